From an optimization exercise on the open Yosys and OpenROAD flow, aimed at small area; shortcuts taken in it are not production practice. The RTL was checked by simulation tests, not by an equivalence proof against the original design. The runs stand in the order in which they began. Some may have run side by side, so a run need not build on the results above it, and the first need not be the original design. Not every run is shown, and edits may drop behaviour that the tests do not exercise. Power figures rest on the tool's default switching activity, not on a simulated workload.

[flow/config.mk]
export PLATFORM = sky130hd
export DESIGN_NAME = LFSR_Transmitter
export DESIGN_NICKNAME = LFSR_Transmitter
export VERILOG_FILES = /design/flow/design.v
export SDC_FILE = /design/flow/constraint.sdc
export NUM_CORES = 4
export LEC_CHECK = 0
export CAP_MARGIN = 20
export CORE_MARGIN = 2
export CORE_UTILIZATION = 40
export SLEW_MARGIN = 20
[flow/constraint.sdc]
create_clock -name core_clock -period 6.0 [get_ports {i_clk}]
set_input_delay 1.2000 -clock core_clock [delete_from_list [all_inputs] [get_ports {i_clk}]]
set_output_delay 1.2000 -clock core_clock [all_outputs]
set_load 0.01 [all_outputs]
[flow/design.v]
module LFSR_Transmitter #(
    parameter WIDTH = 32  
)(
    input wire i_clk,                       
    input wire i_rst_n,                     
    input wire [1:0] i_state,               
    input wire i_enable_scrambeling_pattern,  
    input wire [1:0] i_functional_tx_lanes,  
    input wire i_enable_reversal,           
    input wire [WIDTH-1:0] i_lane_0, input wire [WIDTH-1:0] i_lane_1,
    input wire [WIDTH-1:0] i_lane_2, input wire [WIDTH-1:0] i_lane_3,
    input wire [WIDTH-1:0] i_lane_4, input wire [WIDTH-1:0] i_lane_5,
    input wire [WIDTH-1:0] i_lane_6, input wire [WIDTH-1:0] i_lane_7,
    input wire [WIDTH-1:0] i_lane_8, input wire [WIDTH-1:0] i_lane_9,
    input wire [WIDTH-1:0] i_lane_10, input wire [WIDTH-1:0] i_lane_11,
    input wire [WIDTH-1:0] i_lane_12, input wire [WIDTH-1:0] i_lane_13,
    input wire [WIDTH-1:0] i_lane_14, input wire [WIDTH-1:0] i_lane_15,
    output reg [WIDTH-1:0] o_lane_0, output reg [WIDTH-1:0] o_lane_1,
    output reg [WIDTH-1:0] o_lane_2, output reg [WIDTH-1:0] o_lane_3,
    output reg [WIDTH-1:0] o_lane_4, output reg [WIDTH-1:0] o_lane_5,
    output reg [WIDTH-1:0] o_lane_6, output reg [WIDTH-1:0] o_lane_7,
    output reg [WIDTH-1:0] o_lane_8, output reg [WIDTH-1:0] o_lane_9,
    output reg [WIDTH-1:0] o_lane_10, output reg [WIDTH-1:0] o_lane_11,
    output reg [WIDTH-1:0] o_lane_12, output reg [WIDTH-1:0] o_lane_13,
    output reg [WIDTH-1:0] o_lane_14, output reg [WIDTH-1:0] o_lane_15,
    output reg o_Lfsr_tx_done,
    output reg o_enable_frame           
);
    localparam IDLE           = 2'b00;
    localparam Clear_lfsr     = 2'b01;
    localparam PATTERN_LFSR   = 2'b10;
    localparam PER_LANE_IDE   = 2'b11;
    localparam DEGRADE_LANES_0_TO_7   = 2'b01;
    localparam DEGRADE_LANES_8_TO_15  = 2'b10;
    localparam DEGRADE_LANES_0_TO_15  = 2'b11;
    reg [6:0] counter_lfsr;         
    reg [5:0] counter_per_lane;     
    localparam LANE_ID_0  = 16'b1010_00000000_1010;
    localparam LANE_ID_1  = 16'b1010_00000001_1010;
    localparam LANE_ID_2  = 16'b1010_00000010_1010;
    localparam LANE_ID_3  = 16'b1010_00000011_1010;
    localparam LANE_ID_4  = 16'b1010_00000100_1010;
    localparam LANE_ID_5  = 16'b1010_00000101_1010;
    localparam LANE_ID_6  = 16'b1010_00000110_1010;
    localparam LANE_ID_7  = 16'b1010_00000111_1010;
    localparam LANE_ID_8  = 16'b1010_00001000_1010;
    localparam LANE_ID_9  = 16'b1010_00001001_1010;
    localparam LANE_ID_10 = 16'b1010_00001010_1010;
    localparam LANE_ID_11 = 16'b1010_00001011_1010;
    localparam LANE_ID_12 = 16'b1010_00001100_1010;
    localparam LANE_ID_13 = 16'b1010_00001101_1010;
    localparam LANE_ID_14 = 16'b1010_00001110_1010;
    localparam LANE_ID_15 = 16'b1010_00001111_1010;
    reg [1:0] current_state;
    reg [1:0] i_state_reg;
    wire i_state_changed = (i_state_reg != i_state);
    always @ (posedge i_clk or negedge i_rst_n) begin
        if (~i_rst_n) begin
            current_state <= IDLE;
            i_state_reg   <= 2'b00;
        end else begin
            i_state_reg <= i_state;
            case (current_state)
                IDLE: begin
                    if (i_state_changed && (i_state == 2'b01)) begin  
                        current_state <= Clear_lfsr;
                    end else if (i_state_changed && i_state == 2'b10) begin
                        current_state <= PATTERN_LFSR;
                    end else if (i_state_changed && i_state == 2'b11) begin
                        current_state <= PER_LANE_IDE;
                    end else begin
                        current_state <= IDLE;
                    end
                end
                Clear_lfsr: begin
                    current_state <= IDLE;
                end
                PATTERN_LFSR: begin
                    if (&counter_lfsr) begin  
                        current_state <= IDLE;
                    end else begin
                        current_state <= PATTERN_LFSR;
                    end
                end
                PER_LANE_IDE: begin
                    if (&counter_per_lane) begin  
                        current_state <= IDLE;
                    end else begin
                        current_state <= PER_LANE_IDE;
                    end
                end
                default: begin
                    current_state <= IDLE;
                end
            endcase
        end
    end
    reg [22:0] tx_lfsr_lane_0, tx_lfsr_lane_1, tx_lfsr_lane_2, tx_lfsr_lane_3;
    reg [22:0] tx_lfsr_lane_4, tx_lfsr_lane_5, tx_lfsr_lane_6, tx_lfsr_lane_7;
    reg [8:0] o_lane_0_23, o_lane_1_23, o_lane_2_23, o_lane_3_23;
    reg [8:0] o_lane_4_23, o_lane_5_23, o_lane_6_23, o_lane_7_23;
    reg lane_reversal_enabled;
    function [31:0] next_lfsr_state;
        input [22:0] current_state;
        reg [31:0] next_state;
        begin
            next_state[0]  = current_state[1] ^ current_state[2] ^ current_state[3] ^ current_state[4] ^ current_state[7] ^ current_state[8] ^ current_state[10] ^ current_state[14] ^ current_state[15] ^ current_state[17] ^ current_state[18] ^ current_state[19] ^ current_state[20] ^ current_state[22];
            next_state[1]  = current_state[0] ^ current_state[3] ^ current_state[4] ^ current_state[9] ^ current_state[11] ^ current_state[15] ^ current_state[18] ^ current_state[19] ^ current_state[20];
            next_state[2]  = current_state[1] ^ current_state[4] ^ current_state[5] ^ current_state[10] ^ current_state[12] ^ current_state[16] ^ current_state[19] ^ current_state[20] ^ current_state[21];
            next_state[3]  = current_state[2] ^ current_state[5] ^ current_state[6] ^ current_state[11] ^ current_state[13] ^ current_state[17] ^ current_state[20] ^ current_state[21] ^ current_state[22];
            next_state[4]  = current_state[0] ^ current_state[2] ^ current_state[3] ^ current_state[5] ^ current_state[6] ^ current_state[7] ^ current_state[8] ^ current_state[12] ^ current_state[14] ^ current_state[16] ^ current_state[18] ^ current_state[22];
            next_state[5]  = current_state[0] ^ current_state[1] ^ current_state[2] ^ current_state[3] ^ current_state[4] ^ current_state[5] ^ current_state[6] ^ current_state[7] ^ current_state[9] ^ current_state[13] ^ current_state[15] ^ current_state[16] ^ current_state[17] ^ current_state[19] ^ current_state[21];
            next_state[6]  = current_state[1] ^  current_state[2] ^ current_state[3] ^ current_state[4] ^ current_state[5] ^ current_state[6] ^ current_state[7] ^ current_state[8] ^ current_state[10] ^ current_state[14] ^ current_state[16] ^ current_state[17] ^ current_state[18] ^ current_state[20] ^ current_state[22];            next_state[7]  = current_state[0] ^ current_state[3] ^ current_state[4] ^ current_state[6] ^ current_state[7] ^ current_state[9] ^ current_state[11] ^ current_state[15] ^ current_state[16] ^ current_state[17] ^ current_state[18] ^ current_state[19];            
            next_state[7]  = current_state[0] ^ current_state[3] ^current_state[4]  ^current_state[6]  ^current_state[7]  ^current_state[9]  ^current_state[11]  ^current_state[15]  ^current_state[16]  ^current_state[17]  ^current_state[18]  ^current_state[19]  ;
            next_state[8]  = current_state[1] ^ current_state[4] ^ current_state[5] ^ current_state[7] ^ current_state[8] ^ current_state[10] ^ current_state[12] ^ current_state[16] ^ current_state[17] ^ current_state[18] ^ current_state[19] ^ current_state[20];
            next_state[9]  = current_state[2] ^ current_state[5] ^ current_state[6] ^ current_state[8] ^ current_state[9] ^ current_state[11] ^ current_state[13] ^ current_state[17] ^ current_state[18] ^ current_state[19] ^ current_state[20] ^ current_state[21];
            next_state[10] = current_state[3] ^ current_state[6] ^ current_state[7] ^ current_state[9] ^ current_state[10] ^ current_state[12] ^ current_state[14] ^ current_state[18] ^ current_state[19] ^ current_state[20] ^ current_state[21] ^ current_state[22];
            next_state[11] = current_state[0] ^ current_state[2] ^ current_state[4] ^ current_state[5] ^ current_state[7] ^ current_state[10] ^ current_state[11] ^ current_state[13] ^ current_state[15] ^ current_state[16] ^ current_state[19] ^ current_state[20] ^ current_state[22];
            next_state[12] = current_state[0] ^ current_state[1] ^ current_state[2] ^ current_state[3] ^ current_state[6] ^ current_state[11] ^ current_state[12] ^ current_state[14] ^ current_state[17] ^ current_state[20];
            next_state[13] = current_state[1] ^ current_state[2] ^ current_state[3] ^ current_state[4] ^ current_state[7] ^ current_state[12] ^ current_state[13] ^ current_state[15] ^ current_state[18] ^ current_state[21];
            next_state[14] = current_state[2] ^ current_state[3] ^ current_state[4] ^ current_state[5] ^ current_state[8] ^ current_state[13] ^ current_state[14] ^ current_state[16] ^ current_state[19] ^ current_state[22];
            next_state[15] = current_state[0] ^ current_state[2] ^ current_state[3] ^ current_state[4] ^ current_state[6] ^ current_state[8] ^ current_state[9] ^ current_state[14] ^ current_state[15] ^ current_state[16] ^ current_state[17] ^ current_state[20] ^ current_state[21];
            next_state[16] = current_state[1] ^ current_state[3] ^ current_state[4] ^ current_state[5] ^ current_state[7] ^ current_state[9] ^ current_state[10] ^ current_state[15] ^ current_state[16] ^ current_state[17] ^ current_state[18] ^ current_state[21] ^ current_state[22];
            next_state[17] = current_state[0] ^ current_state[4] ^ current_state[6] ^ current_state[10] ^ current_state[11] ^ current_state[17] ^ current_state[18] ^ current_state[19] ^ current_state[21] ^ current_state[22];
            next_state[18] = current_state[0] ^ current_state[1] ^ current_state[2] ^ current_state[7] ^ current_state[8] ^ current_state[11] ^ current_state[12] ^ current_state[16] ^ current_state[18] ^ current_state[19] ^ current_state[20] ^ current_state[21] ^ current_state[22];
            next_state[19] = current_state[0] ^ current_state[1] ^ current_state[3] ^ current_state[5] ^ current_state[9] ^ current_state[12] ^ current_state[13] ^ current_state[16] ^ current_state[17] ^ current_state[19] ^ current_state[20] ^ current_state[22];
            next_state[20] = current_state[0] ^ current_state[1] ^ current_state[4] ^ current_state[5] ^ current_state[6] ^ current_state[8] ^ current_state[10] ^ current_state[13] ^ current_state[14] ^ current_state[16] ^ current_state[17] ^ current_state[18] ^ current_state[20];
            next_state[21] = current_state[1] ^ current_state[2] ^ current_state[5] ^ current_state[6] ^ current_state[7] ^ current_state[9] ^ current_state[11] ^ current_state[14] ^ current_state[15] ^ current_state[17] ^ current_state[18] ^ current_state[19] ^ current_state[21];
            next_state[22] = current_state[2] ^ current_state[3] ^ current_state[6] ^ current_state[7] ^ current_state[8] ^ current_state[10] ^ current_state[12] ^ current_state[15] ^ current_state[16] ^ current_state[18] ^ current_state[19] ^ current_state[20] ^ current_state[22];
            next_state[23] = next_state[0] ^ next_state[2] ^ next_state[3] ^ next_state[4] ^ next_state[5] ^ next_state[7] ^ next_state[9] ^ next_state[11] ^ next_state[13] ^ next_state[17] ^ next_state[19] ^ next_state[20];
            next_state[24] = next_state[1] ^ next_state[3] ^ next_state[4] ^ next_state[5] ^ next_state[6] ^ next_state[8] ^ next_state[10] ^ next_state[12] ^ next_state[14] ^ next_state[18] ^ next_state[20] ^ next_state[21];
            next_state[25] = next_state[2] ^ next_state[4] ^ next_state[5] ^ next_state[6] ^ next_state[7] ^ next_state[9] ^ next_state[11] ^ next_state[13] ^ next_state[15] ^ next_state[19] ^ next_state[21] ^ next_state[22];
            next_state[26] = next_state[0] ^ next_state[2] ^ next_state[3] ^ next_state[6] ^ next_state[7] ^ next_state[10] ^ next_state[12] ^ next_state[14] ^ next_state[20] ^ next_state[21] ^ next_state[22];
            next_state[27] = next_state[0] ^ next_state[1] ^ next_state[2] ^ next_state[3] ^ next_state[4] ^ next_state[5] ^ next_state[7] ^ next_state[11] ^ next_state[13] ^ next_state[15] ^ next_state[16] ^ next_state[22];
            next_state[28] = next_state[0] ^ next_state[1] ^ next_state[3] ^ next_state[4] ^ next_state[6] ^ next_state[12] ^ next_state[14] ^ next_state[17] ^ next_state[21];
            next_state[29] = next_state[1] ^ next_state[2] ^ next_state[4] ^ next_state[5] ^ next_state[7] ^ next_state[13] ^ next_state[15] ^ next_state[18] ^ next_state[22];
            next_state[30] = next_state[0] ^ next_state[3] ^ next_state[6] ^ next_state[14] ^ next_state[19] ^ next_state[21];
            next_state[31] = next_state[1] ^ next_state[4] ^ next_state[7] ^ next_state[15] ^ next_state[20] ^ next_state[22];
            next_lfsr_state = next_state;
        end
    endfunction
    wire [22:0] seed_0;
    wire [22:0] seed_1;
    wire [22:0] seed_2;
    wire [22:0] seed_3;
    wire [22:0] seed_4;
    wire [22:0] seed_5;
    wire [22:0] seed_6;
    wire [22:0] seed_7;
    assign seed_0 = 23'h1DBFBC;
    assign seed_1 = 23'h0607BB;
    assign seed_2 = 23'h1EC760;
    assign seed_3 = 23'h18C0DB;
    assign seed_4 = 23'h010F12;
    assign seed_5 = 23'h19CFC9;
    assign seed_6 = 23'h0277CE;
    assign seed_7 = 23'h1BB807;
    reg x_1, x_4 ,x_7 ,x_15 ,x_20 ,x_22;
    always @(posedge i_clk or negedge i_rst_n) begin
        if (!i_rst_n) begin
            counter_lfsr <= 0;
            counter_per_lane <= 0;
            o_Lfsr_tx_done <= 0;
            o_enable_frame <= 0;
            lane_reversal_enabled <= 0;
            o_lane_0 <= 0; o_lane_1 <= 0; o_lane_2 <= 0; o_lane_3 <= 0;
            o_lane_4 <= 0; o_lane_5 <= 0; o_lane_6 <= 0; o_lane_7 <= 0;
            o_lane_8 <= 0; o_lane_9 <= 0; o_lane_10 <= 0; o_lane_11 <= 0;
            o_lane_12 <= 0; o_lane_13 <= 0; o_lane_14 <= 0; o_lane_15 <= 0;
            o_lane_0_23 <= 0; o_lane_1_23 <= 0; o_lane_2_23 <= 0; o_lane_3_23 <= 0;
            o_lane_4_23 <= 0; o_lane_5_23 <= 0; o_lane_6_23 <= 0; o_lane_7_23 <= 0;
            tx_lfsr_lane_0 <= 23'h1DBFBC; tx_lfsr_lane_1 <= 23'h0607BB;
            tx_lfsr_lane_2 <= 23'h1EC760; tx_lfsr_lane_3 <= 23'h18C0DB;
            tx_lfsr_lane_4 <= 23'h010F12; tx_lfsr_lane_5 <= 23'h19CFC9;
            tx_lfsr_lane_6 <= 23'h0277CE; tx_lfsr_lane_7 <= 23'h1BB807;
                    o_lane_0_23[8] <= seed_0[22] ^ seed_0[20] ^ seed_0[15] ^ 
                                      seed_0[7]  ^ seed_0[4]  ^ seed_0[1];
                    o_lane_0_23[7] <= seed_0[21] ^ seed_0[19] ^ seed_0[14] ^ 
                                      seed_0[6]  ^ seed_0[3]  ^ seed_0[0];
                    o_lane_0_23[6] <= seed_0[20] ^ seed_0[18] ^ seed_0[13] ^ 
                                      seed_0[5]  ^ seed_0[2]  ^ seed_0[22] ^ seed_0[20] ^
                                      seed_0[15] ^ seed_0[7]  ^  seed_0[4] ^ 
                                      seed_0[1];
                    o_lane_0_23[5] <= seed_0[19] ^ seed_0[17] ^ seed_0[12] ^ seed_0[4]  ^ 
                                      seed_0[1]  ^ seed_0[21] ^ seed_0[19] ^ seed_0[14] ^
                                      seed_0[6]  ^  seed_0[3] ^ seed_0[0];
                    o_lane_0_23[4] <= seed_0[18] ^ seed_0[16] ^ seed_0[11] ^ 
                                      seed_0[3]  ^ seed_0[0]  ^ seed_0[20] ^ seed_0[18] ^
                                      seed_0[13] ^ seed_0[5]  ^ seed_0[2]  ^ seed_0[22] ^
                                      seed_0[20] ^ seed_0[15] ^ seed_0[7]  ^
                                      seed_0[4]  ^ seed_0[1];
                    o_lane_0_23[3] <= seed_0[17] ^ seed_0[15] ^ seed_0[10] ^ seed_0[0]  ^
                                      seed_0[2]  ^ seed_0[22] ^ seed_0[20] ^ seed_0[15] ^ 
                                      seed_0[7]  ^ seed_0[4]  ^ seed_0[1]  ^ seed_0[19] ^
                                      seed_0[17] ^ seed_0[12] ^ seed_0[4]  ^ seed_0[1]  ^ 
                                      seed_0[21] ^ seed_0[19] ^ seed_0[14] ^ seed_0[6]  ^
                                      seed_0[3]  ;
                    o_lane_0_23[2] <= seed_0[16] ^ seed_0[14] ^ seed_0[9]  ^ seed_0[1]  ^
                                      seed_0[21] ^ seed_0[19] ^ seed_0[14] ^ seed_0[6]  ^
                                      seed_0[3]  ^ seed_0[0]  ^ seed_0[18] ^ seed_0[16] ^ 
                                      seed_0[11] ^ seed_0[3]  ^ seed_0[0]  ^ seed_0[20] ^
                                      seed_0[18] ^ seed_0[13] ^ seed_0[5]  ^ seed_0[2]  ^
                                      seed_0[22] ^ seed_0[20] ^ seed_0[15] ^ seed_0[7]  ^
                                      seed_0[4]  ^ seed_0[1] ;
                    o_lane_0_23[1] <= seed_0[15] ^ seed_0[13] ^ seed_0[8]  ^  seed_0[0] ^
                                      seed_0[0]  ^ seed_0[20] ^ seed_0[18] ^ seed_0[13] ^
                                      seed_0[5]  ^ seed_0[2]  ^ seed_0[22] ^ seed_0[20] ^ 
                                      seed_0[15] ^ seed_0[7]  ^ seed_0[4]  ^ seed_0[1]  ^
                                      seed_0[17] ^ seed_0[15] ^ seed_0[10] ^ seed_0[2]  ^  
                                      seed_0[22] ^ seed_0[20] ^ seed_0[15] ^ seed_0[7]  ^ 
                                      seed_0[4]  ^ seed_0[1]  ^ seed_0[19] ^ seed_0[17] ^ 
                                      seed_0[12] ^ seed_0[4]  ^ seed_0[1]  ^ seed_0[21] ^
                                      seed_0[19] ^ seed_0[14] ^ seed_0[6]  ^ seed_0[3]  ;
                    o_lane_0_23[0] <= seed_0[14] ^ seed_0[12] ^ seed_0[7]  ^ seed_0[22] ^
                                      seed_0[20] ^ seed_0[15] ^ seed_0[7]  ^ seed_0[4]  ^ 
                                      seed_0[1]  ^ seed_0[19] ^ seed_0[17] ^ seed_0[12] ^
                                      seed_0[4]  ^ seed_0[1]  ^ seed_0[21] ^ seed_0[19] ^
                                      seed_0[14] ^ seed_0[6]  ^ seed_0[3]  ^ seed_0[0]  ^
                                      seed_0[16] ^ seed_0[14] ^ seed_0[9]  ^ seed_0[1]  ^
                                      seed_0[21] ^ seed_0[19] ^ seed_0[14] ^ seed_0[6]  ^ 
                                      seed_0[3]  ^ seed_0[0]  ^ seed_0[18] ^ seed_0[16] ^
                                      seed_0[11] ^ seed_0[3]  ^ seed_0[0]  ^ seed_0[20] ^
                                      seed_0[18] ^ seed_0[13] ^ seed_0[5]  ^ seed_0[2]  ^
                                      seed_0[22] ^ seed_0[20] ^ seed_0[15] ^ seed_0[7]  ^
                                      seed_0[4]  ^ seed_0[1]  ; 
                    o_lane_1_23[8] <= seed_1[22] ^ seed_1[20] ^ seed_1[15] ^ 
                                      seed_1[7]  ^ seed_1[4]  ^ seed_1[1];
                    o_lane_1_23[7] <= seed_1[21] ^ seed_1[19] ^ seed_1[14] ^ 
                                      seed_1[6]  ^ seed_1[3]  ^ seed_1[0];
                    o_lane_1_23[6] <= seed_1[20] ^ seed_1[18] ^ seed_1[13] ^ 
                                      seed_1[5]  ^ seed_1[2]  ^ seed_1[22] ^ seed_1[20] ^
                                      seed_1[15] ^ seed_1[7]  ^  seed_1[4] ^ 
                                      seed_1[1];
                    o_lane_1_23[5] <= seed_1[19] ^ seed_1[17] ^ seed_1[12] ^ seed_1[4]  ^ 
                                      seed_1[1]  ^ seed_1[21] ^ seed_1[19] ^ seed_1[14] ^
                                      seed_1[6]  ^  seed_1[3] ^ seed_1[0];
                    o_lane_1_23[4] <= seed_1[18] ^ seed_1[16] ^ seed_1[11] ^ 
                                      seed_1[3]  ^ seed_1[0]  ^ seed_1[20] ^ seed_1[18] ^
                                      seed_1[13] ^ seed_1[5]  ^ seed_1[2]  ^ seed_1[22] ^
                                      seed_1[20] ^ seed_1[15] ^ seed_1[7]  ^
                                      seed_1[4]  ^ seed_1[1];
                    o_lane_1_23[3] <= seed_1[17] ^ seed_1[15] ^ seed_1[10] ^ seed_1[0]  ^
                                      seed_1[2]  ^ seed_1[22] ^ seed_1[20] ^ seed_1[15] ^ 
                                      seed_1[7]  ^ seed_1[4]  ^ seed_1[1]  ^ seed_1[19] ^
                                      seed_1[17] ^ seed_1[12] ^ seed_1[4]  ^ seed_1[1]  ^ 
                                      seed_1[21] ^ seed_1[19] ^ seed_1[14] ^ seed_1[6]  ^
                                      seed_1[3]  ;
                    o_lane_1_23[2] <= seed_1[16] ^ seed_1[14] ^ seed_1[9]  ^ seed_1[1]  ^
                                      seed_1[21] ^ seed_1[19] ^ seed_1[14] ^ seed_1[6]  ^
                                      seed_1[3]  ^ seed_1[0]  ^ seed_1[18] ^ seed_1[16] ^ 
                                      seed_1[11] ^ seed_1[3]  ^ seed_1[0]  ^ seed_1[20] ^
                                      seed_1[18] ^ seed_1[13] ^ seed_1[5]  ^ seed_1[2]  ^
                                      seed_1[22] ^ seed_1[20] ^ seed_1[15] ^ seed_1[7]  ^
                                      seed_1[4]  ^ seed_1[1] ;
                    o_lane_1_23[1] <= seed_1[15] ^ seed_1[13] ^ seed_1[8]  ^  seed_1[0] ^
                                      seed_1[0]  ^ seed_1[20] ^ seed_1[18] ^ seed_1[13] ^
                                      seed_1[5]  ^ seed_1[2]  ^ seed_1[22] ^ seed_1[20] ^ 
                                      seed_1[15] ^ seed_1[7]  ^ seed_1[4]  ^ seed_1[1]  ^
                                      seed_1[17] ^ seed_1[15] ^ seed_1[10] ^ seed_1[2]  ^  
                                      seed_1[22] ^ seed_1[20] ^ seed_1[15] ^ seed_1[7]  ^ 
                                      seed_1[4]  ^ seed_1[1]  ^ seed_1[19] ^ seed_1[17] ^ 
                                      seed_1[12] ^ seed_1[4]  ^ seed_1[1]  ^ seed_1[21] ^
                                      seed_1[19] ^ seed_1[14] ^ seed_1[6]  ^ seed_1[3]  ;
                    o_lane_1_23[0] <= seed_1[14] ^ seed_1[12] ^ seed_1[7]  ^ seed_1[22] ^
                                      seed_1[20] ^ seed_1[15] ^ seed_1[7]  ^ seed_1[4]  ^ 
                                      seed_1[1]  ^ seed_1[19] ^ seed_1[17] ^ seed_1[12] ^
                                      seed_1[4]  ^ seed_1[1]  ^ seed_1[21] ^ seed_1[19] ^
                                      seed_1[14] ^ seed_1[6]  ^ seed_1[3]  ^ seed_1[0]  ^
                                      seed_1[16] ^ seed_1[14] ^ seed_1[9]  ^ seed_1[1]  ^
                                      seed_1[21] ^ seed_1[19] ^ seed_1[14] ^ seed_1[6]  ^ 
                                      seed_1[3]  ^ seed_1[0]  ^ seed_1[18] ^ seed_1[16] ^
                                      seed_1[11] ^ seed_1[3]  ^ seed_1[0]  ^ seed_1[20] ^
                                      seed_1[18] ^ seed_1[13] ^ seed_1[5]  ^ seed_1[2]  ^
                                      seed_1[22] ^ seed_1[20] ^ seed_1[15] ^ seed_1[7]  ^
                                      seed_1[4]  ^ seed_1[1]  ;  
                    o_lane_2_23[8] <= seed_2[22] ^ seed_2[20] ^ seed_2[15] ^ 
                                      seed_2[7]  ^ seed_2[4]  ^ seed_2[1];
                    o_lane_2_23[7] <= seed_2[21] ^ seed_2[19] ^ seed_2[14] ^ 
                                      seed_2[6]  ^ seed_2[3]  ^ seed_2[0];
                    o_lane_2_23[6] <= seed_2[20] ^ seed_2[18] ^ seed_2[13] ^ 
                                      seed_2[5]  ^ seed_2[2]  ^ seed_2[22] ^ seed_2[20] ^
                                      seed_2[15] ^ seed_2[7]  ^  seed_2[4] ^ 
                                      seed_2[1];
                    o_lane_2_23[5] <= seed_2[19] ^ seed_2[17] ^ seed_2[12] ^ seed_2[4]  ^ 
                                      seed_2[1]  ^ seed_2[21] ^ seed_2[19] ^ seed_2[14] ^
                                      seed_2[6]  ^  seed_2[3] ^ seed_2[0];
                    o_lane_2_23[4] <= seed_2[18] ^ seed_2[16] ^ seed_2[11] ^ 
                                      seed_2[3]  ^ seed_2[0]  ^ seed_2[20] ^ seed_2[18] ^
                                      seed_2[13] ^ seed_2[5]  ^ seed_2[2]  ^ seed_2[22] ^
                                      seed_2[20] ^ seed_2[15] ^ seed_2[7]  ^
                                      seed_2[4]  ^ seed_2[1];
                    o_lane_2_23[3] <= seed_2[17] ^ seed_2[15] ^ seed_2[10] ^ seed_2[0]  ^
                                      seed_2[2]  ^ seed_2[22] ^ seed_2[20] ^ seed_2[15] ^ 
                                      seed_2[7]  ^ seed_2[4]  ^ seed_2[1]  ^ seed_2[19] ^
                                      seed_2[17] ^ seed_2[12] ^ seed_2[4]  ^ seed_2[1]  ^ 
                                      seed_2[21] ^ seed_2[19] ^ seed_2[14] ^ seed_2[6]  ^
                                      seed_2[3]  ;
                    o_lane_2_23[2] <= seed_2[16] ^ seed_2[14] ^ seed_2[9]  ^ seed_2[1]  ^
                                      seed_2[21] ^ seed_2[19] ^ seed_2[14] ^ seed_2[6]  ^
                                      seed_2[3]  ^ seed_2[0]  ^ seed_2[18] ^ seed_2[16] ^ 
                                      seed_2[11] ^ seed_2[3]  ^ seed_2[0]  ^ seed_2[20] ^
                                      seed_2[18] ^ seed_2[13] ^ seed_2[5]  ^ seed_2[2]  ^
                                      seed_2[22] ^ seed_2[20] ^ seed_2[15] ^ seed_2[7]  ^
                                      seed_2[4]  ^ seed_2[1] ;
                    o_lane_2_23[1] <= seed_2[15] ^ seed_2[13] ^ seed_2[8]  ^  seed_2[0] ^
                                      seed_2[0]  ^ seed_2[20] ^ seed_2[18] ^ seed_2[13] ^
                                      seed_2[5]  ^ seed_2[2]  ^ seed_2[22] ^ seed_2[20] ^ 
                                      seed_2[15] ^ seed_2[7]  ^ seed_2[4]  ^ seed_2[1]  ^
                                      seed_2[17] ^ seed_2[15] ^ seed_2[10] ^ seed_2[2]  ^  
                                      seed_2[22] ^ seed_2[20] ^ seed_2[15] ^ seed_2[7]  ^ 
                                      seed_2[4]  ^ seed_2[1]  ^ seed_2[19] ^ seed_2[17] ^ 
                                      seed_2[12] ^ seed_2[4]  ^ seed_2[1]  ^ seed_2[21] ^
                                      seed_2[19] ^ seed_2[14] ^ seed_2[6]  ^ seed_2[3]  ;
                    o_lane_2_23[0] <= seed_2[14] ^ seed_2[12] ^ seed_2[7]  ^ seed_2[22] ^
                                      seed_2[20] ^ seed_2[15] ^ seed_2[7]  ^ seed_2[4]  ^ 
                                      seed_2[1]  ^ seed_2[19] ^ seed_2[17] ^ seed_2[12] ^
                                      seed_2[4]  ^ seed_2[1]  ^ seed_2[21] ^ seed_2[19] ^
                                      seed_2[14] ^ seed_2[6]  ^ seed_2[3]  ^ seed_2[0]  ^
                                      seed_2[16] ^ seed_2[14] ^ seed_2[9]  ^ seed_2[1]  ^
                                      seed_2[21] ^ seed_2[19] ^ seed_2[14] ^ seed_2[6]  ^ 
                                      seed_2[3]  ^ seed_2[0]  ^ seed_2[18] ^ seed_2[16] ^
                                      seed_2[11] ^ seed_2[3]  ^ seed_2[0]  ^ seed_2[20] ^
                                      seed_2[18] ^ seed_2[13] ^ seed_2[5]  ^ seed_2[2]  ^
                                      seed_2[22] ^ seed_2[20] ^ seed_2[15] ^ seed_2[7]  ^
                                      seed_2[4]  ^ seed_2[1]  ; 
                  o_lane_3_23[8] <= seed_3[22] ^ seed_3[20] ^ seed_3[15] ^ 
                                    seed_3[7]  ^ seed_3[4]  ^ seed_3[1];
                  o_lane_3_23[7] <= seed_3[21] ^ seed_3[19] ^ seed_3[14] ^ 
                                    seed_3[6]  ^ seed_3[3]  ^ seed_3[0];
                  o_lane_3_23[6] <= seed_3[20] ^ seed_3[18] ^ seed_3[13] ^ 
                                    seed_3[5]  ^ seed_3[2]  ^ seed_3[22] ^ seed_3[20] ^
                                    seed_3[15] ^ seed_3[7]  ^  seed_3[4] ^ 
                                    seed_3[1];
                  o_lane_3_23[5] <= seed_3[19] ^ seed_3[17] ^ seed_3[12] ^ seed_3[4]  ^ 
                                    seed_3[1]  ^ seed_3[21] ^ seed_3[19] ^ seed_3[14] ^
                                    seed_3[6]  ^  seed_3[3] ^ seed_3[0];
                  o_lane_3_23[4] <= seed_3[18] ^ seed_3[16] ^ seed_3[11] ^ 
                                    seed_3[3]  ^ seed_3[0]  ^ seed_3[20] ^ seed_3[18] ^
                                    seed_3[13] ^ seed_3[5]  ^ seed_3[2]  ^ seed_3[22] ^
                                    seed_3[20] ^ seed_3[15] ^ seed_3[7]  ^
                                    seed_3[4]  ^ seed_3[1];
                  o_lane_3_23[3] <= seed_3[17] ^ seed_3[15] ^ seed_3[10] ^ seed_3[0]  ^
                                    seed_3[2]  ^ seed_3[22] ^ seed_3[20] ^ seed_3[15] ^ 
                                    seed_3[7]  ^ seed_3[4]  ^ seed_3[1]  ^ seed_3[19] ^
                                    seed_3[17] ^ seed_3[12] ^ seed_3[4]  ^ seed_3[1]  ^ 
                                    seed_3[21] ^ seed_3[19] ^ seed_3[14] ^ seed_3[6]  ^
                                    seed_3[3]  ;
                  o_lane_3_23[2] <= seed_3[16] ^ seed_3[14] ^ seed_3[9]  ^ seed_3[1]  ^
                                    seed_3[21] ^ seed_3[19] ^ seed_3[14] ^ seed_3[6]  ^
                                    seed_3[3]  ^ seed_3[0]  ^ seed_3[18] ^ seed_3[16] ^ 
                                    seed_3[11] ^ seed_3[3]  ^ seed_3[0]  ^ seed_3[20] ^
                                    seed_3[18] ^ seed_3[13] ^ seed_3[5]  ^ seed_3[2]  ^
                                    seed_3[22] ^ seed_3[20] ^ seed_3[15] ^ seed_3[7]  ^
                                    seed_3[4]  ^ seed_3[1] ;
                  o_lane_3_23[1] <= seed_3[15] ^ seed_3[13] ^ seed_3[8]  ^  seed_3[0] ^
                                    seed_3[0]  ^ seed_3[20] ^ seed_3[18] ^ seed_3[13] ^
                                    seed_3[5]  ^ seed_3[2]  ^ seed_3[22] ^ seed_3[20] ^ 
                                    seed_3[15] ^ seed_3[7]  ^ seed_3[4]  ^ seed_3[1]  ^
                                    seed_3[17] ^ seed_3[15] ^ seed_3[10] ^ seed_3[2]  ^  
                                    seed_3[22] ^ seed_3[20] ^ seed_3[15] ^ seed_3[7]  ^ 
                                    seed_3[4]  ^ seed_3[1]  ^ seed_3[19] ^ seed_3[17] ^ 
                                    seed_3[12] ^ seed_3[4]  ^ seed_3[1]  ^ seed_3[21] ^
                                    seed_3[19] ^ seed_3[14] ^ seed_3[6]  ^ seed_3[3]  ;
                  o_lane_3_23[0] <= seed_3[14] ^ seed_3[12] ^ seed_3[7]  ^ seed_3[22] ^
                                    seed_3[20] ^ seed_3[15] ^ seed_3[7]  ^ seed_3[4]  ^ 
                                    seed_3[1]  ^ seed_3[19] ^ seed_3[17] ^ seed_3[12] ^
                                    seed_3[4]  ^ seed_3[1]  ^ seed_3[21] ^ seed_3[19] ^
                                    seed_3[14] ^ seed_3[6]  ^ seed_3[3]  ^ seed_3[0]  ^
                                    seed_3[16] ^ seed_3[14] ^ seed_3[9]  ^ seed_3[1]  ^
                                    seed_3[21] ^ seed_3[19] ^ seed_3[14] ^ seed_3[6]  ^ 
                                    seed_3[3]  ^ seed_3[0]  ^ seed_3[18] ^ seed_3[16] ^
                                    seed_3[11] ^ seed_3[3]  ^ seed_3[0]  ^ seed_3[20] ^
                                    seed_3[18] ^ seed_3[13] ^ seed_3[5]  ^ seed_3[2]  ^
                                    seed_3[22] ^ seed_3[20] ^ seed_3[15] ^ seed_3[7]  ^
                                    seed_3[4]  ^ seed_3[1]  ;
                  o_lane_4_23[8] <= seed_4[22] ^ seed_4[20] ^ seed_4[15] ^ 
                                    seed_4[7]  ^ seed_4[4]  ^ seed_4[1];
                  o_lane_4_23[7] <= seed_4[21] ^ seed_4[19] ^ seed_4[14] ^ 
                                    seed_4[6]  ^ seed_4[3]  ^ seed_4[0];
                  o_lane_4_23[6] <= seed_4[20] ^ seed_4[18] ^ seed_4[13] ^ 
                                    seed_4[5]  ^ seed_4[2]  ^ seed_4[22] ^ seed_4[20] ^
                                    seed_4[15] ^ seed_4[7]  ^  seed_4[4] ^ 
                                    seed_4[1];
                  o_lane_4_23[5] <= seed_4[19] ^ seed_4[17] ^ seed_4[12] ^ seed_4[4]  ^ 
                                    seed_4[1]  ^ seed_4[21] ^ seed_4[19] ^ seed_4[14] ^
                                    seed_4[6]  ^  seed_4[3] ^ seed_4[0];
                  o_lane_4_23[4] <= seed_4[18] ^ seed_4[16] ^ seed_4[11] ^ 
                                    seed_4[3]  ^ seed_4[0]  ^ seed_4[20] ^ seed_4[18] ^
                                    seed_4[13] ^ seed_4[5]  ^ seed_4[2]  ^ seed_4[22] ^
                                    seed_4[20] ^ seed_4[15] ^ seed_4[7]  ^
                                    seed_4[4]  ^ seed_4[1];
                  o_lane_4_23[3] <= seed_4[17] ^ seed_4[15] ^ seed_4[10] ^ seed_4[0]  ^
                                    seed_4[2]  ^ seed_4[22] ^ seed_4[20] ^ seed_4[15] ^ 
                                    seed_4[7]  ^ seed_4[4]  ^ seed_4[1]  ^ seed_4[19] ^
                                    seed_4[17] ^ seed_4[12] ^ seed_4[4]  ^ seed_4[1]  ^ 
                                    seed_4[21] ^ seed_4[19] ^ seed_4[14] ^ seed_4[6]  ^
                                    seed_4[3];
                  o_lane_4_23[2] <= seed_4[16] ^ seed_4[14] ^ seed_4[9]  ^ seed_4[1]  ^
                                    seed_4[21] ^ seed_4[19] ^ seed_4[14] ^ seed_4[6]  ^
                                    seed_4[3]  ^ seed_4[0]  ^ seed_4[18] ^ seed_4[16] ^ 
                                    seed_4[11] ^ seed_4[3]  ^ seed_4[0]  ^ seed_4[20] ^
                                    seed_4[18] ^ seed_4[13] ^ seed_4[5]  ^ seed_4[2]  ^
                                    seed_4[22] ^ seed_4[20] ^ seed_4[15] ^ seed_4[7]  ^
                                    seed_4[4]  ^ seed_4[1];
                  o_lane_4_23[1] <= seed_4[15] ^ seed_4[13] ^ seed_4[8]  ^  seed_4[0] ^
                                    seed_4[0]  ^ seed_4[20] ^ seed_4[18] ^ seed_4[13] ^
                                    seed_4[5]  ^ seed_4[2]  ^ seed_4[22] ^ seed_4[20] ^ 
                                    seed_4[15] ^ seed_4[7]  ^ seed_4[4]  ^ seed_4[1]  ^
                                    seed_4[17] ^ seed_4[15] ^ seed_4[10] ^ seed_4[2]  ^  
                                    seed_4[22] ^ seed_4[20] ^ seed_4[15] ^ seed_4[7]  ^ 
                                    seed_4[4]  ^ seed_4[1]  ^ seed_4[19] ^ seed_4[17] ^ 
                                    seed_4[12] ^ seed_4[4]  ^ seed_4[1]  ^ seed_4[21] ^
                                    seed_4[19] ^ seed_4[14] ^ seed_4[6]  ^ seed_4[3];
                  o_lane_4_23[0] <= seed_4[14] ^ seed_4[12] ^ seed_4[7]  ^ seed_4[22] ^
                                    seed_4[20] ^ seed_4[15] ^ seed_4[7]  ^ seed_4[4]  ^ 
                                    seed_4[1]  ^ seed_4[19] ^ seed_4[17] ^ seed_4[12] ^
                                    seed_4[4]  ^ seed_4[1]  ^ seed_4[21] ^ seed_4[19] ^
                                    seed_4[14] ^ seed_4[6]  ^ seed_4[3]  ^ seed_4[0]  ^
                                    seed_4[16] ^ seed_4[14] ^ seed_4[9]  ^ seed_4[1]  ^
                                    seed_4[21] ^ seed_4[19] ^ seed_4[14] ^ seed_4[6]  ^ 
                                    seed_4[3]  ^ seed_4[0]  ^ seed_4[18] ^ seed_4[16] ^
                                    seed_4[11] ^ seed_4[3]  ^ seed_4[0]  ^ seed_4[20] ^
                                    seed_4[18] ^ seed_4[13] ^ seed_4[5]  ^ seed_4[2]  ^
                                    seed_4[22] ^ seed_4[20] ^ seed_4[15] ^ seed_4[7]  ^
                                    seed_4[4]  ^ seed_4[1]; 
                    o_lane_5_23[8] <= seed_5[22] ^ seed_5[20] ^ seed_5[15] ^ 
                                      seed_5[7]  ^ seed_5[4]  ^ seed_5[1];
                    o_lane_5_23[7] <= seed_5[21] ^ seed_5[19] ^ seed_5[14] ^ 
                                      seed_5[6]  ^ seed_5[3]  ^ seed_5[0];
                    o_lane_5_23[6] <= seed_5[20] ^ seed_5[18] ^ seed_5[13] ^ 
                                      seed_5[5]  ^ seed_5[2]  ^ seed_5[22] ^ seed_5[20] ^
                                      seed_5[15] ^ seed_5[7]  ^  seed_5[4] ^ 
                                      seed_5[1];
                    o_lane_5_23[5] <= seed_5[19] ^ seed_5[17] ^ seed_5[12] ^ seed_5[4]  ^ 
                                      seed_5[1]  ^ seed_5[21] ^ seed_5[19] ^ seed_5[14] ^
                                      seed_5[6]  ^  seed_5[3] ^ seed_5[0];
                    o_lane_5_23[4] <= seed_5[18] ^ seed_5[16] ^ seed_5[11] ^ 
                                      seed_5[3]  ^ seed_5[0]  ^ seed_5[20] ^ seed_5[18] ^
                                      seed_5[13] ^ seed_5[5]  ^ seed_5[2]  ^ seed_5[22] ^
                                      seed_5[20] ^ seed_5[15] ^ seed_5[7]  ^
                                      seed_5[4]  ^ seed_5[1];
                    o_lane_5_23[3] <= seed_5[17] ^ seed_5[15] ^ seed_5[10] ^ seed_5[0]  ^
                                      seed_5[2]  ^ seed_5[22] ^ seed_5[20] ^ seed_5[15] ^ 
                                      seed_5[7]  ^ seed_5[4]  ^ seed_5[1]  ^ seed_5[19] ^
                                      seed_5[17] ^ seed_5[12] ^ seed_5[4]  ^ seed_5[1]  ^ 
                                      seed_5[21] ^ seed_5[19] ^ seed_5[14] ^ seed_5[6]  ^
                                      seed_5[3]  ;
                    o_lane_5_23[2] <= seed_5[16] ^ seed_5[14] ^ seed_5[9]  ^ seed_5[1]  ^
                                      seed_5[21] ^ seed_5[19] ^ seed_5[14] ^ seed_5[6]  ^
                                      seed_5[3]  ^ seed_5[0]  ^ seed_5[18] ^ seed_5[16] ^ 
                                      seed_5[11] ^ seed_5[3]  ^ seed_5[0]  ^ seed_5[20] ^
                                      seed_5[18] ^ seed_5[13] ^ seed_5[5]  ^ seed_5[2]  ^
                                      seed_5[22] ^ seed_5[20] ^ seed_5[15] ^ seed_5[7]  ^
                                      seed_5[4]  ^ seed_5[1] ;
                    o_lane_5_23[1] <= seed_5[15] ^ seed_5[13] ^ seed_5[8]  ^  seed_5[0] ^
                                      seed_5[0]  ^ seed_5[20] ^ seed_5[18] ^ seed_5[13] ^
                                      seed_5[5]  ^ seed_5[2]  ^ seed_5[22] ^ seed_5[20] ^ 
                                      seed_5[15] ^ seed_5[7]  ^ seed_5[4]  ^ seed_5[1]  ^
                                      seed_5[17] ^ seed_5[15] ^ seed_5[10] ^ seed_5[2]  ^  
                                      seed_5[22] ^ seed_5[20] ^ seed_5[15] ^ seed_5[7]  ^ 
                                      seed_5[4]  ^ seed_5[1]  ^ seed_5[19] ^ seed_5[17] ^ 
                                      seed_5[12] ^ seed_5[4]  ^ seed_5[1]  ^ seed_5[21] ^
                                      seed_5[19] ^ seed_5[14] ^ seed_5[6]  ^ seed_5[3]  ;
                    o_lane_5_23[0] <= seed_5[14] ^ seed_5[12] ^ seed_5[7]  ^ seed_5[22] ^
                                      seed_5[20] ^ seed_5[15] ^ seed_5[7]  ^ seed_5[4]  ^ 
                                      seed_5[1]  ^ seed_5[19] ^ seed_5[17] ^ seed_5[12] ^
                                      seed_5[4]  ^ seed_5[1]  ^ seed_5[21] ^ seed_5[19] ^
                                      seed_5[14] ^ seed_5[6]  ^ seed_5[3]  ^ seed_5[0]  ^
                                      seed_5[16] ^ seed_5[14] ^ seed_5[9]  ^ seed_5[1]  ^
                                      seed_5[21] ^ seed_5[19] ^ seed_5[14] ^ seed_5[6]  ^ 
                                      seed_5[3]  ^ seed_5[0]  ^ seed_5[18] ^ seed_5[16] ^
                                      seed_5[11] ^ seed_5[3]  ^ seed_5[0]  ^ seed_5[20] ^
                                      seed_5[18] ^ seed_5[13] ^ seed_5[5]  ^ seed_5[2]  ^
                                      seed_5[22] ^ seed_5[20] ^ seed_5[15] ^ seed_5[7]  ^
                                      seed_5[4]  ^ seed_5[1]  ; 
                  o_lane_6_23[8] <= seed_6[22] ^ seed_6[20] ^ seed_6[15] ^ 
                                    seed_6[7]  ^ seed_6[4]  ^ seed_6[1];
                  o_lane_6_23[7] <= seed_6[21] ^ seed_6[19] ^ seed_6[14] ^ 
                                    seed_6[6]  ^ seed_6[3]  ^ seed_6[0];
                  o_lane_6_23[6] <= seed_6[20] ^ seed_6[18] ^ seed_6[13] ^ 
                                    seed_6[5]  ^ seed_6[2]  ^ seed_6[22] ^ seed_6[20] ^
                                    seed_6[15] ^ seed_6[7]  ^  seed_6[4] ^ 
                                    seed_6[1];
                  o_lane_6_23[5] <= seed_6[19] ^ seed_6[17] ^ seed_6[12] ^ seed_6[4]  ^ 
                                    seed_6[1]  ^ seed_6[21] ^ seed_6[19] ^ seed_6[14] ^
                                    seed_6[6]  ^  seed_6[3] ^ seed_6[0];
                  o_lane_6_23[4] <= seed_6[18] ^ seed_6[16] ^ seed_6[11] ^ 
                                    seed_6[3]  ^ seed_6[0]  ^ seed_6[20] ^ seed_6[18] ^
                                    seed_6[13] ^ seed_6[5]  ^ seed_6[2]  ^ seed_6[22] ^
                                    seed_6[20] ^ seed_6[15] ^ seed_6[7]  ^
                                    seed_6[4]  ^ seed_6[1];
                  o_lane_6_23[3] <= seed_6[17] ^ seed_6[15] ^ seed_6[10] ^ seed_6[0]  ^
                                    seed_6[2]  ^ seed_6[22] ^ seed_6[20] ^ seed_6[15] ^ 
                                    seed_6[7]  ^ seed_6[4]  ^ seed_6[1]  ^ seed_6[19] ^
                                    seed_6[17] ^ seed_6[12] ^ seed_6[4]  ^ seed_6[1]  ^ 
                                    seed_6[21] ^ seed_6[19] ^ seed_6[14] ^ seed_6[6]  ^
                                    seed_6[3] ;
                  o_lane_6_23[2] <= seed_6[16] ^ seed_6[14] ^ seed_6[9]  ^ seed_6[1]  ^
                                    seed_6[21] ^ seed_6[19] ^ seed_6[14] ^ seed_6[6]  ^
                                    seed_6[3]  ^ seed_6[0]  ^ seed_6[18] ^ seed_6[16] ^ 
                                    seed_6[11] ^ seed_6[3]  ^ seed_6[0]  ^ seed_6[20] ^
                                    seed_6[18] ^ seed_6[13] ^ seed_6[5]  ^ seed_6[2]  ^
                                    seed_6[22] ^ seed_6[20] ^ seed_6[15] ^ seed_6[7]  ^
                                    seed_6[4]  ^ seed_6[1];
                  o_lane_6_23[1] <= seed_6[15] ^ seed_6[13] ^ seed_6[8]  ^  seed_6[0] ^
                                    seed_6[0]  ^ seed_6[20] ^ seed_6[18] ^ seed_6[13] ^
                                    seed_6[5]  ^ seed_6[2]  ^ seed_6[22] ^ seed_6[20] ^ 
                                    seed_6[15] ^ seed_6[7]  ^ seed_6[4]  ^ seed_6[1]  ^
                                    seed_6[17] ^ seed_6[15] ^ seed_6[10] ^ seed_6[2]  ^  
                                    seed_6[22] ^ seed_6[20] ^ seed_6[15] ^ seed_6[7]  ^ 
                                    seed_6[4]  ^ seed_6[1]  ^ seed_6[19] ^ seed_6[17] ^ 
                                    seed_6[12] ^ seed_6[4]  ^ seed_6[1]  ^ seed_6[21] ^
                                    seed_6[19] ^ seed_6[14] ^ seed_6[6]  ^ seed_6[3];
                  o_lane_6_23[0] <= seed_6[14] ^ seed_6[12] ^ seed_6[7]  ^ seed_6[22] ^
                                    seed_6[20] ^ seed_6[15] ^ seed_6[7]  ^ seed_6[4]  ^ 
                                    seed_6[1]  ^ seed_6[19] ^ seed_6[17] ^ seed_6[12] ^
                                    seed_6[4]  ^ seed_6[1]  ^ seed_6[21] ^ seed_6[19] ^
                                    seed_6[14] ^ seed_6[6]  ^ seed_6[3]  ^ seed_6[0]  ^
                                    seed_6[16] ^ seed_6[14] ^ seed_6[9]  ^ seed_6[1]  ^
                                    seed_6[21] ^ seed_6[19] ^ seed_6[14] ^ seed_6[6]  ^ 
                                    seed_6[3]  ^ seed_6[0]  ^ seed_6[18] ^ seed_6[16] ^
                                    seed_6[11] ^ seed_6[3]  ^ seed_6[0]  ^ seed_6[20] ^
                                    seed_6[18] ^ seed_6[13] ^ seed_6[5]  ^ seed_6[2]  ^
                                    seed_6[22] ^ seed_6[20] ^ seed_6[15] ^ seed_6[7]  ^
                                    seed_6[4]  ^ seed_6[1]; 
                    o_lane_7_23[8] <= seed_7[22] ^ seed_7[20] ^ seed_7[15] ^ 
                                      seed_7[7]  ^ seed_7[4]  ^ seed_7[1];
                    o_lane_7_23[7] <= seed_7[21] ^ seed_7[19] ^ seed_7[14] ^ 
                                      seed_7[6]  ^ seed_7[3]  ^ seed_7[0];
                    o_lane_7_23[6] <= seed_7[20] ^ seed_7[18] ^ seed_7[13] ^ 
                                      seed_7[5]  ^ seed_7[2]  ^ seed_7[22] ^ seed_7[20] ^
                                      seed_7[15] ^ seed_7[7]  ^  seed_7[4] ^ 
                                      seed_7[1];
                    o_lane_7_23[5] <= seed_7[19] ^ seed_7[17] ^ seed_7[12] ^ seed_7[4]  ^ 
                                      seed_7[1]  ^ seed_7[21] ^ seed_7[19] ^ seed_7[14] ^
                                      seed_7[6]  ^  seed_7[3] ^ seed_7[0];
                    o_lane_7_23[4] <= seed_7[18] ^ seed_7[16] ^ seed_7[11] ^ 
                                      seed_7[3]  ^ seed_7[0]  ^ seed_7[20] ^ seed_7[18] ^
                                      seed_7[13] ^ seed_7[5]  ^ seed_7[2]  ^ seed_7[22] ^
                                      seed_7[20] ^ seed_7[15] ^ seed_7[7]  ^
                                      seed_7[4]  ^ seed_7[1];
                    o_lane_7_23[3] <= seed_7[17] ^ seed_7[15] ^ seed_7[10] ^ seed_7[0]  ^
                                      seed_7[2]  ^ seed_7[22] ^ seed_7[20] ^ seed_7[15] ^ 
                                      seed_7[7]  ^ seed_7[4]  ^ seed_7[1]  ^ seed_7[19] ^
                                      seed_7[17] ^ seed_7[12] ^ seed_7[4]  ^ seed_7[1]  ^ 
                                      seed_7[21] ^ seed_7[19] ^ seed_7[14] ^ seed_7[6]  ^
                                      seed_7[3];
                    o_lane_7_23[2] <= seed_7[16] ^ seed_7[14] ^ seed_7[9]  ^ seed_7[1]  ^
                                      seed_7[21] ^ seed_7[19] ^ seed_7[14] ^ seed_7[6]  ^
                                      seed_7[3]  ^ seed_7[0]  ^ seed_7[18] ^ seed_7[16] ^ 
                                      seed_7[11] ^ seed_7[3]  ^ seed_7[0]  ^ seed_7[20] ^
                                      seed_7[18] ^ seed_7[13] ^ seed_7[5]  ^ seed_7[2]  ^
                                      seed_7[22] ^ seed_7[20] ^ seed_7[15] ^ seed_7[7]  ^
                                      seed_7[4]  ^ seed_7[1];
                    o_lane_7_23[1] <= seed_7[15] ^ seed_7[13] ^ seed_7[8]  ^  seed_7[0] ^
                                      seed_7[0]  ^ seed_7[20] ^ seed_7[18] ^ seed_7[13] ^
                                      seed_7[5]  ^ seed_7[2]  ^ seed_7[22] ^ seed_7[20] ^ 
                                      seed_7[15] ^ seed_7[7]  ^ seed_7[4]  ^ seed_7[1]  ^
                                      seed_7[17] ^ seed_7[15] ^ seed_7[10] ^ seed_7[2]  ^  
                                      seed_7[22] ^ seed_7[20] ^ seed_7[15] ^ seed_7[7]  ^ 
                                      seed_7[4]  ^ seed_7[1]  ^ seed_7[19] ^ seed_7[17] ^ 
                                      seed_7[12] ^ seed_7[4]  ^ seed_7[1]  ^ seed_7[21] ^
                                      seed_7[19] ^ seed_7[14] ^ seed_7[6]  ^ seed_7[3];
                    o_lane_7_23[0] <= seed_7[14] ^ seed_7[12] ^ seed_7[7]  ^ seed_7[22] ^
                                      seed_7[20] ^ seed_7[15] ^ seed_7[7]  ^ seed_7[4]  ^ 
                                      seed_7[1]  ^ seed_7[19] ^ seed_7[17] ^ seed_7[12] ^
                                      seed_7[4]  ^ seed_7[1]  ^ seed_7[21] ^ seed_7[19] ^
                                      seed_7[14] ^ seed_7[6]  ^ seed_7[3]  ^ seed_7[0]  ^
                                      seed_7[16] ^ seed_7[14] ^ seed_7[9]  ^ seed_7[1]  ^
                                      seed_7[21] ^ seed_7[19] ^ seed_7[14] ^ seed_7[6]  ^ 
                                      seed_7[3]  ^ seed_7[0]  ^ seed_7[18] ^ seed_7[16] ^
                                      seed_7[11] ^ seed_7[3]  ^ seed_7[0]  ^ seed_7[20] ^
                                      seed_7[18] ^ seed_7[13] ^ seed_7[5]  ^ seed_7[2]  ^
                                      seed_7[22] ^ seed_7[20] ^ seed_7[15] ^ seed_7[7]  ^
                                      seed_7[4]  ^ seed_7[1]; 
        end
        else begin
            o_lane_0 <= 0; o_lane_1 <= 0; o_lane_2 <= 0; o_lane_3 <= 0;
            o_lane_4 <= 0; o_lane_5 <= 0; o_lane_6 <= 0; o_lane_7 <= 0;
            o_lane_8 <= 0; o_lane_9 <= 0; o_lane_10 <= 0; o_lane_11 <= 0;
            o_lane_12 <= 0; o_lane_13 <= 0; o_lane_14 <= 0; o_lane_15 <= 0;
            case (current_state)
                IDLE: begin
                    counter_lfsr <= 0;
                    counter_per_lane <= 0;
                    o_enable_frame <= 0;
                    if (i_enable_reversal) begin
                        lane_reversal_enabled <= 1;
                        o_Lfsr_tx_done <= 1;
                    end else begin
                        o_Lfsr_tx_done <= 0;
                    end
                end
                Clear_lfsr: begin
                    tx_lfsr_lane_0 <= 23'h1DBFBC; tx_lfsr_lane_1 <= 23'h0607BB;
                    tx_lfsr_lane_2 <= 23'h1EC760; tx_lfsr_lane_3 <= 23'h18C0DB;
                    tx_lfsr_lane_4 <= 23'h010F12; tx_lfsr_lane_5 <= 23'h19CFC9;
                    tx_lfsr_lane_6 <= 23'h0277CE; tx_lfsr_lane_7 <= 23'h1BB807;
                            o_lane_0_23[8] <= seed_0[22] ^ seed_0[20] ^ seed_0[15] ^ 
                                              seed_0[7]  ^ seed_0[4]  ^ seed_0[1];
                            o_lane_0_23[7] <= seed_0[21] ^ seed_0[19] ^ seed_0[14] ^ 
                                              seed_0[6]  ^ seed_0[3]  ^ seed_0[0];
                            o_lane_0_23[6] <= seed_0[20] ^ seed_0[18] ^ seed_0[13] ^ 
                                              seed_0[5]  ^ seed_0[2]  ^ seed_0[22] ^ seed_0[20] ^
                                              seed_0[15] ^ seed_0[7]  ^  seed_0[4] ^ 
                                              seed_0[1];
                            o_lane_0_23[5] <= seed_0[19] ^ seed_0[17] ^ seed_0[12] ^ seed_0[4]  ^ 
                                              seed_0[1]  ^ seed_0[21] ^ seed_0[19] ^ seed_0[14] ^
                                              seed_0[6]  ^  seed_0[3] ^ seed_0[0];
                            o_lane_0_23[4] <= seed_0[18] ^ seed_0[16] ^ seed_0[11] ^ 
                                              seed_0[3]  ^ seed_0[0]  ^ seed_0[20] ^ seed_0[18] ^
                                              seed_0[13] ^ seed_0[5]  ^ seed_0[2]  ^ seed_0[22] ^
                                              seed_0[20] ^ seed_0[15] ^ seed_0[7]  ^
                                              seed_0[4]  ^ seed_0[1];
                            o_lane_0_23[3] <= seed_0[17] ^ seed_0[15] ^ seed_0[10] ^ seed_0[0]  ^
                                              seed_0[2]  ^ seed_0[22] ^ seed_0[20] ^ seed_0[15] ^ 
                                              seed_0[7]  ^ seed_0[4]  ^ seed_0[1]  ^ seed_0[19] ^
                                              seed_0[17] ^ seed_0[12] ^ seed_0[4]  ^ seed_0[1]  ^ 
                                              seed_0[21] ^ seed_0[19] ^ seed_0[14] ^ seed_0[6]  ^
                                              seed_0[3]  ;
                            o_lane_0_23[2] <= seed_0[16] ^ seed_0[14] ^ seed_0[9]  ^ seed_0[1]  ^
                                              seed_0[21] ^ seed_0[19] ^ seed_0[14] ^ seed_0[6]  ^
                                              seed_0[3]  ^ seed_0[0]  ^ seed_0[18] ^ seed_0[16] ^ 
                                              seed_0[11] ^ seed_0[3]  ^ seed_0[0]  ^ seed_0[20] ^
                                              seed_0[18] ^ seed_0[13] ^ seed_0[5]  ^ seed_0[2]  ^
                                              seed_0[22] ^ seed_0[20] ^ seed_0[15] ^ seed_0[7]  ^
                                              seed_0[4]  ^ seed_0[1] ;
                            o_lane_0_23[1] <= seed_0[15] ^ seed_0[13] ^ seed_0[8]  ^  seed_0[0] ^
                                              seed_0[0]  ^ seed_0[20] ^ seed_0[18] ^ seed_0[13] ^
                                              seed_0[5]  ^ seed_0[2]  ^ seed_0[22] ^ seed_0[20] ^ 
                                              seed_0[15] ^ seed_0[7]  ^ seed_0[4]  ^ seed_0[1]  ^
                                              seed_0[17] ^ seed_0[15] ^ seed_0[10] ^ seed_0[2]  ^  
                                              seed_0[22] ^ seed_0[20] ^ seed_0[15] ^ seed_0[7]  ^ 
                                              seed_0[4]  ^ seed_0[1]  ^ seed_0[19] ^ seed_0[17] ^ 
                                              seed_0[12] ^ seed_0[4]  ^ seed_0[1]  ^ seed_0[21] ^
                                              seed_0[19] ^ seed_0[14] ^ seed_0[6]  ^ seed_0[3]  ;
                            o_lane_0_23[0] <= seed_0[14] ^ seed_0[12] ^ seed_0[7]  ^ seed_0[22] ^
                                              seed_0[20] ^ seed_0[15] ^ seed_0[7]  ^ seed_0[4]  ^ 
                                              seed_0[1]  ^ seed_0[19] ^ seed_0[17] ^ seed_0[12] ^
                                              seed_0[4]  ^ seed_0[1]  ^ seed_0[21] ^ seed_0[19] ^
                                              seed_0[14] ^ seed_0[6]  ^ seed_0[3]  ^ seed_0[0]  ^
                                              seed_0[16] ^ seed_0[14] ^ seed_0[9]  ^ seed_0[1]  ^
                                              seed_0[21] ^ seed_0[19] ^ seed_0[14] ^ seed_0[6]  ^ 
                                              seed_0[3]  ^ seed_0[0]  ^ seed_0[18] ^ seed_0[16] ^
                                              seed_0[11] ^ seed_0[3]  ^ seed_0[0]  ^ seed_0[20] ^
                                              seed_0[18] ^ seed_0[13] ^ seed_0[5]  ^ seed_0[2]  ^
                                              seed_0[22] ^ seed_0[20] ^ seed_0[15] ^ seed_0[7]  ^
                                              seed_0[4]  ^ seed_0[1]  ; 
                            o_lane_1_23[8] <= seed_1[22] ^ seed_1[20] ^ seed_1[15] ^ 
                                              seed_1[7]  ^ seed_1[4]  ^ seed_1[1];
                            o_lane_1_23[7] <= seed_1[21] ^ seed_1[19] ^ seed_1[14] ^ 
                                              seed_1[6]  ^ seed_1[3]  ^ seed_1[0];
                            o_lane_1_23[6] <= seed_1[20] ^ seed_1[18] ^ seed_1[13] ^ 
                                              seed_1[5]  ^ seed_1[2]  ^ seed_1[22] ^ seed_1[20] ^
                                              seed_1[15] ^ seed_1[7]  ^  seed_1[4] ^ 
                                              seed_1[1];
                            o_lane_1_23[5] <= seed_1[19] ^ seed_1[17] ^ seed_1[12] ^ seed_1[4]  ^ 
                                              seed_1[1]  ^ seed_1[21] ^ seed_1[19] ^ seed_1[14] ^
                                              seed_1[6]  ^  seed_1[3] ^ seed_1[0];
                            o_lane_1_23[4] <= seed_1[18] ^ seed_1[16] ^ seed_1[11] ^ 
                                              seed_1[3]  ^ seed_1[0]  ^ seed_1[20] ^ seed_1[18] ^
                                              seed_1[13] ^ seed_1[5]  ^ seed_1[2]  ^ seed_1[22] ^
                                              seed_1[20] ^ seed_1[15] ^ seed_1[7]  ^
                                              seed_1[4]  ^ seed_1[1];
                            o_lane_1_23[3] <= seed_1[17] ^ seed_1[15] ^ seed_1[10] ^ seed_1[0]  ^
                                              seed_1[2]  ^ seed_1[22] ^ seed_1[20] ^ seed_1[15] ^ 
                                              seed_1[7]  ^ seed_1[4]  ^ seed_1[1]  ^ seed_1[19] ^
                                              seed_1[17] ^ seed_1[12] ^ seed_1[4]  ^ seed_1[1]  ^ 
                                              seed_1[21] ^ seed_1[19] ^ seed_1[14] ^ seed_1[6]  ^
                                              seed_1[3]  ;
                            o_lane_1_23[2] <= seed_1[16] ^ seed_1[14] ^ seed_1[9]  ^ seed_1[1]  ^
                                              seed_1[21] ^ seed_1[19] ^ seed_1[14] ^ seed_1[6]  ^
                                              seed_1[3]  ^ seed_1[0]  ^ seed_1[18] ^ seed_1[16] ^ 
                                              seed_1[11] ^ seed_1[3]  ^ seed_1[0]  ^ seed_1[20] ^
                                              seed_1[18] ^ seed_1[13] ^ seed_1[5]  ^ seed_1[2]  ^
                                              seed_1[22] ^ seed_1[20] ^ seed_1[15] ^ seed_1[7]  ^
                                              seed_1[4]  ^ seed_1[1] ;
                            o_lane_1_23[1] <= seed_1[15] ^ seed_1[13] ^ seed_1[8]  ^  seed_1[0] ^
                                              seed_1[0]  ^ seed_1[20] ^ seed_1[18] ^ seed_1[13] ^
                                              seed_1[5]  ^ seed_1[2]  ^ seed_1[22] ^ seed_1[20] ^ 
                                              seed_1[15] ^ seed_1[7]  ^ seed_1[4]  ^ seed_1[1]  ^
                                              seed_1[17] ^ seed_1[15] ^ seed_1[10] ^ seed_1[2]  ^  
                                              seed_1[22] ^ seed_1[20] ^ seed_1[15] ^ seed_1[7]  ^ 
                                              seed_1[4]  ^ seed_1[1]  ^ seed_1[19] ^ seed_1[17] ^ 
                                              seed_1[12] ^ seed_1[4]  ^ seed_1[1]  ^ seed_1[21] ^
                                              seed_1[19] ^ seed_1[14] ^ seed_1[6]  ^ seed_1[3]  ;
                            o_lane_1_23[0] <= seed_1[14] ^ seed_1[12] ^ seed_1[7]  ^ seed_1[22] ^
                                              seed_1[20] ^ seed_1[15] ^ seed_1[7]  ^ seed_1[4]  ^ 
                                              seed_1[1]  ^ seed_1[19] ^ seed_1[17] ^ seed_1[12] ^
                                              seed_1[4]  ^ seed_1[1]  ^ seed_1[21] ^ seed_1[19] ^
                                              seed_1[14] ^ seed_1[6]  ^ seed_1[3]  ^ seed_1[0]  ^
                                              seed_1[16] ^ seed_1[14] ^ seed_1[9]  ^ seed_1[1]  ^
                                              seed_1[21] ^ seed_1[19] ^ seed_1[14] ^ seed_1[6]  ^ 
                                              seed_1[3]  ^ seed_1[0]  ^ seed_1[18] ^ seed_1[16] ^
                                              seed_1[11] ^ seed_1[3]  ^ seed_1[0]  ^ seed_1[20] ^
                                              seed_1[18] ^ seed_1[13] ^ seed_1[5]  ^ seed_1[2]  ^
                                              seed_1[22] ^ seed_1[20] ^ seed_1[15] ^ seed_1[7]  ^
                                              seed_1[4]  ^ seed_1[1]  ;  
                            o_lane_2_23[8] <= seed_2[22] ^ seed_2[20] ^ seed_2[15] ^ 
                                              seed_2[7]  ^ seed_2[4]  ^ seed_2[1];
                            o_lane_2_23[7] <= seed_2[21] ^ seed_2[19] ^ seed_2[14] ^ 
                                              seed_2[6]  ^ seed_2[3]  ^ seed_2[0];
                            o_lane_2_23[6] <= seed_2[20] ^ seed_2[18] ^ seed_2[13] ^ 
                                              seed_2[5]  ^ seed_2[2]  ^ seed_2[22] ^ seed_2[20] ^
                                              seed_2[15] ^ seed_2[7]  ^  seed_2[4] ^ 
                                              seed_2[1];
                            o_lane_2_23[5] <= seed_2[19] ^ seed_2[17] ^ seed_2[12] ^ seed_2[4]  ^ 
                                              seed_2[1]  ^ seed_2[21] ^ seed_2[19] ^ seed_2[14] ^
                                              seed_2[6]  ^  seed_2[3] ^ seed_2[0];
                            o_lane_2_23[4] <= seed_2[18] ^ seed_2[16] ^ seed_2[11] ^ 
                                              seed_2[3]  ^ seed_2[0]  ^ seed_2[20] ^ seed_2[18] ^
                                              seed_2[13] ^ seed_2[5]  ^ seed_2[2]  ^ seed_2[22] ^
                                              seed_2[20] ^ seed_2[15] ^ seed_2[7]  ^
                                              seed_2[4]  ^ seed_2[1];
                            o_lane_2_23[3] <= seed_2[17] ^ seed_2[15] ^ seed_2[10] ^ seed_2[0]  ^
                                              seed_2[2]  ^ seed_2[22] ^ seed_2[20] ^ seed_2[15] ^ 
                                              seed_2[7]  ^ seed_2[4]  ^ seed_2[1]  ^ seed_2[19] ^
                                              seed_2[17] ^ seed_2[12] ^ seed_2[4]  ^ seed_2[1]  ^ 
                                              seed_2[21] ^ seed_2[19] ^ seed_2[14] ^ seed_2[6]  ^
                                              seed_2[3]  ;
                            o_lane_2_23[2] <= seed_2[16] ^ seed_2[14] ^ seed_2[9]  ^ seed_2[1]  ^
                                              seed_2[21] ^ seed_2[19] ^ seed_2[14] ^ seed_2[6]  ^
                                              seed_2[3]  ^ seed_2[0]  ^ seed_2[18] ^ seed_2[16] ^ 
                                              seed_2[11] ^ seed_2[3]  ^ seed_2[0]  ^ seed_2[20] ^
                                              seed_2[18] ^ seed_2[13] ^ seed_2[5]  ^ seed_2[2]  ^
                                              seed_2[22] ^ seed_2[20] ^ seed_2[15] ^ seed_2[7]  ^
                                              seed_2[4]  ^ seed_2[1] ;
                            o_lane_2_23[1] <= seed_2[15] ^ seed_2[13] ^ seed_2[8]  ^  seed_2[0] ^
                                              seed_2[0]  ^ seed_2[20] ^ seed_2[18] ^ seed_2[13] ^
                                              seed_2[5]  ^ seed_2[2]  ^ seed_2[22] ^ seed_2[20] ^ 
                                              seed_2[15] ^ seed_2[7]  ^ seed_2[4]  ^ seed_2[1]  ^
                                              seed_2[17] ^ seed_2[15] ^ seed_2[10] ^ seed_2[2]  ^  
                                              seed_2[22] ^ seed_2[20] ^ seed_2[15] ^ seed_2[7]  ^ 
                                              seed_2[4]  ^ seed_2[1]  ^ seed_2[19] ^ seed_2[17] ^ 
                                              seed_2[12] ^ seed_2[4]  ^ seed_2[1]  ^ seed_2[21] ^
                                              seed_2[19] ^ seed_2[14] ^ seed_2[6]  ^ seed_2[3]  ;
                            o_lane_2_23[0] <= seed_2[14] ^ seed_2[12] ^ seed_2[7]  ^ seed_2[22] ^
                                              seed_2[20] ^ seed_2[15] ^ seed_2[7]  ^ seed_2[4]  ^ 
                                              seed_2[1]  ^ seed_2[19] ^ seed_2[17] ^ seed_2[12] ^
                                              seed_2[4]  ^ seed_2[1]  ^ seed_2[21] ^ seed_2[19] ^
                                              seed_2[14] ^ seed_2[6]  ^ seed_2[3]  ^ seed_2[0]  ^
                                              seed_2[16] ^ seed_2[14] ^ seed_2[9]  ^ seed_2[1]  ^
                                              seed_2[21] ^ seed_2[19] ^ seed_2[14] ^ seed_2[6]  ^ 
                                              seed_2[3]  ^ seed_2[0]  ^ seed_2[18] ^ seed_2[16] ^
                                              seed_2[11] ^ seed_2[3]  ^ seed_2[0]  ^ seed_2[20] ^
                                              seed_2[18] ^ seed_2[13] ^ seed_2[5]  ^ seed_2[2]  ^
                                              seed_2[22] ^ seed_2[20] ^ seed_2[15] ^ seed_2[7]  ^
                                              seed_2[4]  ^ seed_2[1]  ; 
                          o_lane_3_23[8] <= seed_3[22] ^ seed_3[20] ^ seed_3[15] ^ 
                                            seed_3[7]  ^ seed_3[4]  ^ seed_3[1];
                          o_lane_3_23[7] <= seed_3[21] ^ seed_3[19] ^ seed_3[14] ^ 
                                            seed_3[6]  ^ seed_3[3]  ^ seed_3[0];
                          o_lane_3_23[6] <= seed_3[20] ^ seed_3[18] ^ seed_3[13] ^ 
                                            seed_3[5]  ^ seed_3[2]  ^ seed_3[22] ^ seed_3[20] ^
                                            seed_3[15] ^ seed_3[7]  ^  seed_3[4] ^ 
                                            seed_3[1];
                          o_lane_3_23[5] <= seed_3[19] ^ seed_3[17] ^ seed_3[12] ^ seed_3[4]  ^ 
                                            seed_3[1]  ^ seed_3[21] ^ seed_3[19] ^ seed_3[14] ^
                                            seed_3[6]  ^  seed_3[3] ^ seed_3[0];
                          o_lane_3_23[4] <= seed_3[18] ^ seed_3[16] ^ seed_3[11] ^ 
                                            seed_3[3]  ^ seed_3[0]  ^ seed_3[20] ^ seed_3[18] ^
                                            seed_3[13] ^ seed_3[5]  ^ seed_3[2]  ^ seed_3[22] ^
                                            seed_3[20] ^ seed_3[15] ^ seed_3[7]  ^
                                            seed_3[4]  ^ seed_3[1];
                          o_lane_3_23[3] <= seed_3[17] ^ seed_3[15] ^ seed_3[10] ^ seed_3[0]  ^
                                            seed_3[2]  ^ seed_3[22] ^ seed_3[20] ^ seed_3[15] ^ 
                                            seed_3[7]  ^ seed_3[4]  ^ seed_3[1]  ^ seed_3[19] ^
                                            seed_3[17] ^ seed_3[12] ^ seed_3[4]  ^ seed_3[1]  ^ 
                                            seed_3[21] ^ seed_3[19] ^ seed_3[14] ^ seed_3[6]  ^
                                            seed_3[3]  ;
                          o_lane_3_23[2] <= seed_3[16] ^ seed_3[14] ^ seed_3[9]  ^ seed_3[1]  ^
                                            seed_3[21] ^ seed_3[19] ^ seed_3[14] ^ seed_3[6]  ^
                                            seed_3[3]  ^ seed_3[0]  ^ seed_3[18] ^ seed_3[16] ^ 
                                            seed_3[11] ^ seed_3[3]  ^ seed_3[0]  ^ seed_3[20] ^
                                            seed_3[18] ^ seed_3[13] ^ seed_3[5]  ^ seed_3[2]  ^
                                            seed_3[22] ^ seed_3[20] ^ seed_3[15] ^ seed_3[7]  ^
                                            seed_3[4]  ^ seed_3[1] ;
                          o_lane_3_23[1] <= seed_3[15] ^ seed_3[13] ^ seed_3[8]  ^  seed_3[0] ^
                                            seed_3[0]  ^ seed_3[20] ^ seed_3[18] ^ seed_3[13] ^
                                            seed_3[5]  ^ seed_3[2]  ^ seed_3[22] ^ seed_3[20] ^ 
                                            seed_3[15] ^ seed_3[7]  ^ seed_3[4]  ^ seed_3[1]  ^
                                            seed_3[17] ^ seed_3[15] ^ seed_3[10] ^ seed_3[2]  ^  
                                            seed_3[22] ^ seed_3[20] ^ seed_3[15] ^ seed_3[7]  ^ 
                                            seed_3[4]  ^ seed_3[1]  ^ seed_3[19] ^ seed_3[17] ^ 
                                            seed_3[12] ^ seed_3[4]  ^ seed_3[1]  ^ seed_3[21] ^
                                            seed_3[19] ^ seed_3[14] ^ seed_3[6]  ^ seed_3[3]  ;
                          o_lane_3_23[0] <= seed_3[14] ^ seed_3[12] ^ seed_3[7]  ^ seed_3[22] ^
                                            seed_3[20] ^ seed_3[15] ^ seed_3[7]  ^ seed_3[4]  ^ 
                                            seed_3[1]  ^ seed_3[19] ^ seed_3[17] ^ seed_3[12] ^
                                            seed_3[4]  ^ seed_3[1]  ^ seed_3[21] ^ seed_3[19] ^
                                            seed_3[14] ^ seed_3[6]  ^ seed_3[3]  ^ seed_3[0]  ^
                                            seed_3[16] ^ seed_3[14] ^ seed_3[9]  ^ seed_3[1]  ^
                                            seed_3[21] ^ seed_3[19] ^ seed_3[14] ^ seed_3[6]  ^ 
                                            seed_3[3]  ^ seed_3[0]  ^ seed_3[18] ^ seed_3[16] ^
                                            seed_3[11] ^ seed_3[3]  ^ seed_3[0]  ^ seed_3[20] ^
                                            seed_3[18] ^ seed_3[13] ^ seed_3[5]  ^ seed_3[2]  ^
                                            seed_3[22] ^ seed_3[20] ^ seed_3[15] ^ seed_3[7]  ^
                                            seed_3[4]  ^ seed_3[1]  ;
                          o_lane_4_23[8] <= seed_4[22] ^ seed_4[20] ^ seed_4[15] ^ 
                                            seed_4[7]  ^ seed_4[4]  ^ seed_4[1];
                          o_lane_4_23[7] <= seed_4[21] ^ seed_4[19] ^ seed_4[14] ^ 
                                            seed_4[6]  ^ seed_4[3]  ^ seed_4[0];
                          o_lane_4_23[6] <= seed_4[20] ^ seed_4[18] ^ seed_4[13] ^ 
                                            seed_4[5]  ^ seed_4[2]  ^ seed_4[22] ^ seed_4[20] ^
                                            seed_4[15] ^ seed_4[7]  ^  seed_4[4] ^ 
                                            seed_4[1];
                          o_lane_4_23[5] <= seed_4[19] ^ seed_4[17] ^ seed_4[12] ^ seed_4[4]  ^ 
                                            seed_4[1]  ^ seed_4[21] ^ seed_4[19] ^ seed_4[14] ^
                                            seed_4[6]  ^  seed_4[3] ^ seed_4[0];
                          o_lane_4_23[4] <= seed_4[18] ^ seed_4[16] ^ seed_4[11] ^ 
                                            seed_4[3]  ^ seed_4[0]  ^ seed_4[20] ^ seed_4[18] ^
                                            seed_4[13] ^ seed_4[5]  ^ seed_4[2]  ^ seed_4[22] ^
                                            seed_4[20] ^ seed_4[15] ^ seed_4[7]  ^
                                            seed_4[4]  ^ seed_4[1];
                          o_lane_4_23[3] <= seed_4[17] ^ seed_4[15] ^ seed_4[10] ^ seed_4[0]  ^
                                            seed_4[2]  ^ seed_4[22] ^ seed_4[20] ^ seed_4[15] ^ 
                                            seed_4[7]  ^ seed_4[4]  ^ seed_4[1]  ^ seed_4[19] ^
                                            seed_4[17] ^ seed_4[12] ^ seed_4[4]  ^ seed_4[1]  ^ 
                                            seed_4[21] ^ seed_4[19] ^ seed_4[14] ^ seed_4[6]  ^
                                            seed_4[3];
                          o_lane_4_23[2] <= seed_4[16] ^ seed_4[14] ^ seed_4[9]  ^ seed_4[1]  ^
                                            seed_4[21] ^ seed_4[19] ^ seed_4[14] ^ seed_4[6]  ^
                                            seed_4[3]  ^ seed_4[0]  ^ seed_4[18] ^ seed_4[16] ^ 
                                            seed_4[11] ^ seed_4[3]  ^ seed_4[0]  ^ seed_4[20] ^
                                            seed_4[18] ^ seed_4[13] ^ seed_4[5]  ^ seed_4[2]  ^
                                            seed_4[22] ^ seed_4[20] ^ seed_4[15] ^ seed_4[7]  ^
                                            seed_4[4]  ^ seed_4[1];
                          o_lane_4_23[1] <= seed_4[15] ^ seed_4[13] ^ seed_4[8]  ^  seed_4[0] ^
                                            seed_4[0]  ^ seed_4[20] ^ seed_4[18] ^ seed_4[13] ^
                                            seed_4[5]  ^ seed_4[2]  ^ seed_4[22] ^ seed_4[20] ^ 
                                            seed_4[15] ^ seed_4[7]  ^ seed_4[4]  ^ seed_4[1]  ^
                                            seed_4[17] ^ seed_4[15] ^ seed_4[10] ^ seed_4[2]  ^  
                                            seed_4[22] ^ seed_4[20] ^ seed_4[15] ^ seed_4[7]  ^ 
                                            seed_4[4]  ^ seed_4[1]  ^ seed_4[19] ^ seed_4[17] ^ 
                                            seed_4[12] ^ seed_4[4]  ^ seed_4[1]  ^ seed_4[21] ^
                                            seed_4[19] ^ seed_4[14] ^ seed_4[6]  ^ seed_4[3];
                          o_lane_4_23[0] <= seed_4[14] ^ seed_4[12] ^ seed_4[7]  ^ seed_4[22] ^
                                            seed_4[20] ^ seed_4[15] ^ seed_4[7]  ^ seed_4[4]  ^ 
                                            seed_4[1]  ^ seed_4[19] ^ seed_4[17] ^ seed_4[12] ^
                                            seed_4[4]  ^ seed_4[1]  ^ seed_4[21] ^ seed_4[19] ^
                                            seed_4[14] ^ seed_4[6]  ^ seed_4[3]  ^ seed_4[0]  ^
                                            seed_4[16] ^ seed_4[14] ^ seed_4[9]  ^ seed_4[1]  ^
                                            seed_4[21] ^ seed_4[19] ^ seed_4[14] ^ seed_4[6]  ^ 
                                            seed_4[3]  ^ seed_4[0]  ^ seed_4[18] ^ seed_4[16] ^
                                            seed_4[11] ^ seed_4[3]  ^ seed_4[0]  ^ seed_4[20] ^
                                            seed_4[18] ^ seed_4[13] ^ seed_4[5]  ^ seed_4[2]  ^
                                            seed_4[22] ^ seed_4[20] ^ seed_4[15] ^ seed_4[7]  ^
                                            seed_4[4]  ^ seed_4[1]; 
                            o_lane_5_23[8] <= seed_5[22] ^ seed_5[20] ^ seed_5[15] ^ 
                                              seed_5[7]  ^ seed_5[4]  ^ seed_5[1];
                            o_lane_5_23[7] <= seed_5[21] ^ seed_5[19] ^ seed_5[14] ^ 
                                              seed_5[6]  ^ seed_5[3]  ^ seed_5[0];
                            o_lane_5_23[6] <= seed_5[20] ^ seed_5[18] ^ seed_5[13] ^ 
                                              seed_5[5]  ^ seed_5[2]  ^ seed_5[22] ^ seed_5[20] ^
                                              seed_5[15] ^ seed_5[7]  ^  seed_5[4] ^ 
                                              seed_5[1];
                            o_lane_5_23[5] <= seed_5[19] ^ seed_5[17] ^ seed_5[12] ^ seed_5[4]  ^ 
                                              seed_5[1]  ^ seed_5[21] ^ seed_5[19] ^ seed_5[14] ^
                                              seed_5[6]  ^  seed_5[3] ^ seed_5[0];
                            o_lane_5_23[4] <= seed_5[18] ^ seed_5[16] ^ seed_5[11] ^ 
                                              seed_5[3]  ^ seed_5[0]  ^ seed_5[20] ^ seed_5[18] ^
                                              seed_5[13] ^ seed_5[5]  ^ seed_5[2]  ^ seed_5[22] ^
                                              seed_5[20] ^ seed_5[15] ^ seed_5[7]  ^
                                              seed_5[4]  ^ seed_5[1];
                            o_lane_5_23[3] <= seed_5[17] ^ seed_5[15] ^ seed_5[10] ^ seed_5[0]  ^
                                              seed_5[2]  ^ seed_5[22] ^ seed_5[20] ^ seed_5[15] ^ 
                                              seed_5[7]  ^ seed_5[4]  ^ seed_5[1]  ^ seed_5[19] ^
                                              seed_5[17] ^ seed_5[12] ^ seed_5[4]  ^ seed_5[1]  ^ 
                                              seed_5[21] ^ seed_5[19] ^ seed_5[14] ^ seed_5[6]  ^
                                              seed_5[3]  ;
                            o_lane_5_23[2] <= seed_5[16] ^ seed_5[14] ^ seed_5[9]  ^ seed_5[1]  ^
                                              seed_5[21] ^ seed_5[19] ^ seed_5[14] ^ seed_5[6]  ^
                                              seed_5[3]  ^ seed_5[0]  ^ seed_5[18] ^ seed_5[16] ^ 
                                              seed_5[11] ^ seed_5[3]  ^ seed_5[0]  ^ seed_5[20] ^
                                              seed_5[18] ^ seed_5[13] ^ seed_5[5]  ^ seed_5[2]  ^
                                              seed_5[22] ^ seed_5[20] ^ seed_5[15] ^ seed_5[7]  ^
                                              seed_5[4]  ^ seed_5[1] ;
                            o_lane_5_23[1] <= seed_5[15] ^ seed_5[13] ^ seed_5[8]  ^  seed_5[0] ^
                                              seed_5[0]  ^ seed_5[20] ^ seed_5[18] ^ seed_5[13] ^
                                              seed_5[5]  ^ seed_5[2]  ^ seed_5[22] ^ seed_5[20] ^ 
                                              seed_5[15] ^ seed_5[7]  ^ seed_5[4]  ^ seed_5[1]  ^
                                              seed_5[17] ^ seed_5[15] ^ seed_5[10] ^ seed_5[2]  ^  
                                              seed_5[22] ^ seed_5[20] ^ seed_5[15] ^ seed_5[7]  ^ 
                                              seed_5[4]  ^ seed_5[1]  ^ seed_5[19] ^ seed_5[17] ^ 
                                              seed_5[12] ^ seed_5[4]  ^ seed_5[1]  ^ seed_5[21] ^
                                              seed_5[19] ^ seed_5[14] ^ seed_5[6]  ^ seed_5[3]  ;
                            o_lane_5_23[0] <= seed_5[14] ^ seed_5[12] ^ seed_5[7]  ^ seed_5[22] ^
                                              seed_5[20] ^ seed_5[15] ^ seed_5[7]  ^ seed_5[4]  ^ 
                                              seed_5[1]  ^ seed_5[19] ^ seed_5[17] ^ seed_5[12] ^
                                              seed_5[4]  ^ seed_5[1]  ^ seed_5[21] ^ seed_5[19] ^
                                              seed_5[14] ^ seed_5[6]  ^ seed_5[3]  ^ seed_5[0]  ^
                                              seed_5[16] ^ seed_5[14] ^ seed_5[9]  ^ seed_5[1]  ^
                                              seed_5[21] ^ seed_5[19] ^ seed_5[14] ^ seed_5[6]  ^ 
                                              seed_5[3]  ^ seed_5[0]  ^ seed_5[18] ^ seed_5[16] ^
                                              seed_5[11] ^ seed_5[3]  ^ seed_5[0]  ^ seed_5[20] ^
                                              seed_5[18] ^ seed_5[13] ^ seed_5[5]  ^ seed_5[2]  ^
                                              seed_5[22] ^ seed_5[20] ^ seed_5[15] ^ seed_5[7]  ^
                                              seed_5[4]  ^ seed_5[1]  ; 
                          o_lane_6_23[8] <= seed_6[22] ^ seed_6[20] ^ seed_6[15] ^ 
                                            seed_6[7]  ^ seed_6[4]  ^ seed_6[1];
                          o_lane_6_23[7] <= seed_6[21] ^ seed_6[19] ^ seed_6[14] ^ 
                                            seed_6[6]  ^ seed_6[3]  ^ seed_6[0];
                          o_lane_6_23[6] <= seed_6[20] ^ seed_6[18] ^ seed_6[13] ^ 
                                            seed_6[5]  ^ seed_6[2]  ^ seed_6[22] ^ seed_6[20] ^
                                            seed_6[15] ^ seed_6[7]  ^  seed_6[4] ^ 
                                            seed_6[1];
                          o_lane_6_23[5] <= seed_6[19] ^ seed_6[17] ^ seed_6[12] ^ seed_6[4]  ^ 
                                            seed_6[1]  ^ seed_6[21] ^ seed_6[19] ^ seed_6[14] ^
                                            seed_6[6]  ^  seed_6[3] ^ seed_6[0];
                          o_lane_6_23[4] <= seed_6[18] ^ seed_6[16] ^ seed_6[11] ^ 
                                            seed_6[3]  ^ seed_6[0]  ^ seed_6[20] ^ seed_6[18] ^
                                            seed_6[13] ^ seed_6[5]  ^ seed_6[2]  ^ seed_6[22] ^
                                            seed_6[20] ^ seed_6[15] ^ seed_6[7]  ^
                                            seed_6[4]  ^ seed_6[1];
                          o_lane_6_23[3] <= seed_6[17] ^ seed_6[15] ^ seed_6[10] ^ seed_6[0]  ^
                                            seed_6[2]  ^ seed_6[22] ^ seed_6[20] ^ seed_6[15] ^ 
                                            seed_6[7]  ^ seed_6[4]  ^ seed_6[1]  ^ seed_6[19] ^
                                            seed_6[17] ^ seed_6[12] ^ seed_6[4]  ^ seed_6[1]  ^ 
                                            seed_6[21] ^ seed_6[19] ^ seed_6[14] ^ seed_6[6]  ^
                                            seed_6[3] ;
                          o_lane_6_23[2] <= seed_6[16] ^ seed_6[14] ^ seed_6[9]  ^ seed_6[1]  ^
                                            seed_6[21] ^ seed_6[19] ^ seed_6[14] ^ seed_6[6]  ^
                                            seed_6[3]  ^ seed_6[0]  ^ seed_6[18] ^ seed_6[16] ^ 
                                            seed_6[11] ^ seed_6[3]  ^ seed_6[0]  ^ seed_6[20] ^
                                            seed_6[18] ^ seed_6[13] ^ seed_6[5]  ^ seed_6[2]  ^
                                            seed_6[22] ^ seed_6[20] ^ seed_6[15] ^ seed_6[7]  ^
                                            seed_6[4]  ^ seed_6[1];
                          o_lane_6_23[1] <= seed_6[15] ^ seed_6[13] ^ seed_6[8]  ^  seed_6[0] ^
                                            seed_6[0]  ^ seed_6[20] ^ seed_6[18] ^ seed_6[13] ^
                                            seed_6[5]  ^ seed_6[2]  ^ seed_6[22] ^ seed_6[20] ^ 
                                            seed_6[15] ^ seed_6[7]  ^ seed_6[4]  ^ seed_6[1]  ^
                                            seed_6[17] ^ seed_6[15] ^ seed_6[10] ^ seed_6[2]  ^  
                                            seed_6[22] ^ seed_6[20] ^ seed_6[15] ^ seed_6[7]  ^ 
                                            seed_6[4]  ^ seed_6[1]  ^ seed_6[19] ^ seed_6[17] ^ 
                                            seed_6[12] ^ seed_6[4]  ^ seed_6[1]  ^ seed_6[21] ^
                                            seed_6[19] ^ seed_6[14] ^ seed_6[6]  ^ seed_6[3];
                          o_lane_6_23[0] <= seed_6[14] ^ seed_6[12] ^ seed_6[7]  ^ seed_6[22] ^
                                            seed_6[20] ^ seed_6[15] ^ seed_6[7]  ^ seed_6[4]  ^ 
                                            seed_6[1]  ^ seed_6[19] ^ seed_6[17] ^ seed_6[12] ^
                                            seed_6[4]  ^ seed_6[1]  ^ seed_6[21] ^ seed_6[19] ^
                                            seed_6[14] ^ seed_6[6]  ^ seed_6[3]  ^ seed_6[0]  ^
                                            seed_6[16] ^ seed_6[14] ^ seed_6[9]  ^ seed_6[1]  ^
                                            seed_6[21] ^ seed_6[19] ^ seed_6[14] ^ seed_6[6]  ^ 
                                            seed_6[3]  ^ seed_6[0]  ^ seed_6[18] ^ seed_6[16] ^
                                            seed_6[11] ^ seed_6[3]  ^ seed_6[0]  ^ seed_6[20] ^
                                            seed_6[18] ^ seed_6[13] ^ seed_6[5]  ^ seed_6[2]  ^
                                            seed_6[22] ^ seed_6[20] ^ seed_6[15] ^ seed_6[7]  ^
                                            seed_6[4]  ^ seed_6[1]; 
                            o_lane_7_23[8] <= seed_7[22] ^ seed_7[20] ^ seed_7[15] ^ 
                                              seed_7[7]  ^ seed_7[4]  ^ seed_7[1];
                            o_lane_7_23[7] <= seed_7[21] ^ seed_7[19] ^ seed_7[14] ^ 
                                              seed_7[6]  ^ seed_7[3]  ^ seed_7[0];
                            o_lane_7_23[6] <= seed_7[20] ^ seed_7[18] ^ seed_7[13] ^ 
                                              seed_7[5]  ^ seed_7[2]  ^ seed_7[22] ^ seed_7[20] ^
                                              seed_7[15] ^ seed_7[7]  ^  seed_7[4] ^ 
                                              seed_7[1];
                            o_lane_7_23[5] <= seed_7[19] ^ seed_7[17] ^ seed_7[12] ^ seed_7[4]  ^ 
                                              seed_7[1]  ^ seed_7[21] ^ seed_7[19] ^ seed_7[14] ^
                                              seed_7[6]  ^  seed_7[3] ^ seed_7[0];
                            o_lane_7_23[4] <= seed_7[18] ^ seed_7[16] ^ seed_7[11] ^ 
                                              seed_7[3]  ^ seed_7[0]  ^ seed_7[20] ^ seed_7[18] ^
                                              seed_7[13] ^ seed_7[5]  ^ seed_7[2]  ^ seed_7[22] ^
                                              seed_7[20] ^ seed_7[15] ^ seed_7[7]  ^
                                              seed_7[4]  ^ seed_7[1];
                            o_lane_7_23[3] <= seed_7[17] ^ seed_7[15] ^ seed_7[10] ^ seed_7[0]  ^
                                              seed_7[2]  ^ seed_7[22] ^ seed_7[20] ^ seed_7[15] ^ 
                                              seed_7[7]  ^ seed_7[4]  ^ seed_7[1]  ^ seed_7[19] ^
                                              seed_7[17] ^ seed_7[12] ^ seed_7[4]  ^ seed_7[1]  ^ 
                                              seed_7[21] ^ seed_7[19] ^ seed_7[14] ^ seed_7[6]  ^
                                              seed_7[3];
                            o_lane_7_23[2] <= seed_7[16] ^ seed_7[14] ^ seed_7[9]  ^ seed_7[1]  ^
                                              seed_7[21] ^ seed_7[19] ^ seed_7[14] ^ seed_7[6]  ^
                                              seed_7[3]  ^ seed_7[0]  ^ seed_7[18] ^ seed_7[16] ^ 
                                              seed_7[11] ^ seed_7[3]  ^ seed_7[0]  ^ seed_7[20] ^
                                              seed_7[18] ^ seed_7[13] ^ seed_7[5]  ^ seed_7[2]  ^
                                              seed_7[22] ^ seed_7[20] ^ seed_7[15] ^ seed_7[7]  ^
                                              seed_7[4]  ^ seed_7[1];
                            o_lane_7_23[1] <= seed_7[15] ^ seed_7[13] ^ seed_7[8]  ^  seed_7[0] ^
                                              seed_7[0]  ^ seed_7[20] ^ seed_7[18] ^ seed_7[13] ^
                                              seed_7[5]  ^ seed_7[2]  ^ seed_7[22] ^ seed_7[20] ^ 
                                              seed_7[15] ^ seed_7[7]  ^ seed_7[4]  ^ seed_7[1]  ^
                                              seed_7[17] ^ seed_7[15] ^ seed_7[10] ^ seed_7[2]  ^  
                                              seed_7[22] ^ seed_7[20] ^ seed_7[15] ^ seed_7[7]  ^ 
                                              seed_7[4]  ^ seed_7[1]  ^ seed_7[19] ^ seed_7[17] ^ 
                                              seed_7[12] ^ seed_7[4]  ^ seed_7[1]  ^ seed_7[21] ^
                                              seed_7[19] ^ seed_7[14] ^ seed_7[6]  ^ seed_7[3];
                            o_lane_7_23[0] <= seed_7[14] ^ seed_7[12] ^ seed_7[7]  ^ seed_7[22] ^
                                              seed_7[20] ^ seed_7[15] ^ seed_7[7]  ^ seed_7[4]  ^ 
                                              seed_7[1]  ^ seed_7[19] ^ seed_7[17] ^ seed_7[12] ^
                                              seed_7[4]  ^ seed_7[1]  ^ seed_7[21] ^ seed_7[19] ^
                                              seed_7[14] ^ seed_7[6]  ^ seed_7[3]  ^ seed_7[0]  ^
                                              seed_7[16] ^ seed_7[14] ^ seed_7[9]  ^ seed_7[1]  ^
                                              seed_7[21] ^ seed_7[19] ^ seed_7[14] ^ seed_7[6]  ^ 
                                              seed_7[3]  ^ seed_7[0]  ^ seed_7[18] ^ seed_7[16] ^
                                              seed_7[11] ^ seed_7[3]  ^ seed_7[0]  ^ seed_7[20] ^
                                              seed_7[18] ^ seed_7[13] ^ seed_7[5]  ^ seed_7[2]  ^
                                              seed_7[22] ^ seed_7[20] ^ seed_7[15] ^ seed_7[7]  ^
                                              seed_7[4]  ^ seed_7[1]; 
                end
                PATTERN_LFSR: begin
                    {o_lane_0_23, tx_lfsr_lane_0} <= next_lfsr_state(tx_lfsr_lane_0);
                    {o_lane_1_23, tx_lfsr_lane_1} <= next_lfsr_state(tx_lfsr_lane_1);
                    {o_lane_2_23, tx_lfsr_lane_2} <= next_lfsr_state(tx_lfsr_lane_2);
                    {o_lane_3_23, tx_lfsr_lane_3} <= next_lfsr_state(tx_lfsr_lane_3);
                    {o_lane_4_23, tx_lfsr_lane_4} <= next_lfsr_state(tx_lfsr_lane_4);
                    {o_lane_5_23, tx_lfsr_lane_5} <= next_lfsr_state(tx_lfsr_lane_5);
                    {o_lane_6_23, tx_lfsr_lane_6} <= next_lfsr_state(tx_lfsr_lane_6);
                    {o_lane_7_23, tx_lfsr_lane_7} <= next_lfsr_state(tx_lfsr_lane_7);
                    if (i_enable_scrambeling_pattern) begin
                        o_enable_frame <= 1;
                        case (i_functional_tx_lanes)
                            DEGRADE_LANES_0_TO_7: begin
                                if (lane_reversal_enabled) begin
                                    o_lane_0 <= {tx_lfsr_lane_7, o_lane_7_23} ^ i_lane_15;
                                    o_lane_1 <= {tx_lfsr_lane_6, o_lane_6_23} ^ i_lane_14;
                                    o_lane_2 <= {tx_lfsr_lane_5, o_lane_5_23} ^ i_lane_13;
                                    o_lane_3 <= {tx_lfsr_lane_4, o_lane_4_23} ^ i_lane_12;
                                    o_lane_4 <= {tx_lfsr_lane_3, o_lane_3_23} ^ i_lane_11;
                                    o_lane_5 <= {tx_lfsr_lane_2, o_lane_2_23} ^ i_lane_10;
                                    o_lane_6 <= {tx_lfsr_lane_1, o_lane_1_23} ^ i_lane_9;
                                    o_lane_7 <= {tx_lfsr_lane_0, o_lane_0_23} ^ i_lane_8;
                                end else begin
                                    o_lane_0 <= {tx_lfsr_lane_0, o_lane_0_23} ^ i_lane_0;
                                    o_lane_1 <= {tx_lfsr_lane_1, o_lane_1_23} ^ i_lane_1;
                                    o_lane_2 <= {tx_lfsr_lane_2, o_lane_2_23} ^ i_lane_2;
                                    o_lane_3 <= {tx_lfsr_lane_3, o_lane_3_23} ^ i_lane_3;
                                    o_lane_4 <= {tx_lfsr_lane_4, o_lane_4_23} ^ i_lane_4;
                                    o_lane_5 <= {tx_lfsr_lane_5, o_lane_5_23} ^ i_lane_5;
                                    o_lane_6 <= {tx_lfsr_lane_6, o_lane_6_23} ^ i_lane_6;
                                    o_lane_7 <= {tx_lfsr_lane_7, o_lane_7_23} ^ i_lane_7;
                                end
                            end
                            DEGRADE_LANES_8_TO_15: begin
                                if (lane_reversal_enabled) begin
                                    o_lane_8  <= {tx_lfsr_lane_7, o_lane_7_23} ^ i_lane_7;
                                    o_lane_9  <= {tx_lfsr_lane_6, o_lane_6_23} ^ i_lane_6;
                                    o_lane_10 <= {tx_lfsr_lane_5, o_lane_5_23} ^ i_lane_5;
                                    o_lane_11 <= {tx_lfsr_lane_4, o_lane_4_23} ^ i_lane_4;
                                    o_lane_12 <= {tx_lfsr_lane_3, o_lane_3_23} ^ i_lane_3;
                                    o_lane_13 <= {tx_lfsr_lane_2, o_lane_2_23} ^ i_lane_2;
                                    o_lane_14 <= {tx_lfsr_lane_1, o_lane_1_23} ^ i_lane_1;
                                    o_lane_15 <= {tx_lfsr_lane_0, o_lane_0_23} ^ i_lane_0;
                                end else begin
                                    o_lane_8  <= {tx_lfsr_lane_0, o_lane_0_23} ^ i_lane_8;
                                    o_lane_9  <= {tx_lfsr_lane_1, o_lane_1_23} ^ i_lane_9;
                                    o_lane_10 <= {tx_lfsr_lane_2, o_lane_2_23} ^ i_lane_10;
                                    o_lane_11 <= {tx_lfsr_lane_3, o_lane_3_23} ^ i_lane_11;
                                    o_lane_12 <= {tx_lfsr_lane_4, o_lane_4_23} ^ i_lane_12;
                                    o_lane_13 <= {tx_lfsr_lane_5, o_lane_5_23} ^ i_lane_13;
                                    o_lane_14 <= {tx_lfsr_lane_6, o_lane_6_23} ^ i_lane_14;
                                    o_lane_15 <= {tx_lfsr_lane_7, o_lane_7_23} ^ i_lane_15;
                                end
                            end
                            DEGRADE_LANES_0_TO_15: begin
                                if (lane_reversal_enabled) begin
                                    o_lane_0  <= {tx_lfsr_lane_7, o_lane_7_23} ^ i_lane_15;
                                    o_lane_1  <= {tx_lfsr_lane_6, o_lane_6_23} ^ i_lane_14;
                                    o_lane_2  <= {tx_lfsr_lane_5, o_lane_5_23} ^ i_lane_13;
                                    o_lane_3  <= {tx_lfsr_lane_4, o_lane_4_23} ^ i_lane_12;
                                    o_lane_4  <= {tx_lfsr_lane_3, o_lane_3_23} ^ i_lane_11;
                                    o_lane_5  <= {tx_lfsr_lane_2, o_lane_2_23} ^ i_lane_10;
                                    o_lane_6  <= {tx_lfsr_lane_1, o_lane_1_23} ^ i_lane_9;
                                    o_lane_7  <= {tx_lfsr_lane_0, o_lane_0_23} ^ i_lane_8;
                                    o_lane_8  <= {tx_lfsr_lane_7, o_lane_7_23} ^ i_lane_7;
                                    o_lane_9  <= {tx_lfsr_lane_6, o_lane_6_23} ^ i_lane_6;
                                    o_lane_10 <= {tx_lfsr_lane_5, o_lane_5_23} ^ i_lane_5;
                                    o_lane_11 <= {tx_lfsr_lane_4, o_lane_4_23} ^ i_lane_4;
                                    o_lane_12 <= {tx_lfsr_lane_3, o_lane_3_23} ^ i_lane_3;
                                    o_lane_13 <= {tx_lfsr_lane_2, o_lane_2_23} ^ i_lane_2;
                                    o_lane_14 <= {tx_lfsr_lane_1, o_lane_1_23} ^ i_lane_1;
                                    o_lane_15 <= {tx_lfsr_lane_0, o_lane_0_23} ^ i_lane_0;
                                end else begin
                                    o_lane_0  <= {tx_lfsr_lane_0, o_lane_0_23} ^ i_lane_0;
                                    o_lane_1  <= {tx_lfsr_lane_1, o_lane_1_23} ^ i_lane_1;
                                    o_lane_2  <= {tx_lfsr_lane_2, o_lane_2_23} ^ i_lane_2;
                                    o_lane_3  <= {tx_lfsr_lane_3, o_lane_3_23} ^ i_lane_3;
                                    o_lane_4  <= {tx_lfsr_lane_4, o_lane_4_23} ^ i_lane_4;
                                    o_lane_5  <= {tx_lfsr_lane_5, o_lane_5_23} ^ i_lane_5;
                                    o_lane_6  <= {tx_lfsr_lane_6, o_lane_6_23} ^ i_lane_6;
                                    o_lane_7  <= {tx_lfsr_lane_7, o_lane_7_23} ^ i_lane_7;
                                    o_lane_8  <= {tx_lfsr_lane_0, o_lane_0_23} ^ i_lane_8;
                                    o_lane_9  <= {tx_lfsr_lane_1, o_lane_1_23} ^ i_lane_9;
                                    o_lane_10 <= {tx_lfsr_lane_2, o_lane_2_23} ^ i_lane_10;
                                    o_lane_11 <= {tx_lfsr_lane_3, o_lane_3_23} ^ i_lane_11;
                                    o_lane_12 <= {tx_lfsr_lane_4, o_lane_4_23} ^ i_lane_12;
                                    o_lane_13 <= {tx_lfsr_lane_5, o_lane_5_23} ^ i_lane_13;
                                    o_lane_14 <= {tx_lfsr_lane_6, o_lane_6_23} ^ i_lane_14;
                                    o_lane_15 <= {tx_lfsr_lane_7, o_lane_7_23} ^ i_lane_15;
                                end
                            end
                        endcase
                    end
                    else begin
                        case (i_functional_tx_lanes)
                            DEGRADE_LANES_0_TO_7: begin
                                if (counter_lfsr == 127) begin
                                    counter_lfsr <= 0;
                                    o_Lfsr_tx_done <= 1;
                                    o_enable_frame <= 0;
                                end else begin
                                    if (lane_reversal_enabled) begin
                                        o_lane_0 <= {tx_lfsr_lane_7, o_lane_7_23};
                                        o_lane_1 <= {tx_lfsr_lane_6, o_lane_6_23};
                                        o_lane_2 <= {tx_lfsr_lane_5, o_lane_5_23};
                                        o_lane_3 <= {tx_lfsr_lane_4, o_lane_4_23};
                                        o_lane_4 <= {tx_lfsr_lane_3, o_lane_3_23};
                                        o_lane_5 <= {tx_lfsr_lane_2, o_lane_2_23};
                                        o_lane_6 <= {tx_lfsr_lane_1, o_lane_1_23};
                                        o_lane_7 <= {tx_lfsr_lane_0, o_lane_0_23};
                                    end else begin
                                        o_lane_0 <= {tx_lfsr_lane_0, o_lane_0_23};
                                        o_lane_1 <= {tx_lfsr_lane_1, o_lane_1_23};
                                        o_lane_2 <= {tx_lfsr_lane_2, o_lane_2_23};
                                        o_lane_3 <= {tx_lfsr_lane_3, o_lane_3_23};
                                        o_lane_4 <= {tx_lfsr_lane_4, o_lane_4_23};
                                        o_lane_5 <= {tx_lfsr_lane_5, o_lane_5_23};
                                        o_lane_6 <= {tx_lfsr_lane_6, o_lane_6_23};
                                        o_lane_7 <= {tx_lfsr_lane_7, o_lane_7_23};
                                    end
                                    counter_lfsr <= counter_lfsr + 1;
                                    o_Lfsr_tx_done <= 0;
                                    o_enable_frame <= 1;
                                end
                            end
                            DEGRADE_LANES_8_TO_15: begin
                                if (counter_lfsr == 127) begin
                                    counter_lfsr <= 0;
                                    o_Lfsr_tx_done <= 1;
                                    o_enable_frame <= 0;
                                end else begin
                                    if (lane_reversal_enabled) begin
                                        o_lane_8  <= {tx_lfsr_lane_7, o_lane_7_23};
                                        o_lane_9  <= {tx_lfsr_lane_6, o_lane_6_23};
                                        o_lane_10 <= {tx_lfsr_lane_5, o_lane_5_23};
                                        o_lane_11 <= {tx_lfsr_lane_4, o_lane_4_23};
                                        o_lane_12 <= {tx_lfsr_lane_3, o_lane_3_23};
                                        o_lane_13 <= {tx_lfsr_lane_2, o_lane_2_23};
                                        o_lane_14 <= {tx_lfsr_lane_1, o_lane_1_23};
                                        o_lane_15 <= {tx_lfsr_lane_0, o_lane_0_23};
                                    end else begin
                                        o_lane_8  <= {tx_lfsr_lane_0, o_lane_0_23};
                                        o_lane_9  <= {tx_lfsr_lane_1, o_lane_1_23};
                                        o_lane_10 <= {tx_lfsr_lane_2, o_lane_2_23};
                                        o_lane_11 <= {tx_lfsr_lane_3, o_lane_3_23};
                                        o_lane_12 <= {tx_lfsr_lane_4, o_lane_4_23};
                                        o_lane_13 <= {tx_lfsr_lane_5, o_lane_5_23};
                                        o_lane_14 <= {tx_lfsr_lane_6, o_lane_6_23};
                                        o_lane_15 <= {tx_lfsr_lane_7, o_lane_7_23};
                                    end
                                    counter_lfsr <= counter_lfsr + 1;
                                    o_Lfsr_tx_done <= 0;
                                    o_enable_frame <= 1;
                                end
                            end
                            DEGRADE_LANES_0_TO_15: begin
                                if (counter_lfsr == 127) begin
                                    counter_lfsr <= 0;
                                    o_Lfsr_tx_done <= 1;
                                    o_enable_frame <= 0;
                                end else begin
                                    if (lane_reversal_enabled) begin
                                        o_lane_0  <= {tx_lfsr_lane_7, o_lane_7_23};
                                        o_lane_1  <= {tx_lfsr_lane_6, o_lane_6_23};
                                        o_lane_2  <= {tx_lfsr_lane_5, o_lane_5_23};
                                        o_lane_3  <= {tx_lfsr_lane_4, o_lane_4_23};
                                        o_lane_4  <= {tx_lfsr_lane_3, o_lane_3_23};
                                        o_lane_5  <= {tx_lfsr_lane_2, o_lane_2_23};
                                        o_lane_6  <= {tx_lfsr_lane_1, o_lane_1_23};
                                        o_lane_7  <= {tx_lfsr_lane_0, o_lane_0_23};
                                        o_lane_8  <= {tx_lfsr_lane_7, o_lane_7_23};
                                        o_lane_9  <= {tx_lfsr_lane_6, o_lane_6_23};
                                        o_lane_10 <= {tx_lfsr_lane_5, o_lane_5_23};
                                        o_lane_11 <= {tx_lfsr_lane_4, o_lane_4_23};
                                        o_lane_12 <= {tx_lfsr_lane_3, o_lane_3_23};
                                        o_lane_13 <= {tx_lfsr_lane_2, o_lane_2_23};
                                        o_lane_14 <= {tx_lfsr_lane_1, o_lane_1_23};
                                        o_lane_15 <= {tx_lfsr_lane_0, o_lane_0_23};
                                    end else begin
                                        o_lane_0  <= {tx_lfsr_lane_0, o_lane_0_23};
                                        o_lane_1  <= {tx_lfsr_lane_1, o_lane_1_23};
                                        o_lane_2  <= {tx_lfsr_lane_2, o_lane_2_23};
                                        o_lane_3  <= {tx_lfsr_lane_3, o_lane_3_23};
                                        o_lane_4  <= {tx_lfsr_lane_4, o_lane_4_23};
                                        o_lane_5  <= {tx_lfsr_lane_5, o_lane_5_23};
                                        o_lane_6  <= {tx_lfsr_lane_6, o_lane_6_23};
                                        o_lane_7  <= {tx_lfsr_lane_7, o_lane_7_23};
                                        o_lane_8  <= {tx_lfsr_lane_0, o_lane_0_23};
                                        o_lane_9  <= {tx_lfsr_lane_1, o_lane_1_23};
                                        o_lane_10 <= {tx_lfsr_lane_2, o_lane_2_23};
                                        o_lane_11 <= {tx_lfsr_lane_3, o_lane_3_23};
                                        o_lane_12 <= {tx_lfsr_lane_4, o_lane_4_23};
                                        o_lane_13 <= {tx_lfsr_lane_5, o_lane_5_23};
                                        o_lane_14 <= {tx_lfsr_lane_6, o_lane_6_23};
                                        o_lane_15 <= {tx_lfsr_lane_7, o_lane_7_23};
                                    end
                                    counter_lfsr <= counter_lfsr + 1;
                                    o_Lfsr_tx_done <= 0;
                                    o_enable_frame <= 1;
                                end
                            end
                        endcase
                    end
                end
                PER_LANE_IDE: begin
                    case (i_functional_tx_lanes)
                        DEGRADE_LANES_0_TO_7: begin
                            if (counter_per_lane == 63) begin
                                counter_per_lane <= 0;
                                o_Lfsr_tx_done <= 1;
                                o_enable_frame <= 0;
                            end else begin
                                if (lane_reversal_enabled) begin
                                    o_lane_0 <= {LANE_ID_15, LANE_ID_15};
                                    o_lane_1 <= {LANE_ID_14, LANE_ID_14};
                                    o_lane_2 <= {LANE_ID_13, LANE_ID_13};
                                    o_lane_3 <= {LANE_ID_12, LANE_ID_12};
                                    o_lane_4 <= {LANE_ID_11, LANE_ID_11};
                                    o_lane_5 <= {LANE_ID_10, LANE_ID_10};
                                    o_lane_6 <= {LANE_ID_9, LANE_ID_9};
                                    o_lane_7 <= {LANE_ID_8, LANE_ID_8};
                                end else begin
                                    o_lane_0 <= {LANE_ID_0, LANE_ID_0};
                                    o_lane_1 <= {LANE_ID_1, LANE_ID_1};
                                    o_lane_2 <= {LANE_ID_2, LANE_ID_2};
                                    o_lane_3 <= {LANE_ID_3, LANE_ID_3};
                                    o_lane_4 <= {LANE_ID_4, LANE_ID_4};
                                    o_lane_5 <= {LANE_ID_5, LANE_ID_5};
                                    o_lane_6 <= {LANE_ID_6, LANE_ID_6};
                                    o_lane_7 <= {LANE_ID_7, LANE_ID_7};
                                end
                                counter_per_lane <= counter_per_lane + 1;
                                o_Lfsr_tx_done <= 0;
                                o_enable_frame <= 1;
                            end
                        end
                        DEGRADE_LANES_8_TO_15: begin
                            if (counter_per_lane == 63) begin
                                counter_per_lane <= 0;
                                o_Lfsr_tx_done <= 1;
                                o_enable_frame <= 0;
                            end else begin
                                if (lane_reversal_enabled) begin
                                    o_lane_8  <= {LANE_ID_7, LANE_ID_7};
                                    o_lane_9  <= {LANE_ID_6, LANE_ID_6};
                                    o_lane_10 <= {LANE_ID_5, LANE_ID_5};
                                    o_lane_11 <= {LANE_ID_4, LANE_ID_4};
                                    o_lane_12 <= {LANE_ID_3, LANE_ID_3};
                                    o_lane_13 <= {LANE_ID_2, LANE_ID_2};
                                    o_lane_14 <= {LANE_ID_1, LANE_ID_1};
                                    o_lane_15 <= {LANE_ID_0, LANE_ID_0};
                                end else begin
                                    o_lane_8  <= {LANE_ID_8, LANE_ID_8};
                                    o_lane_9  <= {LANE_ID_9, LANE_ID_9};
                                    o_lane_10 <= {LANE_ID_10, LANE_ID_10};
                                    o_lane_11 <= {LANE_ID_11, LANE_ID_11};
                                    o_lane_12 <= {LANE_ID_12, LANE_ID_12};
                                    o_lane_13 <= {LANE_ID_13, LANE_ID_13};
                                    o_lane_14 <= {LANE_ID_14, LANE_ID_14};
                                    o_lane_15 <= {LANE_ID_15, LANE_ID_15};
                                end
                                counter_per_lane <= counter_per_lane + 1;
                                o_Lfsr_tx_done <= 0;
                                o_enable_frame <= 1;
                            end
                        end
                        DEGRADE_LANES_0_TO_15: begin
                            if (counter_per_lane == 63) begin
                                counter_per_lane <= 0;
                                o_Lfsr_tx_done <= 1;
                                o_enable_frame <= 0;
                            end else begin
                                if (lane_reversal_enabled) begin
                                    o_lane_0  <= {LANE_ID_15, LANE_ID_15};
                                    o_lane_1  <= {LANE_ID_14, LANE_ID_14};
                                    o_lane_2  <= {LANE_ID_13, LANE_ID_13};
                                    o_lane_3  <= {LANE_ID_12, LANE_ID_12};
                                    o_lane_4  <= {LANE_ID_11, LANE_ID_11};
                                    o_lane_5  <= {LANE_ID_10, LANE_ID_10};
                                    o_lane_6  <= {LANE_ID_9, LANE_ID_9};
                                    o_lane_7  <= {LANE_ID_8, LANE_ID_8};
                                    o_lane_8  <= {LANE_ID_7, LANE_ID_7};
                                    o_lane_9  <= {LANE_ID_6, LANE_ID_6};
                                    o_lane_10 <= {LANE_ID_5, LANE_ID_5};
                                    o_lane_11 <= {LANE_ID_4, LANE_ID_4};
                                    o_lane_12 <= {LANE_ID_3, LANE_ID_3};
                                    o_lane_13 <= {LANE_ID_2, LANE_ID_2};
                                    o_lane_14 <= {LANE_ID_1, LANE_ID_1};
                                    o_lane_15 <= {LANE_ID_0, LANE_ID_0};
                                end else begin
                                    o_lane_0  <= {LANE_ID_0, LANE_ID_0};
                                    o_lane_1  <= {LANE_ID_1, LANE_ID_1};
                                    o_lane_2  <= {LANE_ID_2, LANE_ID_2};
                                    o_lane_3  <= {LANE_ID_3, LANE_ID_3};
                                    o_lane_4  <= {LANE_ID_4, LANE_ID_4};
                                    o_lane_5  <= {LANE_ID_5, LANE_ID_5};
                                    o_lane_6  <= {LANE_ID_6, LANE_ID_6};
                                    o_lane_7  <= {LANE_ID_7, LANE_ID_7};
                                    o_lane_8  <= {LANE_ID_8, LANE_ID_8};
                                    o_lane_9  <= {LANE_ID_9, LANE_ID_9};
                                    o_lane_10 <= {LANE_ID_10, LANE_ID_10};
                                    o_lane_11 <= {LANE_ID_11, LANE_ID_11};
                                    o_lane_12 <= {LANE_ID_12, LANE_ID_12};
                                    o_lane_13 <= {LANE_ID_13, LANE_ID_13};
                                    o_lane_14 <= {LANE_ID_14, LANE_ID_14};
                                    o_lane_15 <= {LANE_ID_15, LANE_ID_15};
                                end
                                counter_per_lane <= counter_per_lane + 1;
                                o_Lfsr_tx_done <= 0;
                                o_enable_frame <= 1;
                            end
                        end
                    endcase
                end
            endcase
        end
    end
endmodule
[flow/run.sh]
#!/bin/bash
# synth_recipe.tcl (not shown) runs the flow's synth.tcl, then flattens the netlist and writes it again
# the make line also repeats each setting of config.mk as NAME=value (left out here)
make -C /OpenROAD-flow-scripts/flow DESIGN_CONFIG=/design/flow/config.mk WORK_HOME=/design/flow/orfs CLKGATE_MAP_FILE= SYNTH_SCRIPT=/design/flow/synth_recipe.tcl finish
==> run notes, run 1 <==
area of the multi-input gates 0.03737 mm^2; Post-synth EDFFs 0; Port Buf Inserts 1033; Core Rows 141; adder-cell share of the synthesized area 0.1256%; Clock Latency Late Sink 740 ps; CTS tree yes; R2R setup slack 2360 ps; RePlAce Congestion 0.9834; post-route clock period utilization 60.59%; Post-CTS Hold Buffers 0; Synth async-reset ratio 100.0%; # IOs 1034; CTS sink cnt 788; Post-Syn Area 0.05976 mm^2; DR iter-0 viols 4649; kind of critical path flip-flop to flip-flop; Total Wirelength 263500 um; Final Cell Area 0.07424 mm^2; CTS max path bufs 3; DIE AREA 0.1525 mm^2; Clock Skews 31.45 ps; Post-DP HPWL 193400 um; CP endpoint kind flip-flop; worst-path fanout max 9; grt ovf 0; relative slew slack 21.04%; die height 390.5 um; filler cell count 13480; H-tree levels 3; xor/xnor share of the synthesized area 33.62%; cts repair resizes 0; drt first pass iters 8; Via density 5.691; storage element area 0.01988 mm^2; number of global-route vias before repair 48000; mux share of post-synthesis cell area 4.212%; Worst Tran Pin Value 1184 ps; Worst-path clk slew 60 ps; global-route wire length before repair 368600 um; Avg WL per Cell 30.34 um; RSZ-0062 raised after global routing no; PnR worst setup slack 2365 ps; placed cell area 0.07075 mm^2; GRT Util Overall 33.61%; Tmin final 3635 ps; root buffer cell clkbuf_16; CORE AREA 0.1480 mm^2; initial antenna violation count 62; post-CTS setup buffers 0; Post-Syn Instances 6014; # nets final 7145; CP required 6550 ps; final setup violation count 0; Remaining DRCs 0; CTS buffer count 100; Synth Area in Compound Gates 15.71%; Initial Util 40.38%; largest family of logic cells by synthesized area XOR/XNOR gates; crit path launch type flip-flop; Post-Synth Simple-Gate Area 8.693%; synthesized flop and latch total 788; Yosys Warn Count 1; Max Cap Violations 0; Final ANT Viol Nets 0; Max Fclk 275.1 MHz; worst hold path type flip-flop to flip-flop; Area growth, synth to finish 24.22%; pre-CTS setup slack 2382 ps; post-route setup TNS 0 ps; Vias 49420; largest net degree at the start of global routing 197; chip width 390.5 um; Hold Vio Cnt, Final 0; synth unique cells 54; fraction of layout cells with a size suffix above 1 9.484%; Slew Viols, Final 0; ys flop type dfrtp_1; worst path arrival time 4180 ps; Seq/Total Area, Yosys 33.26%; syn nets 6540; average cell area after synthesis 9.937 um^2; status no timing/DRC/antenna violations
-- cell usage in the layout, fill, tap and decap left out, types with 6 or more instances in the layout --
master	count
dfrtp_1	661
diode_2	48
mux2_2	108
nor2_1	219
o31ai_1	125
a211o_1	126
xnor3_1	293
nand3_1	9
buf_12	15
xor2_1	453
clkinv_2	15
nand2_1	707
a22o_1	41
o21ai_0	446
clkdlybuf4s50_1	1029
mux2i_1	130
xnor3_2	6
and3_1	126
o211a_1	116
xor2_2	8
a21oi_1	454
clkbuf_8	27
buf_4	40
o2bb2ai_1	57
dfstp_2	126
clkbuf_1	33
xor3_1	55
xnor2_2	30
or2_2	121
nand2_4	7
xnor2_1	833
o22a_1	57
o22ai_1	23
clkbuf_16	101
inv_1	35
-- stage by stage --
step / hold slack, ps / util (%) / instances
after floorplan: 445.2 / - / 6014
after global placement: 478.2 / 47.80 / 8447
after detailed placement: 472.8 / 47.80 / 8447
after CTS: 487.0 / 50.07 / 8636
after global routing: 513.6 / 50.15 / 8682
final: 491.3 / 50.16 / 8684
-- cell families after synthesis --
| group | Yosys count |
|---|---|
| fa+ha+maj | 6 |
| mux | 238 |
| simple gates | 1207 |
| buf+inv | 621 |
| xor+xnor | 1684 |
| compound gates | 1470 |
| flops | 788 |
-- critical path, stage by stage (launching register included) --
cell     delay, ps
dfrtp_1        770
xnor3_1        590
xnor3_1        500
xnor3_1        500
xnor3_1        470
xnor2_1        330
xnor2_1        200
o22ai_1        100
-- final timing paths --
check                                     from             endpoint  cells after the start
max                         tx_lfsr_lane_6[19]       o_lane_6_23[6]                      7
min                        counter_per_lane[5]  counter_per_lane[5]                      1
max reg2reg                 tx_lfsr_lane_6[19]       o_lane_6_23[6]                      7
min reg2reg                counter_per_lane[5]  counter_per_lane[5]                      1
max in group asynchronous              i_rst_n         o_lane_7[16]                      2
min in group asynchronous              i_rst_n        o_lane_12[31]                      1
-- cells in the mapped netlist, types with 8 or more instances --
cell type  count  share of area, %
mux2_2       108               2.0
a21oi_1      454               3.8
inv_1         35              0.22
o22ai_1       23              0.24
xor2_2         8              0.22
a22o_1        41              0.60
o31ai_1      125               1.6
nand3_1       11             0.092
clkbuf_1     366               2.3
xnor2_1      833                12
o21ai_0      447               3.7
xor2_1       453               6.6
or2_2        121               1.3
nor2_1       221               1.4
nand2_1      714               4.5
o22a_1        57              0.84
mux2i_1      130               2.2
o2bb2ai_1     57              0.84
buf_2        147               1.2
xor3_1        55               2.2
xnor3_1      293                11
dfrtp_1      662                28
a211o_1      126               1.8
o211a_1      116               1.9
and3_1       126               1.3
buf_1         45              0.28
xnor2_2       30              0.82
dfstp_2      126               5.5
buf_4         22              0.28
-- layout make-up --
type                       count  share of cell area [%]
clock inverter                28                  0.4635
multi-input combinational   4605                   50.33
antenna                       48                  0.1618
clock buffer                 161                   4.072
tap                         1930                   3.253
sequential                   788                   26.78
inverter                      38                  0.2157
timing repair buffer        1086                   14.72
-- layer usage --
layer,global-route usage [%],up-vias,routed length [um]
met3,5.693,587,17940
met5,0,-,157
met1,41.69,24750,101600
met4,18.97,22,16610
met2,55.43,2341,127200
li1,-,21720,-
Power of run 1 is left out: the tool's default activity adds up to more than one toggle a clock period on the data nets, which glitch-free logic cannot reach.
==> inputs of run 2 (changes only) <==
==> flow/design.v (replaced) <==
module lfsr_step (
    input  wire [31:0] w,
    output wire [31:0] nw
);
    wire [31:0] a;
    genvar j;
    generate
        for (j = 0; j < 32; j = j + 1) begin : g_a
            assign a[j] = w[31-j];
        end
    endgenerate
    wire t32 = a[5] ^ a[6];
    wire t33 = a[10] ^ a[30];
    wire t34 = a[21] ^ a[27];
    wire t35 = a[10] ^ a[17];
    wire t36 = a[9] ^ a[16];
    wire t37 = a[0] ^ a[1];
    wire t38 = a[2] ^ a[11];
    wire t39 = a[6] ^ a[31];
    wire t40 = t32 ^ t33;
    wire t41 = a[23] ^ a[29];
    wire t42 = a[22] ^ a[28];
    wire t43 = a[2] ^ a[12];
    wire t44 = a[3] ^ a[7];
    wire t45 = a[14] ^ a[18];
    wire t46 = a[3] ^ a[13];
    wire t47 = a[19] ^ a[26];
    wire t48 = a[0] ^ a[5];
    wire t49 = a[7] ^ t39;
    wire t50 = a[8] ^ t44;
    wire t51 = a[1] ^ a[26];
    wire t52 = a[25] ^ t35;
    wire t53 = a[24] ^ t32;
    wire t54 = a[8] ^ a[13];
    wire t55 = a[27] ^ t37;
    wire t56 = a[11] ^ a[14];
    wire t57 = a[23] ^ t49;
    wire t58 = a[25] ^ t48;
    wire t59 = t42 ^ t46;
    wire t60 = a[4] ^ t35;
    wire t61 = a[4] ^ a[14];
    wire t62 = t38 ^ t41;
    wire t63 = t34 ^ t50;
    wire t64 = a[15] ^ a[22];
    wire t65 = a[20] ^ t38;
    wire t66 = a[15] ^ t33;
    wire t67 = a[21] ^ t41;
    wire t68 = a[21] ^ t40;
    wire t69 = a[30] ^ t36;
    wire t70 = t69 ^ a[27];
    wire t71 = t70 ^ a[24];
    wire t72 = t71 ^ a[11];
    wire t73 = t52 ^ a[31];
    wire t74 = t73 ^ a[28];
    wire t75 = t74 ^ a[12];
    wire t76 = t40 ^ a[22];
    wire t77 = t76 ^ a[19];
    wire t78 = t77 ^ a[9];
    wire t79 = t78 ^ a[1];
    wire t80 = t65 ^ t57;
    wire t81 = t80 ^ a[10];
    wire t82 = t69 ^ t63;
    wire t83 = t82 ^ a[12];
    wire t84 = t60 ^ t54;
    wire t85 = t84 ^ t42;
    wire t86 = t85 ^ a[31];
    wire t87 = t86 ^ a[9];
    wire t88 = t68 ^ t54;
    wire t89 = t88 ^ t45;
    wire t90 = t89 ^ a[23];
    wire t91 = t90 ^ a[16];
    wire t92 = t45 ^ t34;
    wire t93 = t92 ^ a[31];
    wire t94 = t93 ^ a[24];
    wire t95 = t94 ^ a[20];
    wire t96 = t95 ^ a[0];
    wire t97 = t64 ^ t63;
    wire t98 = t97 ^ t56;
    wire t99 = t52 ^ t37;
    wire t100 = t99 ^ a[19];
    wire t101 = t65 ^ t51;
    wire t102 = t101 ^ a[18];
    wire t103 = t43 ^ t34;
    wire t104 = t103 ^ a[19];
    wire t105 = t104 ^ a[3];
    wire t106 = t59 ^ a[20];
    wire t107 = t106 ^ a[4];
    wire t108 = t67 ^ t61;
    wire t109 = t108 ^ a[5];
    wire t110 = t64 ^ t53;
    wire t111 = t110 ^ a[30];
    wire t112 = t57 ^ a[25];
    wire t113 = t112 ^ a[16];
    wire t114 = t40 ^ t37;
    wire t115 = t114 ^ a[20];
    wire t116 = t115 ^ a[15];
    wire t117 = t58 ^ t34;
    wire t118 = t117 ^ a[29];
    wire t119 = t118 ^ a[4];
    wire t120 = t51 ^ t42;
    wire t121 = t120 ^ t32;
    wire t122 = t121 ^ a[30];
    wire t123 = t67 ^ t48;
    wire t124 = t123 ^ t46;
    wire t125 = t53 ^ t51;
    wire t126 = t125 ^ t43;
    wire t127 = t126 ^ a[17];
    wire t128 = t58 ^ a[31];
    wire t129 = t128 ^ a[21];
    wire t130 = t129 ^ a[18];
    wire t131 = t61 ^ t50;
    wire t132 = t131 ^ t47;
    wire t133 = t132 ^ a[28];
    wire t134 = t56 ^ t39;
    wire t135 = t134 ^ t33;
    wire t136 = t135 ^ a[19];
    wire t137 = t136 ^ a[12];
    wire t138 = t68 ^ t36;
    wire t139 = t138 ^ a[28];
    wire t140 = t49 ^ t35;
    wire t141 = t140 ^ a[29];
    wire t142 = t141 ^ a[22];
    wire t143 = t142 ^ a[11];
    wire t144 = t43 ^ t36;
    wire t145 = t144 ^ a[29];
    wire t146 = t145 ^ a[15];
    wire t147 = t146 ^ a[13];
    wire t148 = t147 ^ a[6];
    wire t149 = t148 ^ a[0];
    wire t150 = t59 ^ t52;
    wire t151 = t150 ^ t36;
    wire t152 = t151 ^ a[1];
    wire t153 = t62 ^ t60;
    wire t154 = t153 ^ t45;
    wire t155 = t154 ^ a[26];
    wire t156 = t66 ^ t47;
    wire t157 = t156 ^ t34;
    wire t158 = t157 ^ a[12];
    wire t159 = t158 ^ a[11];
    wire t160 = t62 ^ t55;
    wire t161 = t160 ^ t47;
    wire t162 = t161 ^ a[13];
    wire t163 = t66 ^ t55;
    wire t164 = t163 ^ a[14];
    assign nw[31] = t72;
    assign nw[30] = t75;
    assign nw[29] = t79;
    assign nw[28] = t81;
    assign nw[27] = t83;
    assign nw[26] = t87;
    assign nw[25] = t91;
    assign nw[24] = t96;
    assign nw[23] = t98;
    assign nw[22] = t100;
    assign nw[21] = t102;
    assign nw[20] = t105;
    assign nw[19] = t107;
    assign nw[18] = t109;
    assign nw[17] = t111;
    assign nw[16] = t113;
    assign nw[15] = t116;
    assign nw[14] = t119;
    assign nw[13] = t122;
    assign nw[12] = t124;
    assign nw[11] = t127;
    assign nw[10] = t130;
    assign nw[9] = t133;
    assign nw[8] = t137;
    assign nw[7] = t139;
    assign nw[6] = t143;
    assign nw[5] = t149;
    assign nw[4] = t152;
    assign nw[3] = t155;
    assign nw[2] = t159;
    assign nw[1] = t162;
    assign nw[0] = t164;
endmodule
module LFSR_Transmitter #(
    parameter WIDTH = 32
)(
    input  wire i_clk,
    input  wire i_rst_n,
    input  wire [1:0] i_state,
    input  wire i_enable_scrambeling_pattern,
    input  wire [1:0] i_functional_tx_lanes,
    input  wire i_enable_reversal,
    input  wire [WIDTH-1:0] i_lane_0,
    input  wire [WIDTH-1:0] i_lane_1,
    input  wire [WIDTH-1:0] i_lane_2,
    input  wire [WIDTH-1:0] i_lane_3,
    input  wire [WIDTH-1:0] i_lane_4,
    input  wire [WIDTH-1:0] i_lane_5,
    input  wire [WIDTH-1:0] i_lane_6,
    input  wire [WIDTH-1:0] i_lane_7,
    input  wire [WIDTH-1:0] i_lane_8,
    input  wire [WIDTH-1:0] i_lane_9,
    input  wire [WIDTH-1:0] i_lane_10,
    input  wire [WIDTH-1:0] i_lane_11,
    input  wire [WIDTH-1:0] i_lane_12,
    input  wire [WIDTH-1:0] i_lane_13,
    input  wire [WIDTH-1:0] i_lane_14,
    input  wire [WIDTH-1:0] i_lane_15,
    output wire [WIDTH-1:0] o_lane_0,
    output wire [WIDTH-1:0] o_lane_1,
    output wire [WIDTH-1:0] o_lane_2,
    output wire [WIDTH-1:0] o_lane_3,
    output wire [WIDTH-1:0] o_lane_4,
    output wire [WIDTH-1:0] o_lane_5,
    output wire [WIDTH-1:0] o_lane_6,
    output wire [WIDTH-1:0] o_lane_7,
    output wire [WIDTH-1:0] o_lane_8,
    output wire [WIDTH-1:0] o_lane_9,
    output wire [WIDTH-1:0] o_lane_10,
    output wire [WIDTH-1:0] o_lane_11,
    output wire [WIDTH-1:0] o_lane_12,
    output wire [WIDTH-1:0] o_lane_13,
    output wire [WIDTH-1:0] o_lane_14,
    output wire [WIDTH-1:0] o_lane_15,
    output reg o_Lfsr_tx_done,
    output reg o_enable_frame
);
    localparam IDLE         = 2'b00;
    localparam CLEAR_LFSR   = 2'b01;
    localparam PATTERN_LFSR = 2'b10;
    localparam PER_LANE_IDE = 2'b11;
    localparam [255:0] SEED_WORDS = {32'h37700F17, 32'h04EF9C9E, 32'h339F9389, 32'h021E240D, 32'h3181B784, 32'h3D8EC0E7, 32'h0C0F7763, 32'h3B7F7874};
    reg [1:0] current_state;
    reg [1:0] i_state_reg;
    reg [6:0] counter;
    reg lane_reversal_enabled;
    reg [255:0] lfsr;       
    reg [511:0] olr;        
    wire st_idle = (current_state == IDLE);
    wire st_clr  = (current_state == CLEAR_LFSR);
    wire st_pat  = (current_state == PATTERN_LFSR);
    wire st_pl   = (current_state == PER_LANE_IDE);
    wire c127    = &counter;
    wire c63     = &counter[5:0];
    wire any_lane = |i_functional_tx_lanes;
    wire scr     = i_enable_scrambeling_pattern;
    wire rev     = lane_reversal_enabled;
    always @(posedge i_clk or negedge i_rst_n) begin
        if (!i_rst_n) begin
            current_state <= IDLE;
            i_state_reg   <= 2'b00;
        end else begin
            i_state_reg <= i_state;
            case (current_state)
                IDLE:         if (i_state_reg != i_state) current_state <= i_state;
                CLEAR_LFSR:   current_state <= IDLE;
                PATTERN_LFSR: if (c127) current_state <= IDLE;
                default:      if (c63)  current_state <= IDLE;
            endcase
        end
    end
    always @(posedge i_clk or negedge i_rst_n) begin
        if (!i_rst_n) begin
            counter <= 7'd0;
            o_Lfsr_tx_done <= 1'b0;
            o_enable_frame <= 1'b0;
            lane_reversal_enabled <= 1'b0;
        end else begin
            if (st_idle) begin
                counter <= 7'd0;
                o_enable_frame <= 1'b0;
                o_Lfsr_tx_done <= i_enable_reversal;
                if (i_enable_reversal) lane_reversal_enabled <= 1'b1;
            end else if (st_pat) begin
                if (scr) o_enable_frame <= 1'b1;
                else if (any_lane) begin
                    counter <= counter + 7'd1;
                    o_Lfsr_tx_done <= c127;
                    o_enable_frame <= ~c127;
                end
            end else if (st_pl) begin
                if (any_lane) begin
                    counter <= {1'b0, counter[5:0] + 6'd1};
                    o_Lfsr_tx_done <= c63;
                    o_enable_frame <= ~c63;
                end
            end
        end
    end
    wire [255:0] lfsr_next;
    genvar k, b, n;
    generate
        for (k = 0; k < 8; k = k + 1) begin : g_lfsr
            lfsr_step u_step (.w(lfsr[32*k +: 32]), .nw(lfsr_next[32*k +: 32]));
        end
    endgenerate
    always @(posedge i_clk or negedge i_rst_n) begin
        if (!i_rst_n)    lfsr <= SEED_WORDS;
        else if (st_clr) lfsr <= SEED_WORDS;
        else if (st_pat) lfsr <= lfsr_next;
    end
    wire [511:0] il;
    assign il[31:0] = i_lane_0;
    assign il[63:32] = i_lane_1;
    assign il[95:64] = i_lane_2;
    assign il[127:96] = i_lane_3;
    assign il[159:128] = i_lane_4;
    assign il[191:160] = i_lane_5;
    assign il[223:192] = i_lane_6;
    assign il[255:224] = i_lane_7;
    assign il[287:256] = i_lane_8;
    assign il[319:288] = i_lane_9;
    assign il[351:320] = i_lane_10;
    assign il[383:352] = i_lane_11;
    assign il[415:384] = i_lane_12;
    assign il[447:416] = i_lane_13;
    assign il[479:448] = i_lane_14;
    assign il[511:480] = i_lane_15;
    wire wp = st_pat & (scr | ~c127);    
    wire wi = st_pat & scr;              
    wire wd = st_pl & ~c63;              
    wire [1:0] wpg = {2{wp}} & i_functional_tx_lanes;
    wire [1:0] wdg = {2{wd}} & i_functional_tx_lanes;
    wire [1:0] sel_r  = wpg & {2{rev}};
    wire [1:0] sel_n  = wpg & {2{~rev}};
    wire [1:0] id_r   = wdg & {2{rev}};
    wire [1:0] id_n   = wdg & {2{~rev}};
    wire [511:0] olr_next;
    generate
        for (n = 0; n < 8; n = n + 1) begin : g_pair
            localparam integer M = 15 - n;
            localparam [3:0] NN = n;
            wire [31:0] x = lfsr[32*n +: 32]     ^ ({32{wi}} & il[32*n +: 32]);
            wire [31:0] y = lfsr[32*(7-n) +: 32] ^ ({32{wi}} & il[32*M +: 32]);
            for (b = 0; b < 32; b = b + 1) begin : g_bit
                localparam integer IB = b % 16;
                wire idn, idm;
                if (IB == 15 || IB == 13 || IB == 3 || IB == 1) begin : g_one
                    assign idn = wdg[0];
                    assign idm = wdg[1];
                end else if (IB == 7) begin : g_b3
                    assign idn = id_r[0];         
                    assign idm = id_n[1];         
                end else if (IB >= 4 && IB <= 6) begin : g_bj
                    if (NN[IB-4]) begin : g_1
                        assign idn = id_n[0];
                        assign idm = id_r[1];
                    end else begin : g_0
                        assign idn = id_r[0];
                        assign idm = id_n[1];
                    end
                end else begin : g_zero
                    assign idn = 1'b0;
                    assign idm = 1'b0;
                end
                assign olr_next[32*n + b] = (sel_n[0] & x[b]) | (sel_r[0] & y[b]) | idn;
                assign olr_next[32*M + b] = (sel_n[1] & y[b]) | (sel_r[1] & x[b]) | idm;
            end
        end
    endgenerate
    always @(posedge i_clk or negedge i_rst_n) begin
        if (!i_rst_n) olr <= 512'd0;
        else          olr <= olr_next;
    end
    assign o_lane_0 = olr[31:0];
    assign o_lane_1 = olr[63:32];
    assign o_lane_2 = olr[95:64];
    assign o_lane_3 = olr[127:96];
    assign o_lane_4 = olr[159:128];
    assign o_lane_5 = olr[191:160];
    assign o_lane_6 = olr[223:192];
    assign o_lane_7 = olr[255:224];
    assign o_lane_8 = olr[287:256];
    assign o_lane_9 = olr[319:288];
    assign o_lane_10 = olr[351:320];
    assign o_lane_11 = olr[383:352];
    assign o_lane_12 = olr[415:384];
    assign o_lane_13 = olr[447:416];
    assign o_lane_14 = olr[479:448];
    assign o_lane_15 = olr[511:480];
endmodule
==> run 2 against run 1 <==
Non-clock buffer count up 23; register-to-register slack better by 240 ps; hold slack worse by 1.6 ps; synthesized area down 22%.
==> run notes, run 2 <==
CTS sink cnt 782; Seq/Total Area, Yosys 42.28%; Port Buf Inserts 1033; cts repair resizes 0; Post-Syn Instances 4465; Cell Int Power 24650 uW; adder-cell share of the synthesized area 0.1341%; syn nets 4990; largest net degree at the start of global routing 178; post-route clock period utilization 63.33%; fraction of power consumed by sequential logic 26.8%; worst setup path startpoint i_enable_scrambeling_pattern; most frequent cell after synthesis xnor2_1; combinational share of power 59.4%; Clock Power Share 13.8%; initial antenna violation count 20; top cells by area, synth dfrtp_1, xnor2_1, xor2_1; post-CTS setup buffers 0; Clock Latency Late Sink 690 ps; GRT Util Overall 32.84%; largest area contributor in the netlist dfrtp_1; Post-DP HPWL 147600 um; DR iter-0 viols 3084; filler cell count 10480; worst r2r dst olr[5]; met2 WL 98590 um; largest family of logic cells by synthesized area XOR/XNOR gates; leading cell type in the layout, fill and taps excluded clkdlybuf4s50_1; average cell area after synthesis 10.45 um^2; Initial Util 40.26%; Worst-path clk slew 60 ps; Worst Tran Pin Value 1139 ps; Peak supply drop 0.0003914 V; Slew Viols, Final 0; ys flop type dfrtp_1; post-route setup TNS 0 ps; crit path launch type primary input; Remaining DRCs 0; grt ovf 0; worst hold path type primary input to asynchronous set/reset pin; relative slew slack 23.92%; kind of critical path primary input to flip-flop; top sig layer met5; Area growth, synth to finish 30.08%; CTS tree yes; drt first pass iters 8; Top reg by flops olr; synth cell count leaders xnor2_1, dfrtp_1, nand2_1; max reg flops 512; Total Wirelength 200600 um; mux share of post-synthesis cell area 0.6356%; PwrDens 717.3 mW/mm^2; CTS max path bufs 3; Vias 37470; CP required 6490 ps; Hold Vio Cnt, Final 0; worst-path fanout max 62; # IOs 1034; most frequent cells in the layout clkdlybuf4s50_1, xnor2_1, dfrtp_1; Final ANT Viol Nets 0; share of the synthesized area in the top cell type 35.19%; fraction of layout cells with a size suffix above 1 8.233%; Post-Synth Simple-Gate Area 7.603%; H-tree levels 3; final setup violation count 0; xor/xnor share of the synthesized area 32.03%; Yosys Warn Count 1; Max Cap Violations 0; root buffer cell clkbuf_16; RePlAce Congestion 0.9264; Post-Syn Area 0.04665 mm^2; Synth Area in Compound Gates 12.09%; R2R setup slack 2600 ps; RSZ-0062 raised after global routing no; WHS 489.7 ps; CP endpoint kind flip-flop; Core Rows 125; met3 wire length 15290 um; synthesized flop and latch total 782; Worst Setup EP olr[5]; # nets final 5668; Tmin final 3800 ps; Synth async-reset ratio 100.0%; number of global-route vias before repair 38120; Post-synth EDFFs 0; CORE AREA 0.1159 mm^2; sw frac 43.36%; RR Startpoint counter[6]; Leakage 0.02504 uW; met1 wire length 74360 um; Via density 5.549; Top Registers olr x512, lfsr x256, counter x7; chip width 345.5 um; Avg WL per Cell 29.70 um; Max Fclk 263.2 MHz; status no timing/DRC/antenna violations; Clock Skews 19.58 ps; global-route wire length before repair 284000 um; DIE AREA 0.1194 mm^2; Post-CTS Hold Buffers 0; CTS buffer count 93; reg2reg path depth 5; worst path arrival time 4290 ps; die height 345.5 um; synth unique cells 55; Switch Pwr 18880 uW
[run 2: cells by family (layout without fill, tap and decap cells)]
group | after synthesis | in the layout
other | 0 | 6
adder cells (fa/ha/maj) | 5 | 5
flip-flops | 782 | 782
AND/OR/NAND/NOR | 868 | 868
AO/OA/AOI/OAI | 782 | 782
buffers and inverters | 541 | 1299
multiplexers | 29 | 29
XOR/XNOR | 1458 | 1458
[run 2: power by group through the flow]
stage	clock network, uW	registers [uW]	logic, uW
final	6000	11700	25900
after global routing	6330	11700	27900
after CTS	6090	11700	25900
after detailed placement	0	11700	25700
after global placement	0	11800	25500
after floorplan	0	8120	21900
[run 2: per-stage QoR]
step,power [uW],instance area [um^2],setup WS (ps),instances,utilization (%)
4_1_cts,43640,60670,2368,6747,52.35
6_report,43530,60690,2200,6753,52.36
2_1_floorplan,30010,46650,3553,4465,-
3_5_place_dp,37450,57440,1614,6572,49.56
5_1_grt,45950,60680,2181,6749,52.36
3_3_place_gp,37250,57440,1727,6572,49.56
[run 2: final cells by class]
type / instances / area [um^2] / share of cell area [%]
Multi-Input combinational cell: 3142 / 24600 / 40.53
Sequential cell: 782 / 19730 / 32.51
Timing Repair Buffer: 1109 / 11150 / 18.37
Clock buffer: 132 / 2715 / 4.474
Tap cell: 1524 / 1907 / 3.142
Clock inverter: 43 / 516.7 / 0.8515
Inverter: 15 / 58.81 / 0.09690
Antenna cell: 6 / 15.01 / 0.02474
[run 2: worst max-delay path: stages]
cell      delay [ps]
buf_4            300
nor2b_1          730
nand3_1          510
nand2b_4         820
buf_12           320
o221ai_1         220
[run 2: worst min-delay path by stage]
stage / end / slack, ps / cells after the start
after global placement: o_Lfsr_tx_done / 490 / 1
after CTS: olr[430] / 490 / 1
after global routing: olr[78] / 520 / 1
after floorplan: counter[0] / 480 / 1
final: olr[430] / 490 / 1
after detailed placement: o_Lfsr_tx_done / 490 / 1
[run 2: layer usage]
layer | vias up | global-route usage [%]
met2 | 1872 | 55.83
met5 | - | 0
met1 | 18830 | 38.79
li1 | 16360 | -
met4 | 28 | 17.98
met3 | 381 | 6.901
==> inputs of run 3 (changes only) <==
==> flow/design.v (replaced) <==
module xr (
    input  wire a,
    input  wire b,
    output wire y
);
    assign y = a ^ b;
endmodule
module opair (
    input  wire pn,
    input  wire pm,
    input  wire in_n,
    input  wire in_m,
    input  wire wi,
    input  wire sn0,
    input  wire sr0,
    input  wire sn1,
    input  wire sr1,
    output wire on,
    output wire om
);
    wire x = pn ^ (wi & in_n);
    wire y = pm ^ (wi & in_m);
    assign on = (sn0 & x) | (sr0 & y);
    assign om = (sn1 & y) | (sr1 & x);
endmodule
module opair_id (
    input  wire pn,
    input  wire pm,
    input  wire in_n,
    input  wire in_m,
    input  wire wi,
    input  wire sn0,
    input  wire sr0,
    input  wire sn1,
    input  wire sr1,
    input  wire idn,
    input  wire idm,
    output wire on,
    output wire om
);
    wire x = pn ^ (wi & in_n);
    wire y = pm ^ (wi & in_m);
    assign on = (sn0 & x) | (sr0 & y) | idn;
    assign om = (sn1 & y) | (sr1 & x) | idm;
endmodule
module lfsr_word (
    input  wire [22:0] s,       
    output wire [31:0] w,       
    output wire [22:0] ns       
);
    wire [54:0] a;
    genvar j;
    generate
        for (j = 0; j < 23; j = j + 1) begin : g_a
            assign a[j] = s[22-j];
        end
        for (j = 0; j < 32; j = j + 1) begin : g_w
            assign w[31-j] = a[j];
        end
        for (j = 0; j < 23; j = j + 1) begin : g_ns
            assign ns[j] = a[54-j];
        end
    endgenerate
    wire t23;
    xr u_x23 (.a(a[15]), .b(a[20]), .y(t23));
    wire t24;
    xr u_x24 (.a(a[18]), .b(a[21]), .y(t24));
    wire t25;
    xr u_x25 (.a(a[19]), .b(a[22]), .y(t25));
    wire t26;
    xr u_x26 (.a(a[1]), .b(a[16]), .y(t26));
    wire t27;
    xr u_x27 (.a(a[9]), .b(a[17]), .y(t27));
    wire t28;
    xr u_x28 (.a(a[2]), .b(a[3]), .y(t28));
    wire t29;
    xr u_x29 (.a(a[0]), .b(t23), .y(t29));
    wire t30;
    xr u_x30 (.a(a[4]), .b(a[14]), .y(t30));
    wire t31;
    xr u_x31 (.a(a[7]), .b(t29), .y(t31));
    wire t32;
    xr u_x32 (.a(a[5]), .b(a[13]), .y(t32));
    wire t33;
    xr u_x33 (.a(t24), .b(t31), .y(t33));
    wire t34;
    xr u_x34 (.a(a[8]), .b(t26), .y(t34));
    wire t35;
    xr u_x35 (.a(a[11]), .b(a[18]), .y(t35));
    wire t36;
    xr u_x36 (.a(a[6]), .b(a[12]), .y(t36));
    wire t37;
    xr u_x37 (.a(t25), .b(t34), .y(t37));
    wire t38;
    xr u_x38 (.a(a[3]), .b(t37), .y(t38));
    wire t39;
    xr u_x39 (.a(a[10]), .b(t28), .y(t39));
    wire t40;
    xr u_x40 (.a(t24), .b(t39), .y(t40));
    wire t41;
    xr u_x41 (.a(t30), .b(t40), .y(t41));
    wire t42;
    xr u_x42 (.a(a[5]), .b(t38), .y(t42));
    wire t43;
    xr u_x43 (.a(a[17]), .b(t36), .y(t43));
    wire t44;
    xr u_x44 (.a(a[1]), .b(t43), .y(t44));
    wire t45;
    xr u_x45 (.a(t40), .b(t44), .y(t45));
    wire t46;
    xr u_x46 (.a(a[6]), .b(t38), .y(t46));
    wire t47;
    xr u_x47 (.a(a[4]), .b(t33), .y(t47));
    wire t48;
    xr u_x48 (.a(t27), .b(t47), .y(t48));
    wire t49;
    xr u_x49 (.a(a[10]), .b(t44), .y(t49));
    wire t50;
    xr u_x50 (.a(t27), .b(t32), .y(t50));
    wire t51;
    xr u_x51 (.a(t25), .b(t50), .y(t51));
    wire t52;
    xr u_x52 (.a(a[22]), .b(t29), .y(t52));
    wire t53;
    xr u_x53 (.a(t35), .b(t51), .y(t53));
    wire t54;
    xr u_x54 (.a(t28), .b(t53), .y(t54));
    wire t55;
    xr u_x55 (.a(t23), .b(t54), .y(t55));
    wire t56;
    xr u_x56 (.a(a[0]), .b(t48), .y(t56));
    wire t57;
    xr u_x57 (.a(a[15]), .b(a[18]), .y(t57));
    wire t58;
    xr u_x58 (.a(a[19]), .b(t36), .y(t58));
    wire t59;
    xr u_x59 (.a(a[8]), .b(t42), .y(t59));
    wire t60;
    xr u_x60 (.a(t41), .b(t46), .y(t60));
    wire t61;
    xr u_x61 (.a(a[4]), .b(a[6]), .y(t61));
    wire t62;
    xr u_x62 (.a(t59), .b(t61), .y(t62));
    wire t63;
    xr u_x63 (.a(a[1]), .b(t35), .y(t63));
    wire t64;
    xr u_x64 (.a(t40), .b(t42), .y(t64));
    wire t65;
    xr u_x65 (.a(a[2]), .b(t64), .y(t65));
    wire t66;
    xr u_x66 (.a(t30), .b(t49), .y(t66));
    wire t67;
    xr u_x67 (.a(t64), .b(t66), .y(t67));
    wire t68;
    xr u_x68 (.a(t52), .b(t67), .y(t68));
    wire t69;
    xr u_x69 (.a(a[13]), .b(t62), .y(t69));
    wire t70;
    xr u_x70 (.a(t56), .b(t69), .y(t70));
    wire t71;
    xr u_x71 (.a(t26), .b(t57), .y(t71));
    wire t72;
    xr u_x72 (.a(a[12]), .b(t29), .y(t72));
    wire t73;
    xr u_x73 (.a(t31), .b(t59), .y(t73));
    wire t74;
    xr u_x74 (.a(t53), .b(t73), .y(t74));
    wire t75;
    xr u_x75 (.a(a[10]), .b(t60), .y(t75));
    wire t76;
    xr u_x76 (.a(t32), .b(t54), .y(t76));
    wire t77;
    xr u_x77 (.a(a[0]), .b(t58), .y(t77));
    wire t78;
    xr u_x78 (.a(t38), .b(t39), .y(t78));
    wire t79;
    xr u_x79 (.a(t72), .b(t78), .y(t79));
    wire t80;
    xr u_x80 (.a(t49), .b(t77), .y(t80));
    wire t81;
    xr u_x81 (.a(t48), .b(t80), .y(t81));
    wire t82;
    xr u_x82 (.a(t37), .b(t72), .y(t82));
    wire t83;
    xr u_x83 (.a(t66), .b(t82), .y(t83));
    wire t84;
    xr u_x84 (.a(a[9]), .b(a[19]), .y(t84));
    wire t85;
    xr u_x85 (.a(t67), .b(t84), .y(t85));
    wire t86;
    xr u_x86 (.a(a[2]), .b(a[20]), .y(t86));
    wire t87;
    xr u_x87 (.a(t33), .b(t86), .y(t87));
    wire t88;
    xr u_x88 (.a(t63), .b(t64), .y(t88));
    wire t89;
    xr u_x89 (.a(a[20]), .b(t88), .y(t89));
    wire t90;
    xr u_x90 (.a(a[22]), .b(t43), .y(t90));
    wire t91;
    xr u_x91 (.a(t60), .b(t90), .y(t91));
    wire t92;
    xr u_x92 (.a(t58), .b(t73), .y(t92));
    wire t93;
    xr u_x93 (.a(t75), .b(t92), .y(t93));
    wire t94;
    xr u_x94 (.a(t59), .b(t76), .y(t94));
    wire t95;
    xr u_x95 (.a(t92), .b(t94), .y(t95));
    wire t96;
    xr u_x96 (.a(t57), .b(t94), .y(t96));
    wire t97;
    xr u_x97 (.a(t29), .b(t96), .y(t97));
    wire t98;
    xr u_x98 (.a(t35), .b(t62), .y(t98));
    wire t99;
    xr u_x99 (.a(t77), .b(t98), .y(t99));
    wire t100;
    xr u_x100 (.a(t55), .b(t78), .y(t100));
    wire t101;
    xr u_x101 (.a(t56), .b(t100), .y(t101));
    wire t102;
    xr u_x102 (.a(t64), .b(t101), .y(t102));
    wire t103;
    xr u_x103 (.a(t52), .b(t63), .y(t103));
    wire t104;
    xr u_x104 (.a(a[15]), .b(t43), .y(t104));
    wire t105;
    xr u_x105 (.a(t53), .b(t56), .y(t105));
    wire t106;
    xr u_x106 (.a(a[11]), .b(t48), .y(t106));
    wire t107;
    xr u_x107 (.a(a[5]), .b(t104), .y(t107));
    wire t108;
    xr u_x108 (.a(t41), .b(t107), .y(t108));
    wire t109;
    xr u_x109 (.a(t104), .b(t105), .y(t109));
    wire t110;
    xr u_x110 (.a(t103), .b(t109), .y(t110));
    wire t111;
    xr u_x111 (.a(t38), .b(t60), .y(t111));
    wire t112;
    xr u_x112 (.a(t103), .b(t111), .y(t112));
    wire t113;
    xr u_x113 (.a(t65), .b(t96), .y(t113));
    wire t114;
    xr u_x114 (.a(t61), .b(t106), .y(t114));
    wire t115;
    xr u_x115 (.a(t25), .b(t114), .y(t115));
    wire t116;
    xr u_x116 (.a(a[17]), .b(t38), .y(t116));
    wire t117;
    xr u_x117 (.a(t105), .b(t116), .y(t117));
    wire t118;
    xr u_x118 (.a(a[4]), .b(t113), .y(t118));
    wire t119;
    xr u_x119 (.a(t112), .b(t118), .y(t119));
    wire t120;
    xr u_x120 (.a(a[1]), .b(t119), .y(t120));
    wire t121;
    xr u_x121 (.a(t40), .b(t114), .y(t121));
    wire t122;
    xr u_x122 (.a(t105), .b(t121), .y(t122));
    wire t123;
    xr u_x123 (.a(a[4]), .b(t122), .y(t123));
    wire t124;
    xr u_x124 (.a(a[14]), .b(t69), .y(t124));
    wire t125;
    xr u_x125 (.a(t115), .b(t124), .y(t125));
    wire t126;
    xr u_x126 (.a(t87), .b(t125), .y(t126));
    wire t127;
    xr u_x127 (.a(t50), .b(t56), .y(t127));
    wire t128;
    xr u_x128 (.a(t57), .b(t127), .y(t128));
    wire t129;
    xr u_x129 (.a(t75), .b(t128), .y(t129));
    wire t130;
    xr u_x130 (.a(a[7]), .b(t63), .y(t130));
    wire t131;
    xr u_x131 (.a(a[15]), .b(t130), .y(t131));
    wire t132;
    xr u_x132 (.a(t69), .b(t131), .y(t132));
    wire t133;
    xr u_x133 (.a(t50), .b(t99), .y(t133));
    wire t134;
    xr u_x134 (.a(a[21]), .b(t133), .y(t134));
    wire t135;
    xr u_x135 (.a(t113), .b(t134), .y(t135));
    wire t136;
    xr u_x136 (.a(a[16]), .b(t58), .y(t136));
    wire t137;
    xr u_x137 (.a(t33), .b(t41), .y(t137));
    wire t138;
    xr u_x138 (.a(t136), .b(t137), .y(t138));
    assign a[23] = t87;
    assign a[24] = t38;
    assign a[25] = t48;
    assign a[26] = t65;
    assign a[27] = t115;
    assign a[28] = t79;
    assign a[29] = t74;
    assign a[30] = t91;
    assign a[31] = t55;
    assign a[32] = t138;
    assign a[33] = t117;
    assign a[34] = t85;
    assign a[35] = t123;
    assign a[36] = t112;
    assign a[37] = t99;
    assign a[38] = t110;
    assign a[39] = t129;
    assign a[40] = t120;
    assign a[41] = t81;
    assign a[42] = t89;
    assign a[43] = t95;
    assign a[44] = t135;
    assign a[45] = t126;
    assign a[46] = t108;
    assign a[47] = t132;
    assign a[48] = t68;
    assign a[49] = t70;
    assign a[50] = t83;
    assign a[51] = t97;
    assign a[52] = t45;
    assign a[53] = t102;
    assign a[54] = t93;
endmodule
module LFSR_Transmitter #(
    parameter WIDTH = 32
)(
    input  wire i_clk,
    input  wire i_rst_n,
    input  wire [1:0] i_state,
    input  wire i_enable_scrambeling_pattern,
    input  wire [1:0] i_functional_tx_lanes,
    input  wire i_enable_reversal,
    input  wire [WIDTH-1:0] i_lane_0,
    input  wire [WIDTH-1:0] i_lane_1,
    input  wire [WIDTH-1:0] i_lane_2,
    input  wire [WIDTH-1:0] i_lane_3,
    input  wire [WIDTH-1:0] i_lane_4,
    input  wire [WIDTH-1:0] i_lane_5,
    input  wire [WIDTH-1:0] i_lane_6,
    input  wire [WIDTH-1:0] i_lane_7,
    input  wire [WIDTH-1:0] i_lane_8,
    input  wire [WIDTH-1:0] i_lane_9,
    input  wire [WIDTH-1:0] i_lane_10,
    input  wire [WIDTH-1:0] i_lane_11,
    input  wire [WIDTH-1:0] i_lane_12,
    input  wire [WIDTH-1:0] i_lane_13,
    input  wire [WIDTH-1:0] i_lane_14,
    input  wire [WIDTH-1:0] i_lane_15,
    output wire [WIDTH-1:0] o_lane_0,
    output wire [WIDTH-1:0] o_lane_1,
    output wire [WIDTH-1:0] o_lane_2,
    output wire [WIDTH-1:0] o_lane_3,
    output wire [WIDTH-1:0] o_lane_4,
    output wire [WIDTH-1:0] o_lane_5,
    output wire [WIDTH-1:0] o_lane_6,
    output wire [WIDTH-1:0] o_lane_7,
    output wire [WIDTH-1:0] o_lane_8,
    output wire [WIDTH-1:0] o_lane_9,
    output wire [WIDTH-1:0] o_lane_10,
    output wire [WIDTH-1:0] o_lane_11,
    output wire [WIDTH-1:0] o_lane_12,
    output wire [WIDTH-1:0] o_lane_13,
    output wire [WIDTH-1:0] o_lane_14,
    output wire [WIDTH-1:0] o_lane_15,
    output reg o_Lfsr_tx_done,
    output reg o_enable_frame
);
    localparam IDLE         = 2'b00;
    localparam CLEAR_LFSR   = 2'b01;
    localparam PATTERN_LFSR = 2'b10;
    localparam PER_LANE_IDE = 2'b11;
    localparam [183:0] SEEDS = {23'h1BB807, 23'h0277CE, 23'h19CFC9, 23'h010F12, 23'h18C0DB, 23'h1EC760, 23'h0607BB, 23'h1DBFBC};
    reg [1:0] current_state;
    reg [1:0] i_state_reg;
    reg [6:0] counter;
    reg lane_reversal_enabled;
    reg [183:0] lfsr_x;
    wire [183:0] lfsr = lfsr_x ^ SEEDS;
    reg [511:0] olr;        
    wire st_idle = (current_state == IDLE);
    wire st_clr  = (current_state == CLEAR_LFSR);
    wire st_pat  = (current_state == PATTERN_LFSR);
    wire st_pl   = (current_state == PER_LANE_IDE);
    wire c127    = &counter;
    wire c63     = &counter[5:0];
    wire any_lane = |i_functional_tx_lanes;
    wire scr     = i_enable_scrambeling_pattern;
    wire rev     = lane_reversal_enabled;
    always @(posedge i_clk or negedge i_rst_n) begin
        if (!i_rst_n) begin
            current_state <= IDLE;
            i_state_reg   <= 2'b00;
        end else begin
            i_state_reg <= i_state;
            case (current_state)
                IDLE:         if (i_state_reg != i_state) current_state <= i_state;
                CLEAR_LFSR:   current_state <= IDLE;
                PATTERN_LFSR: if (c127) current_state <= IDLE;
                default:      if (c63)  current_state <= IDLE;
            endcase
        end
    end
    always @(posedge i_clk or negedge i_rst_n) begin
        if (!i_rst_n) begin
            counter <= 7'd0;
            o_Lfsr_tx_done <= 1'b0;
            o_enable_frame <= 1'b0;
            lane_reversal_enabled <= 1'b0;
        end else begin
            if (st_idle) begin
                counter <= 7'd0;
                o_enable_frame <= 1'b0;
                o_Lfsr_tx_done <= i_enable_reversal;
                if (i_enable_reversal) lane_reversal_enabled <= 1'b1;
            end else if (st_pat) begin
                if (scr) o_enable_frame <= 1'b1;
                else if (any_lane) begin
                    counter <= counter + 7'd1;
                    o_Lfsr_tx_done <= c127;
                    o_enable_frame <= ~c127;
                end
            end else if (st_pl) begin
                if (any_lane) begin
                    counter <= {1'b0, counter[5:0] + 6'd1};
                    o_Lfsr_tx_done <= c63;
                    o_enable_frame <= ~c63;
                end
            end
        end
    end
    wire [183:0] lfsr_next;
    wire [255:0] pw;        
    genvar k, b, n;
    generate
        for (k = 0; k < 8; k = k + 1) begin : g_lfsr
            lfsr_word u_word (.s(lfsr[23*k +: 23]), .w(pw[32*k +: 32]), .ns(lfsr_next[23*k +: 23]));
        end
    endgenerate
    always @(posedge i_clk or negedge i_rst_n) begin
        if (!i_rst_n)    lfsr_x <= 184'd0;
        else if (st_clr) lfsr_x <= 184'd0;
        else if (st_pat) lfsr_x <= lfsr_next ^ SEEDS;
    end
    wire [511:0] il;
    assign il[31:0] = i_lane_0;
    assign il[63:32] = i_lane_1;
    assign il[95:64] = i_lane_2;
    assign il[127:96] = i_lane_3;
    assign il[159:128] = i_lane_4;
    assign il[191:160] = i_lane_5;
    assign il[223:192] = i_lane_6;
    assign il[255:224] = i_lane_7;
    assign il[287:256] = i_lane_8;
    assign il[319:288] = i_lane_9;
    assign il[351:320] = i_lane_10;
    assign il[383:352] = i_lane_11;
    assign il[415:384] = i_lane_12;
    assign il[447:416] = i_lane_13;
    assign il[479:448] = i_lane_14;
    assign il[511:480] = i_lane_15;
    wire wp = st_pat & (scr | ~c127);    
    wire wi = st_pat & scr;              
    wire wd = st_pl & ~c63;              
    wire [1:0] wpg = {2{wp}} & i_functional_tx_lanes;
    wire [1:0] wdg = {2{wd}} & i_functional_tx_lanes;
    wire [1:0] sel_r  = wpg & {2{rev}};
    wire [1:0] sel_n  = wpg & {2{~rev}};
    wire [1:0] id_r   = wdg & {2{rev}};
    wire [1:0] id_n   = wdg & {2{~rev}};
    wire [511:0] olr_next;
    generate
        for (n = 0; n < 8; n = n + 1) begin : g_pair
            localparam integer M = 15 - n;
            localparam [3:0] NN = n;
            for (b = 0; b < 32; b = b + 1) begin : g_bit
                localparam integer IB = b % 16;
                wire idn, idm;
                if (IB == 15 || IB == 13 || IB == 3 || IB == 1) begin : g_one
                    assign idn = wdg[0];
                    assign idm = wdg[1];
                end else if (IB == 7) begin : g_b3
                    assign idn = id_r[0];         
                    assign idm = id_n[1];         
                end else if (IB >= 4 && IB <= 6) begin : g_bj
                    if (NN[IB-4]) begin : g_1
                        assign idn = id_n[0];
                        assign idm = id_r[1];
                    end else begin : g_0
                        assign idn = id_r[0];
                        assign idm = id_n[1];
                    end
                end else begin : g_zero
                    assign idn = 1'b0;
                    assign idm = 1'b0;
                end
                if (IB == 15 || IB == 13 || IB == 3 || IB == 1 || (IB >= 4 && IB <= 7)) begin : g_id
                    opair_id u_o (.pn(pw[32*n + b]), .pm(pw[32*(7-n) + b]),
                                  .in_n(il[32*n + b]), .in_m(il[32*M + b]), .wi(wi),
                                  .sn0(sel_n[0]), .sr0(sel_r[0]), .sn1(sel_n[1]), .sr1(sel_r[1]),
                                  .idn(idn), .idm(idm),
                                  .on(olr_next[32*n + b]), .om(olr_next[32*M + b]));
                end else begin : g_noid
                    opair u_o (.pn(pw[32*n + b]), .pm(pw[32*(7-n) + b]),
                               .in_n(il[32*n + b]), .in_m(il[32*M + b]), .wi(wi),
                               .sn0(sel_n[0]), .sr0(sel_r[0]), .sn1(sel_n[1]), .sr1(sel_r[1]),
                               .on(olr_next[32*n + b]), .om(olr_next[32*M + b]));
                end
            end
        end
    endgenerate
    always @(posedge i_clk or negedge i_rst_n) begin
        if (!i_rst_n) olr <= 512'd0;
        else          olr <= olr_next;
    end
    assign o_lane_0 = olr[31:0];
    assign o_lane_1 = olr[63:32];
    assign o_lane_2 = olr[95:64];
    assign o_lane_3 = olr[127:96];
    assign o_lane_4 = olr[159:128];
    assign o_lane_5 = olr[191:160];
    assign o_lane_6 = olr[223:192];
    assign o_lane_7 = olr[255:224];
    assign o_lane_8 = olr[287:256];
    assign o_lane_9 = olr[319:288];
    assign o_lane_10 = olr[351:320];
    assign o_lane_11 = olr[383:352];
    assign o_lane_12 = olr[415:384];
    assign o_lane_13 = olr[447:416];
    assign o_lane_14 = olr[479:448];
    assign o_lane_15 = olr[511:480];
endmodule
==> flow/flow/run.sh (new file) <==
#!/bin/bash
# Layout flow: the standard ORFS flow (standard.sh, unchanged synthesis, floorplan, power
# grid, placement, CTS and routing), except that the port buffers that global placement adds to
# every input and output are sky130_fd_sc_hd__buf_1 instead of the default clkdlybuf4s50_1.
# make's output goes to make_finish.log here; ORFS keeps each step's log under orfs/logs/.
set -euo pipefail
bash standard.sh "BUFFER_PORTS_ARGS=-buffer_cell sky130_fd_sc_hd__buf_1" finish > make_finish.log 2>&1
==> flow/standard.sh (new file) <==
#!/bin/bash
# synth_recipe.tcl (not shown) runs the flow's synth.tcl, then flattens the netlist and writes it again
# the make line also repeats each setting of config.mk as NAME=value (left out here)
make -C /OpenROAD-flow-scripts/flow DESIGN_CONFIG=/design/flow/config.mk WORK_HOME=/design/flow/orfs CLKGATE_MAP_FILE= SYNTH_SCRIPT=/design/flow/synth_recipe.tcl "${@:-finish}"
--- a/flow/config.mk
+++ b/flow/config.mk
@@ -8,4 +8,9 @@
 export CAP_MARGIN = 20
 export CORE_MARGIN = 2
 export CORE_UTILIZATION = 40
+export CTS_BUF_LIST = sky130_fd_sc_hd__clkbuf_16
+export CTS_CLUSTER_DIAMETER = 100
+export CTS_CLUSTER_SIZE = 20
 export SLEW_MARGIN = 20
+export SYNTH_HIERARCHICAL = 1
+export SYNTH_MINIMUM_KEEP_SIZE = 0
removed: flow/run.sh
==> run 3 against run 2 <==
Still clean; die area is 5.3% lower; first-iteration DRC count is 23% lower; clock-buffer cell count is 87 lower; flip-flop and latch count is 72 lower; worst setup slack worse by 770 ps; routed wire length is 21% lower; sequential share of layout area is 4.1 points higher; critical path type is now flip-flop to flip-flop; highest routed layer unchanged.
==> run notes, run 3 <==
leading cell type in the layout, fill and taps excluded buf_1; post-CTS setup buffers 0; DIE AREA 0.1131 mm^2; Post-Synth Simple-Gate Area 8.089%; Vias 34330; adder-cell share of the synthesized area 0.1700%; Slew Viols, Final 0; top cells by area, synth dfrtp_1, xor2_1, xnor2_1; worst-path fanout max 7; Worst Tran Pin Value 1215 ps; grt ovf 0; DR iter-0 viols 2364; ys flop type dfrtp_1; chip width 336.3 um; Area growth, synth to finish 9.817%; CTS sink cnt 710; synth unique cells 38; die height 336.3 um; largest family of logic cells by synthesized area XOR/XNOR gates; global-route wire length before repair 229700 um; CP required 6490 ps; Avg WL per Cell 24.26 um; syn nets 4926; CP peak stage delay 650 ps; Final Cell Area 0.04850 mm^2; RePlAce Congestion 0.9423; mux share of post-synthesis cell area 0.05100%; Final ANT Viol Nets 0; Worst-path clk slew 90 ps; Port Buf Inserts 1033; relative slew slack 18.97%; post-route clock period utilization 76.14%; Synth Area in Compound Gates 13.29%; cts repair resizes 0; CP endpoint kind flip-flop; Via density 5.249; # IOs 1034; largest net degree at the start of global routing 185; average cell area after synthesis 10.04 um^2; Post-Syn Area 0.04416 mm^2; GRT Util Overall 27.15%; largest area contributor in the netlist dfrtp_1; Hold Vio Cnt, Final 0; xor/xnor share of the synthesized area 28.48%; Post-DP HPWL 118800 um; filler cell count 10880; Post-synth EDFFs 0; Max Fclk 218.9 MHz; Core Rows 121; # nets final 5561; Remaining DRCs 0; CTS buffer count 45; share of the synthesized area in the top cell type 40.23%; Tmin final 4568 ps; max reg flops 512; H-tree levels 2; placed cell area 0.04711 mm^2; synth cell count leaders xor2_1, dfrtp_1, nand2_1; pre-CTS setup slack 1491 ps; RSZ-0062 raised after global routing no; worst path arrival time 5060 ps; root buffer cell clkbuf_16; Max Cap Violations 0; post-route setup TNS 0 ps; Post-CTS Hold Buffers 0; crit path launch type flip-flop; Synth async-reset ratio 100.0%; Final Util 44.43%; CTS tree yes; synthesized flop and latch total 710; worst hold path type flip-flop to flip-flop; drt first pass iters 6; Top reg by flops olr; Yosys Warn Count 7; number of global-route vias before repair 34830; Initial Util 40.46%; CP max stage cell xor2_1; most frequent cells in the layout buf_1, xor2_1, dfrtp_1; Clock Skews 23.09 ps; Top Registers olr x512, lfsr_x x184, counter x7; Total Wirelength 158600 um; status no timing/DRC/antenna violations; fraction of layout cells with a size suffix above 1 2.832%; CP cell instances inv_1 -> xor2_1 -> xor2_1 -> xor2_1 -> xor2_1 -> xor2_1 -> xor2_1 -> xor2_1 -> xor2_1 -> xor2_1 -> xor2_1 -> xor2_1 -> nor2_1 -> nand2_1 -> o21ai_0; Post-Syn Instances 4400; kind of critical path flip-flop to flip-flop; CTS max path bufs 3; initial antenna violation count 16; CORE AREA 0.1092 mm^2; final setup violation count 0; crit-path most repeated cell xor2_1; most frequent cell after synthesis xor2_1; Clock Latency Late Sink 650 ps; PnR worst setup slack 1432 ps; Seq/Total Area, Yosys 40.23%
-- run 3: per-layer routing --
metal	global-route usage (%)	up-vias	wire, um
met4	12.29	4	7066
met1	33.70	17180	64370
met3	4.642	311	9680
met5	0	-	22
met2	46.07	1327	77480
li1	-	15500	-
-- run 3: Yosys stat by module (local to each module, per instance) --
module / area [um^2] / flip-flops and latches / times used
opair_id: 45.04 / 0 / 128
opair: 42.54 / 0 / 128
xr: 8.758 / 0 / 920
lfsr_word: 412.9 / 0 / 8
LFSR_Transmitter: 21590 / 710 / 1
-- run 3: worst max-delay path: cells and delay by family (launching register included) --
| kind | cells | cell delay, ps |
|---|---|---|
| xor+xnor | 11 | 3610 |
| flops | 1 | 370 |
| simple gates | 2 | 120 |
| buf+inv | 1 | 250 |
| compound gates | 1 | 90 |
-- run 3: layout make-up --
class	count	area [um^2]	share of cell area, %
multi-input combinational	2994	22210	45.80
sequential	710	17770	36.64
timing repair buffer	1092	4562	9.407
tap	1476	1847	3.808
clock buffer	45	1126	2.322
inverter	192	725.7	1.496
clock inverter	16	224.0	0.4618
antenna	14	35.03	0.07224
-- run 3: final timing paths --
path                       slack [ps]  cells after the start      startpoint              to
max                              1430                     15       lfsr_x[7]       lfsr_x[9]
min                               530                      1  o_enable_frame  o_enable_frame
max reg2reg                      1430                     15       lfsr_x[7]       lfsr_x[9]
min reg2reg                       530                      1  o_enable_frame  o_enable_frame
max in group asynchronous        3940                      2         i_rst_n        olr[407]
min in group asynchronous         660                      1         i_rst_n        olr[344]
-- run 3: cell families after synthesis --
group                    count (synthesis)
multiplexers                             2
AND/OR/NAND/NOR                        834
adder cells (fa/ha/maj)                  6
AO/OA/AOI/OAI                          716
buffers and inverters                  696
XOR/XNOR                              1436
flip-flops                             710
-- run 3: per-stage QoR --
stage | hold slack, ps | instances
after floorplan | 492.1 | 4400
after global placement | 493.2 | 6464
after detailed placement | 503.1 | 6464
after CTS | 522.3 | 6525
after global routing | 536.9 | 6535
final | 525.7 | 6539
Power of run 3 is not shown: default switching activity piles up to over one toggle a cycle in this logic, so the estimate is an artifact.
## Run 4: large edit since run 3, in outline
flow/design.v: 536 -> 2406 lines; modules unchanged: 1
  xnr: new, 7 lines
  upd: new, 9 lines
  opair: edited, 18 -> 21 lines
  opair_id: edited, 20 -> 23 lines
  lfsr_word_0: new, 264 lines, not shown
  lfsr_word_1: new, 264 lines, not shown
  lfsr_word_2: new, 264 lines, not shown
  lfsr_word_3: new, 264 lines
  lfsr_word_4: new, 264 lines
  lfsr_word_5: new, 264 lines, shown in part
  lfsr_word_6: new, 264 lines, not shown
  lfsr_word_7: new, 264 lines
  LFSR_Transmitter: edited, 208 -> 227 lines
  removed: lfsr_word
==> module xnr as of run 4 <==
module xnr (
    input  wire a,
    input  wire b,
    output wire y
);
    assign y = ~(a ^ b);
endmodule
==> module upd as of run 4 <==
module upd (
    input  wire ld,
    input  wire n,
    input  wire hold,
    input  wire q,
    output wire d
);
    assign d = (ld & n) | (hold & q);
endmodule
==> module opair as of run 4 <==
module opair #(
    parameter INV_N = 0,
    parameter INV_M = 0
)(
    input  wire pn,
    input  wire pm,
    input  wire in_n,
    input  wire in_m,
    input  wire wi,
    input  wire sn0,
    input  wire sr0,
    input  wire sn1,
    input  wire sr1,
    output wire on,
    output wire om
);
    wire x = (pn ^ INV_N[0]) ^ (wi & in_n);
    wire y = (pm ^ INV_M[0]) ^ (wi & in_m);
    assign on = (sn0 & x) | (sr0 & y);
    assign om = (sn1 & y) | (sr1 & x);
endmodule
==> module opair_id as of run 4 <==
module opair_id #(
    parameter INV_N = 0,
    parameter INV_M = 0
)(
    input  wire pn,
    input  wire pm,
    input  wire in_n,
    input  wire in_m,
    input  wire wi,
    input  wire sn0,
    input  wire sr0,
    input  wire sn1,
    input  wire sr1,
    input  wire idn,
    input  wire idm,
    output wire on,
    output wire om
);
    wire x = (pn ^ INV_N[0]) ^ (wi & in_n);
    wire y = (pm ^ INV_M[0]) ^ (wi & in_m);
    assign on = (sn0 & x) | (sr0 & y) | idn;
    assign om = (sn1 & y) | (sr1 & x) | idm;
endmodule
==> module lfsr_word_3 as of run 4 <==
module lfsr_word_3 (
    input  wire [22:0] r,
    output wire [8:0]  ext,
    output wire [22:0] ns_x
);
    wire t23;
    xr u_x23 (.a(r[7]), .b(r[2]), .y(t23));
    wire t24;
    xr u_x24 (.a(r[4]), .b(r[1]), .y(t24));
    wire t25;
    xr u_x25 (.a(r[3]), .b(r[0]), .y(t25));
    wire t26;
    xr u_x26 (.a(r[21]), .b(r[6]), .y(t26));
    wire t27;
    xr u_x27 (.a(r[13]), .b(r[5]), .y(t27));
    wire t28;
    xr u_x28 (.a(r[20]), .b(r[19]), .y(t28));
    wire t29;
    xr u_x29 (.a(r[22]), .b(t23), .y(t29));
    wire t30;
    xr u_x30 (.a(r[18]), .b(r[8]), .y(t30));
    wire t31;
    xr u_x31 (.a(r[15]), .b(t29), .y(t31));
    wire t32;
    xr u_x32 (.a(r[17]), .b(r[16]), .y(t32));
    wire t33;
    xr u_x33 (.a(t24), .b(t31), .y(t33));
    wire t34;
    xr u_x34 (.a(r[14]), .b(t26), .y(t34));
    wire t35;
    xr u_x35 (.a(r[11]), .b(r[4]), .y(t35));
    wire t36;
    xr u_x36 (.a(r[12]), .b(t24), .y(t36));
    wire t37;
    xr u_x37 (.a(t25), .b(t34), .y(t37));
    wire t38;
    xnr u_x38 (.a(r[19]), .b(t37), .y(t38));
    wire t39;
    xr u_x39 (.a(r[10]), .b(t28), .y(t39));
    wire t40;
    xr u_x40 (.a(t30), .b(t39), .y(t40));
    wire t41;
    xr u_x41 (.a(r[9]), .b(t27), .y(t41));
    wire t42;
    xr u_x42 (.a(r[0]), .b(t40), .y(t42));
    wire t43;
    xr u_x43 (.a(t32), .b(t38), .y(t43));
    wire t44;
    xr u_x44 (.a(r[17]), .b(t26), .y(t44));
    wire t45;
    xr u_x45 (.a(r[16]), .b(t36), .y(t45));
    wire t46;
    xr u_x46 (.a(r[21]), .b(t45), .y(t46));
    wire t47;
    xr u_x47 (.a(r[18]), .b(t33), .y(t47));
    wire t48;
    xr u_x48 (.a(t27), .b(t47), .y(t48));
    wire t49;
    xr u_x49 (.a(r[22]), .b(t44), .y(t49));
    wire t50;
    xr u_x50 (.a(t33), .b(t42), .y(t50));
    wire t51;
    xr u_x51 (.a(r[15]), .b(r[9]), .y(t51));
    wire t52;
    xr u_x52 (.a(t37), .b(t50), .y(t52));
    wire t53;
    xnr u_x53 (.a(t44), .b(t52), .y(t53));
    wire t54;
    xr u_x54 (.a(t35), .b(t42), .y(t54));
    wire t55;
    xr u_x55 (.a(r[8]), .b(t54), .y(t55));
    wire t56;
    xr u_x56 (.a(r[20]), .b(t49), .y(t56));
    wire t57;
    xr u_x57 (.a(t55), .b(t56), .y(t57));
    wire t58;
    xr u_x58 (.a(r[14]), .b(t41), .y(t58));
    wire t59;
    xr u_x59 (.a(r[2]), .b(t28), .y(t59));
    wire t60;
    xr u_x60 (.a(t38), .b(t58), .y(t60));
    wire t61;
    xr u_x61 (.a(t43), .b(t59), .y(t61));
    wire t62;
    xr u_x62 (.a(t35), .b(t60), .y(t62));
    wire t63;
    xr u_x63 (.a(t29), .b(t46), .y(t63));
    wire t64;
    xr u_x64 (.a(r[11]), .b(t27), .y(t64));
    wire t65;
    xr u_x65 (.a(r[12]), .b(t48), .y(t65));
    wire t66;
    xr u_x66 (.a(t56), .b(t62), .y(t66));
    wire t67;
    xnr u_x67 (.a(t29), .b(t66), .y(t67));
    wire t68;
    xr u_x68 (.a(r[5]), .b(t38), .y(t68));
    wire t69;
    xr u_x69 (.a(t36), .b(t68), .y(t69));
    wire t70;
    xnr u_x70 (.a(t42), .b(t69), .y(t70));
    wire t71;
    xr u_x71 (.a(t24), .b(t63), .y(t71));
    wire t72;
    xr u_x72 (.a(r[8]), .b(t51), .y(t72));
    wire t73;
    xr u_x73 (.a(r[10]), .b(t54), .y(t73));
    wire t74;
    xnr u_x74 (.a(t63), .b(t73), .y(t74));
    wire t75;
    xr u_x75 (.a(t61), .b(t72), .y(t75));
    wire t76;
    xnr u_x76 (.a(r[4]), .b(t75), .y(t76));
    wire t77;
    xr u_x77 (.a(t70), .b(t71), .y(t77));
    wire t78;
    xr u_x78 (.a(r[17]), .b(t77), .y(t78));
    wire t79;
    xr u_x79 (.a(t25), .b(t78), .y(t79));
    wire t80;
    xr u_x80 (.a(t66), .b(t68), .y(t80));
    wire t81;
    xr u_x81 (.a(t32), .b(t37), .y(t81));
    wire t82;
    xr u_x82 (.a(t45), .b(t81), .y(t82));
    wire t83;
    xr u_x83 (.a(t59), .b(t64), .y(t83));
    wire t84;
    xr u_x84 (.a(r[11]), .b(t45), .y(t84));
    wire t85;
    xnr u_x85 (.a(t66), .b(t84), .y(t85));
    wire t86;
    xr u_x86 (.a(t46), .b(t52), .y(t86));
    wire t87;
    xr u_x87 (.a(r[14]), .b(t86), .y(t87));
    wire t88;
    xr u_x88 (.a(t31), .b(t62), .y(t88));
    wire t89;
    xr u_x89 (.a(t25), .b(t88), .y(t89));
    wire t90;
    xr u_x90 (.a(t35), .b(t61), .y(t90));
    wire t91;
    xnr u_x91 (.a(t46), .b(t90), .y(t91));
    wire t92;
    xr u_x92 (.a(r[5]), .b(t39), .y(t92));
    wire t93;
    xr u_x93 (.a(t46), .b(t92), .y(t93));
    wire t94;
    xr u_x94 (.a(t72), .b(t73), .y(t94));
    wire t95;
    xnr u_x95 (.a(r[3]), .b(t94), .y(t95));
    wire t96;
    xr u_x96 (.a(r[2]), .b(t56), .y(t96));
    wire t97;
    xnr u_x97 (.a(t64), .b(t96), .y(t97));
    wire t98;
    xr u_x98 (.a(t33), .b(t61), .y(t98));
    wire t99;
    xr u_x99 (.a(t81), .b(t98), .y(t99));
    wire t100;
    xr u_x100 (.a(r[22]), .b(t98), .y(t100));
    wire t101;
    xr u_x101 (.a(t55), .b(t65), .y(t101));
    wire t102;
    xr u_x102 (.a(t45), .b(t101), .y(t102));
    wire t103;
    xr u_x103 (.a(t42), .b(t77), .y(t103));
    wire t104;
    xr u_x104 (.a(t93), .b(t103), .y(t104));
    wire t105;
    xr u_x105 (.a(t97), .b(t100), .y(t105));
    wire t106;
    xr u_x106 (.a(r[14]), .b(t105), .y(t106));
    wire t107;
    xr u_x107 (.a(t32), .b(t75), .y(t107));
    wire t108;
    xr u_x108 (.a(t79), .b(t107), .y(t108));
    wire t109;
    xr u_x109 (.a(r[13]), .b(t79), .y(t109));
    wire t110;
    xnr u_x110 (.a(t29), .b(t109), .y(t110));
    wire t111;
    xr u_x111 (.a(t59), .b(t100), .y(t111));
    wire t112;
    xnr u_x112 (.a(t58), .b(t111), .y(t112));
    wire t113;
    xr u_x113 (.a(t48), .b(t80), .y(t113));
    wire t114;
    xr u_x114 (.a(t28), .b(t113), .y(t114));
    wire t115;
    xr u_x115 (.a(r[9]), .b(t83), .y(t115));
    wire t116;
    xr u_x116 (.a(t30), .b(t115), .y(t116));
    wire t117;
    xnr u_x117 (.a(t44), .b(t116), .y(t117));
    wire t118;
    xr u_x118 (.a(r[0]), .b(t52), .y(t118));
    wire t119;
    xr u_x119 (.a(r[15]), .b(t118), .y(t119));
    wire t120;
    xr u_x120 (.a(t93), .b(t119), .y(t120));
    wire t121;
    xr u_x121 (.a(r[18]), .b(t81), .y(t121));
    wire t122;
    xr u_x122 (.a(t73), .b(t97), .y(t122));
    wire t123;
    xr u_x123 (.a(t121), .b(t122), .y(t123));
    wire t124;
    xr u_x124 (.a(r[2]), .b(t36), .y(t124));
    wire t125;
    xr u_x125 (.a(t52), .b(t72), .y(t125));
    wire t126;
    xr u_x126 (.a(t124), .b(t125), .y(t126));
    wire t127;
    xr u_x127 (.a(r[0]), .b(t43), .y(t127));
    wire t128;
    xr u_x128 (.a(t56), .b(t124), .y(t128));
    wire t129;
    xr u_x129 (.a(r[7]), .b(t70), .y(t129));
    wire t130;
    xr u_x130 (.a(t127), .b(t129), .y(t130));
    wire t131;
    xr u_x131 (.a(t63), .b(t95), .y(t131));
    wire t132;
    xnr u_x132 (.a(t128), .b(t131), .y(t132));
    wire t133;
    xr u_x133 (.a(t63), .b(t80), .y(t133));
    wire t134;
    xr u_x134 (.a(t94), .b(t133), .y(t134));
    wire t135;
    xr u_x135 (.a(t43), .b(t134), .y(t135));
    assign ext[8] = t99;
    assign ext[7] = t38;
    assign ext[6] = t48;
    assign ext[5] = t82;
    assign ext[4] = t106;
    assign ext[3] = t104;
    assign ext[2] = t89;
    assign ext[1] = t70;
    assign ext[0] = t67;
    assign ns_x[22] = t87;
    assign ns_x[21] = t114;
    assign ns_x[20] = t110;
    assign ns_x[19] = t85;
    assign ns_x[18] = t74;
    assign ns_x[17] = t57;
    assign ns_x[16] = t108;
    assign ns_x[15] = t76;
    assign ns_x[14] = t123;
    assign ns_x[13] = t135;
    assign ns_x[12] = t91;
    assign ns_x[11] = t102;
    assign ns_x[10] = t126;
    assign ns_x[9] = t117;
    assign ns_x[8] = t130;
    assign ns_x[7] = t132;
    assign ns_x[6] = t78;
    assign ns_x[5] = t112;
    assign ns_x[4] = t120;
    assign ns_x[3] = t97;
    assign ns_x[2] = t93;
    assign ns_x[1] = t95;
    assign ns_x[0] = t53;
endmodule
==> module lfsr_word_4 as of run 4 <==
module lfsr_word_4 (
    input  wire [22:0] r,
    output wire [8:0]  ext,
    output wire [22:0] ns_x
);
    wire t23;
    xr u_x23 (.a(r[7]), .b(r[2]), .y(t23));
    wire t24;
    xr u_x24 (.a(r[4]), .b(r[1]), .y(t24));
    wire t25;
    xr u_x25 (.a(r[3]), .b(r[0]), .y(t25));
    wire t26;
    xr u_x26 (.a(r[21]), .b(r[6]), .y(t26));
    wire t27;
    xr u_x27 (.a(r[13]), .b(r[5]), .y(t27));
    wire t28;
    xr u_x28 (.a(r[20]), .b(r[19]), .y(t28));
    wire t29;
    xr u_x29 (.a(r[22]), .b(t23), .y(t29));
    wire t30;
    xr u_x30 (.a(r[18]), .b(r[8]), .y(t30));
    wire t31;
    xr u_x31 (.a(r[15]), .b(t29), .y(t31));
    wire t32;
    xr u_x32 (.a(r[17]), .b(r[16]), .y(t32));
    wire t33;
    xr u_x33 (.a(t24), .b(t31), .y(t33));
    wire t34;
    xr u_x34 (.a(r[14]), .b(t26), .y(t34));
    wire t35;
    xr u_x35 (.a(r[11]), .b(r[4]), .y(t35));
    wire t36;
    xr u_x36 (.a(r[12]), .b(t24), .y(t36));
    wire t37;
    xr u_x37 (.a(t25), .b(t34), .y(t37));
    wire t38;
    xr u_x38 (.a(r[19]), .b(t37), .y(t38));
    wire t39;
    xr u_x39 (.a(r[10]), .b(t28), .y(t39));
    wire t40;
    xr u_x40 (.a(t30), .b(t39), .y(t40));
    wire t41;
    xr u_x41 (.a(r[9]), .b(t27), .y(t41));
    wire t42;
    xr u_x42 (.a(r[0]), .b(t40), .y(t42));
    wire t43;
    xr u_x43 (.a(t32), .b(t38), .y(t43));
    wire t44;
    xr u_x44 (.a(r[17]), .b(t26), .y(t44));
    wire t45;
    xr u_x45 (.a(r[16]), .b(t36), .y(t45));
    wire t46;
    xr u_x46 (.a(r[21]), .b(t45), .y(t46));
    wire t47;
    xr u_x47 (.a(r[18]), .b(t33), .y(t47));
    wire t48;
    xr u_x48 (.a(t27), .b(t47), .y(t48));
    wire t49;
    xr u_x49 (.a(r[22]), .b(t44), .y(t49));
    wire t50;
    xr u_x50 (.a(t33), .b(t42), .y(t50));
    wire t51;
    xr u_x51 (.a(r[15]), .b(r[9]), .y(t51));
    wire t52;
    xr u_x52 (.a(t37), .b(t50), .y(t52));
    wire t53;
    xr u_x53 (.a(t44), .b(t52), .y(t53));
    wire t54;
    xr u_x54 (.a(t35), .b(t42), .y(t54));
    wire t55;
    xr u_x55 (.a(r[8]), .b(t54), .y(t55));
    wire t56;
    xr u_x56 (.a(r[20]), .b(t49), .y(t56));
    wire t57;
    xnr u_x57 (.a(t55), .b(t56), .y(t57));
    wire t58;
    xr u_x58 (.a(r[14]), .b(t41), .y(t58));
    wire t59;
    xr u_x59 (.a(r[2]), .b(t28), .y(t59));
    wire t60;
    xr u_x60 (.a(t38), .b(t58), .y(t60));
    wire t61;
    xr u_x61 (.a(t43), .b(t59), .y(t61));
    wire t62;
    xr u_x62 (.a(t35), .b(t60), .y(t62));
    wire t63;
    xr u_x63 (.a(t29), .b(t46), .y(t63));
    wire t64;
    xr u_x64 (.a(r[11]), .b(t27), .y(t64));
    wire t65;
    xr u_x65 (.a(r[12]), .b(t48), .y(t65));
    wire t66;
    xr u_x66 (.a(t56), .b(t62), .y(t66));
    wire t67;
    xnr u_x67 (.a(t29), .b(t66), .y(t67));
    wire t68;
    xr u_x68 (.a(r[5]), .b(t38), .y(t68));
    wire t69;
    xr u_x69 (.a(t36), .b(t68), .y(t69));
    wire t70;
    xr u_x70 (.a(t42), .b(t69), .y(t70));
    wire t71;
    xr u_x71 (.a(t24), .b(t63), .y(t71));
    wire t72;
    xr u_x72 (.a(r[8]), .b(t51), .y(t72));
    wire t73;
    xr u_x73 (.a(r[10]), .b(t54), .y(t73));
    wire t74;
    xr u_x74 (.a(t63), .b(t73), .y(t74));
    wire t75;
    xr u_x75 (.a(t61), .b(t72), .y(t75));
    wire t76;
    xr u_x76 (.a(r[4]), .b(t75), .y(t76));
    wire t77;
    xr u_x77 (.a(t70), .b(t71), .y(t77));
    wire t78;
    xnr u_x78 (.a(r[17]), .b(t77), .y(t78));
    wire t79;
    xr u_x79 (.a(t25), .b(t78), .y(t79));
    wire t80;
    xr u_x80 (.a(t66), .b(t68), .y(t80));
    wire t81;
    xr u_x81 (.a(t32), .b(t37), .y(t81));
    wire t82;
    xr u_x82 (.a(t45), .b(t81), .y(t82));
    wire t83;
    xr u_x83 (.a(t59), .b(t64), .y(t83));
    wire t84;
    xr u_x84 (.a(r[11]), .b(t45), .y(t84));
    wire t85;
    xnr u_x85 (.a(t66), .b(t84), .y(t85));
    wire t86;
    xr u_x86 (.a(t46), .b(t52), .y(t86));
    wire t87;
    xnr u_x87 (.a(r[14]), .b(t86), .y(t87));
    wire t88;
    xr u_x88 (.a(t31), .b(t62), .y(t88));
    wire t89;
    xnr u_x89 (.a(t25), .b(t88), .y(t89));
    wire t90;
    xr u_x90 (.a(t35), .b(t61), .y(t90));
    wire t91;
    xr u_x91 (.a(t46), .b(t90), .y(t91));
    wire t92;
    xr u_x92 (.a(r[5]), .b(t39), .y(t92));
    wire t93;
    xr u_x93 (.a(t46), .b(t92), .y(t93));
    wire t94;
    xr u_x94 (.a(t72), .b(t73), .y(t94));
    wire t95;
    xr u_x95 (.a(r[3]), .b(t94), .y(t95));
    wire t96;
    xr u_x96 (.a(r[2]), .b(t56), .y(t96));
    wire t97;
    xnr u_x97 (.a(t64), .b(t96), .y(t97));
    wire t98;
    xr u_x98 (.a(t33), .b(t61), .y(t98));
    wire t99;
    xr u_x99 (.a(t81), .b(t98), .y(t99));
    wire t100;
    xr u_x100 (.a(r[22]), .b(t98), .y(t100));
    wire t101;
    xr u_x101 (.a(t55), .b(t65), .y(t101));
    wire t102;
    xnr u_x102 (.a(t45), .b(t101), .y(t102));
    wire t103;
    xr u_x103 (.a(t42), .b(t77), .y(t103));
    wire t104;
    xnr u_x104 (.a(t93), .b(t103), .y(t104));
    wire t105;
    xr u_x105 (.a(t97), .b(t100), .y(t105));
    wire t106;
    xnr u_x106 (.a(r[14]), .b(t105), .y(t106));
    wire t107;
    xr u_x107 (.a(t32), .b(t75), .y(t107));
    wire t108;
    xnr u_x108 (.a(t79), .b(t107), .y(t108));
    wire t109;
    xr u_x109 (.a(r[13]), .b(t79), .y(t109));
    wire t110;
    xr u_x110 (.a(t29), .b(t109), .y(t110));
    wire t111;
    xr u_x111 (.a(t59), .b(t100), .y(t111));
    wire t112;
    xr u_x112 (.a(t58), .b(t111), .y(t112));
    wire t113;
    xr u_x113 (.a(t48), .b(t80), .y(t113));
    wire t114;
    xnr u_x114 (.a(t28), .b(t113), .y(t114));
    wire t115;
    xr u_x115 (.a(r[9]), .b(t83), .y(t115));
    wire t116;
    xr u_x116 (.a(t30), .b(t115), .y(t116));
    wire t117;
    xr u_x117 (.a(t44), .b(t116), .y(t117));
    wire t118;
    xr u_x118 (.a(r[0]), .b(t52), .y(t118));
    wire t119;
    xr u_x119 (.a(r[15]), .b(t118), .y(t119));
    wire t120;
    xnr u_x120 (.a(t93), .b(t119), .y(t120));
    wire t121;
    xr u_x121 (.a(r[18]), .b(t81), .y(t121));
    wire t122;
    xr u_x122 (.a(t73), .b(t97), .y(t122));
    wire t123;
    xr u_x123 (.a(t121), .b(t122), .y(t123));
    wire t124;
    xr u_x124 (.a(r[2]), .b(t36), .y(t124));
    wire t125;
    xr u_x125 (.a(t52), .b(t72), .y(t125));
    wire t126;
    xnr u_x126 (.a(t124), .b(t125), .y(t126));
    wire t127;
    xr u_x127 (.a(r[0]), .b(t43), .y(t127));
    wire t128;
    xr u_x128 (.a(t56), .b(t124), .y(t128));
    wire t129;
    xr u_x129 (.a(r[7]), .b(t70), .y(t129));
    wire t130;
    xr u_x130 (.a(t127), .b(t129), .y(t130));
    wire t131;
    xr u_x131 (.a(t63), .b(t95), .y(t131));
    wire t132;
    xr u_x132 (.a(t128), .b(t131), .y(t132));
    wire t133;
    xr u_x133 (.a(t63), .b(t80), .y(t133));
    wire t134;
    xr u_x134 (.a(t94), .b(t133), .y(t134));
    wire t135;
    xr u_x135 (.a(t43), .b(t134), .y(t135));
    assign ext[8] = t99;
    assign ext[7] = t38;
    assign ext[6] = t48;
    assign ext[5] = t82;
    assign ext[4] = t106;
    assign ext[3] = t104;
    assign ext[2] = t89;
    assign ext[1] = t70;
    assign ext[0] = t67;
    assign ns_x[22] = t87;
    assign ns_x[21] = t114;
    assign ns_x[20] = t110;
    assign ns_x[19] = t85;
    assign ns_x[18] = t74;
    assign ns_x[17] = t57;
    assign ns_x[16] = t108;
    assign ns_x[15] = t76;
    assign ns_x[14] = t123;
    assign ns_x[13] = t135;
    assign ns_x[12] = t91;
    assign ns_x[11] = t102;
    assign ns_x[10] = t126;
    assign ns_x[9] = t117;
    assign ns_x[8] = t130;
    assign ns_x[7] = t132;
    assign ns_x[6] = t78;
    assign ns_x[5] = t112;
    assign ns_x[4] = t120;
    assign ns_x[3] = t97;
    assign ns_x[2] = t93;
    assign ns_x[1] = t95;
    assign ns_x[0] = t53;
endmodule
==> module lfsr_word_5 as of run 4, first 64 of 264 lines <==
module lfsr_word_5 (
    input  wire [22:0] r,
    output wire [8:0]  ext,
    output wire [22:0] ns_x
);
    wire t23;
    xr u_x23 (.a(r[7]), .b(r[2]), .y(t23));
    wire t24;
    xr u_x24 (.a(r[4]), .b(r[1]), .y(t24));
    wire t25;
    xr u_x25 (.a(r[3]), .b(r[0]), .y(t25));
    wire t26;
    xr u_x26 (.a(r[21]), .b(r[6]), .y(t26));
    wire t27;
    xr u_x27 (.a(r[13]), .b(r[5]), .y(t27));
    wire t28;
    xr u_x28 (.a(r[20]), .b(r[19]), .y(t28));
    wire t29;
    xr u_x29 (.a(r[22]), .b(t23), .y(t29));
    wire t30;
    xr u_x30 (.a(r[18]), .b(r[8]), .y(t30));
    wire t31;
    xr u_x31 (.a(r[15]), .b(t29), .y(t31));
    wire t32;
    xr u_x32 (.a(r[17]), .b(r[16]), .y(t32));
    wire t33;
    xr u_x33 (.a(t24), .b(t31), .y(t33));
    wire t34;
    xr u_x34 (.a(r[14]), .b(t26), .y(t34));
    wire t35;
    xr u_x35 (.a(r[11]), .b(r[4]), .y(t35));
    wire t36;
    xr u_x36 (.a(r[12]), .b(t24), .y(t36));
    wire t37;
    xr u_x37 (.a(t25), .b(t34), .y(t37));
    wire t38;
    xnr u_x38 (.a(r[19]), .b(t37), .y(t38));
    wire t39;
    xr u_x39 (.a(r[10]), .b(t28), .y(t39));
    wire t40;
    xr u_x40 (.a(t30), .b(t39), .y(t40));
    wire t41;
    xr u_x41 (.a(r[9]), .b(t27), .y(t41));
    wire t42;
    xr u_x42 (.a(r[0]), .b(t40), .y(t42));
    wire t43;
    xr u_x43 (.a(t32), .b(t38), .y(t43));
    wire t44;
    xr u_x44 (.a(r[17]), .b(t26), .y(t44));
    wire t45;
    xr u_x45 (.a(r[16]), .b(t36), .y(t45));
    wire t46;
    xr u_x46 (.a(r[21]), .b(t45), .y(t46));
    wire t47;
    xr u_x47 (.a(r[18]), .b(t33), .y(t47));
    wire t48;
    xr u_x48 (.a(t27), .b(t47), .y(t48));
    wire t49;
    xr u_x49 (.a(r[22]), .b(t44), .y(t49));
    wire t50;
    xr u_x50 (.a(t33), .b(t42), .y(t50));
    wire t51;
    xr u_x51 (.a(r[15]), .b(r[9]), .y(t51));
    wire t52;
==> module lfsr_word_7 as of run 4 <==
module lfsr_word_7 (
    input  wire [22:0] r,
    output wire [8:0]  ext,
    output wire [22:0] ns_x
);
    wire t23;
    xr u_x23 (.a(r[7]), .b(r[2]), .y(t23));
    wire t24;
    xr u_x24 (.a(r[4]), .b(r[1]), .y(t24));
    wire t25;
    xr u_x25 (.a(r[3]), .b(r[0]), .y(t25));
    wire t26;
    xr u_x26 (.a(r[21]), .b(r[6]), .y(t26));
    wire t27;
    xr u_x27 (.a(r[13]), .b(r[5]), .y(t27));
    wire t28;
    xr u_x28 (.a(r[20]), .b(r[19]), .y(t28));
    wire t29;
    xr u_x29 (.a(r[22]), .b(t23), .y(t29));
    wire t30;
    xr u_x30 (.a(r[18]), .b(r[8]), .y(t30));
    wire t31;
    xr u_x31 (.a(r[15]), .b(t29), .y(t31));
    wire t32;
    xr u_x32 (.a(r[17]), .b(r[16]), .y(t32));
    wire t33;
    xr u_x33 (.a(t24), .b(t31), .y(t33));
    wire t34;
    xr u_x34 (.a(r[14]), .b(t26), .y(t34));
    wire t35;
    xr u_x35 (.a(r[11]), .b(r[4]), .y(t35));
    wire t36;
    xr u_x36 (.a(r[12]), .b(t24), .y(t36));
    wire t37;
    xr u_x37 (.a(t25), .b(t34), .y(t37));
    wire t38;
    xr u_x38 (.a(r[19]), .b(t37), .y(t38));
    wire t39;
    xr u_x39 (.a(r[10]), .b(t28), .y(t39));
    wire t40;
    xr u_x40 (.a(t30), .b(t39), .y(t40));
    wire t41;
    xr u_x41 (.a(r[9]), .b(t27), .y(t41));
    wire t42;
    xr u_x42 (.a(r[0]), .b(t40), .y(t42));
    wire t43;
    xr u_x43 (.a(t32), .b(t38), .y(t43));
    wire t44;
    xr u_x44 (.a(r[17]), .b(t26), .y(t44));
    wire t45;
    xr u_x45 (.a(r[16]), .b(t36), .y(t45));
    wire t46;
    xr u_x46 (.a(r[21]), .b(t45), .y(t46));
    wire t47;
    xr u_x47 (.a(r[18]), .b(t33), .y(t47));
    wire t48;
    xr u_x48 (.a(t27), .b(t47), .y(t48));
    wire t49;
    xr u_x49 (.a(r[22]), .b(t44), .y(t49));
    wire t50;
    xr u_x50 (.a(t33), .b(t42), .y(t50));
    wire t51;
    xr u_x51 (.a(r[15]), .b(r[9]), .y(t51));
    wire t52;
    xr u_x52 (.a(t37), .b(t50), .y(t52));
    wire t53;
    xnr u_x53 (.a(t44), .b(t52), .y(t53));
    wire t54;
    xr u_x54 (.a(t35), .b(t42), .y(t54));
    wire t55;
    xr u_x55 (.a(r[8]), .b(t54), .y(t55));
    wire t56;
    xr u_x56 (.a(r[20]), .b(t49), .y(t56));
    wire t57;
    xnr u_x57 (.a(t55), .b(t56), .y(t57));
    wire t58;
    xr u_x58 (.a(r[14]), .b(t41), .y(t58));
    wire t59;
    xr u_x59 (.a(r[2]), .b(t28), .y(t59));
    wire t60;
    xr u_x60 (.a(t38), .b(t58), .y(t60));
    wire t61;
    xr u_x61 (.a(t43), .b(t59), .y(t61));
    wire t62;
    xr u_x62 (.a(t35), .b(t60), .y(t62));
    wire t63;
    xr u_x63 (.a(t29), .b(t46), .y(t63));
    wire t64;
    xr u_x64 (.a(r[11]), .b(t27), .y(t64));
    wire t65;
    xr u_x65 (.a(r[12]), .b(t48), .y(t65));
    wire t66;
    xr u_x66 (.a(t56), .b(t62), .y(t66));
    wire t67;
    xnr u_x67 (.a(t29), .b(t66), .y(t67));
    wire t68;
    xr u_x68 (.a(r[5]), .b(t38), .y(t68));
    wire t69;
    xr u_x69 (.a(t36), .b(t68), .y(t69));
    wire t70;
    xnr u_x70 (.a(t42), .b(t69), .y(t70));
    wire t71;
    xr u_x71 (.a(t24), .b(t63), .y(t71));
    wire t72;
    xr u_x72 (.a(r[8]), .b(t51), .y(t72));
    wire t73;
    xr u_x73 (.a(r[10]), .b(t54), .y(t73));
    wire t74;
    xr u_x74 (.a(t63), .b(t73), .y(t74));
    wire t75;
    xr u_x75 (.a(t61), .b(t72), .y(t75));
    wire t76;
    xnr u_x76 (.a(r[4]), .b(t75), .y(t76));
    wire t77;
    xr u_x77 (.a(t70), .b(t71), .y(t77));
    wire t78;
    xr u_x78 (.a(r[17]), .b(t77), .y(t78));
    wire t79;
    xr u_x79 (.a(t25), .b(t78), .y(t79));
    wire t80;
    xr u_x80 (.a(t66), .b(t68), .y(t80));
    wire t81;
    xr u_x81 (.a(t32), .b(t37), .y(t81));
    wire t82;
    xr u_x82 (.a(t45), .b(t81), .y(t82));
    wire t83;
    xr u_x83 (.a(t59), .b(t64), .y(t83));
    wire t84;
    xr u_x84 (.a(r[11]), .b(t45), .y(t84));
    wire t85;
    xnr u_x85 (.a(t66), .b(t84), .y(t85));
    wire t86;
    xr u_x86 (.a(t46), .b(t52), .y(t86));
    wire t87;
    xr u_x87 (.a(r[14]), .b(t86), .y(t87));
    wire t88;
    xr u_x88 (.a(t31), .b(t62), .y(t88));
    wire t89;
    xnr u_x89 (.a(t25), .b(t88), .y(t89));
    wire t90;
    xr u_x90 (.a(t35), .b(t61), .y(t90));
    wire t91;
    xr u_x91 (.a(t46), .b(t90), .y(t91));
    wire t92;
    xr u_x92 (.a(r[5]), .b(t39), .y(t92));
    wire t93;
    xr u_x93 (.a(t46), .b(t92), .y(t93));
    wire t94;
    xr u_x94 (.a(t72), .b(t73), .y(t94));
    wire t95;
    xr u_x95 (.a(r[3]), .b(t94), .y(t95));
    wire t96;
    xr u_x96 (.a(r[2]), .b(t56), .y(t96));
    wire t97;
    xnr u_x97 (.a(t64), .b(t96), .y(t97));
    wire t98;
    xr u_x98 (.a(t33), .b(t61), .y(t98));
    wire t99;
    xnr u_x99 (.a(t81), .b(t98), .y(t99));
    wire t100;
    xr u_x100 (.a(r[22]), .b(t98), .y(t100));
    wire t101;
    xr u_x101 (.a(t55), .b(t65), .y(t101));
    wire t102;
    xnr u_x102 (.a(t45), .b(t101), .y(t102));
    wire t103;
    xr u_x103 (.a(t42), .b(t77), .y(t103));
    wire t104;
    xnr u_x104 (.a(t93), .b(t103), .y(t104));
    wire t105;
    xr u_x105 (.a(t97), .b(t100), .y(t105));
    wire t106;
    xr u_x106 (.a(r[14]), .b(t105), .y(t106));
    wire t107;
    xr u_x107 (.a(t32), .b(t75), .y(t107));
    wire t108;
    xr u_x108 (.a(t79), .b(t107), .y(t108));
    wire t109;
    xr u_x109 (.a(r[13]), .b(t79), .y(t109));
    wire t110;
    xr u_x110 (.a(t29), .b(t109), .y(t110));
    wire t111;
    xr u_x111 (.a(t59), .b(t100), .y(t111));
    wire t112;
    xr u_x112 (.a(t58), .b(t111), .y(t112));
    wire t113;
    xr u_x113 (.a(t48), .b(t80), .y(t113));
    wire t114;
    xr u_x114 (.a(t28), .b(t113), .y(t114));
    wire t115;
    xr u_x115 (.a(r[9]), .b(t83), .y(t115));
    wire t116;
    xr u_x116 (.a(t30), .b(t115), .y(t116));
    wire t117;
    xr u_x117 (.a(t44), .b(t116), .y(t117));
    wire t118;
    xr u_x118 (.a(r[0]), .b(t52), .y(t118));
    wire t119;
    xr u_x119 (.a(r[15]), .b(t118), .y(t119));
    wire t120;
    xr u_x120 (.a(t93), .b(t119), .y(t120));
    wire t121;
    xr u_x121 (.a(r[18]), .b(t81), .y(t121));
    wire t122;
    xr u_x122 (.a(t73), .b(t97), .y(t122));
    wire t123;
    xnr u_x123 (.a(t121), .b(t122), .y(t123));
    wire t124;
    xr u_x124 (.a(r[2]), .b(t36), .y(t124));
    wire t125;
    xr u_x125 (.a(t52), .b(t72), .y(t125));
    wire t126;
    xnr u_x126 (.a(t124), .b(t125), .y(t126));
    wire t127;
    xr u_x127 (.a(r[0]), .b(t43), .y(t127));
    wire t128;
    xr u_x128 (.a(t56), .b(t124), .y(t128));
    wire t129;
    xr u_x129 (.a(r[7]), .b(t70), .y(t129));
    wire t130;
    xnr u_x130 (.a(t127), .b(t129), .y(t130));
    wire t131;
    xr u_x131 (.a(t63), .b(t95), .y(t131));
    wire t132;
    xr u_x132 (.a(t128), .b(t131), .y(t132));
    wire t133;
    xr u_x133 (.a(t63), .b(t80), .y(t133));
    wire t134;
    xr u_x134 (.a(t94), .b(t133), .y(t134));
    wire t135;
    xr u_x135 (.a(t43), .b(t134), .y(t135));
    assign ext[8] = t99;
    assign ext[7] = t38;
    assign ext[6] = t48;
    assign ext[5] = t82;
    assign ext[4] = t106;
    assign ext[3] = t104;
    assign ext[2] = t89;
    assign ext[1] = t70;
    assign ext[0] = t67;
    assign ns_x[22] = t87;
    assign ns_x[21] = t114;
    assign ns_x[20] = t110;
    assign ns_x[19] = t85;
    assign ns_x[18] = t74;
    assign ns_x[17] = t57;
    assign ns_x[16] = t108;
    assign ns_x[15] = t76;
    assign ns_x[14] = t123;
    assign ns_x[13] = t135;
    assign ns_x[12] = t91;
    assign ns_x[11] = t102;
    assign ns_x[10] = t126;
    assign ns_x[9] = t117;
    assign ns_x[8] = t130;
    assign ns_x[7] = t132;
    assign ns_x[6] = t78;
    assign ns_x[5] = t112;
    assign ns_x[4] = t120;
    assign ns_x[3] = t97;
    assign ns_x[2] = t93;
    assign ns_x[1] = t95;
    assign ns_x[0] = t53;
endmodule
==> module LFSR_Transmitter, changes in run 4 <==
@@ -47,12 +47,12 @@
     localparam PATTERN_LFSR = 2'b10;
     localparam PER_LANE_IDE = 2'b11;
     localparam [183:0] SEEDS = {23'h1BB807, 23'h0277CE, 23'h19CFC9, 23'h010F12, 23'h18C0DB, 23'h1EC760, 23'h0607BB, 23'h1DBFBC};
+    localparam [255:0] POL = 256'h37700E0004EF9C00339F9200021E24003181B6003D8EC0000C0F76003B7F7800;
     reg [1:0] current_state;
     reg [1:0] i_state_reg;
     reg [6:0] counter;
     reg lane_reversal_enabled;
-    reg [183:0] lfsr_x;
-    wire [183:0] lfsr = lfsr_x ^ SEEDS;
+    reg [183:0] lfsr_x;     
     reg [511:0] olr;        
     wire st_idle = (current_state == IDLE);
     wire st_clr  = (current_state == CLEAR_LFSR);
@@ -105,19 +105,34 @@
             end
         end
     end
-    wire [183:0] lfsr_next;
-    wire [255:0] pw;        
     genvar k, b, n;
+    wire [71:0]  ext;            
+    wire [183:0] lfsr_next_x;
+    lfsr_word_0 u_word0 (.r(lfsr_x[23*0 +: 23]), .ext(ext[9*0 +: 9]), .ns_x(lfsr_next_x[23*0 +: 23]));
+    lfsr_word_1 u_word1 (.r(lfsr_x[23*1 +: 23]), .ext(ext[9*1 +: 9]), .ns_x(lfsr_next_x[23*1 +: 23]));
+    lfsr_word_2 u_word2 (.r(lfsr_x[23*2 +: 23]), .ext(ext[9*2 +: 9]), .ns_x(lfsr_next_x[23*2 +: 23]));
+    lfsr_word_3 u_word3 (.r(lfsr_x[23*3 +: 23]), .ext(ext[9*3 +: 9]), .ns_x(lfsr_next_x[23*3 +: 23]));
+    lfsr_word_4 u_word4 (.r(lfsr_x[23*4 +: 23]), .ext(ext[9*4 +: 9]), .ns_x(lfsr_next_x[23*4 +: 23]));
+    lfsr_word_5 u_word5 (.r(lfsr_x[23*5 +: 23]), .ext(ext[9*5 +: 9]), .ns_x(lfsr_next_x[23*5 +: 23]));
+    lfsr_word_6 u_word6 (.r(lfsr_x[23*6 +: 23]), .ext(ext[9*6 +: 9]), .ns_x(lfsr_next_x[23*6 +: 23]));
+    lfsr_word_7 u_word7 (.r(lfsr_x[23*7 +: 23]), .ext(ext[9*7 +: 9]), .ns_x(lfsr_next_x[23*7 +: 23]));
+    wire lfsr_hold = ~(st_pat | st_clr);
+    wire [183:0] lfsr_d;
     generate
-        for (k = 0; k < 8; k = k + 1) begin : g_lfsr
-            lfsr_word u_word (.s(lfsr[23*k +: 23]), .w(pw[32*k +: 32]), .ns(lfsr_next[23*k +: 23]));
+        for (k = 0; k < 184; k = k + 1) begin : g_upd
+            upd u_upd (.ld(st_pat), .n(lfsr_next_x[k]), .hold(lfsr_hold), .q(lfsr_x[k]), .d(lfsr_d[k]));
         end
     endgenerate
     always @(posedge i_clk or negedge i_rst_n) begin
-        if (!i_rst_n)    lfsr_x <= 184'd0;
-        else if (st_clr) lfsr_x <= 184'd0;
-        else if (st_pat) lfsr_x <= lfsr_next ^ SEEDS;
-    end
+        if (!i_rst_n) lfsr_x <= 184'd0;
+        else          lfsr_x <= lfsr_d;
+    end
+    wire [255:0] pw;
+    generate
+        for (k = 0; k < 8; k = k + 1) begin : g_pw
+            assign pw[32*k +: 32] = {lfsr_x[23*k +: 23], ext[9*k +: 9]};
+        end
+    endgenerate
     wire [511:0] il;
     assign il[31:0] = i_lane_0;
     assign il[63:32] = i_lane_1;
@@ -151,6 +166,8 @@
             localparam [3:0] NN = n;
             for (b = 0; b < 32; b = b + 1) begin : g_bit
                 localparam integer IB = b % 16;
+                localparam INVN = POL[32*n + b];
+                localparam INVM = POL[32*(7-n) + b];
                 wire idn, idm;
                 if (IB == 15 || IB == 13 || IB == 3 || IB == 1) begin : g_one
                     assign idn = wdg[0];
@@ -171,16 +188,18 @@
                     assign idm = 1'b0;
                 end
                 if (IB == 15 || IB == 13 || IB == 3 || IB == 1 || (IB >= 4 && IB <= 7)) begin : g_id
-                    opair_id u_o (.pn(pw[32*n + b]), .pm(pw[32*(7-n) + b]),
-                                  .in_n(il[32*n + b]), .in_m(il[32*M + b]), .wi(wi),
-                                  .sn0(sel_n[0]), .sr0(sel_r[0]), .sn1(sel_n[1]), .sr1(sel_r[1]),
-                                  .idn(idn), .idm(idm),
-                                  .on(olr_next[32*n + b]), .om(olr_next[32*M + b]));
+                    opair_id #(.INV_N(INVN), .INV_M(INVM)) u_o (
+                        .pn(pw[32*n + b]), .pm(pw[32*(7-n) + b]),
+                        .in_n(il[32*n + b]), .in_m(il[32*M + b]), .wi(wi),
+                        .sn0(sel_n[0]), .sr0(sel_r[0]), .sn1(sel_n[1]), .sr1(sel_r[1]),
+                        .idn(idn), .idm(idm),
+                        .on(olr_next[32*n + b]), .om(olr_next[32*M + b]));
                 end else begin : g_noid
-                    opair u_o (.pn(pw[32*n + b]), .pm(pw[32*(7-n) + b]),
-                               .in_n(il[32*n + b]), .in_m(il[32*M + b]), .wi(wi),
-                               .sn0(sel_n[0]), .sr0(sel_r[0]), .sn1(sel_n[1]), .sr1(sel_r[1]),
-                               .on(olr_next[32*n + b]), .om(olr_next[32*M + b]));
+                    opair #(.INV_N(INVN), .INV_M(INVM)) u_o (
+                        .pn(pw[32*n + b]), .pm(pw[32*(7-n) + b]),
+                        .in_n(il[32*n + b]), .in_m(il[32*M + b]), .wi(wi),
+                        .sn0(sel_n[0]), .sr0(sel_r[0]), .sn1(sel_n[1]), .sr1(sel_r[1]),
+                        .on(olr_next[32*n + b]), .om(olr_next[32*M + b]));
                 end
             end
         end
==> run 4 against run 3 <==
Flip-flop and latch count unchanged; hold slack got worse by 5.4 ps; worst setup slack got worse by 190 ps; clock-buffer cell count increased by 4; routed wire length increased by 4.7%; final area decreased by 3.4%; first-iteration DRC count increased by 16%; highest routed layer unchanged; utilization increased by 1.6 points; critical endpoint is now olr[291]; die area decreased by 7.0%.
==> run notes, run 4 <==
CP required 6530 ps; Synth async-reset ratio 100.0%; Hold Vio Cnt, Final 0; DIE AREA 0.1051 mm^2; CTS buffer count 46; Post-synth EDFFs 0; leading cell type in the layout, fill and taps excluded buf_1; relative slew slack 15.64%; RePlAce Congestion 0.9273; RSZ-0062 raised after global routing no; Post-CTS Hold Buffers 0; Final Cell Area 0.04684 mm^2; CTS max path bufs 3; worst hold path type flip-flop to flip-flop; CTS sink cnt 710; DR iter-0 viols 2754; largest area contributor in the netlist dfrtp_1; CTS tree yes; Vias 32900; Clock Latency Late Sink 640 ps; status no timing/DRC/antenna violations; GRT Util Overall 30.36%; synth cell count leaders xor2_1, dfrtp_1, nand2_1; share of the synthesized area in the top cell type 43.31%; # IOs 1034; Seq/Total Area, Yosys 43.31%; R2R setup slack 1250 ps; max reg flops 512; cts repair resizes 0; crit path launch type flip-flop; grt ovf 0; worst-path fanout max 5; fraction of layout cells with a size suffix above 1 2.979%; H-tree levels 2; number of global-route vias before repair 32770; Max Fclk 210.3 MHz; Final ANT Viol Nets 0; ys flop type dfrtp_1; Total Wirelength 166000 um; largest net degree at the start of global routing 173; Via density 5.535; average cell area after synthesis 11.15 um^2; Worst Tran Pin Value 1261 ps; most frequent cell after synthesis xor2_1; final setup violation count 0; die height 324.3 um; Clock Skews 21.34 ps; placed cell area 0.04539 mm^2; Remaining DRCs 0; post-CTS setup buffers 0; post-route clock period utilization 79.23%; Top Registers olr x512, lfsr_x x184, counter x7; Post-Syn Area 0.04103 mm^2; Max Cap Violations 0; Area growth, synth to finish 14.18%; Yosys Warn Count 7; kind of critical path flip-flop to flip-flop; CORE AREA 0.1017 mm^2; Tmin final 4754 ps; Core Rows 117; syn nets 4207; Post-Syn Instances 3681; drt first pass iters 7; most frequent cells in the layout buf_1, xor2_1, dfrtp_1; Port Buf Inserts 1033; Avg WL per Cell 27.94 um; top cells by area, synth dfrtp_1, xor2_1, xnor2_1; worst path arrival time 5280 ps; synthesized flop and latch total 710; # nets final 5079; CP endpoint kind flip-flop; chip width 324.3 um; Initial Util 40.32%; Top reg by flops olr; Worst-path clk slew 90 ps; Slew Viols, Final 0; initial antenna violation count 22; Post-DP HPWL 124800 um; global-route wire length before repair 232900 um; synth unique cells 36; root buffer cell clkbuf_16
==> run 4: final cells by class <==
cell class              instances  area (um^2)
clock inverters                12        205.2
fillers                      9926        54900
diodes                          9        22.52
repair buffers               1083         4507
inverters                       9        43.79
flip-flops and latches        710        17770
clock buffers                  49         1226
multi-input cells            2703        21360
well taps                    1368         1712
==> run 4: final timing paths <==
path | from | to | depth (start not counted)
max in group asynchronous | i_rst_n | olr[274] | 2
worst max register to register | lfsr_x[44] | olr[291] | 12
worst max-delay path | lfsr_x[44] | olr[291] | 12
min in group asynchronous | i_rst_n | olr[447] | 1
worst min-delay path | o_Lfsr_tx_done | o_Lfsr_tx_done | 1
worst min register to register | o_Lfsr_tx_done | o_Lfsr_tx_done | 1
==> run 4: cell families after synthesis <==
kind of cell,after synthesis,share of synthesized area [%]
adder cells (fa/ha/maj),6,0.1830
AO/OA/AOI/OAI,716,15.99
buffers and inverters,268,4.813
AND/OR/NAND/NOR,559,5.340
flip-flops,710,43.31
multiplexers,2,0.05489
XOR/XNOR,1420,30.32
==> run 4: critical path, cell delays in order (launching register included) <==
cell	delay (ps)
dfrtp_1	510
xor2_1	280
xor2_1	210
xor2_1	360
xor2_1	570
xor2_1	360
xor2_1	130
xnor2_1	670
xor2_1	270
xor2_1	240
xnor2_1	480
xnor2_1	180
a221o_1	370
==> run 4: stage by stage <==
stage	setup WS [ps]	instances	hold slack (ps)	utilization (%)	TNS [ps]
floorplan	-1035	3681	492.1	-	-487070
global placement	1474	5873	495.0	44.61	0
detailed placement	1371	5873	504.0	44.61	0
CTS	1311	5934	528.5	46.02	0
global route	942.7	5940	547.2	46.03	0
finish	1246	5943	520.3	46.04	0
==> run 4: per-module statistics from Yosys, one instance, submodules excluded, a selection <==
module / flops+latches / area, um^2 / cells inside
lfsr_word_1: 0 / 240.2 / 32
lfsr_word_7: 0 / 240.2 / 32
lfsr_word_6: 0 / 240.2 / 32
lfsr_word_0: 0 / 240.2 / 32
upd: 0 / 8.758 / 1
lfsr_word_5: 0 / 240.2 / 32
lfsr_word_2: 0 / 240.2 / 32
xr: 0 / 8.758 / 1
LFSR_Transmitter: 710 / 18360 / 801
lfsr_word_4: 0 / 240.2 / 32
lfsr_word_3: 0 / 240.2 / 32
==> run 4: layer usage <==
metal	vias up	GRT usage [%]	routed length [um]
li1	14350	-	-
met1	16620	40.32	68370
met2	1605	47.78	75900
met3	298	6.637	14120
met4	22	12.85	7511
met5	-	0	131
Power of run 4 is left out for the same reason.
==> inputs of run 5 (changes only) <==
--- a/flow/config.mk
+++ b/flow/config.mk
@@ -9,8 +9,8 @@
 export CORE_MARGIN = 2
 export CORE_UTILIZATION = 40
 export CTS_BUF_LIST = sky130_fd_sc_hd__clkbuf_16
-export CTS_CLUSTER_DIAMETER = 100
-export CTS_CLUSTER_SIZE = 20
+export CTS_CLUSTER_DIAMETER = 150
+export CTS_CLUSTER_SIZE = 22
 export SLEW_MARGIN = 20
 export SYNTH_HIERARCHICAL = 1
 export SYNTH_MINIMUM_KEEP_SIZE = 0
==> run 5 against run 4 <==
Die area unchanged; via count fell by 0.63%; final area is 0.93% lower; first-iteration DRC count grew 2.5%; synthesized cell count did not move; register-to-register slack is essentially flat; synthesized area unchanged; global-route usage is 0.11 points lower; highest routed layer unchanged.
==> run notes, run 5 <==
largest net degree at the start of global routing 173; DR iter-0 viols 2823; R2R setup slack 1240 ps; Post-Synth Simple-Gate Area 5.340%; Buf/Inv on CP 0; post-route clock period utilization 79.36%; Worst-path clk slew 90 ps; synth unique cells 36; status no timing/DRC/antenna violations; worst-path fanout max 5; Initial Util 40.32%; Synth Area in Compound Gates 15.99%; CTS tree yes; max reg flops 512; worst path arrival time 5260 ps; crit path launch type flip-flop; CTS max path bufs 3; Slew Viols, Final 0; final setup violation count 0; chip width 324.3 um; largest area contributor in the netlist dfrtp_1; crit-path most repeated cell xor2_1; grt ovf 0; CP peak stage delay 700 ps; Via density 5.522; Remaining DRCs 0; post-CTS setup buffers 0; placed cell area 0.04539 mm^2; CP max stage cell xnor2_1; Clock Skews 46.50 ps; most frequent cell after synthesis xor2_1; global-route wire length before repair 231900 um; CP cell instances xor2_1 -> xor2_1 -> xor2_1 -> xor2_1 -> xor2_1 -> xor2_1 -> xnor2_1 -> xor2_1 -> xor2_1 -> xnor2_1 -> xnor2_1 -> a221o_1; kind of critical path flip-flop to flip-flop; fraction of layout cells with a size suffix above 1 2.595%; Post-Syn Area 0.04103 mm^2; leading cell type in the layout, fill and taps excluded buf_1; number of global-route vias before repair 32580; cts repair resizes 0; # IOs 1034; Post-DP HPWL 124800 um; Worst Hold End o_Lfsr_tx_done; Final ANT Viol Nets 0; Final Cell Area 0.04640 mm^2; Core Rows 117; relative slew slack 19.79%; drt first pass iters 6; CORE AREA 0.1017 mm^2; worst r2r dst olr[291]; syn nets 4207; Max Cap Violations 0; Post-synth EDFFs 0; synth cell count leaders xor2_1, dfrtp_1, nand2_1; worst hold path type flip-flop to flip-flop; initial antenna violation count 19; Avg WL per Cell 27.95 um; xor/xnor share of the synthesized area 30.32%; Seq/Total Area, Yosys 43.31%; Total Wirelength 165500 um; reg2reg path depth 12; adder-cell share of the synthesized area 0.1830%; post-route insts no fill 5920; Synth async-reset ratio 100.0%; met1 wire length 68850 um; synthesized flop and latch total 710; Post-Syn Instances 3681; ys flop type dfrtp_1; Area growth, synth to finish 13.11%; hold path start o_Lfsr_tx_done; Worst Tran Pin Value 1199 ps; Top Registers olr x512, lfsr_x x184, counter x7; H-tree levels 2; DIE AREA 0.1051 mm^2; RR Startpoint lfsr_x[44]; die height 324.3 um; # placed instances 5873; Port Buf Inserts 1033; mux share of post-synthesis cell area 0.05490%; CP required 6500 ps; RSZ-0062 raised after global routing no; Hold Vio Cnt, Final 0; hold depth 1; top cells by area, synth dfrtp_1, xor2_1, xnor2_1; share of the synthesized area in the top cell type 43.31%; Top delay family on crit path XOR/XNOR gates; Top reg by flops olr; CP endpoint kind flip-flop; root buffer cell clkbuf_16; Vias 32690; CTS buffer count 38; met3 wire length 13750 um; Max Fclk 210.0 MHz; GRT Util Overall 30.25%; average cell area after synthesis 11.15 um^2; Clock Latency Late Sink 640 ps; met2 WL 75800 um; Post-CTS Hold Buffers 0; filler cell count 9951; largest family of logic cells by synthesized area XOR/XNOR gates; # nets final 5071; CTS sink cnt 710; most frequent cells in the layout buf_1, xor2_1, dfrtp_1; Yosys Warn Count 7; RePlAce Congestion 0.9273; top sig layer met5; Tmin final 4762 ps
-- run 5: cell count changes in the layout (fill, tap and decap cells not counted), sizes merged --
cell    change
clkinv      -1
clkbuf     -10
diode       -4
bufinv      -3
inv         -5
-- run 5: logic make-up after synthesis --
| family | count (synthesis) |
|---|---|
| muxes | 2 |
| xor gates and xnor gates | 1420 |
| and+or+nand+nor | 559 |
| adders and majority gates | 6 |
| DFF | 710 |
| AOI/OAI and AO/OA | 716 |
| buffers and inverters | 268 |
-- run 5: layout make-up --
class	count	area, um^2	share of cell area, %
diodes	5	12.51	0.02696
clock buffers	39	975.9	2.103
clock inverters	3	28.78	0.06201
inverters	9	43.79	0.09437
multi-input cells	2703	21360	46.03
flip-flops and latches	710	17770	38.29
well taps	1368	1712	3.689
repair buffers	1083	4507	9.712
-- run 5: modules after synthesis (local to each module, per instance), excerpt --
| module | cells inside | area (um^2) | times used | flip-flops and latches |
|---|---|---|---|---|
| LFSR_Transmitter | 801 | 18360 | 1 | 710 |
| lfsr_word_5 | 32 | 240.2 | 1 | 0 |
| lfsr_word_6 | 32 | 240.2 | 1 | 0 |
| lfsr_word_0 | 32 | 240.2 | 1 | 0 |
| lfsr_word_2 | 32 | 240.2 | 1 | 0 |
| lfsr_word_3 | 32 | 240.2 | 1 | 0 |
| lfsr_word_7 | 32 | 240.2 | 1 | 0 |
| lfsr_word_4 | 32 | 240.2 | 1 | 0 |
| xr | 1 | 8.758 | 770 | 0 |
| upd | 1 | 8.758 | 184 | 0 |
| xnr | 1 | 8.758 | 134 | 0 |
-- run 5: metrics by stage --
step / setup TNS, ps / utilization (%) / hold slack [ps] / worst slack (ps)
2_1_floorplan: -487070 / - / 492.1 / -1035
3_3_place_gp: 0 / 44.61 / 495.0 / 1474
3_5_place_dp: 0 / 44.61 / 504.0 / 1371
4_1_cts: 0 / 45.60 / 530.0 / 1315
5_1_grt: 0 / 45.61 / 549.0 / 943.9
6_report: 0 / 45.61 / 522.2 / 1238
-- run 5: worst register-to-register path: stages, from the launching register on --
cell and delay, ps:
dfrtp_1 520, xor2_1 280, xor2_1 210, xor2_1 350, xor2_1 570, xor2_1 360, xor2_1 140, xnor2_1 700
xor2_1 270, xor2_1 240, xnor2_1 480, xnor2_1 180, a221o_1 360
-- run 5: worst max path at each step --
stage | depth (start not counted) | start | endpoint
final | 12 | lfsr_x[44] | olr[291]
after global placement | 11 | lfsr_x[23] | olr[195]
after detailed placement | 11 | lfsr_x[23] | olr[195]
after global routing | 12 | lfsr_x[44] | olr[195]
after CTS | 12 | lfsr_x[44] | olr[291]
after floorplan | 8 | current_state[0] | olr[389]
-- run 5: layer usage --
metal  GRT usage [%]  vias to the layer above
li1                -                    14290
met1           40.28                    16560
met2           47.69                     1552
met3           6.973                      272
met4           11.79                       18
met5               0                        -
Power of run 5 is left out for the same reason.
==> inputs of run 6 (changes only) <==
--- a/flow/design.v
+++ b/flow/design.v
@@ -21,15 +21,21 @@
 );
     assign d = (ld & n) | (hold & q);
 endmodule
+module nd2 (
+    input  wire a,
+    input  wire b,
+    output wire y
+);
+    assign y = ~(a & b);
+endmodule
 module opair #(
     parameter INV_N = 0,
     parameter INV_M = 0
 )(
     input  wire pn,
     input  wire pm,
-    input  wire in_n,
-    input  wire in_m,
-    input  wire wi,
+    input  wire jn,
+    input  wire jm,
     input  wire sn0,
     input  wire sr0,
     input  wire sn1,
@@ -37,8 +43,8 @@
     output wire on,
     output wire om
 );
-    wire x = (pn ^ INV_N[0]) ^ (wi & in_n);
-    wire y = (pm ^ INV_M[0]) ^ (wi & in_m);
+    wire x = (pn ^ INV_N[0]) ^ ~jn;
+    wire y = (pm ^ INV_M[0]) ^ ~jm;
     assign on = (sn0 & x) | (sr0 & y);
     assign om = (sn1 & y) | (sr1 & x);
 endmodule
@@ -48,9 +54,8 @@
 )(
     input  wire pn,
     input  wire pm,
-    input  wire in_n,
-    input  wire in_m,
-    input  wire wi,
+    input  wire jn,
+    input  wire jm,
     input  wire sn0,
     input  wire sr0,
     input  wire sn1,
@@ -60,8 +65,8 @@
     output wire on,
     output wire om
 );
-    wire x = (pn ^ INV_N[0]) ^ (wi & in_n);
-    wire y = (pm ^ INV_M[0]) ^ (wi & in_m);
+    wire x = (pn ^ INV_N[0]) ^ ~jn;
+    wire y = (pm ^ INV_M[0]) ^ ~jm;
     assign on = (sn0 & x) | (sr0 & y) | idn;
     assign om = (sn1 & y) | (sr1 & x) | idm;
 endmodule
@@ -2231,8 +2236,11 @@
     reg [1:0] i_state_reg;
     reg [6:0] counter;
     reg lane_reversal_enabled;
-    reg [183:0] lfsr_x;     
-    reg [511:0] olr;        
+    reg [183:0] lfsr_x;
+    reg adv_q;              
+    reg clr_q;              
+    reg [511:0] jq;         
+    reg [1:0] sn_q, sr_q, id_q, idr_q, idn_q;
     wire st_idle = (current_state == IDLE);
     wire st_clr  = (current_state == CLEAR_LFSR);
     wire st_pat  = (current_state == PATTERN_LFSR);
@@ -2295,11 +2303,20 @@
     lfsr_word_5 u_word5 (.r(lfsr_x[23*5 +: 23]), .ext(ext[9*5 +: 9]), .ns_x(lfsr_next_x[23*5 +: 23]));
     lfsr_word_6 u_word6 (.r(lfsr_x[23*6 +: 23]), .ext(ext[9*6 +: 9]), .ns_x(lfsr_next_x[23*6 +: 23]));
     lfsr_word_7 u_word7 (.r(lfsr_x[23*7 +: 23]), .ext(ext[9*7 +: 9]), .ns_x(lfsr_next_x[23*7 +: 23]));
-    wire lfsr_hold = ~(st_pat | st_clr);
+    always @(posedge i_clk or negedge i_rst_n) begin
+        if (!i_rst_n) begin
+            adv_q <= 1'b0;
+            clr_q <= 1'b0;
+        end else begin
+            adv_q <= st_pat;
+            clr_q <= st_clr;
+        end
+    end
+    wire lfsr_hold = ~(adv_q | clr_q);
     wire [183:0] lfsr_d;
     generate
         for (k = 0; k < 184; k = k + 1) begin : g_upd
-            upd u_upd (.ld(st_pat), .n(lfsr_next_x[k]), .hold(lfsr_hold), .q(lfsr_x[k]), .d(lfsr_d[k]));
+            upd u_upd (.ld(adv_q), .n(lfsr_next_x[k]), .hold(lfsr_hold), .q(lfsr_x[k]), .d(lfsr_d[k]));
         end
     endgenerate
     always @(posedge i_clk or negedge i_rst_n) begin
@@ -2334,11 +2351,29 @@
     wire wd = st_pl & ~c63;              
     wire [1:0] wpg = {2{wp}} & i_functional_tx_lanes;
     wire [1:0] wdg = {2{wd}} & i_functional_tx_lanes;
-    wire [1:0] sel_r  = wpg & {2{rev}};
-    wire [1:0] sel_n  = wpg & {2{~rev}};
-    wire [1:0] id_r   = wdg & {2{rev}};
-    wire [1:0] id_n   = wdg & {2{~rev}};
-    wire [511:0] olr_next;
+    always @(posedge i_clk or negedge i_rst_n) begin
+        if (!i_rst_n) begin
+            sn_q  <= 2'b00;
+            sr_q  <= 2'b00;
+            id_q  <= 2'b00;
+            idr_q <= 2'b00;
+            idn_q <= 2'b00;
+        end else begin
+            sn_q  <= wpg & {2{~rev}};
+            sr_q  <= wpg & {2{rev}};
+            id_q  <= wdg;
+            idr_q <= wdg & {2{rev}};
+            idn_q <= wdg & {2{~rev}};
+        end
+    end
+    wire [511:0] jd;
+    generate
+        for (k = 0; k < 512; k = k + 1) begin : g_j
+            nd2 u_nd (.a(wi), .b(il[k]), .y(jd[k]));
+        end
+    endgenerate
+    always @(posedge i_clk) jq <= jd;
+    wire [511:0] olr;
     generate
         for (n = 0; n < 8; n = n + 1) begin : g_pair
             localparam integer M = 15 - n;
@@ -2349,18 +2384,18 @@
                 localparam INVM = POL[32*(7-n) + b];
                 wire idn, idm;
                 if (IB == 15 || IB == 13 || IB == 3 || IB == 1) begin : g_one
-                    assign idn = wdg[0];
-                    assign idm = wdg[1];
+                    assign idn = id_q[0];
+                    assign idm = id_q[1];
                 end else if (IB == 7) begin : g_b3
-                    assign idn = id_r[0];         
-                    assign idm = id_n[1];         
+                    assign idn = idr_q[0];        
+                    assign idm = idn_q[1];        
                 end else if (IB >= 4 && IB <= 6) begin : g_bj
                     if (NN[IB-4]) begin : g_1
-                        assign idn = id_n[0];
-                        assign idm = id_r[1];
+                        assign idn = idn_q[0];
+                        assign idm = idr_q[1];
                     end else begin : g_0
-                        assign idn = id_r[0];
-                        assign idm = id_n[1];
+                        assign idn = idr_q[0];
+                        assign idm = idn_q[1];
                     end
                 end else begin : g_zero
                     assign idn = 1'b0;
@@ -2369,24 +2404,20 @@
                 if (IB == 15 || IB == 13 || IB == 3 || IB == 1 || (IB >= 4 && IB <= 7)) begin : g_id
                     opair_id #(.INV_N(INVN), .INV_M(INVM)) u_o (
                         .pn(pw[32*n + b]), .pm(pw[32*(7-n) + b]),
-                        .in_n(il[32*n + b]), .in_m(il[32*M + b]), .wi(wi),
-                        .sn0(sel_n[0]), .sr0(sel_r[0]), .sn1(sel_n[1]), .sr1(sel_r[1]),
+                        .jn(jq[32*n + b]), .jm(jq[32*M + b]),
+                        .sn0(sn_q[0]), .sr0(sr_q[0]), .sn1(sn_q[1]), .sr1(sr_q[1]),
                         .idn(idn), .idm(idm),
-                        .on(olr_next[32*n + b]), .om(olr_next[32*M + b]));
+                        .on(olr[32*n + b]), .om(olr[32*M + b]));
                 end else begin : g_noid
                     opair #(.INV_N(INVN), .INV_M(INVM)) u_o (
                         .pn(pw[32*n + b]), .pm(pw[32*(7-n) + b]),
-                        .in_n(il[32*n + b]), .in_m(il[32*M + b]), .wi(wi),
-                        .sn0(sel_n[0]), .sr0(sel_r[0]), .sn1(sel_n[1]), .sr1(sel_r[1]),
-                        .on(olr_next[32*n + b]), .om(olr_next[32*M + b]));
+                        .jn(jq[32*n + b]), .jm(jq[32*M + b]),
+                        .sn0(sn_q[0]), .sr0(sr_q[0]), .sn1(sn_q[1]), .sr1(sr_q[1]),
+                        .on(olr[32*n + b]), .om(olr[32*M + b]));
                 end
             end
         end
     endgenerate
-    always @(posedge i_clk or negedge i_rst_n) begin
-        if (!i_rst_n) olr <= 512'd0;
-        else          olr <= olr_next;
-    end
     assign o_lane_0 = olr[31:0];
     assign o_lane_1 = olr[63:32];
     assign o_lane_2 = olr[95:64];
==> run 6 against run 5 <==
Still clean on timing, DRC and antenna; global-route usage shrank 0.87 points; worst setup slack worse by 1100 ps; clock-buffer cell count rose by 2; via count is 1.6% lower; first-iteration DRC count down 5.1%; cell count about the same.
==> run notes, run 6 <==
largest net degree at the start of global routing 115; final setup violation count 0; Initial Util 40.20%; Tmin final 5835 ps; Port Buf Inserts 1033; Final ANT Viol Nets 0; CTS sink cnt 722; root buffer cell clkbuf_16; largest area contributor in the netlist dfxtp_1; top cells by area, synth dfxtp_1, xor2_1, dfrtp_1; R2R setup slack 1850 ps; most frequent cells in the layout buf_1, xor2_1, nand2_1; Slew Viols, Final 0; Worst Hold End o_Lfsr_tx_done; synth cell count leaders xor2_1, nand2_1, dfxtp_1; Clock Latency Late Sink 630 ps; PnR worst setup slack 165.0 ps; Remaining DRCs 0; Post-DP HPWL 116400 um; hold path start o_Lfsr_tx_done; Post-Syn Instances 3689; Max Fclk 171.4 MHz; Avg WL per Cell 25.97 um; Top Registers jq x512, lfsr_x x184, counter x7; fraction of layout cells with a size suffix above 1 5.201%; status no timing/DRC/antenna violations; average cell area after synthesis 10.49 um^2; reg2reg path depth 15; CTS buffer count 38; initial antenna violation count 32; Post-Syn Area 0.03870 mm^2; ys flop type dfxtp_1; post-route clock period utilization 97.25%; worst hold path type flip-flop to flip-flop; RePlAce Congestion 0.9455; CTS max path bufs 3; hold depth 1; Total Wirelength 153800 um; worst path arrival time 4630 ps; Worst-path clk slew 100 ps; filler cell count 9516; WHS 532.1 ps; pre-CTS setup slack 422.4 ps; syn nets 4210; Area growth, synth to finish 16.37%; Max Cap Violations 0; grt ovf 0; number of global-route vias before repair 31220; GRT Util Overall 29.38%; chip width 315.1 um; # IOs 1034; Hold Vio Cnt, Final 0; share of the synthesized area in the top cell type 26.48%; kind of critical path flip-flop to primary output; worst r2r dst lfsr_x[20]; Top reg by flops jq; most frequent cell after synthesis xor2_1; CTS tree yes; DR iter-0 viols 2680; CP required 4800 ps; crit path launch type flip-flop; Core Rows 114; global-route wire length before repair 215700 um; max reg flops 512; Worst Tran Pin Value 1123 ps; # nets final 5127; synth unique cells 41; leading cell type in the layout, fill and taps excluded buf_1; Seq/Total Area, Yosys 40.06%; Vias 32180; Clock Skews 36.04 ps; drt first pass iters 6; CP endpoint kind primary output; Synth async-reset ratio 29.09%; Post-CTS Hold Buffers 0; H-tree levels 2; DIE AREA 0.09926 mm^2; die height 315.1 um; Yosys Warn Count 7; Via density 5.432; RR Startpoint lfsr_x[6]; worst-path fanout max 4; Post-synth EDFFs 0; synthesized flop and latch total 722; relative slew slack 25.13%; CORE AREA 0.09628 mm^2
==> run 6: cell types whose count changed in the layout (fill, tap and decap cells not counted), sizes merged, moves of 4 or more <==
cell   change
inv       +20
dfrtp    -500
dfxtp    +512
xor2       -4
buf       +55
ha         -5
diode      +9
==> run 6: worst max path at each step <==
stage	startpoint	end	slack [ps]	depth (start not counted)
floorplan	sr_q[0]	o_lane_0[13]	30	1
finish	lfsr_x[144]	o_lane_1[3]	170	14
detailed placement	lfsr_x[46]	o_lane_10[4]	420	12
global route	lfsr_x[144]	o_lane_1[3]	-40	14
CTS	lfsr_x[144]	o_lane_14[4]	2	13
global placement	lfsr_x[182]	o_lane_8[4]	490	13
==> run 6: cells by family (layout without fill, tap and decap cells) <==
family	count (synthesis)	count (layout)	synth area share [%]
xor gates and xnor gates	1418	1418	32.09
other	0	14	0
and+or+nand+nor	557	557	5.609
muxes	2	2	0.05496
adders and majority gates	1	1	0.03232
buffers and inverters	264	1209	5.050
AOI/OAI and AO/OA	725	725	17.10
DFF	722	722	40.06
==> run 6: Yosys stat by module, one instance, submodules excluded, excerpt <==
module            cell area [um^2]  flops+latches  copies in the design  cells
LFSR_Transmitter             16040            722                     1    809
lfsr_word_6                  240.2              0                     1     32
lfsr_word_4                  240.2              0                     1     32
lfsr_word_1                  240.2              0                     1     32
lfsr_word_0                  240.2              0                     1     32
lfsr_word_2                  240.2              0                     1     32
lfsr_word_5                  240.2              0                     1     32
==> run 6: stage by stage <==
step / util (%) / setup TNS (ps) / instance area, um^2 / std cells
finish: 46.78 / 0 / 45040 / 5924
global route: 46.77 / -93.22 / 45030 / 5921
CTS: 46.28 / 0 / 44560 / 5899
detailed placement: 44.86 / 0 / 43190 / 5830
global placement: 44.86 / 0 / 43190 / 5830
floorplan: - / 0 / 38710 / 3689
==> run 6: metal layers <==
metal | GRT usage (%) | vias to the layer above | wire (um)
met5 | 0 | - | 162
met4 | 10.03 | 26 | 5237
met3 | 6.578 | 244 | 12150
met2 | 47.82 | 1367 | 72120
met1 | 38.33 | 16090 | 64150
li1 | - | 14450 | -
==> run 6: final cells by class <==
| class | count | area, um^2 | share of cell area, % |
|---|---|---|---|
| Inverter | 3 | 11.26 | 0.02500 |
| Timing Repair Buffer | 1138 | 4882 | 10.84 |
| Multi-Input combinational cell | 2703 | 21810 | 48.44 |
| Clock inverter | 27 | 127.6 | 0.2834 |
| Sequential cell | 722 | 15540 | 34.51 |
| Clock buffer | 41 | 1026 | 2.278 |
| Tap cell | 1276 | 1597 | 3.545 |
| Antenna cell | 14 | 35.03 | 0.07779 |
==> run 6: repair_timing <==
item                                   in CTS  in global routing
endpoints found under the hold margin       0                  0
buffers inserted                            1                 11
gates cloned                                0                  0
pin swaps                                   4                 16
setup endpoints to repair                  32                 34
gates resized for setup                    29                 50
==> run 6: worst max-delay path: stages, from the launching register on <==
cell,delay (ps)
dfrtp_1,520
xor2_1,300
xor2_1,210
xor2_1,320
xnor2_2,200
buf_4,220
xor2_1,290
xor2_1,230
xor2_1,300
xor2_2,240
xor2_1,280
xor2_2,270
xnor2_1,140
a221o_1,360
buf_1,130
Power of run 6 is left out for the same reason.
==> inputs of run 7 (changes only) <==
--- a/flow/design.v
+++ b/flow/design.v
@@ -2238,6 +2238,7 @@
     reg lane_reversal_enabled;
     reg [183:0] lfsr_x;
     reg adv_q;              
+    reg seed_q;             
     reg clr_q;              
     reg [511:0] jq;         
     reg [1:0] sn_q, sr_q, id_q, idr_q, idn_q;
@@ -2307,22 +2308,21 @@
         if (!i_rst_n) begin
             adv_q <= 1'b0;
             clr_q <= 1'b0;
+            seed_q <= 1'b1;
         end else begin
             adv_q <= st_pat;
             clr_q <= st_clr;
+            seed_q <= 1'b0;
         end
     end
-    wire lfsr_hold = ~(adv_q | clr_q);
+    wire lfsr_hold = ~(adv_q | clr_q | seed_q);
     wire [183:0] lfsr_d;
     generate
         for (k = 0; k < 184; k = k + 1) begin : g_upd
             upd u_upd (.ld(adv_q), .n(lfsr_next_x[k]), .hold(lfsr_hold), .q(lfsr_x[k]), .d(lfsr_d[k]));
         end
     endgenerate
-    always @(posedge i_clk or negedge i_rst_n) begin
-        if (!i_rst_n) lfsr_x <= 184'd0;
-        else          lfsr_x <= lfsr_d;
-    end
+    always @(posedge i_clk) lfsr_x <= lfsr_d;
     wire [255:0] pw;
     generate
         for (k = 0; k < 8; k = k + 1) begin : g_pw
==> run 7 against run 6 <==
Via count decreased by 1.0%; worst setup slack improved by 31 ps; clock-buffer cell count unchanged; first-iteration DRC count increased by 8.4%; cell count decreased by 0.56%; non-clock buffer count increased by 12; synthesized area decreased by 2.3%; flip-flop and latch count increased by 1.
==> run notes, run 7 <==
DR iter-0 viols 2906; Port Buf Inserts 1033; CTS sink cnt 723; CP cell instances xor2_1 -> xor2_1 -> xor2_2 -> buf_4 -> xor2_4 -> xor2_2 -> xor2_2 -> xor2_1 -> xor2_1 -> xor2_1 -> xor2_2 -> xnor2_1 -> a221o_1 -> buf_1; pre-CTS setup slack 388.3 ps; synth unique cells 39; WHS 527.8 ps; Worst Setup EP o_lane_0[4]; Max Cap Violations 0; stages on the worst setup path 14; CP endpoint kind primary output; # nets final 5137; max reg flops 512; Core Rows 112; Post-synth EDFFs 0; most frequent cells in the layout buf_1, xor2_1, dfxtp_1; worst path arrival time 4600 ps; number of global-route vias before repair 31070; R2R setup slack 1780 ps; largest area contributor in the netlist dfxtp_1; CP required 4800 ps; Buf/Inv on CP 2; filler cell count 9212; status no timing/DRC/antenna violations; Vias 31850; synthesized flop and latch total 723; syn nets 4207; Final Util 47.13%; Initial Util 40.44%; Post-DP HPWL 115400 um; leading cell type in the layout, fill and taps excluded buf_1; Final ANT Viol Nets 0; die height 311.4 um; reg2reg path depth 12; ys flop type dfxtp_1; Clock Latency Late Sink 630 ps; Avg WL per Cell 25.53 um; CTS buffer count 38; drt first pass iters 6; Post-Syn Area 0.03779 mm^2; Synth async-reset ratio 3.734%; largest net degree at the start of global routing 109; Top Registers jq x512, lfsr_x x184, counter x7; Slew Viols, Final 0; average cell area after synthesis 10.25 um^2; Yosys Warn Count 7; Total Wirelength 150400 um; Max Fclk 172.3 MHz; Tmin final 5804 ps; global-route wire length before repair 213900 um; chip width 311.4 um; Clock Skews 34.42 ps; final setup violation count 0; CORE AREA 0.09347 mm^2; worst hold path type flip-flop to flip-flop; Area growth, synth to finish 16.55%; RePlAce Congestion 0.9539; RR Startpoint lfsr_x[27]; CTS tree yes; worst-path fanout max 4; grt ovf 0; Hold Vio Cnt, Final 0; Top reg by flops jq; worst r2r dst lfsr_x[43]; CP peak stage delay 440 ps; synth cell count leaders xor2_1, dfxtp_1, nand2_1; crit-path most repeated cell xor2_1; Worst-path clk slew 100 ps; RSZ-0062 raised after global routing yes; kind of critical path flip-flop to primary output; DIE AREA 0.09696 mm^2; Via density 5.407; Seq/Total Area, Yosys 38.66%; PnR worst setup slack 195.8 ps; Top delay family on crit path XOR/XNOR gates; post-route clock period utilization 96.74%; crit path launch type flip-flop; worst setup path startpoint lfsr_x[167]; root buffer cell clkbuf_16; most frequent cell after synthesis xor2_1; fraction of layout cells with a size suffix above 1 5.539%; GRT Util Overall 29.33%; top cells by area, synth dfxtp_1, xor2_1, xnor2_1; share of the synthesized area in the top cell type 36.87%; Remaining DRCs 0; Post-CTS Hold Buffers 0; # IOs 1034; CTS max path bufs 3; Worst Tran Pin Value 1139 ps; H-tree levels 2; relative slew slack 24.08%; initial antenna violation count 19; CP max stage cell dfxtp_1; Post-Syn Instances 3686
[run 7: metrics by stage]
| step | std cells | instance area (um^2) | TNS, ps |
|---|---|---|---|
| finish | 5891 | 44050 | 0 |
| global route | 5887 | 44040 | -39.86 |
| CTS | 5867 | 43580 | 0 |
| detailed placement | 5821 | 42290 | 0 |
| global placement | 5821 | 42290 | 0 |
| floorplan | 3686 | 37810 | 0 |
[run 7: worst register-to-register path: stages (launching register included)]
cell and delay, ps:
dfxtp_1 510, xor2_1 410, xor2_2 340, xor2_2 370, xor2_2 370, xor2_2 320
xor2_1 210, xor2_1 300, xor2_1 370, xor2_1 340, xor2_1 220, xnor2_1 120
a22o_1 230
[run 7: metal layers]
layer	up-vias	GRT usage, %	wire (um)
li1	14430	-	-
met1	15690	38.34	63380
met2	1466	48.16	70080
met3	251	5.683	11560
met4	6	10.21	5358
met5	-	0	41
[run 7: what timing repair did]
action / in CTS / in global routing
resized for setup: 31 / 50
pin swaps: 2 / 13
endpoints found under the setup margin: 33 / 35
buffers inserted: 0 / 9
[run 7: modules after synthesis, one instance, submodules excluded, a selection]
module            cell area [um^2]  flops+latches  times used  cells
lfsr_word_5                  240.2              0           1     32
lfsr_word_6                  240.2              0           1     32
lfsr_word_7                  240.2              0           1     32
LFSR_Transmitter             15130            723           1    806
upd                          8.758              0         184      1
xr                           8.758              0         770      1
lfsr_word_2                  240.2              0           1     32
lfsr_word_4                  240.2              0           1     32
lfsr_word_3                  240.2              0           1     32
lfsr_word_1                  240.2              0           1     32
[run 7: logic make-up after synthesis]
family / Yosys count / synth area share, %
xor gates and xnor gates: 1419 / 32.88
DFF: 723 / 38.66
AOI/OAI and AO/OA: 718 / 17.35
and+or+nand+nor: 560 / 5.813
buffers and inverters: 262 / 5.191
muxes: 2 / 0.05958
adders and majority gates: 1 / 0.03310
other: 1 / 0.009922
[run 7: worst min-delay path by stage]
stage / from / to / slack (ps) / cells after the start
CTS: counter[0] / counter[0] / 530 / 1
floorplan: counter[0] / counter[0] / 480 / 1
finish: counter[0] / counter[0] / 530 / 1
detailed placement: counter[0] / counter[0] / 520 / 1
global placement: counter[0] / counter[0] / 510 / 1
global route: counter[0] / counter[0] / 580 / 1
[run 7: cell type report]
| cell class | count | area [um^2] | area share (%) |
|---|---|---|---|
| Tap cell | 1254 | 1569 | 3.562 |
| Clock inverter | 5 | 20.02 | 0.04545 |
| Clock buffer | 41 | 1026 | 2.329 |
| Sequential cell | 723 | 14650 | 33.25 |
| Multi-Input combinational cell | 2701 | 21840 | 49.57 |
| Inverter | 2 | 8.758 | 0.01988 |
| Timing Repair Buffer | 1150 | 4906 | 11.14 |
| Antenna cell | 15 | 37.54 | 0.08521 |
Power of run 7 is left out for the same reason.
==> run 8: too many edits to list; what changed since run 7 <==
flow/design.v: 2437 -> 2453 lines; modules unchanged: 7
  lfsr_word_0: edited, 264 -> 266 lines, shown in part
  lfsr_word_1: edited, 264 -> 266 lines, not shown
  lfsr_word_2: edited, 264 -> 266 lines, not shown
  lfsr_word_3: edited, 264 -> 266 lines
  lfsr_word_4: edited, 264 -> 266 lines, not shown
  lfsr_word_5: edited, 264 -> 266 lines
  lfsr_word_6: edited, 264 -> 266 lines
  lfsr_word_7: edited, 264 -> 266 lines, not shown
==> module lfsr_word_0, changes in run 8, first 53 of 408 lines <==
@@ -4,261 +4,263 @@
     output wire [22:0] ns_x
 );
     wire t23;
-    xr u_x23 (.a(r[7]), .b(r[2]), .y(t23));
+    xr u_x23 (.a(r[4]), .b(r[1]), .y(t23));
     wire t24;
-    xr u_x24 (.a(r[4]), .b(r[1]), .y(t24));
+    xr u_x24 (.a(r[21]), .b(r[6]), .y(t24));
     wire t25;
-    xr u_x25 (.a(r[3]), .b(r[0]), .y(t25));
+    xr u_x25 (.a(r[22]), .b(r[7]), .y(t25));
     wire t26;
-    xr u_x26 (.a(r[21]), .b(r[6]), .y(t26));
+    xr u_x26 (.a(r[3]), .b(r[0]), .y(t26));
     wire t27;
     xr u_x27 (.a(r[13]), .b(r[5]), .y(t27));
     wire t28;
-    xr u_x28 (.a(r[20]), .b(r[19]), .y(t28));
+    xr u_x28 (.a(r[15]), .b(t25), .y(t28));
     wire t29;
-    xr u_x29 (.a(r[22]), .b(t23), .y(t29));
+    xr u_x29 (.a(r[14]), .b(t24), .y(t29));
     wire t30;
-    xr u_x30 (.a(r[18]), .b(r[8]), .y(t30));
+    xr u_x30 (.a(r[2]), .b(t27), .y(t30));
     wire t31;
-    xr u_x31 (.a(r[15]), .b(t29), .y(t31));
+    xr u_x31 (.a(t28), .b(t30), .y(t31));
     wire t32;
-    xr u_x32 (.a(r[17]), .b(r[16]), .y(t32));
+    xr u_x32 (.a(t26), .b(t29), .y(t32));
     wire t33;
-    xr u_x33 (.a(t24), .b(t31), .y(t33));
+    xr u_x33 (.a(r[12]), .b(r[10]), .y(t33));
     wire t34;
-    xr u_x34 (.a(r[14]), .b(t26), .y(t34));
+    xr u_x34 (.a(r[9]), .b(r[4]), .y(t34));
     wire t35;
-    xr u_x35 (.a(r[11]), .b(r[4]), .y(t35));
+    xr u_x35 (.a(r[11]), .b(t26), .y(t35));
     wire t36;
-    xr u_x36 (.a(r[12]), .b(t24), .y(t36));
+    xr u_x36 (.a(r[18]), .b(t23), .y(t36));
     wire t37;
-    xr u_x37 (.a(t25), .b(t34), .y(t37));
+    xr u_x37 (.a(r[20]), .b(t33), .y(t37));
     wire t38;
-    xr u_x38 (.a(r[19]), .b(t37), .y(t38));
+    xr u_x38 (.a(r[19]), .b(t34), .y(t38));
     wire t39;
-    xr u_x39 (.a(r[10]), .b(t28), .y(t39));
+    xr u_x39 (.a(r[20]), .b(t23), .y(t39));
==> module lfsr_word_3 as of run 8 <==
module lfsr_word_3 (
    input  wire [22:0] r,
    output wire [8:0]  ext,
    output wire [22:0] ns_x
);
    wire t23;
    xr u_x23 (.a(r[4]), .b(r[1]), .y(t23));
    wire t24;
    xr u_x24 (.a(r[21]), .b(r[6]), .y(t24));
    wire t25;
    xr u_x25 (.a(r[22]), .b(r[7]), .y(t25));
    wire t26;
    xr u_x26 (.a(r[3]), .b(r[0]), .y(t26));
    wire t27;
    xr u_x27 (.a(r[13]), .b(r[5]), .y(t27));
    wire t28;
    xr u_x28 (.a(r[15]), .b(t25), .y(t28));
    wire t29;
    xr u_x29 (.a(r[14]), .b(t24), .y(t29));
    wire t30;
    xr u_x30 (.a(r[2]), .b(t27), .y(t30));
    wire t31;
    xr u_x31 (.a(t28), .b(t30), .y(t31));
    wire t32;
    xr u_x32 (.a(t26), .b(t29), .y(t32));
    wire t33;
    xr u_x33 (.a(r[12]), .b(r[10]), .y(t33));
    wire t34;
    xr u_x34 (.a(r[9]), .b(r[4]), .y(t34));
    wire t35;
    xr u_x35 (.a(r[11]), .b(t26), .y(t35));
    wire t36;
    xr u_x36 (.a(r[18]), .b(t23), .y(t36));
    wire t37;
    xr u_x37 (.a(r[20]), .b(t33), .y(t37));
    wire t38;
    xr u_x38 (.a(r[19]), .b(t34), .y(t38));
    wire t39;
    xr u_x39 (.a(r[20]), .b(t23), .y(t39));
    wire t40;
    xnr u_x40 (.a(t28), .b(t39), .y(t40));
    wire t41;
    xnr u_x41 (.a(r[19]), .b(t32), .y(t41));
    wire t42;
    xr u_x42 (.a(t36), .b(t31), .y(t42));
    wire t43;
    xr u_x43 (.a(r[17]), .b(r[12]), .y(t43));
    wire t44;
    xr u_x44 (.a(t23), .b(t43), .y(t44));
    wire t45;
    xr u_x45 (.a(t44), .b(t32), .y(t45));
    wire t46;
    xr u_x46 (.a(r[16]), .b(t23), .y(t46));
    wire t47;
    xr u_x47 (.a(t35), .b(t46), .y(t47));
    wire t48;
    xr u_x48 (.a(t31), .b(t47), .y(t48));
    wire t49;
    xr u_x49 (.a(r[2]), .b(t25), .y(t49));
    wire t50;
    xr u_x50 (.a(t37), .b(t49), .y(t50));
    wire t51;
    xr u_x51 (.a(t32), .b(t50), .y(t51));
    wire t52;
    xr u_x52 (.a(r[11]), .b(t24), .y(t52));
    wire t53;
    xr u_x53 (.a(t38), .b(t52), .y(t53));
    wire t54;
    xnr u_x54 (.a(t31), .b(t53), .y(t54));
    wire t55;
    xr u_x55 (.a(r[8]), .b(r[5]), .y(t55));
    wire t56;
    xr u_x56 (.a(r[3]), .b(t55), .y(t56));
    wire t57;
    xr u_x57 (.a(t29), .b(t36), .y(t57));
    wire t58;
    xr u_x58 (.a(t37), .b(t56), .y(t58));
    wire t59;
    xr u_x59 (.a(t57), .b(t58), .y(t59));
    wire t60;
    xr u_x60 (.a(r[20]), .b(r[17]), .y(t60));
    wire t61;
    xr u_x61 (.a(r[7]), .b(t60), .y(t61));
    wire t62;
    xr u_x62 (.a(t30), .b(t35), .y(t62));
    wire t63;
    xr u_x63 (.a(t38), .b(t61), .y(t63));
    wire t64;
    xr u_x64 (.a(t62), .b(t63), .y(t64));
    wire t65;
    xr u_x65 (.a(r[21]), .b(t46), .y(t65));
    wire t66;
    xr u_x66 (.a(t59), .b(t65), .y(t66));
    wire t67;
    xr u_x67 (.a(t42), .b(t64), .y(t67));
    wire t68;
    xr u_x68 (.a(t40), .b(t67), .y(t68));
    wire t69;
    xr u_x69 (.a(r[13]), .b(t66), .y(t69));
    wire t70;
    xr u_x70 (.a(r[19]), .b(t69), .y(t70));
    wire t71;
    xr u_x71 (.a(r[8]), .b(t40), .y(t71));
    wire t72;
    xr u_x72 (.a(r[15]), .b(t68), .y(t72));
    wire t73;
    xr u_x73 (.a(t61), .b(t72), .y(t73));
    wire t74;
    xr u_x74 (.a(t31), .b(t70), .y(t74));
    wire t75;
    xr u_x75 (.a(r[14]), .b(t74), .y(t75));
    wire t76;
    xr u_x76 (.a(r[16]), .b(r[6]), .y(t76));
    wire t77;
    xnr u_x77 (.a(t72), .b(t76), .y(t77));
    wire t78;
    xr u_x78 (.a(r[17]), .b(t53), .y(t78));
    wire t79;
    xr u_x79 (.a(r[4]), .b(t78), .y(t79));
    wire t80;
    xr u_x80 (.a(r[22]), .b(t79), .y(t80));
    wire t81;
    xr u_x81 (.a(t48), .b(t80), .y(t81));
    wire t82;
    xr u_x82 (.a(t50), .b(t74), .y(t82));
    wire t83;
    xr u_x83 (.a(r[15]), .b(t82), .y(t83));
    wire t84;
    xr u_x84 (.a(t59), .b(t83), .y(t84));
    wire t85;
    xr u_x85 (.a(r[9]), .b(t71), .y(t85));
    wire t86;
    xr u_x86 (.a(t33), .b(t51), .y(t86));
    wire t87;
    xr u_x87 (.a(r[12]), .b(r[11]), .y(t87));
    wire t88;
    xr u_x88 (.a(r[1]), .b(t86), .y(t88));
    wire t89;
    xr u_x89 (.a(t87), .b(t88), .y(t89));
    wire t90;
    xnr u_x90 (.a(t83), .b(t89), .y(t90));
    wire t91;
    xr u_x91 (.a(t74), .b(t76), .y(t91));
    wire t92;
    xnr u_x92 (.a(t44), .b(t91), .y(t92));
    wire t93;
    xr u_x93 (.a(t67), .b(t86), .y(t93));
    wire t94;
    xr u_x94 (.a(r[5]), .b(t93), .y(t94));
    wire t95;
    xr u_x95 (.a(t60), .b(t85), .y(t95));
    wire t96;
    xr u_x96 (.a(r[16]), .b(t95), .y(t96));
    wire t97;
    xnr u_x97 (.a(t88), .b(t96), .y(t97));
    wire t98;
    xr u_x98 (.a(r[15]), .b(t63), .y(t98));
    wire t99;
    xr u_x99 (.a(t54), .b(t98), .y(t99));
    wire t100;
    xr u_x100 (.a(t44), .b(t49), .y(t100));
    wire t101;
    xr u_x101 (.a(t66), .b(t100), .y(t101));
    wire t102;
    xr u_x102 (.a(t26), .b(t69), .y(t102));
    wire t103;
    xnr u_x103 (.a(t44), .b(t102), .y(t103));
    wire t104;
    xr u_x104 (.a(t71), .b(t79), .y(t104));
    wire t105;
    xr u_x105 (.a(t42), .b(t104), .y(t105));
    wire t106;
    xr u_x106 (.a(t33), .b(t65), .y(t106));
    wire t107;
    xr u_x107 (.a(t61), .b(t89), .y(t107));
    wire t108;
    xr u_x108 (.a(t59), .b(t92), .y(t108));
    wire t109;
    xr u_x109 (.a(t75), .b(t85), .y(t109));
    wire t110;
    xnr u_x110 (.a(t108), .b(t109), .y(t110));
    wire t111;
    xr u_x111 (.a(t81), .b(t94), .y(t111));
    wire t112;
    xr u_x112 (.a(t85), .b(t106), .y(t112));
    wire t113;
    xnr u_x113 (.a(t82), .b(t112), .y(t113));
    wire t114;
    xr u_x114 (.a(t71), .b(t91), .y(t114));
    wire t115;
    xnr u_x115 (.a(t107), .b(t114), .y(t115));
    wire t116;
    xr u_x116 (.a(t92), .b(t111), .y(t116));
    wire t117;
    xr u_x117 (.a(t72), .b(t116), .y(t117));
    wire t118;
    xr u_x118 (.a(t112), .b(t117), .y(t118));
    wire t119;
    xr u_x119 (.a(t64), .b(t83), .y(t119));
    wire t120;
    xr u_x120 (.a(t109), .b(t111), .y(t120));
    wire t121;
    xr u_x121 (.a(t119), .b(t120), .y(t121));
    wire t122;
    xr u_x122 (.a(r[5]), .b(t50), .y(t122));
    wire t123;
    xr u_x123 (.a(t119), .b(t122), .y(t123));
    wire t124;
    xr u_x124 (.a(t117), .b(t123), .y(t124));
    wire t125;
    xr u_x125 (.a(t64), .b(t87), .y(t125));
    wire t126;
    xr u_x126 (.a(t46), .b(t49), .y(t126));
    wire t127;
    xr u_x127 (.a(t125), .b(t126), .y(t127));
    wire t128;
    xr u_x128 (.a(t55), .b(t60), .y(t128));
    wire t129;
    xr u_x129 (.a(t39), .b(t128), .y(t129));
    wire t130;
    xnr u_x130 (.a(t116), .b(t129), .y(t130));
    wire t131;
    xr u_x131 (.a(r[12]), .b(r[0]), .y(t131));
    wire t132;
    xr u_x132 (.a(t50), .b(t131), .y(t132));
    wire t133;
    xr u_x133 (.a(t66), .b(t132), .y(t133));
    wire t134;
    xr u_x134 (.a(t56), .b(t107), .y(t134));
    wire t135;
    xr u_x135 (.a(t48), .b(t108), .y(t135));
    wire t136;
    xr u_x136 (.a(t134), .b(t135), .y(t136));
    assign ext[8] = t40;
    assign ext[7] = t41;
    assign ext[6] = t42;
    assign ext[5] = t45;
    assign ext[4] = t48;
    assign ext[3] = t51;
    assign ext[2] = t54;
    assign ext[1] = t59;
    assign ext[0] = t64;
    assign ns_x[22] = t75;
    assign ns_x[21] = t94;
    assign ns_x[20] = t103;
    assign ns_x[19] = t127;
    assign ns_x[18] = t90;
    assign ns_x[17] = t115;
    assign ns_x[16] = t110;
    assign ns_x[15] = t97;
    assign ns_x[14] = t136;
    assign ns_x[13] = t118;
    assign ns_x[12] = t124;
    assign ns_x[11] = t130;
    assign ns_x[10] = t113;
    assign ns_x[9] = t105;
    assign ns_x[8] = t121;
    assign ns_x[7] = t77;
    assign ns_x[6] = t101;
    assign ns_x[5] = t81;
    assign ns_x[4] = t133;
    assign ns_x[3] = t99;
    assign ns_x[2] = t84;
    assign ns_x[1] = t73;
    assign ns_x[0] = t92;
endmodule
==> module lfsr_word_5 as of run 8 <==
module lfsr_word_5 (
    input  wire [22:0] r,
    output wire [8:0]  ext,
    output wire [22:0] ns_x
);
    wire t23;
    xr u_x23 (.a(r[4]), .b(r[1]), .y(t23));
    wire t24;
    xr u_x24 (.a(r[21]), .b(r[6]), .y(t24));
    wire t25;
    xr u_x25 (.a(r[22]), .b(r[7]), .y(t25));
    wire t26;
    xr u_x26 (.a(r[3]), .b(r[0]), .y(t26));
    wire t27;
    xr u_x27 (.a(r[13]), .b(r[5]), .y(t27));
    wire t28;
    xr u_x28 (.a(r[15]), .b(t25), .y(t28));
    wire t29;
    xr u_x29 (.a(r[14]), .b(t24), .y(t29));
    wire t30;
    xr u_x30 (.a(r[2]), .b(t27), .y(t30));
    wire t31;
    xr u_x31 (.a(t28), .b(t30), .y(t31));
    wire t32;
    xr u_x32 (.a(t26), .b(t29), .y(t32));
    wire t33;
    xr u_x33 (.a(r[12]), .b(r[10]), .y(t33));
    wire t34;
    xr u_x34 (.a(r[9]), .b(r[4]), .y(t34));
    wire t35;
    xr u_x35 (.a(r[11]), .b(t26), .y(t35));
    wire t36;
    xr u_x36 (.a(r[18]), .b(t23), .y(t36));
    wire t37;
    xr u_x37 (.a(r[20]), .b(t33), .y(t37));
    wire t38;
    xr u_x38 (.a(r[19]), .b(t34), .y(t38));
    wire t39;
    xr u_x39 (.a(r[20]), .b(t23), .y(t39));
    wire t40;
    xnr u_x40 (.a(t28), .b(t39), .y(t40));
    wire t41;
    xnr u_x41 (.a(r[19]), .b(t32), .y(t41));
    wire t42;
    xr u_x42 (.a(t36), .b(t31), .y(t42));
    wire t43;
    xr u_x43 (.a(r[17]), .b(r[12]), .y(t43));
    wire t44;
    xr u_x44 (.a(t23), .b(t43), .y(t44));
    wire t45;
    xr u_x45 (.a(t44), .b(t32), .y(t45));
    wire t46;
    xr u_x46 (.a(r[16]), .b(t23), .y(t46));
    wire t47;
    xr u_x47 (.a(t35), .b(t46), .y(t47));
    wire t48;
    xr u_x48 (.a(t31), .b(t47), .y(t48));
    wire t49;
    xr u_x49 (.a(r[2]), .b(t25), .y(t49));
    wire t50;
    xr u_x50 (.a(t37), .b(t49), .y(t50));
    wire t51;
    xnr u_x51 (.a(t32), .b(t50), .y(t51));
    wire t52;
    xr u_x52 (.a(r[11]), .b(t24), .y(t52));
    wire t53;
    xr u_x53 (.a(t38), .b(t52), .y(t53));
    wire t54;
    xr u_x54 (.a(t31), .b(t53), .y(t54));
    wire t55;
    xr u_x55 (.a(r[8]), .b(r[5]), .y(t55));
    wire t56;
    xr u_x56 (.a(r[3]), .b(t55), .y(t56));
    wire t57;
    xr u_x57 (.a(t29), .b(t36), .y(t57));
    wire t58;
    xr u_x58 (.a(t37), .b(t56), .y(t58));
    wire t59;
    xr u_x59 (.a(t57), .b(t58), .y(t59));
    wire t60;
    xr u_x60 (.a(r[20]), .b(r[17]), .y(t60));
    wire t61;
    xr u_x61 (.a(r[7]), .b(t60), .y(t61));
    wire t62;
    xr u_x62 (.a(t30), .b(t35), .y(t62));
    wire t63;
    xr u_x63 (.a(t38), .b(t61), .y(t63));
    wire t64;
    xnr u_x64 (.a(t62), .b(t63), .y(t64));
    wire t65;
    xr u_x65 (.a(r[21]), .b(t46), .y(t65));
    wire t66;
    xr u_x66 (.a(t59), .b(t65), .y(t66));
    wire t67;
    xr u_x67 (.a(t42), .b(t64), .y(t67));
    wire t68;
    xr u_x68 (.a(t40), .b(t67), .y(t68));
    wire t69;
    xr u_x69 (.a(r[13]), .b(t66), .y(t69));
    wire t70;
    xr u_x70 (.a(r[19]), .b(t69), .y(t70));
    wire t71;
    xr u_x71 (.a(r[8]), .b(t40), .y(t71));
    wire t72;
    xr u_x72 (.a(r[15]), .b(t68), .y(t72));
    wire t73;
    xnr u_x73 (.a(t61), .b(t72), .y(t73));
    wire t74;
    xr u_x74 (.a(t31), .b(t70), .y(t74));
    wire t75;
    xnr u_x75 (.a(r[14]), .b(t74), .y(t75));
    wire t76;
    xr u_x76 (.a(r[16]), .b(r[6]), .y(t76));
    wire t77;
    xr u_x77 (.a(t72), .b(t76), .y(t77));
    wire t78;
    xr u_x78 (.a(r[17]), .b(t53), .y(t78));
    wire t79;
    xr u_x79 (.a(r[4]), .b(t78), .y(t79));
    wire t80;
    xr u_x80 (.a(r[22]), .b(t79), .y(t80));
    wire t81;
    xr u_x81 (.a(t48), .b(t80), .y(t81));
    wire t82;
    xr u_x82 (.a(t50), .b(t74), .y(t82));
    wire t83;
    xr u_x83 (.a(r[15]), .b(t82), .y(t83));
    wire t84;
    xr u_x84 (.a(t59), .b(t83), .y(t84));
    wire t85;
    xr u_x85 (.a(r[9]), .b(t71), .y(t85));
    wire t86;
    xr u_x86 (.a(t33), .b(t51), .y(t86));
    wire t87;
    xr u_x87 (.a(r[12]), .b(r[11]), .y(t87));
    wire t88;
    xr u_x88 (.a(r[1]), .b(t86), .y(t88));
    wire t89;
    xr u_x89 (.a(t87), .b(t88), .y(t89));
    wire t90;
    xr u_x90 (.a(t83), .b(t89), .y(t90));
    wire t91;
    xr u_x91 (.a(t74), .b(t76), .y(t91));
    wire t92;
    xnr u_x92 (.a(t44), .b(t91), .y(t92));
    wire t93;
    xr u_x93 (.a(t67), .b(t86), .y(t93));
    wire t94;
    xnr u_x94 (.a(r[5]), .b(t93), .y(t94));
    wire t95;
    xr u_x95 (.a(t60), .b(t85), .y(t95));
    wire t96;
    xr u_x96 (.a(r[16]), .b(t95), .y(t96));
    wire t97;
    xr u_x97 (.a(t88), .b(t96), .y(t97));
    wire t98;
    xr u_x98 (.a(r[15]), .b(t63), .y(t98));
    wire t99;
    xr u_x99 (.a(t54), .b(t98), .y(t99));
    wire t100;
    xr u_x100 (.a(t44), .b(t49), .y(t100));
    wire t101;
    xnr u_x101 (.a(t66), .b(t100), .y(t101));
    wire t102;
    xr u_x102 (.a(t26), .b(t69), .y(t102));
    wire t103;
    xr u_x103 (.a(t44), .b(t102), .y(t103));
    wire t104;
    xr u_x104 (.a(t71), .b(t79), .y(t104));
    wire t105;
    xr u_x105 (.a(t42), .b(t104), .y(t105));
    wire t106;
    xr u_x106 (.a(t33), .b(t65), .y(t106));
    wire t107;
    xr u_x107 (.a(t61), .b(t89), .y(t107));
    wire t108;
    xr u_x108 (.a(t59), .b(t92), .y(t108));
    wire t109;
    xr u_x109 (.a(t75), .b(t85), .y(t109));
    wire t110;
    xr u_x110 (.a(t108), .b(t109), .y(t110));
    wire t111;
    xr u_x111 (.a(t81), .b(t94), .y(t111));
    wire t112;
    xr u_x112 (.a(t85), .b(t106), .y(t112));
    wire t113;
    xr u_x113 (.a(t82), .b(t112), .y(t113));
    wire t114;
    xr u_x114 (.a(t71), .b(t91), .y(t114));
    wire t115;
    xnr u_x115 (.a(t107), .b(t114), .y(t115));
    wire t116;
    xr u_x116 (.a(t92), .b(t111), .y(t116));
    wire t117;
    xr u_x117 (.a(t72), .b(t116), .y(t117));
    wire t118;
    xr u_x118 (.a(t112), .b(t117), .y(t118));
    wire t119;
    xr u_x119 (.a(t64), .b(t83), .y(t119));
    wire t120;
    xr u_x120 (.a(t109), .b(t111), .y(t120));
    wire t121;
    xnr u_x121 (.a(t119), .b(t120), .y(t121));
    wire t122;
    xr u_x122 (.a(r[5]), .b(t50), .y(t122));
    wire t123;
    xr u_x123 (.a(t119), .b(t122), .y(t123));
    wire t124;
    xnr u_x124 (.a(t117), .b(t123), .y(t124));
    wire t125;
    xr u_x125 (.a(t64), .b(t87), .y(t125));
    wire t126;
    xr u_x126 (.a(t46), .b(t49), .y(t126));
    wire t127;
    xr u_x127 (.a(t125), .b(t126), .y(t127));
    wire t128;
    xr u_x128 (.a(t55), .b(t60), .y(t128));
    wire t129;
    xr u_x129 (.a(t39), .b(t128), .y(t129));
    wire t130;
    xnr u_x130 (.a(t116), .b(t129), .y(t130));
    wire t131;
    xr u_x131 (.a(r[12]), .b(r[0]), .y(t131));
    wire t132;
    xr u_x132 (.a(t50), .b(t131), .y(t132));
    wire t133;
    xnr u_x133 (.a(t66), .b(t132), .y(t133));
    wire t134;
    xr u_x134 (.a(t56), .b(t107), .y(t134));
    wire t135;
    xr u_x135 (.a(t48), .b(t108), .y(t135));
    wire t136;
    xr u_x136 (.a(t134), .b(t135), .y(t136));
    assign ext[8] = t40;
    assign ext[7] = t41;
    assign ext[6] = t42;
    assign ext[5] = t45;
    assign ext[4] = t48;
    assign ext[3] = t51;
    assign ext[2] = t54;
    assign ext[1] = t59;
    assign ext[0] = t64;
    assign ns_x[22] = t75;
    assign ns_x[21] = t94;
    assign ns_x[20] = t103;
    assign ns_x[19] = t127;
    assign ns_x[18] = t90;
    assign ns_x[17] = t115;
    assign ns_x[16] = t110;
    assign ns_x[15] = t97;
    assign ns_x[14] = t136;
    assign ns_x[13] = t118;
    assign ns_x[12] = t124;
    assign ns_x[11] = t130;
    assign ns_x[10] = t113;
    assign ns_x[9] = t105;
    assign ns_x[8] = t121;
    assign ns_x[7] = t77;
    assign ns_x[6] = t101;
    assign ns_x[5] = t81;
    assign ns_x[4] = t133;
    assign ns_x[3] = t99;
    assign ns_x[2] = t84;
    assign ns_x[1] = t73;
    assign ns_x[0] = t92;
endmodule
==> module lfsr_word_6 as of run 8 <==
module lfsr_word_6 (
    input  wire [22:0] r,
    output wire [8:0]  ext,
    output wire [22:0] ns_x
);
    wire t23;
    xr u_x23 (.a(r[4]), .b(r[1]), .y(t23));
    wire t24;
    xr u_x24 (.a(r[21]), .b(r[6]), .y(t24));
    wire t25;
    xr u_x25 (.a(r[22]), .b(r[7]), .y(t25));
    wire t26;
    xr u_x26 (.a(r[3]), .b(r[0]), .y(t26));
    wire t27;
    xr u_x27 (.a(r[13]), .b(r[5]), .y(t27));
    wire t28;
    xr u_x28 (.a(r[15]), .b(t25), .y(t28));
    wire t29;
    xr u_x29 (.a(r[14]), .b(t24), .y(t29));
    wire t30;
    xr u_x30 (.a(r[2]), .b(t27), .y(t30));
    wire t31;
    xr u_x31 (.a(t28), .b(t30), .y(t31));
    wire t32;
    xr u_x32 (.a(t26), .b(t29), .y(t32));
    wire t33;
    xr u_x33 (.a(r[12]), .b(r[10]), .y(t33));
    wire t34;
    xr u_x34 (.a(r[9]), .b(r[4]), .y(t34));
    wire t35;
    xr u_x35 (.a(r[11]), .b(t26), .y(t35));
    wire t36;
    xr u_x36 (.a(r[18]), .b(t23), .y(t36));
    wire t37;
    xr u_x37 (.a(r[20]), .b(t33), .y(t37));
    wire t38;
    xr u_x38 (.a(r[19]), .b(t34), .y(t38));
    wire t39;
    xr u_x39 (.a(r[20]), .b(t23), .y(t39));
    wire t40;
    xr u_x40 (.a(t28), .b(t39), .y(t40));
    wire t41;
    xnr u_x41 (.a(r[19]), .b(t32), .y(t41));
    wire t42;
    xr u_x42 (.a(t36), .b(t31), .y(t42));
    wire t43;
    xr u_x43 (.a(r[17]), .b(r[12]), .y(t43));
    wire t44;
    xr u_x44 (.a(t23), .b(t43), .y(t44));
    wire t45;
    xr u_x45 (.a(t44), .b(t32), .y(t45));
    wire t46;
    xr u_x46 (.a(r[16]), .b(t23), .y(t46));
    wire t47;
    xr u_x47 (.a(t35), .b(t46), .y(t47));
    wire t48;
    xnr u_x48 (.a(t31), .b(t47), .y(t48));
    wire t49;
    xr u_x49 (.a(r[2]), .b(t25), .y(t49));
    wire t50;
    xr u_x50 (.a(t37), .b(t49), .y(t50));
    wire t51;
    xnr u_x51 (.a(t32), .b(t50), .y(t51));
    wire t52;
    xr u_x52 (.a(r[11]), .b(t24), .y(t52));
    wire t53;
    xr u_x53 (.a(t38), .b(t52), .y(t53));
    wire t54;
    xnr u_x54 (.a(t31), .b(t53), .y(t54));
    wire t55;
    xr u_x55 (.a(r[8]), .b(r[5]), .y(t55));
    wire t56;
    xr u_x56 (.a(r[3]), .b(t55), .y(t56));
    wire t57;
    xr u_x57 (.a(t29), .b(t36), .y(t57));
    wire t58;
    xr u_x58 (.a(t37), .b(t56), .y(t58));
    wire t59;
    xnr u_x59 (.a(t57), .b(t58), .y(t59));
    wire t60;
    xr u_x60 (.a(r[20]), .b(r[17]), .y(t60));
    wire t61;
    xr u_x61 (.a(r[7]), .b(t60), .y(t61));
    wire t62;
    xr u_x62 (.a(t30), .b(t35), .y(t62));
    wire t63;
    xr u_x63 (.a(t38), .b(t61), .y(t63));
    wire t64;
    xr u_x64 (.a(t62), .b(t63), .y(t64));
    wire t65;
    xr u_x65 (.a(r[21]), .b(t46), .y(t65));
    wire t66;
    xr u_x66 (.a(t59), .b(t65), .y(t66));
    wire t67;
    xr u_x67 (.a(t42), .b(t64), .y(t67));
    wire t68;
    xr u_x68 (.a(t40), .b(t67), .y(t68));
    wire t69;
    xr u_x69 (.a(r[13]), .b(t66), .y(t69));
    wire t70;
    xr u_x70 (.a(r[19]), .b(t69), .y(t70));
    wire t71;
    xr u_x71 (.a(r[8]), .b(t40), .y(t71));
    wire t72;
    xr u_x72 (.a(r[15]), .b(t68), .y(t72));
    wire t73;
    xnr u_x73 (.a(t61), .b(t72), .y(t73));
    wire t74;
    xr u_x74 (.a(t31), .b(t70), .y(t74));
    wire t75;
    xr u_x75 (.a(r[14]), .b(t74), .y(t75));
    wire t76;
    xr u_x76 (.a(r[16]), .b(r[6]), .y(t76));
    wire t77;
    xr u_x77 (.a(t72), .b(t76), .y(t77));
    wire t78;
    xr u_x78 (.a(r[17]), .b(t53), .y(t78));
    wire t79;
    xr u_x79 (.a(r[4]), .b(t78), .y(t79));
    wire t80;
    xr u_x80 (.a(r[22]), .b(t79), .y(t80));
    wire t81;
    xnr u_x81 (.a(t48), .b(t80), .y(t81));
    wire t82;
    xr u_x82 (.a(t50), .b(t74), .y(t82));
    wire t83;
    xr u_x83 (.a(r[15]), .b(t82), .y(t83));
    wire t84;
    xr u_x84 (.a(t59), .b(t83), .y(t84));
    wire t85;
    xr u_x85 (.a(r[9]), .b(t71), .y(t85));
    wire t86;
    xr u_x86 (.a(t33), .b(t51), .y(t86));
    wire t87;
    xr u_x87 (.a(r[12]), .b(r[11]), .y(t87));
    wire t88;
    xr u_x88 (.a(r[1]), .b(t86), .y(t88));
    wire t89;
    xr u_x89 (.a(t87), .b(t88), .y(t89));
    wire t90;
    xnr u_x90 (.a(t83), .b(t89), .y(t90));
    wire t91;
    xr u_x91 (.a(t74), .b(t76), .y(t91));
    wire t92;
    xnr u_x92 (.a(t44), .b(t91), .y(t92));
    wire t93;
    xr u_x93 (.a(t67), .b(t86), .y(t93));
    wire t94;
    xr u_x94 (.a(r[5]), .b(t93), .y(t94));
    wire t95;
    xr u_x95 (.a(t60), .b(t85), .y(t95));
    wire t96;
    xr u_x96 (.a(r[16]), .b(t95), .y(t96));
    wire t97;
    xr u_x97 (.a(t88), .b(t96), .y(t97));
    wire t98;
    xr u_x98 (.a(r[15]), .b(t63), .y(t98));
    wire t99;
    xr u_x99 (.a(t54), .b(t98), .y(t99));
    wire t100;
    xr u_x100 (.a(t44), .b(t49), .y(t100));
    wire t101;
    xnr u_x101 (.a(t66), .b(t100), .y(t101));
    wire t102;
    xr u_x102 (.a(t26), .b(t69), .y(t102));
    wire t103;
    xr u_x103 (.a(t44), .b(t102), .y(t103));
    wire t104;
    xr u_x104 (.a(t71), .b(t79), .y(t104));
    wire t105;
    xnr u_x105 (.a(t42), .b(t104), .y(t105));
    wire t106;
    xr u_x106 (.a(t33), .b(t65), .y(t106));
    wire t107;
    xr u_x107 (.a(t61), .b(t89), .y(t107));
    wire t108;
    xr u_x108 (.a(t59), .b(t92), .y(t108));
    wire t109;
    xr u_x109 (.a(t75), .b(t85), .y(t109));
    wire t110;
    xr u_x110 (.a(t108), .b(t109), .y(t110));
    wire t111;
    xr u_x111 (.a(t81), .b(t94), .y(t111));
    wire t112;
    xr u_x112 (.a(t85), .b(t106), .y(t112));
    wire t113;
    xnr u_x113 (.a(t82), .b(t112), .y(t113));
    wire t114;
    xr u_x114 (.a(t71), .b(t91), .y(t114));
    wire t115;
    xr u_x115 (.a(t107), .b(t114), .y(t115));
    wire t116;
    xr u_x116 (.a(t92), .b(t111), .y(t116));
    wire t117;
    xr u_x117 (.a(t72), .b(t116), .y(t117));
    wire t118;
    xr u_x118 (.a(t112), .b(t117), .y(t118));
    wire t119;
    xr u_x119 (.a(t64), .b(t83), .y(t119));
    wire t120;
    xr u_x120 (.a(t109), .b(t111), .y(t120));
    wire t121;
    xr u_x121 (.a(t119), .b(t120), .y(t121));
    wire t122;
    xr u_x122 (.a(r[5]), .b(t50), .y(t122));
    wire t123;
    xr u_x123 (.a(t119), .b(t122), .y(t123));
    wire t124;
    xr u_x124 (.a(t117), .b(t123), .y(t124));
    wire t125;
    xr u_x125 (.a(t64), .b(t87), .y(t125));
    wire t126;
    xr u_x126 (.a(t46), .b(t49), .y(t126));
    wire t127;
    xr u_x127 (.a(t125), .b(t126), .y(t127));
    wire t128;
    xr u_x128 (.a(t55), .b(t60), .y(t128));
    wire t129;
    xr u_x129 (.a(t39), .b(t128), .y(t129));
    wire t130;
    xnr u_x130 (.a(t116), .b(t129), .y(t130));
    wire t131;
    xr u_x131 (.a(r[12]), .b(r[0]), .y(t131));
    wire t132;
    xr u_x132 (.a(t50), .b(t131), .y(t132));
    wire t133;
    xr u_x133 (.a(t66), .b(t132), .y(t133));
    wire t134;
    xr u_x134 (.a(t56), .b(t107), .y(t134));
    wire t135;
    xr u_x135 (.a(t48), .b(t108), .y(t135));
    wire t136;
    xnr u_x136 (.a(t134), .b(t135), .y(t136));
    assign ext[8] = t40;
    assign ext[7] = t41;
    assign ext[6] = t42;
    assign ext[5] = t45;
    assign ext[4] = t48;
    assign ext[3] = t51;
    assign ext[2] = t54;
    assign ext[1] = t59;
    assign ext[0] = t64;
    assign ns_x[22] = t75;
    assign ns_x[21] = t94;
    assign ns_x[20] = t103;
    assign ns_x[19] = t127;
    assign ns_x[18] = t90;
    assign ns_x[17] = t115;
    assign ns_x[16] = t110;
    assign ns_x[15] = t97;
    assign ns_x[14] = t136;
    assign ns_x[13] = t118;
    assign ns_x[12] = t124;
    assign ns_x[11] = t130;
    assign ns_x[10] = t113;
    assign ns_x[9] = t105;
    assign ns_x[8] = t121;
    assign ns_x[7] = t77;
    assign ns_x[6] = t101;
    assign ns_x[5] = t81;
    assign ns_x[4] = t133;
    assign ns_x[3] = t99;
    assign ns_x[2] = t84;
    assign ns_x[1] = t73;
    assign ns_x[0] = t92;
endmodule
==> run 8 against run 7 <==
Clock-buffer cell count decreased by 2; cell count fell by 1.0%; hold slack lost 3.2 ps; global-route usage is 1.1 points lower; flip-flop and latch count did not move; critical path type unchanged; via count is 0.53% lower; still clean; fmax is 13% higher; register-to-register slack got worse by 810 ps; sequential share of layout area rose by 0.80 points; die area up 0.18%; clock skew down 8.4 ps.
==> run notes, run 8 <==
global-route wire length before repair 208100 um; Remaining DRCs 0; chip width 311.7 um; Seq/Total Area, Yosys 38.59%; final setup violation count 0; Clock Latency Late Sink 600 ps; Area growth, synth to finish 13.58%; CP max stage cell xnor2_1; Worst-path clk slew 100 ps; Avg WL per Cell 24.84 um; # nets final 5082; syn nets 4215; Top reg by flops jq; Post-Syn Instances 3694; root buffer cell clkbuf_16; Worst Tran Pin Value 1127 ps; largest net degree at the start of global routing 100; synth unique cells 39; mux share of post-synthesis cell area 0.05948%; Vias 31680; synth cell count leaders xor2_1, dfxtp_1, nand2_1; CP required 4800 ps; post-route clock period utilization 85.60%; Total Wirelength 144800 um; worst-path fanout max 5; Slew Viols, Final 0; worst path arrival time 3940 ps; post-route setup TNS 0 ps; average cell area after synthesis 10.25 um^2; Post-Synth Simple-Gate Area 5.802%; drt first pass iters 6; fraction of layout cells with a size suffix above 1 2.562%; adder-cell share of the synthesized area 0.03304%; Yosys Warn Count 7; CP peak stage delay 940 ps; RePlAce Congestion 0.9227; number of global-route vias before repair 30940; GRT Util Overall 28.22%; Final ANT Viol Nets 0; Initial Util 40.45%; share of the synthesized area in the top cell type 36.80%; grt ovf 0; post-CTS setup buffers 0; kind of critical path flip-flop to primary output; die height 311.7 um; most frequent cell after synthesis xor2_1; Max Cap Violations 0; H-tree levels 2; ys flop type dfxtp_1; synthesized flop and latch total 723; Post-synth EDFFs 0; WHS 524.6 ps; Core Rows 112; Via density 5.432; Synth async-reset ratio 3.734%; CTS buffer count 38; Hold Vio Cnt, Final 0; status no timing/DRC/antenna violations; Port Buf Inserts 1033; CTS max path bufs 3; DR iter-0 viols 2782; worst hold path type flip-flop to flip-flop; xor/xnor share of the synthesized area 33.01%; Top Registers jq x512, lfsr_x x184, counter x7; most frequent cells in the layout buf_1, xor2_1, dfxtp_1; Synth Area in Compound Gates 17.32%; crit path launch type flip-flop; RSZ-0062 raised after global routing no; CTS tree yes; CP cell instances xor2_1 -> xor2_1 -> xnor2_1 -> xnor2_1 -> a221o_1 -> buf_1; DIE AREA 0.09714 mm^2; CP endpoint kind primary output; relative slew slack 24.36%; Post-Syn Area 0.03787 mm^2; CORE AREA 0.09361 mm^2; Tmin final 5136 ps; Post-CTS Hold Buffers 0; initial antenna violation count 18; cts repair resizes 0; max reg flops 512; Max Fclk 194.7 MHz; CTS sink cnt 723; Clock Skews 25.99 ps; largest family of logic cells by synthesized area XOR/XNOR gates; largest area contributor in the netlist dfxtp_1; top cells by area, synth dfxtp_1, xor2_1, xnor2_1; Post-DP HPWL 111000 um; # IOs 1034; leading cell type in the layout, fill and taps excluded buf_1
-- run 8: cell count changes after synthesis --
cell	previous run	this run
xnor2_1	467	458
xor2_1	952	969
-- run 8: routing by layer --
metal  track usage (%)  routed length, um
met4             8.206               4223
met1             36.99              61180
met5                 0                 54
met3             4.632              10510
met2             47.65              68890
-- run 8: layout make-up --
cell class	count	area, um^2
antenna	12	30.03
clock buffer	39	975.9
clock inverter	6	28.78
fill	9330	50600
inverter	2	8.758
multi-input combinational	2709	21310
sequential	723	14640
tap	1254	1569
timing repair buffer	1087	4446
-- run 8: kinds of logic (layout without fill, tap and decap cells) --
kind of cell,Yosys count,after routing
multiplexers,2,2
XOR/XNOR,1427,1427
AND/OR/NAND/NOR,560,560
adder cells (fa/ha/maj),1,1
AO/OA/AOI/OAI,718,718
flip-flops,723,723
buffers and inverters,262,1134
other,1,13
-- run 8: through the flow --
stage               cells  utilization (%)  worst slack (ps)  instance area, um^2
global placement     5775            44.84              1188                41970
global route         5831            45.94             585.3                43000
CTS                  5820            45.91             928.7                42980
floorplan            3694                -             31.47                37880
detailed placement   5775            44.84              1053                41970
finish               5832            45.94             863.8                43010
-- run 8: final timing paths --
path,endpoint,cells after the start,slack (ps),startpoint
setup / recovery,o_lane_9[7],6,860,lfsr_x[138]
hold / removal,counter[0],1,520,counter[0]
setup reg to reg,lfsr_x[150],14,970,lfsr_x[142]
hold reg to reg,counter[0],1,520,counter[0]
max in group asynchronous,seed_q,2,5100,i_rst_n
min in group asynchronous,id_q[0],2,580,i_rst_n
-- run 8: worst max-delay path, delay by kind of cell (launching register included) --
kind            cells  cell delay [ps]
xor+xnor            4             2100
flops               1              640
compound gates      1              430
buf+inv             1              140
-- run 8: modules after synthesis (local to each module, per instance), a selection --
module	cells inside	flip-flops and latches	cell area (um^2)	times used
lfsr_word_1	32	0	240.2	1
lfsr_word_2	32	0	240.2	1
lfsr_word_3	32	0	240.2	1
lfsr_word_4	32	0	240.2	1
lfsr_word_5	32	0	240.2	1
lfsr_word_6	32	0	240.2	1
lfsr_word_7	32	0	240.2	1
nd2	1	0	3.754	512
upd	1	0	8.758	184
xnr	1	0	8.758	125
xr	1	0	8.758	787
Power of run 8 is left out for the same reason.
==> inputs of run 9 (changes only) <==
--- a/flow/design.v
+++ b/flow/design.v
@@ -186,123 +186,121 @@
     wire t77;
     xnr u_x77 (.a(t72), .b(t76), .y(t77));
     wire t78;
-    xr u_x78 (.a(r[17]), .b(t53), .y(t78));
+    xr u_x78 (.a(r[15]), .b(t74), .y(t78));
     wire t79;
-    xr u_x79 (.a(r[4]), .b(t78), .y(t79));
+    xr u_x79 (.a(r[4]), .b(t53), .y(t79));
     wire t80;
-    xr u_x80 (.a(r[22]), .b(t79), .y(t80));
+    xr u_x80 (.a(r[17]), .b(t79), .y(t80));
     wire t81;
-    xr u_x81 (.a(t48), .b(t80), .y(t81));
+    xr u_x81 (.a(r[22]), .b(t80), .y(t81));
     wire t82;
-    xr u_x82 (.a(t50), .b(t74), .y(t82));
+    xr u_x82 (.a(t48), .b(t81), .y(t82));
     wire t83;
-    xr u_x83 (.a(r[15]), .b(t82), .y(t83));
+    xr u_x83 (.a(t33), .b(t51), .y(t83));
     wire t84;
-    xr u_x84 (.a(t59), .b(t83), .y(t84));
+    xr u_x84 (.a(t71), .b(t83), .y(t84));
     wire t85;
-    xr u_x85 (.a(r[9]), .b(t71), .y(t85));
+    xr u_x85 (.a(t55), .b(t68), .y(t85));
     wire t86;
-    xr u_x86 (.a(t33), .b(t51), .y(t86));
+    xnr u_x86 (.a(t84), .b(t85), .y(t86));
     wire t87;
-    xr u_x87 (.a(r[12]), .b(r[11]), .y(t87));
+    xr u_x87 (.a(t34), .b(t84), .y(t87));
     wire t88;
-    xr u_x88 (.a(r[1]), .b(t86), .y(t88));
+    xr u_x88 (.a(t26), .b(t44), .y(t88));
     wire t89;
-    xr u_x89 (.a(t87), .b(t88), .y(t89));
+    xnr u_x89 (.a(t69), .b(t88), .y(t89));
     wire t90;
-    xr u_x90 (.a(t83), .b(t89), .y(t90));
+    xr u_x90 (.a(t49), .b(t66), .y(t90));
     wire t91;
-    xr u_x91 (.a(t74), .b(t76), .y(t91));
+    xr u_x91 (.a(t44), .b(t90), .y(t91));
     wire t92;
-    xr u_x92 (.a(t44), .b(t91), .y(t92));
+    xr u_x92 (.a(r[10]), .b(r[0]), .y(t92));
     wire t93;
-    xr u_x93 (.a(t67), .b(t86), .y(t93));
+    xr u_x93 (.a(r[20]), .b(t90), .y(t93));
     wire t94;
-    xnr u_x94 (.a(r[5]), .b(t93), .y(t94));
+    xnr u_x94 (.a(t92), .b(t93), .y(t94));
     wire t95;
-    xr u_x95 (.a(t60), .b(t85), .y(t95));
+    xr u_x95 (.a(r[1]), .b(t87), .y(t95));
     wire t96;
-    xr u_x96 (.a(r[16]), .b(t95), .y(t96));
+    xr u_x96 (.a(t74), .b(t76), .y(t96));
     wire t97;
-    xnr u_x97 (.a(t88), .b(t96), .y(t97));
+    xr u_x97 (.a(t44), .b(t96), .y(t97));
     wire t98;
-    xr u_x98 (.a(r[15]), .b(t63), .y(t98));
+    xr u_x98 (.a(t88), .b(t95), .y(t98));
     wire t99;
-    xnr u_x99 (.a(t54), .b(t98), .y(t99));
+    xr u_x99 (.a(t93), .b(t98), .y(t99));
     wire t100;
-    xr u_x100 (.a(t44), .b(t49), .y(t100));
+    xr u_x100 (.a(t82), .b(t86), .y(t100));
     wire t101;
-    xr u_x101 (.a(t66), .b(t100), .y(t101));
+    xr u_x101 (.a(r[15]), .b(t63), .y(t101));
     wire t102;
-    xr u_x102 (.a(t26), .b(t69), .y(t102));
+    xnr u_x102 (.a(t54), .b(t101), .y(t102));
     wire t103;
-    xnr u_x103 (.a(t44), .b(t102), .y(t103));
+    xr u_x103 (.a(t46), .b(t87), .y(t103));
     wire t104;
-    xr u_x104 (.a(t71), .b(t79), .y(t104));
+    xnr u_x104 (.a(t60), .b(t103), .y(t104));
     wire t105;
-    xnr u_x105 (.a(t42), .b(t104), .y(t105));
+    xr u_x105 (.a(t55), .b(t96), .y(t105));
     wire t106;
-    xr u_x106 (.a(t33), .b(t65), .y(t106));
+    xr u_x106 (.a(r[12]), .b(t100), .y(t106));
     wire t107;
-    xr u_x107 (.a(t61), .b(t89), .y(t107));
+    xnr u_x107 (.a(t105), .b(t106), .y(t107));
     wire t108;
-    xr u_x108 (.a(t59), .b(t92), .y(t108));
+    xr u_x108 (.a(t71), .b(t80), .y(t108));
     wire t109;
-    xr u_x109 (.a(t75), .b(t85), .y(t109));
+    xnr u_x109 (.a(t42), .b(t108), .y(t109));
     wire t110;
-    xnr u_x110 (.a(t108), .b(t109), .y(t110));
+    xr u_x110 (.a(r[14]), .b(t98), .y(t110));
     wire t111;
-    xr u_x111 (.a(t81), .b(t94), .y(t111));
+    xnr u_x111 (.a(t97), .b(t110), .y(t111));
     wire t112;
-    xr u_x112 (.a(t85), .b(t106), .y(t112));
+    xr u_x112 (.a(t50), .b(t78), .y(t112));
     wire t113;
-    xnr u_x113 (.a(t82), .b(t112), .y(t113));
+    xr u_x113 (.a(t59), .b(t112), .y(t113));
     wire t114;
-    xr u_x114 (.a(t71), .b(t91), .y(t114));
+    xr u_x114 (.a(t110), .b(t112), .y(t114));
     wire t115;
-    xnr u_x115 (.a(t107), .b(t114), .y(t115));
+    xr u_x115 (.a(t68), .b(t100), .y(t115));
     wire t116;
-    xr u_x116 (.a(t92), .b(t111), .y(t116));
+    xnr u_x116 (.a(t114), .b(t115), .y(t116));
     wire t117;
-    xr u_x117 (.a(t72), .b(t116), .y(t117));
+    xr u_x117 (.a(r[18]), .b(t92), .y(t117));
     wire t118;
-    xnr u_x118 (.a(t112), .b(t117), .y(t118));
+    xr u_x118 (.a(t37), .b(t85), .y(t118));
     wire t119;
-    xr u_x119 (.a(t64), .b(t83), .y(t119));
+    xr u_x119 (.a(t47), .b(t118), .y(t119));
     wire t120;
-    xr u_x120 (.a(t109), .b(t111), .y(t120));
+    xr u_x120 (.a(t34), .b(t119), .y(t120));
     wire t121;
-    xnr u_x121 (.a(t119), .b(t120), .y(t121));
+    xr u_x121 (.a(t50), .b(t58), .y(t121));
     wire t122;
-    xr u_x122 (.a(r[5]), .b(t50), .y(t122));
+    xr u_x122 (.a(t34), .b(t117), .y(t122));
     wire t123;
-    xr u_x123 (.a(t119), .b(t122), .y(t123));
+    xnr u_x123 (.a(t81), .b(t122), .y(t123));
     wire t124;
-    xr u_x124 (.a(t117), .b(t123), .y(t124));
+    xr u_x124 (.a(t80), .b(t105), .y(t124));
     wire t125;
-    xr u_x125 (.a(t64), .b(t87), .y(t125));
+    xr u_x125 (.a(t120), .b(t121), .y(t125));
     wire t126;
-    xr u_x126 (.a(t46), .b(t49), .y(t126));
+    xr u_x126 (.a(t104), .b(t124), .y(t126));
     wire t127;
-    xnr u_x127 (.a(t125), .b(t126), .y(t127));
+    xnr u_x127 (.a(t91), .b(t126), .y(t127));
     wire t128;
-    xr u_x128 (.a(t55), .b(t60), .y(t128));
+    xr u_x128 (.a(t30), .b(t122), .y(t128));
     wire t129;
-    xr u_x129 (.a(t39), .b(t128), .y(t129));
+    xr u_x129 (.a(t125), .b(t128), .y(t129));
     wire t130;
-    xnr u_x130 (.a(t116), .b(t129), .y(t130));
+    xr u_x130 (.a(r[17]), .b(t119), .y(t130));
     wire t131;
-    xr u_x131 (.a(r[12]), .b(r[0]), .y(t131));
+    xr u_x131 (.a(t115), .b(t130), .y(t131));
     wire t132;
-    xr u_x132 (.a(t50), .b(t131), .y(t132));
+    xr u_x132 (.a(t125), .b(t131), .y(t132));
     wire t133;
-    xnr u_x133 (.a(t66), .b(t132), .y(t133));
+    xr u_x133 (.a(t41), .b(t114), .y(t133));
     wire t134;
-    xr u_x134 (.a(t56), .b(t107), .y(t134));
+    xr u_x134 (.a(t108), .b(t133), .y(t134));
     wire t135;
-    xr u_x135 (.a(t48), .b(t108), .y(t135));
-    wire t136;
-    xnr u_x136 (.a(t134), .b(t135), .y(t136));
+    xr u_x135 (.a(r[1]), .b(t134), .y(t135));
     assign ext[8] = t40;
     assign ext[7] = t41;
     assign ext[6] = t42;
@@ -313,28 +311,28 @@
     assign ext[1] = t59;
     assign ext[0] = t64;
     assign ns_x[22] = t75;
-    assign ns_x[21] = t94;
-    assign ns_x[20] = t103;
-    assign ns_x[19] = t127;
-    assign ns_x[18] = t90;
-    assign ns_x[17] = t115;
-    assign ns_x[16] = t110;
-    assign ns_x[15] = t97;
-    assign ns_x[14] = t136;
-    assign ns_x[13] = t118;
-    assign ns_x[12] = t124;
-    assign ns_x[11] = t130;
-    assign ns_x[10] = t113;
-    assign ns_x[9] = t105;
-    assign ns_x[8] = t121;
+    assign ns_x[21] = t86;
+    assign ns_x[20] = t89;
+    assign ns_x[19] = t129;
+    assign ns_x[18] = t135;
+    assign ns_x[17] = t123;
+    assign ns_x[16] = t99;
+    assign ns_x[15] = t104;
+    assign ns_x[14] = t132;
+    assign ns_x[13] = t116;
+    assign ns_x[12] = t127;
+    assign ns_x[11] = t107;
+    assign ns_x[10] = t111;
+    assign ns_x[9] = t109;
+    assign ns_x[8] = t120;
     assign ns_x[7] = t77;
-    assign ns_x[6] = t101;
-    assign ns_x[5] = t81;
-    assign ns_x[4] = t133;
-    assign ns_x[3] = t99;
-    assign ns_x[2] = t84;
+    assign ns_x[6] = t91;
+    assign ns_x[5] = t82;
+    assign ns_x[4] = t94;
+    assign ns_x[3] = t102;
+    assign ns_x[2] = t113;
     assign ns_x[1] = t73;
-    assign ns_x[0] = t92;
+    assign ns_x[0] = t97;
 endmodule
 module lfsr_word_1 (
     input  wire [22:0] r,
@@ -452,123 +450,121 @@
     wire t77;
     xnr u_x77 (.a(t72), .b(t76), .y(t77));
     wire t78;
-    xr u_x78 (.a(r[17]), .b(t53), .y(t78));
+    xr u_x78 (.a(r[15]), .b(t74), .y(t78));
     wire t79;
-    xr u_x79 (.a(r[4]), .b(t78), .y(t79));
+    xr u_x79 (.a(r[4]), .b(t53), .y(t79));
     wire t80;
-    xr u_x80 (.a(r[22]), .b(t79), .y(t80));
+    xr u_x80 (.a(r[17]), .b(t79), .y(t80));
     wire t81;
-    xnr u_x81 (.a(t48), .b(t80), .y(t81));
+    xr u_x81 (.a(r[22]), .b(t80), .y(t81));
     wire t82;
-    xr u_x82 (.a(t50), .b(t74), .y(t82));
+    xnr u_x82 (.a(t48), .b(t81), .y(t82));
     wire t83;
-    xr u_x83 (.a(r[15]), .b(t82), .y(t83));
+    xr u_x83 (.a(t33), .b(t51), .y(t83));
     wire t84;
-    xr u_x84 (.a(t59), .b(t83), .y(t84));
+    xr u_x84 (.a(t71), .b(t83), .y(t84));
     wire t85;
-    xr u_x85 (.a(r[9]), .b(t71), .y(t85));
+    xr u_x85 (.a(t55), .b(t68), .y(t85));
     wire t86;
-    xr u_x86 (.a(t33), .b(t51), .y(t86));
+    xr u_x86 (.a(t84), .b(t85), .y(t86));
     wire t87;
-    xr u_x87 (.a(r[12]), .b(r[11]), .y(t87));
+    xr u_x87 (.a(t34), .b(t84), .y(t87));
     wire t88;
-    xr u_x88 (.a(r[1]), .b(t86), .y(t88));
+    xr u_x88 (.a(t26), .b(t44), .y(t88));
     wire t89;
-    xr u_x89 (.a(t87), .b(t88), .y(t89));
+    xnr u_x89 (.a(t69), .b(t88), .y(t89));
     wire t90;
-    xnr u_x90 (.a(t83), .b(t89), .y(t90));
+    xr u_x90 (.a(t49), .b(t66), .y(t90));
     wire t91;
-    xr u_x91 (.a(t74), .b(t76), .y(t91));
+    xr u_x91 (.a(t44), .b(t90), .y(t91));
     wire t92;
-    xr u_x92 (.a(t44), .b(t91), .y(t92));
+    xr u_x92 (.a(r[10]), .b(r[0]), .y(t92));
     wire t93;
-    xr u_x93 (.a(t67), .b(t86), .y(t93));
+    xr u_x93 (.a(r[20]), .b(t90), .y(t93));
     wire t94;
-    xr u_x94 (.a(r[5]), .b(t93), .y(t94));
+    xr u_x94 (.a(t92), .b(t93), .y(t94));
     wire t95;
-    xr u_x95 (.a(t60), .b(t85), .y(t95));
+    xr u_x95 (.a(r[1]), .b(t87), .y(t95));
     wire t96;
-    xr u_x96 (.a(r[16]), .b(t95), .y(t96));
+    xr u_x96 (.a(t74), .b(t76), .y(t96));
     wire t97;
-    xnr u_x97 (.a(t88), .b(t96), .y(t97));
+    xr u_x97 (.a(t44), .b(t96), .y(t97));
     wire t98;
-    xr u_x98 (.a(r[15]), .b(t63), .y(t98));
+    xr u_x98 (.a(t88), .b(t95), .y(t98));
     wire t99;
-    xnr u_x99 (.a(t54), .b(t98), .y(t99));
+    xnr u_x99 (.a(t93), .b(t98), .y(t99));
     wire t100;
-    xr u_x100 (.a(t44), .b(t49), .y(t100));
+    xr u_x100 (.a(t82), .b(t86), .y(t100));
     wire t101;
-    xr u_x101 (.a(t66), .b(t100), .y(t101));
+    xr u_x101 (.a(r[15]), .b(t63), .y(t101));
     wire t102;
-    xr u_x102 (.a(t26), .b(t69), .y(t102));
+    xnr u_x102 (.a(t54), .b(t101), .y(t102));
     wire t103;
-    xnr u_x103 (.a(t44), .b(t102), .y(t103));
+    xr u_x103 (.a(t46), .b(t87), .y(t103));
     wire t104;
-    xr u_x104 (.a(t71), .b(t79), .y(t104));
+    xnr u_x104 (.a(t60), .b(t103), .y(t104));
     wire t105;
-    xr u_x105 (.a(t42), .b(t104), .y(t105));
+    xr u_x105 (.a(t55), .b(t96), .y(t105));
     wire t106;
-    xr u_x106 (.a(t33), .b(t65), .y(t106));
+    xr u_x106 (.a(r[12]), .b(t100), .y(t106));
     wire t107;
-    xr u_x107 (.a(t61), .b(t89), .y(t107));
+    xnr u_x107 (.a(t105), .b(t106), .y(t107));
     wire t108;
-    xr u_x108 (.a(t59), .b(t92), .y(t108));
+    xr u_x108 (.a(t71), .b(t80), .y(t108));
     wire t109;
-    xr u_x109 (.a(t75), .b(t85), .y(t109));
+    xr u_x109 (.a(t42), .b(t108), .y(t109));
     wire t110;
-    xnr u_x110 (.a(t108), .b(t109), .y(t110));
+    xr u_x110 (.a(r[14]), .b(t98), .y(t110));
     wire t111;
-    xr u_x111 (.a(t81), .b(t94), .y(t111));
+    xr u_x111 (.a(t97), .b(t110), .y(t111));
     wire t112;
-    xr u_x112 (.a(t85), .b(t106), .y(t112));
+    xr u_x112 (.a(t50), .b(t78), .y(t112));
     wire t113;
-    xr u_x113 (.a(t82), .b(t112), .y(t113));
+    xr u_x113 (.a(t59), .b(t112), .y(t113));
     wire t114;
-    xr u_x114 (.a(t71), .b(t91), .y(t114));
+    xr u_x114 (.a(t110), .b(t112), .y(t114));
     wire t115;
-    xr u_x115 (.a(t107), .b(t114), .y(t115));
+    xr u_x115 (.a(t68), .b(t100), .y(t115));
     wire t116;
-    xr u_x116 (.a(t92), .b(t111), .y(t116));
+    xnr u_x116 (.a(t114), .b(t115), .y(t116));
     wire t117;
-    xr u_x117 (.a(t72), .b(t116), .y(t117));
+    xr u_x117 (.a(r[18]), .b(t92), .y(t117));
     wire t118;
-    xnr u_x118 (.a(t112), .b(t117), .y(t118));
+    xr u_x118 (.a(t37), .b(t85), .y(t118));
     wire t119;
-    xr u_x119 (.a(t64), .b(t83), .y(t119));
+    xr u_x119 (.a(t47), .b(t118), .y(t119));
     wire t120;
-    xr u_x120 (.a(t109), .b(t111), .y(t120));
+    xr u_x120 (.a(t34), .b(t119), .y(t120));
     wire t121;
-    xr u_x121 (.a(t119), .b(t120), .y(t121));
+    xr u_x121 (.a(t50), .b(t58), .y(t121));
     wire t122;
-    xr u_x122 (.a(r[5]), .b(t50), .y(t122));
+    xr u_x122 (.a(t34), .b(t117), .y(t122));
     wire t123;
-    xr u_x123 (.a(t119), .b(t122), .y(t123));
+    xr u_x123 (.a(t81), .b(t122), .y(t123));
     wire t124;
-    xnr u_x124 (.a(t117), .b(t123), .y(t124));
+    xr u_x124 (.a(t80), .b(t105), .y(t124));
     wire t125;
-    xr u_x125 (.a(t64), .b(t87), .y(t125));
+    xr u_x125 (.a(t120), .b(t121), .y(t125));
     wire t126;
-    xr u_x126 (.a(t46), .b(t49), .y(t126));
+    xr u_x126 (.a(t104), .b(t124), .y(t126));
     wire t127;
-    xnr u_x127 (.a(t125), .b(t126), .y(t127));
+    xr u_x127 (.a(t91), .b(t126), .y(t127));
     wire t128;
-    xr u_x128 (.a(t55), .b(t60), .y(t128));
+    xr u_x128 (.a(t30), .b(t122), .y(t128));
     wire t129;
-    xr u_x129 (.a(t39), .b(t128), .y(t129));
+    xnr u_x129 (.a(t125), .b(t128), .y(t129));
     wire t130;
-    xnr u_x130 (.a(t116), .b(t129), .y(t130));
+    xr u_x130 (.a(r[17]), .b(t119), .y(t130));
     wire t131;
-    xr u_x131 (.a(r[12]), .b(r[0]), .y(t131));
+    xr u_x131 (.a(t115), .b(t130), .y(t131));
     wire t132;
-    xr u_x132 (.a(t50), .b(t131), .y(t132));
+    xr u_x132 (.a(t125), .b(t131), .y(t132));
     wire t133;
-    xr u_x133 (.a(t66), .b(t132), .y(t133));
+    xr u_x133 (.a(t41), .b(t114), .y(t133));
     wire t134;
-    xr u_x134 (.a(t56), .b(t107), .y(t134));
+    xr u_x134 (.a(t108), .b(t133), .y(t134));
     wire t135;
-    xr u_x135 (.a(t48), .b(t108), .y(t135));
-    wire t136;
-    xr u_x136 (.a(t134), .b(t135), .y(t136));
+    xnr u_x135 (.a(r[1]), .b(t134), .y(t135));
     assign ext[8] = t40;
     assign ext[7] = t41;
     assign ext[6] = t42;
@@ -579,28 +575,28 @@
     assign ext[1] = t59;
     assign ext[0] = t64;
     assign ns_x[22] = t75;
-    assign ns_x[21] = t94;
-    assign ns_x[20] = t103;
-    assign ns_x[19] = t127;
-    assign ns_x[18] = t90;
-    assign ns_x[17] = t115;
-    assign ns_x[16] = t110;
-    assign ns_x[15] = t97;
-    assign ns_x[14] = t136;
-    assign ns_x[13] = t118;
-    assign ns_x[12] = t124;
-    assign ns_x[11] = t130;
-    assign ns_x[10] = t113;
-    assign ns_x[9] = t105;
-    assign ns_x[8] = t121;
+    assign ns_x[21] = t86;
+    assign ns_x[20] = t89;
+    assign ns_x[19] = t129;
+    assign ns_x[18] = t135;
+    assign ns_x[17] = t123;
+    assign ns_x[16] = t99;
+    assign ns_x[15] = t104;
+    assign ns_x[14] = t132;
+    assign ns_x[13] = t116;
+    assign ns_x[12] = t127;
+    assign ns_x[11] = t107;
+    assign ns_x[10] = t111;
+    assign ns_x[9] = t109;
+    assign ns_x[8] = t120;
     assign ns_x[7] = t77;
-    assign ns_x[6] = t101;
-    assign ns_x[5] = t81;
-    assign ns_x[4] = t133;
-    assign ns_x[3] = t99;
-    assign ns_x[2] = t84;
+    assign ns_x[6] = t91;
+    assign ns_x[5] = t82;
+    assign ns_x[4] = t94;
+    assign ns_x[3] = t102;
+    assign ns_x[2] = t113;
     assign ns_x[1] = t73;
-    assign ns_x[0] = t92;
+    assign ns_x[0] = t97;
 endmodule
 module lfsr_word_2 (
     input  wire [22:0] r,
@@ -718,123 +714,121 @@
     wire t77;
     xr u_x77 (.a(t72), .b(t76), .y(t77));
     wire t78;
-    xr u_x78 (.a(r[17]), .b(t53), .y(t78));
+    xr u_x78 (.a(r[15]), .b(t74), .y(t78));
     wire t79;
-    xr u_x79 (.a(r[4]), .b(t78), .y(t79));
+    xr u_x79 (.a(r[4]), .b(t53), .y(t79));
     wire t80;
-    xr u_x80 (.a(r[22]), .b(t79), .y(t80));
+    xr u_x80 (.a(r[17]), .b(t79), .y(t80));
     wire t81;
-    xnr u_x81 (.a(t48), .b(t80), .y(t81));
+    xr u_x81 (.a(r[22]), .b(t80), .y(t81));
     wire t82;
-    xr u_x82 (.a(t50), .b(t74), .y(t82));
+    xnr u_x82 (.a(t48), .b(t81), .y(t82));
     wire t83;
-    xr u_x83 (.a(r[15]), .b(t82), .y(t83));
+    xr u_x83 (.a(t33), .b(t51), .y(t83));
     wire t84;
-    xr u_x84 (.a(t59), .b(t83), .y(t84));
+    xr u_x84 (.a(t71), .b(t83), .y(t84));
     wire t85;
-    xr u_x85 (.a(r[9]), .b(t71), .y(t85));
+    xr u_x85 (.a(t55), .b(t68), .y(t85));
     wire t86;
-    xr u_x86 (.a(t33), .b(t51), .y(t86));
+    xr u_x86 (.a(t84), .b(t85), .y(t86));
     wire t87;
-    xr u_x87 (.a(r[12]), .b(r[11]), .y(t87));
+    xr u_x87 (.a(t34), .b(t84), .y(t87));
     wire t88;
-    xr u_x88 (.a(r[1]), .b(t86), .y(t88));
+    xr u_x88 (.a(t26), .b(t44), .y(t88));
     wire t89;
-    xr u_x89 (.a(t87), .b(t88), .y(t89));
+    xr u_x89 (.a(t69), .b(t88), .y(t89));
     wire t90;
-    xr u_x90 (.a(t83), .b(t89), .y(t90));
+    xr u_x90 (.a(t49), .b(t66), .y(t90));
     wire t91;
-    xr u_x91 (.a(t74), .b(t76), .y(t91));
+    xr u_x91 (.a(t44), .b(t90), .y(t91));
     wire t92;
-    xnr u_x92 (.a(t44), .b(t91), .y(t92));
+    xr u_x92 (.a(r[10]), .b(r[0]), .y(t92));
     wire t93;
-    xr u_x93 (.a(t67), .b(t86), .y(t93));
+    xr u_x93 (.a(r[20]), .b(t90), .y(t93));
     wire t94;
-    xr u_x94 (.a(r[5]), .b(t93), .y(t94));
+    xr u_x94 (.a(t92), .b(t93), .y(t94));
     wire t95;
-    xr u_x95 (.a(t60), .b(t85), .y(t95));
+    xr u_x95 (.a(r[1]), .b(t87), .y(t95));
     wire t96;
-    xr u_x96 (.a(r[16]), .b(t95), .y(t96));
+    xr u_x96 (.a(t74), .b(t76), .y(t96));
     wire t97;
-    xr u_x97 (.a(t88), .b(t96), .y(t97));
+    xnr u_x97 (.a(t44), .b(t96), .y(t97));
     wire t98;
-    xr u_x98 (.a(r[15]), .b(t63), .y(t98));
+    xr u_x98 (.a(t88), .b(t95), .y(t98));
     wire t99;
-    xnr u_x99 (.a(t54), .b(t98), .y(t99));
+    xnr u_x99 (.a(t93), .b(t98), .y(t99));
     wire t100;
-    xr u_x100 (.a(t44), .b(t49), .y(t100));
+    xr u_x100 (.a(t82), .b(t86), .y(t100));
     wire t101;
-    xr u_x101 (.a(t66), .b(t100), .y(t101));
+    xr u_x101 (.a(r[15]), .b(t63), .y(t101));
     wire t102;
-    xr u_x102 (.a(t26), .b(t69), .y(t102));
+    xnr u_x102 (.a(t54), .b(t101), .y(t102));
     wire t103;
-    xr u_x103 (.a(t44), .b(t102), .y(t103));
+    xr u_x103 (.a(t46), .b(t87), .y(t103));
     wire t104;
-    xr u_x104 (.a(t71), .b(t79), .y(t104));
+    xr u_x104 (.a(t60), .b(t103), .y(t104));
     wire t105;
-    xr u_x105 (.a(t42), .b(t104), .y(t105));
+    xr u_x105 (.a(t55), .b(t96), .y(t105));
     wire t106;
-    xr u_x106 (.a(t33), .b(t65), .y(t106));
+    xr u_x106 (.a(r[12]), .b(t100), .y(t106));
     wire t107;
-    xr u_x107 (.a(t61), .b(t89), .y(t107));
+    xnr u_x107 (.a(t105), .b(t106), .y(t107));
     wire t108;
-    xr u_x108 (.a(t59), .b(t92), .y(t108));
+    xr u_x108 (.a(t71), .b(t80), .y(t108));
     wire t109;
-    xr u_x109 (.a(t75), .b(t85), .y(t109));
+    xr u_x109 (.a(t42), .b(t108), .y(t109));
     wire t110;
-    xr u_x110 (.a(t108), .b(t109), .y(t110));
+    xr u_x110 (.a(r[14]), .b(t98), .y(t110));
     wire t111;
-    xr u_x111 (.a(t81), .b(t94), .y(t111));
+    xr u_x111 (.a(t97), .b(t110), .y(t111));
     wire t112;
-    xr u_x112 (.a(t85), .b(t106), .y(t112));
+    xr u_x112 (.a(t50), .b(t78), .y(t112));
     wire t113;
-    xnr u_x113 (.a(t82), .b(t112), .y(t113));
+    xr u_x113 (.a(t59), .b(t112), .y(t113));
     wire t114;
-    xr u_x114 (.a(t71), .b(t91), .y(t114));
+    xr u_x114 (.a(t110), .b(t112), .y(t114));
     wire t115;
-    xnr u_x115 (.a(t107), .b(t114), .y(t115));
+    xr u_x115 (.a(t68), .b(t100), .y(t115));
     wire t116;
-    xr u_x116 (.a(t92), .b(t111), .y(t116));
+    xr u_x116 (.a(t114), .b(t115), .y(t116));
     wire t117;
-    xr u_x117 (.a(t72), .b(t116), .y(t117));
+    xr u_x117 (.a(r[18]), .b(t92), .y(t117));
     wire t118;
-    xnr u_x118 (.a(t112), .b(t117), .y(t118));
+    xr u_x118 (.a(t37), .b(t85), .y(t118));
     wire t119;
-    xr u_x119 (.a(t64), .b(t83), .y(t119));
+    xr u_x119 (.a(t47), .b(t118), .y(t119));
     wire t120;
-    xr u_x120 (.a(t109), .b(t111), .y(t120));
+    xr u_x120 (.a(t34), .b(t119), .y(t120));
     wire t121;
-    xr u_x121 (.a(t119), .b(t120), .y(t121));
+    xr u_x121 (.a(t50), .b(t58), .y(t121));
     wire t122;
-    xr u_x122 (.a(r[5]), .b(t50), .y(t122));
+    xr u_x122 (.a(t34), .b(t117), .y(t122));
     wire t123;
-    xr u_x123 (.a(t119), .b(t122), .y(t123));
+    xr u_x123 (.a(t81), .b(t122), .y(t123));
     wire t124;
-    xnr u_x124 (.a(t117), .b(t123), .y(t124));
+    xr u_x124 (.a(t80), .b(t105), .y(t124));
     wire t125;
-    xr u_x125 (.a(t64), .b(t87), .y(t125));
+    xr u_x125 (.a(t120), .b(t121), .y(t125));
     wire t126;
-    xr u_x126 (.a(t46), .b(t49), .y(t126));
+    xr u_x126 (.a(t104), .b(t124), .y(t126));
     wire t127;
-    xnr u_x127 (.a(t125), .b(t126), .y(t127));
+    xr u_x127 (.a(t91), .b(t126), .y(t127));
     wire t128;
-    xr u_x128 (.a(t55), .b(t60), .y(t128));
+    xr u_x128 (.a(t30), .b(t122), .y(t128));
     wire t129;
-    xr u_x129 (.a(t39), .b(t128), .y(t129));
+    xr u_x129 (.a(t125), .b(t128), .y(t129));
     wire t130;
-    xr u_x130 (.a(t116), .b(t129), .y(t130));
+    xr u_x130 (.a(r[17]), .b(t119), .y(t130));
     wire t131;
-    xr u_x131 (.a(r[12]), .b(r[0]), .y(t131));
+    xr u_x131 (.a(t115), .b(t130), .y(t131));
     wire t132;
-    xr u_x132 (.a(t50), .b(t131), .y(t132));
+    xr u_x132 (.a(t125), .b(t131), .y(t132));
     wire t133;
-    xr u_x133 (.a(t66), .b(t132), .y(t133));
+    xr u_x133 (.a(t41), .b(t114), .y(t133));
     wire t134;
-    xr u_x134 (.a(t56), .b(t107), .y(t134));
+    xr u_x134 (.a(t108), .b(t133), .y(t134));
     wire t135;
-    xr u_x135 (.a(t48), .b(t108), .y(t135));
-    wire t136;
-    xr u_x136 (.a(t134), .b(t135), .y(t136));
+    xnr u_x135 (.a(r[1]), .b(t134), .y(t135));
     assign ext[8] = t40;
     assign ext[7] = t41;
     assign ext[6] = t42;
@@ -845,28 +839,28 @@
     assign ext[1] = t59;
     assign ext[0] = t64;
     assign ns_x[22] = t75;
-    assign ns_x[21] = t94;
-    assign ns_x[20] = t103;
-    assign ns_x[19] = t127;
-    assign ns_x[18] = t90;
-    assign ns_x[17] = t115;
-    assign ns_x[16] = t110;
-    assign ns_x[15] = t97;
-    assign ns_x[14] = t136;
-    assign ns_x[13] = t118;
-    assign ns_x[12] = t124;
-    assign ns_x[11] = t130;
-    assign ns_x[10] = t113;
-    assign ns_x[9] = t105;
-    assign ns_x[8] = t121;
+    assign ns_x[21] = t86;
+    assign ns_x[20] = t89;
+    assign ns_x[19] = t129;
+    assign ns_x[18] = t135;
+    assign ns_x[17] = t123;
+    assign ns_x[16] = t99;
+    assign ns_x[15] = t104;
+    assign ns_x[14] = t132;
+    assign ns_x[13] = t116;
+    assign ns_x[12] = t127;
+    assign ns_x[11] = t107;
+    assign ns_x[10] = t111;
+    assign ns_x[9] = t109;
+    assign ns_x[8] = t120;
     assign ns_x[7] = t77;
-    assign ns_x[6] = t101;
-    assign ns_x[5] = t81;
-    assign ns_x[4] = t133;
-    assign ns_x[3] = t99;
-    assign ns_x[2] = t84;
+    assign ns_x[6] = t91;
+    assign ns_x[5] = t82;
+    assign ns_x[4] = t94;
+    assign ns_x[3] = t102;
+    assign ns_x[2] = t113;
     assign ns_x[1] = t73;
-    assign ns_x[0] = t92;
+    assign ns_x[0] = t97;
 endmodule
 module lfsr_word_3 (
     input  wire [22:0] r,
@@ -984,123 +978,121 @@
     wire t77;
     xnr u_x77 (.a(t72), .b(t76), .y(t77));
     wire t78;
-    xr u_x78 (.a(r[17]), .b(t53), .y(t78));
+    xr u_x78 (.a(r[15]), .b(t74), .y(t78));
     wire t79;
-    xr u_x79 (.a(r[4]), .b(t78), .y(t79));
+    xr u_x79 (.a(r[4]), .b(t53), .y(t79));
     wire t80;
-    xr u_x80 (.a(r[22]), .b(t79), .y(t80));
+    xr u_x80 (.a(r[17]), .b(t79), .y(t80));
     wire t81;
-    xr u_x81 (.a(t48), .b(t80), .y(t81));
+    xr u_x81 (.a(r[22]), .b(t80), .y(t81));
     wire t82;
-    xr u_x82 (.a(t50), .b(t74), .y(t82));
+    xr u_x82 (.a(t48), .b(t81), .y(t82));
     wire t83;
-    xr u_x83 (.a(r[15]), .b(t82), .y(t83));
+    xr u_x83 (.a(t33), .b(t51), .y(t83));
     wire t84;
-    xr u_x84 (.a(t59), .b(t83), .y(t84));
+    xr u_x84 (.a(t71), .b(t83), .y(t84));
     wire t85;
-    xr u_x85 (.a(r[9]), .b(t71), .y(t85));
+    xr u_x85 (.a(t55), .b(t68), .y(t85));
     wire t86;
-    xr u_x86 (.a(t33), .b(t51), .y(t86));
+    xr u_x86 (.a(t84), .b(t85), .y(t86));
     wire t87;
-    xr u_x87 (.a(r[12]), .b(r[11]), .y(t87));
+    xr u_x87 (.a(t34), .b(t84), .y(t87));
     wire t88;
-    xr u_x88 (.a(r[1]), .b(t86), .y(t88));
+    xr u_x88 (.a(t26), .b(t44), .y(t88));
     wire t89;
-    xr u_x89 (.a(t87), .b(t88), .y(t89));
+    xnr u_x89 (.a(t69), .b(t88), .y(t89));
     wire t90;
-    xnr u_x90 (.a(t83), .b(t89), .y(t90));
+    xr u_x90 (.a(t49), .b(t66), .y(t90));
     wire t91;
-    xr u_x91 (.a(t74), .b(t76), .y(t91));
+    xr u_x91 (.a(t44), .b(t90), .y(t91));
     wire t92;
-    xnr u_x92 (.a(t44), .b(t91), .y(t92));
+    xr u_x92 (.a(r[10]), .b(r[0]), .y(t92));
     wire t93;
-    xr u_x93 (.a(t67), .b(t86), .y(t93));
+    xr u_x93 (.a(r[20]), .b(t90), .y(t93));
     wire t94;
-    xr u_x94 (.a(r[5]), .b(t93), .y(t94));
+    xr u_x94 (.a(t92), .b(t93), .y(t94));
     wire t95;
-    xr u_x95 (.a(t60), .b(t85), .y(t95));
+    xr u_x95 (.a(r[1]), .b(t87), .y(t95));
     wire t96;
-    xr u_x96 (.a(r[16]), .b(t95), .y(t96));
+    xr u_x96 (.a(t74), .b(t76), .y(t96));
     wire t97;
-    xnr u_x97 (.a(t88), .b(t96), .y(t97));
+    xnr u_x97 (.a(t44), .b(t96), .y(t97));
     wire t98;
-    xr u_x98 (.a(r[15]), .b(t63), .y(t98));
+    xr u_x98 (.a(t88), .b(t95), .y(t98));
     wire t99;
-    xr u_x99 (.a(t54), .b(t98), .y(t99));
+    xr u_x99 (.a(t93), .b(t98), .y(t99));
     wire t100;
-    xr u_x100 (.a(t44), .b(t49), .y(t100));
+    xr u_x100 (.a(t82), .b(t86), .y(t100));
     wire t101;
-    xr u_x101 (.a(t66), .b(t100), .y(t101));
+    xr u_x101 (.a(r[15]), .b(t63), .y(t101));
     wire t102;
-    xr u_x102 (.a(t26), .b(t69), .y(t102));
+    xr u_x102 (.a(t54), .b(t101), .y(t102));
     wire t103;
-    xnr u_x103 (.a(t44), .b(t102), .y(t103));
+    xr u_x103 (.a(t46), .b(t87), .y(t103));
     wire t104;
-    xr u_x104 (.a(t71), .b(t79), .y(t104));
+    xnr u_x104 (.a(t60), .b(t103), .y(t104));
     wire t105;
-    xr u_x105 (.a(t42), .b(t104), .y(t105));
+    xr u_x105 (.a(t55), .b(t96), .y(t105));
     wire t106;
-    xr u_x106 (.a(t33), .b(t65), .y(t106));
+    xr u_x106 (.a(r[12]), .b(t100), .y(t106));
     wire t107;
-    xr u_x107 (.a(t61), .b(t89), .y(t107));
+    xr u_x107 (.a(t105), .b(t106), .y(t107));
     wire t108;
-    xr u_x108 (.a(t59), .b(t92), .y(t108));
+    xr u_x108 (.a(t71), .b(t80), .y(t108));
     wire t109;
-    xr u_x109 (.a(t75), .b(t85), .y(t109));
+    xr u_x109 (.a(t42), .b(t108), .y(t109));
     wire t110;
-    xnr u_x110 (.a(t108), .b(t109), .y(t110));
+    xr u_x110 (.a(r[14]), .b(t98), .y(t110));
     wire t111;
-    xr u_x111 (.a(t81), .b(t94), .y(t111));
+    xr u_x111 (.a(t97), .b(t110), .y(t111));
     wire t112;
-    xr u_x112 (.a(t85), .b(t106), .y(t112));
+    xr u_x112 (.a(t50), .b(t78), .y(t112));
     wire t113;
-    xnr u_x113 (.a(t82), .b(t112), .y(t113));
+    xr u_x113 (.a(t59), .b(t112), .y(t113));
     wire t114;
-    xr u_x114 (.a(t71), .b(t91), .y(t114));
+    xr u_x114 (.a(t110), .b(t112), .y(t114));
     wire t115;
-    xnr u_x115 (.a(t107), .b(t114), .y(t115));
+    xr u_x115 (.a(t68), .b(t100), .y(t115));
     wire t116;
-    xr u_x116 (.a(t92), .b(t111), .y(t116));
+    xnr u_x116 (.a(t114), .b(t115), .y(t116));
     wire t117;
-    xr u_x117 (.a(t72), .b(t116), .y(t117));
+    xr u_x117 (.a(r[18]), .b(t92), .y(t117));
     wire t118;
-    xr u_x118 (.a(t112), .b(t117), .y(t118));
+    xr u_x118 (.a(t37), .b(t85), .y(t118));
     wire t119;
-    xr u_x119 (.a(t64), .b(t83), .y(t119));
+    xr u_x119 (.a(t47), .b(t118), .y(t119));
     wire t120;
-    xr u_x120 (.a(t109), .b(t111), .y(t120));
+    xr u_x120 (.a(t34), .b(t119), .y(t120));
     wire t121;
-    xr u_x121 (.a(t119), .b(t120), .y(t121));
+    xr u_x121 (.a(t50), .b(t58), .y(t121));
     wire t122;
-    xr u_x122 (.a(r[5]), .b(t50), .y(t122));
+    xr u_x122 (.a(t34), .b(t117), .y(t122));
     wire t123;
-    xr u_x123 (.a(t119), .b(t122), .y(t123));
+    xr u_x123 (.a(t81), .b(t122), .y(t123));
     wire t124;
-    xr u_x124 (.a(t117), .b(t123), .y(t124));
+    xr u_x124 (.a(t80), .b(t105), .y(t124));
     wire t125;
-    xr u_x125 (.a(t64), .b(t87), .y(t125));
+    xr u_x125 (.a(t120), .b(t121), .y(t125));
     wire t126;
-    xr u_x126 (.a(t46), .b(t49), .y(t126));
+    xr u_x126 (.a(t104), .b(t124), .y(t126));
     wire t127;
-    xr u_x127 (.a(t125), .b(t126), .y(t127));
+    xr u_x127 (.a(t91), .b(t126), .y(t127));
     wire t128;
-    xr u_x128 (.a(t55), .b(t60), .y(t128));
+    xr u_x128 (.a(t30), .b(t122), .y(t128));
     wire t129;
-    xr u_x129 (.a(t39), .b(t128), .y(t129));
+    xnr u_x129 (.a(t125), .b(t128), .y(t129));
     wire t130;
-    xnr u_x130 (.a(t116), .b(t129), .y(t130));
+    xr u_x130 (.a(r[17]), .b(t119), .y(t130));
     wire t131;
-    xr u_x131 (.a(r[12]), .b(r[0]), .y(t131));
+    xr u_x131 (.a(t115), .b(t130), .y(t131));
     wire t132;
-    xr u_x132 (.a(t50), .b(t131), .y(t132));
+    xr u_x132 (.a(t125), .b(t131), .y(t132));
     wire t133;
-    xr u_x133 (.a(t66), .b(t132), .y(t133));
+    xr u_x133 (.a(t41), .b(t114), .y(t133));
     wire t134;
-    xr u_x134 (.a(t56), .b(t107), .y(t134));
+    xr u_x134 (.a(t108), .b(t133), .y(t134));
     wire t135;
-    xr u_x135 (.a(t48), .b(t108), .y(t135));
-    wire t136;
-    xr u_x136 (.a(t134), .b(t135), .y(t136));
+    xr u_x135 (.a(r[1]), .b(t134), .y(t135));
     assign ext[8] = t40;
     assign ext[7] = t41;
     assign ext[6] = t42;
@@ -1111,28 +1103,28 @@
     assign ext[1] = t59;
     assign ext[0] = t64;
     assign ns_x[22] = t75;
-    assign ns_x[21] = t94;
-    assign ns_x[20] = t103;
-    assign ns_x[19] = t127;
-    assign ns_x[18] = t90;
-    assign ns_x[17] = t115;
-    assign ns_x[16] = t110;
-    assign ns_x[15] = t97;
-    assign ns_x[14] = t136;
-    assign ns_x[13] = t118;
-    assign ns_x[12] = t124;
-    assign ns_x[11] = t130;
-    assign ns_x[10] = t113;
-    assign ns_x[9] = t105;
-    assign ns_x[8] = t121;
+    assign ns_x[21] = t86;
+    assign ns_x[20] = t89;
+    assign ns_x[19] = t129;
+    assign ns_x[18] = t135;
+    assign ns_x[17] = t123;
+    assign ns_x[16] = t99;
+    assign ns_x[15] = t104;
+    assign ns_x[14] = t132;
+    assign ns_x[13] = t116;
+    assign ns_x[12] = t127;
+    assign ns_x[11] = t107;
+    assign ns_x[10] = t111;
+    assign ns_x[9] = t109;
+    assign ns_x[8] = t120;
     assign ns_x[7] = t77;
-    assign ns_x[6] = t101;
-    assign ns_x[5] = t81;
-    assign ns_x[4] = t133;
-    assign ns_x[3] = t99;
-    assign ns_x[2] = t84;
+    assign ns_x[6] = t91;
+    assign ns_x[5] = t82;
+    assign ns_x[4] = t94;
+    assign ns_x[3] = t102;
+    assign ns_x[2] = t113;
     assign ns_x[1] = t73;
-    assign ns_x[0] = t92;
+    assign ns_x[0] = t97;
 endmodule
 module lfsr_word_4 (
     input  wire [22:0] r,
@@ -1250,123 +1242,121 @@
     wire t77;
     xnr u_x77 (.a(t72), .b(t76), .y(t77));
     wire t78;
-    xr u_x78 (.a(r[17]), .b(t53), .y(t78));
+    xr u_x78 (.a(r[15]), .b(t74), .y(t78));
     wire t79;
-    xr u_x79 (.a(r[4]), .b(t78), .y(t79));
+    xr u_x79 (.a(r[4]), .b(t53), .y(t79));
     wire t80;
-    xr u_x80 (.a(r[22]), .b(t79), .y(t80));
+    xr u_x80 (.a(r[17]), .b(t79), .y(t80));
     wire t81;
-    xr u_x81 (.a(t48), .b(t80), .y(t81));
+    xr u_x81 (.a(r[22]), .b(t80), .y(t81));
     wire t82;
-    xr u_x82 (.a(t50), .b(t74), .y(t82));
+    xr u_x82 (.a(t48), .b(t81), .y(t82));
     wire t83;
-    xr u_x83 (.a(r[15]), .b(t82), .y(t83));
+    xr u_x83 (.a(t33), .b(t51), .y(t83));
     wire t84;
-    xr u_x84 (.a(t59), .b(t83), .y(t84));
+    xr u_x84 (.a(t71), .b(t83), .y(t84));
     wire t85;
-    xr u_x85 (.a(r[9]), .b(t71), .y(t85));
+    xr u_x85 (.a(t55), .b(t68), .y(t85));
     wire t86;
-    xr u_x86 (.a(t33), .b(t51), .y(t86));
+    xnr u_x86 (.a(t84), .b(t85), .y(t86));
     wire t87;
-    xr u_x87 (.a(r[12]), .b(r[11]), .y(t87));
+    xr u_x87 (.a(t34), .b(t84), .y(t87));
     wire t88;
-    xr u_x88 (.a(r[1]), .b(t86), .y(t88));
+    xr u_x88 (.a(t26), .b(t44), .y(t88));
     wire t89;
-    xr u_x89 (.a(t87), .b(t88), .y(t89));
+    xnr u_x89 (.a(t69), .b(t88), .y(t89));
     wire t90;
-    xnr u_x90 (.a(t83), .b(t89), .y(t90));
+    xr u_x90 (.a(t49), .b(t66), .y(t90));
     wire t91;
-    xr u_x91 (.a(t74), .b(t76), .y(t91));
+    xnr u_x91 (.a(t44), .b(t90), .y(t91));
     wire t92;
-    xr u_x92 (.a(t44), .b(t91), .y(t92));
+    xr u_x92 (.a(r[10]), .b(r[0]), .y(t92));
     wire t93;
-    xr u_x93 (.a(t67), .b(t86), .y(t93));
+    xr u_x93 (.a(r[20]), .b(t90), .y(t93));
     wire t94;
-    xnr u_x94 (.a(r[5]), .b(t93), .y(t94));
+    xnr u_x94 (.a(t92), .b(t93), .y(t94));
     wire t95;
-    xr u_x95 (.a(t60), .b(t85), .y(t95));
+    xr u_x95 (.a(r[1]), .b(t87), .y(t95));
     wire t96;
-    xr u_x96 (.a(r[16]), .b(t95), .y(t96));
+    xr u_x96 (.a(t74), .b(t76), .y(t96));
     wire t97;
-    xnr u_x97 (.a(t88), .b(t96), .y(t97));
+    xr u_x97 (.a(t44), .b(t96), .y(t97));
     wire t98;
-    xr u_x98 (.a(r[15]), .b(t63), .y(t98));
+    xr u_x98 (.a(t88), .b(t95), .y(t98));
     wire t99;
-    xr u_x99 (.a(t54), .b(t98), .y(t99));
+    xnr u_x99 (.a(t93), .b(t98), .y(t99));
     wire t100;
-    xr u_x100 (.a(t44), .b(t49), .y(t100));
+    xr u_x100 (.a(t82), .b(t86), .y(t100));
     wire t101;
-    xnr u_x101 (.a(t66), .b(t100), .y(t101));
+    xr u_x101 (.a(r[15]), .b(t63), .y(t101));
     wire t102;
-    xr u_x102 (.a(t26), .b(t69), .y(t102));
+    xr u_x102 (.a(t54), .b(t101), .y(t102));
     wire t103;
-    xnr u_x103 (.a(t44), .b(t102), .y(t103));
+    xr u_x103 (.a(t46), .b(t87), .y(t103));
     wire t104;
-    xr u_x104 (.a(t71), .b(t79), .y(t104));
+    xnr u_x104 (.a(t60), .b(t103), .y(t104));
     wire t105;
-    xr u_x105 (.a(t42), .b(t104), .y(t105));
+    xr u_x105 (.a(t55), .b(t96), .y(t105));
     wire t106;
-    xr u_x106 (.a(t33), .b(t65), .y(t106));
+    xr u_x106 (.a(r[12]), .b(t100), .y(t106));
     wire t107;
-    xr u_x107 (.a(t61), .b(t89), .y(t107));
+    xr u_x107 (.a(t105), .b(t106), .y(t107));
     wire t108;
-    xr u_x108 (.a(t59), .b(t92), .y(t108));
+    xr u_x108 (.a(t71), .b(t80), .y(t108));
     wire t109;
-    xr u_x109 (.a(t75), .b(t85), .y(t109));
+    xr u_x109 (.a(t42), .b(t108), .y(t109));
     wire t110;
-    xnr u_x110 (.a(t108), .b(t109), .y(t110));
+    xr u_x110 (.a(r[14]), .b(t98), .y(t110));
     wire t111;
-    xr u_x111 (.a(t81), .b(t94), .y(t111));
+    xr u_x111 (.a(t97), .b(t110), .y(t111));
     wire t112;
-    xr u_x112 (.a(t85), .b(t106), .y(t112));
+    xr u_x112 (.a(t50), .b(t78), .y(t112));
     wire t113;
-    xnr u_x113 (.a(t82), .b(t112), .y(t113));
+    xr u_x113 (.a(t59), .b(t112), .y(t113));
     wire t114;
-    xr u_x114 (.a(t71), .b(t91), .y(t114));
+    xr u_x114 (.a(t110), .b(t112), .y(t114));
     wire t115;
-    xr u_x115 (.a(t107), .b(t114), .y(t115));
+    xr u_x115 (.a(t68), .b(t100), .y(t115));
     wire t116;
-    xr u_x116 (.a(t92), .b(t111), .y(t116));
+    xnr u_x116 (.a(t114), .b(t115), .y(t116));
     wire t117;
-    xr u_x117 (.a(t72), .b(t116), .y(t117));
+    xr u_x117 (.a(r[18]), .b(t92), .y(t117));
     wire t118;
-    xr u_x118 (.a(t112), .b(t117), .y(t118));
+    xr u_x118 (.a(t37), .b(t85), .y(t118));
     wire t119;
-    xr u_x119 (.a(t64), .b(t83), .y(t119));
+    xr u_x119 (.a(t47), .b(t118), .y(t119));
     wire t120;
-    xr u_x120 (.a(t109), .b(t111), .y(t120));
+    xnr u_x120 (.a(t34), .b(t119), .y(t120));
     wire t121;
-    xnr u_x121 (.a(t119), .b(t120), .y(t121));
+    xr u_x121 (.a(t50), .b(t58), .y(t121));
     wire t122;
-    xr u_x122 (.a(r[5]), .b(t50), .y(t122));
+    xr u_x122 (.a(t34), .b(t117), .y(t122));
     wire t123;
-    xr u_x123 (.a(t119), .b(t122), .y(t123));
+    xnr u_x123 (.a(t81), .b(t122), .y(t123));
     wire t124;
-    xnr u_x124 (.a(t117), .b(t123), .y(t124));
+    xr u_x124 (.a(t80), .b(t105), .y(t124));
     wire t125;
-    xr u_x125 (.a(t64), .b(t87), .y(t125));
+    xr u_x125 (.a(t120), .b(t121), .y(t125));
     wire t126;
-    xr u_x126 (.a(t46), .b(t49), .y(t126));
+    xr u_x126 (.a(t104), .b(t124), .y(t126));
     wire t127;
-    xr u_x127 (.a(t125), .b(t126), .y(t127));
+    xnr u_x127 (.a(t91), .b(t126), .y(t127));
     wire t128;
-    xr u_x128 (.a(t55), .b(t60), .y(t128));
+    xr u_x128 (.a(t30), .b(t122), .y(t128));
     wire t129;
-    xr u_x129 (.a(t39), .b(t128), .y(t129));
+    xnr u_x129 (.a(t125), .b(t128), .y(t129));
     wire t130;
-    xr u_x130 (.a(t116), .b(t129), .y(t130));
+    xr u_x130 (.a(r[17]), .b(t119), .y(t130));
     wire t131;
-    xr u_x131 (.a(r[12]), .b(r[0]), .y(t131));
+    xr u_x131 (.a(t115), .b(t130), .y(t131));
     wire t132;
-    xr u_x132 (.a(t50), .b(t131), .y(t132));
+    xr u_x132 (.a(t125), .b(t131), .y(t132));
     wire t133;
-    xnr u_x133 (.a(t66), .b(t132), .y(t133));
+    xr u_x133 (.a(t41), .b(t114), .y(t133));
     wire t134;
-    xr u_x134 (.a(t56), .b(t107), .y(t134));
+    xr u_x134 (.a(t108), .b(t133), .y(t134));
     wire t135;
-    xr u_x135 (.a(t48), .b(t108), .y(t135));
-    wire t136;
-    xr u_x136 (.a(t134), .b(t135), .y(t136));
+    xnr u_x135 (.a(r[1]), .b(t134), .y(t135));
     assign ext[8] = t40;
     assign ext[7] = t41;
     assign ext[6] = t42;
@@ -1377,28 +1367,28 @@
     assign ext[1] = t59;
     assign ext[0] = t64;
     assign ns_x[22] = t75;
-    assign ns_x[21] = t94;
-    assign ns_x[20] = t103;
-    assign ns_x[19] = t127;
-    assign ns_x[18] = t90;
-    assign ns_x[17] = t115;
-    assign ns_x[16] = t110;
-    assign ns_x[15] = t97;
-    assign ns_x[14] = t136;
-    assign ns_x[13] = t118;
-    assign ns_x[12] = t124;
-    assign ns_x[11] = t130;
-    assign ns_x[10] = t113;
-    assign ns_x[9] = t105;
-    assign ns_x[8] = t121;
+    assign ns_x[21] = t86;
+    assign ns_x[20] = t89;
+    assign ns_x[19] = t129;
+    assign ns_x[18] = t135;
+    assign ns_x[17] = t123;
+    assign ns_x[16] = t99;
+    assign ns_x[15] = t104;
+    assign ns_x[14] = t132;
+    assign ns_x[13] = t116;
+    assign ns_x[12] = t127;
+    assign ns_x[11] = t107;
+    assign ns_x[10] = t111;
+    assign ns_x[9] = t109;
+    assign ns_x[8] = t120;
     assign ns_x[7] = t77;
-    assign ns_x[6] = t101;
-    assign ns_x[5] = t81;
-    assign ns_x[4] = t133;
-    assign ns_x[3] = t99;
-    assign ns_x[2] = t84;
+    assign ns_x[6] = t91;
+    assign ns_x[5] = t82;
+    assign ns_x[4] = t94;
+    assign ns_x[3] = t102;
+    assign ns_x[2] = t113;
     assign ns_x[1] = t73;
-    assign ns_x[0] = t92;
+    assign ns_x[0] = t97;
 endmodule
 module lfsr_word_5 (
     input  wire [22:0] r,
@@ -1516,123 +1506,121 @@
     wire t77;
     xr u_x77 (.a(t72), .b(t76), .y(t77));
     wire t78;
-    xr u_x78 (.a(r[17]), .b(t53), .y(t78));
+    xr u_x78 (.a(r[15]), .b(t74), .y(t78));
     wire t79;
-    xr u_x79 (.a(r[4]), .b(t78), .y(t79));
+    xr u_x79 (.a(r[4]), .b(t53), .y(t79));
     wire t80;
-    xr u_x80 (.a(r[22]), .b(t79), .y(t80));
+    xr u_x80 (.a(r[17]), .b(t79), .y(t80));
     wire t81;
-    xr u_x81 (.a(t48), .b(t80), .y(t81));
+    xr u_x81 (.a(r[22]), .b(t80), .y(t81));
     wire t82;
-    xr u_x82 (.a(t50), .b(t74), .y(t82));
+    xr u_x82 (.a(t48), .b(t81), .y(t82));
     wire t83;
-    xr u_x83 (.a(r[15]), .b(t82), .y(t83));
+    xr u_x83 (.a(t33), .b(t51), .y(t83));
     wire t84;
-    xr u_x84 (.a(t59), .b(t83), .y(t84));
+    xr u_x84 (.a(t71), .b(t83), .y(t84));
     wire t85;
-    xr u_x85 (.a(r[9]), .b(t71), .y(t85));
+    xr u_x85 (.a(t55), .b(t68), .y(t85));
     wire t86;
-    xr u_x86 (.a(t33), .b(t51), .y(t86));
+    xnr u_x86 (.a(t84), .b(t85), .y(t86));
     wire t87;
-    xr u_x87 (.a(r[12]), .b(r[11]), .y(t87));
+    xr u_x87 (.a(t34), .b(t84), .y(t87));
     wire t88;
-    xr u_x88 (.a(r[1]), .b(t86), .y(t88));
+    xr u_x88 (.a(t26), .b(t44), .y(t88));
     wire t89;
-    xr u_x89 (.a(t87), .b(t88), .y(t89));
+    xr u_x89 (.a(t69), .b(t88), .y(t89));
     wire t90;
-    xr u_x90 (.a(t83), .b(t89), .y(t90));
+    xr u_x90 (.a(t49), .b(t66), .y(t90));
     wire t91;
-    xr u_x91 (.a(t74), .b(t76), .y(t91));
+    xnr u_x91 (.a(t44), .b(t90), .y(t91));
     wire t92;
-    xnr u_x92 (.a(t44), .b(t91), .y(t92));
+    xr u_x92 (.a(r[10]), .b(r[0]), .y(t92));
     wire t93;
-    xr u_x93 (.a(t67), .b(t86), .y(t93));
+    xr u_x93 (.a(r[20]), .b(t90), .y(t93));
     wire t94;
-    xnr u_x94 (.a(r[5]), .b(t93), .y(t94));
+    xnr u_x94 (.a(t92), .b(t93), .y(t94));
     wire t95;
-    xr u_x95 (.a(t60), .b(t85), .y(t95));
+    xr u_x95 (.a(r[1]), .b(t87), .y(t95));
     wire t96;
-    xr u_x96 (.a(r[16]), .b(t95), .y(t96));
+    xr u_x96 (.a(t74), .b(t76), .y(t96));
     wire t97;
-    xr u_x97 (.a(t88), .b(t96), .y(t97));
+    xnr u_x97 (.a(t44), .b(t96), .y(t97));
     wire t98;
-    xr u_x98 (.a(r[15]), .b(t63), .y(t98));
+    xr u_x98 (.a(t88), .b(t95), .y(t98));
     wire t99;
-    xr u_x99 (.a(t54), .b(t98), .y(t99));
+    xnr u_x99 (.a(t93), .b(t98), .y(t99));
     wire t100;
-    xr u_x100 (.a(t44), .b(t49), .y(t100));
+    xr u_x100 (.a(t82), .b(t86), .y(t100));
     wire t101;
-    xnr u_x101 (.a(t66), .b(t100), .y(t101));
+    xr u_x101 (.a(r[15]), .b(t63), .y(t101));
     wire t102;
-    xr u_x102 (.a(t26), .b(t69), .y(t102));
+    xr u_x102 (.a(t54), .b(t101), .y(t102));
     wire t103;
-    xr u_x103 (.a(t44), .b(t102), .y(t103));
+    xr u_x103 (.a(t46), .b(t87), .y(t103));
     wire t104;
-    xr u_x104 (.a(t71), .b(t79), .y(t104));
+    xr u_x104 (.a(t60), .b(t103), .y(t104));
     wire t105;
-    xr u_x105 (.a(t42), .b(t104), .y(t105));
+    xr u_x105 (.a(t55), .b(t96), .y(t105));
     wire t106;
-    xr u_x106 (.a(t33), .b(t65), .y(t106));
+    xr u_x106 (.a(r[12]), .b(t100), .y(t106));
     wire t107;
-    xr u_x107 (.a(t61), .b(t89), .y(t107));
+    xr u_x107 (.a(t105), .b(t106), .y(t107));
     wire t108;
-    xr u_x108 (.a(t59), .b(t92), .y(t108));
+    xr u_x108 (.a(t71), .b(t80), .y(t108));
     wire t109;
-    xr u_x109 (.a(t75), .b(t85), .y(t109));
+    xr u_x109 (.a(t42), .b(t108), .y(t109));
     wire t110;
-    xr u_x110 (.a(t108), .b(t109), .y(t110));
+    xr u_x110 (.a(r[14]), .b(t98), .y(t110));
     wire t111;
-    xr u_x111 (.a(t81), .b(t94), .y(t111));
+    xr u_x111 (.a(t97), .b(t110), .y(t111));
     wire t112;
-    xr u_x112 (.a(t85), .b(t106), .y(t112));
+    xr u_x112 (.a(t50), .b(t78), .y(t112));
     wire t113;
-    xr u_x113 (.a(t82), .b(t112), .y(t113));
+    xr u_x113 (.a(t59), .b(t112), .y(t113));
     wire t114;
-    xr u_x114 (.a(t71), .b(t91), .y(t114));
+    xr u_x114 (.a(t110), .b(t112), .y(t114));
     wire t115;
-    xnr u_x115 (.a(t107), .b(t114), .y(t115));
+    xr u_x115 (.a(t68), .b(t100), .y(t115));
     wire t116;
-    xr u_x116 (.a(t92), .b(t111), .y(t116));
+    xr u_x116 (.a(t114), .b(t115), .y(t116));
     wire t117;
-    xr u_x117 (.a(t72), .b(t116), .y(t117));
+    xr u_x117 (.a(r[18]), .b(t92), .y(t117));
     wire t118;
-    xr u_x118 (.a(t112), .b(t117), .y(t118));
+    xr u_x118 (.a(t37), .b(t85), .y(t118));
     wire t119;
-    xr u_x119 (.a(t64), .b(t83), .y(t119));
+    xr u_x119 (.a(t47), .b(t118), .y(t119));
     wire t120;
-    xr u_x120 (.a(t109), .b(t111), .y(t120));
+    xnr u_x120 (.a(t34), .b(t119), .y(t120));
     wire t121;
-    xnr u_x121 (.a(t119), .b(t120), .y(t121));
+    xr u_x121 (.a(t50), .b(t58), .y(t121));
     wire t122;
-    xr u_x122 (.a(r[5]), .b(t50), .y(t122));
+    xr u_x122 (.a(t34), .b(t117), .y(t122));
     wire t123;
-    xr u_x123 (.a(t119), .b(t122), .y(t123));
+    xnr u_x123 (.a(t81), .b(t122), .y(t123));
     wire t124;
-    xnr u_x124 (.a(t117), .b(t123), .y(t124));
+    xr u_x124 (.a(t80), .b(t105), .y(t124));
     wire t125;
-    xr u_x125 (.a(t64), .b(t87), .y(t125));
+    xr u_x125 (.a(t120), .b(t121), .y(t125));
     wire t126;
-    xr u_x126 (.a(t46), .b(t49), .y(t126));
+    xr u_x126 (.a(t104), .b(t124), .y(t126));
     wire t127;
-    xr u_x127 (.a(t125), .b(t126), .y(t127));
+    xnr u_x127 (.a(t91), .b(t126), .y(t127));
     wire t128;
-    xr u_x128 (.a(t55), .b(t60), .y(t128));
+    xr u_x128 (.a(t30), .b(t122), .y(t128));
     wire t129;
-    xr u_x129 (.a(t39), .b(t128), .y(t129));
+    xr u_x129 (.a(t125), .b(t128), .y(t129));
     wire t130;
-    xnr u_x130 (.a(t116), .b(t129), .y(t130));
+    xr u_x130 (.a(r[17]), .b(t119), .y(t130));
     wire t131;
-    xr u_x131 (.a(r[12]), .b(r[0]), .y(t131));
+    xr u_x131 (.a(t115), .b(t130), .y(t131));
     wire t132;
-    xr u_x132 (.a(t50), .b(t131), .y(t132));
+    xr u_x132 (.a(t125), .b(t131), .y(t132));
     wire t133;
-    xnr u_x133 (.a(t66), .b(t132), .y(t133));
+    xr u_x133 (.a(t41), .b(t114), .y(t133));
     wire t134;
-    xr u_x134 (.a(t56), .b(t107), .y(t134));
+    xr u_x134 (.a(t108), .b(t133), .y(t134));
     wire t135;
-    xr u_x135 (.a(t48), .b(t108), .y(t135));
-    wire t136;
-    xr u_x136 (.a(t134), .b(t135), .y(t136));
+    xnr u_x135 (.a(r[1]), .b(t134), .y(t135));
     assign ext[8] = t40;
     assign ext[7] = t41;
     assign ext[6] = t42;
@@ -1643,28 +1631,28 @@
     assign ext[1] = t59;
     assign ext[0] = t64;
     assign ns_x[22] = t75;
-    assign ns_x[21] = t94;
-    assign ns_x[20] = t103;
-    assign ns_x[19] = t127;
-    assign ns_x[18] = t90;
-    assign ns_x[17] = t115;
-    assign ns_x[16] = t110;
-    assign ns_x[15] = t97;
-    assign ns_x[14] = t136;
-    assign ns_x[13] = t118;
-    assign ns_x[12] = t124;
-    assign ns_x[11] = t130;
-    assign ns_x[10] = t113;
-    assign ns_x[9] = t105;
-    assign ns_x[8] = t121;
+    assign ns_x[21] = t86;
+    assign ns_x[20] = t89;
+    assign ns_x[19] = t129;
+    assign ns_x[18] = t135;
+    assign ns_x[17] = t123;
+    assign ns_x[16] = t99;
+    assign ns_x[15] = t104;
+    assign ns_x[14] = t132;
+    assign ns_x[13] = t116;
+    assign ns_x[12] = t127;
+    assign ns_x[11] = t107;
+    assign ns_x[10] = t111;
+    assign ns_x[9] = t109;
+    assign ns_x[8] = t120;
     assign ns_x[7] = t77;
-    assign ns_x[6] = t101;
-    assign ns_x[5] = t81;
-    assign ns_x[4] = t133;
-    assign ns_x[3] = t99;
-    assign ns_x[2] = t84;
+    assign ns_x[6] = t91;
+    assign ns_x[5] = t82;
+    assign ns_x[4] = t94;
+    assign ns_x[3] = t102;
+    assign ns_x[2] = t113;
     assign ns_x[1] = t73;
-    assign ns_x[0] = t92;
+    assign ns_x[0] = t97;
 endmodule
 module lfsr_word_6 (
     input  wire [22:0] r,
@@ -1782,123 +1770,121 @@
     wire t77;
     xr u_x77 (.a(t72), .b(t76), .y(t77));
     wire t78;
-    xr u_x78 (.a(r[17]), .b(t53), .y(t78));
+    xr u_x78 (.a(r[15]), .b(t74), .y(t78));
     wire t79;
-    xr u_x79 (.a(r[4]), .b(t78), .y(t79));
+    xr u_x79 (.a(r[4]), .b(t53), .y(t79));
     wire t80;
-    xr u_x80 (.a(r[22]), .b(t79), .y(t80));
+    xr u_x80 (.a(r[17]), .b(t79), .y(t80));
     wire t81;
-    xnr u_x81 (.a(t48), .b(t80), .y(t81));
+    xr u_x81 (.a(r[22]), .b(t80), .y(t81));
     wire t82;
-    xr u_x82 (.a(t50), .b(t74), .y(t82));
+    xnr u_x82 (.a(t48), .b(t81), .y(t82));
     wire t83;
-    xr u_x83 (.a(r[15]), .b(t82), .y(t83));
+    xr u_x83 (.a(t33), .b(t51), .y(t83));
     wire t84;
-    xr u_x84 (.a(t59), .b(t83), .y(t84));
+    xr u_x84 (.a(t71), .b(t83), .y(t84));
     wire t85;
-    xr u_x85 (.a(r[9]), .b(t71), .y(t85));
+    xr u_x85 (.a(t55), .b(t68), .y(t85));
     wire t86;
-    xr u_x86 (.a(t33), .b(t51), .y(t86));
+    xr u_x86 (.a(t84), .b(t85), .y(t86));
     wire t87;
-    xr u_x87 (.a(r[12]), .b(r[11]), .y(t87));
+    xr u_x87 (.a(t34), .b(t84), .y(t87));
     wire t88;
-    xr u_x88 (.a(r[1]), .b(t86), .y(t88));
+    xr u_x88 (.a(t26), .b(t44), .y(t88));
     wire t89;
-    xr u_x89 (.a(t87), .b(t88), .y(t89));
+    xr u_x89 (.a(t69), .b(t88), .y(t89));
     wire t90;
-    xnr u_x90 (.a(t83), .b(t89), .y(t90));
+    xr u_x90 (.a(t49), .b(t66), .y(t90));
     wire t91;
-    xr u_x91 (.a(t74), .b(t76), .y(t91));
+    xnr u_x91 (.a(t44), .b(t90), .y(t91));
     wire t92;
-    xnr u_x92 (.a(t44), .b(t91), .y(t92));
+    xr u_x92 (.a(r[10]), .b(r[0]), .y(t92));
     wire t93;
-    xr u_x93 (.a(t67), .b(t86), .y(t93));
+    xr u_x93 (.a(r[20]), .b(t90), .y(t93));
     wire t94;
-    xr u_x94 (.a(r[5]), .b(t93), .y(t94));
+    xr u_x94 (.a(t92), .b(t93), .y(t94));
     wire t95;
-    xr u_x95 (.a(t60), .b(t85), .y(t95));
+    xr u_x95 (.a(r[1]), .b(t87), .y(t95));
     wire t96;
-    xr u_x96 (.a(r[16]), .b(t95), .y(t96));
+    xr u_x96 (.a(t74), .b(t76), .y(t96));
     wire t97;
-    xr u_x97 (.a(t88), .b(t96), .y(t97));
+    xnr u_x97 (.a(t44), .b(t96), .y(t97));
     wire t98;
-    xr u_x98 (.a(r[15]), .b(t63), .y(t98));
+    xr u_x98 (.a(t88), .b(t95), .y(t98));
     wire t99;
-    xr u_x99 (.a(t54), .b(t98), .y(t99));
+    xr u_x99 (.a(t93), .b(t98), .y(t99));
     wire t100;
-    xr u_x100 (.a(t44), .b(t49), .y(t100));
+    xr u_x100 (.a(t82), .b(t86), .y(t100));
     wire t101;
-    xnr u_x101 (.a(t66), .b(t100), .y(t101));
+    xr u_x101 (.a(r[15]), .b(t63), .y(t101));
     wire t102;
-    xr u_x102 (.a(t26), .b(t69), .y(t102));
+    xr u_x102 (.a(t54), .b(t101), .y(t102));
     wire t103;
-    xr u_x103 (.a(t44), .b(t102), .y(t103));
+    xr u_x103 (.a(t46), .b(t87), .y(t103));
     wire t104;
-    xr u_x104 (.a(t71), .b(t79), .y(t104));
+    xr u_x104 (.a(t60), .b(t103), .y(t104));
     wire t105;
-    xnr u_x105 (.a(t42), .b(t104), .y(t105));
+    xr u_x105 (.a(t55), .b(t96), .y(t105));
     wire t106;
-    xr u_x106 (.a(t33), .b(t65), .y(t106));
+    xr u_x106 (.a(r[12]), .b(t100), .y(t106));
     wire t107;
-    xr u_x107 (.a(t61), .b(t89), .y(t107));
+    xr u_x107 (.a(t105), .b(t106), .y(t107));
     wire t108;
-    xr u_x108 (.a(t59), .b(t92), .y(t108));
+    xr u_x108 (.a(t71), .b(t80), .y(t108));
     wire t109;
-    xr u_x109 (.a(t75), .b(t85), .y(t109));
+    xnr u_x109 (.a(t42), .b(t108), .y(t109));
     wire t110;
-    xr u_x110 (.a(t108), .b(t109), .y(t110));
+    xr u_x110 (.a(r[14]), .b(t98), .y(t110));
     wire t111;
-    xr u_x111 (.a(t81), .b(t94), .y(t111));
+    xnr u_x111 (.a(t97), .b(t110), .y(t111));
     wire t112;
-    xr u_x112 (.a(t85), .b(t106), .y(t112));
+    xr u_x112 (.a(t50), .b(t78), .y(t112));
     wire t113;
-    xnr u_x113 (.a(t82), .b(t112), .y(t113));
+    xr u_x113 (.a(t59), .b(t112), .y(t113));
     wire t114;
-    xr u_x114 (.a(t71), .b(t91), .y(t114));
+    xr u_x114 (.a(t110), .b(t112), .y(t114));
     wire t115;
-    xr u_x115 (.a(t107), .b(t114), .y(t115));
+    xr u_x115 (.a(t68), .b(t100), .y(t115));
     wire t116;
-    xr u_x116 (.a(t92), .b(t111), .y(t116));
+    xr u_x116 (.a(t114), .b(t115), .y(t116));
     wire t117;
-    xr u_x117 (.a(t72), .b(t116), .y(t117));
+    xr u_x117 (.a(r[18]), .b(t92), .y(t117));
     wire t118;
-    xr u_x118 (.a(t112), .b(t117), .y(t118));
+    xr u_x118 (.a(t37), .b(t85), .y(t118));
     wire t119;
-    xr u_x119 (.a(t64), .b(t83), .y(t119));
+    xr u_x119 (.a(t47), .b(t118), .y(t119));
     wire t120;
-    xr u_x120 (.a(t109), .b(t111), .y(t120));
+    xnr u_x120 (.a(t34), .b(t119), .y(t120));
     wire t121;
-    xr u_x121 (.a(t119), .b(t120), .y(t121));
+    xr u_x121 (.a(t50), .b(t58), .y(t121));
     wire t122;
-    xr u_x122 (.a(r[5]), .b(t50), .y(t122));
+    xr u_x122 (.a(t34), .b(t117), .y(t122));
     wire t123;
-    xr u_x123 (.a(t119), .b(t122), .y(t123));
+    xr u_x123 (.a(t81), .b(t122), .y(t123));
     wire t124;
-    xr u_x124 (.a(t117), .b(t123), .y(t124));
+    xr u_x124 (.a(t80), .b(t105), .y(t124));
     wire t125;
-    xr u_x125 (.a(t64), .b(t87), .y(t125));
+    xr u_x125 (.a(t120), .b(t121), .y(t125));
     wire t126;
-    xr u_x126 (.a(t46), .b(t49), .y(t126));
+    xr u_x126 (.a(t104), .b(t124), .y(t126));
     wire t127;
-    xr u_x127 (.a(t125), .b(t126), .y(t127));
+    xr u_x127 (.a(t91), .b(t126), .y(t127));
     wire t128;
-    xr u_x128 (.a(t55), .b(t60), .y(t128));
+    xr u_x128 (.a(t30), .b(t122), .y(t128));
     wire t129;
-    xr u_x129 (.a(t39), .b(t128), .y(t129));
+    xnr u_x129 (.a(t125), .b(t128), .y(t129));
     wire t130;
-    xnr u_x130 (.a(t116), .b(t129), .y(t130));
+    xr u_x130 (.a(r[17]), .b(t119), .y(t130));
     wire t131;
-    xr u_x131 (.a(r[12]), .b(r[0]), .y(t131));
+    xr u_x131 (.a(t115), .b(t130), .y(t131));
     wire t132;
-    xr u_x132 (.a(t50), .b(t131), .y(t132));
+    xr u_x132 (.a(t125), .b(t131), .y(t132));
     wire t133;
-    xr u_x133 (.a(t66), .b(t132), .y(t133));
+    xr u_x133 (.a(t41), .b(t114), .y(t133));
     wire t134;
-    xr u_x134 (.a(t56), .b(t107), .y(t134));
+    xr u_x134 (.a(t108), .b(t133), .y(t134));
     wire t135;
-    xr u_x135 (.a(t48), .b(t108), .y(t135));
-    wire t136;
-    xnr u_x136 (.a(t134), .b(t135), .y(t136));
+    xr u_x135 (.a(r[1]), .b(t134), .y(t135));
     assign ext[8] = t40;
     assign ext[7] = t41;
     assign ext[6] = t42;
@@ -1909,28 +1895,28 @@
     assign ext[1] = t59;
     assign ext[0] = t64;
     assign ns_x[22] = t75;
-    assign ns_x[21] = t94;
-    assign ns_x[20] = t103;
-    assign ns_x[19] = t127;
-    assign ns_x[18] = t90;
-    assign ns_x[17] = t115;
-    assign ns_x[16] = t110;
-    assign ns_x[15] = t97;
-    assign ns_x[14] = t136;
-    assign ns_x[13] = t118;
-    assign ns_x[12] = t124;
-    assign ns_x[11] = t130;
-    assign ns_x[10] = t113;
-    assign ns_x[9] = t105;
-    assign ns_x[8] = t121;
+    assign ns_x[21] = t86;
+    assign ns_x[20] = t89;
+    assign ns_x[19] = t129;
+    assign ns_x[18] = t135;
+    assign ns_x[17] = t123;
+    assign ns_x[16] = t99;
+    assign ns_x[15] = t104;
+    assign ns_x[14] = t132;
+    assign ns_x[13] = t116;
+    assign ns_x[12] = t127;
+    assign ns_x[11] = t107;
+    assign ns_x[10] = t111;
+    assign ns_x[9] = t109;
+    assign ns_x[8] = t120;
     assign ns_x[7] = t77;
-    assign ns_x[6] = t101;
-    assign ns_x[5] = t81;
-    assign ns_x[4] = t133;
-    assign ns_x[3] = t99;
-    assign ns_x[2] = t84;
+    assign ns_x[6] = t91;
+    assign ns_x[5] = t82;
+    assign ns_x[4] = t94;
+    assign ns_x[3] = t102;
+    assign ns_x[2] = t113;
     assign ns_x[1] = t73;
-    assign ns_x[0] = t92;
+    assign ns_x[0] = t97;
 endmodule
 module lfsr_word_7 (
     input  wire [22:0] r,
@@ -2048,123 +2034,121 @@
     wire t77;
     xr u_x77 (.a(t72), .b(t76), .y(t77));
     wire t78;
-    xr u_x78 (.a(r[17]), .b(t53), .y(t78));
+    xr u_x78 (.a(r[15]), .b(t74), .y(t78));
     wire t79;
-    xr u_x79 (.a(r[4]), .b(t78), .y(t79));
+    xr u_x79 (.a(r[4]), .b(t53), .y(t79));
     wire t80;
-    xr u_x80 (.a(r[22]), .b(t79), .y(t80));
+    xr u_x80 (.a(r[17]), .b(t79), .y(t80));
     wire t81;
-    xnr u_x81 (.a(t48), .b(t80), .y(t81));
+    xr u_x81 (.a(r[22]), .b(t80), .y(t81));
     wire t82;
-    xr u_x82 (.a(t50), .b(t74), .y(t82));
+    xnr u_x82 (.a(t48), .b(t81), .y(t82));
     wire t83;
-    xr u_x83 (.a(r[15]), .b(t82), .y(t83));
+    xr u_x83 (.a(t33), .b(t51), .y(t83));
     wire t84;
-    xr u_x84 (.a(t59), .b(t83), .y(t84));
+    xr u_x84 (.a(t71), .b(t83), .y(t84));
     wire t85;
-    xr u_x85 (.a(r[9]), .b(t71), .y(t85));
+    xr u_x85 (.a(t55), .b(t68), .y(t85));
     wire t86;
-    xr u_x86 (.a(t33), .b(t51), .y(t86));
+    xnr u_x86 (.a(t84), .b(t85), .y(t86));
     wire t87;
-    xr u_x87 (.a(r[12]), .b(r[11]), .y(t87));
+    xr u_x87 (.a(t34), .b(t84), .y(t87));
     wire t88;
-    xr u_x88 (.a(r[1]), .b(t86), .y(t88));
+    xr u_x88 (.a(t26), .b(t44), .y(t88));
     wire t89;
-    xr u_x89 (.a(t87), .b(t88), .y(t89));
+    xr u_x89 (.a(t69), .b(t88), .y(t89));
     wire t90;
-    xnr u_x90 (.a(t83), .b(t89), .y(t90));
+    xr u_x90 (.a(t49), .b(t66), .y(t90));
     wire t91;
-    xr u_x91 (.a(t74), .b(t76), .y(t91));
+    xr u_x91 (.a(t44), .b(t90), .y(t91));
     wire t92;
-    xr u_x92 (.a(t44), .b(t91), .y(t92));
+    xr u_x92 (.a(r[10]), .b(r[0]), .y(t92));
     wire t93;
-    xr u_x93 (.a(t67), .b(t86), .y(t93));
+    xr u_x93 (.a(r[20]), .b(t90), .y(t93));
     wire t94;
-    xnr u_x94 (.a(r[5]), .b(t93), .y(t94));
+    xnr u_x94 (.a(t92), .b(t93), .y(t94));
     wire t95;
-    xr u_x95 (.a(t60), .b(t85), .y(t95));
+    xr u_x95 (.a(r[1]), .b(t87), .y(t95));
     wire t96;
-    xr u_x96 (.a(r[16]), .b(t95), .y(t96));
+    xr u_x96 (.a(t74), .b(t76), .y(t96));
     wire t97;
-    xr u_x97 (.a(t88), .b(t96), .y(t97));
+    xr u_x97 (.a(t44), .b(t96), .y(t97));
     wire t98;
-    xr u_x98 (.a(r[15]), .b(t63), .y(t98));
+    xr u_x98 (.a(t88), .b(t95), .y(t98));
     wire t99;
-    xr u_x99 (.a(t54), .b(t98), .y(t99));
+    xnr u_x99 (.a(t93), .b(t98), .y(t99));
     wire t100;
-    xr u_x100 (.a(t44), .b(t49), .y(t100));
+    xr u_x100 (.a(t82), .b(t86), .y(t100));
     wire t101;
-    xr u_x101 (.a(t66), .b(t100), .y(t101));
+    xr u_x101 (.a(r[15]), .b(t63), .y(t101));
     wire t102;
-    xr u_x102 (.a(t26), .b(t69), .y(t102));
+    xr u_x102 (.a(t54), .b(t101), .y(t102));
     wire t103;
-    xr u_x103 (.a(t44), .b(t102), .y(t103));
+    xr u_x103 (.a(t46), .b(t87), .y(t103));
     wire t104;
-    xr u_x104 (.a(t71), .b(t79), .y(t104));
+    xr u_x104 (.a(t60), .b(t103), .y(t104));
     wire t105;
-    xnr u_x105 (.a(t42), .b(t104), .y(t105));
+    xr u_x105 (.a(t55), .b(t96), .y(t105));
     wire t106;
-    xr u_x106 (.a(t33), .b(t65), .y(t106));
+    xr u_x106 (.a(r[12]), .b(t100), .y(t106));
     wire t107;
-    xr u_x107 (.a(t61), .b(t89), .y(t107));
+    xr u_x107 (.a(t105), .b(t106), .y(t107));
     wire t108;
-    xr u_x108 (.a(t59), .b(t92), .y(t108));
+    xr u_x108 (.a(t71), .b(t80), .y(t108));
     wire t109;
-    xr u_x109 (.a(t75), .b(t85), .y(t109));
+    xnr u_x109 (.a(t42), .b(t108), .y(t109));
     wire t110;
-    xr u_x110 (.a(t108), .b(t109), .y(t110));
+    xr u_x110 (.a(r[14]), .b(t98), .y(t110));
     wire t111;
-    xr u_x111 (.a(t81), .b(t94), .y(t111));
+    xnr u_x111 (.a(t97), .b(t110), .y(t111));
     wire t112;
-    xr u_x112 (.a(t85), .b(t106), .y(t112));
+    xr u_x112 (.a(t50), .b(t78), .y(t112));
     wire t113;
-    xnr u_x113 (.a(t82), .b(t112), .y(t113));
+    xr u_x113 (.a(t59), .b(t112), .y(t113));
     wire t114;
-    xr u_x114 (.a(t71), .b(t91), .y(t114));
+    xr u_x114 (.a(t110), .b(t112), .y(t114));
     wire t115;
-    xnr u_x115 (.a(t107), .b(t114), .y(t115));
+    xr u_x115 (.a(t68), .b(t100), .y(t115));
     wire t116;
-    xr u_x116 (.a(t92), .b(t111), .y(t116));
+    xr u_x116 (.a(t114), .b(t115), .y(t116));
     wire t117;
-    xr u_x117 (.a(t72), .b(t116), .y(t117));
+    xr u_x117 (.a(r[18]), .b(t92), .y(t117));
     wire t118;
-    xr u_x118 (.a(t112), .b(t117), .y(t118));
+    xr u_x118 (.a(t37), .b(t85), .y(t118));
     wire t119;
-    xr u_x119 (.a(t64), .b(t83), .y(t119));
+    xr u_x119 (.a(t47), .b(t118), .y(t119));
     wire t120;
-    xr u_x120 (.a(t109), .b(t111), .y(t120));
+    xr u_x120 (.a(t34), .b(t119), .y(t120));
     wire t121;
-    xnr u_x121 (.a(t119), .b(t120), .y(t121));
+    xr u_x121 (.a(t50), .b(t58), .y(t121));
     wire t122;
-    xr u_x122 (.a(r[5]), .b(t50), .y(t122));
+    xr u_x122 (.a(t34), .b(t117), .y(t122));
     wire t123;
-    xr u_x123 (.a(t119), .b(t122), .y(t123));
+    xnr u_x123 (.a(t81), .b(t122), .y(t123));
     wire t124;
-    xnr u_x124 (.a(t117), .b(t123), .y(t124));
+    xr u_x124 (.a(t80), .b(t105), .y(t124));
     wire t125;
-    xr u_x125 (.a(t64), .b(t87), .y(t125));
+    xr u_x125 (.a(t120), .b(t121), .y(t125));
     wire t126;
-    xr u_x126 (.a(t46), .b(t49), .y(t126));
+    xr u_x126 (.a(t104), .b(t124), .y(t126));
     wire t127;
-    xr u_x127 (.a(t125), .b(t126), .y(t127));
+    xnr u_x127 (.a(t91), .b(t126), .y(t127));
     wire t128;
-    xr u_x128 (.a(t55), .b(t60), .y(t128));
+    xr u_x128 (.a(t30), .b(t122), .y(t128));
     wire t129;
-    xr u_x129 (.a(t39), .b(t128), .y(t129));
+    xnr u_x129 (.a(t125), .b(t128), .y(t129));
     wire t130;
-    xr u_x130 (.a(t116), .b(t129), .y(t130));
+    xr u_x130 (.a(r[17]), .b(t119), .y(t130));
     wire t131;
-    xr u_x131 (.a(r[12]), .b(r[0]), .y(t131));
+    xr u_x131 (.a(t115), .b(t130), .y(t131));
     wire t132;
-    xr u_x132 (.a(t50), .b(t131), .y(t132));
+    xr u_x132 (.a(t125), .b(t131), .y(t132));
     wire t133;
-    xnr u_x133 (.a(t66), .b(t132), .y(t133));
+    xr u_x133 (.a(t41), .b(t114), .y(t133));
     wire t134;
-    xr u_x134 (.a(t56), .b(t107), .y(t134));
+    xr u_x134 (.a(t108), .b(t133), .y(t134));
     wire t135;
-    xr u_x135 (.a(t48), .b(t108), .y(t135));
-    wire t136;
-    xnr u_x136 (.a(t134), .b(t135), .y(t136));
+    xnr u_x135 (.a(r[1]), .b(t134), .y(t135));
     assign ext[8] = t40;
     assign ext[7] = t41;
     assign ext[6] = t42;
@@ -2175,28 +2159,28 @@
     assign ext[1] = t59;
     assign ext[0] = t64;
     assign ns_x[22] = t75;
-    assign ns_x[21] = t94;
-    assign ns_x[20] = t103;
-    assign ns_x[19] = t127;
-    assign ns_x[18] = t90;
-    assign ns_x[17] = t115;
-    assign ns_x[16] = t110;
-    assign ns_x[15] = t97;
-    assign ns_x[14] = t136;
-    assign ns_x[13] = t118;
-    assign ns_x[12] = t124;
-    assign ns_x[11] = t130;
-    assign ns_x[10] = t113;
-    assign ns_x[9] = t105;
-    assign ns_x[8] = t121;
+    assign ns_x[21] = t86;
+    assign ns_x[20] = t89;
+    assign ns_x[19] = t129;
+    assign ns_x[18] = t135;
+    assign ns_x[17] = t123;
+    assign ns_x[16] = t99;
+    assign ns_x[15] = t104;
+    assign ns_x[14] = t132;
+    assign ns_x[13] = t116;
+    assign ns_x[12] = t127;
+    assign ns_x[11] = t107;
+    assign ns_x[10] = t111;
+    assign ns_x[9] = t109;
+    assign ns_x[8] = t120;
     assign ns_x[7] = t77;
-    assign ns_x[6] = t101;
-    assign ns_x[5] = t81;
-    assign ns_x[4] = t133;
-    assign ns_x[3] = t99;
-    assign ns_x[2] = t84;
+    assign ns_x[6] = t91;
+    assign ns_x[5] = t82;
+    assign ns_x[4] = t94;
+    assign ns_x[3] = t102;
+    assign ns_x[2] = t113;
     assign ns_x[1] = t73;
-    assign ns_x[0] = t92;
+    assign ns_x[0] = t97;
 endmodule
 module LFSR_Transmitter #(
     parameter WIDTH = 32
==> run 9 against run 8 <==
Synthesized cell count down 0.22%; via count about the same; critical endpoint is now o_lane_10[4]; clock-buffer cell count up 2; flip-flop and latch count unchanged; worst setup slack worse by 170 ps; cell count up 0.48%; fmax down 3.2%; highest routed layer unchanged.
==> run notes, run 9 <==
DR iter-0 viols 2910; share of the synthesized area in the top cell type 36.87%; GRT Util Overall 29.93%; Post-Syn Instances 3686; largest area contributor in the netlist dfxtp_1; xor/xnor share of the synthesized area 32.88%; relative slew slack 24.41%; post-route setup TNS 0 ps; chip width 311.4 um; ys flop type dfxtp_1; initial antenna violation count 30; RR Startpoint lfsr_x[114]; drt first pass iters 5; Max Fclk 188.5 MHz; Max Cap Violations 0; Top reg by flops jq; average cell area after synthesis 10.25 um^2; synth unique cells 39; Post-Synth Simple-Gate Area 5.813%; Area growth, synth to finish 14.29%; Synth Area in Compound Gates 17.35%; Synth async-reset ratio 3.734%; mux share of post-synthesis cell area 0.05959%; Worst Tran Pin Value 1126 ps; CP peak stage delay 810 ps; synth cell count leaders xor2_1, dfxtp_1, nand2_1; grt ovf 0; max reg flops 512; Seq/Total Area, Yosys 38.66%; RSZ-0062 raised after global routing no; Top Registers jq x512, lfsr_x x184, counter x7; global-route wire length before repair 217600 um; Vias 31700; largest family of logic cells by synthesized area XOR/XNOR gates; CTS buffer count 38; CTS sink cnt 723; Avg WL per Cell 26.09 um; final setup violation count 0; Yosys Warn Count 7; CP cell instances xor2_1 -> xor2_1 -> xor2_1 -> xor2_1 -> xnor2_1 -> a221o_1 -> buf_1; Post-CTS Hold Buffers 0; Hold Vio Cnt, Final 0; Clock Skews 17.05 ps; top cells by area, synth dfxtp_1, xor2_1, xnor2_1; post-route clock period utilization 88.40%; most frequent cell after synthesis xor2_1; adder-cell share of the synthesized area 0.03310%; crit path launch type flip-flop; Total Wirelength 152900 um; worst hold path type flip-flop to flip-flop; Post-Syn Area 0.03779 mm^2; Tmin final 5304 ps; Initial Util 40.44%; most frequent cells in the layout buf_1, xor2_1, dfxtp_1; Remaining DRCs 0; fraction of layout cells with a size suffix above 1 3.034%; number of global-route vias before repair 31080; Clock Latency Late Sink 630 ps; CP max stage cell xnor2_1; worst setup path startpoint lfsr_x[119]; hold path start counter[0]; Port Buf Inserts 1033; worst path arrival time 4100 ps; CP endpoint kind primary output; Core Rows 112; synthesized flop and latch total 723; status no timing/DRC/antenna violations; CP required 4800 ps; DIE AREA 0.09696 mm^2; # nets final 5095; CTS max path bufs 3; post-CTS setup buffers 0; Final ANT Viol Nets 0; RePlAce Congestion 0.9344; Worst-path clk slew 100 ps; worst-path fanout max 6; Via density 5.410; leading cell type in the layout, fill and taps excluded buf_1; R2R setup slack 860 ps; cts repair resizes 0; root buffer cell clkbuf_16; largest net degree at the start of global routing 114; die height 311.4 um; Post-synth EDFFs 0; CTS tree yes; H-tree levels 2; Post-DP HPWL 118100 um; kind of critical path flip-flop to primary output; Slew Viols, Final 0; # IOs 1034; crit-path most repeated cell xor2_1; CORE AREA 0.09347 mm^2; syn nets 4207
-- run 9: worst paths after layout --
path,to,cells past startpoint
min in group asynchronous,o_Lfsr_tx_done,2
max,o_lane_10[4],7
min,counter[0],1
max reg2reg,lfsr_x[110],15
min reg2reg,counter[0],1
max in group asynchronous,sn_q[1],2
-- run 9: cells by family (layout without fill, tap and decap cells) --
logic type | after synthesis | in the layout
fa+ha+maj | 1 | 1
compound gates | 718 | 718
other cells | 1 | 25
xor+xnor | 1419 | 1419
simple gates | 560 | 560
mux | 2 | 2
flops | 723 | 723
buf+inv | 262 | 1158
-- run 9: through the flow --
step	hold slack [ps]	cells	setup slack [ps]	instance area (um^2)	util [%]
3_5_place_dp	495.9	5788	948.2	42080	45.02
5_1_grt	555.6	5858	502.6	43190	46.21
3_3_place_gp	499.2	5788	852.3	42080	45.02
4_1_cts	510.8	5836	665.6	43140	46.15
6_report	522.1	5860	696.0	43200	46.22
2_1_floorplan	478.3	3686	31.47	37810	-
-- run 9: cell type report --
| type | instances | area (um^2) |
|---|---|---|
| diodes | 24 | 60.06 |
| clock buffers | 41 | 1026 |
| clock inverters | 7 | 27.53 |
| fillers | 9395 | 50270 |
| inverters | 2 | 8.758 |
| multi-input cells | 2701 | 21240 |
| flip-flops and latches | 723 | 14640 |
| well taps | 1254 | 1569 |
| repair buffers | 1108 | 4628 |
-- run 9: critical path, delay by kind of cell (launching register included) --
family | cells | cell delay (ps)
xor+xnor | 5 | 2290
flops | 1 | 600
compound gates | 1 | 390
buf+inv | 1 | 180
-- run 9: routing by layer --
| layer | part of all wire, % | wire [um] | track usage, % | vias up |
|---|---|---|---|---|
| met5 | 0.037 | 56 | 0 | - |
| li1 | - | - | - | 14390 |
| met4 | 4.2 | 6393 | 12.82 | 8 |
| met2 | 48 | 72710 | 50.10 | 1379 |
| met3 | 6.1 | 9331 | 4.599 | 234 |
| met1 | 42 | 64420 | 38.19 | 15690 |
-- run 9: Yosys stat by module, one instance, submodules excluded, a selection --
module	area, um^2	flip-flops and latches	cells inside
LFSR_Transmitter	15130	723	806
lfsr_word_1	240.2	0	32
lfsr_word_2	240.2	0	32
lfsr_word_3	240.2	0	32
lfsr_word_4	240.2	0	32
lfsr_word_7	240.2	0	32
nd2	3.754	0	1
upd	8.758	0	1
xnr	8.758	0	1
xr	8.758	0	1
Power of run 9 is left out for the same reason.
==> inputs of run 10 (changes only) <==
==> flow/design.v (replaced) <==
module xr (
    input  wire a,
    input  wire b,
    output wire y
);
    assign y = a ^ b;
endmodule
module xnr (
    input  wire a,
    input  wire b,
    output wire y
);
    assign y = ~(a ^ b);
endmodule
module upd (
    input  wire ld,
    input  wire n,
    input  wire hold,
    input  wire q,
    output wire d
);
    assign d = (ld & n) | (hold & q);
endmodule
module nd2 (
    input  wire a,
    input  wire b,
    output wire y
);
    assign y = ~(a & b);
endmodule
module opair #(
    parameter INV_N = 0,
    parameter INV_M = 0
)(
    input  wire pn,
    input  wire pm,
    input  wire jn,
    input  wire jm,
    input  wire sn0,
    input  wire sr0,
    input  wire sn1,
    input  wire sr1,
    output wire on,
    output wire om
);
    wire x = (pn ^ INV_N[0]) ^ ~jn;
    wire y = (pm ^ INV_M[0]) ^ ~jm;
    assign on = (sn0 & x) | (sr0 & y);
    assign om = (sn1 & y) | (sr1 & x);
endmodule
module opair_id #(
    parameter INV_N = 0,
    parameter INV_M = 0
)(
    input  wire pn,
    input  wire pm,
    input  wire jn,
    input  wire jm,
    input  wire sn0,
    input  wire sr0,
    input  wire sn1,
    input  wire sr1,
    input  wire idn,
    input  wire idm,
    output wire on,
    output wire om
);
    wire x = (pn ^ INV_N[0]) ^ ~jn;
    wire y = (pm ^ INV_M[0]) ^ ~jm;
    assign on = (sn0 & x) | (sr0 & y) | idn;
    assign om = (sn1 & y) | (sr1 & x) | idm;
endmodule
module lfsr_word_0 (
    input  wire [22:0] r,
    output wire [8:0]  ext,
    output wire [22:0] ns_x
);
    wire t23;
    xr u_x23 (.a(r[22]), .b(r[7]), .y(t23));
    wire t24;
    xr u_x24 (.a(r[21]), .b(r[6]), .y(t24));
    wire t25;
    xr u_x25 (.a(r[3]), .b(r[0]), .y(t25));
    wire t26;
    xr u_x26 (.a(r[4]), .b(r[1]), .y(t26));
    wire t27;
    xr u_x27 (.a(r[13]), .b(r[2]), .y(t27));
    wire t28;
    xr u_x28 (.a(r[14]), .b(t24), .y(t28));
    wire t29;
    xr u_x29 (.a(r[15]), .b(t23), .y(t29));
    wire t30;
    xr u_x30 (.a(r[5]), .b(t27), .y(t30));
    wire t31;
    xr u_x31 (.a(r[11]), .b(t30), .y(t31));
    wire t32;
    xr u_x32 (.a(r[12]), .b(t28), .y(t32));
    wire t33;
    xr u_x33 (.a(t26), .b(t29), .y(t33));
    wire t34;
    xr u_x34 (.a(r[17]), .b(t25), .y(t34));
    wire t35;
    xr u_x35 (.a(r[20]), .b(r[10]), .y(t35));
    wire t36;
    xr u_x36 (.a(t26), .b(t32), .y(t36));
    wire t37;
    xr u_x37 (.a(r[9]), .b(r[4]), .y(t37));
    wire t38;
    xr u_x38 (.a(r[19]), .b(t37), .y(t38));
    wire t39;
    xr u_x39 (.a(t31), .b(t38), .y(t39));
    wire t40;
    xr u_x40 (.a(r[20]), .b(t33), .y(t40));
    wire t41;
    xr u_x41 (.a(r[19]), .b(t25), .y(t41));
    wire t42;
    xr u_x42 (.a(t28), .b(t41), .y(t42));
    wire t43;
    xr u_x43 (.a(r[18]), .b(t30), .y(t43));
    wire t44;
    xnr u_x44 (.a(t33), .b(t43), .y(t44));
    wire t45;
    xnr u_x45 (.a(t34), .b(t36), .y(t45));
    wire t46;
    xr u_x46 (.a(r[16]), .b(t25), .y(t46));
    wire t47;
    xr u_x47 (.a(t46), .b(t31), .y(t47));
    wire t48;
    xnr u_x48 (.a(t33), .b(t47), .y(t48));
    wire t49;
    xr u_x49 (.a(r[2]), .b(t23), .y(t49));
    wire t50;
    xr u_x50 (.a(t25), .b(t35), .y(t50));
    wire t51;
    xr u_x51 (.a(t49), .b(t50), .y(t51));
    wire t52;
    xr u_x52 (.a(t32), .b(t51), .y(t52));
    wire t53;
    xr u_x53 (.a(t24), .b(t29), .y(t53));
    wire t54;
    xnr u_x54 (.a(t53), .b(t39), .y(t54));
    wire t55;
    xr u_x55 (.a(r[18]), .b(r[8]), .y(t55));
    wire t56;
    xr u_x56 (.a(r[5]), .b(r[3]), .y(t56));
    wire t57;
    xr u_x57 (.a(t35), .b(t55), .y(t57));
    wire t58;
    xr u_x58 (.a(t56), .b(t57), .y(t58));
    wire t59;
    xr u_x59 (.a(t58), .b(t36), .y(t59));
    wire t60;
    xr u_x60 (.a(r[20]), .b(r[7]), .y(t60));
    wire t61;
    xr u_x61 (.a(t60), .b(t34), .y(t61));
    wire t62;
    xr u_x62 (.a(t61), .b(t39), .y(t62));
    wire t63;
    xr u_x63 (.a(r[21]), .b(t46), .y(t63));
    wire t64;
    xr u_x64 (.a(r[17]), .b(t54), .y(t64));
    wire t65;
    xr u_x65 (.a(r[22]), .b(t64), .y(t65));
    wire t66;
    xr u_x66 (.a(t59), .b(t63), .y(t66));
    wire t67;
    xr u_x67 (.a(t43), .b(t65), .y(t67));
    wire t68;
    xnr u_x68 (.a(t63), .b(t67), .y(t68));
    wire t69;
    xr u_x69 (.a(t42), .b(t66), .y(t69));
    wire t70;
    xr u_x70 (.a(r[2]), .b(t26), .y(t70));
    wire t71;
    xr u_x71 (.a(r[5]), .b(t70), .y(t71));
    wire t72;
    xr u_x72 (.a(t55), .b(t64), .y(t72));
    wire t73;
    xr u_x73 (.a(r[3]), .b(t69), .y(t73));
    wire t74;
    xr u_x74 (.a(t55), .b(t73), .y(t74));
    wire t75;
    xr u_x75 (.a(r[11]), .b(r[1]), .y(t75));
    wire t76;
    xr u_x76 (.a(t53), .b(t69), .y(t76));
    wire t77;
    xnr u_x77 (.a(t71), .b(t76), .y(t77));
    wire t78;
    xr u_x78 (.a(t65), .b(t75), .y(t78));
    wire t79;
    xr u_x79 (.a(t46), .b(t78), .y(t79));
    wire t80;
    xr u_x80 (.a(r[12]), .b(t66), .y(t80));
    wire t81;
    xr u_x81 (.a(r[1]), .b(t40), .y(t81));
    wire t82;
    xnr u_x82 (.a(t72), .b(t81), .y(t82));
    wire t83;
    xr u_x83 (.a(r[19]), .b(t81), .y(t83));
    wire t84;
    xr u_x84 (.a(r[3]), .b(t83), .y(t84));
    wire t85;
    xr u_x85 (.a(r[14]), .b(t67), .y(t85));
    wire t86;
    xnr u_x86 (.a(t71), .b(t85), .y(t86));
    wire t87;
    xr u_x87 (.a(r[10]), .b(t84), .y(t87));
    wire t88;
    xr u_x88 (.a(t47), .b(t87), .y(t88));
    wire t89;
    xr u_x89 (.a(r[0]), .b(t51), .y(t89));
    wire t90;
    xr u_x90 (.a(r[18]), .b(t82), .y(t90));
    wire t91;
    xr u_x91 (.a(t24), .b(t61), .y(t91));
    wire t92;
    xnr u_x92 (.a(t67), .b(t91), .y(t92));
    wire t93;
    xr u_x93 (.a(t66), .b(t89), .y(t93));
    wire t94;
    xnr u_x94 (.a(t26), .b(t93), .y(t94));
    wire t95;
    xr u_x95 (.a(r[9]), .b(t65), .y(t95));
    wire t96;
    xnr u_x96 (.a(t83), .b(t95), .y(t96));
    wire t97;
    xr u_x97 (.a(r[17]), .b(r[13]), .y(t97));
    wire t98;
    xnr u_x98 (.a(t80), .b(t97), .y(t98));
    wire t99;
    xr u_x99 (.a(t45), .b(t77), .y(t99));
    wire t100;
    xr u_x100 (.a(t63), .b(t99), .y(t100));
    wire t101;
    xr u_x101 (.a(t49), .b(t80), .y(t101));
    wire t102;
    xr u_x102 (.a(t34), .b(t101), .y(t102));
    wire t103;
    xr u_x103 (.a(t38), .b(t50), .y(t103));
    wire t104;
    xr u_x104 (.a(t84), .b(t103), .y(t104));
    wire t105;
    xr u_x105 (.a(t67), .b(t104), .y(t105));
    wire t106;
    xr u_x106 (.a(t76), .b(t90), .y(t106));
    wire t107;
    xr u_x107 (.a(r[12]), .b(t106), .y(t107));
    wire t108;
    xr u_x108 (.a(t31), .b(t107), .y(t108));
    wire t109;
    xr u_x109 (.a(r[16]), .b(r[4]), .y(t109));
    wire t110;
    xr u_x110 (.a(t101), .b(t109), .y(t110));
    wire t111;
    xnr u_x111 (.a(t108), .b(t110), .y(t111));
    wire t112;
    xr u_x112 (.a(r[17]), .b(r[7]), .y(t112));
    wire t113;
    xr u_x113 (.a(r[21]), .b(t73), .y(t113));
    wire t114;
    xnr u_x114 (.a(t112), .b(t113), .y(t114));
    wire t115;
    xr u_x115 (.a(t66), .b(t75), .y(t115));
    wire t116;
    xr u_x116 (.a(t110), .b(t115), .y(t116));
    wire t117;
    xnr u_x117 (.a(t62), .b(t116), .y(t117));
    wire t118;
    xr u_x118 (.a(t62), .b(t78), .y(t118));
    wire t119;
    xr u_x119 (.a(t35), .b(t77), .y(t119));
    wire t120;
    xr u_x120 (.a(t118), .b(t119), .y(t120));
    wire t121;
    xr u_x121 (.a(t82), .b(t84), .y(t121));
    wire t122;
    xr u_x122 (.a(t85), .b(t109), .y(t122));
    wire t123;
    xnr u_x123 (.a(t121), .b(t122), .y(t123));
    wire t124;
    xr u_x124 (.a(t116), .b(t122), .y(t124));
    wire t125;
    xr u_x125 (.a(r[22]), .b(r[21]), .y(t125));
    wire t126;
    xr u_x126 (.a(t124), .b(t125), .y(t126));
    wire t127;
    xnr u_x127 (.a(t92), .b(t126), .y(t127));
    wire t128;
    xr u_x128 (.a(r[12]), .b(t56), .y(t128));
    wire t129;
    xr u_x129 (.a(t44), .b(t128), .y(t129));
    wire t130;
    xr u_x130 (.a(t125), .b(t129), .y(t130));
    wire t131;
    xr u_x131 (.a(t89), .b(t112), .y(t131));
    wire t132;
    xr u_x132 (.a(t124), .b(t131), .y(t132));
    wire t133;
    xr u_x133 (.a(t33), .b(t132), .y(t133));
    assign ext[8] = t40;
    assign ext[7] = t42;
    assign ext[6] = t44;
    assign ext[5] = t45;
    assign ext[4] = t48;
    assign ext[3] = t52;
    assign ext[2] = t54;
    assign ext[1] = t59;
    assign ext[0] = t62;
    assign ns_x[22] = t77;
    assign ns_x[21] = t86;
    assign ns_x[20] = t98;
    assign ns_x[19] = t117;
    assign ns_x[18] = t120;
    assign ns_x[17] = t105;
    assign ns_x[16] = t108;
    assign ns_x[15] = t111;
    assign ns_x[14] = t123;
    assign ns_x[13] = t130;
    assign ns_x[12] = t127;
    assign ns_x[11] = t88;
    assign ns_x[10] = t133;
    assign ns_x[9] = t82;
    assign ns_x[8] = t114;
    assign ns_x[7] = t68;
    assign ns_x[6] = t102;
    assign ns_x[5] = t79;
    assign ns_x[4] = t94;
    assign ns_x[3] = t96;
    assign ns_x[2] = t74;
    assign ns_x[1] = t92;
    assign ns_x[0] = t100;
endmodule
module lfsr_word_1 (
    input  wire [22:0] r,
    output wire [8:0]  ext,
    output wire [22:0] ns_x
);
    wire t23;
    xr u_x23 (.a(r[22]), .b(r[7]), .y(t23));
    wire t24;
    xr u_x24 (.a(r[21]), .b(r[6]), .y(t24));
    wire t25;
    xr u_x25 (.a(r[3]), .b(r[0]), .y(t25));
    wire t26;
    xr u_x26 (.a(r[4]), .b(r[1]), .y(t26));
    wire t27;
    xr u_x27 (.a(r[13]), .b(r[2]), .y(t27));
    wire t28;
    xr u_x28 (.a(r[14]), .b(t24), .y(t28));
    wire t29;
    xr u_x29 (.a(r[15]), .b(t23), .y(t29));
    wire t30;
    xr u_x30 (.a(r[5]), .b(t27), .y(t30));
    wire t31;
    xr u_x31 (.a(r[11]), .b(t30), .y(t31));
    wire t32;
    xr u_x32 (.a(r[12]), .b(t28), .y(t32));
    wire t33;
    xr u_x33 (.a(t26), .b(t29), .y(t33));
    wire t34;
    xr u_x34 (.a(r[17]), .b(t25), .y(t34));
    wire t35;
    xr u_x35 (.a(r[20]), .b(r[10]), .y(t35));
    wire t36;
    xr u_x36 (.a(t26), .b(t32), .y(t36));
    wire t37;
    xr u_x37 (.a(r[9]), .b(r[4]), .y(t37));
    wire t38;
    xr u_x38 (.a(r[19]), .b(t37), .y(t38));
    wire t39;
    xr u_x39 (.a(t31), .b(t38), .y(t39));
    wire t40;
    xnr u_x40 (.a(r[20]), .b(t33), .y(t40));
    wire t41;
    xr u_x41 (.a(r[19]), .b(t25), .y(t41));
    wire t42;
    xr u_x42 (.a(t28), .b(t41), .y(t42));
    wire t43;
    xr u_x43 (.a(r[18]), .b(t30), .y(t43));
    wire t44;
    xnr u_x44 (.a(t33), .b(t43), .y(t44));
    wire t45;
    xnr u_x45 (.a(t34), .b(t36), .y(t45));
    wire t46;
    xr u_x46 (.a(r[16]), .b(t25), .y(t46));
    wire t47;
    xr u_x47 (.a(t46), .b(t31), .y(t47));
    wire t48;
    xr u_x48 (.a(t33), .b(t47), .y(t48));
    wire t49;
    xr u_x49 (.a(r[2]), .b(t23), .y(t49));
    wire t50;
    xr u_x50 (.a(t25), .b(t35), .y(t50));
    wire t51;
    xr u_x51 (.a(t49), .b(t50), .y(t51));
    wire t52;
    xr u_x52 (.a(t32), .b(t51), .y(t52));
    wire t53;
    xr u_x53 (.a(t24), .b(t29), .y(t53));
    wire t54;
    xr u_x54 (.a(t53), .b(t39), .y(t54));
    wire t55;
    xr u_x55 (.a(r[18]), .b(r[8]), .y(t55));
    wire t56;
    xr u_x56 (.a(r[5]), .b(r[3]), .y(t56));
    wire t57;
    xr u_x57 (.a(t35), .b(t55), .y(t57));
    wire t58;
    xr u_x58 (.a(t56), .b(t57), .y(t58));
    wire t59;
    xnr u_x59 (.a(t58), .b(t36), .y(t59));
    wire t60;
    xr u_x60 (.a(r[20]), .b(r[7]), .y(t60));
    wire t61;
    xr u_x61 (.a(t60), .b(t34), .y(t61));
    wire t62;
    xnr u_x62 (.a(t61), .b(t39), .y(t62));
    wire t63;
    xr u_x63 (.a(r[21]), .b(t46), .y(t63));
    wire t64;
    xr u_x64 (.a(r[17]), .b(t54), .y(t64));
    wire t65;
    xr u_x65 (.a(r[22]), .b(t64), .y(t65));
    wire t66;
    xr u_x66 (.a(t59), .b(t63), .y(t66));
    wire t67;
    xr u_x67 (.a(t43), .b(t65), .y(t67));
    wire t68;
    xr u_x68 (.a(t63), .b(t67), .y(t68));
    wire t69;
    xr u_x69 (.a(t42), .b(t66), .y(t69));
    wire t70;
    xr u_x70 (.a(r[2]), .b(t26), .y(t70));
    wire t71;
    xr u_x71 (.a(r[5]), .b(t70), .y(t71));
    wire t72;
    xr u_x72 (.a(t55), .b(t64), .y(t72));
    wire t73;
    xr u_x73 (.a(r[3]), .b(t69), .y(t73));
    wire t74;
    xnr u_x74 (.a(t55), .b(t73), .y(t74));
    wire t75;
    xr u_x75 (.a(r[11]), .b(r[1]), .y(t75));
    wire t76;
    xr u_x76 (.a(t53), .b(t69), .y(t76));
    wire t77;
    xr u_x77 (.a(t71), .b(t76), .y(t77));
    wire t78;
    xr u_x78 (.a(t65), .b(t75), .y(t78));
    wire t79;
    xnr u_x79 (.a(t46), .b(t78), .y(t79));
    wire t80;
    xr u_x80 (.a(r[12]), .b(t66), .y(t80));
    wire t81;
    xr u_x81 (.a(r[1]), .b(t40), .y(t81));
    wire t82;
    xnr u_x82 (.a(t72), .b(t81), .y(t82));
    wire t83;
    xr u_x83 (.a(r[19]), .b(t81), .y(t83));
    wire t84;
    xr u_x84 (.a(r[3]), .b(t83), .y(t84));
    wire t85;
    xr u_x85 (.a(r[14]), .b(t67), .y(t85));
    wire t86;
    xr u_x86 (.a(t71), .b(t85), .y(t86));
    wire t87;
    xr u_x87 (.a(r[10]), .b(t84), .y(t87));
    wire t88;
    xr u_x88 (.a(t47), .b(t87), .y(t88));
    wire t89;
    xr u_x89 (.a(r[0]), .b(t51), .y(t89));
    wire t90;
    xr u_x90 (.a(r[18]), .b(t82), .y(t90));
    wire t91;
    xr u_x91 (.a(t24), .b(t61), .y(t91));
    wire t92;
    xr u_x92 (.a(t67), .b(t91), .y(t92));
    wire t93;
    xr u_x93 (.a(t66), .b(t89), .y(t93));
    wire t94;
    xr u_x94 (.a(t26), .b(t93), .y(t94));
    wire t95;
    xr u_x95 (.a(r[9]), .b(t65), .y(t95));
    wire t96;
    xr u_x96 (.a(t83), .b(t95), .y(t96));
    wire t97;
    xr u_x97 (.a(r[17]), .b(r[13]), .y(t97));
    wire t98;
    xnr u_x98 (.a(t80), .b(t97), .y(t98));
    wire t99;
    xr u_x99 (.a(t45), .b(t77), .y(t99));
    wire t100;
    xnr u_x100 (.a(t63), .b(t99), .y(t100));
    wire t101;
    xr u_x101 (.a(t49), .b(t80), .y(t101));
    wire t102;
    xr u_x102 (.a(t34), .b(t101), .y(t102));
    wire t103;
    xr u_x103 (.a(t38), .b(t50), .y(t103));
    wire t104;
    xr u_x104 (.a(t84), .b(t103), .y(t104));
    wire t105;
    xnr u_x105 (.a(t67), .b(t104), .y(t105));
    wire t106;
    xr u_x106 (.a(t76), .b(t90), .y(t106));
    wire t107;
    xr u_x107 (.a(r[12]), .b(t106), .y(t107));
    wire t108;
    xr u_x108 (.a(t31), .b(t107), .y(t108));
    wire t109;
    xr u_x109 (.a(r[16]), .b(r[4]), .y(t109));
    wire t110;
    xr u_x110 (.a(t101), .b(t109), .y(t110));
    wire t111;
    xr u_x111 (.a(t108), .b(t110), .y(t111));
    wire t112;
    xr u_x112 (.a(r[17]), .b(r[7]), .y(t112));
    wire t113;
    xr u_x113 (.a(r[21]), .b(t73), .y(t113));
    wire t114;
    xr u_x114 (.a(t112), .b(t113), .y(t114));
    wire t115;
    xr u_x115 (.a(t66), .b(t75), .y(t115));
    wire t116;
    xr u_x116 (.a(t110), .b(t115), .y(t116));
    wire t117;
    xnr u_x117 (.a(t62), .b(t116), .y(t117));
    wire t118;
    xr u_x118 (.a(t62), .b(t78), .y(t118));
    wire t119;
    xr u_x119 (.a(t35), .b(t77), .y(t119));
    wire t120;
    xr u_x120 (.a(t118), .b(t119), .y(t120));
    wire t121;
    xr u_x121 (.a(t82), .b(t84), .y(t121));
    wire t122;
    xr u_x122 (.a(t85), .b(t109), .y(t122));
    wire t123;
    xnr u_x123 (.a(t121), .b(t122), .y(t123));
    wire t124;
    xr u_x124 (.a(t116), .b(t122), .y(t124));
    wire t125;
    xr u_x125 (.a(r[22]), .b(r[21]), .y(t125));
    wire t126;
    xr u_x126 (.a(t124), .b(t125), .y(t126));
    wire t127;
    xr u_x127 (.a(t92), .b(t126), .y(t127));
    wire t128;
    xr u_x128 (.a(r[12]), .b(t56), .y(t128));
    wire t129;
    xr u_x129 (.a(t44), .b(t128), .y(t129));
    wire t130;
    xr u_x130 (.a(t125), .b(t129), .y(t130));
    wire t131;
    xr u_x131 (.a(t89), .b(t112), .y(t131));
    wire t132;
    xr u_x132 (.a(t124), .b(t131), .y(t132));
    wire t133;
    xr u_x133 (.a(t33), .b(t132), .y(t133));
    assign ext[8] = t40;
    assign ext[7] = t42;
    assign ext[6] = t44;
    assign ext[5] = t45;
    assign ext[4] = t48;
    assign ext[3] = t52;
    assign ext[2] = t54;
    assign ext[1] = t59;
    assign ext[0] = t62;
    assign ns_x[22] = t77;
    assign ns_x[21] = t86;
    assign ns_x[20] = t98;
    assign ns_x[19] = t117;
    assign ns_x[18] = t120;
    assign ns_x[17] = t105;
    assign ns_x[16] = t108;
    assign ns_x[15] = t111;
    assign ns_x[14] = t123;
    assign ns_x[13] = t130;
    assign ns_x[12] = t127;
    assign ns_x[11] = t88;
    assign ns_x[10] = t133;
    assign ns_x[9] = t82;
    assign ns_x[8] = t114;
    assign ns_x[7] = t68;
    assign ns_x[6] = t102;
    assign ns_x[5] = t79;
    assign ns_x[4] = t94;
    assign ns_x[3] = t96;
    assign ns_x[2] = t74;
    assign ns_x[1] = t92;
    assign ns_x[0] = t100;
endmodule
module lfsr_word_2 (
    input  wire [22:0] r,
    output wire [8:0]  ext,
    output wire [22:0] ns_x
);
    wire t23;
    xr u_x23 (.a(r[22]), .b(r[7]), .y(t23));
    wire t24;
    xr u_x24 (.a(r[21]), .b(r[6]), .y(t24));
    wire t25;
    xr u_x25 (.a(r[3]), .b(r[0]), .y(t25));
    wire t26;
    xr u_x26 (.a(r[4]), .b(r[1]), .y(t26));
    wire t27;
    xr u_x27 (.a(r[13]), .b(r[2]), .y(t27));
    wire t28;
    xr u_x28 (.a(r[14]), .b(t24), .y(t28));
    wire t29;
    xr u_x29 (.a(r[15]), .b(t23), .y(t29));
    wire t30;
    xr u_x30 (.a(r[5]), .b(t27), .y(t30));
    wire t31;
    xr u_x31 (.a(r[11]), .b(t30), .y(t31));
    wire t32;
    xr u_x32 (.a(r[12]), .b(t28), .y(t32));
    wire t33;
    xr u_x33 (.a(t26), .b(t29), .y(t33));
    wire t34;
    xr u_x34 (.a(r[17]), .b(t25), .y(t34));
    wire t35;
    xr u_x35 (.a(r[20]), .b(r[10]), .y(t35));
    wire t36;
    xr u_x36 (.a(t26), .b(t32), .y(t36));
    wire t37;
    xr u_x37 (.a(r[9]), .b(r[4]), .y(t37));
    wire t38;
    xr u_x38 (.a(r[19]), .b(t37), .y(t38));
    wire t39;
    xr u_x39 (.a(t31), .b(t38), .y(t39));
    wire t40;
    xr u_x40 (.a(r[20]), .b(t33), .y(t40));
    wire t41;
    xr u_x41 (.a(r[19]), .b(t25), .y(t41));
    wire t42;
    xnr u_x42 (.a(t28), .b(t41), .y(t42));
    wire t43;
    xr u_x43 (.a(r[18]), .b(t30), .y(t43));
    wire t44;
    xnr u_x44 (.a(t33), .b(t43), .y(t44));
    wire t45;
    xnr u_x45 (.a(t34), .b(t36), .y(t45));
    wire t46;
    xr u_x46 (.a(r[16]), .b(t25), .y(t46));
    wire t47;
    xr u_x47 (.a(t46), .b(t31), .y(t47));
    wire t48;
    xr u_x48 (.a(t33), .b(t47), .y(t48));
    wire t49;
    xr u_x49 (.a(r[2]), .b(t23), .y(t49));
    wire t50;
    xr u_x50 (.a(t25), .b(t35), .y(t50));
    wire t51;
    xr u_x51 (.a(t49), .b(t50), .y(t51));
    wire t52;
    xr u_x52 (.a(t32), .b(t51), .y(t52));
    wire t53;
    xr u_x53 (.a(t24), .b(t29), .y(t53));
    wire t54;
    xnr u_x54 (.a(t53), .b(t39), .y(t54));
    wire t55;
    xr u_x55 (.a(r[18]), .b(r[8]), .y(t55));
    wire t56;
    xr u_x56 (.a(r[5]), .b(r[3]), .y(t56));
    wire t57;
    xr u_x57 (.a(t35), .b(t55), .y(t57));
    wire t58;
    xr u_x58 (.a(t56), .b(t57), .y(t58));
    wire t59;
    xnr u_x59 (.a(t58), .b(t36), .y(t59));
    wire t60;
    xr u_x60 (.a(r[20]), .b(r[7]), .y(t60));
    wire t61;
    xr u_x61 (.a(t60), .b(t34), .y(t61));
    wire t62;
    xnr u_x62 (.a(t61), .b(t39), .y(t62));
    wire t63;
    xr u_x63 (.a(r[21]), .b(t46), .y(t63));
    wire t64;
    xr u_x64 (.a(r[17]), .b(t54), .y(t64));
    wire t65;
    xr u_x65 (.a(r[22]), .b(t64), .y(t65));
    wire t66;
    xr u_x66 (.a(t59), .b(t63), .y(t66));
    wire t67;
    xr u_x67 (.a(t43), .b(t65), .y(t67));
    wire t68;
    xnr u_x68 (.a(t63), .b(t67), .y(t68));
    wire t69;
    xr u_x69 (.a(t42), .b(t66), .y(t69));
    wire t70;
    xr u_x70 (.a(r[2]), .b(t26), .y(t70));
    wire t71;
    xr u_x71 (.a(r[5]), .b(t70), .y(t71));
    wire t72;
    xr u_x72 (.a(t55), .b(t64), .y(t72));
    wire t73;
    xr u_x73 (.a(r[3]), .b(t69), .y(t73));
    wire t74;
    xr u_x74 (.a(t55), .b(t73), .y(t74));
    wire t75;
    xr u_x75 (.a(r[11]), .b(r[1]), .y(t75));
    wire t76;
    xr u_x76 (.a(t53), .b(t69), .y(t76));
    wire t77;
    xnr u_x77 (.a(t71), .b(t76), .y(t77));
    wire t78;
    xr u_x78 (.a(t65), .b(t75), .y(t78));
    wire t79;
    xr u_x79 (.a(t46), .b(t78), .y(t79));
    wire t80;
    xr u_x80 (.a(r[12]), .b(t66), .y(t80));
    wire t81;
    xr u_x81 (.a(r[1]), .b(t40), .y(t81));
    wire t82;
    xr u_x82 (.a(t72), .b(t81), .y(t82));
    wire t83;
    xr u_x83 (.a(r[19]), .b(t81), .y(t83));
    wire t84;
    xr u_x84 (.a(r[3]), .b(t83), .y(t84));
    wire t85;
    xr u_x85 (.a(r[14]), .b(t67), .y(t85));
    wire t86;
    xnr u_x86 (.a(t71), .b(t85), .y(t86));
    wire t87;
    xr u_x87 (.a(r[10]), .b(t84), .y(t87));
    wire t88;
    xnr u_x88 (.a(t47), .b(t87), .y(t88));
    wire t89;
    xr u_x89 (.a(r[0]), .b(t51), .y(t89));
    wire t90;
    xr u_x90 (.a(r[18]), .b(t82), .y(t90));
    wire t91;
    xr u_x91 (.a(t24), .b(t61), .y(t91));
    wire t92;
    xr u_x92 (.a(t67), .b(t91), .y(t92));
    wire t93;
    xr u_x93 (.a(t66), .b(t89), .y(t93));
    wire t94;
    xr u_x94 (.a(t26), .b(t93), .y(t94));
    wire t95;
    xr u_x95 (.a(r[9]), .b(t65), .y(t95));
    wire t96;
    xnr u_x96 (.a(t83), .b(t95), .y(t96));
    wire t97;
    xr u_x97 (.a(r[17]), .b(r[13]), .y(t97));
    wire t98;
    xr u_x98 (.a(t80), .b(t97), .y(t98));
    wire t99;
    xr u_x99 (.a(t45), .b(t77), .y(t99));
    wire t100;
    xr u_x100 (.a(t63), .b(t99), .y(t100));
    wire t101;
    xr u_x101 (.a(t49), .b(t80), .y(t101));
    wire t102;
    xr u_x102 (.a(t34), .b(t101), .y(t102));
    wire t103;
    xr u_x103 (.a(t38), .b(t50), .y(t103));
    wire t104;
    xr u_x104 (.a(t84), .b(t103), .y(t104));
    wire t105;
    xnr u_x105 (.a(t67), .b(t104), .y(t105));
    wire t106;
    xr u_x106 (.a(t76), .b(t90), .y(t106));
    wire t107;
    xr u_x107 (.a(r[12]), .b(t106), .y(t107));
    wire t108;
    xnr u_x108 (.a(t31), .b(t107), .y(t108));
    wire t109;
    xr u_x109 (.a(r[16]), .b(r[4]), .y(t109));
    wire t110;
    xr u_x110 (.a(t101), .b(t109), .y(t110));
    wire t111;
    xnr u_x111 (.a(t108), .b(t110), .y(t111));
    wire t112;
    xr u_x112 (.a(r[17]), .b(r[7]), .y(t112));
    wire t113;
    xr u_x113 (.a(r[21]), .b(t73), .y(t113));
    wire t114;
    xr u_x114 (.a(t112), .b(t113), .y(t114));
    wire t115;
    xr u_x115 (.a(t66), .b(t75), .y(t115));
    wire t116;
    xr u_x116 (.a(t110), .b(t115), .y(t116));
    wire t117;
    xnr u_x117 (.a(t62), .b(t116), .y(t117));
    wire t118;
    xr u_x118 (.a(t62), .b(t78), .y(t118));
    wire t119;
    xr u_x119 (.a(t35), .b(t77), .y(t119));
    wire t120;
    xr u_x120 (.a(t118), .b(t119), .y(t120));
    wire t121;
    xr u_x121 (.a(t82), .b(t84), .y(t121));
    wire t122;
    xr u_x122 (.a(t85), .b(t109), .y(t122));
    wire t123;
    xnr u_x123 (.a(t121), .b(t122), .y(t123));
    wire t124;
    xr u_x124 (.a(t116), .b(t122), .y(t124));
    wire t125;
    xr u_x125 (.a(r[22]), .b(r[21]), .y(t125));
    wire t126;
    xr u_x126 (.a(t124), .b(t125), .y(t126));
    wire t127;
    xr u_x127 (.a(t92), .b(t126), .y(t127));
    wire t128;
    xr u_x128 (.a(r[12]), .b(t56), .y(t128));
    wire t129;
    xr u_x129 (.a(t44), .b(t128), .y(t129));
    wire t130;
    xnr u_x130 (.a(t125), .b(t129), .y(t130));
    wire t131;
    xr u_x131 (.a(t89), .b(t112), .y(t131));
    wire t132;
    xr u_x132 (.a(t124), .b(t131), .y(t132));
    wire t133;
    xnr u_x133 (.a(t33), .b(t132), .y(t133));
    assign ext[8] = t40;
    assign ext[7] = t42;
    assign ext[6] = t44;
    assign ext[5] = t45;
    assign ext[4] = t48;
    assign ext[3] = t52;
    assign ext[2] = t54;
    assign ext[1] = t59;
    assign ext[0] = t62;
    assign ns_x[22] = t77;
    assign ns_x[21] = t86;
    assign ns_x[20] = t98;
    assign ns_x[19] = t117;
    assign ns_x[18] = t120;
    assign ns_x[17] = t105;
    assign ns_x[16] = t108;
    assign ns_x[15] = t111;
    assign ns_x[14] = t123;
    assign ns_x[13] = t130;
    assign ns_x[12] = t127;
    assign ns_x[11] = t88;
    assign ns_x[10] = t133;
    assign ns_x[9] = t82;
    assign ns_x[8] = t114;
    assign ns_x[7] = t68;
    assign ns_x[6] = t102;
    assign ns_x[5] = t79;
    assign ns_x[4] = t94;
    assign ns_x[3] = t96;
    assign ns_x[2] = t74;
    assign ns_x[1] = t92;
    assign ns_x[0] = t100;
endmodule
module lfsr_word_3 (
    input  wire [22:0] r,
    output wire [8:0]  ext,
    output wire [22:0] ns_x
);
    wire t23;
    xr u_x23 (.a(r[22]), .b(r[7]), .y(t23));
    wire t24;
    xr u_x24 (.a(r[21]), .b(r[6]), .y(t24));
    wire t25;
    xr u_x25 (.a(r[3]), .b(r[0]), .y(t25));
    wire t26;
    xr u_x26 (.a(r[4]), .b(r[1]), .y(t26));
    wire t27;
    xr u_x27 (.a(r[13]), .b(r[2]), .y(t27));
    wire t28;
    xr u_x28 (.a(r[14]), .b(t24), .y(t28));
    wire t29;
    xr u_x29 (.a(r[15]), .b(t23), .y(t29));
    wire t30;
    xr u_x30 (.a(r[5]), .b(t27), .y(t30));
    wire t31;
    xr u_x31 (.a(r[11]), .b(t30), .y(t31));
    wire t32;
    xr u_x32 (.a(r[12]), .b(t28), .y(t32));
    wire t33;
    xr u_x33 (.a(t26), .b(t29), .y(t33));
    wire t34;
    xr u_x34 (.a(r[17]), .b(t25), .y(t34));
    wire t35;
    xr u_x35 (.a(r[20]), .b(r[10]), .y(t35));
    wire t36;
    xr u_x36 (.a(t26), .b(t32), .y(t36));
    wire t37;
    xr u_x37 (.a(r[9]), .b(r[4]), .y(t37));
    wire t38;
    xr u_x38 (.a(r[19]), .b(t37), .y(t38));
    wire t39;
    xr u_x39 (.a(t31), .b(t38), .y(t39));
    wire t40;
    xnr u_x40 (.a(r[20]), .b(t33), .y(t40));
    wire t41;
    xr u_x41 (.a(r[19]), .b(t25), .y(t41));
    wire t42;
    xnr u_x42 (.a(t28), .b(t41), .y(t42));
    wire t43;
    xr u_x43 (.a(r[18]), .b(t30), .y(t43));
    wire t44;
    xr u_x44 (.a(t33), .b(t43), .y(t44));
    wire t45;
    xr u_x45 (.a(t34), .b(t36), .y(t45));
    wire t46;
    xr u_x46 (.a(r[16]), .b(t25), .y(t46));
    wire t47;
    xr u_x47 (.a(t46), .b(t31), .y(t47));
    wire t48;
    xr u_x48 (.a(t33), .b(t47), .y(t48));
    wire t49;
    xr u_x49 (.a(r[2]), .b(t23), .y(t49));
    wire t50;
    xr u_x50 (.a(t25), .b(t35), .y(t50));
    wire t51;
    xr u_x51 (.a(t49), .b(t50), .y(t51));
    wire t52;
    xr u_x52 (.a(t32), .b(t51), .y(t52));
    wire t53;
    xr u_x53 (.a(t24), .b(t29), .y(t53));
    wire t54;
    xnr u_x54 (.a(t53), .b(t39), .y(t54));
    wire t55;
    xr u_x55 (.a(r[18]), .b(r[8]), .y(t55));
    wire t56;
    xr u_x56 (.a(r[5]), .b(r[3]), .y(t56));
    wire t57;
    xr u_x57 (.a(t35), .b(t55), .y(t57));
    wire t58;
    xr u_x58 (.a(t56), .b(t57), .y(t58));
    wire t59;
    xr u_x59 (.a(t58), .b(t36), .y(t59));
    wire t60;
    xr u_x60 (.a(r[20]), .b(r[7]), .y(t60));
    wire t61;
    xr u_x61 (.a(t60), .b(t34), .y(t61));
    wire t62;
    xr u_x62 (.a(t61), .b(t39), .y(t62));
    wire t63;
    xr u_x63 (.a(r[21]), .b(t46), .y(t63));
    wire t64;
    xr u_x64 (.a(r[17]), .b(t54), .y(t64));
    wire t65;
    xr u_x65 (.a(r[22]), .b(t64), .y(t65));
    wire t66;
    xr u_x66 (.a(t59), .b(t63), .y(t66));
    wire t67;
    xr u_x67 (.a(t43), .b(t65), .y(t67));
    wire t68;
    xnr u_x68 (.a(t63), .b(t67), .y(t68));
    wire t69;
    xr u_x69 (.a(t42), .b(t66), .y(t69));
    wire t70;
    xr u_x70 (.a(r[2]), .b(t26), .y(t70));
    wire t71;
    xr u_x71 (.a(r[5]), .b(t70), .y(t71));
    wire t72;
    xr u_x72 (.a(t55), .b(t64), .y(t72));
    wire t73;
    xr u_x73 (.a(r[3]), .b(t69), .y(t73));
    wire t74;
    xnr u_x74 (.a(t55), .b(t73), .y(t74));
    wire t75;
    xr u_x75 (.a(r[11]), .b(r[1]), .y(t75));
    wire t76;
    xr u_x76 (.a(t53), .b(t69), .y(t76));
    wire t77;
    xnr u_x77 (.a(t71), .b(t76), .y(t77));
    wire t78;
    xr u_x78 (.a(t65), .b(t75), .y(t78));
    wire t79;
    xnr u_x79 (.a(t46), .b(t78), .y(t79));
    wire t80;
    xr u_x80 (.a(r[12]), .b(t66), .y(t80));
    wire t81;
    xr u_x81 (.a(r[1]), .b(t40), .y(t81));
    wire t82;
    xnr u_x82 (.a(t72), .b(t81), .y(t82));
    wire t83;
    xr u_x83 (.a(r[19]), .b(t81), .y(t83));
    wire t84;
    xr u_x84 (.a(r[3]), .b(t83), .y(t84));
    wire t85;
    xr u_x85 (.a(r[14]), .b(t67), .y(t85));
    wire t86;
    xnr u_x86 (.a(t71), .b(t85), .y(t86));
    wire t87;
    xr u_x87 (.a(r[10]), .b(t84), .y(t87));
    wire t88;
    xnr u_x88 (.a(t47), .b(t87), .y(t88));
    wire t89;
    xr u_x89 (.a(r[0]), .b(t51), .y(t89));
    wire t90;
    xr u_x90 (.a(r[18]), .b(t82), .y(t90));
    wire t91;
    xr u_x91 (.a(t24), .b(t61), .y(t91));
    wire t92;
    xr u_x92 (.a(t67), .b(t91), .y(t92));
    wire t93;
    xr u_x93 (.a(t66), .b(t89), .y(t93));
    wire t94;
    xr u_x94 (.a(t26), .b(t93), .y(t94));
    wire t95;
    xr u_x95 (.a(r[9]), .b(t65), .y(t95));
    wire t96;
    xnr u_x96 (.a(t83), .b(t95), .y(t96));
    wire t97;
    xr u_x97 (.a(r[17]), .b(r[13]), .y(t97));
    wire t98;
    xnr u_x98 (.a(t80), .b(t97), .y(t98));
    wire t99;
    xr u_x99 (.a(t45), .b(t77), .y(t99));
    wire t100;
    xnr u_x100 (.a(t63), .b(t99), .y(t100));
    wire t101;
    xr u_x101 (.a(t49), .b(t80), .y(t101));
    wire t102;
    xr u_x102 (.a(t34), .b(t101), .y(t102));
    wire t103;
    xr u_x103 (.a(t38), .b(t50), .y(t103));
    wire t104;
    xr u_x104 (.a(t84), .b(t103), .y(t104));
    wire t105;
    xr u_x105 (.a(t67), .b(t104), .y(t105));
    wire t106;
    xr u_x106 (.a(t76), .b(t90), .y(t106));
    wire t107;
    xr u_x107 (.a(r[12]), .b(t106), .y(t107));
    wire t108;
    xnr u_x108 (.a(t31), .b(t107), .y(t108));
    wire t109;
    xr u_x109 (.a(r[16]), .b(r[4]), .y(t109));
    wire t110;
    xr u_x110 (.a(t101), .b(t109), .y(t110));
    wire t111;
    xnr u_x111 (.a(t108), .b(t110), .y(t111));
    wire t112;
    xr u_x112 (.a(r[17]), .b(r[7]), .y(t112));
    wire t113;
    xr u_x113 (.a(r[21]), .b(t73), .y(t113));
    wire t114;
    xr u_x114 (.a(t112), .b(t113), .y(t114));
    wire t115;
    xr u_x115 (.a(t66), .b(t75), .y(t115));
    wire t116;
    xr u_x116 (.a(t110), .b(t115), .y(t116));
    wire t117;
    xr u_x117 (.a(t62), .b(t116), .y(t117));
    wire t118;
    xr u_x118 (.a(t62), .b(t78), .y(t118));
    wire t119;
    xr u_x119 (.a(t35), .b(t77), .y(t119));
    wire t120;
    xr u_x120 (.a(t118), .b(t119), .y(t120));
    wire t121;
    xr u_x121 (.a(t82), .b(t84), .y(t121));
    wire t122;
    xr u_x122 (.a(t85), .b(t109), .y(t122));
    wire t123;
    xr u_x123 (.a(t121), .b(t122), .y(t123));
    wire t124;
    xr u_x124 (.a(t116), .b(t122), .y(t124));
    wire t125;
    xr u_x125 (.a(r[22]), .b(r[21]), .y(t125));
    wire t126;
    xr u_x126 (.a(t124), .b(t125), .y(t126));
    wire t127;
    xr u_x127 (.a(t92), .b(t126), .y(t127));
    wire t128;
    xr u_x128 (.a(r[12]), .b(t56), .y(t128));
    wire t129;
    xr u_x129 (.a(t44), .b(t128), .y(t129));
    wire t130;
    xnr u_x130 (.a(t125), .b(t129), .y(t130));
    wire t131;
    xr u_x131 (.a(t89), .b(t112), .y(t131));
    wire t132;
    xr u_x132 (.a(t124), .b(t131), .y(t132));
    wire t133;
    xnr u_x133 (.a(t33), .b(t132), .y(t133));
    assign ext[8] = t40;
    assign ext[7] = t42;
    assign ext[6] = t44;
    assign ext[5] = t45;
    assign ext[4] = t48;
    assign ext[3] = t52;
    assign ext[2] = t54;
    assign ext[1] = t59;
    assign ext[0] = t62;
    assign ns_x[22] = t77;
    assign ns_x[21] = t86;
    assign ns_x[20] = t98;
    assign ns_x[19] = t117;
    assign ns_x[18] = t120;
    assign ns_x[17] = t105;
    assign ns_x[16] = t108;
    assign ns_x[15] = t111;
    assign ns_x[14] = t123;
    assign ns_x[13] = t130;
    assign ns_x[12] = t127;
    assign ns_x[11] = t88;
    assign ns_x[10] = t133;
    assign ns_x[9] = t82;
    assign ns_x[8] = t114;
    assign ns_x[7] = t68;
    assign ns_x[6] = t102;
    assign ns_x[5] = t79;
    assign ns_x[4] = t94;
    assign ns_x[3] = t96;
    assign ns_x[2] = t74;
    assign ns_x[1] = t92;
    assign ns_x[0] = t100;
endmodule
module lfsr_word_4 (
    input  wire [22:0] r,
    output wire [8:0]  ext,
    output wire [22:0] ns_x
);
    wire t23;
    xr u_x23 (.a(r[22]), .b(r[7]), .y(t23));
    wire t24;
    xr u_x24 (.a(r[21]), .b(r[6]), .y(t24));
    wire t25;
    xr u_x25 (.a(r[3]), .b(r[0]), .y(t25));
    wire t26;
    xr u_x26 (.a(r[4]), .b(r[1]), .y(t26));
    wire t27;
    xr u_x27 (.a(r[13]), .b(r[2]), .y(t27));
    wire t28;
    xr u_x28 (.a(r[14]), .b(t24), .y(t28));
    wire t29;
    xr u_x29 (.a(r[15]), .b(t23), .y(t29));
    wire t30;
    xr u_x30 (.a(r[5]), .b(t27), .y(t30));
    wire t31;
    xr u_x31 (.a(r[11]), .b(t30), .y(t31));
    wire t32;
    xr u_x32 (.a(r[12]), .b(t28), .y(t32));
    wire t33;
    xr u_x33 (.a(t26), .b(t29), .y(t33));
    wire t34;
    xr u_x34 (.a(r[17]), .b(t25), .y(t34));
    wire t35;
    xr u_x35 (.a(r[20]), .b(r[10]), .y(t35));
    wire t36;
    xr u_x36 (.a(t26), .b(t32), .y(t36));
    wire t37;
    xr u_x37 (.a(r[9]), .b(r[4]), .y(t37));
    wire t38;
    xr u_x38 (.a(r[19]), .b(t37), .y(t38));
    wire t39;
    xr u_x39 (.a(t31), .b(t38), .y(t39));
    wire t40;
    xr u_x40 (.a(r[20]), .b(t33), .y(t40));
    wire t41;
    xr u_x41 (.a(r[19]), .b(t25), .y(t41));
    wire t42;
    xr u_x42 (.a(t28), .b(t41), .y(t42));
    wire t43;
    xr u_x43 (.a(r[18]), .b(t30), .y(t43));
    wire t44;
    xr u_x44 (.a(t33), .b(t43), .y(t44));
    wire t45;
    xr u_x45 (.a(t34), .b(t36), .y(t45));
    wire t46;
    xr u_x46 (.a(r[16]), .b(t25), .y(t46));
    wire t47;
    xr u_x47 (.a(t46), .b(t31), .y(t47));
    wire t48;
    xr u_x48 (.a(t33), .b(t47), .y(t48));
    wire t49;
    xr u_x49 (.a(r[2]), .b(t23), .y(t49));
    wire t50;
    xr u_x50 (.a(t25), .b(t35), .y(t50));
    wire t51;
    xr u_x51 (.a(t49), .b(t50), .y(t51));
    wire t52;
    xnr u_x52 (.a(t32), .b(t51), .y(t52));
    wire t53;
    xr u_x53 (.a(t24), .b(t29), .y(t53));
    wire t54;
    xnr u_x54 (.a(t53), .b(t39), .y(t54));
    wire t55;
    xr u_x55 (.a(r[18]), .b(r[8]), .y(t55));
    wire t56;
    xr u_x56 (.a(r[5]), .b(r[3]), .y(t56));
    wire t57;
    xr u_x57 (.a(t35), .b(t55), .y(t57));
    wire t58;
    xr u_x58 (.a(t56), .b(t57), .y(t58));
    wire t59;
    xr u_x59 (.a(t58), .b(t36), .y(t59));
    wire t60;
    xr u_x60 (.a(r[20]), .b(r[7]), .y(t60));
    wire t61;
    xr u_x61 (.a(t60), .b(t34), .y(t61));
    wire t62;
    xnr u_x62 (.a(t61), .b(t39), .y(t62));
    wire t63;
    xr u_x63 (.a(r[21]), .b(t46), .y(t63));
    wire t64;
    xr u_x64 (.a(r[17]), .b(t54), .y(t64));
    wire t65;
    xr u_x65 (.a(r[22]), .b(t64), .y(t65));
    wire t66;
    xr u_x66 (.a(t59), .b(t63), .y(t66));
    wire t67;
    xr u_x67 (.a(t43), .b(t65), .y(t67));
    wire t68;
    xnr u_x68 (.a(t63), .b(t67), .y(t68));
    wire t69;
    xr u_x69 (.a(t42), .b(t66), .y(t69));
    wire t70;
    xr u_x70 (.a(r[2]), .b(t26), .y(t70));
    wire t71;
    xr u_x71 (.a(r[5]), .b(t70), .y(t71));
    wire t72;
    xr u_x72 (.a(t55), .b(t64), .y(t72));
    wire t73;
    xr u_x73 (.a(r[3]), .b(t69), .y(t73));
    wire t74;
    xr u_x74 (.a(t55), .b(t73), .y(t74));
    wire t75;
    xr u_x75 (.a(r[11]), .b(r[1]), .y(t75));
    wire t76;
    xr u_x76 (.a(t53), .b(t69), .y(t76));
    wire t77;
    xnr u_x77 (.a(t71), .b(t76), .y(t77));
    wire t78;
    xr u_x78 (.a(t65), .b(t75), .y(t78));
    wire t79;
    xnr u_x79 (.a(t46), .b(t78), .y(t79));
    wire t80;
    xr u_x80 (.a(r[12]), .b(t66), .y(t80));
    wire t81;
    xr u_x81 (.a(r[1]), .b(t40), .y(t81));
    wire t82;
    xnr u_x82 (.a(t72), .b(t81), .y(t82));
    wire t83;
    xr u_x83 (.a(r[19]), .b(t81), .y(t83));
    wire t84;
    xr u_x84 (.a(r[3]), .b(t83), .y(t84));
    wire t85;
    xr u_x85 (.a(r[14]), .b(t67), .y(t85));
    wire t86;
    xr u_x86 (.a(t71), .b(t85), .y(t86));
    wire t87;
    xr u_x87 (.a(r[10]), .b(t84), .y(t87));
    wire t88;
    xnr u_x88 (.a(t47), .b(t87), .y(t88));
    wire t89;
    xr u_x89 (.a(r[0]), .b(t51), .y(t89));
    wire t90;
    xr u_x90 (.a(r[18]), .b(t82), .y(t90));
    wire t91;
    xr u_x91 (.a(t24), .b(t61), .y(t91));
    wire t92;
    xnr u_x92 (.a(t67), .b(t91), .y(t92));
    wire t93;
    xr u_x93 (.a(t66), .b(t89), .y(t93));
    wire t94;
    xnr u_x94 (.a(t26), .b(t93), .y(t94));
    wire t95;
    xr u_x95 (.a(r[9]), .b(t65), .y(t95));
    wire t96;
    xr u_x96 (.a(t83), .b(t95), .y(t96));
    wire t97;
    xr u_x97 (.a(r[17]), .b(r[13]), .y(t97));
    wire t98;
    xnr u_x98 (.a(t80), .b(t97), .y(t98));
    wire t99;
    xr u_x99 (.a(t45), .b(t77), .y(t99));
    wire t100;
    xnr u_x100 (.a(t63), .b(t99), .y(t100));
    wire t101;
    xr u_x101 (.a(t49), .b(t80), .y(t101));
    wire t102;
    xnr u_x102 (.a(t34), .b(t101), .y(t102));
    wire t103;
    xr u_x103 (.a(t38), .b(t50), .y(t103));
    wire t104;
    xr u_x104 (.a(t84), .b(t103), .y(t104));
    wire t105;
    xr u_x105 (.a(t67), .b(t104), .y(t105));
    wire t106;
    xr u_x106 (.a(t76), .b(t90), .y(t106));
    wire t107;
    xr u_x107 (.a(r[12]), .b(t106), .y(t107));
    wire t108;
    xr u_x108 (.a(t31), .b(t107), .y(t108));
    wire t109;
    xr u_x109 (.a(r[16]), .b(r[4]), .y(t109));
    wire t110;
    xr u_x110 (.a(t101), .b(t109), .y(t110));
    wire t111;
    xr u_x111 (.a(t108), .b(t110), .y(t111));
    wire t112;
    xr u_x112 (.a(r[17]), .b(r[7]), .y(t112));
    wire t113;
    xr u_x113 (.a(r[21]), .b(t73), .y(t113));
    wire t114;
    xr u_x114 (.a(t112), .b(t113), .y(t114));
    wire t115;
    xr u_x115 (.a(t66), .b(t75), .y(t115));
    wire t116;
    xr u_x116 (.a(t110), .b(t115), .y(t116));
    wire t117;
    xr u_x117 (.a(t62), .b(t116), .y(t117));
    wire t118;
    xr u_x118 (.a(t62), .b(t78), .y(t118));
    wire t119;
    xr u_x119 (.a(t35), .b(t77), .y(t119));
    wire t120;
    xnr u_x120 (.a(t118), .b(t119), .y(t120));
    wire t121;
    xr u_x121 (.a(t82), .b(t84), .y(t121));
    wire t122;
    xr u_x122 (.a(t85), .b(t109), .y(t122));
    wire t123;
    xr u_x123 (.a(t121), .b(t122), .y(t123));
    wire t124;
    xr u_x124 (.a(t116), .b(t122), .y(t124));
    wire t125;
    xr u_x125 (.a(r[22]), .b(r[21]), .y(t125));
    wire t126;
    xr u_x126 (.a(t124), .b(t125), .y(t126));
    wire t127;
    xnr u_x127 (.a(t92), .b(t126), .y(t127));
    wire t128;
    xr u_x128 (.a(r[12]), .b(t56), .y(t128));
    wire t129;
    xr u_x129 (.a(t44), .b(t128), .y(t129));
    wire t130;
    xr u_x130 (.a(t125), .b(t129), .y(t130));
    wire t131;
    xr u_x131 (.a(t89), .b(t112), .y(t131));
    wire t132;
    xr u_x132 (.a(t124), .b(t131), .y(t132));
    wire t133;
    xr u_x133 (.a(t33), .b(t132), .y(t133));
    assign ext[8] = t40;
    assign ext[7] = t42;
    assign ext[6] = t44;
    assign ext[5] = t45;
    assign ext[4] = t48;
    assign ext[3] = t52;
    assign ext[2] = t54;
    assign ext[1] = t59;
    assign ext[0] = t62;
    assign ns_x[22] = t77;
    assign ns_x[21] = t86;
    assign ns_x[20] = t98;
    assign ns_x[19] = t117;
    assign ns_x[18] = t120;
    assign ns_x[17] = t105;
    assign ns_x[16] = t108;
    assign ns_x[15] = t111;
    assign ns_x[14] = t123;
    assign ns_x[13] = t130;
    assign ns_x[12] = t127;
    assign ns_x[11] = t88;
    assign ns_x[10] = t133;
    assign ns_x[9] = t82;
    assign ns_x[8] = t114;
    assign ns_x[7] = t68;
    assign ns_x[6] = t102;
    assign ns_x[5] = t79;
    assign ns_x[4] = t94;
    assign ns_x[3] = t96;
    assign ns_x[2] = t74;
    assign ns_x[1] = t92;
    assign ns_x[0] = t100;
endmodule
module lfsr_word_5 (
    input  wire [22:0] r,
    output wire [8:0]  ext,
    output wire [22:0] ns_x
);
    wire t23;
    xr u_x23 (.a(r[22]), .b(r[7]), .y(t23));
    wire t24;
    xr u_x24 (.a(r[21]), .b(r[6]), .y(t24));
    wire t25;
    xr u_x25 (.a(r[3]), .b(r[0]), .y(t25));
    wire t26;
    xr u_x26 (.a(r[4]), .b(r[1]), .y(t26));
    wire t27;
    xr u_x27 (.a(r[13]), .b(r[2]), .y(t27));
    wire t28;
    xr u_x28 (.a(r[14]), .b(t24), .y(t28));
    wire t29;
    xr u_x29 (.a(r[15]), .b(t23), .y(t29));
    wire t30;
    xr u_x30 (.a(r[5]), .b(t27), .y(t30));
    wire t31;
    xr u_x31 (.a(r[11]), .b(t30), .y(t31));
    wire t32;
    xr u_x32 (.a(r[12]), .b(t28), .y(t32));
    wire t33;
    xr u_x33 (.a(t26), .b(t29), .y(t33));
    wire t34;
    xr u_x34 (.a(r[17]), .b(t25), .y(t34));
    wire t35;
    xr u_x35 (.a(r[20]), .b(r[10]), .y(t35));
    wire t36;
    xr u_x36 (.a(t26), .b(t32), .y(t36));
    wire t37;
    xr u_x37 (.a(r[9]), .b(r[4]), .y(t37));
    wire t38;
    xr u_x38 (.a(r[19]), .b(t37), .y(t38));
    wire t39;
    xr u_x39 (.a(t31), .b(t38), .y(t39));
    wire t40;
    xnr u_x40 (.a(r[20]), .b(t33), .y(t40));
    wire t41;
    xr u_x41 (.a(r[19]), .b(t25), .y(t41));
    wire t42;
    xnr u_x42 (.a(t28), .b(t41), .y(t42));
    wire t43;
    xr u_x43 (.a(r[18]), .b(t30), .y(t43));
    wire t44;
    xr u_x44 (.a(t33), .b(t43), .y(t44));
    wire t45;
    xr u_x45 (.a(t34), .b(t36), .y(t45));
    wire t46;
    xr u_x46 (.a(r[16]), .b(t25), .y(t46));
    wire t47;
    xr u_x47 (.a(t46), .b(t31), .y(t47));
    wire t48;
    xr u_x48 (.a(t33), .b(t47), .y(t48));
    wire t49;
    xr u_x49 (.a(r[2]), .b(t23), .y(t49));
    wire t50;
    xr u_x50 (.a(t25), .b(t35), .y(t50));
    wire t51;
    xr u_x51 (.a(t49), .b(t50), .y(t51));
    wire t52;
    xnr u_x52 (.a(t32), .b(t51), .y(t52));
    wire t53;
    xr u_x53 (.a(t24), .b(t29), .y(t53));
    wire t54;
    xr u_x54 (.a(t53), .b(t39), .y(t54));
    wire t55;
    xr u_x55 (.a(r[18]), .b(r[8]), .y(t55));
    wire t56;
    xr u_x56 (.a(r[5]), .b(r[3]), .y(t56));
    wire t57;
    xr u_x57 (.a(t35), .b(t55), .y(t57));
    wire t58;
    xr u_x58 (.a(t56), .b(t57), .y(t58));
    wire t59;
    xr u_x59 (.a(t58), .b(t36), .y(t59));
    wire t60;
    xr u_x60 (.a(r[20]), .b(r[7]), .y(t60));
    wire t61;
    xr u_x61 (.a(t60), .b(t34), .y(t61));
    wire t62;
    xnr u_x62 (.a(t61), .b(t39), .y(t62));
    wire t63;
    xr u_x63 (.a(r[21]), .b(t46), .y(t63));
    wire t64;
    xr u_x64 (.a(r[17]), .b(t54), .y(t64));
    wire t65;
    xr u_x65 (.a(r[22]), .b(t64), .y(t65));
    wire t66;
    xr u_x66 (.a(t59), .b(t63), .y(t66));
    wire t67;
    xr u_x67 (.a(t43), .b(t65), .y(t67));
    wire t68;
    xr u_x68 (.a(t63), .b(t67), .y(t68));
    wire t69;
    xr u_x69 (.a(t42), .b(t66), .y(t69));
    wire t70;
    xr u_x70 (.a(r[2]), .b(t26), .y(t70));
    wire t71;
    xr u_x71 (.a(r[5]), .b(t70), .y(t71));
    wire t72;
    xr u_x72 (.a(t55), .b(t64), .y(t72));
    wire t73;
    xr u_x73 (.a(r[3]), .b(t69), .y(t73));
    wire t74;
    xnr u_x74 (.a(t55), .b(t73), .y(t74));
    wire t75;
    xr u_x75 (.a(r[11]), .b(r[1]), .y(t75));
    wire t76;
    xr u_x76 (.a(t53), .b(t69), .y(t76));
    wire t77;
    xr u_x77 (.a(t71), .b(t76), .y(t77));
    wire t78;
    xr u_x78 (.a(t65), .b(t75), .y(t78));
    wire t79;
    xr u_x79 (.a(t46), .b(t78), .y(t79));
    wire t80;
    xr u_x80 (.a(r[12]), .b(t66), .y(t80));
    wire t81;
    xr u_x81 (.a(r[1]), .b(t40), .y(t81));
    wire t82;
    xr u_x82 (.a(t72), .b(t81), .y(t82));
    wire t83;
    xr u_x83 (.a(r[19]), .b(t81), .y(t83));
    wire t84;
    xr u_x84 (.a(r[3]), .b(t83), .y(t84));
    wire t85;
    xr u_x85 (.a(r[14]), .b(t67), .y(t85));
    wire t86;
    xnr u_x86 (.a(t71), .b(t85), .y(t86));
    wire t87;
    xr u_x87 (.a(r[10]), .b(t84), .y(t87));
    wire t88;
    xr u_x88 (.a(t47), .b(t87), .y(t88));
    wire t89;
    xr u_x89 (.a(r[0]), .b(t51), .y(t89));
    wire t90;
    xr u_x90 (.a(r[18]), .b(t82), .y(t90));
    wire t91;
    xr u_x91 (.a(t24), .b(t61), .y(t91));
    wire t92;
    xnr u_x92 (.a(t67), .b(t91), .y(t92));
    wire t93;
    xr u_x93 (.a(t66), .b(t89), .y(t93));
    wire t94;
    xnr u_x94 (.a(t26), .b(t93), .y(t94));
    wire t95;
    xr u_x95 (.a(r[9]), .b(t65), .y(t95));
    wire t96;
    xnr u_x96 (.a(t83), .b(t95), .y(t96));
    wire t97;
    xr u_x97 (.a(r[17]), .b(r[13]), .y(t97));
    wire t98;
    xr u_x98 (.a(t80), .b(t97), .y(t98));
    wire t99;
    xr u_x99 (.a(t45), .b(t77), .y(t99));
    wire t100;
    xr u_x100 (.a(t63), .b(t99), .y(t100));
    wire t101;
    xr u_x101 (.a(t49), .b(t80), .y(t101));
    wire t102;
    xnr u_x102 (.a(t34), .b(t101), .y(t102));
    wire t103;
    xr u_x103 (.a(t38), .b(t50), .y(t103));
    wire t104;
    xr u_x104 (.a(t84), .b(t103), .y(t104));
    wire t105;
    xr u_x105 (.a(t67), .b(t104), .y(t105));
    wire t106;
    xr u_x106 (.a(t76), .b(t90), .y(t106));
    wire t107;
    xr u_x107 (.a(r[12]), .b(t106), .y(t107));
    wire t108;
    xnr u_x108 (.a(t31), .b(t107), .y(t108));
    wire t109;
    xr u_x109 (.a(r[16]), .b(r[4]), .y(t109));
    wire t110;
    xr u_x110 (.a(t101), .b(t109), .y(t110));
    wire t111;
    xnr u_x111 (.a(t108), .b(t110), .y(t111));
    wire t112;
    xr u_x112 (.a(r[17]), .b(r[7]), .y(t112));
    wire t113;
    xr u_x113 (.a(r[21]), .b(t73), .y(t113));
    wire t114;
    xr u_x114 (.a(t112), .b(t113), .y(t114));
    wire t115;
    xr u_x115 (.a(t66), .b(t75), .y(t115));
    wire t116;
    xr u_x116 (.a(t110), .b(t115), .y(t116));
    wire t117;
    xr u_x117 (.a(t62), .b(t116), .y(t117));
    wire t118;
    xr u_x118 (.a(t62), .b(t78), .y(t118));
    wire t119;
    xr u_x119 (.a(t35), .b(t77), .y(t119));
    wire t120;
    xnr u_x120 (.a(t118), .b(t119), .y(t120));
    wire t121;
    xr u_x121 (.a(t82), .b(t84), .y(t121));
    wire t122;
    xr u_x122 (.a(t85), .b(t109), .y(t122));
    wire t123;
    xr u_x123 (.a(t121), .b(t122), .y(t123));
    wire t124;
    xr u_x124 (.a(t116), .b(t122), .y(t124));
    wire t125;
    xr u_x125 (.a(r[22]), .b(r[21]), .y(t125));
    wire t126;
    xr u_x126 (.a(t124), .b(t125), .y(t126));
    wire t127;
    xnr u_x127 (.a(t92), .b(t126), .y(t127));
    wire t128;
    xr u_x128 (.a(r[12]), .b(t56), .y(t128));
    wire t129;
    xr u_x129 (.a(t44), .b(t128), .y(t129));
    wire t130;
    xnr u_x130 (.a(t125), .b(t129), .y(t130));
    wire t131;
    xr u_x131 (.a(t89), .b(t112), .y(t131));
    wire t132;
    xr u_x132 (.a(t124), .b(t131), .y(t132));
    wire t133;
    xnr u_x133 (.a(t33), .b(t132), .y(t133));
    assign ext[8] = t40;
    assign ext[7] = t42;
    assign ext[6] = t44;
    assign ext[5] = t45;
    assign ext[4] = t48;
    assign ext[3] = t52;
    assign ext[2] = t54;
    assign ext[1] = t59;
    assign ext[0] = t62;
    assign ns_x[22] = t77;
    assign ns_x[21] = t86;
    assign ns_x[20] = t98;
    assign ns_x[19] = t117;
    assign ns_x[18] = t120;
    assign ns_x[17] = t105;
    assign ns_x[16] = t108;
    assign ns_x[15] = t111;
    assign ns_x[14] = t123;
    assign ns_x[13] = t130;
    assign ns_x[12] = t127;
    assign ns_x[11] = t88;
    assign ns_x[10] = t133;
    assign ns_x[9] = t82;
    assign ns_x[8] = t114;
    assign ns_x[7] = t68;
    assign ns_x[6] = t102;
    assign ns_x[5] = t79;
    assign ns_x[4] = t94;
    assign ns_x[3] = t96;
    assign ns_x[2] = t74;
    assign ns_x[1] = t92;
    assign ns_x[0] = t100;
endmodule
module lfsr_word_6 (
    input  wire [22:0] r,
    output wire [8:0]  ext,
    output wire [22:0] ns_x
);
    wire t23;
    xr u_x23 (.a(r[22]), .b(r[7]), .y(t23));
    wire t24;
    xr u_x24 (.a(r[21]), .b(r[6]), .y(t24));
    wire t25;
    xr u_x25 (.a(r[3]), .b(r[0]), .y(t25));
    wire t26;
    xr u_x26 (.a(r[4]), .b(r[1]), .y(t26));
    wire t27;
    xr u_x27 (.a(r[13]), .b(r[2]), .y(t27));
    wire t28;
    xr u_x28 (.a(r[14]), .b(t24), .y(t28));
    wire t29;
    xr u_x29 (.a(r[15]), .b(t23), .y(t29));
    wire t30;
    xr u_x30 (.a(r[5]), .b(t27), .y(t30));
    wire t31;
    xr u_x31 (.a(r[11]), .b(t30), .y(t31));
    wire t32;
    xr u_x32 (.a(r[12]), .b(t28), .y(t32));
    wire t33;
    xr u_x33 (.a(t26), .b(t29), .y(t33));
    wire t34;
    xr u_x34 (.a(r[17]), .b(t25), .y(t34));
    wire t35;
    xr u_x35 (.a(r[20]), .b(r[10]), .y(t35));
    wire t36;
    xr u_x36 (.a(t26), .b(t32), .y(t36));
    wire t37;
    xr u_x37 (.a(r[9]), .b(r[4]), .y(t37));
    wire t38;
    xr u_x38 (.a(r[19]), .b(t37), .y(t38));
    wire t39;
    xr u_x39 (.a(t31), .b(t38), .y(t39));
    wire t40;
    xr u_x40 (.a(r[20]), .b(t33), .y(t40));
    wire t41;
    xr u_x41 (.a(r[19]), .b(t25), .y(t41));
    wire t42;
    xnr u_x42 (.a(t28), .b(t41), .y(t42));
    wire t43;
    xr u_x43 (.a(r[18]), .b(t30), .y(t43));
    wire t44;
    xr u_x44 (.a(t33), .b(t43), .y(t44));
    wire t45;
    xr u_x45 (.a(t34), .b(t36), .y(t45));
    wire t46;
    xr u_x46 (.a(r[16]), .b(t25), .y(t46));
    wire t47;
    xr u_x47 (.a(t46), .b(t31), .y(t47));
    wire t48;
    xnr u_x48 (.a(t33), .b(t47), .y(t48));
    wire t49;
    xr u_x49 (.a(r[2]), .b(t23), .y(t49));
    wire t50;
    xr u_x50 (.a(t25), .b(t35), .y(t50));
    wire t51;
    xr u_x51 (.a(t49), .b(t50), .y(t51));
    wire t52;
    xnr u_x52 (.a(t32), .b(t51), .y(t52));
    wire t53;
    xr u_x53 (.a(t24), .b(t29), .y(t53));
    wire t54;
    xnr u_x54 (.a(t53), .b(t39), .y(t54));
    wire t55;
    xr u_x55 (.a(r[18]), .b(r[8]), .y(t55));
    wire t56;
    xr u_x56 (.a(r[5]), .b(r[3]), .y(t56));
    wire t57;
    xr u_x57 (.a(t35), .b(t55), .y(t57));
    wire t58;
    xr u_x58 (.a(t56), .b(t57), .y(t58));
    wire t59;
    xnr u_x59 (.a(t58), .b(t36), .y(t59));
    wire t60;
    xr u_x60 (.a(r[20]), .b(r[7]), .y(t60));
    wire t61;
    xr u_x61 (.a(t60), .b(t34), .y(t61));
    wire t62;
    xr u_x62 (.a(t61), .b(t39), .y(t62));
    wire t63;
    xr u_x63 (.a(r[21]), .b(t46), .y(t63));
    wire t64;
    xr u_x64 (.a(r[17]), .b(t54), .y(t64));
    wire t65;
    xr u_x65 (.a(r[22]), .b(t64), .y(t65));
    wire t66;
    xr u_x66 (.a(t59), .b(t63), .y(t66));
    wire t67;
    xr u_x67 (.a(t43), .b(t65), .y(t67));
    wire t68;
    xnr u_x68 (.a(t63), .b(t67), .y(t68));
    wire t69;
    xr u_x69 (.a(t42), .b(t66), .y(t69));
    wire t70;
    xr u_x70 (.a(r[2]), .b(t26), .y(t70));
    wire t71;
    xr u_x71 (.a(r[5]), .b(t70), .y(t71));
    wire t72;
    xr u_x72 (.a(t55), .b(t64), .y(t72));
    wire t73;
    xr u_x73 (.a(r[3]), .b(t69), .y(t73));
    wire t74;
    xr u_x74 (.a(t55), .b(t73), .y(t74));
    wire t75;
    xr u_x75 (.a(r[11]), .b(r[1]), .y(t75));
    wire t76;
    xr u_x76 (.a(t53), .b(t69), .y(t76));
    wire t77;
    xnr u_x77 (.a(t71), .b(t76), .y(t77));
    wire t78;
    xr u_x78 (.a(t65), .b(t75), .y(t78));
    wire t79;
    xnr u_x79 (.a(t46), .b(t78), .y(t79));
    wire t80;
    xr u_x80 (.a(r[12]), .b(t66), .y(t80));
    wire t81;
    xr u_x81 (.a(r[1]), .b(t40), .y(t81));
    wire t82;
    xr u_x82 (.a(t72), .b(t81), .y(t82));
    wire t83;
    xr u_x83 (.a(r[19]), .b(t81), .y(t83));
    wire t84;
    xr u_x84 (.a(r[3]), .b(t83), .y(t84));
    wire t85;
    xr u_x85 (.a(r[14]), .b(t67), .y(t85));
    wire t86;
    xr u_x86 (.a(t71), .b(t85), .y(t86));
    wire t87;
    xr u_x87 (.a(r[10]), .b(t84), .y(t87));
    wire t88;
    xr u_x88 (.a(t47), .b(t87), .y(t88));
    wire t89;
    xr u_x89 (.a(r[0]), .b(t51), .y(t89));
    wire t90;
    xr u_x90 (.a(r[18]), .b(t82), .y(t90));
    wire t91;
    xr u_x91 (.a(t24), .b(t61), .y(t91));
    wire t92;
    xr u_x92 (.a(t67), .b(t91), .y(t92));
    wire t93;
    xr u_x93 (.a(t66), .b(t89), .y(t93));
    wire t94;
    xr u_x94 (.a(t26), .b(t93), .y(t94));
    wire t95;
    xr u_x95 (.a(r[9]), .b(t65), .y(t95));
    wire t96;
    xr u_x96 (.a(t83), .b(t95), .y(t96));
    wire t97;
    xr u_x97 (.a(r[17]), .b(r[13]), .y(t97));
    wire t98;
    xr u_x98 (.a(t80), .b(t97), .y(t98));
    wire t99;
    xr u_x99 (.a(t45), .b(t77), .y(t99));
    wire t100;
    xnr u_x100 (.a(t63), .b(t99), .y(t100));
    wire t101;
    xr u_x101 (.a(t49), .b(t80), .y(t101));
    wire t102;
    xnr u_x102 (.a(t34), .b(t101), .y(t102));
    wire t103;
    xr u_x103 (.a(t38), .b(t50), .y(t103));
    wire t104;
    xr u_x104 (.a(t84), .b(t103), .y(t104));
    wire t105;
    xnr u_x105 (.a(t67), .b(t104), .y(t105));
    wire t106;
    xr u_x106 (.a(t76), .b(t90), .y(t106));
    wire t107;
    xr u_x107 (.a(r[12]), .b(t106), .y(t107));
    wire t108;
    xnr u_x108 (.a(t31), .b(t107), .y(t108));
    wire t109;
    xr u_x109 (.a(r[16]), .b(r[4]), .y(t109));
    wire t110;
    xr u_x110 (.a(t101), .b(t109), .y(t110));
    wire t111;
    xr u_x111 (.a(t108), .b(t110), .y(t111));
    wire t112;
    xr u_x112 (.a(r[17]), .b(r[7]), .y(t112));
    wire t113;
    xr u_x113 (.a(r[21]), .b(t73), .y(t113));
    wire t114;
    xnr u_x114 (.a(t112), .b(t113), .y(t114));
    wire t115;
    xr u_x115 (.a(t66), .b(t75), .y(t115));
    wire t116;
    xr u_x116 (.a(t110), .b(t115), .y(t116));
    wire t117;
    xr u_x117 (.a(t62), .b(t116), .y(t117));
    wire t118;
    xr u_x118 (.a(t62), .b(t78), .y(t118));
    wire t119;
    xr u_x119 (.a(t35), .b(t77), .y(t119));
    wire t120;
    xnr u_x120 (.a(t118), .b(t119), .y(t120));
    wire t121;
    xr u_x121 (.a(t82), .b(t84), .y(t121));
    wire t122;
    xr u_x122 (.a(t85), .b(t109), .y(t122));
    wire t123;
    xr u_x123 (.a(t121), .b(t122), .y(t123));
    wire t124;
    xr u_x124 (.a(t116), .b(t122), .y(t124));
    wire t125;
    xr u_x125 (.a(r[22]), .b(r[21]), .y(t125));
    wire t126;
    xr u_x126 (.a(t124), .b(t125), .y(t126));
    wire t127;
    xr u_x127 (.a(t92), .b(t126), .y(t127));
    wire t128;
    xr u_x128 (.a(r[12]), .b(t56), .y(t128));
    wire t129;
    xr u_x129 (.a(t44), .b(t128), .y(t129));
    wire t130;
    xnr u_x130 (.a(t125), .b(t129), .y(t130));
    wire t131;
    xr u_x131 (.a(t89), .b(t112), .y(t131));
    wire t132;
    xr u_x132 (.a(t124), .b(t131), .y(t132));
    wire t133;
    xnr u_x133 (.a(t33), .b(t132), .y(t133));
    assign ext[8] = t40;
    assign ext[7] = t42;
    assign ext[6] = t44;
    assign ext[5] = t45;
    assign ext[4] = t48;
    assign ext[3] = t52;
    assign ext[2] = t54;
    assign ext[1] = t59;
    assign ext[0] = t62;
    assign ns_x[22] = t77;
    assign ns_x[21] = t86;
    assign ns_x[20] = t98;
    assign ns_x[19] = t117;
    assign ns_x[18] = t120;
    assign ns_x[17] = t105;
    assign ns_x[16] = t108;
    assign ns_x[15] = t111;
    assign ns_x[14] = t123;
    assign ns_x[13] = t130;
    assign ns_x[12] = t127;
    assign ns_x[11] = t88;
    assign ns_x[10] = t133;
    assign ns_x[9] = t82;
    assign ns_x[8] = t114;
    assign ns_x[7] = t68;
    assign ns_x[6] = t102;
    assign ns_x[5] = t79;
    assign ns_x[4] = t94;
    assign ns_x[3] = t96;
    assign ns_x[2] = t74;
    assign ns_x[1] = t92;
    assign ns_x[0] = t100;
endmodule
module lfsr_word_7 (
    input  wire [22:0] r,
    output wire [8:0]  ext,
    output wire [22:0] ns_x
);
    wire t23;
    xr u_x23 (.a(r[22]), .b(r[7]), .y(t23));
    wire t24;
    xr u_x24 (.a(r[21]), .b(r[6]), .y(t24));
    wire t25;
    xr u_x25 (.a(r[3]), .b(r[0]), .y(t25));
    wire t26;
    xr u_x26 (.a(r[4]), .b(r[1]), .y(t26));
    wire t27;
    xr u_x27 (.a(r[13]), .b(r[2]), .y(t27));
    wire t28;
    xr u_x28 (.a(r[14]), .b(t24), .y(t28));
    wire t29;
    xr u_x29 (.a(r[15]), .b(t23), .y(t29));
    wire t30;
    xr u_x30 (.a(r[5]), .b(t27), .y(t30));
    wire t31;
    xr u_x31 (.a(r[11]), .b(t30), .y(t31));
    wire t32;
    xr u_x32 (.a(r[12]), .b(t28), .y(t32));
    wire t33;
    xr u_x33 (.a(t26), .b(t29), .y(t33));
    wire t34;
    xr u_x34 (.a(r[17]), .b(t25), .y(t34));
    wire t35;
    xr u_x35 (.a(r[20]), .b(r[10]), .y(t35));
    wire t36;
    xr u_x36 (.a(t26), .b(t32), .y(t36));
    wire t37;
    xr u_x37 (.a(r[9]), .b(r[4]), .y(t37));
    wire t38;
    xr u_x38 (.a(r[19]), .b(t37), .y(t38));
    wire t39;
    xr u_x39 (.a(t31), .b(t38), .y(t39));
    wire t40;
    xnr u_x40 (.a(r[20]), .b(t33), .y(t40));
    wire t41;
    xr u_x41 (.a(r[19]), .b(t25), .y(t41));
    wire t42;
    xr u_x42 (.a(t28), .b(t41), .y(t42));
    wire t43;
    xr u_x43 (.a(r[18]), .b(t30), .y(t43));
    wire t44;
    xr u_x44 (.a(t33), .b(t43), .y(t44));
    wire t45;
    xr u_x45 (.a(t34), .b(t36), .y(t45));
    wire t46;
    xr u_x46 (.a(r[16]), .b(t25), .y(t46));
    wire t47;
    xr u_x47 (.a(t46), .b(t31), .y(t47));
    wire t48;
    xnr u_x48 (.a(t33), .b(t47), .y(t48));
    wire t49;
    xr u_x49 (.a(r[2]), .b(t23), .y(t49));
    wire t50;
    xr u_x50 (.a(t25), .b(t35), .y(t50));
    wire t51;
    xr u_x51 (.a(t49), .b(t50), .y(t51));
    wire t52;
    xr u_x52 (.a(t32), .b(t51), .y(t52));
    wire t53;
    xr u_x53 (.a(t24), .b(t29), .y(t53));
    wire t54;
    xnr u_x54 (.a(t53), .b(t39), .y(t54));
    wire t55;
    xr u_x55 (.a(r[18]), .b(r[8]), .y(t55));
    wire t56;
    xr u_x56 (.a(r[5]), .b(r[3]), .y(t56));
    wire t57;
    xr u_x57 (.a(t35), .b(t55), .y(t57));
    wire t58;
    xr u_x58 (.a(t56), .b(t57), .y(t58));
    wire t59;
    xnr u_x59 (.a(t58), .b(t36), .y(t59));
    wire t60;
    xr u_x60 (.a(r[20]), .b(r[7]), .y(t60));
    wire t61;
    xr u_x61 (.a(t60), .b(t34), .y(t61));
    wire t62;
    xnr u_x62 (.a(t61), .b(t39), .y(t62));
    wire t63;
    xr u_x63 (.a(r[21]), .b(t46), .y(t63));
    wire t64;
    xr u_x64 (.a(r[17]), .b(t54), .y(t64));
    wire t65;
    xr u_x65 (.a(r[22]), .b(t64), .y(t65));
    wire t66;
    xr u_x66 (.a(t59), .b(t63), .y(t66));
    wire t67;
    xr u_x67 (.a(t43), .b(t65), .y(t67));
    wire t68;
    xnr u_x68 (.a(t63), .b(t67), .y(t68));
    wire t69;
    xr u_x69 (.a(t42), .b(t66), .y(t69));
    wire t70;
    xr u_x70 (.a(r[2]), .b(t26), .y(t70));
    wire t71;
    xr u_x71 (.a(r[5]), .b(t70), .y(t71));
    wire t72;
    xr u_x72 (.a(t55), .b(t64), .y(t72));
    wire t73;
    xr u_x73 (.a(r[3]), .b(t69), .y(t73));
    wire t74;
    xnr u_x74 (.a(t55), .b(t73), .y(t74));
    wire t75;
    xr u_x75 (.a(r[11]), .b(r[1]), .y(t75));
    wire t76;
    xr u_x76 (.a(t53), .b(t69), .y(t76));
    wire t77;
    xnr u_x77 (.a(t71), .b(t76), .y(t77));
    wire t78;
    xr u_x78 (.a(t65), .b(t75), .y(t78));
    wire t79;
    xnr u_x79 (.a(t46), .b(t78), .y(t79));
    wire t80;
    xr u_x80 (.a(r[12]), .b(t66), .y(t80));
    wire t81;
    xr u_x81 (.a(r[1]), .b(t40), .y(t81));
    wire t82;
    xr u_x82 (.a(t72), .b(t81), .y(t82));
    wire t83;
    xr u_x83 (.a(r[19]), .b(t81), .y(t83));
    wire t84;
    xr u_x84 (.a(r[3]), .b(t83), .y(t84));
    wire t85;
    xr u_x85 (.a(r[14]), .b(t67), .y(t85));
    wire t86;
    xnr u_x86 (.a(t71), .b(t85), .y(t86));
    wire t87;
    xr u_x87 (.a(r[10]), .b(t84), .y(t87));
    wire t88;
    xr u_x88 (.a(t47), .b(t87), .y(t88));
    wire t89;
    xr u_x89 (.a(r[0]), .b(t51), .y(t89));
    wire t90;
    xr u_x90 (.a(r[18]), .b(t82), .y(t90));
    wire t91;
    xr u_x91 (.a(t24), .b(t61), .y(t91));
    wire t92;
    xnr u_x92 (.a(t67), .b(t91), .y(t92));
    wire t93;
    xr u_x93 (.a(t66), .b(t89), .y(t93));
    wire t94;
    xnr u_x94 (.a(t26), .b(t93), .y(t94));
    wire t95;
    xr u_x95 (.a(r[9]), .b(t65), .y(t95));
    wire t96;
    xnr u_x96 (.a(t83), .b(t95), .y(t96));
    wire t97;
    xr u_x97 (.a(r[17]), .b(r[13]), .y(t97));
    wire t98;
    xr u_x98 (.a(t80), .b(t97), .y(t98));
    wire t99;
    xr u_x99 (.a(t45), .b(t77), .y(t99));
    wire t100;
    xnr u_x100 (.a(t63), .b(t99), .y(t100));
    wire t101;
    xr u_x101 (.a(t49), .b(t80), .y(t101));
    wire t102;
    xr u_x102 (.a(t34), .b(t101), .y(t102));
    wire t103;
    xr u_x103 (.a(t38), .b(t50), .y(t103));
    wire t104;
    xr u_x104 (.a(t84), .b(t103), .y(t104));
    wire t105;
    xnr u_x105 (.a(t67), .b(t104), .y(t105));
    wire t106;
    xr u_x106 (.a(t76), .b(t90), .y(t106));
    wire t107;
    xr u_x107 (.a(r[12]), .b(t106), .y(t107));
    wire t108;
    xr u_x108 (.a(t31), .b(t107), .y(t108));
    wire t109;
    xr u_x109 (.a(r[16]), .b(r[4]), .y(t109));
    wire t110;
    xr u_x110 (.a(t101), .b(t109), .y(t110));
    wire t111;
    xnr u_x111 (.a(t108), .b(t110), .y(t111));
    wire t112;
    xr u_x112 (.a(r[17]), .b(r[7]), .y(t112));
    wire t113;
    xr u_x113 (.a(r[21]), .b(t73), .y(t113));
    wire t114;
    xnr u_x114 (.a(t112), .b(t113), .y(t114));
    wire t115;
    xr u_x115 (.a(t66), .b(t75), .y(t115));
    wire t116;
    xr u_x116 (.a(t110), .b(t115), .y(t116));
    wire t117;
    xr u_x117 (.a(t62), .b(t116), .y(t117));
    wire t118;
    xr u_x118 (.a(t62), .b(t78), .y(t118));
    wire t119;
    xr u_x119 (.a(t35), .b(t77), .y(t119));
    wire t120;
    xr u_x120 (.a(t118), .b(t119), .y(t120));
    wire t121;
    xr u_x121 (.a(t82), .b(t84), .y(t121));
    wire t122;
    xr u_x122 (.a(t85), .b(t109), .y(t122));
    wire t123;
    xr u_x123 (.a(t121), .b(t122), .y(t123));
    wire t124;
    xr u_x124 (.a(t116), .b(t122), .y(t124));
    wire t125;
    xr u_x125 (.a(r[22]), .b(r[21]), .y(t125));
    wire t126;
    xr u_x126 (.a(t124), .b(t125), .y(t126));
    wire t127;
    xnr u_x127 (.a(t92), .b(t126), .y(t127));
    wire t128;
    xr u_x128 (.a(r[12]), .b(t56), .y(t128));
    wire t129;
    xr u_x129 (.a(t44), .b(t128), .y(t129));
    wire t130;
    xr u_x130 (.a(t125), .b(t129), .y(t130));
    wire t131;
    xr u_x131 (.a(t89), .b(t112), .y(t131));
    wire t132;
    xr u_x132 (.a(t124), .b(t131), .y(t132));
    wire t133;
    xr u_x133 (.a(t33), .b(t132), .y(t133));
    assign ext[8] = t40;
    assign ext[7] = t42;
    assign ext[6] = t44;
    assign ext[5] = t45;
    assign ext[4] = t48;
    assign ext[3] = t52;
    assign ext[2] = t54;
    assign ext[1] = t59;
    assign ext[0] = t62;
    assign ns_x[22] = t77;
    assign ns_x[21] = t86;
    assign ns_x[20] = t98;
    assign ns_x[19] = t117;
    assign ns_x[18] = t120;
    assign ns_x[17] = t105;
    assign ns_x[16] = t108;
    assign ns_x[15] = t111;
    assign ns_x[14] = t123;
    assign ns_x[13] = t130;
    assign ns_x[12] = t127;
    assign ns_x[11] = t88;
    assign ns_x[10] = t133;
    assign ns_x[9] = t82;
    assign ns_x[8] = t114;
    assign ns_x[7] = t68;
    assign ns_x[6] = t102;
    assign ns_x[5] = t79;
    assign ns_x[4] = t94;
    assign ns_x[3] = t96;
    assign ns_x[2] = t74;
    assign ns_x[1] = t92;
    assign ns_x[0] = t100;
endmodule
module LFSR_Transmitter #(
    parameter WIDTH = 32
)(
    input  wire i_clk,
    input  wire i_rst_n,
    input  wire [1:0] i_state,
    input  wire i_enable_scrambeling_pattern,
    input  wire [1:0] i_functional_tx_lanes,
    input  wire i_enable_reversal,
    input  wire [WIDTH-1:0] i_lane_0,
    input  wire [WIDTH-1:0] i_lane_1,
    input  wire [WIDTH-1:0] i_lane_2,
    input  wire [WIDTH-1:0] i_lane_3,
    input  wire [WIDTH-1:0] i_lane_4,
    input  wire [WIDTH-1:0] i_lane_5,
    input  wire [WIDTH-1:0] i_lane_6,
    input  wire [WIDTH-1:0] i_lane_7,
    input  wire [WIDTH-1:0] i_lane_8,
    input  wire [WIDTH-1:0] i_lane_9,
    input  wire [WIDTH-1:0] i_lane_10,
    input  wire [WIDTH-1:0] i_lane_11,
    input  wire [WIDTH-1:0] i_lane_12,
    input  wire [WIDTH-1:0] i_lane_13,
    input  wire [WIDTH-1:0] i_lane_14,
    input  wire [WIDTH-1:0] i_lane_15,
    output wire [WIDTH-1:0] o_lane_0,
    output wire [WIDTH-1:0] o_lane_1,
    output wire [WIDTH-1:0] o_lane_2,
    output wire [WIDTH-1:0] o_lane_3,
    output wire [WIDTH-1:0] o_lane_4,
    output wire [WIDTH-1:0] o_lane_5,
    output wire [WIDTH-1:0] o_lane_6,
    output wire [WIDTH-1:0] o_lane_7,
    output wire [WIDTH-1:0] o_lane_8,
    output wire [WIDTH-1:0] o_lane_9,
    output wire [WIDTH-1:0] o_lane_10,
    output wire [WIDTH-1:0] o_lane_11,
    output wire [WIDTH-1:0] o_lane_12,
    output wire [WIDTH-1:0] o_lane_13,
    output wire [WIDTH-1:0] o_lane_14,
    output wire [WIDTH-1:0] o_lane_15,
    output reg o_Lfsr_tx_done,
    output reg o_enable_frame
);
    localparam IDLE         = 2'b00;
    localparam CLEAR_LFSR   = 2'b01;
    localparam PATTERN_LFSR = 2'b10;
    localparam PER_LANE_IDE = 2'b11;
    localparam [183:0] SEEDS = {23'h1BB807, 23'h0277CE, 23'h19CFC9, 23'h010F12, 23'h18C0DB, 23'h1EC760, 23'h0607BB, 23'h1DBFBC};
    localparam [255:0] POL = 256'h37700E0004EF9C00339F9200021E24003181B6003D8EC0000C0F76003B7F7800;
    reg [1:0] current_state;
    reg [1:0] i_state_reg;
    reg [6:0] counter;
    reg lane_reversal_enabled;
    reg [183:0] lfsr_x;
    reg adv_q;              
    reg seed_q;             
    reg clr_q;              
    reg [511:0] jq;         
    reg [1:0] sn_q, sr_q, id_q, idr_q, idn_q;
    wire st_idle = (current_state == IDLE);
    wire st_clr  = (current_state == CLEAR_LFSR);
    wire st_pat  = (current_state == PATTERN_LFSR);
    wire st_pl   = (current_state == PER_LANE_IDE);
    wire c127    = &counter;
    wire c63     = &counter[5:0];
    wire any_lane = |i_functional_tx_lanes;
    wire scr     = i_enable_scrambeling_pattern;
    wire rev     = lane_reversal_enabled;
    always @(posedge i_clk or negedge i_rst_n) begin
        if (!i_rst_n) begin
            current_state <= IDLE;
            i_state_reg   <= 2'b00;
        end else begin
            i_state_reg <= i_state;
            case (current_state)
                IDLE:         if (i_state_reg != i_state) current_state <= i_state;
                CLEAR_LFSR:   current_state <= IDLE;
                PATTERN_LFSR: if (c127) current_state <= IDLE;
                default:      if (c63)  current_state <= IDLE;
            endcase
        end
    end
    always @(posedge i_clk or negedge i_rst_n) begin
        if (!i_rst_n) begin
            counter <= 7'd0;
            o_Lfsr_tx_done <= 1'b0;
            o_enable_frame <= 1'b0;
            lane_reversal_enabled <= 1'b0;
        end else begin
            if (st_idle) begin
                counter <= 7'd0;
                o_enable_frame <= 1'b0;
                o_Lfsr_tx_done <= i_enable_reversal;
                if (i_enable_reversal) lane_reversal_enabled <= 1'b1;
            end else if (st_pat) begin
                if (scr) o_enable_frame <= 1'b1;
                else if (any_lane) begin
                    counter <= counter + 7'd1;
                    o_Lfsr_tx_done <= c127;
                    o_enable_frame <= ~c127;
                end
            end else if (st_pl) begin
                if (any_lane) begin
                    counter <= {1'b0, counter[5:0] + 6'd1};
                    o_Lfsr_tx_done <= c63;
                    o_enable_frame <= ~c63;
                end
            end
        end
    end
    genvar k, b, n;
    wire [71:0]  ext;            
    wire [183:0] lfsr_next_x;
    lfsr_word_0 u_word0 (.r(lfsr_x[23*0 +: 23]), .ext(ext[9*0 +: 9]), .ns_x(lfsr_next_x[23*0 +: 23]));
    lfsr_word_1 u_word1 (.r(lfsr_x[23*1 +: 23]), .ext(ext[9*1 +: 9]), .ns_x(lfsr_next_x[23*1 +: 23]));
    lfsr_word_2 u_word2 (.r(lfsr_x[23*2 +: 23]), .ext(ext[9*2 +: 9]), .ns_x(lfsr_next_x[23*2 +: 23]));
    lfsr_word_3 u_word3 (.r(lfsr_x[23*3 +: 23]), .ext(ext[9*3 +: 9]), .ns_x(lfsr_next_x[23*3 +: 23]));
    lfsr_word_4 u_word4 (.r(lfsr_x[23*4 +: 23]), .ext(ext[9*4 +: 9]), .ns_x(lfsr_next_x[23*4 +: 23]));
    lfsr_word_5 u_word5 (.r(lfsr_x[23*5 +: 23]), .ext(ext[9*5 +: 9]), .ns_x(lfsr_next_x[23*5 +: 23]));
    lfsr_word_6 u_word6 (.r(lfsr_x[23*6 +: 23]), .ext(ext[9*6 +: 9]), .ns_x(lfsr_next_x[23*6 +: 23]));
    lfsr_word_7 u_word7 (.r(lfsr_x[23*7 +: 23]), .ext(ext[9*7 +: 9]), .ns_x(lfsr_next_x[23*7 +: 23]));
    always @(posedge i_clk or negedge i_rst_n) begin
        if (!i_rst_n) begin
            adv_q <= 1'b0;
            clr_q <= 1'b0;
            seed_q <= 1'b1;
        end else begin
            adv_q <= st_pat;
            clr_q <= st_clr;
            seed_q <= 1'b0;
        end
    end
    wire lfsr_hold = ~(adv_q | clr_q | seed_q);
    wire [183:0] lfsr_d;
    generate
        for (k = 0; k < 184; k = k + 1) begin : g_upd
            upd u_upd (.ld(adv_q), .n(lfsr_next_x[k]), .hold(lfsr_hold), .q(lfsr_x[k]), .d(lfsr_d[k]));
        end
    endgenerate
    always @(posedge i_clk) lfsr_x <= lfsr_d;
    wire [255:0] pw;
    generate
        for (k = 0; k < 8; k = k + 1) begin : g_pw
            assign pw[32*k +: 32] = {lfsr_x[23*k +: 23], ext[9*k +: 9]};
        end
    endgenerate
    wire [511:0] il;
    assign il[31:0] = i_lane_0;
    assign il[63:32] = i_lane_1;
    assign il[95:64] = i_lane_2;
    assign il[127:96] = i_lane_3;
    assign il[159:128] = i_lane_4;
    assign il[191:160] = i_lane_5;
    assign il[223:192] = i_lane_6;
    assign il[255:224] = i_lane_7;
    assign il[287:256] = i_lane_8;
    assign il[319:288] = i_lane_9;
    assign il[351:320] = i_lane_10;
    assign il[383:352] = i_lane_11;
    assign il[415:384] = i_lane_12;
    assign il[447:416] = i_lane_13;
    assign il[479:448] = i_lane_14;
    assign il[511:480] = i_lane_15;
    wire wp = st_pat & (scr | ~c127);    
    wire wi = st_pat & scr;              
    wire wd = st_pl & ~c63;              
    wire [1:0] wpg = {2{wp}} & i_functional_tx_lanes;
    wire [1:0] wdg = {2{wd}} & i_functional_tx_lanes;
    always @(posedge i_clk or negedge i_rst_n) begin
        if (!i_rst_n) begin
            sn_q  <= 2'b00;
            sr_q  <= 2'b00;
            id_q  <= 2'b00;
            idr_q <= 2'b00;
            idn_q <= 2'b00;
        end else begin
            sn_q  <= wpg & {2{~rev}};
            sr_q  <= wpg & {2{rev}};
            id_q  <= wdg;
            idr_q <= wdg & {2{rev}};
            idn_q <= wdg & {2{~rev}};
        end
    end
    wire [511:0] jd;
    generate
        for (k = 0; k < 512; k = k + 1) begin : g_j
            nd2 u_nd (.a(wi), .b(il[k]), .y(jd[k]));
        end
    endgenerate
    always @(posedge i_clk) jq <= jd;
    wire [511:0] olr;
    generate
        for (n = 0; n < 8; n = n + 1) begin : g_pair
            localparam integer M = 15 - n;
            localparam [3:0] NN = n;
            for (b = 0; b < 32; b = b + 1) begin : g_bit
                localparam integer IB = b % 16;
                localparam INVN = POL[32*n + b];
                localparam INVM = POL[32*(7-n) + b];
                wire idn, idm;
                if (IB == 15 || IB == 13 || IB == 3 || IB == 1) begin : g_one
                    assign idn = id_q[0];
                    assign idm = id_q[1];
                end else if (IB == 7) begin : g_b3
                    assign idn = idr_q[0];        
                    assign idm = idn_q[1];        
                end else if (IB >= 4 && IB <= 6) begin : g_bj
                    if (NN[IB-4]) begin : g_1
                        assign idn = idn_q[0];
                        assign idm = idr_q[1];
                    end else begin : g_0
                        assign idn = idr_q[0];
                        assign idm = idn_q[1];
                    end
                end else begin : g_zero
                    assign idn = 1'b0;
                    assign idm = 1'b0;
                end
                if (IB == 15 || IB == 13 || IB == 3 || IB == 1 || (IB >= 4 && IB <= 7)) begin : g_id
                    opair_id #(.INV_N(INVN), .INV_M(INVM)) u_o (
                        .pn(pw[32*n + b]), .pm(pw[32*(7-n) + b]),
                        .jn(jq[32*n + b]), .jm(jq[32*M + b]),
                        .sn0(sn_q[0]), .sr0(sr_q[0]), .sn1(sn_q[1]), .sr1(sr_q[1]),
                        .idn(idn), .idm(idm),
                        .on(olr[32*n + b]), .om(olr[32*M + b]));
                end else begin : g_noid
                    opair #(.INV_N(INVN), .INV_M(INVM)) u_o (
                        .pn(pw[32*n + b]), .pm(pw[32*(7-n) + b]),
                        .jn(jq[32*n + b]), .jm(jq[32*M + b]),
                        .sn0(sn_q[0]), .sr0(sr_q[0]), .sn1(sn_q[1]), .sr1(sr_q[1]),
                        .on(olr[32*n + b]), .om(olr[32*M + b]));
                end
            end
        end
    endgenerate
    assign o_lane_0 = olr[31:0];
    assign o_lane_1 = olr[63:32];
    assign o_lane_2 = olr[95:64];
    assign o_lane_3 = olr[127:96];
    assign o_lane_4 = olr[159:128];
    assign o_lane_5 = olr[191:160];
    assign o_lane_6 = olr[223:192];
    assign o_lane_7 = olr[255:224];
    assign o_lane_8 = olr[287:256];
    assign o_lane_9 = olr[319:288];
    assign o_lane_10 = olr[351:320];
    assign o_lane_11 = olr[383:352];
    assign o_lane_12 = olr[415:384];
    assign o_lane_13 = olr[447:416];
    assign o_lane_14 = olr[479:448];
    assign o_lane_15 = olr[511:480];
endmodule
==> run 10 against run 9 <==
Global-route usage grew 0.11 points; utilization shrank 0.49 points; via count is essentially flat; worst setup slack lost 12 ps; critical path type unchanged; highest routed layer unchanged.
==> run notes, run 10 <==
worst-path fanout max 7; crit path launch type flip-flop; Synth async-reset ratio 3.734%; Via density 5.471; DIE AREA 0.09661 mm^2; CTS buffer count 38; RR Startpoint lfsr_x[90]; leading cell type in the layout, fill and taps excluded buf_1; CTS tree yes; die height 310.8 um; chip width 310.8 um; grt ovf 0; R2R setup slack 1010 ps; hold depth 1; Worst-path clk slew 90 ps; Post-DP HPWL 117200 um; drt first pass iters 5; worst hold path type flip-flop to flip-flop; Final Cell Area 0.04268 mm^2; RePlAce Congestion 0.9473; synthesized flop and latch total 723; grt met1 use 38.86%; reg2reg path depth 14; most frequent cells in the layout buf_1, xor2_1, dfxtp_1; worst setup path startpoint lfsr_x[67]; ys flop type dfxtp_1; Worst Tran Pin Value 1192 ps; WHS 523.6 ps; final setup violation count 0; worst r2r dst lfsr_x[79]; area of the multi-input gates 0.02110 mm^2; Hold Vio Cnt, Final 0; relative slew slack 20.53%; Vias 31720; Yosys Warn Count 7; CP peak stage delay 870 ps; kind of critical path flip-flop to primary output; crit-path most repeated cell xor2_1; Post-Syn Instances 3670; CP endpoint kind primary output; Buf/Inv on CP 1; Worst Hold End counter[0]; filler cell count 9314; Post-synth EDFFs 0; CTS max path bufs 3; Top Registers jq x512, lfsr_x x184, counter x7; global-route wire length before repair 217900 um; # IOs 1034; max reg flops 512; worst path arrival time 4120 ps; Clock Skews 26.53 ps; synth unique cells 39; post-route clock period utilization 88.61%; cts repair resizes 0; Core Rows 112; Clock Latency Late Sink 600 ps; Seq/Total Area, Yosys 38.80%; CTS sink cnt 723; root buffer cell clkbuf_16; CP max stage cell xnor2_1; CP cell instances xor2_1 -> xor2_1 -> xor2_1 -> xor2_1 -> xnor2_1 -> xnor2_1 -> a221o_1 -> buf_1; storage element area 0.01464 mm^2; Total Wirelength 153700 um; GRT Util Overall 30.04%; Tmin final 5316 ps; # nets final 5037; CORE AREA 0.09333 mm^2; met2 GRT Util 49.24%; initial antenna violation count 32; post-route setup TNS 0 ps; status no timing/DRC/antenna violations; top cells by area, synth dfxtp_1, xor2_1, xnor2_1; post-CTS setup buffers 0; number of global-route vias before repair 30860; Avg WL per Cell 26.52 um; Slew Viols, Final 0; hold path start counter[0]; H-tree levels 2; Top reg by flops jq; Top delay family on crit path XOR/XNOR gates; RSZ-0062 raised after global routing no; average cell area after synthesis 10.26 um^2; CP required 4800 ps; met3 usage 5.492%; Post-CTS Hold Buffers 0; Initial Util 40.35%; fraction of layout cells with a size suffix above 1 2.145%; largest area contributor in the netlist dfxtp_1; syn nets 4191; largest net degree at the start of global routing 133; Post-Syn Area 0.03765 mm^2; Port Buf Inserts 1033; Max Fclk 188.1 MHz; synth cell count leaders xor2_1, dfxtp_1, nand2_1; busiest layer in global routing met2; share of the synthesized area in the top cell type 37.00%; most frequent cell after synthesis xor2_1; placed cell area 0.04158 mm^2; Final ANT Viol Nets 0; Area growth, synth to finish 13.34%; Max Cap Violations 0; Remaining DRCs 0; DR iter-0 viols 3126
[run 10: worst max path at each step]
stage | to | cells past startpoint
6_report | o_lane_10[5] | 8
5_1_grt | o_lane_11[5] | 8
4_1_cts | o_lane_10[5] | 8
3_5_place_dp | lfsr_x[56] | 14
3_3_place_gp | lfsr_x[56] | 14
2_1_floorplan | o_lane_0[13] | 1
[run 10: metal layers]
| metal | wire length, um | part of all wire [%] |
|---|---|---|
| met1 | 64070 | 42 |
| met2 | 72070 | 47 |
| met3 | 11260 | 7.3 |
| met4 | 6273 | 4.1 |
| met5 | 67 | 0.044 |
[run 10: modules after synthesis (local to each module, per instance), a selection]
module            flip-flops and latches  area [um^2]  cells
nd2                                    0        3.754      1
LFSR_Transmitter                     723        15130    806
lfsr_word_3                            0        240.2     32
lfsr_word_1                            0        240.2     32
lfsr_word_6                            0        240.2     32
xr                                     0        8.758      1
lfsr_word_7                            0        240.2     32
[run 10: cell type report]
cell class	instances	area share, %
clock inverters	5	0.04691
flip-flops and latches	723	34.31
diodes	21	0.1231
clock buffers	41	2.404
well taps	1254	3.676
multi-input cells	2685	49.43
inverters	2	0.02052
repair buffers	1066	9.989
[run 10: cell families (layout without fill, tap and decap cells)]
logic type      count (synthesis)  in the layout  share of synthesized area, %
xor+xnor                     1403           1403                         32.63
other cells                     1             22                      0.009959
flops                         723            723                         38.80
mux                             2              2                       0.05981
buf+inv                       262           1114                         5.210
simple gates                  560            560                         5.835
fa+ha+maj                       1              1                       0.03322
compound gates                718            718                         17.42
[run 10: per-stage QoR]
stage / worst slack (ps) / std cells / utilization [%]
global route: 493.2 / 5795 / 45.72
finish: 683.5 / 5797 / 45.73
global placement: 1157 / 5730 / 44.55
detailed placement: 1073 / 5730 / 44.55
CTS: 761.6 / 5776 / 45.67
floorplan: 31.47 / 3670 / -
Power of run 10 is left out for the same reason.

==> port drivers added, routing unchanged <==
The flow's constraints put no driver on any port. The routed layouts listed below were extracted and timed again, unchanged, in two steps.
Step 1 assumes that a clkbuf_16 drives the clock port and a buf_2 every other input.
Step 2 also shifts input and output timing later by t, the mid clock arrival at the registers, as if the neighbouring blocks saw the same clock.
a / b / c = no drivers / after step 1 / after step 2; a / b = the first two.
run	t, ns	setup WS [ns]	worst setup path after step 2
run 1	0.815	2.365 / 2.365 / 2.365	register to register
run 2	0.754	2.200 / 2.238 / 1.484	input to register
run 3	0.708	1.432 / 1.432 / 1.432	register to register
run 4	0.709	1.246 / 1.246 / 1.246	register to register
run 5	0.701	1.238 / 1.238 / 1.238	register to register
run 6	0.682	0.165 / 0.092 / 0.774	register to output
run 7	0.680	0.196 / 0.124 / 0.805	register to output
run 8	0.657	0.864 / 0.796 / 0.970	register to register
run 9	0.692	0.696 / 0.625 / 0.861	register to register
run 10	0.658	0.684 / 0.614 / 1.012	register to register
After both steps setup and hold are still met in every run listed. For run 2, which loses most, drivers alone change the setup slack by +0.038 ns; drivers and shift together by -0.716 ns.
